This design comes from an exercise in tuning for small area and a short achievable clock period on the open sky130 flow, not from production work. At most, simulation tests tie the RTL to the original design; equivalence was not proved. Order is by start time. A run may have started before the one above it ended, and the first run may already hold edits. Some runs may be left out. An edit can pass the tests and still lose a function that they never use. Function not checked in runs 5 to 14, 17 to 27 and 33 to 35: the RTL went through the layout flow alone. Power and IR drop assume default switching activity.

<file path="flow/run.sh">
#!/bin/bash
# synth_recipe.tcl (not shown) runs the flow's synth.tcl, then flattens the netlist and writes it again
# the make line also repeats each setting of config.mk as NAME=value (left out here)
make -C /OpenROAD-flow-scripts/flow DESIGN_CONFIG=/design/flow/config.mk WORK_HOME=/design/flow/orfs CLKGATE_MAP_FILE= SYNTH_SCRIPT=/design/flow/synth_recipe.tcl finish
</file>
<file path="flow/config.mk">
export PLATFORM = sky130hd
export DESIGN_NAME = bit_population_counter
export DESIGN_NICKNAME = bit_population_counter
export VERILOG_FILES = /design/flow/design.v
export SDC_FILE = /design/flow/constraint.sdc
export NUM_CORES = 4
export LEC_CHECK = 0
export CAP_MARGIN = 20
export CORE_MARGIN = 2
export CORE_UTILIZATION = 40
export SLEW_MARGIN = 20
</file>
<file path="flow/constraint.sdc">
create_clock -name core_clock -period 11.0 [get_ports {clk_i}]
set_input_delay 2.2000 -clock core_clock [delete_from_list [all_inputs] [get_ports {clk_i}]]
set_output_delay 2.2000 -clock core_clock [all_outputs]
set_load 0.01 [all_outputs]
</file>
<file path="flow/design.v">
module bit_population_counter #(
  parameter WIDTH                 = 256
) (
  input  logic                    clk_i,
  input  logic                    srst_i,
  input  logic [WIDTH-1:0]        data_i,
  input  logic                    data_val_i,
  output logic [$clog2(WIDTH):0]  data_o,
  output logic                    data_val_o
);
logic [$clog2(WIDTH):0] cnt;
always_ff @( posedge clk_i )
  begin
    if( srst_i )
      data_val_o <= 0;
    else
      data_val_o <= data_val_i;
  end
always_ff @( posedge clk_i )
  begin
    if( data_val_i === 1'b1 )
      data_o <= cnt;
  end
always_comb
  begin
    cnt = ($clog2(WIDTH)+1)'(0);   
    for( int i = 0; i < WIDTH; i++ )
      cnt = cnt + data_i[i];
  end
endmodule
</file>
==> results of run 1 <==
## state kept, by name (all words and copies together), names as in the netlist
register	cells
data_o	9
data_val_o	1
## cell usage after synthesis
library cell,n
o31a_1,1
o21ai_2,1
nor3_1,1
nor2b_1,2
o21ai_1,1
dfxtp_1,1
ha_1,38
a21oi_1,3
nor2b_4,1
nand2_1,1
a21boi_1,1
nand2b_1,1
o22ai_1,1
inv_1,422
fa_1,242
nand3b_1,1
o21a_1,2
a21oi_2,1
nor2_1,6
edfxtp_1,9
or3_1,1
a21boi_2,1
xnor2_1,4
## routing by layer
metal / track usage / up-vias / part of all wire
met5: 0 / - / 0
met3: 0.0253 / 4 / 0.060
met1: 0.214 / 2454 / 0.40
met4: 0.00684 / 0 / 0.0026
met2: 0.307 / 140 / 0.54
li1: - / 2414 / -
## worst max path at each step
stage / start / to / cells past startpoint
CTS: data_i[173] / data_o[8]$_DFFE_PP_ / 26
detailed placement: data_i[173] / data_o[6]$_DFFE_PP_ / 23
global route: data_i[173] / data_o[8]$_DFFE_PP_ / 26
finish: data_i[173] / data_o[8]$_DFFE_PP_ / 26
floorplan: data_i[149] / data_o[6]$_DFFE_PP_ / 24
global placement: data_i[173] / data_o[8]$_DFFE_PP_ / 26
## cells in the final DEF (no fill, tap or decap), drive strengths merged, types with 3 or more instances in the layout
| cell type | n |
|---|---|
| inv | 422 |
| clkdlybuf4s50 | 268 |
| fa | 242 |
| ha | 38 |
| edfxtp | 9 |
| nor2 | 6 |
| xnor2 | 4 |
| a21oi | 4 |
| clkbuf | 4 |
| nor2b | 3 |
## cells by family (layout without fill, tap and decap cells)
| group | Yosys count | after routing | share of synthesized area |
|---|---|---|---|
| AO/OA/AOI/OAI | 12 | 12 | 0.0117 |
| XOR/XNOR | 4 | 4 | 0.00474 |
| adder cells (fa/ha/maj) | 280 | 280 | 0.720 |
| buffers and inverters | 422 | 694 | 0.214 |
| flip-flops | 10 | 10 | 0.0393 |
| AND/OR/NAND/NOR | 14 | 14 | 0.0105 |
## metrics by stage
step                std cells  utilization  cell area (sq um)  hold WS [ns]  worst slack, ns
finish                   1243        0.580              10500          2.50             1.32
global route             1243        0.580              10500          2.51            0.985
CTS                      1243        0.580              10500          2.50             1.23
detailed placement       1239        0.575              10400          2.73            0.994
global placement         1239        0.575              10400          2.74             1.05
floorplan                 742            -               7390          2.27             1.75
## final cells by class
cell class	instances	share of cell area
multi-input cells	310	0.528
inverters	422	0.152
well taps	229	0.0274
repair buffers	268	0.257
clock buffers	4	0.00850
flip-flops and latches	10	0.0278
==> impl_metrics.tcl, run 1 <==
set metrics [dict create \
    cpMostUsedCell "fa_1" \
    yosysTopAreaCellShare 0.655 \
    ios 269 \
    synthTopCellsByArea "fa_1, inv_1, ha_1" \
    io_buffers 268 \
    whs_path_depth 2 \
    worstSetupPathType "in2reg" \
    path_buf_inv 9 \
    crit_arrival_ns 9.65 \
    die_y_um 140 \
    clk_path_buf_depth 2 \
    ys_seq_elements 10 \
    hold_viol_final 0 \
    path_clk_slew_ns 0.04 \
    wire_per_inst_um 12.2 \
    globalRouteOverflowTotal 0 \
    viasPerCell 4.03 \
    synth.avg_cell_area_sq_um 9.96 \
    fin_nets 1554 \
    grt_max_degree 11 \
    setup-tns-final_ns 0 \
    cts-root-buf "clkbuf_16" \
    synth_cells 742 \
    fillers 1633 \
    slew_headroom 0.698 \
    regArea_sq_um 290 \
    cp.required_ns 10.97 \
    cp-start-kind "input port" \
    htreeDepth 1 \
    drive_gt1_frac 0.00789 \
    hold_end "data_val_o$_SDFF_PP0_" \
    setup_violations 0 \
    die_area_sq_mm 0.0196 \
    drtAntennaViolNets 0 \
    diodes 0 \
    grt_pass1_vias 5771 \
    status "no timing/DRC/antenna violations" \
    cpMaxStageDelayCell "fa_1" \
    antenna_found_initial 0 \
    clock_sinks 10 \
    multi_input_area_sq_mm 0.00552 \
    core-area_sq_mm 0.0180 \
    max_freq_mhz 103 \
    end_kind "register" \
    postCtsResizedCells 0 \
    hold_class "in2reg" \
    ys_warn_count 1 \
    via_count 5012 \
    cp_max_fo 4 \
    area_growth_pct 41.4 \
    postCtsHoldBufs 0 \
    firstDrtPassIters 4 \
    ys_types 23 \
    cts_buffers 3 \
    first_iter_violations 63 \
    drt-total-wl_um 15100 \
    rows 49 \
    grt_use_total 0.164 \
    cp_top_family "adder cells" \
    rsz0062_at_grt "false" \
    slowest_delay_ns 0.56 \
    start_util 0.410 \
    post_cts_buffers 0 \
    max-cap-violations 0 \
    fin_crit_ns 9.68 \
    slew_violations 0 \
    drc_errors 0 \
    syn_area_sq_mm 0.00739 \
    hold_start "srst_i" \
    dp_hpwl_um 15400 \
    globalplace.congestion 0.779 \
    synth-seq-area-share 0.0393 \
    yosys.area.top_type "fa_1" \
    period_share 0.880 \
    cts_tree "yes" \
    die_w_um 140 \
    grt_pass1_wl_um 26000 \
    tightestPinTransition_ns 0.451 \
]
Power of run 1 is not shown: default switching activity piles up to over one toggle a cycle in this logic, so the estimate is an artifact.
==> run 2: changes to the inputs <==
==> flow/design.v (replaced) <==
module pc_fa (
  input  logic a,
  input  logic b,
  input  logic ci,
  output logic s,
  output logic co
);
  assign s  = a ^ b ^ ci;
  assign co = ( a & b ) | ( a & ci ) | ( b & ci );
endmodule
module pc_ha (
  input  logic a,
  input  logic b,
  output logic s,
  output logic co
);
  assign s  = a ^ b;
  assign co = a & b;
endmodule
module bit_population_counter #(
  parameter WIDTH                 = 256
) (
  input  logic                    clk_i,
  input  logic                    srst_i,
  input  logic [WIDTH-1:0]        data_i,
  input  logic                    data_val_i,
  output logic [$clog2(WIDTH):0]  data_o,
  output logic                    data_val_o
);
logic [18:0] cs_d, cs_q;
logic s1, c2, s3, c4, s5, c6, s7, c8, s9, c10, s11, c12, s13, c14, s15, c16;
logic s17, c18, s19, c20, s21, c22, s23, c24, s25, c26, s27, c28, s29, c30, s31, c32;
logic s33, c34, s35, c36, s37, c38, s39, c40, s41, c42, s43, c44, s45, c46, s47, c48;
logic s49, c50, s51, c52, s53, c54, s55, c56, s57, c58, s59, c60, s61, c62, s63, c64;
logic s65, c66, s67, c68, s69, c70, s71, c72, s73, c74, s75, c76, s77, c78, s79, c80;
logic s81, c82, s83, c84, s85, c86, s87, c88, s89, c90, s91, c92, s93, c94, s95, c96;
logic s97, c98, s99, c100, s101, c102, s103, c104, s105, c106, s107, c108, s109, c110, s111, c112;
logic s113, c114, s115, c116, s117, c118, s119, c120, s121, c122, s123, c124, s125, c126, s127, c128;
logic s129, c130, s131, c132, s133, c134, s135, c136, s137, c138, s139, c140, s141, c142, s143, c144;
logic s145, c146, s147, c148, s149, c150, s151, c152, s153, c154, s155, c156, s157, c158, s159, c160;
logic s161, c162, s163, c164, s165, c166, s167, c168, s169, c170, s171, c172, s173, c174, s175, c176;
logic s177, c178, s179, c180, s181, c182, s183, c184, s185, c186, s187, c188, s189, c190, s191, c192;
logic s193, c194, s195, c196, s197, c198, s199, c200, s201, c202, s203, c204, s205, c206, s207, c208;
logic s209, c210, s211, c212, s213, c214, s215, c216, s217, c218, s219, c220, s221, c222, s223, c224;
logic s225, c226, s227, c228, s229, c230, s231, c232, s233, c234, s235, c236, s237, c238, s239, c240;
logic s241, c242, s243, c244, s245, c246, s247, c248, s249, c250, s251, c252, s253, c254, s255, c256;
logic s257, c258, s259, c260, s261, c262, s263, c264, s265, c266, s267, c268, s269, c270, s271, c272;
logic s273, c274, s275, c276, s277, c278, s279, c280, s281, c282, s283, c284, s285, c286, s287, c288;
logic s289, c290, s291, c292, s293, c294, s295, c296, s297, c298, s299, c300, s301, c302, s303, c304;
logic s305, c306, s307, c308, s309, c310, s311, c312, s313, c314, s315, c316, s317, c318, s319, c320;
logic s321, c322, s323, c324, s325, c326, s327, c328, s329, c330, s331, c332, s333, c334, s335, c336;
logic s337, c338, s339, c340, s341, c342, s343, c344, s345, c346, s347, c348, s349, c350, s351, c352;
logic s353, c354, s355, c356, s357, c358, s359, c360, s361, c362, s363, c364, s365, c366, s367, c368;
logic s369, c370, s371, c372, s373, c374, s375, c376, s377, c378, s379, c380, s381, c382, s383, c384;
logic s385, c386, s387, c388, s389, c390, s391, c392, s393, c394, s395, c396, s397, c398, s399, c400;
logic s401, c402, s403, c404, s405, c406, s407, c408, s409, c410, s411, c412, s413, c414, s415, c416;
logic s417, c418, s419, c420, s421, c422, s423, c424, s425, c426, s427, c428, s429, c430, s431, c432;
logic s433, c434, s435, c436, s437, c438, s439, c440, s441, c442, s443, c444, s445, c446, s447, c448;
logic s449, c450, s451, c452, s453, c454, s455, c456, s457, c458, s459, c460, s461, c462, s463, c464;
logic s465, c466, s467, c468, s469, c470, s471, c472, s473, c474, s475, c476, s477, c478, s479, c480;
logic s481, c482, s483, c484, s485, c486, s487, c488, s489, c490, s491, c492, s493, c494, s495, c496;
logic s497, c498, s499, c500, s501, c502, s503, c504, s505, c506, s507, c508, s509, c510;
  pc_fa u_s1 (.a(data_i[0]), .b(data_i[1]), .ci(data_i[2]), .s(s1), .co(c2));
  pc_fa u_s3 (.a(data_i[3]), .b(data_i[4]), .ci(data_i[5]), .s(s3), .co(c4));
  pc_fa u_s5 (.a(data_i[6]), .b(data_i[7]), .ci(data_i[8]), .s(s5), .co(c6));
  pc_fa u_s7 (.a(data_i[9]), .b(data_i[10]), .ci(data_i[11]), .s(s7), .co(c8));
  pc_fa u_s9 (.a(data_i[12]), .b(data_i[13]), .ci(data_i[14]), .s(s9), .co(c10));
  pc_fa u_s11 (.a(data_i[15]), .b(data_i[16]), .ci(data_i[17]), .s(s11), .co(c12));
  pc_fa u_s13 (.a(data_i[18]), .b(data_i[19]), .ci(data_i[20]), .s(s13), .co(c14));
  pc_fa u_s15 (.a(data_i[21]), .b(data_i[22]), .ci(data_i[23]), .s(s15), .co(c16));
  pc_fa u_s17 (.a(data_i[24]), .b(data_i[25]), .ci(data_i[26]), .s(s17), .co(c18));
  pc_fa u_s19 (.a(data_i[27]), .b(data_i[28]), .ci(data_i[29]), .s(s19), .co(c20));
  pc_fa u_s21 (.a(data_i[30]), .b(data_i[31]), .ci(data_i[32]), .s(s21), .co(c22));
  pc_fa u_s23 (.a(data_i[33]), .b(data_i[34]), .ci(data_i[35]), .s(s23), .co(c24));
  pc_fa u_s25 (.a(data_i[36]), .b(data_i[37]), .ci(data_i[38]), .s(s25), .co(c26));
  pc_fa u_s27 (.a(data_i[39]), .b(data_i[40]), .ci(data_i[41]), .s(s27), .co(c28));
  pc_fa u_s29 (.a(data_i[42]), .b(data_i[43]), .ci(data_i[44]), .s(s29), .co(c30));
  pc_fa u_s31 (.a(data_i[45]), .b(data_i[46]), .ci(data_i[47]), .s(s31), .co(c32));
  pc_fa u_s33 (.a(data_i[48]), .b(data_i[49]), .ci(data_i[50]), .s(s33), .co(c34));
  pc_fa u_s35 (.a(data_i[51]), .b(data_i[52]), .ci(data_i[53]), .s(s35), .co(c36));
  pc_fa u_s37 (.a(data_i[54]), .b(data_i[55]), .ci(data_i[56]), .s(s37), .co(c38));
  pc_fa u_s39 (.a(data_i[57]), .b(data_i[58]), .ci(data_i[59]), .s(s39), .co(c40));
  pc_fa u_s41 (.a(data_i[60]), .b(data_i[61]), .ci(data_i[62]), .s(s41), .co(c42));
  pc_fa u_s43 (.a(data_i[63]), .b(data_i[64]), .ci(data_i[65]), .s(s43), .co(c44));
  pc_fa u_s45 (.a(data_i[66]), .b(data_i[67]), .ci(data_i[68]), .s(s45), .co(c46));
  pc_fa u_s47 (.a(data_i[69]), .b(data_i[70]), .ci(data_i[71]), .s(s47), .co(c48));
  pc_fa u_s49 (.a(data_i[72]), .b(data_i[73]), .ci(data_i[74]), .s(s49), .co(c50));
  pc_fa u_s51 (.a(data_i[75]), .b(data_i[76]), .ci(data_i[77]), .s(s51), .co(c52));
  pc_fa u_s53 (.a(data_i[78]), .b(data_i[79]), .ci(data_i[80]), .s(s53), .co(c54));
  pc_fa u_s55 (.a(data_i[81]), .b(data_i[82]), .ci(data_i[83]), .s(s55), .co(c56));
  pc_fa u_s57 (.a(data_i[84]), .b(data_i[85]), .ci(data_i[86]), .s(s57), .co(c58));
  pc_fa u_s59 (.a(data_i[87]), .b(data_i[88]), .ci(data_i[89]), .s(s59), .co(c60));
  pc_fa u_s61 (.a(data_i[90]), .b(data_i[91]), .ci(data_i[92]), .s(s61), .co(c62));
  pc_fa u_s63 (.a(data_i[93]), .b(data_i[94]), .ci(data_i[95]), .s(s63), .co(c64));
  pc_fa u_s65 (.a(data_i[96]), .b(data_i[97]), .ci(data_i[98]), .s(s65), .co(c66));
  pc_fa u_s67 (.a(data_i[99]), .b(data_i[100]), .ci(data_i[101]), .s(s67), .co(c68));
  pc_fa u_s69 (.a(data_i[102]), .b(data_i[103]), .ci(data_i[104]), .s(s69), .co(c70));
  pc_fa u_s71 (.a(data_i[105]), .b(data_i[106]), .ci(data_i[107]), .s(s71), .co(c72));
  pc_fa u_s73 (.a(data_i[108]), .b(data_i[109]), .ci(data_i[110]), .s(s73), .co(c74));
  pc_fa u_s75 (.a(data_i[111]), .b(data_i[112]), .ci(data_i[113]), .s(s75), .co(c76));
  pc_fa u_s77 (.a(data_i[114]), .b(data_i[115]), .ci(data_i[116]), .s(s77), .co(c78));
  pc_fa u_s79 (.a(data_i[117]), .b(data_i[118]), .ci(data_i[119]), .s(s79), .co(c80));
  pc_fa u_s81 (.a(data_i[120]), .b(data_i[121]), .ci(data_i[122]), .s(s81), .co(c82));
  pc_fa u_s83 (.a(data_i[123]), .b(data_i[124]), .ci(data_i[125]), .s(s83), .co(c84));
  pc_fa u_s85 (.a(data_i[126]), .b(data_i[127]), .ci(data_i[128]), .s(s85), .co(c86));
  pc_fa u_s87 (.a(data_i[129]), .b(data_i[130]), .ci(data_i[131]), .s(s87), .co(c88));
  pc_fa u_s89 (.a(data_i[132]), .b(data_i[133]), .ci(data_i[134]), .s(s89), .co(c90));
  pc_fa u_s91 (.a(data_i[135]), .b(data_i[136]), .ci(data_i[137]), .s(s91), .co(c92));
  pc_fa u_s93 (.a(data_i[138]), .b(data_i[139]), .ci(data_i[140]), .s(s93), .co(c94));
  pc_fa u_s95 (.a(data_i[141]), .b(data_i[142]), .ci(data_i[143]), .s(s95), .co(c96));
  pc_fa u_s97 (.a(data_i[144]), .b(data_i[145]), .ci(data_i[146]), .s(s97), .co(c98));
  pc_fa u_s99 (.a(data_i[147]), .b(data_i[148]), .ci(data_i[149]), .s(s99), .co(c100));
  pc_fa u_s101 (.a(data_i[150]), .b(data_i[151]), .ci(data_i[152]), .s(s101), .co(c102));
  pc_fa u_s103 (.a(data_i[153]), .b(data_i[154]), .ci(data_i[155]), .s(s103), .co(c104));
  pc_fa u_s105 (.a(data_i[156]), .b(data_i[157]), .ci(data_i[158]), .s(s105), .co(c106));
  pc_fa u_s107 (.a(data_i[159]), .b(data_i[160]), .ci(data_i[161]), .s(s107), .co(c108));
  pc_fa u_s109 (.a(data_i[162]), .b(data_i[163]), .ci(data_i[164]), .s(s109), .co(c110));
  pc_fa u_s111 (.a(data_i[165]), .b(data_i[166]), .ci(data_i[167]), .s(s111), .co(c112));
  pc_fa u_s113 (.a(data_i[168]), .b(data_i[169]), .ci(data_i[170]), .s(s113), .co(c114));
  pc_fa u_s115 (.a(data_i[171]), .b(data_i[172]), .ci(data_i[173]), .s(s115), .co(c116));
  pc_fa u_s117 (.a(data_i[174]), .b(data_i[175]), .ci(data_i[176]), .s(s117), .co(c118));
  pc_fa u_s119 (.a(data_i[177]), .b(data_i[178]), .ci(data_i[179]), .s(s119), .co(c120));
  pc_fa u_s121 (.a(data_i[180]), .b(data_i[181]), .ci(data_i[182]), .s(s121), .co(c122));
  pc_fa u_s123 (.a(data_i[183]), .b(data_i[184]), .ci(data_i[185]), .s(s123), .co(c124));
  pc_fa u_s125 (.a(data_i[186]), .b(data_i[187]), .ci(data_i[188]), .s(s125), .co(c126));
  pc_fa u_s127 (.a(data_i[189]), .b(data_i[190]), .ci(data_i[191]), .s(s127), .co(c128));
  pc_fa u_s129 (.a(data_i[192]), .b(data_i[193]), .ci(data_i[194]), .s(s129), .co(c130));
  pc_fa u_s131 (.a(data_i[195]), .b(data_i[196]), .ci(data_i[197]), .s(s131), .co(c132));
  pc_fa u_s133 (.a(data_i[198]), .b(data_i[199]), .ci(data_i[200]), .s(s133), .co(c134));
  pc_fa u_s135 (.a(data_i[201]), .b(data_i[202]), .ci(data_i[203]), .s(s135), .co(c136));
  pc_fa u_s137 (.a(data_i[204]), .b(data_i[205]), .ci(data_i[206]), .s(s137), .co(c138));
  pc_fa u_s139 (.a(data_i[207]), .b(data_i[208]), .ci(data_i[209]), .s(s139), .co(c140));
  pc_fa u_s141 (.a(data_i[210]), .b(data_i[211]), .ci(data_i[212]), .s(s141), .co(c142));
  pc_fa u_s143 (.a(data_i[213]), .b(data_i[214]), .ci(data_i[215]), .s(s143), .co(c144));
  pc_fa u_s145 (.a(data_i[216]), .b(data_i[217]), .ci(data_i[218]), .s(s145), .co(c146));
  pc_fa u_s147 (.a(data_i[219]), .b(data_i[220]), .ci(data_i[221]), .s(s147), .co(c148));
  pc_fa u_s149 (.a(data_i[222]), .b(data_i[223]), .ci(data_i[224]), .s(s149), .co(c150));
  pc_fa u_s151 (.a(data_i[225]), .b(data_i[226]), .ci(data_i[227]), .s(s151), .co(c152));
  pc_fa u_s153 (.a(data_i[228]), .b(data_i[229]), .ci(data_i[230]), .s(s153), .co(c154));
  pc_fa u_s155 (.a(data_i[231]), .b(data_i[232]), .ci(data_i[233]), .s(s155), .co(c156));
  pc_fa u_s157 (.a(data_i[234]), .b(data_i[235]), .ci(data_i[236]), .s(s157), .co(c158));
  pc_fa u_s159 (.a(data_i[237]), .b(data_i[238]), .ci(data_i[239]), .s(s159), .co(c160));
  pc_fa u_s161 (.a(data_i[240]), .b(data_i[241]), .ci(data_i[242]), .s(s161), .co(c162));
  pc_fa u_s163 (.a(data_i[243]), .b(data_i[244]), .ci(data_i[245]), .s(s163), .co(c164));
  pc_fa u_s165 (.a(data_i[246]), .b(data_i[247]), .ci(data_i[248]), .s(s165), .co(c166));
  pc_fa u_s167 (.a(data_i[249]), .b(data_i[250]), .ci(data_i[251]), .s(s167), .co(c168));
  pc_fa u_s169 (.a(data_i[252]), .b(data_i[253]), .ci(data_i[254]), .s(s169), .co(c170));
  pc_fa u_s171 (.a(data_i[255]), .b(s1), .ci(s3), .s(s171), .co(c172));
  pc_fa u_s173 (.a(s5), .b(s7), .ci(s9), .s(s173), .co(c174));
  pc_fa u_s175 (.a(s11), .b(s13), .ci(s15), .s(s175), .co(c176));
  pc_fa u_s177 (.a(s17), .b(s19), .ci(s21), .s(s177), .co(c178));
  pc_fa u_s179 (.a(s23), .b(s25), .ci(s27), .s(s179), .co(c180));
  pc_fa u_s181 (.a(s29), .b(s31), .ci(s33), .s(s181), .co(c182));
  pc_fa u_s183 (.a(s35), .b(s37), .ci(s39), .s(s183), .co(c184));
  pc_fa u_s185 (.a(s41), .b(s43), .ci(s45), .s(s185), .co(c186));
  pc_fa u_s187 (.a(s47), .b(s49), .ci(s51), .s(s187), .co(c188));
  pc_fa u_s189 (.a(s53), .b(s55), .ci(s57), .s(s189), .co(c190));
  pc_fa u_s191 (.a(s59), .b(s61), .ci(s63), .s(s191), .co(c192));
  pc_fa u_s193 (.a(s65), .b(s67), .ci(s69), .s(s193), .co(c194));
  pc_fa u_s195 (.a(s71), .b(s73), .ci(s75), .s(s195), .co(c196));
  pc_fa u_s197 (.a(s77), .b(s79), .ci(s81), .s(s197), .co(c198));
  pc_fa u_s199 (.a(s83), .b(s85), .ci(s87), .s(s199), .co(c200));
  pc_fa u_s201 (.a(s89), .b(s91), .ci(s93), .s(s201), .co(c202));
  pc_fa u_s203 (.a(s95), .b(s97), .ci(s99), .s(s203), .co(c204));
  pc_fa u_s205 (.a(s101), .b(s103), .ci(s105), .s(s205), .co(c206));
  pc_fa u_s207 (.a(s107), .b(s109), .ci(s111), .s(s207), .co(c208));
  pc_fa u_s209 (.a(s113), .b(s115), .ci(s117), .s(s209), .co(c210));
  pc_fa u_s211 (.a(s119), .b(s121), .ci(s123), .s(s211), .co(c212));
  pc_fa u_s213 (.a(s125), .b(s127), .ci(s129), .s(s213), .co(c214));
  pc_fa u_s215 (.a(s131), .b(s133), .ci(s135), .s(s215), .co(c216));
  pc_fa u_s217 (.a(s137), .b(s139), .ci(s141), .s(s217), .co(c218));
  pc_fa u_s219 (.a(s143), .b(s145), .ci(s147), .s(s219), .co(c220));
  pc_fa u_s221 (.a(s149), .b(s151), .ci(s153), .s(s221), .co(c222));
  pc_fa u_s223 (.a(s155), .b(s157), .ci(s159), .s(s223), .co(c224));
  pc_fa u_s225 (.a(s161), .b(s163), .ci(s165), .s(s225), .co(c226));
  pc_fa u_s227 (.a(s167), .b(s169), .ci(s171), .s(s227), .co(c228));
  pc_fa u_s229 (.a(s173), .b(s175), .ci(s177), .s(s229), .co(c230));
  pc_fa u_s231 (.a(s179), .b(s181), .ci(s183), .s(s231), .co(c232));
  pc_fa u_s233 (.a(s185), .b(s187), .ci(s189), .s(s233), .co(c234));
  pc_fa u_s235 (.a(s191), .b(s193), .ci(s195), .s(s235), .co(c236));
  pc_fa u_s237 (.a(s197), .b(s199), .ci(s201), .s(s237), .co(c238));
  pc_fa u_s239 (.a(s203), .b(s205), .ci(s207), .s(s239), .co(c240));
  pc_fa u_s241 (.a(s209), .b(s211), .ci(s213), .s(s241), .co(c242));
  pc_fa u_s243 (.a(s215), .b(s217), .ci(s219), .s(s243), .co(c244));
  pc_fa u_s245 (.a(s221), .b(s223), .ci(s225), .s(s245), .co(c246));
  pc_fa u_s247 (.a(s227), .b(s229), .ci(s231), .s(s247), .co(c248));
  pc_fa u_s249 (.a(s233), .b(s235), .ci(s237), .s(s249), .co(c250));
  pc_fa u_s251 (.a(s239), .b(s241), .ci(s243), .s(s251), .co(c252));
  pc_fa u_s253 (.a(s245), .b(s247), .ci(s249), .s(s253), .co(c254));
  pc_fa u_s255 (.a(c2), .b(c4), .ci(c6), .s(s255), .co(c256));
  pc_fa u_s257 (.a(c8), .b(c10), .ci(c12), .s(s257), .co(c258));
  pc_fa u_s259 (.a(c14), .b(c16), .ci(c18), .s(s259), .co(c260));
  pc_fa u_s261 (.a(c20), .b(c22), .ci(c24), .s(s261), .co(c262));
  pc_fa u_s263 (.a(c26), .b(c28), .ci(c30), .s(s263), .co(c264));
  pc_fa u_s265 (.a(c32), .b(c34), .ci(c36), .s(s265), .co(c266));
  pc_fa u_s267 (.a(c38), .b(c40), .ci(c42), .s(s267), .co(c268));
  pc_fa u_s269 (.a(c44), .b(c46), .ci(c48), .s(s269), .co(c270));
  pc_fa u_s271 (.a(c50), .b(c52), .ci(c54), .s(s271), .co(c272));
  pc_fa u_s273 (.a(c56), .b(c58), .ci(c60), .s(s273), .co(c274));
  pc_fa u_s275 (.a(c62), .b(c64), .ci(c66), .s(s275), .co(c276));
  pc_fa u_s277 (.a(c68), .b(c70), .ci(c72), .s(s277), .co(c278));
  pc_fa u_s279 (.a(c74), .b(c76), .ci(c78), .s(s279), .co(c280));
  pc_fa u_s281 (.a(c80), .b(c82), .ci(c84), .s(s281), .co(c282));
  pc_fa u_s283 (.a(c86), .b(c88), .ci(c90), .s(s283), .co(c284));
  pc_fa u_s285 (.a(c92), .b(c94), .ci(c96), .s(s285), .co(c286));
  pc_fa u_s287 (.a(c98), .b(c100), .ci(c102), .s(s287), .co(c288));
  pc_fa u_s289 (.a(c104), .b(c106), .ci(c108), .s(s289), .co(c290));
  pc_fa u_s291 (.a(c110), .b(c112), .ci(c114), .s(s291), .co(c292));
  pc_fa u_s293 (.a(c116), .b(c118), .ci(c120), .s(s293), .co(c294));
  pc_fa u_s295 (.a(c122), .b(c124), .ci(c126), .s(s295), .co(c296));
  pc_fa u_s297 (.a(c128), .b(c130), .ci(c132), .s(s297), .co(c298));
  pc_fa u_s299 (.a(c134), .b(c136), .ci(c138), .s(s299), .co(c300));
  pc_fa u_s301 (.a(c140), .b(c142), .ci(c144), .s(s301), .co(c302));
  pc_fa u_s303 (.a(c146), .b(c148), .ci(c150), .s(s303), .co(c304));
  pc_fa u_s305 (.a(c152), .b(c154), .ci(c156), .s(s305), .co(c306));
  pc_fa u_s307 (.a(c158), .b(c160), .ci(c162), .s(s307), .co(c308));
  pc_fa u_s309 (.a(c164), .b(c166), .ci(c168), .s(s309), .co(c310));
  pc_fa u_s311 (.a(c170), .b(c172), .ci(c174), .s(s311), .co(c312));
  pc_fa u_s313 (.a(c176), .b(c178), .ci(c180), .s(s313), .co(c314));
  pc_fa u_s315 (.a(c182), .b(c184), .ci(c186), .s(s315), .co(c316));
  pc_fa u_s317 (.a(c188), .b(c190), .ci(c192), .s(s317), .co(c318));
  pc_fa u_s319 (.a(c194), .b(c196), .ci(c198), .s(s319), .co(c320));
  pc_fa u_s321 (.a(c200), .b(c202), .ci(c204), .s(s321), .co(c322));
  pc_fa u_s323 (.a(c206), .b(c208), .ci(c210), .s(s323), .co(c324));
  pc_fa u_s325 (.a(c212), .b(c214), .ci(c216), .s(s325), .co(c326));
  pc_fa u_s327 (.a(c218), .b(c220), .ci(c222), .s(s327), .co(c328));
  pc_fa u_s329 (.a(c224), .b(c226), .ci(s255), .s(s329), .co(c330));
  pc_fa u_s331 (.a(s257), .b(s259), .ci(s261), .s(s331), .co(c332));
  pc_fa u_s333 (.a(s263), .b(s265), .ci(s267), .s(s333), .co(c334));
  pc_fa u_s335 (.a(s269), .b(s271), .ci(s273), .s(s335), .co(c336));
  pc_fa u_s337 (.a(s275), .b(s277), .ci(s279), .s(s337), .co(c338));
  pc_fa u_s339 (.a(s281), .b(s283), .ci(s285), .s(s339), .co(c340));
  pc_fa u_s341 (.a(s287), .b(s289), .ci(s291), .s(s341), .co(c342));
  pc_fa u_s343 (.a(s293), .b(s295), .ci(s297), .s(s343), .co(c344));
  pc_fa u_s345 (.a(s299), .b(s301), .ci(s303), .s(s345), .co(c346));
  pc_fa u_s347 (.a(s305), .b(s307), .ci(s309), .s(s347), .co(c348));
  pc_fa u_s349 (.a(c228), .b(s311), .ci(c230), .s(s349), .co(c350));
  pc_fa u_s351 (.a(c232), .b(c234), .ci(c236), .s(s351), .co(c352));
  pc_fa u_s353 (.a(c238), .b(c240), .ci(c242), .s(s353), .co(c354));
  pc_fa u_s355 (.a(c244), .b(c246), .ci(s313), .s(s355), .co(c356));
  pc_fa u_s357 (.a(s315), .b(s317), .ci(s319), .s(s357), .co(c358));
  pc_fa u_s359 (.a(s321), .b(s323), .ci(s325), .s(s359), .co(c360));
  pc_fa u_s361 (.a(s327), .b(s329), .ci(s331), .s(s361), .co(c362));
  pc_fa u_s363 (.a(s333), .b(s335), .ci(s337), .s(s363), .co(c364));
  pc_fa u_s365 (.a(s339), .b(s341), .ci(s343), .s(s365), .co(c366));
  pc_fa u_s367 (.a(s345), .b(s347), .ci(s349), .s(s367), .co(c368));
  pc_fa u_s369 (.a(c248), .b(s351), .ci(s353), .s(s369), .co(c370));
  pc_fa u_s371 (.a(s355), .b(s357), .ci(s359), .s(s371), .co(c372));
  pc_fa u_s373 (.a(s361), .b(s363), .ci(s365), .s(s373), .co(c374));
  pc_fa u_s375 (.a(c250), .b(c252), .ci(s367), .s(s375), .co(c376));
  pc_fa u_s377 (.a(c254), .b(s369), .ci(s371), .s(s377), .co(c378));
  pc_fa u_s379 (.a(s373), .b(s375), .ci(s377), .s(s379), .co(c380));
  pc_fa u_s381 (.a(c256), .b(c258), .ci(c260), .s(s381), .co(c382));
  pc_fa u_s383 (.a(c262), .b(c264), .ci(c266), .s(s383), .co(c384));
  pc_fa u_s385 (.a(c268), .b(c270), .ci(c272), .s(s385), .co(c386));
  pc_fa u_s387 (.a(c274), .b(c276), .ci(c278), .s(s387), .co(c388));
  pc_fa u_s389 (.a(c280), .b(c282), .ci(c284), .s(s389), .co(c390));
  pc_fa u_s391 (.a(c286), .b(c288), .ci(c290), .s(s391), .co(c392));
  pc_fa u_s393 (.a(c292), .b(c294), .ci(c296), .s(s393), .co(c394));
  pc_fa u_s395 (.a(c298), .b(c300), .ci(c302), .s(s395), .co(c396));
  pc_fa u_s397 (.a(c304), .b(c306), .ci(c308), .s(s397), .co(c398));
  pc_fa u_s399 (.a(c310), .b(c312), .ci(c314), .s(s399), .co(c400));
  pc_fa u_s401 (.a(c316), .b(c318), .ci(c320), .s(s401), .co(c402));
  pc_fa u_s403 (.a(c322), .b(c324), .ci(c326), .s(s403), .co(c404));
  pc_fa u_s405 (.a(c328), .b(c330), .ci(c332), .s(s405), .co(c406));
  pc_fa u_s407 (.a(c334), .b(c336), .ci(c338), .s(s407), .co(c408));
  pc_fa u_s409 (.a(c340), .b(c342), .ci(c344), .s(s409), .co(c410));
  pc_fa u_s411 (.a(c346), .b(c348), .ci(s381), .s(s411), .co(c412));
  pc_fa u_s413 (.a(s383), .b(s385), .ci(s387), .s(s413), .co(c414));
  pc_fa u_s415 (.a(s389), .b(s391), .ci(s393), .s(s415), .co(c416));
  pc_fa u_s417 (.a(s395), .b(s397), .ci(c350), .s(s417), .co(c418));
  pc_fa u_s419 (.a(s399), .b(c352), .ci(c354), .s(s419), .co(c420));
  pc_fa u_s421 (.a(c356), .b(c358), .ci(c360), .s(s421), .co(c422));
  pc_fa u_s423 (.a(c362), .b(c364), .ci(c366), .s(s423), .co(c424));
  pc_fa u_s425 (.a(s401), .b(s403), .ci(s405), .s(s425), .co(c426));
  pc_fa u_s427 (.a(s407), .b(s409), .ci(s411), .s(s427), .co(c428));
  pc_fa u_s429 (.a(s413), .b(s415), .ci(c368), .s(s429), .co(c430));
  pc_fa u_s431 (.a(s417), .b(c370), .ci(s419), .s(s431), .co(c432));
  pc_fa u_s433 (.a(c372), .b(c374), .ci(s421), .s(s433), .co(c434));
  pc_fa u_s435 (.a(s423), .b(s425), .ci(s427), .s(s435), .co(c436));
  pc_fa u_s437 (.a(c376), .b(s429), .ci(s431), .s(s437), .co(c438));
  pc_fa u_s439 (.a(c378), .b(s433), .ci(s435), .s(s439), .co(c440));
  pc_fa u_s441 (.a(c382), .b(c384), .ci(c386), .s(s441), .co(c442));
  pc_fa u_s443 (.a(c388), .b(c390), .ci(c392), .s(s443), .co(c444));
  pc_fa u_s445 (.a(c394), .b(c396), .ci(c398), .s(s445), .co(c446));
  pc_fa u_s447 (.a(c400), .b(c402), .ci(c404), .s(s447), .co(c448));
  pc_fa u_s449 (.a(c406), .b(c408), .ci(c410), .s(s449), .co(c450));
  pc_fa u_s451 (.a(c412), .b(c414), .ci(c416), .s(s451), .co(c452));
  pc_fa u_s453 (.a(s441), .b(s443), .ci(s445), .s(s453), .co(c454));
  pc_fa u_s455 (.a(c418), .b(c420), .ci(s447), .s(s455), .co(c456));
  pc_fa u_s457 (.a(s449), .b(s451), .ci(s453), .s(s457), .co(c458));
  pc_fa u_s459 (.a(c422), .b(c424), .ci(c426), .s(s459), .co(c460));
  pc_fa u_s461 (.a(c428), .b(c430), .ci(c432), .s(s461), .co(c462));
  pc_fa u_s463 (.a(s455), .b(s457), .ci(c434), .s(s463), .co(c464));
  pc_fa u_s465 (.a(c442), .b(c444), .ci(c446), .s(s465), .co(c466));
  pc_fa u_s467 (.a(c448), .b(c450), .ci(c452), .s(s467), .co(c468));
  pc_fa u_s469 (.a(c454), .b(s465), .ci(c456), .s(s469), .co(c470));
  pc_fa u_s471 (.a(s467), .b(c458), .ci(c460), .s(s471), .co(c472));
  pc_fa u_s473 (.a(c466), .b(c468), .ci(c470), .s(s473), .co(c474));
assign cs_d[0] = s251;  
assign cs_d[1] = s253;  
assign cs_d[2] = s379;  
assign cs_d[3] = s437;  
assign cs_d[4] = c380;  
assign cs_d[5] = s439;  
assign cs_d[6] = c436;  
assign cs_d[7] = s459;  
assign cs_d[8] = c438;  
assign cs_d[9] = s461;  
assign cs_d[10] = c440;  
assign cs_d[11] = s463;  
assign cs_d[12] = c462;  
assign cs_d[13] = s469;  
assign cs_d[14] = c464;  
assign cs_d[15] = s471;  
assign cs_d[16] = c472;  
assign cs_d[17] = s473;  
assign cs_d[18] = c474;  
always_ff @( posedge clk_i )
  cs_q <= cs_d;
always_ff @( posedge clk_i )
  begin
    if( srst_i )
      data_val_o <= 1'b0;
    else
      data_val_o <= data_val_i;
  end
  pc_ha u_s475 (.a(cs_q[0]), .b(cs_q[1]), .s(s475), .co(c476));
  pc_ha u_s477 (.a(cs_q[2]), .b(c476), .s(s477), .co(c478));
  pc_fa u_s479 (.a(cs_q[3]), .b(cs_q[4]), .ci(cs_q[5]), .s(s479), .co(c480));
  pc_ha u_s481 (.a(c478), .b(s479), .s(s481), .co(c482));
  pc_fa u_s483 (.a(cs_q[6]), .b(cs_q[7]), .ci(cs_q[8]), .s(s483), .co(c484));
  pc_fa u_s485 (.a(cs_q[9]), .b(cs_q[10]), .ci(cs_q[11]), .s(s485), .co(c486));
  pc_fa u_s487 (.a(c480), .b(s483), .ci(s485), .s(s487), .co(c488));
  pc_ha u_s489 (.a(c482), .b(s487), .s(s489), .co(c490));
  pc_fa u_s491 (.a(cs_q[12]), .b(cs_q[13]), .ci(cs_q[14]), .s(s491), .co(c492));
  pc_fa u_s493 (.a(cs_q[15]), .b(c484), .ci(c486), .s(s493), .co(c494));
  pc_fa u_s495 (.a(s491), .b(c488), .ci(s493), .s(s495), .co(c496));
  pc_ha u_s497 (.a(c490), .b(s495), .s(s497), .co(c498));
  pc_fa u_s499 (.a(cs_q[16]), .b(cs_q[17]), .ci(c492), .s(s499), .co(c500));
  pc_fa u_s501 (.a(c494), .b(s499), .ci(c496), .s(s501), .co(c502));
  pc_ha u_s503 (.a(c498), .b(s501), .s(s503), .co(c504));
  pc_fa u_s505 (.a(cs_q[18]), .b(c500), .ci(c502), .s(s505), .co(c506));
  pc_ha u_s507 (.a(c504), .b(s505), .s(s507), .co(c508));
  pc_ha u_s509 (.a(c506), .b(c508), .s(s509), .co(c510));
assign data_o = {c510, s509, s507, s503, s497, s489, s481, s477, s475};
endmodule
==> flow/flow/run.sh (new file) <==
#!/bin/bash
# The standard layout, with plain buf_1 cells as the port buffers.
set -euo pipefail
export BUFFER_PORTS_ARGS="-buffer_cell sky130_fd_sc_hd__buf_1"
bash standard.sh > standard.log 2>&1
==> flow/standard.sh (new file) <==
#!/bin/bash
# synth_recipe.tcl (not shown) runs the flow's synth.tcl, then flattens the netlist and writes it again
# the make line also repeats each setting of config.mk as NAME=value (left out here)
make -C /OpenROAD-flow-scripts/flow DESIGN_CONFIG=/design/flow/config.mk WORK_HOME=/design/flow/orfs CLKGATE_MAP_FILE= SYNTH_SCRIPT=/design/flow/synth_recipe.tcl "${@:-finish}"
--- a/flow/config.mk
+++ b/flow/config.mk
@@ -10,2 +10,3 @@
 export CORE_UTILIZATION = 40
 export SLEW_MARGIN = 20
+export SYNTH_HIERARCHICAL = 1
removed: flow/run.sh
==> impl_metrics.tcl, run 2 <==
set metrics [dict create \
    status "no timing/DRC/antenna violations" \
    via_count 3234 \
    globalRouteOverflowTotal 0 \
    synth_cells 285 \
    first_iter_violations 41 \
    cts_tree "yes" \
    area_growth_pct 22.9 \
    synth-seq-area-share 0.0724 \
    netlist_top_cells_count "fa_1, dfxtp_1, buf_4" \
    slew_headroom 0.885 \
    die_y_um 122 \
    yosysTopAreaCellShare 0.895 \
    setup_slack_ns 5.17 \
    die_w_um 122 \
    regMostFlops "cs_q" \
    postCtsResizedCells 0 \
    drc_errors 0 \
    drtAntennaViolNets 0 \
    clock_sinks 20 \
    diodes 0 \
    synth.avg_cell_area_sq_um 19.4 \
    io_buffers 268 \
    tightestPinTransition_ns 0.173 \
    largest_reg_flops 19 \
    globalplace.congestion 0.872 \
    antenna_found_initial 0 \
    cp.required_ns 11.13 \
    max-cap-violations 0 \
    hold_start "data_val_i" \
    setup-tns-final_ns 0 \
    ios 269 \
    yosys.area.top_type "fa_1" \
    drive_gt1_frac 0.00912 \
    rows 42 \
    end_kind "register" \
    reg_top3 "cs_q: 19 flops, data_val_o: 1 flops" \
    dp_slack_ns 4.86 \
    grt_use_total 0.182 \
    fin_nets 1063 \
    rsz0062_at_grt "false" \
    cp_max_fo 1 \
    synth_ff_type "dfxtp_1" \
    critPathLaunch "data_i[33]" \
    fin_crit_ns 5.83 \
    path_clk_slew_ns 0.06 \
    hold_class "in2reg" \
    wire_per_inst_um 17.3 \
    yosysMostFrequentCell "fa_1" \
    max_freq_mhz 172 \
    post_cts_buffers 0 \
    dp_hpwl_um 12900 \
    async_reset_ff_frac 0 \
    cts-root-buf "clkbuf_16" \
    grt_pass1_vias 4186 \
    grt_max_degree 13 \
    synthTopCellsByArea "fa_1, dfxtp_1, ha_1" \
    fillers 1153 \
    setup_violations 0 \
    ys_warn_count 7 \
    crit_arrival_ns 5.96 \
    placedCellCount 720 \
    finalNonFillerCells 724 \
    period_share 0.530 \
    whs_path_depth 2 \
    clk_path_buf_depth 2 \
    synth_edf_count 0 \
    syn_area_sq_mm 0.00553 \
    cts_buffers 3 \
    final_common_cell "buf_1" \
    worstSetupPathType "in2reg" \
    hold_viol_final 0 \
    drt-total-wl_um 12500 \
    grt_pass1_wl_um 20100 \
    hold_end "data_val_o$_SDFF_PP0_" \
    cp-start-kind "input port" \
    viasPerCell 4.47 \
    slew_violations 0 \
    die_area_sq_mm 0.0148 \
    ys_seq_elements 20 \
    postCtsHoldBufs 0 \
    htreeDepth 1 \
    firstDrtPassIters 4 \
    start_util 0.414 \
    core-area_sq_mm 0.0133 \
    layout_common_cells "buf_1, fa_1, dfxtp_1" \
    ys_types 5 \
]
-- run 2: cell type report --
type                       instances  area [sq um]  area share
multi-input combinational        256          5060       0.745
tap                              176           220      0.0324
clock buffer                       3          75.1      0.0111
timing repair buffer             268          1010       0.148
clock inverter                     1          30.0     0.00442
sequential                        20           400      0.0590
-- run 2: stage by stage --
step / utilization / hold slack (ns) / cell area, sq um
after floorplan: - / 2.26 / 5530
after global placement: 0.501 / 2.41 / 6690
after detailed placement: 0.501 / 2.42 / 6690
after CTS: 0.509 / 2.16 / 6790
after global routing: 0.509 / 2.16 / 6790
final: 0.509 / 2.16 / 6790
-- run 2: worst max path at each step --
| stage | endpoint | slack [ns] | cells past startpoint |
|---|---|---|---|
| floorplan | cs_q[17]$_DFF_P_ | 5.14 | 8 |
| global placement | cs_q[17]$_DFF_P_ | 4.92 | 9 |
| detailed placement | cs_q[17]$_DFF_P_ | 4.86 | 9 |
| CTS | cs_q[17]$_DFF_P_ | 5.14 | 9 |
| global route | cs_q[17]$_DFF_P_ | 5.05 | 9 |
| finish | cs_q[17]$_DFF_P_ | 5.17 | 9 |
-- run 2: modules after synthesis (local to each module, per instance) --
module                  cell area (sq um)  cells  flip-flops and latches  times used
pc_fa                                20.0      1                       0         247
bit_population_counter                482     30                      20           1
pc_ha                                12.5      1                       0           8
-- run 2: metal layers --
metal,GRT usage,up-vias,share of wire
met3,0.0187,2,0.058
li1,-,1379,-
met4,0.00862,0,0.00032
met5,0,-,0
met2,0.351,145,0.57
met1,0.233,1708,0.38
-- run 2: kinds of logic after synthesis --
logic type | share of synthesized area
adder cells (fa/ha/maj) | 0.913
buffers and inverters | 0.0122
flip-flops | 0.0724
AND/OR/NAND/NOR | 0.00249
-- run 2: critical path, stage by stage --
cell and delay, ns:
buf_1 0.10, fa_1 0.51, fa_1 0.53, fa_1 0.47
fa_1 0.47, fa_1 0.43, fa_1 0.41, fa_1 0.39
fa_1 0.45
Power of run 2 is not shown: the default activity estimate is doubtful for this run.
==> run 3: changes to the inputs <==
==> flow/run.sh (new file) <==
#!/bin/bash
# synth_recipe.tcl (not shown) runs the flow's synth.tcl, then flattens the netlist and writes it again
# the make line also repeats each setting of config.mk as NAME=value (left out here)
make -C /OpenROAD-flow-scripts/flow DESIGN_CONFIG=/design/flow/config.mk WORK_HOME=/design/flow/orfs CLKGATE_MAP_FILE= SYNTH_SCRIPT=/design/flow/synth_recipe.tcl finish
removed: flow/flow/run.sh
removed: flow/standard.sh
==> impl_metrics.tcl, run 3 <==
set metrics [dict create \
    netlist_top_cells_count "fa_1, dfxtp_1, buf_4" \
    area_growth_pct 52.7 \
    syn_area_sq_mm 0.00553 \
    worstSetupPathType "in2reg" \
    async_reset_ff_frac 0 \
    core-area_sq_mm 0.0133 \
    drc_errors 0 \
    rsz0062_at_grt "false" \
    comb_power_share 0.897 \
    reg_top3 "cs_q: 19 flops, data_val_o: 1 flops" \
    setup_violations 0 \
    peakVddDrop_uv 231 \
    post_cts_buffers 0 \
    p_switching_mw 1.20 \
    slowest_delay_ns 0.54 \
    cp-start-kind "input port" \
    synth_cells 285 \
    power.share.switching 0.455 \
    status "no timing/DRC/antenna violations" \
    whs_path_depth 2 \
    globalplace.congestion 0.800 \
    io_buffers 268 \
    pwr-share-clk 0.028 \
    postCtsResizedCells 0 \
    start_util 0.414 \
    die_area_sq_mm 0.0148 \
    grt_use_total 0.209 \
    setup-tns-final_ns 0 \
    postPlaceCellArea_sq_mm 0.00836 \
    hold_class "in2reg" \
    diodes 0 \
    hold_end "data_val_o$_SDFF_PP0_" \
    clock_sinks 20 \
    power.leakage_nw 3.13 \
    ios 269 \
    period_share 0.563 \
    cts_buffers 3 \
    max_freq_mhz 161 \
    grt_pass1_wl_um 22900 \
    grt_max_degree 11 \
    via_count 3256 \
    globalRouteOverflowTotal 0 \
    clk_path_buf_depth 2 \
    die_w_um 122 \
    viasPerCell 4.50 \
    rows 42 \
    power_density_mw_per_mm2 313 \
    yosysMostFrequentCell "fa_1" \
    firstDrtPassIters 4 \
    yosysTopAreaCellShare 0.895 \
    totalPowerFinal_mw 2.64 \
    final_common_cell "clkdlybuf4s50_1" \
    slew_headroom 0.883 \
    crit_arrival_ns 6.32 \
    regMostFlops "cs_q" \
    synth.avg_cell_area_sq_um 19.4 \
    hold_start "data_val_i" \
    cp.required_ns 11.13 \
    postCtsHoldBufs 0 \
    cts_tree "yes" \
    wire_per_inst_um 19.5 \
    critical_path.cell_chain "clkdlybuf4s50_1 > fa_1 > fa_1 > fa_1 > fa_1 > fa_1 > fa_1 > fa_1 > fa_1" \
    drt-total-wl_um 14100 \
    path_clk_slew_ns 0.05 \
    fin_nets 1063 \
    cts-root-buf "clkbuf_16" \
    end_kind "register" \
    grt_pass1_vias 4522 \
    tightestPinTransition_ns 0.175 \
    cp_max_fo 1 \
    layout_common_cells "clkdlybuf4s50_1, fa_1, dfxtp_1" \
    synth-seq-area-share 0.0724 \
    yosys.area.top_type "fa_1" \
    antenna_found_initial 0 \
    first_iter_violations 47 \
    ys_types 5 \
    ys_warn_count 7 \
    synthTopCellsByArea "fa_1, dfxtp_1, ha_1" \
    max-cap-violations 0 \
    drtAntennaViolNets 0 \
    htreeDepth 1 \
    cpMostUsedCell "fa_1" \
    largest_reg_flops 19 \
    dp_hpwl_um 14400 \
    die_y_um 122 \
    p_seq_frac 0.076 \
    final_area_sq_mm 0.00844 \
    drive_gt1_frac 0.00731 \
    synth_ff_type "dfxtp_1" \
    ys_seq_elements 20 \
    slew_violations 0 \
    cpMaxStageDelayCell "fa_1" \
    fin_crit_ns 6.19 \
    hold_viol_final 0 \
    internal-power_mw 1.44 \
    synth_edf_count 0 \
]
-- run 3: how the worst max path moves through the flow --
stage | startpoint | end | slack [ns] | depth (start not counted)
6_report | data_i[33] | cs_q[17]$_DFF_P_ | 4.81 | 9
5_1_grt | data_i[33] | cs_q[17]$_DFF_P_ | 4.65 | 9
4_1_cts | data_i[33] | cs_q[17]$_DFF_P_ | 4.77 | 9
3_5_place_dp | data_i[33] | cs_q[17]$_DFF_P_ | 4.49 | 9
3_3_place_gp | data_i[33] | cs_q[17]$_DFF_P_ | 4.55 | 9
2_1_floorplan | data_i[33] | cs_q[17]$_DFF_P_ | 5.14 | 8
-- run 3: critical path, delay by kind of cell --
family,cells,cell delay (ns)
adder cells (fa/ha/maj),8,3.69
buffers and inverters,1,0.43
-- run 3: metal layers --
metal / share of wire / track usage / wire (um) / vias to the layer above
li1: - / - / - / 1380
met1: 0.37 / 0.272 / 5260 / 1727
met2: 0.56 / 0.395 / 7930 / 143
met3: 0.060 / 0.0272 / 852 / 6
met4: 0.0051 / 0.0129 / 72 / 0
met5: 0 / 0 / 0 / -
-- run 3: modules after synthesis (local to each module, per instance) --
module | times used | flops+latches | cells | area (sq um)
pc_ha | 8 | 0 | 1 | 12.5
pc_fa | 247 | 0 | 1 | 20.0
bit_population_counter | 1 | 20 | 30 | 482
-- run 3: cell families (layout without fill, tap and decap cells) --
kind of cell | count (synthesis) | in the layout | synth area share
buffers and inverters | 9 | 271 | 0.0122
and+or+nand+nor | 1 | 1 | 0.00249
adders and majority gates | 255 | 255 | 0.913
DFF | 20 | 20 | 0.0724
-- run 3: through the flow --
| step | utilization | worst slack (ns) | hold slack, ns | cells |
|---|---|---|---|---|
| after floorplan | - | 5.14 | 2.26 | 285 |
| after global placement | 0.626 | 4.55 | 2.77 | 720 |
| after detailed placement | 0.626 | 4.49 | 2.78 | 720 |
| after CTS | 0.632 | 4.77 | 2.52 | 723 |
| after global routing | 0.632 | 4.65 | 2.52 | 723 |
| final | 0.632 | 4.81 | 2.52 | 723 |
-- run 3: area by class of cell --
class	count	area, sq um
multi-input combinational	256	5060
fill	1036	4910
timing repair buffer	268	2680
sequential	20	400
tap	176	220
clock buffer	3	75.1
-- run 3: power groups by stage --
stage	registers [mW]	logic [mW]	clock network [mW]
2_1_floorplan	0.198	1.61	0
3_3_place_gp	0.202	2.30	0
3_5_place_dp	0.203	2.40	0
4_1_cts	0.201	2.40	0.0742
5_1_grt	0.205	2.72	0.0772
6_report	0.200	2.37	0.0728
==> run 4: changes to the inputs <==
==> flow/flow/run.sh (new file) <==
#!/bin/bash
# The standard layout, with plain buf_1 cells as the port buffers and a small clock tree.
set -euo pipefail
export BUFFER_PORTS_ARGS="-buffer_cell sky130_fd_sc_hd__buf_1"
export CTS_ARGS="-sink_clustering_enable -repair_clock_nets -dont_use_dummy_load -buf_list sky130_fd_sc_hd__clkbuf_4"
bash standard.sh > standard.log 2>&1
==> flow/standard.sh (new file) <==
#!/bin/bash
# synth_recipe.tcl (not shown) runs the flow's synth.tcl, then flattens the netlist and writes it again
# the make line also repeats each setting of config.mk as NAME=value (left out here)
make -C /OpenROAD-flow-scripts/flow DESIGN_CONFIG=/design/flow/config.mk WORK_HOME=/design/flow/orfs CLKGATE_MAP_FILE= SYNTH_SCRIPT=/design/flow/synth_recipe.tcl "${@:-finish}"
--- a/flow/config.mk
+++ b/flow/config.mk
@@ -6,7 +6,9 @@
 export NUM_CORES = 4
 export LEC_CHECK = 0
+export ABC_AREA = 1
 export CAP_MARGIN = 20
 export CORE_MARGIN = 2
 export CORE_UTILIZATION = 40
+export CTS_BUF_LIST = sky130_fd_sc_hd__clkbuf_4
 export SLEW_MARGIN = 20
 export SYNTH_HIERARCHICAL = 1
removed: flow/run.sh
==> impl_metrics.tcl, run 4 <==
set metrics [dict create \
    status "no timing/DRC/antenna violations" \
    hold_class "in2reg" \
    yosysTopAreaCellShare 0.895 \
    finalNonFillerCells 724 \
    placedCellCount 721 \
    yosys.area.top_type "fa_1" \
    fin_nets 1064 \
    start_util 0.414 \
    hold_viol_final 0 \
    power.share.switching 0.494 \
    viasPerCell 4.46 \
    post_cts_buffers 0 \
    die_w_um 122 \
    grt_pass1_vias 4307 \
    period_share 0.524 \
    power.leakage_nw 2.38 \
    totalPowerFinal_mw 2.44 \
    use_met1 0.233 \
    area_growth_pct 21.4 \
    core-area_sq_mm 0.0133 \
    synth_edf_count 0 \
    cts_buffers 3 \
    synth_cells 286 \
    tightestPinTransition_ns 0.178 \
    final_common_cell "buf_1" \
    final_area_sq_mm 0.00670 \
    busiest_layer "met2" \
    ys_warn_count 7 \
    async_reset_ff_frac 0 \
    netlist_top_cells_count "fa_1, dfxtp_1, buf_4" \
    dp_hpwl_um 12900 \
    peakVddDrop_uv 277 \
    internal-power_mw 1.24 \
    ys_seq_elements 20 \
    globalRouteOverflowTotal 0 \
    globalplace.congestion 0.839 \
    rows 42 \
    drc_errors 0 \
    max_freq_mhz 174 \
    wire_per_inst_um 17.5 \
    drtAntennaViolNets 0 \
    fin_crit_ns 5.76 \
    clock_sinks 20 \
    synth_ff_type "dfxtp_1" \
    drive_gt1_frac 0.00730 \
    setup_violations 0 \
    ios 269 \
    met2_usage 0.369 \
    synth-seq-area-share 0.0725 \
    max-cap-violations 0 \
    htreeDepth 1 \
    power_density_mw_per_mm2 364 \
    via_count 3229 \
    synthTopCellsByArea "fa_1, dfxtp_1, ha_1" \
    grt_pass1_wl_um 20800 \
    reg_top3 "cs_q: 19 flops, data_val_o: 1 flops" \
    p_seq_frac 0.082 \
    cts-root-buf "clkbuf_4" \
    rsz0062_at_grt "false" \
    firstDrtPassIters 4 \
    cp_max_fo 1 \
    cp-start-kind "input port" \
    yosysMostFrequentCell "fa_1" \
    die_area_sq_mm 0.0148 \
    cp.required_ns 11.19 \
    postCtsHoldBufs 0 \
    io_buffers 268 \
    pwr-share-clk 0.014 \
    antenna_found_initial 0 \
    grtUsageMet3 0.0240 \
    slew_headroom 0.881 \
    largest_reg_flops 19 \
    syn_area_sq_mm 0.00552 \
    diodes 0 \
    die_y_um 122 \
    first_iter_violations 76 \
    slew_violations 0 \
    crit_arrival_ns 5.95 \
    comb_power_share 0.904 \
    path_clk_slew_ns 0.11 \
    worstSetupPathType "in2reg" \
    p_switching_mw 1.20 \
    drt-total-wl_um 12700 \
    layout_common_cells "buf_1, fa_1, dfxtp_1" \
    end_kind "register" \
    grt_max_degree 11 \
    ys_types 6 \
    clk_path_buf_depth 2 \
    cts_tree "yes" \
    synth.avg_cell_area_sq_um 19.3 \
    postPlaceCellArea_sq_mm 0.00668 \
    grt_use_total 0.188 \
    regMostFlops "cs_q" \
    setup-tns-final_ns 0 \
    fillers 1187 \
    postCtsResizedCells 0 \
]
run 4: through the flow:
step	util	setup WS (ns)	hold WS, ns
after floorplan	-	5.14	2.27
after global placement	0.501	4.93	2.38
after detailed placement	0.501	4.88	2.38
after CTS	0.502	5.22	2.06
after global routing	0.502	5.15	2.04
final	0.502	5.24	2.06
run 4: logic make-up (layout without fill, tap and decap cells):
group	after synthesis	after routing	synth area share
fa+ha+maj	255	255	0.913
buf+inv	10	272	0.0129
simple gates	1	1	0.00113
flops	20	20	0.0725
run 4: modules after synthesis, one instance, submodules excluded:
module	times used	flip-flops and latches	cells inside	area, sq um
pc_ha	8	0	1	12.5
bit_population_counter	1	20	31	478
pc_fa	247	0	1	20.0
run 4: path summary, 6_finish.rpt:
check	startpoint	endpoint	cells after the start
min	srst_i	data_val_o$_SDFF_PP0_	2
max	data_i[114]	cs_q[17]$_DFF_P_	9
run 4: power by group through the flow:
stage	Sequential [mW]	Combinational, mW	Clock (mW)
after detailed placement	0.204	2.28	0
after CTS	0.202	2.29	0.0358
final	0.200	2.21	0.0345
after global placement	0.202	2.19	0
after floorplan	0.198	1.61	0
after global routing	0.205	2.56	0.0396
run 4: critical path, cell delays in order:
cell and delay (ns):
buf_1 0.09, fa_1 0.50, fa_1 0.54, fa_1 0.47
fa_1 0.50, fa_1 0.41, fa_1 0.41, fa_1 0.39
fa_1 0.44
run 4: area by class of cell:
type / instances / area [sq um] / share of cell area
clock buffer: 3 / 22.5 / 0.00336
sequential: 20 / 400 / 0.0597
tap: 176 / 220 / 0.0328
inverter: 1 / 3.75 / 0.000560
timing repair buffer: 268 / 1010 / 0.150
multi-input combinational: 256 / 5050 / 0.753
run 4: per-layer routing:
layer	vias to the layer above	wire, um
li1	1382	-
met2	152	7250
met1	1691	4600
met3	4	803
met4	0	31
met5	-	0
==> run 5: changes to the inputs <==
--- a/flow/design.v
+++ b/flow/design.v
@@ -28,5 +28,5 @@
   output logic                    data_val_o
 );
-logic [18:0] cs_d, cs_q;
+logic [16:0] cs_d, cs_q;
 logic s1, c2, s3, c4, s5, c6, s7, c8, s9, c10, s11, c12, s13, c14, s15, c16;
 logic s17, c18, s19, c20, s21, c22, s23, c24, s25, c26, s27, c28, s29, c30, s31, c32;
@@ -59,6 +59,5 @@
 logic s449, c450, s451, c452, s453, c454, s455, c456, s457, c458, s459, c460, s461, c462, s463, c464;
 logic s465, c466, s467, c468, s469, c470, s471, c472, s473, c474, s475, c476, s477, c478, s479, c480;
-logic s481, c482, s483, c484, s485, c486, s487, c488, s489, c490, s491, c492, s493, c494, s495, c496;
-logic s497, c498, s499, c500, s501, c502, s503, c504, s505, c506, s507, c508, s509, c510;
+logic s481, c482, s483, c484, s485, c486, s487, c488, s489, c490, s491, c492, s493, c494;
   pc_fa u_s1 (.a(data_i[0]), .b(data_i[1]), .ci(data_i[2]), .s(s1), .co(c2));
   pc_fa u_s3 (.a(data_i[3]), .b(data_i[4]), .ci(data_i[5]), .s(s3), .co(c4));
@@ -293,9 +292,11 @@
   pc_fa u_s461 (.a(c428), .b(c430), .ci(c432), .s(s461), .co(c462));
   pc_fa u_s463 (.a(s455), .b(s457), .ci(c434), .s(s463), .co(c464));
-  pc_fa u_s465 (.a(c442), .b(c444), .ci(c446), .s(s465), .co(c466));
-  pc_fa u_s467 (.a(c448), .b(c450), .ci(c452), .s(s467), .co(c468));
-  pc_fa u_s469 (.a(c454), .b(s465), .ci(c456), .s(s469), .co(c470));
-  pc_fa u_s471 (.a(s467), .b(c458), .ci(c460), .s(s471), .co(c472));
-  pc_fa u_s473 (.a(c466), .b(c468), .ci(c470), .s(s473), .co(c474));
+  pc_fa u_s465 (.a(c436), .b(s459), .ci(c438), .s(s465), .co(c466));
+  pc_fa u_s467 (.a(c442), .b(c444), .ci(c446), .s(s467), .co(c468));
+  pc_fa u_s469 (.a(c448), .b(c450), .ci(c452), .s(s469), .co(c470));
+  pc_fa u_s471 (.a(c454), .b(s467), .ci(c456), .s(s471), .co(c472));
+  pc_fa u_s473 (.a(s469), .b(c458), .ci(c460), .s(s473), .co(c474));
+  pc_fa u_s475 (.a(c462), .b(s471), .ci(c464), .s(s475), .co(c476));
+  pc_fa u_s477 (.a(c468), .b(c470), .ci(c472), .s(s477), .co(c478));
 assign cs_d[0] = s251;  
 assign cs_d[1] = s253;  
@@ -304,17 +305,15 @@
 assign cs_d[4] = c380;  
 assign cs_d[5] = s439;  
-assign cs_d[6] = c436;  
-assign cs_d[7] = s459;  
-assign cs_d[8] = c438;  
-assign cs_d[9] = s461;  
-assign cs_d[10] = c440;  
-assign cs_d[11] = s463;  
-assign cs_d[12] = c462;  
-assign cs_d[13] = s469;  
-assign cs_d[14] = c464;  
-assign cs_d[15] = s471;  
-assign cs_d[16] = c472;  
-assign cs_d[17] = s473;  
-assign cs_d[18] = c474;  
+assign cs_d[6] = s461;  
+assign cs_d[7] = c440;  
+assign cs_d[8] = s463;  
+assign cs_d[9] = s465;  
+assign cs_d[10] = s473;  
+assign cs_d[11] = c466;  
+assign cs_d[12] = s475;  
+assign cs_d[13] = c474;  
+assign cs_d[14] = s477;  
+assign cs_d[15] = c476;  
+assign cs_d[16] = c478;  
 always_ff @( posedge clk_i )
   cs_q <= cs_d;
@@ -326,22 +325,12 @@
       data_val_o <= data_val_i;
   end
-  pc_ha u_s475 (.a(cs_q[0]), .b(cs_q[1]), .s(s475), .co(c476));
-  pc_ha u_s477 (.a(cs_q[2]), .b(c476), .s(s477), .co(c478));
   pc_fa u_s479 (.a(cs_q[3]), .b(cs_q[4]), .ci(cs_q[5]), .s(s479), .co(c480));
-  pc_ha u_s481 (.a(c478), .b(s479), .s(s481), .co(c482));
-  pc_fa u_s483 (.a(cs_q[6]), .b(cs_q[7]), .ci(cs_q[8]), .s(s483), .co(c484));
-  pc_fa u_s485 (.a(cs_q[9]), .b(cs_q[10]), .ci(cs_q[11]), .s(s485), .co(c486));
-  pc_fa u_s487 (.a(c480), .b(s483), .ci(s485), .s(s487), .co(c488));
-  pc_ha u_s489 (.a(c482), .b(s487), .s(s489), .co(c490));
-  pc_fa u_s491 (.a(cs_q[12]), .b(cs_q[13]), .ci(cs_q[14]), .s(s491), .co(c492));
-  pc_fa u_s493 (.a(cs_q[15]), .b(c484), .ci(c486), .s(s493), .co(c494));
-  pc_fa u_s495 (.a(s491), .b(c488), .ci(s493), .s(s495), .co(c496));
-  pc_ha u_s497 (.a(c490), .b(s495), .s(s497), .co(c498));
-  pc_fa u_s499 (.a(cs_q[16]), .b(cs_q[17]), .ci(c492), .s(s499), .co(c500));
-  pc_fa u_s501 (.a(c494), .b(s499), .ci(c496), .s(s501), .co(c502));
-  pc_ha u_s503 (.a(c498), .b(s501), .s(s503), .co(c504));
-  pc_fa u_s505 (.a(cs_q[18]), .b(c500), .ci(c502), .s(s505), .co(c506));
-  pc_ha u_s507 (.a(c504), .b(s505), .s(s507), .co(c508));
-  pc_ha u_s509 (.a(c506), .b(c508), .s(s509), .co(c510));
-assign data_o = {c510, s509, s507, s503, s497, s489, s481, s477, s475};
+  pc_fa u_s481 (.a(cs_q[6]), .b(cs_q[7]), .ci(cs_q[8]), .s(s481), .co(c482));
+  pc_fa u_s483 (.a(cs_q[9]), .b(c480), .ci(s481), .s(s483), .co(c484));
+  pc_fa u_s485 (.a(cs_q[10]), .b(cs_q[11]), .ci(cs_q[12]), .s(s485), .co(c486));
+  pc_fa u_s487 (.a(c482), .b(s485), .ci(c484), .s(s487), .co(c488));
+  pc_fa u_s489 (.a(cs_q[13]), .b(cs_q[14]), .ci(cs_q[15]), .s(s489), .co(c490));
+  pc_fa u_s491 (.a(c486), .b(s489), .ci(c488), .s(s491), .co(c492));
+  pc_fa u_s493 (.a(cs_q[16]), .b(c490), .ci(c492), .s(s493), .co(c494));
+assign data_o = {1'b0, c494, s493, s491, s487, s483, s479, cs_q[2], cs_q[0]} + {1'b0, 1'b0, 1'b0, 1'b0, 1'b0, 1'b0, 1'b0, 1'b0, cs_q[1]};
 endmodule
==> flow/flow/run.sh (replaced) <==
#!/bin/bash
# The standard layout, with plain buf_1 cells as the port buffers and a small clock tree.
set -euo pipefail
export BUFFER_PORTS_ARGS="-buffer_cell sky130_fd_sc_hd__buf_1"
bash standard.sh > standard.log 2>&1
--- a/flow/config.mk
+++ b/flow/config.mk
@@ -6,9 +6,7 @@
 export NUM_CORES = 4
 export LEC_CHECK = 0
-export ABC_AREA = 1
 export CAP_MARGIN = 20
 export CORE_MARGIN = 2
 export CORE_UTILIZATION = 40
-export CTS_BUF_LIST = sky130_fd_sc_hd__clkbuf_4
 export SLEW_MARGIN = 20
 export SYNTH_HIERARCHICAL = 1
==> impl_metrics.tcl, run 5 <==
set metrics [dict create \
    rsz0062_at_grt "false" \
    synth-seq-area-share 0.0663 \
    die_w_um 121 \
    fin_nets 1064 \
    ys_warn_count 7 \
    clk_path_buf_depth 2 \
    synth_ff_type "dfxtp_1" \
    postPlaceCellArea_sq_mm 0.00666 \
    htreeDepth 1 \
    ys_seq_elements 18 \
    regMostFlops "cs_q" \
    diodes 0 \
    viasPerCell 4.50 \
    cpMostUsedCell "fa_1" \
    drtAntennaViolNets 0 \
    yosysMostFrequentCell "fa_1" \
    grt_pass1_vias 4309 \
    postCtsHoldBufs 0 \
    end_kind "register" \
    path_clk_slew_ns 0.05 \
    cp_num_cells 9 \
    final_common_cell "buf_1" \
    synth_mux_area_frac 0 \
    cp_top_family "adder cells" \
    hold_viol_final 0 \
    io_buffers 268 \
    core-area_sq_mm 0.0132 \
    ys_types 12 \
    netlist_top_cells_count "fa_1, dfxtp_1, xnor2_1" \
    yosysTopAreaCellShare 0.910 \
    synth.avg_cell_area_sq_um 19.2 \
    drive_gt1_frac 0.00542 \
    start_util 0.411 \
    drc_errors 0 \
    synth-xor-area-share 0.00967 \
    rows 42 \
    firstDrtPassIters 2 \
    final_area_sq_mm 0.00674 \
    worstSetupPathType "in2reg" \
    synth_cells 283 \
    die_area_sq_mm 0.0145 \
    globalRouteOverflowTotal 0 \
    fin_crit_ns 6.02 \
    slowest_delay_ns 0.53 \
    globalplace.congestion 0.839 \
    layout_common_cells "buf_1, fa_1, dfxtp_1" \
    cts_buffers 3 \
    synth_edf_count 0 \
    setup-tns-final_ns 0 \
    largest_reg_flops 17 \
    max-cap-violations 0 \
    whs_path_depth 2 \
    ios 269 \
    postCtsResizedCells 0 \
    tightestPinTransition_ns 0.183 \
    setup_violations 0 \
    async_reset_ff_frac 0 \
    reg_top3 "cs_q: 17 flops, data_val_o: 1 flops" \
    placedCellCount 727 \
    path_buf_inv 1 \
    crit_arrival_ns 6.14 \
    post_cts_buffers 0 \
    yosys.area.top_type "fa_1" \
    dp_hpwl_um 12900 \
    area_growth_pct 23.9 \
    via_count 3287 \
    status "no timing/DRC/antenna violations" \
    cp_max_fo 1 \
    cp.required_ns 11.13 \
    first_iter_violations 64 \
    slew_violations 0 \
    die_y_um 121 \
    synth_adder_area_share 0.914 \
    cts-root-buf "clkbuf_16" \
    slew_headroom 0.878 \
    critical_path.cell_chain "buf_1 > fa_1 > fa_1 > fa_1 > fa_1 > fa_1 > fa_1 > fa_1 > fa_1" \
    grt_max_degree 10 \
    hold_class "in2reg" \
    cts_tree "yes" \
    cp-start-kind "input port" \
    synthSimpleGateAreaFrac 0.00990 \
    synthTopCellsByArea "fa_1, dfxtp_1, xnor2_1" \
    finalNonFillerCells 730 \
    drt-total-wl_um 12600 \
    period_share 0.547 \
    fillers 1200 \
    cpMaxStageDelayCell "fa_1" \
    syn_area_sq_mm 0.00544 \
    wire_per_inst_um 17.3 \
    max_freq_mhz 166 \
    clock_sinks 18 \
    grt_use_total 0.190 \
    grt_pass1_wl_um 20900 \
    synth_compound_area_frac 0 \
    antenna_found_initial 0 \
    hold-worst-slack_ns 2.11 \
    synth_top_family_by_area "adder cells" \
]
[run 5: changes by cell type in the layout (fill, tap and decap cells not counted), moves of 2 or more]
cell	delta
ha_1	-6
clkbuf_16	+3
dfxtp_1	-2
nand3_1	+3
xnor2_1	+5
nand2_1	+2
clkbuf_4	-3
[run 5: kinds of logic after synthesis]
logic type / Yosys count
flip-flops: 18
AND/OR/NAND/NOR: 10
adder cells (fa/ha/maj): 249
XOR/XNOR: 6
[run 5: per-module statistics from Yosys, one instance, submodules excluded]
module / copies in the design / area [sq um]
pc_fa: 247 / 20.0
bit_population_counter: 1 / 492
[run 5: final timing paths]
path | slack [ns] | startpoint | to
setup / recovery | 4.98 | data_i[204] | cs_q[12]$_DFF_P_
hold / removal | 2.11 | srst_i | data_val_o$_SDFF_PP0_
[run 5: final cells by class]
type                    count  area [sq um]  area share
repair buffers            268          1010       0.149
well taps                 176           220      0.0327
multi-input cells         265          5080       0.753
clock buffers               3          75.1      0.0111
flip-flops and latches     18           360      0.0535
[run 5: metal layers]
layer,vias to the layer above,global-route usage,share of wire
met1,1752,0.244,0.37
met4,0,0.0131,0.0027
met5,-,0,0
li1,1402,-,-
met3,6,0.0198,0.051
met2,127,0.363,0.58
[run 5: metrics by stage]
stage | utilization | setup slack [ns]
final | 0.509 | 4.98
after detailed placement | 0.503 | 4.69
after global placement | 0.503 | 4.74
after CTS | 0.509 | 4.96
after floorplan | - | 4.97
after global routing | 0.509 | 4.86
Power of run 5 is not shown: the default activity estimate is doubtful for this run.
==> run 6: changes to the inputs <==
--- a/flow/design.v
+++ b/flow/design.v
@@ -28,5 +28,5 @@
   output logic                    data_val_o
 );
-logic [16:0] cs_d, cs_q;
+logic [18:0] cs_d, cs_q;
 logic s1, c2, s3, c4, s5, c6, s7, c8, s9, c10, s11, c12, s13, c14, s15, c16;
 logic s17, c18, s19, c20, s21, c22, s23, c24, s25, c26, s27, c28, s29, c30, s31, c32;
@@ -58,6 +58,5 @@
 logic s433, c434, s435, c436, s437, c438, s439, c440, s441, c442, s443, c444, s445, c446, s447, c448;
 logic s449, c450, s451, c452, s453, c454, s455, c456, s457, c458, s459, c460, s461, c462, s463, c464;
-logic s465, c466, s467, c468, s469, c470, s471, c472, s473, c474, s475, c476, s477, c478, s479, c480;
-logic s481, c482, s483, c484, s485, c486, s487, c488, s489, c490, s491, c492, s493, c494;
+logic s465, c466, s467, c468, s469, c470, s471, c472, s473, c474;
   pc_fa u_s1 (.a(data_i[0]), .b(data_i[1]), .ci(data_i[2]), .s(s1), .co(c2));
   pc_fa u_s3 (.a(data_i[3]), .b(data_i[4]), .ci(data_i[5]), .s(s3), .co(c4));
@@ -292,11 +291,9 @@
   pc_fa u_s461 (.a(c428), .b(c430), .ci(c432), .s(s461), .co(c462));
   pc_fa u_s463 (.a(s455), .b(s457), .ci(c434), .s(s463), .co(c464));
-  pc_fa u_s465 (.a(c436), .b(s459), .ci(c438), .s(s465), .co(c466));
-  pc_fa u_s467 (.a(c442), .b(c444), .ci(c446), .s(s467), .co(c468));
-  pc_fa u_s469 (.a(c448), .b(c450), .ci(c452), .s(s469), .co(c470));
-  pc_fa u_s471 (.a(c454), .b(s467), .ci(c456), .s(s471), .co(c472));
-  pc_fa u_s473 (.a(s469), .b(c458), .ci(c460), .s(s473), .co(c474));
-  pc_fa u_s475 (.a(c462), .b(s471), .ci(c464), .s(s475), .co(c476));
-  pc_fa u_s477 (.a(c468), .b(c470), .ci(c472), .s(s477), .co(c478));
+  pc_fa u_s465 (.a(c442), .b(c444), .ci(c446), .s(s465), .co(c466));
+  pc_fa u_s467 (.a(c448), .b(c450), .ci(c452), .s(s467), .co(c468));
+  pc_fa u_s469 (.a(c454), .b(s465), .ci(c456), .s(s469), .co(c470));
+  pc_fa u_s471 (.a(s467), .b(c458), .ci(c460), .s(s471), .co(c472));
+  pc_fa u_s473 (.a(c466), .b(c468), .ci(c470), .s(s473), .co(c474));
 assign cs_d[0] = s251;  
 assign cs_d[1] = s253;  
@@ -305,15 +302,17 @@
 assign cs_d[4] = c380;  
 assign cs_d[5] = s439;  
-assign cs_d[6] = s461;  
-assign cs_d[7] = c440;  
-assign cs_d[8] = s463;  
-assign cs_d[9] = s465;  
-assign cs_d[10] = s473;  
-assign cs_d[11] = c466;  
-assign cs_d[12] = s475;  
-assign cs_d[13] = c474;  
-assign cs_d[14] = s477;  
-assign cs_d[15] = c476;  
-assign cs_d[16] = c478;  
+assign cs_d[6] = c436;  
+assign cs_d[7] = s459;  
+assign cs_d[8] = c438;  
+assign cs_d[9] = s461;  
+assign cs_d[10] = c440;  
+assign cs_d[11] = s463;  
+assign cs_d[12] = c462;  
+assign cs_d[13] = s469;  
+assign cs_d[14] = c464;  
+assign cs_d[15] = s471;  
+assign cs_d[16] = c472;  
+assign cs_d[17] = s473;  
+assign cs_d[18] = c474;  
 always_ff @( posedge clk_i )
   cs_q <= cs_d;
@@ -325,12 +324,9 @@
       data_val_o <= data_val_i;
   end
-  pc_fa u_s479 (.a(cs_q[3]), .b(cs_q[4]), .ci(cs_q[5]), .s(s479), .co(c480));
-  pc_fa u_s481 (.a(cs_q[6]), .b(cs_q[7]), .ci(cs_q[8]), .s(s481), .co(c482));
-  pc_fa u_s483 (.a(cs_q[9]), .b(c480), .ci(s481), .s(s483), .co(c484));
-  pc_fa u_s485 (.a(cs_q[10]), .b(cs_q[11]), .ci(cs_q[12]), .s(s485), .co(c486));
-  pc_fa u_s487 (.a(c482), .b(s485), .ci(c484), .s(s487), .co(c488));
-  pc_fa u_s489 (.a(cs_q[13]), .b(cs_q[14]), .ci(cs_q[15]), .s(s489), .co(c490));
-  pc_fa u_s491 (.a(c486), .b(s489), .ci(c488), .s(s491), .co(c492));
-  pc_fa u_s493 (.a(cs_q[16]), .b(c490), .ci(c492), .s(s493), .co(c494));
-assign data_o = {1'b0, c494, s493, s491, s487, s483, s479, cs_q[2], cs_q[0]} + {1'b0, 1'b0, 1'b0, 1'b0, 1'b0, 1'b0, 1'b0, 1'b0, cs_q[1]};
+assign data_o = 9'( {cs_q[18], cs_q[16], cs_q[12], cs_q[6], cs_q[3], cs_q[2], cs_q[0]} )
+              + 9'( {1'b0, cs_q[17], cs_q[13], cs_q[7], cs_q[4], 1'b0, cs_q[1]} )
+              + 9'( {1'b0, 1'b0, cs_q[14], cs_q[8], cs_q[5], 1'b0, 1'b0} )
+              + 9'( {1'b0, 1'b0, cs_q[15], cs_q[9], 1'b0, 1'b0, 1'b0} )
+              + 9'( {1'b0, 1'b0, 1'b0, cs_q[10], 1'b0, 1'b0, 1'b0} )
+              + 9'( {1'b0, 1'b0, 1'b0, cs_q[11], 1'b0, 1'b0, 1'b0} );
 endmodule
--- a/flow/flow/run.sh
+++ b/flow/flow/run.sh
@@ -3,3 +3,4 @@
 set -euo pipefail
 export BUFFER_PORTS_ARGS="-buffer_cell sky130_fd_sc_hd__buf_1"
+export CTS_ARGS="-sink_clustering_enable -repair_clock_nets -dont_use_dummy_load -buf_list sky130_fd_sc_hd__clkbuf_4"
 bash standard.sh > standard.log 2>&1
--- a/flow/config.mk
+++ b/flow/config.mk
@@ -9,4 +9,5 @@
 export CORE_MARGIN = 2
 export CORE_UTILIZATION = 40
+export CTS_BUF_LIST = sky130_fd_sc_hd__clkbuf_4
 export SLEW_MARGIN = 20
 export SYNTH_HIERARCHICAL = 1
==> impl_metrics.tcl, run 6 <==
set metrics [dict create \
    wire_per_inst_um 17.4 \
    async_reset_ff_frac 0 \
    largest_reg_flops 19 \
    syn_area_sq_mm 0.00560 \
    reg_top3 "cs_q: 19 flops, data_val_o: 1 flops" \
    start_util 0.407 \
    cp.required_ns 11.20 \
    dp_hpwl_um 13400 \
    synthTopCellsByArea "fa_1, dfxtp_1, ha_1" \
    yosys.area.top_type "fa_1" \
    via_count 3391 \
    setup-tns-final_ns 0 \
    setup_violations 0 \
    postCtsResizedCells 0 \
    synth_ff_type "dfxtp_1" \
    antenna_found_initial 0 \
    postPlaceCellArea_sq_mm 0.00683 \
    io_buffers 268 \
    rows 43 \
    netlist_top_cells_count "fa_1, dfxtp_1, inv_1" \
    fin_crit_ns 5.79 \
    die_area_sq_mm 0.0150 \
    diodes 0 \
    final_common_cell "buf_1" \
    finalNonFillerCells 755 \
    slew_headroom 0.886 \
    ys_warn_count 7 \
    yosysMostFrequentCell "fa_1" \
    firstDrtPassIters 4 \
    grt_use_total 0.186 \
    end_kind "register" \
    clk_path_buf_depth 2 \
    cts-root-buf "clkbuf_4" \
    status "no timing/DRC/antenna violations" \
    synth-seq-area-share 0.0715 \
    htreeDepth 1 \
    first_iter_violations 34 \
    grt_pass1_vias 4340 \
    regMostFlops "cs_q" \
    synth_edf_count 0 \
    slew_violations 0 \
    cp_max_fo 1 \
    fin_nets 1094 \
    drive_gt1_frac 0.00696 \
    cp-start-kind "input port" \
    cts_tree "yes" \
    crit_arrival_ns 6.00 \
    dp_slack_ns 4.84 \
    clock_sinks 20 \
    synth.avg_cell_area_sq_um 18.4 \
    drc_errors 0 \
    setup_slack_ns 5.21 \
    max_freq_mhz 173 \
    drtAntennaViolNets 0 \
    period_share 0.526 \
    final_area_sq_mm 0.00686 \
    worstSetupPathType "in2reg" \
    drt-total-wl_um 13100 \
    synth_cells 304 \
    grt_pass1_wl_um 20600 \
    ys_seq_elements 20 \
    placedCellCount 752 \
    max-cap-violations 0 \
    core-area_sq_mm 0.0138 \
    yosysTopAreaCellShare 0.876 \
    globalplace.congestion 0.908 \
    tightestPinTransition_ns 0.170 \
    hold_viol_final 0 \
    globalRouteOverflowTotal 0 \
    area_growth_pct 22.4 \
    path_clk_slew_ns 0.12 \
    rsz0062_at_grt "false" \
    post_cts_buffers 0 \
    ys_types 11 \
    postCtsHoldBufs 0 \
    viasPerCell 4.49 \
    die_w_um 122 \
    die_y_um 122 \
    cts_buffers 3 \
    grt_max_degree 13 \
    layout_common_cells "buf_1, fa_1, dfxtp_1" \
    ios 269 \
    hold_class "in2reg" \
]
[run 6: cell count changes after synthesis, sizes merged, moves of 3 or more]
cell,previous run,this run
inv,0,17
xnor2,5,0
nand3,3,0
ha,2,13
[run 6: area by class of cell]
class                      count  area [sq um]
clock buffer                   3          22.5
sequential                    20           400
fill                        1258          6920
inverter                      17          63.8
timing repair buffer         268          1010
tap                          180           225
multi-input combinational    267          5140
[run 6: logic make-up after synthesis]
group                      Yosys count  share of synthesized area
and+or+nand+nor                      1                    0.00112
buffers and inverters               17                     0.0114
AOI/OAI and AO/OA                    5                    0.00670
DFF                                 20                     0.0715
adders and majority gates          258                      0.905
xor gates and xnor gates             3                    0.00469
[run 6: per-stage QoR]
stage          hold WS [ns]  utilization
2_1_floorplan          2.27            -
3_3_place_gp           2.36        0.496
3_5_place_dp           2.36        0.496
4_1_cts                2.05        0.498
5_1_grt                2.06        0.498
6_report               2.06        0.498
[run 6: critical path, stage by stage]
cell	delay (ns)
buf_1	0.09
fa_1	0.50
fa_1	0.53
fa_1	0.48
fa_1	0.49
fa_1	0.43
fa_1	0.44
fa_1	0.39
fa_1	0.44
[run 6: worst paths after layout]
path / start / endpoint / depth (start not counted)
min: srst_i / data_val_o$_SDFF_PP0_ / 2
max: data_i[33] / cs_q[17]$_DFF_P_ / 9
[run 6: per-module statistics from Yosys, one instance, submodules excluded]
module | flip-flops and latches | cells inside | cell area [sq um]
pc_fa | 0 | 1 | 20.0
bit_population_counter | 20 | 67 | 857
[run 6: per-layer routing]
layer,share of wire,track usage
met4,0.015,0.0280
met3,0.053,0.0223
met1,0.36,0.227
met5,0,0
met2,0.57,0.359
Power of run 6 is not shown: the default activity estimate is doubtful for this run.
==> run 7: changes to the inputs <==
--- a/flow/design.v
+++ b/flow/design.v
@@ -18,4 +18,11 @@
   assign co = a & b;
 endmodule
+module pc_cpa (
+  input  logic [8:0] a,
+  input  logic [8:0] b,
+  output logic [8:0] s
+);
+  assign s = a + b;
+endmodule
 module bit_population_counter #(
   parameter WIDTH                 = 256
@@ -28,5 +35,5 @@
   output logic                    data_val_o
 );
-logic [18:0] cs_d, cs_q;
+logic [21:0] cs_d, cs_q;
 logic s1, c2, s3, c4, s5, c6, s7, c8, s9, c10, s11, c12, s13, c14, s15, c16;
 logic s17, c18, s19, c20, s21, c22, s23, c24, s25, c26, s27, c28, s29, c30, s31, c32;
@@ -58,5 +65,6 @@
 logic s433, c434, s435, c436, s437, c438, s439, c440, s441, c442, s443, c444, s445, c446, s447, c448;
 logic s449, c450, s451, c452, s453, c454, s455, c456, s457, c458, s459, c460, s461, c462, s463, c464;
-logic s465, c466, s467, c468, s469, c470, s471, c472, s473, c474;
+logic s465, c466, s467, c468, s469, c470, s471, c472, s473, c474, s475, c476, s477, c478, s479, c480;
+logic s481, c482, s483, c484, s485, c486, s487, c488, s489, c490, s491, c492, s493, c494;
   pc_fa u_s1 (.a(data_i[0]), .b(data_i[1]), .ci(data_i[2]), .s(s1), .co(c2));
   pc_fa u_s3 (.a(data_i[3]), .b(data_i[4]), .ci(data_i[5]), .s(s3), .co(c4));
@@ -248,71 +256,71 @@
   pc_fa u_s375 (.a(c250), .b(c252), .ci(s367), .s(s375), .co(c376));
   pc_fa u_s377 (.a(c254), .b(s369), .ci(s371), .s(s377), .co(c378));
-  pc_fa u_s379 (.a(s373), .b(s375), .ci(s377), .s(s379), .co(c380));
-  pc_fa u_s381 (.a(c256), .b(c258), .ci(c260), .s(s381), .co(c382));
-  pc_fa u_s383 (.a(c262), .b(c264), .ci(c266), .s(s383), .co(c384));
-  pc_fa u_s385 (.a(c268), .b(c270), .ci(c272), .s(s385), .co(c386));
-  pc_fa u_s387 (.a(c274), .b(c276), .ci(c278), .s(s387), .co(c388));
-  pc_fa u_s389 (.a(c280), .b(c282), .ci(c284), .s(s389), .co(c390));
-  pc_fa u_s391 (.a(c286), .b(c288), .ci(c290), .s(s391), .co(c392));
-  pc_fa u_s393 (.a(c292), .b(c294), .ci(c296), .s(s393), .co(c394));
-  pc_fa u_s395 (.a(c298), .b(c300), .ci(c302), .s(s395), .co(c396));
-  pc_fa u_s397 (.a(c304), .b(c306), .ci(c308), .s(s397), .co(c398));
-  pc_fa u_s399 (.a(c310), .b(c312), .ci(c314), .s(s399), .co(c400));
-  pc_fa u_s401 (.a(c316), .b(c318), .ci(c320), .s(s401), .co(c402));
-  pc_fa u_s403 (.a(c322), .b(c324), .ci(c326), .s(s403), .co(c404));
-  pc_fa u_s405 (.a(c328), .b(c330), .ci(c332), .s(s405), .co(c406));
-  pc_fa u_s407 (.a(c334), .b(c336), .ci(c338), .s(s407), .co(c408));
-  pc_fa u_s409 (.a(c340), .b(c342), .ci(c344), .s(s409), .co(c410));
-  pc_fa u_s411 (.a(c346), .b(c348), .ci(s381), .s(s411), .co(c412));
-  pc_fa u_s413 (.a(s383), .b(s385), .ci(s387), .s(s413), .co(c414));
-  pc_fa u_s415 (.a(s389), .b(s391), .ci(s393), .s(s415), .co(c416));
-  pc_fa u_s417 (.a(s395), .b(s397), .ci(c350), .s(s417), .co(c418));
-  pc_fa u_s419 (.a(s399), .b(c352), .ci(c354), .s(s419), .co(c420));
-  pc_fa u_s421 (.a(c356), .b(c358), .ci(c360), .s(s421), .co(c422));
-  pc_fa u_s423 (.a(c362), .b(c364), .ci(c366), .s(s423), .co(c424));
-  pc_fa u_s425 (.a(s401), .b(s403), .ci(s405), .s(s425), .co(c426));
-  pc_fa u_s427 (.a(s407), .b(s409), .ci(s411), .s(s427), .co(c428));
-  pc_fa u_s429 (.a(s413), .b(s415), .ci(c368), .s(s429), .co(c430));
-  pc_fa u_s431 (.a(s417), .b(c370), .ci(s419), .s(s431), .co(c432));
-  pc_fa u_s433 (.a(c372), .b(c374), .ci(s421), .s(s433), .co(c434));
-  pc_fa u_s435 (.a(s423), .b(s425), .ci(s427), .s(s435), .co(c436));
-  pc_fa u_s437 (.a(c376), .b(s429), .ci(s431), .s(s437), .co(c438));
-  pc_fa u_s439 (.a(c378), .b(s433), .ci(s435), .s(s439), .co(c440));
-  pc_fa u_s441 (.a(c382), .b(c384), .ci(c386), .s(s441), .co(c442));
-  pc_fa u_s443 (.a(c388), .b(c390), .ci(c392), .s(s443), .co(c444));
-  pc_fa u_s445 (.a(c394), .b(c396), .ci(c398), .s(s445), .co(c446));
-  pc_fa u_s447 (.a(c400), .b(c402), .ci(c404), .s(s447), .co(c448));
-  pc_fa u_s449 (.a(c406), .b(c408), .ci(c410), .s(s449), .co(c450));
-  pc_fa u_s451 (.a(c412), .b(c414), .ci(c416), .s(s451), .co(c452));
-  pc_fa u_s453 (.a(s441), .b(s443), .ci(s445), .s(s453), .co(c454));
-  pc_fa u_s455 (.a(c418), .b(c420), .ci(s447), .s(s455), .co(c456));
-  pc_fa u_s457 (.a(s449), .b(s451), .ci(s453), .s(s457), .co(c458));
-  pc_fa u_s459 (.a(c422), .b(c424), .ci(c426), .s(s459), .co(c460));
-  pc_fa u_s461 (.a(c428), .b(c430), .ci(c432), .s(s461), .co(c462));
-  pc_fa u_s463 (.a(s455), .b(s457), .ci(c434), .s(s463), .co(c464));
-  pc_fa u_s465 (.a(c442), .b(c444), .ci(c446), .s(s465), .co(c466));
-  pc_fa u_s467 (.a(c448), .b(c450), .ci(c452), .s(s467), .co(c468));
-  pc_fa u_s469 (.a(c454), .b(s465), .ci(c456), .s(s469), .co(c470));
-  pc_fa u_s471 (.a(s467), .b(c458), .ci(c460), .s(s471), .co(c472));
-  pc_fa u_s473 (.a(c466), .b(c468), .ci(c470), .s(s473), .co(c474));
+  pc_fa u_s379 (.a(c256), .b(c258), .ci(c260), .s(s379), .co(c380));
+  pc_fa u_s381 (.a(c262), .b(c264), .ci(c266), .s(s381), .co(c382));
+  pc_fa u_s383 (.a(c268), .b(c270), .ci(c272), .s(s383), .co(c384));
+  pc_fa u_s385 (.a(c274), .b(c276), .ci(c278), .s(s385), .co(c386));
+  pc_fa u_s387 (.a(c280), .b(c282), .ci(c284), .s(s387), .co(c388));
+  pc_fa u_s389 (.a(c286), .b(c288), .ci(c290), .s(s389), .co(c390));
+  pc_fa u_s391 (.a(c292), .b(c294), .ci(c296), .s(s391), .co(c392));
+  pc_fa u_s393 (.a(c298), .b(c300), .ci(c302), .s(s393), .co(c394));
+  pc_fa u_s395 (.a(c304), .b(c306), .ci(c308), .s(s395), .co(c396));
+  pc_fa u_s397 (.a(c310), .b(c312), .ci(c314), .s(s397), .co(c398));
+  pc_fa u_s399 (.a(c316), .b(c318), .ci(c320), .s(s399), .co(c400));
+  pc_fa u_s401 (.a(c322), .b(c324), .ci(c326), .s(s401), .co(c402));
+  pc_fa u_s403 (.a(c328), .b(c330), .ci(c332), .s(s403), .co(c404));
+  pc_fa u_s405 (.a(c334), .b(c336), .ci(c338), .s(s405), .co(c406));
+  pc_fa u_s407 (.a(c340), .b(c342), .ci(c344), .s(s407), .co(c408));
+  pc_fa u_s409 (.a(c346), .b(c348), .ci(s379), .s(s409), .co(c410));
+  pc_fa u_s411 (.a(s381), .b(s383), .ci(s385), .s(s411), .co(c412));
+  pc_fa u_s413 (.a(s387), .b(s389), .ci(s391), .s(s413), .co(c414));
+  pc_fa u_s415 (.a(s393), .b(s395), .ci(c350), .s(s415), .co(c416));
+  pc_fa u_s417 (.a(s397), .b(c352), .ci(c354), .s(s417), .co(c418));
+  pc_fa u_s419 (.a(c356), .b(c358), .ci(c360), .s(s419), .co(c420));
+  pc_fa u_s421 (.a(c362), .b(c364), .ci(c366), .s(s421), .co(c422));
+  pc_fa u_s423 (.a(s399), .b(s401), .ci(s403), .s(s423), .co(c424));
+  pc_fa u_s425 (.a(s405), .b(s407), .ci(s409), .s(s425), .co(c426));
+  pc_fa u_s427 (.a(s411), .b(s413), .ci(c368), .s(s427), .co(c428));
+  pc_fa u_s429 (.a(s415), .b(c370), .ci(s417), .s(s429), .co(c430));
+  pc_fa u_s431 (.a(c372), .b(c374), .ci(s419), .s(s431), .co(c432));
+  pc_fa u_s433 (.a(s421), .b(s423), .ci(s425), .s(s433), .co(c434));
+  pc_fa u_s435 (.a(c376), .b(s427), .ci(s429), .s(s435), .co(c436));
+  pc_fa u_s437 (.a(c380), .b(c382), .ci(c384), .s(s437), .co(c438));
+  pc_fa u_s439 (.a(c386), .b(c388), .ci(c390), .s(s439), .co(c440));
+  pc_fa u_s441 (.a(c392), .b(c394), .ci(c396), .s(s441), .co(c442));
+  pc_fa u_s443 (.a(c398), .b(c400), .ci(c402), .s(s443), .co(c444));
+  pc_fa u_s445 (.a(c404), .b(c406), .ci(c408), .s(s445), .co(c446));
+  pc_fa u_s447 (.a(c410), .b(c412), .ci(c414), .s(s447), .co(c448));
+  pc_fa u_s449 (.a(s437), .b(s439), .ci(s441), .s(s449), .co(c450));
+  pc_fa u_s451 (.a(c416), .b(c418), .ci(s443), .s(s451), .co(c452));
+  pc_fa u_s453 (.a(s445), .b(s447), .ci(s449), .s(s453), .co(c454));
+  pc_fa u_s455 (.a(c420), .b(c422), .ci(c424), .s(s455), .co(c456));
+  pc_fa u_s457 (.a(c426), .b(c428), .ci(c430), .s(s457), .co(c458));
+  pc_fa u_s459 (.a(s451), .b(s453), .ci(c432), .s(s459), .co(c460));
+  pc_fa u_s461 (.a(c438), .b(c440), .ci(c442), .s(s461), .co(c462));
+  pc_fa u_s463 (.a(c444), .b(c446), .ci(c448), .s(s463), .co(c464));
+  pc_fa u_s465 (.a(c450), .b(s461), .ci(c452), .s(s465), .co(c466));
+  pc_fa u_s467 (.a(s463), .b(c454), .ci(c456), .s(s467), .co(c468));
 assign cs_d[0] = s251;  
 assign cs_d[1] = s253;  
-assign cs_d[2] = s379;  
-assign cs_d[3] = s437;  
-assign cs_d[4] = c380;  
-assign cs_d[5] = s439;  
-assign cs_d[6] = c436;  
-assign cs_d[7] = s459;  
-assign cs_d[8] = c438;  
-assign cs_d[9] = s461;  
-assign cs_d[10] = c440;  
-assign cs_d[11] = s463;  
-assign cs_d[12] = c462;  
-assign cs_d[13] = s469;  
-assign cs_d[14] = c464;  
-assign cs_d[15] = s471;  
-assign cs_d[16] = c472;  
-assign cs_d[17] = s473;  
-assign cs_d[18] = c474;  
+assign cs_d[2] = s373;  
+assign cs_d[3] = s375;  
+assign cs_d[4] = s377;  
+assign cs_d[5] = c378;  
+assign cs_d[6] = s431;  
+assign cs_d[7] = s433;  
+assign cs_d[8] = s435;  
+assign cs_d[9] = c434;  
+assign cs_d[10] = s455;  
+assign cs_d[11] = c436;  
+assign cs_d[12] = s457;  
+assign cs_d[13] = s459;  
+assign cs_d[14] = c458;  
+assign cs_d[15] = s465;  
+assign cs_d[16] = c460;  
+assign cs_d[17] = s467;  
+assign cs_d[18] = c462;  
+assign cs_d[19] = c464;  
+assign cs_d[20] = c466;  
+assign cs_d[21] = c468;  
 always_ff @( posedge clk_i )
   cs_q <= cs_d;
@@ -324,9 +332,17 @@
       data_val_o <= data_val_i;
   end
-assign data_o = 9'( {cs_q[18], cs_q[16], cs_q[12], cs_q[6], cs_q[3], cs_q[2], cs_q[0]} )
-              + 9'( {1'b0, cs_q[17], cs_q[13], cs_q[7], cs_q[4], 1'b0, cs_q[1]} )
-              + 9'( {1'b0, 1'b0, cs_q[14], cs_q[8], cs_q[5], 1'b0, 1'b0} )
-              + 9'( {1'b0, 1'b0, cs_q[15], cs_q[9], 1'b0, 1'b0, 1'b0} )
-              + 9'( {1'b0, 1'b0, 1'b0, cs_q[10], 1'b0, 1'b0, 1'b0} )
-              + 9'( {1'b0, 1'b0, 1'b0, cs_q[11], 1'b0, 1'b0, 1'b0} );
+  pc_ha u_s469 (.a(cs_q[9]), .b(cs_q[10]), .s(s469), .co(c470));
+  pc_ha u_s471 (.a(cs_q[14]), .b(cs_q[15]), .s(s471), .co(c472));
+  pc_ha u_s473 (.a(cs_q[18]), .b(cs_q[19]), .s(s473), .co(c474));
+  pc_ha u_s475 (.a(cs_q[5]), .b(cs_q[6]), .s(s475), .co(c476));
+  pc_fa u_s477 (.a(cs_q[11]), .b(cs_q[12]), .ci(cs_q[13]), .s(s477), .co(c478));
+  pc_fa u_s479 (.a(cs_q[16]), .b(cs_q[17]), .ci(c470), .s(s479), .co(c480));
+  pc_fa u_s481 (.a(cs_q[20]), .b(cs_q[21]), .ci(c472), .s(s481), .co(c482));
+  pc_ha u_s483 (.a(cs_q[2]), .b(cs_q[3]), .s(s483), .co(c484));
+  pc_fa u_s485 (.a(cs_q[7]), .b(cs_q[8]), .ci(s475), .s(s485), .co(c486));
+  pc_fa u_s487 (.a(c476), .b(s469), .ci(s477), .s(s487), .co(c488));
+  pc_fa u_s489 (.a(s471), .b(c478), .ci(s479), .s(s489), .co(c490));
+  pc_fa u_s491 (.a(s473), .b(c480), .ci(s481), .s(s491), .co(c492));
+  pc_ha u_s493 (.a(c474), .b(c482), .s(s493), .co(c494));
+  pc_cpa u_cpa (.a({1'b0, c494, c492, c490, c488, c486, c484, s483, cs_q[0]}), .b({1'b0, 1'b0, s493, s491, s489, s487, s485, cs_q[4], cs_q[1]}), .s(data_o));
 endmodule
==> flow/flow/run.sh (replaced) <==
#!/bin/bash
# The standard layout, with plain buf_1 cells as the port buffers and a small clock tree.
set -euo pipefail
export BUFFER_PORTS_ARGS="-buffer_cell sky130_fd_sc_hd__buf_1"
export CTS_ARGS="-sink_clustering_enable -repair_clock_nets -dont_use_dummy_load -buf_list sky130_fd_sc_hd__clkbuf_8"
bash standard.sh > standard.log 2>&1
--- a/flow/config.mk
+++ b/flow/config.mk
@@ -9,5 +9,5 @@
 export CORE_MARGIN = 2
 export CORE_UTILIZATION = 40
-export CTS_BUF_LIST = sky130_fd_sc_hd__clkbuf_4
+export CTS_BUF_LIST = sky130_fd_sc_hd__clkbuf_8
 export SLEW_MARGIN = 20
 export SYNTH_HIERARCHICAL = 1
==> impl_metrics.tcl, run 7 <==
set metrics [dict create \
    status "no timing/DRC/antenna violations" \
    end_kind "register" \
    dp_hpwl_um 13800 \
    async_reset_ff_frac 0 \
    rsz0062_at_grt "false" \
    clk_path_buf_depth 2 \
    synth_cells 313 \
    synth.avg_cell_area_sq_um 18.3 \
    htreeDepth 1 \
    cpMostUsedCell "fa_1" \
    die_y_um 124 \
    worstSetupPathType "in2reg" \
    grt_pass1_wl_um 21500 \
    path_clk_slew_ns 0.08 \
    largest_reg_flops 22 \
    ios 269 \
    io_buffers 268 \
    cts-root-buf "clkbuf_8" \
    yosysMostFrequentCell "fa_1" \
    grt_max_degree 13 \
    firstDrtPassIters 4 \
    drc_errors 0 \
    grt_use_total 0.191 \
    ys_types 24 \
    cp.required_ns 11.15 \
    drtAntennaViolNets 0 \
    final_common_cell "buf_1" \
    cpMaxStageDelayCell "fa_1" \
    period_share 0.511 \
    whs_path_depth 2 \
    core-area_sq_mm 0.0139 \
    grt_pass1_vias 4545 \
    postCtsResizedCells 0 \
    slowest_delay_ns 0.57 \
    synth-seq-area-share 0.0805 \
    synthTopCellsByArea "fa_1, dfxtp_1, ha_1" \
    regMostFlops "cs_q" \
    netlist_top_cells_count "fa_1, dfxtp_1, ha_1" \
    cts_buffers 3 \
    start_util 0.411 \
    fin_crit_ns 5.62 \
    synth_ff_type "dfxtp_1" \
    synth_edf_count 0 \
    drive_gt1_frac 0.0137 \
    area_growth_pct 22.4 \
    via_count 3489 \
    ys_seq_elements 23 \
    path_buf_inv 1 \
    first_iter_violations 62 \
    die_w_um 124 \
    hold_viol_final 0 \
    post_cts_buffers 0 \
    yosysTopAreaCellShare 0.847 \
    globalRouteOverflowTotal 0 \
    cp_top_family "adder cells" \
    globalplace.congestion 0.889 \
    rows 43 \
    cp_max_fo 1 \
    diodes 0 \
    cp-start-kind "input port" \
    hold_class "in2reg" \
    crit_arrival_ns 5.77 \
    critical_path.cell_chain "buf_1 > fa_1 > fa_1 > fa_1 > fa_1 > fa_1 > fa_1 > fa_1" \
    ys_warn_count 7 \
    fin_nets 1103 \
    postCtsHoldBufs 0 \
    die_area_sq_mm 0.0153 \
    wire_per_inst_um 17.7 \
    slew_violations 0 \
    cp_num_cells 8 \
    setup-tns-final_ns 0 \
    drt-total-wl_um 13500 \
    max_freq_mhz 178 \
    setup_violations 0 \
    layout_common_cells "buf_1, fa_1, dfxtp_1" \
    clock_sinks 23 \
    syn_area_sq_mm 0.00572 \
    antenna_found_initial 0 \
    reg_top3 "cs_q: 22 flops, data_val_o: 1 flops" \
    yosys.area.top_type "fa_1" \
    viasPerCell 4.55 \
    max-cap-violations 0 \
    cts_tree "yes" \
]
## run 7: path summary, 6_finish.rpt
kind	endpoint	start	slack, ns
setup / recovery	cs_q[13]$_DFF_P_	data_i[204]	5.38
hold / removal	data_val_o$_SDFF_PP0_	srst_i	2.15
## run 7: metrics by stage
stage | instances | cell area, sq um | worst slack (ns) | hold slack (ns) | utilization
after floorplan | 315 | 5730 | 5.34 | 2.26 | -
after global placement | 763 | 6960 | 5.10 | 2.42 | 0.500
after detailed placement | 763 | 6960 | 5.05 | 2.43 | 0.500
after CTS | 766 | 7000 | 5.36 | 2.15 | 0.503
after global routing | 766 | 7000 | 5.27 | 2.14 | 0.503
final | 766 | 7000 | 5.38 | 2.15 | 0.503
## run 7: logic make-up after synthesis
logic type,synth area share
AOI/OAI and AO/OA,0.0181
xor gates and xnor gates,0.0107
adders and majority gates,0.877
buffers and inverters,0.000655
DFF,0.0805
muxes,0.00175
other,0.000655
and+or+nand+nor,0.0105
## run 7: cell type report
type	count	area [sq um]
sequential	23	460
fill	1204	6930
timing repair buffer	268	1010
inverter	1	3.75
multi-input combinational	291	5270
clock buffer	3	41.3
tap	180	225
## run 7: layer usage
layer	wire length, um	track usage	vias up
met5	0	0	-
met4	94	0.0199	0
met3	629	0.0238	10
met2	8080	0.376	123
met1	4740	0.230	1837
li1	-	-	1519
## run 7: modules after synthesis, one instance, submodules excluded
module | cells | times used
bit_population_counter | 25 | 1
pc_cpa | 41 | 1
pc_fa | 1 | 241
pc_ha | 1 | 6
Power of run 7 is not shown: the default activity estimate is doubtful for this run.
==> run 8: changes to the inputs <==
--- a/flow/design.v
+++ b/flow/design.v
@@ -35,5 +35,5 @@
   output logic                    data_val_o
 );
-logic [21:0] cs_d, cs_q;
+logic [24:0] cs_d, cs_q;
 logic s1, c2, s3, c4, s5, c6, s7, c8, s9, c10, s11, c12, s13, c14, s15, c16;
 logic s17, c18, s19, c20, s21, c22, s23, c24, s25, c26, s27, c28, s29, c30, s31, c32;
@@ -284,21 +284,18 @@
   pc_fa u_s431 (.a(c372), .b(c374), .ci(s419), .s(s431), .co(c432));
   pc_fa u_s433 (.a(s421), .b(s423), .ci(s425), .s(s433), .co(c434));
-  pc_fa u_s435 (.a(c376), .b(s427), .ci(s429), .s(s435), .co(c436));
-  pc_fa u_s437 (.a(c380), .b(c382), .ci(c384), .s(s437), .co(c438));
-  pc_fa u_s439 (.a(c386), .b(c388), .ci(c390), .s(s439), .co(c440));
-  pc_fa u_s441 (.a(c392), .b(c394), .ci(c396), .s(s441), .co(c442));
-  pc_fa u_s443 (.a(c398), .b(c400), .ci(c402), .s(s443), .co(c444));
-  pc_fa u_s445 (.a(c404), .b(c406), .ci(c408), .s(s445), .co(c446));
-  pc_fa u_s447 (.a(c410), .b(c412), .ci(c414), .s(s447), .co(c448));
-  pc_fa u_s449 (.a(s437), .b(s439), .ci(s441), .s(s449), .co(c450));
-  pc_fa u_s451 (.a(c416), .b(c418), .ci(s443), .s(s451), .co(c452));
-  pc_fa u_s453 (.a(s445), .b(s447), .ci(s449), .s(s453), .co(c454));
-  pc_fa u_s455 (.a(c420), .b(c422), .ci(c424), .s(s455), .co(c456));
-  pc_fa u_s457 (.a(c426), .b(c428), .ci(c430), .s(s457), .co(c458));
-  pc_fa u_s459 (.a(s451), .b(s453), .ci(c432), .s(s459), .co(c460));
-  pc_fa u_s461 (.a(c438), .b(c440), .ci(c442), .s(s461), .co(c462));
-  pc_fa u_s463 (.a(c444), .b(c446), .ci(c448), .s(s463), .co(c464));
-  pc_fa u_s465 (.a(c450), .b(s461), .ci(c452), .s(s465), .co(c466));
-  pc_fa u_s467 (.a(s463), .b(c454), .ci(c456), .s(s467), .co(c468));
+  pc_fa u_s435 (.a(c380), .b(c382), .ci(c384), .s(s435), .co(c436));
+  pc_fa u_s437 (.a(c386), .b(c388), .ci(c390), .s(s437), .co(c438));
+  pc_fa u_s439 (.a(c392), .b(c394), .ci(c396), .s(s439), .co(c440));
+  pc_fa u_s441 (.a(c398), .b(c400), .ci(c402), .s(s441), .co(c442));
+  pc_fa u_s443 (.a(c404), .b(c406), .ci(c408), .s(s443), .co(c444));
+  pc_fa u_s445 (.a(c410), .b(c412), .ci(c414), .s(s445), .co(c446));
+  pc_fa u_s447 (.a(s435), .b(s437), .ci(s439), .s(s447), .co(c448));
+  pc_fa u_s449 (.a(c416), .b(c418), .ci(s441), .s(s449), .co(c450));
+  pc_fa u_s451 (.a(s443), .b(s445), .ci(s447), .s(s451), .co(c452));
+  pc_fa u_s453 (.a(c420), .b(c422), .ci(c424), .s(s453), .co(c454));
+  pc_fa u_s455 (.a(c436), .b(c438), .ci(c440), .s(s455), .co(c456));
+  pc_fa u_s457 (.a(c442), .b(c444), .ci(c446), .s(s457), .co(c458));
+  pc_fa u_s459 (.a(c448), .b(s455), .ci(c450), .s(s459), .co(c460));
+  pc_fa u_s461 (.a(s457), .b(c452), .ci(c454), .s(s461), .co(c462));
 assign cs_d[0] = s251;  
 assign cs_d[1] = s253;  
@@ -306,21 +303,24 @@
 assign cs_d[3] = s375;  
 assign cs_d[4] = s377;  
-assign cs_d[5] = c378;  
-assign cs_d[6] = s431;  
-assign cs_d[7] = s433;  
-assign cs_d[8] = s435;  
-assign cs_d[9] = c434;  
-assign cs_d[10] = s455;  
-assign cs_d[11] = c436;  
-assign cs_d[12] = s457;  
-assign cs_d[13] = s459;  
-assign cs_d[14] = c458;  
-assign cs_d[15] = s465;  
-assign cs_d[16] = c460;  
-assign cs_d[17] = s467;  
-assign cs_d[18] = c462;  
-assign cs_d[19] = c464;  
-assign cs_d[20] = c466;  
-assign cs_d[21] = c468;  
+assign cs_d[5] = c376;  
+assign cs_d[6] = s427;  
+assign cs_d[7] = s429;  
+assign cs_d[8] = c378;  
+assign cs_d[9] = s431;  
+assign cs_d[10] = s433;  
+assign cs_d[11] = c426;  
+assign cs_d[12] = c428;  
+assign cs_d[13] = c430;  
+assign cs_d[14] = s449;  
+assign cs_d[15] = s451;  
+assign cs_d[16] = c432;  
+assign cs_d[17] = c434;  
+assign cs_d[18] = s453;  
+assign cs_d[19] = s459;  
+assign cs_d[20] = s461;  
+assign cs_d[21] = c456;  
+assign cs_d[22] = c458;  
+assign cs_d[23] = c460;  
+assign cs_d[24] = c462;  
 always_ff @( posedge clk_i )
   cs_q <= cs_d;
@@ -332,16 +332,19 @@
       data_val_o <= data_val_i;
   end
-  pc_ha u_s469 (.a(cs_q[9]), .b(cs_q[10]), .s(s469), .co(c470));
-  pc_ha u_s471 (.a(cs_q[14]), .b(cs_q[15]), .s(s471), .co(c472));
-  pc_ha u_s473 (.a(cs_q[18]), .b(cs_q[19]), .s(s473), .co(c474));
-  pc_ha u_s475 (.a(cs_q[5]), .b(cs_q[6]), .s(s475), .co(c476));
-  pc_fa u_s477 (.a(cs_q[11]), .b(cs_q[12]), .ci(cs_q[13]), .s(s477), .co(c478));
-  pc_fa u_s479 (.a(cs_q[16]), .b(cs_q[17]), .ci(c470), .s(s479), .co(c480));
-  pc_fa u_s481 (.a(cs_q[20]), .b(cs_q[21]), .ci(c472), .s(s481), .co(c482));
+  pc_fa u_s463 (.a(cs_q[11]), .b(cs_q[12]), .ci(cs_q[13]), .s(s463), .co(c464));
+  pc_fa u_s465 (.a(cs_q[5]), .b(cs_q[6]), .ci(cs_q[7]), .s(s465), .co(c466));
+  pc_fa u_s467 (.a(cs_q[14]), .b(cs_q[15]), .ci(cs_q[16]), .s(s467), .co(c468));
+  pc_ha u_s469 (.a(cs_q[17]), .b(cs_q[18]), .s(s469), .co(c470));
+  pc_ha u_s471 (.a(cs_q[19]), .b(cs_q[20]), .s(s471), .co(c472));
+  pc_ha u_s473 (.a(cs_q[21]), .b(cs_q[22]), .s(s473), .co(c474));
+  pc_ha u_s475 (.a(cs_q[8]), .b(cs_q[9]), .s(s475), .co(c476));
+  pc_fa u_s477 (.a(s469), .b(c466), .ci(s463), .s(s477), .co(c478));
+  pc_fa u_s479 (.a(c470), .b(s471), .ci(c464), .s(s479), .co(c480));
+  pc_fa u_s481 (.a(cs_q[23]), .b(cs_q[24]), .ci(c472), .s(s481), .co(c482));
   pc_ha u_s483 (.a(cs_q[2]), .b(cs_q[3]), .s(s483), .co(c484));
-  pc_fa u_s485 (.a(cs_q[7]), .b(cs_q[8]), .ci(s475), .s(s485), .co(c486));
-  pc_fa u_s487 (.a(c476), .b(s469), .ci(s477), .s(s487), .co(c488));
-  pc_fa u_s489 (.a(s471), .b(c478), .ci(s479), .s(s489), .co(c490));
-  pc_fa u_s491 (.a(s473), .b(c480), .ci(s481), .s(s491), .co(c492));
+  pc_fa u_s485 (.a(cs_q[10]), .b(s475), .ci(s465), .s(s485), .co(c486));
+  pc_fa u_s487 (.a(c476), .b(s467), .ci(s477), .s(s487), .co(c488));
+  pc_fa u_s489 (.a(c468), .b(c478), .ci(s479), .s(s489), .co(c490));
+  pc_fa u_s491 (.a(s473), .b(s481), .ci(c480), .s(s491), .co(c492));
   pc_ha u_s493 (.a(c474), .b(c482), .s(s493), .co(c494));
   pc_cpa u_cpa (.a({1'b0, c494, c492, c490, c488, c486, c484, s483, cs_q[0]}), .b({1'b0, 1'b0, s493, s491, s489, s487, s485, cs_q[4], cs_q[1]}), .s(data_o));
==> impl_metrics.tcl, run 8 <==
set metrics [dict create \
    synth-xor-area-share 0.0106 \
    io_buffers 268 \
    grt_pass1_wl_um 22700 \
    setup-tns-final_ns 0 \
    drc_errors 0 \
    largest_reg_flops 25 \
    ys_seq_elements 26 \
    die_area_sq_mm 0.0154 \
    cts_buffers 3 \
    period_share 0.504 \
    rsz0062_at_grt "false" \
    drtAntennaViolNets 0 \
    first_iter_violations 99 \
    regMostFlops "cs_q" \
    globalRouteOverflowTotal 0 \
    synthSimpleGateAreaFrac 0.0104 \
    crit_arrival_ns 5.70 \
    cp-start-kind "input port" \
    post_cts_buffers 0 \
    postCtsResizedCells 0 \
    fin_crit_ns 5.55 \
    async_reset_ff_frac 0 \
    grt_use_total 0.189 \
    grt_max_degree 16 \
    grt_pass1_vias 4784 \
    worstSetupPathType "in2reg" \
    rows 43 \
    hold_viol_final 0 \
    cp_max_fo 1 \
    final_common_cell "buf_1" \
    synthTopCellsByArea "fa_1, dfxtp_1, ha_1" \
    die_y_um 124 \
    fillers 1217 \
    cp.required_ns 11.15 \
    htreeDepth 1 \
    cts-root-buf "clkbuf_8" \
    dp_hpwl_um 13700 \
    max_freq_mhz 180 \
    synth_cells 316 \
    globalplace.congestion 0.855 \
    start_util 0.413 \
    core-area_sq_mm 0.0140 \
    yosys.area.top_type "fa_1" \
    synth_ff_type "dfxtp_1" \
    reg_top3 "cs_q: 25 flops, data_val_o: 1 flops" \
    setup_slack_ns 5.45 \
    slew_violations 0 \
    synth_compound_area_frac 0.0180 \
    synth_top_family_by_area "adder cells" \
    path_clk_slew_ns 0.09 \
    status "no timing/DRC/antenna violations" \
    clock_sinks 26 \
    synth-seq-area-share 0.0900 \
    hold_end "data_val_o$_SDFF_PP0_" \
    max-cap-violations 0 \
    placedCellCount 766 \
    synth.avg_cell_area_sq_um 18.3 \
    dp_slack_ns 5.10 \
    fin_nets 1106 \
    diodes 0 \
    finalNonFillerCells 769 \
    wire_per_inst_um 17.8 \
    viasPerCell 4.57 \
    ys_types 24 \
    area_growth_pct 22.1 \
    drt-total-wl_um 13700 \
    yosysTopAreaCellShare 0.838 \
    synth_adder_area_share 0.868 \
    netlist_top_cells_count "fa_1, dfxtp_1, ha_1" \
    hold_class "in2reg" \
    whs_path_depth 2 \
    setup_violations 0 \
    die_w_um 124 \
    synth_mux_area_frac 0.00173 \
    drive_gt1_frac 0.0136 \
    clk_path_buf_depth 2 \
    postCtsHoldBufs 0 \
    hold_start "srst_i" \
    end_kind "register" \
    syn_area_sq_mm 0.00578 \
    yosysMostFrequentCell "fa_1" \
    firstDrtPassIters 4 \
    via_count 3516 \
    cts_tree "yes" \
    ys_warn_count 7 \
    antenna_found_initial 0 \
    ios 269 \
    layout_common_cells "buf_1, fa_1, dfxtp_1" \
    synth_edf_count 0 \
]
-- run 8: cell types whose count changed in the layout (fill, tap and decap cells not counted), sizes merged --
cell   change
dfxtp      +3
-- run 8: worst max path at each step --
| stage | start | to | depth (start not counted) |
|---|---|---|---|
| 3_5_place_dp | data_i[204] | cs_q[20]$_DFF_P_ | 8 |
| 2_1_floorplan | data_i[204] | cs_q[20]$_DFF_P_ | 7 |
| 4_1_cts | data_i[204] | cs_q[20]$_DFF_P_ | 8 |
| 6_report | data_i[204] | cs_q[20]$_DFF_P_ | 8 |
| 5_1_grt | data_i[204] | cs_q[20]$_DFF_P_ | 8 |
| 3_3_place_gp | data_i[195] | cs_q[20]$_DFF_P_ | 8 |
-- run 8: kinds of logic after synthesis --
| family | Yosys count |
|---|---|
| AOI/OAI and AO/OA | 14 |
| xor gates and xnor gates | 7 |
| adders and majority gates | 256 |
| buffers and inverters | 1 |
| DFF | 26 |
| muxes | 1 |
| other | 1 |
| and+or+nand+nor | 10 |
-- run 8: per-layer routing --
layer,wire length (um),track usage,up-vias
met1,4880,0.220,1858
met2,8150,0.384,123
met3,568,0.0189,8
li1,-,-,1527
met5,0,0,-
met4,86,0.0172,0
-- run 8: worst max-delay path, stage by stage --
cell and delay (ns):
buf_1 0.10, fa_1 0.51, fa_1 0.48, fa_1 0.48, fa_1 0.49, fa_1 0.46
fa_1 0.50, fa_1 0.48
-- run 8: through the flow --
stage	cell area, sq um	hold WS, ns	util
finish	7060	2.15	0.505
global route	7060	2.14	0.505
detailed placement	7020	2.41	0.502
CTS	7060	2.14	0.505
floorplan	5790	2.26	-
global placement	7020	2.42	0.502
-- run 8: layout make-up --
| type | instances | area (sq um) | share of cell area |
|---|---|---|---|
| repair buffers | 268 | 1010 | 0.142 |
| well taps | 180 | 225 | 0.0319 |
| clock buffers | 3 | 41.3 | 0.00585 |
| flip-flops and latches | 26 | 520 | 0.0737 |
| multi-input cells | 291 | 5270 | 0.746 |
| inverters | 1 | 3.75 | 0.000531 |
-- run 8: per-module statistics from Yosys, one instance, submodules excluded --
module	times used	flops+latches
pc_fa	241	0
pc_cpa	1	0
bit_population_counter	1	26
pc_ha	6	0
Power of run 8 is not shown: the default activity estimate is doubtful for this run.
==> run 9: changes to the inputs <==
--- a/flow/design.v
+++ b/flow/design.v
@@ -18,11 +18,4 @@
   assign co = a & b;
 endmodule
-module pc_cpa (
-  input  logic [8:0] a,
-  input  logic [8:0] b,
-  output logic [8:0] s
-);
-  assign s = a + b;
-endmodule
 module bit_population_counter #(
   parameter WIDTH                 = 256
@@ -35,5 +28,5 @@
   output logic                    data_val_o
 );
-logic [24:0] cs_d, cs_q;
+logic [26:0] cs_d, cs_q;
 logic s1, c2, s3, c4, s5, c6, s7, c8, s9, c10, s11, c12, s13, c14, s15, c16;
 logic s17, c18, s19, c20, s21, c22, s23, c24, s25, c26, s27, c28, s29, c30, s31, c32;
@@ -296,6 +289,4 @@
   pc_fa u_s455 (.a(c436), .b(c438), .ci(c440), .s(s455), .co(c456));
   pc_fa u_s457 (.a(c442), .b(c444), .ci(c446), .s(s457), .co(c458));
-  pc_fa u_s459 (.a(c448), .b(s455), .ci(c450), .s(s459), .co(c460));
-  pc_fa u_s461 (.a(s457), .b(c452), .ci(c454), .s(s461), .co(c462));
 assign cs_d[0] = s251;  
 assign cs_d[1] = s253;  
@@ -317,10 +308,12 @@
 assign cs_d[17] = c434;  
 assign cs_d[18] = s453;  
-assign cs_d[19] = s459;  
-assign cs_d[20] = s461;  
-assign cs_d[21] = c456;  
-assign cs_d[22] = c458;  
-assign cs_d[23] = c460;  
-assign cs_d[24] = c462;  
+assign cs_d[19] = c448;  
+assign cs_d[20] = s455;  
+assign cs_d[21] = c450;  
+assign cs_d[22] = s457;  
+assign cs_d[23] = c452;  
+assign cs_d[24] = c454;  
+assign cs_d[25] = c456;  
+assign cs_d[26] = c458;  
 always_ff @( posedge clk_i )
   cs_q <= cs_d;
@@ -332,20 +325,23 @@
       data_val_o <= data_val_i;
   end
-  pc_fa u_s463 (.a(cs_q[11]), .b(cs_q[12]), .ci(cs_q[13]), .s(s463), .co(c464));
-  pc_fa u_s465 (.a(cs_q[5]), .b(cs_q[6]), .ci(cs_q[7]), .s(s465), .co(c466));
-  pc_fa u_s467 (.a(cs_q[14]), .b(cs_q[15]), .ci(cs_q[16]), .s(s467), .co(c468));
-  pc_ha u_s469 (.a(cs_q[17]), .b(cs_q[18]), .s(s469), .co(c470));
-  pc_ha u_s471 (.a(cs_q[19]), .b(cs_q[20]), .s(s471), .co(c472));
-  pc_ha u_s473 (.a(cs_q[21]), .b(cs_q[22]), .s(s473), .co(c474));
+  pc_fa u_s459 (.a(cs_q[11]), .b(cs_q[12]), .ci(cs_q[13]), .s(s459), .co(c460));
+  pc_ha u_s461 (.a(cs_q[19]), .b(cs_q[20]), .s(s461), .co(c462));
+  pc_fa u_s463 (.a(cs_q[5]), .b(cs_q[6]), .ci(cs_q[7]), .s(s463), .co(c464));
+  pc_fa u_s465 (.a(cs_q[14]), .b(cs_q[15]), .ci(cs_q[16]), .s(s465), .co(c466));
+  pc_ha u_s467 (.a(cs_q[17]), .b(cs_q[18]), .s(s467), .co(c468));
+  pc_fa u_s469 (.a(cs_q[21]), .b(cs_q[22]), .ci(cs_q[23]), .s(s469), .co(c470));
+  pc_fa u_s471 (.a(cs_q[24]), .b(s461), .ci(c460), .s(s471), .co(c472));
+  pc_ha u_s473 (.a(cs_q[25]), .b(cs_q[26]), .s(s473), .co(c474));
   pc_ha u_s475 (.a(cs_q[8]), .b(cs_q[9]), .s(s475), .co(c476));
-  pc_fa u_s477 (.a(s469), .b(c466), .ci(s463), .s(s477), .co(c478));
-  pc_fa u_s479 (.a(c470), .b(s471), .ci(c464), .s(s479), .co(c480));
-  pc_fa u_s481 (.a(cs_q[23]), .b(cs_q[24]), .ci(c472), .s(s481), .co(c482));
+  pc_fa u_s477 (.a(s467), .b(c464), .ci(s459), .s(s477), .co(c478));
+  pc_fa u_s479 (.a(c468), .b(c466), .ci(s469), .s(s479), .co(c480));
+  pc_fa u_s481 (.a(c462), .b(s473), .ci(c470), .s(s481), .co(c482));
   pc_ha u_s483 (.a(cs_q[2]), .b(cs_q[3]), .s(s483), .co(c484));
-  pc_fa u_s485 (.a(cs_q[10]), .b(s475), .ci(s465), .s(s485), .co(c486));
-  pc_fa u_s487 (.a(c476), .b(s467), .ci(s477), .s(s487), .co(c488));
-  pc_fa u_s489 (.a(c468), .b(c478), .ci(s479), .s(s489), .co(c490));
-  pc_fa u_s491 (.a(s473), .b(s481), .ci(c480), .s(s491), .co(c492));
+  pc_fa u_s485 (.a(cs_q[10]), .b(s475), .ci(s463), .s(s485), .co(c486));
+  pc_fa u_s487 (.a(c476), .b(s465), .ci(s477), .s(s487), .co(c488));
+  pc_fa u_s489 (.a(s471), .b(c478), .ci(s479), .s(s489), .co(c490));
+  pc_fa u_s491 (.a(c472), .b(c480), .ci(s481), .s(s491), .co(c492));
   pc_ha u_s493 (.a(c474), .b(c482), .s(s493), .co(c494));
-  pc_cpa u_cpa (.a({1'b0, c494, c492, c490, c488, c486, c484, s483, cs_q[0]}), .b({1'b0, 1'b0, s493, s491, s489, s487, s485, cs_q[4], cs_q[1]}), .s(data_o));
+assign data_o = {1'b0, c494, c492, c490, c488, c486, c484, s483, cs_q[0]}
+              + {1'b0, 1'b0, s493, s491, s489, s487, s485, cs_q[4], cs_q[1]};
 endmodule
==> impl_metrics.tcl, run 9 <==
set metrics [dict create \
    ys_warn_count 7 \
    area_growth_pct 22.0 \
    synth_ff_type "dfxtp_1" \
    clk_path_buf_depth 2 \
    postCtsResizedCells 0 \
    cp.required_ns 8.80 \
    drive_gt1_frac 0.0102 \
    crit_arrival_ns 3.42 \
    slew_violations 0 \
    first_iter_violations 74 \
    hold_viol_final 0 \
    setup_violations 0 \
    globalplace.congestion 0.823 \
    diodes 0 \
    hold_start "srst_i" \
    grt_max_degree 16 \
    post_cts_buffers 0 \
    layout_common_cells "buf_1, fa_1, dfxtp_1" \
    cts-root-buf "clkbuf_8" \
    fin_nets 1105 \
    cp-start-kind "register" \
    via_count 3552 \
    syn_area_sq_mm 0.00578 \
    firstDrtPassIters 4 \
    worstSetupPathType "reg2out" \
    setup-tns-final_ns 0 \
    max_freq_mhz 178 \
    cp_max_fo 6 \
    yosysTopAreaCellShare 0.838 \
    rows 43 \
    async_reset_ff_frac 0 \
    synth_edf_count 0 \
    final_common_cell "buf_1" \
    ios 269 \
    regMostFlops "cs_q" \
    grt_use_total 0.189 \
    rsz0062_at_grt "false" \
    grt_pass1_vias 4665 \
    tightestPinTransition_ns 0.302 \
    drc_errors 0 \
    grt_pass1_wl_um 22600 \
    dp_hpwl_um 13500 \
    fin_crit_ns 5.62 \
    synth.avg_cell_area_sq_um 18.2 \
    drtAntennaViolNets 0 \
    die_area_sq_mm 0.0154 \
    core-area_sq_mm 0.0140 \
    cts_buffers 3 \
    die_w_um 124 \
    hold_end "data_val_o$_SDFF_PP0_" \
    globalRouteOverflowTotal 0 \
    reg_top3 "cs_q: 27 flops, data_val_o: 1 flops" \
    path_clk_slew_ns 0.09 \
    htreeDepth 1 \
    viasPerCell 4.62 \
    yosys.area.top_type "fa_1" \
    hold_class "in2reg" \
    netlist_top_cells_count "fa_1, dfxtp_1, ha_1" \
    whs_path_depth 2 \
    synthTopCellsByArea "fa_1, dfxtp_1, ha_1" \
    largest_reg_flops 27 \
    synth_cells 318 \
    start_util 0.413 \
    wire_per_inst_um 17.5 \
    slew_headroom 0.797 \
    end_kind "output port" \
    antenna_found_initial 0 \
    yosysMostFrequentCell "fa_1" \
    status "no timing/DRC/antenna violations" \
    postCtsHoldBufs 0 \
    die_y_um 124 \
    max-cap-violations 0 \
    period_share 0.511 \
    ys_types 22 \
    cts_tree "yes" \
    ys_seq_elements 28 \
    drt-total-wl_um 13500 \
    clock_sinks 28 \
    io_buffers 268 \
    synth-seq-area-share 0.0970 \
]
run 9: cell count changes after synthesis, moves of 2 or more:
| cell | before | now |
|---|---|---|
| dfxtp_1 | 26 | 28 |
| nor2_1 | 0 | 2 |
| inv_1 | 1 | 5 |
| nand2_1 | 4 | 2 |
| xnor2_1 | 5 | 2 |
| nand3_1 | 1 | 3 |
run 9: worst max path at each step:
stage	slack, ns	start	end
3_3_place_gp	5.51	data_i[195]	cs_q[4]$_DFF_P_
5_1_grt	5.23	cs_q[21]$_DFF_P_	data_o[7]
3_5_place_dp	5.48	data_i[195]	cs_q[4]$_DFF_P_
4_1_cts	5.37	cs_q[21]$_DFF_P_	data_o[7]
2_1_floorplan	5.75	data_i[195]	cs_q[4]$_DFF_P_
6_report	5.38	cs_q[21]$_DFF_P_	data_o[7]
run 9: kinds of logic after synthesis:
family,Yosys count,synth area share
compound gates,13,0.0154
xor+xnor,4,0.00606
fa+ha+maj,255,0.866
buf+inv,5,0.00325
flops,28,0.0970
simple gates,13,0.0119
run 9: area by class of cell:
type | count | area (sq um)
flip-flops and latches | 28 | 561
well taps | 180 | 225
fillers | 1263 | 6940
repair buffers | 268 | 1010
clock buffers | 3 | 41.3
inverters | 5 | 18.8
multi-input cells | 285 | 5200
run 9: critical path, stage by stage, from the launching register on:
cell and delay, ns:
dfxtp_1 0.33, fa_1 0.58, fa_1 0.43, fa_1 0.44
ha_1 0.38, a21oi_2 0.18, o21bai_2 0.09, or4_1 0.47
nand3_1 0.08, buf_1 0.16
run 9: Yosys stat by module (local to each module, per instance):
module | cells | copies in the design | flip-flops and latches
bit_population_counter | 71 | 1 | 28
pc_fa | 1 | 241 | 0
pc_ha | 1 | 6 | 0
run 9: stage by stage:
stage	util	std cells	worst slack, ns	hold WS (ns)	cell area (sq um)
global route	0.504	769	5.23	2.07	7050
floorplan	-	318	5.75	2.27	5780
finish	0.504	769	5.38	2.08	7050
CTS	0.504	769	5.37	2.07	7050
global placement	0.501	766	5.51	2.36	7010
detailed placement	0.501	766	5.48	2.37	7010
run 9: layer usage:
layer	up-vias	wire, um	track usage
met5	-	0	0
met4	0	138	0.0278
met3	13	581	0.0176
met2	127	7760	0.369
met1	1880	5010	0.229
li1	1532	-	-
Power of run 9 is not shown: the default activity estimate is doubtful for this run.
==> run 10: changes to the inputs <==
--- a/flow/design.v
+++ b/flow/design.v
@@ -28,5 +28,5 @@
   output logic                    data_val_o
 );
-logic [26:0] cs_d, cs_q;
+logic [25:0] cs_d, cs_q;
 logic s1, c2, s3, c4, s5, c6, s7, c8, s9, c10, s11, c12, s13, c14, s15, c16;
 logic s17, c18, s19, c20, s21, c22, s23, c24, s25, c26, s27, c28, s29, c30, s31, c32;
@@ -289,4 +289,5 @@
   pc_fa u_s455 (.a(c436), .b(c438), .ci(c440), .s(s455), .co(c456));
   pc_fa u_s457 (.a(c442), .b(c444), .ci(c446), .s(s457), .co(c458));
+  pc_fa u_s459 (.a(c448), .b(s455), .ci(c450), .s(s459), .co(c460));
 assign cs_d[0] = s251;  
 assign cs_d[1] = s253;  
@@ -308,12 +309,11 @@
 assign cs_d[17] = c434;  
 assign cs_d[18] = s453;  
-assign cs_d[19] = c448;  
-assign cs_d[20] = s455;  
-assign cs_d[21] = c450;  
-assign cs_d[22] = s457;  
-assign cs_d[23] = c452;  
-assign cs_d[24] = c454;  
-assign cs_d[25] = c456;  
-assign cs_d[26] = c458;  
+assign cs_d[19] = s457;  
+assign cs_d[20] = c452;  
+assign cs_d[21] = c454;  
+assign cs_d[22] = s459;  
+assign cs_d[23] = c456;  
+assign cs_d[24] = c458;  
+assign cs_d[25] = c460;  
 always_ff @( posedge clk_i )
   cs_q <= cs_d;
@@ -325,16 +325,15 @@
       data_val_o <= data_val_i;
   end
-  pc_fa u_s459 (.a(cs_q[11]), .b(cs_q[12]), .ci(cs_q[13]), .s(s459), .co(c460));
-  pc_ha u_s461 (.a(cs_q[19]), .b(cs_q[20]), .s(s461), .co(c462));
+  pc_fa u_s461 (.a(cs_q[11]), .b(cs_q[12]), .ci(cs_q[13]), .s(s461), .co(c462));
   pc_fa u_s463 (.a(cs_q[5]), .b(cs_q[6]), .ci(cs_q[7]), .s(s463), .co(c464));
   pc_fa u_s465 (.a(cs_q[14]), .b(cs_q[15]), .ci(cs_q[16]), .s(s465), .co(c466));
   pc_ha u_s467 (.a(cs_q[17]), .b(cs_q[18]), .s(s467), .co(c468));
-  pc_fa u_s469 (.a(cs_q[21]), .b(cs_q[22]), .ci(cs_q[23]), .s(s469), .co(c470));
-  pc_fa u_s471 (.a(cs_q[24]), .b(s461), .ci(c460), .s(s471), .co(c472));
-  pc_ha u_s473 (.a(cs_q[25]), .b(cs_q[26]), .s(s473), .co(c474));
+  pc_fa u_s469 (.a(cs_q[19]), .b(cs_q[20]), .ci(cs_q[21]), .s(s469), .co(c470));
+  pc_ha u_s471 (.a(cs_q[22]), .b(c462), .s(s471), .co(c472));
+  pc_ha u_s473 (.a(cs_q[23]), .b(cs_q[24]), .s(s473), .co(c474));
   pc_ha u_s475 (.a(cs_q[8]), .b(cs_q[9]), .s(s475), .co(c476));
-  pc_fa u_s477 (.a(s467), .b(c464), .ci(s459), .s(s477), .co(c478));
+  pc_fa u_s477 (.a(s467), .b(c464), .ci(s461), .s(s477), .co(c478));
   pc_fa u_s479 (.a(c468), .b(c466), .ci(s469), .s(s479), .co(c480));
-  pc_fa u_s481 (.a(c462), .b(s473), .ci(c470), .s(s481), .co(c482));
+  pc_fa u_s481 (.a(cs_q[25]), .b(s473), .ci(c470), .s(s481), .co(c482));
   pc_ha u_s483 (.a(cs_q[2]), .b(cs_q[3]), .s(s483), .co(c484));
   pc_fa u_s485 (.a(cs_q[10]), .b(s475), .ci(s463), .s(s485), .co(c486));
==> impl_metrics.tcl, run 10 <==
set metrics [dict create \
    cts_buffers 3 \
    synth.avg_cell_area_sq_um 18.2 \
    globalplace.congestion 0.857 \
    grt_pass1_vias 4556 \
    drtAntennaViolNets 0 \
    largest_reg_flops 26 \
    htreeDepth 1 \
    drive_gt1_frac 0.0102 \
    drc_errors 0 \
    cp-start-kind "register" \
    netlist_top_cells_count "fa_1, dfxtp_1, ha_1" \
    rsz0062_at_grt "false" \
    fin_nets 1104 \
    wire_per_inst_um 17.7 \
    setup_slack_ns 5.34 \
    fillers 1255 \
    area_growth_pct 22.1 \
    dp_slack_ns 5.26 \
    start_util 0.412 \
    setup-tns-final_ns 0 \
    diodes 0 \
    ios 269 \
    synth_ff_type "dfxtp_1" \
    cts_tree "yes" \
    cp_max_fo 6 \
    worstSetupPathType "reg2out" \
    die_area_sq_mm 0.0154 \
    status "no timing/DRC/antenna violations" \
    hold-worst-slack_ns 2.09 \
    period_share 0.515 \
    hold_viol_final 0 \
    slew_violations 0 \
    ys_warn_count 7 \
    die_w_um 124 \
    grt_use_total 0.195 \
    clk_path_buf_depth 2 \
    yosysMostFrequentCell "fa_1" \
    drt-total-wl_um 13600 \
    rows 43 \
    setup_violations 0 \
    first_iter_violations 109 \
    layout_common_cells "buf_1, fa_1, dfxtp_1" \
    postCtsHoldBufs 0 \
    yosysTopAreaCellShare 0.841 \
    reg_top3 "cs_q: 26 flops, data_val_o: 1 flops" \
    max-cap-violations 0 \
    async_reset_ff_frac 0 \
    syn_area_sq_mm 0.00576 \
    synth_cells 317 \
    hold_class "in2reg" \
    tightestPinTransition_ns 0.263 \
    antenna_found_initial 0 \
    synth_edf_count 0 \
    core-area_sq_mm 0.0140 \
    cts-root-buf "clkbuf_8" \
    postCtsResizedCells 0 \
    slew_headroom 0.823 \
    grt_pass1_wl_um 22100 \
    path_clk_slew_ns 0.10 \
    cp.required_ns 8.80 \
    post_cts_buffers 0 \
    clock_sinks 27 \
    firstDrtPassIters 4 \
    final_common_cell "buf_1" \
    crit_arrival_ns 3.46 \
    synthTopCellsByArea "fa_1, dfxtp_1, ha_1" \
    die_y_um 124 \
    ys_types 22 \
    viasPerCell 4.55 \
    multi_input_area_sq_mm 0.00520 \
    max_freq_mhz 177 \
    ys_seq_elements 27 \
    dp_hpwl_um 13700 \
    end_kind "output port" \
    via_count 3498 \
    globalRouteOverflowTotal 0 \
    grt_max_degree 18 \
    yosys.area.top_type "fa_1" \
    io_buffers 268 \
    synth-seq-area-share 0.0939 \
    regMostFlops "cs_q" \
    fin_crit_ns 5.66 \
    regArea_sq_um 541 \
]
-- run 10: changes by cell type after synthesis --
cell and change:
dfxtp_1 -1
-- run 10: logic make-up after synthesis --
logic type | share of synthesized area
AO/OA/AOI/OAI | 0.0154
adder cells (fa/ha/maj) | 0.869
AND/OR/NAND/NOR | 0.0119
buffers and inverters | 0.00326
XOR/XNOR | 0.00608
flip-flops | 0.0939
-- run 10: area by class of cell --
type                       count  share of cell area
clock buffer                   3             0.00587
inverter                       5             0.00267
sequential                    27              0.0769
tap                          180              0.0320
multi-input combinational    285               0.740
timing repair buffer         268               0.143
-- run 10: modules after synthesis (local to each module, per instance) --
module	flip-flops and latches	copies in the design	cell area (sq um)
bit_population_counter	27	1	860
pc_fa	0	241	20.0
pc_ha	0	6	12.5
-- run 10: routing by layer --
metal	vias up	global-route usage	wire length [um]
li1	1529	-	-
met1	1835	0.242	4940
met2	124	0.378	7880
met3	10	0.0238	701
met4	0	0.0197	75
met5	-	0	0
-- run 10: path summary, 6_finish.rpt --
| check | endpoint | from | depth (start not counted) | slack [ns] |
|---|---|---|---|---|
| setup / recovery | data_o[7] | cs_q[19]$_DFF_P_ | 9 | 5.34 |
| hold / removal | data_val_o$_SDFF_PP0_ | srst_i | 2 | 2.09 |
-- run 10: worst max-delay path: stages, from the launching register on --
cell and delay (ns):
dfxtp_1 0.33, fa_1 0.58, fa_1 0.44, fa_1 0.45
ha_1 0.38, a21oi_2 0.18, o21bai_2 0.09, or4_1 0.49
nand3_1 0.09, buf_1 0.16
-- run 10: through the flow --
stage,cell area (sq um),cells,utilization
after floorplan,5760,317,-
after global placement,6990,765,0.500
after detailed placement,6990,765,0.500
after CTS,7030,768,0.503
after global routing,7030,768,0.503
final,7030,768,0.503
Power of run 10 is not shown: the default activity estimate is doubtful for this run.
==> run 11: changes to the inputs <==
--- a/flow/design.v
+++ b/flow/design.v
@@ -28,5 +28,5 @@
   output logic                    data_val_o
 );
-logic [25:0] cs_d, cs_q;
+logic [24:0] cs_d, cs_q;
 logic s1, c2, s3, c4, s5, c6, s7, c8, s9, c10, s11, c12, s13, c14, s15, c16;
 logic s17, c18, s19, c20, s21, c22, s23, c24, s25, c26, s27, c28, s29, c30, s31, c32;
@@ -290,4 +290,5 @@
   pc_fa u_s457 (.a(c442), .b(c444), .ci(c446), .s(s457), .co(c458));
   pc_fa u_s459 (.a(c448), .b(s455), .ci(c450), .s(s459), .co(c460));
+  pc_fa u_s461 (.a(s457), .b(c452), .ci(c454), .s(s461), .co(c462));
 assign cs_d[0] = s251;  
 assign cs_d[1] = s253;  
@@ -309,11 +310,10 @@
 assign cs_d[17] = c434;  
 assign cs_d[18] = s453;  
-assign cs_d[19] = s457;  
-assign cs_d[20] = c452;  
-assign cs_d[21] = c454;  
-assign cs_d[22] = s459;  
-assign cs_d[23] = c456;  
-assign cs_d[24] = c458;  
-assign cs_d[25] = c460;  
+assign cs_d[19] = s459;  
+assign cs_d[20] = s461;  
+assign cs_d[21] = c456;  
+assign cs_d[22] = c458;  
+assign cs_d[23] = c460;  
+assign cs_d[24] = c462;  
 always_ff @( posedge clk_i )
   cs_q <= cs_d;
@@ -325,20 +325,19 @@
       data_val_o <= data_val_i;
   end
-  pc_fa u_s461 (.a(cs_q[11]), .b(cs_q[12]), .ci(cs_q[13]), .s(s461), .co(c462));
-  pc_fa u_s463 (.a(cs_q[5]), .b(cs_q[6]), .ci(cs_q[7]), .s(s463), .co(c464));
-  pc_fa u_s465 (.a(cs_q[14]), .b(cs_q[15]), .ci(cs_q[16]), .s(s465), .co(c466));
-  pc_ha u_s467 (.a(cs_q[17]), .b(cs_q[18]), .s(s467), .co(c468));
-  pc_fa u_s469 (.a(cs_q[19]), .b(cs_q[20]), .ci(cs_q[21]), .s(s469), .co(c470));
-  pc_ha u_s471 (.a(cs_q[22]), .b(c462), .s(s471), .co(c472));
-  pc_ha u_s473 (.a(cs_q[23]), .b(cs_q[24]), .s(s473), .co(c474));
+  pc_fa u_s463 (.a(cs_q[11]), .b(cs_q[12]), .ci(cs_q[13]), .s(s463), .co(c464));
+  pc_fa u_s465 (.a(cs_q[5]), .b(cs_q[6]), .ci(cs_q[7]), .s(s465), .co(c466));
+  pc_fa u_s467 (.a(cs_q[14]), .b(cs_q[15]), .ci(cs_q[16]), .s(s467), .co(c468));
+  pc_ha u_s469 (.a(cs_q[17]), .b(cs_q[18]), .s(s469), .co(c470));
+  pc_ha u_s471 (.a(cs_q[19]), .b(cs_q[20]), .s(s471), .co(c472));
+  pc_ha u_s473 (.a(cs_q[21]), .b(cs_q[22]), .s(s473), .co(c474));
   pc_ha u_s475 (.a(cs_q[8]), .b(cs_q[9]), .s(s475), .co(c476));
-  pc_fa u_s477 (.a(s467), .b(c464), .ci(s461), .s(s477), .co(c478));
-  pc_fa u_s479 (.a(c468), .b(c466), .ci(s469), .s(s479), .co(c480));
-  pc_fa u_s481 (.a(cs_q[25]), .b(s473), .ci(c470), .s(s481), .co(c482));
+  pc_fa u_s477 (.a(s469), .b(c466), .ci(s463), .s(s477), .co(c478));
+  pc_fa u_s479 (.a(c470), .b(s471), .ci(c464), .s(s479), .co(c480));
+  pc_fa u_s481 (.a(cs_q[23]), .b(cs_q[24]), .ci(c472), .s(s481), .co(c482));
   pc_ha u_s483 (.a(cs_q[2]), .b(cs_q[3]), .s(s483), .co(c484));
-  pc_fa u_s485 (.a(cs_q[10]), .b(s475), .ci(s463), .s(s485), .co(c486));
-  pc_fa u_s487 (.a(c476), .b(s465), .ci(s477), .s(s487), .co(c488));
-  pc_fa u_s489 (.a(s471), .b(c478), .ci(s479), .s(s489), .co(c490));
-  pc_fa u_s491 (.a(c472), .b(c480), .ci(s481), .s(s491), .co(c492));
+  pc_fa u_s485 (.a(cs_q[10]), .b(s475), .ci(s465), .s(s485), .co(c486));
+  pc_fa u_s487 (.a(c476), .b(s467), .ci(s477), .s(s487), .co(c488));
+  pc_fa u_s489 (.a(c468), .b(c478), .ci(s479), .s(s489), .co(c490));
+  pc_fa u_s491 (.a(s473), .b(s481), .ci(c480), .s(s491), .co(c492));
   pc_ha u_s493 (.a(c474), .b(c482), .s(s493), .co(c494));
 assign data_o = {1'b0, c494, c492, c490, c488, c486, c484, s483, cs_q[0]}
==> impl_metrics.tcl, run 11 <==
set metrics [dict create \
    status "no timing/DRC/antenna violations" \
    fin_nets 1103 \
    syn_area_sq_mm 0.00574 \
    yosysTopAreaCellShare 0.844 \
    dp_hpwl_um 13600 \
    first_iter_violations 80 \
    synth.avg_cell_area_sq_um 18.2 \
    fillers 1223 \
    grt_use_total 0.189 \
    synth_cells 316 \
    critical_path.cell_chain "fa_1 > fa_1 > fa_1 > ha_1 > a21oi_2 > o21bai_2 > or4_1 > nand3_1 > buf_1" \
    cp-start-kind "register" \
    slew_violations 0 \
    clk_path_buf_depth 2 \
    ys_warn_count 7 \
    post_cts_buffers 0 \
    clock_sinks 26 \
    synth-seq-area-share 0.0907 \
    drive_gt1_frac 0.0102 \
    die_y_um 124 \
    cpMaxStageDelayCell "fa_1" \
    yosys.area.top_type "fa_1" \
    cpMostUsedCell "fa_1" \
    hold_viol_final 0 \
    cp.required_ns 8.80 \
    ios 269 \
    wire_per_inst_um 17.5 \
    netlist_top_cells_count "fa_1, dfxtp_1, ha_1" \
    placedCellCount 764 \
    period_share 0.509 \
    end_kind "output port" \
    path_clk_slew_ns 0.09 \
    viasPerCell 4.56 \
    crit_arrival_ns 3.40 \
    synthTopCellsByArea "fa_1, dfxtp_1, ha_1" \
    die_area_sq_mm 0.0153 \
    start_util 0.412 \
    cts-root-buf "clkbuf_8" \
    ys_seq_elements 26 \
    globalRouteOverflowTotal 0 \
    grt_pass1_vias 4506 \
    postCtsHoldBufs 0 \
    multi_input_area_sq_mm 0.00520 \
    drtAntennaViolNets 0 \
    max_freq_mhz 179 \
    diodes 0 \
    hold_class "in2reg" \
    cts_tree "yes" \
    reg_top3 "cs_q: 25 flops, data_val_o: 1 flops" \
    worstSetupPathType "reg2out" \
    synth_ff_type "dfxtp_1" \
    max-cap-violations 0 \
    grt_max_degree 16 \
    rows 43 \
    via_count 3501 \
    regMostFlops "cs_q" \
    die_w_um 124 \
    antenna_found_initial 0 \
    setup_violations 0 \
    synth_edf_count 0 \
    slowest_delay_ns 0.54 \
    yosysMostFrequentCell "fa_1" \
    setup-tns-final_ns 0 \
    cts_buffers 3 \
    regArea_sq_um 520 \
    core-area_sq_mm 0.0139 \
    tightestPinTransition_ns 0.252 \
    layout_common_cells "buf_1, fa_1, dfxtp_1" \
    hold-worst-slack_ns 2.08 \
    cp_top_family "adder cells" \
    drt-total-wl_um 13400 \
    area_growth_pct 22.2 \
    htreeDepth 1 \
    io_buffers 268 \
    cp_max_fo 6 \
    rsz0062_at_grt "false" \
    slew_headroom 0.831 \
    finalNonFillerCells 767 \
    largest_reg_flops 25 \
    postCtsResizedCells 0 \
    ys_types 22 \
    drc_errors 0 \
    final_common_cell "buf_1" \
    firstDrtPassIters 4 \
    grt_pass1_wl_um 21100 \
    path_buf_inv 1 \
    fin_crit_ns 5.60 \
    globalplace.congestion 0.844 \
    async_reset_ff_frac 0 \
]
-- run 11: metal layers --
layer,GRT usage,vias up,routed length [um]
met5,0,-,0
met4,0.0362,0,176
met3,0.0243,16,665
met2,0.375,129,7870
met1,0.217,1831,4720
li1,-,1525,-
-- run 11: kinds of logic (layout without fill, tap and decap cells) --
family / Yosys count / count (layout) / share of synthesized area
compound gates: 13 / 13 / 0.0155
xor+xnor: 4 / 4 / 0.00611
fa+ha+maj: 255 / 255 / 0.872
buf+inv: 5 / 276 / 0.00327
flops: 26 / 26 / 0.0907
simple gates: 13 / 13 / 0.0120
-- run 11: per-module statistics from Yosys (local to each module, per instance) --
module	cells	area, sq um	copies in the design	flops+latches
bit_population_counter	69	840	1	26
pc_ha	1	12.5	6	0
pc_fa	1	20.0	241	0
-- run 11: stage by stage --
step	utilization	setup slack, ns	instance area, sq um
floorplan	-	5.42	5740
global placement	0.500	5.15	6970
detailed placement	0.500	5.14	6970
CTS	0.503	5.38	7010
global route	0.503	5.27	7010
finish	0.503	5.40	7010
-- run 11: final cells by class --
type / instances / area share
Inverter: 5 / 0.00268
Multi-Input combinational cell: 285 / 0.742
Timing Repair Buffer: 268 / 0.143
Tap cell: 180 / 0.0321
Clock buffer: 3 / 0.00589
Sequential cell: 26 / 0.0742
-- run 11: path summary, 6_finish.rpt --
kind | start | end | slack [ns] | cells past startpoint
worst min-delay path | srst_i | data_val_o$_SDFF_PP0_ | 2.08 | 2
worst max-delay path | cs_q[11]$_DFF_P_ | data_o[7] | 5.40 | 9
Power of run 11 is not shown: the default activity estimate is doubtful for this run.
==> run 12: changes to the inputs <==
--- a/flow/design.v
+++ b/flow/design.v
@@ -28,5 +28,5 @@
   output logic                    data_val_o
 );
-logic [24:0] cs_d, cs_q;
+logic [22:0] cs_d, cs_q;
 logic s1, c2, s3, c4, s5, c6, s7, c8, s9, c10, s11, c12, s13, c14, s15, c16;
 logic s17, c18, s19, c20, s21, c22, s23, c24, s25, c26, s27, c28, s29, c30, s31, c32;
@@ -287,8 +287,10 @@
   pc_fa u_s451 (.a(s443), .b(s445), .ci(s447), .s(s451), .co(c452));
   pc_fa u_s453 (.a(c420), .b(c422), .ci(c424), .s(s453), .co(c454));
-  pc_fa u_s455 (.a(c436), .b(c438), .ci(c440), .s(s455), .co(c456));
-  pc_fa u_s457 (.a(c442), .b(c444), .ci(c446), .s(s457), .co(c458));
-  pc_fa u_s459 (.a(c448), .b(s455), .ci(c450), .s(s459), .co(c460));
-  pc_fa u_s461 (.a(s457), .b(c452), .ci(c454), .s(s461), .co(c462));
+  pc_fa u_s455 (.a(c426), .b(c428), .ci(c430), .s(s455), .co(c456));
+  pc_fa u_s457 (.a(s449), .b(s451), .ci(c432), .s(s457), .co(c458));
+  pc_fa u_s459 (.a(c436), .b(c438), .ci(c440), .s(s459), .co(c460));
+  pc_fa u_s461 (.a(c442), .b(c444), .ci(c446), .s(s461), .co(c462));
+  pc_fa u_s463 (.a(c448), .b(s459), .ci(c450), .s(s463), .co(c464));
+  pc_fa u_s465 (.a(s461), .b(c452), .ci(c454), .s(s465), .co(c466));
 assign cs_d[0] = s251;  
 assign cs_d[1] = s253;  
@@ -302,18 +304,16 @@
 assign cs_d[9] = s431;  
 assign cs_d[10] = s433;  
-assign cs_d[11] = c426;  
-assign cs_d[12] = c428;  
-assign cs_d[13] = c430;  
-assign cs_d[14] = s449;  
-assign cs_d[15] = s451;  
-assign cs_d[16] = c432;  
-assign cs_d[17] = c434;  
-assign cs_d[18] = s453;  
-assign cs_d[19] = s459;  
-assign cs_d[20] = s461;  
-assign cs_d[21] = c456;  
-assign cs_d[22] = c458;  
-assign cs_d[23] = c460;  
-assign cs_d[24] = c462;  
+assign cs_d[11] = c434;  
+assign cs_d[12] = s453;  
+assign cs_d[13] = s455;  
+assign cs_d[14] = s457;  
+assign cs_d[15] = c456;  
+assign cs_d[16] = s463;  
+assign cs_d[17] = c458;  
+assign cs_d[18] = s465;  
+assign cs_d[19] = c460;  
+assign cs_d[20] = c462;  
+assign cs_d[21] = c464;  
+assign cs_d[22] = c466;  
 always_ff @( posedge clk_i )
   cs_q <= cs_d;
@@ -325,19 +325,17 @@
       data_val_o <= data_val_i;
   end
-  pc_fa u_s463 (.a(cs_q[11]), .b(cs_q[12]), .ci(cs_q[13]), .s(s463), .co(c464));
-  pc_fa u_s465 (.a(cs_q[5]), .b(cs_q[6]), .ci(cs_q[7]), .s(s465), .co(c466));
-  pc_fa u_s467 (.a(cs_q[14]), .b(cs_q[15]), .ci(cs_q[16]), .s(s467), .co(c468));
-  pc_ha u_s469 (.a(cs_q[17]), .b(cs_q[18]), .s(s469), .co(c470));
-  pc_ha u_s471 (.a(cs_q[19]), .b(cs_q[20]), .s(s471), .co(c472));
-  pc_ha u_s473 (.a(cs_q[21]), .b(cs_q[22]), .s(s473), .co(c474));
+  pc_fa u_s467 (.a(cs_q[5]), .b(cs_q[6]), .ci(cs_q[7]), .s(s467), .co(c468));
+  pc_ha u_s469 (.a(cs_q[11]), .b(cs_q[12]), .s(s469), .co(c470));
+  pc_ha u_s471 (.a(cs_q[15]), .b(cs_q[16]), .s(s471), .co(c472));
+  pc_ha u_s473 (.a(cs_q[19]), .b(cs_q[20]), .s(s473), .co(c474));
   pc_ha u_s475 (.a(cs_q[8]), .b(cs_q[9]), .s(s475), .co(c476));
-  pc_fa u_s477 (.a(s469), .b(c466), .ci(s463), .s(s477), .co(c478));
-  pc_fa u_s479 (.a(c470), .b(s471), .ci(c464), .s(s479), .co(c480));
-  pc_fa u_s481 (.a(cs_q[23]), .b(cs_q[24]), .ci(c472), .s(s481), .co(c482));
+  pc_fa u_s477 (.a(cs_q[13]), .b(cs_q[14]), .ci(s469), .s(s477), .co(c478));
+  pc_fa u_s479 (.a(cs_q[17]), .b(cs_q[18]), .ci(c470), .s(s479), .co(c480));
+  pc_fa u_s481 (.a(cs_q[21]), .b(cs_q[22]), .ci(c472), .s(s481), .co(c482));
   pc_ha u_s483 (.a(cs_q[2]), .b(cs_q[3]), .s(s483), .co(c484));
-  pc_fa u_s485 (.a(cs_q[10]), .b(s475), .ci(s465), .s(s485), .co(c486));
-  pc_fa u_s487 (.a(c476), .b(s467), .ci(s477), .s(s487), .co(c488));
-  pc_fa u_s489 (.a(c468), .b(c478), .ci(s479), .s(s489), .co(c490));
-  pc_fa u_s491 (.a(s473), .b(s481), .ci(c480), .s(s491), .co(c492));
+  pc_fa u_s485 (.a(cs_q[10]), .b(s475), .ci(s467), .s(s485), .co(c486));
+  pc_fa u_s487 (.a(c476), .b(c468), .ci(s477), .s(s487), .co(c488));
+  pc_fa u_s489 (.a(s471), .b(c478), .ci(s479), .s(s489), .co(c490));
+  pc_fa u_s491 (.a(s473), .b(c480), .ci(s481), .s(s491), .co(c492));
   pc_ha u_s493 (.a(c474), .b(c482), .s(s493), .co(c494));
 assign data_o = {1'b0, c494, c492, c490, c488, c486, c484, s483, cs_q[0]}
==> impl_metrics.tcl, run 12 <==
set metrics [dict create \
    status "no timing/DRC/antenna violations" \
    cts_tree "yes" \
    drc_errors 0 \
    finalNonFillerCells 765 \
    yosys.area.top_type "fa_1" \
    start_util 0.411 \
    dp_hpwl_um 13500 \
    die_area_sq_mm 0.0152 \
    postCtsHoldBufs 0 \
    rsz0062_at_grt "false" \
    cts-root-buf "clkbuf_8" \
    core-area_sq_mm 0.0139 \
    htreeDepth 1 \
    tightestPinTransition_ns 0.279 \
    die_w_um 123 \
    multi_input_area_sq_mm 0.00520 \
    grt_max_degree 15 \
    rows 43 \
    firstDrtPassIters 4 \
    postCtsResizedCells 0 \
    die_y_um 123 \
    slowest_delay_ns 0.58 \
    reg_top3 "cs_q: 23 flops, data_val_o: 1 flops" \
    postPlaceCellArea_sq_mm 0.00693 \
    post_cts_buffers 0 \
    synth-seq-area-share 0.0843 \
    area_growth_pct 22.3 \
    regArea_sq_um 480 \
    whs_path_depth 2 \
    slew_violations 0 \
    cp.required_ns 11.15 \
    clk_path_buf_depth 2 \
    synth.avg_cell_area_sq_um 18.2 \
    io_buffers 268 \
    cp-start-kind "input port" \
    globalplace.congestion 0.829 \
    via_count 3486 \
    slew_headroom 0.813 \
    max-cap-violations 0 \
    wire_per_inst_um 17.5 \
    placedCellCount 762 \
    critical_path.cell_chain "buf_1 > fa_1 > fa_1 > fa_1 > fa_1 > fa_1 > fa_1 > fa_1" \
    drtAntennaViolNets 0 \
    ys_types 22 \
    hold_end "data_val_o$_SDFF_PP0_" \
    cpMostUsedCell "fa_1" \
    ios 269 \
    diodes 0 \
    grt_pass1_wl_um 21500 \
    globalRouteOverflowTotal 0 \
    final_area_sq_mm 0.00697 \
    setup_violations 0 \
    fillers 1230 \
    hold_viol_final 0 \
    synth_ff_type "dfxtp_1" \
    fin_crit_ns 5.64 \
    ys_warn_count 7 \
    final_common_cell "buf_1" \
    drt-total-wl_um 13400 \
    viasPerCell 4.56 \
    period_share 0.513 \
    cp_max_fo 1 \
    yosysMostFrequentCell "fa_1" \
    crit_arrival_ns 5.79 \
    ys_seq_elements 24 \
    cts_buffers 3 \
    async_reset_ff_frac 0 \
    setup-tns-final_ns 0 \
    cpMaxStageDelayCell "fa_1" \
    antenna_found_initial 0 \
    hold_class "in2reg" \
    grt_use_total 0.190 \
    first_iter_violations 65 \
    fin_nets 1101 \
    grt_pass1_vias 4535 \
    synth_cells 314 \
    clock_sinks 24 \
    synthTopCellsByArea "fa_1, dfxtp_1, ha_1" \
    final_core_util 0.502 \
    path_clk_slew_ns 0.09 \
    synth_edf_count 0 \
    largest_reg_flops 23 \
    yosysTopAreaCellShare 0.850 \
    regMostFlops "cs_q" \
    layout_common_cells "buf_1, fa_1, dfxtp_1" \
    worstSetupPathType "in2reg" \
    syn_area_sq_mm 0.00570 \
    hold_start "srst_i" \
    netlist_top_cells_count "fa_1, dfxtp_1, ha_1" \
    max_freq_mhz 177 \
    drive_gt1_frac 0.0103 \
    end_kind "register" \
]
[run 12: changes by cell type after synthesis, sizes merged]
| cell | previous run | this run |
|---|---|---|
| dfxtp | 26 | 24 |
[run 12: modules after synthesis, one instance, submodules excluded]
module	area, sq um	flops+latches	cells inside	times used
bit_population_counter	800	24	67	1
pc_fa	20.0	0	1	241
pc_ha	12.5	0	1	6
[run 12: kinds of logic after synthesis]
kind of cell | count (synthesis) | share of synthesized area
adders and majority gates | 255 | 0.879
and+or+nand+nor | 13 | 0.0121
xor gates and xnor gates | 4 | 0.00615
DFF | 24 | 0.0843
buffers and inverters | 5 | 0.00329
AOI/OAI and AO/OA | 13 | 0.0156
[run 12: metrics by stage]
step | setup slack, ns | hold WS [ns]
global placement | 5.09 | 2.35
global route | 5.26 | 2.11
floorplan | 5.34 | 2.27
detailed placement | 5.03 | 2.36
CTS | 5.34 | 2.10
finish | 5.36 | 2.10
[run 12: final cells by class]
type                            instances  area share
Multi-Input combinational cell        285       0.746
Timing Repair Buffer                  268       0.144
Sequential cell                        24      0.0689
Tap cell                              180      0.0323
Clock buffer                            3     0.00592
Inverter                                5     0.00269
[run 12: worst max-delay path by stage]
stage / startpoint / endpoint / cells after the start
global placement: data_i[204] / cs_q[14]$_DFF_P_ / 8
global route: data_i[204] / cs_q[14]$_DFF_P_ / 8
CTS: data_i[204] / cs_q[14]$_DFF_P_ / 8
detailed placement: data_i[204] / cs_q[14]$_DFF_P_ / 8
finish: data_i[204] / cs_q[14]$_DFF_P_ / 8
floorplan: data_i[204] / cs_q[14]$_DFF_P_ / 7
[run 12: worst max-delay path: cells and delay by family]
family     cells  cell delay [ns]
buf+inv        1             0.09
fa+ha+maj      7             3.49
[run 12: routing by layer]
| metal | vias to the layer above | routed length, um | GRT usage |
|---|---|---|---|
| met5 | - | 0 | 0 |
| met4 | 0 | 96 | 0.0178 |
| met3 | 8 | 507 | 0.0166 |
| met2 | 110 | 8020 | 0.382 |
| met1 | 1848 | 4790 | 0.228 |
| li1 | 1520 | - | - |
Power of run 12 is not shown: the default activity estimate is doubtful for this run.
==> run 13: changes to the inputs <==
--- a/flow/design.v
+++ b/flow/design.v
@@ -28,5 +28,5 @@
   output logic                    data_val_o
 );
-logic [22:0] cs_d, cs_q;
+logic [21:0] cs_d, cs_q;
 logic s1, c2, s3, c4, s5, c6, s7, c8, s9, c10, s11, c12, s13, c14, s15, c16;
 logic s17, c18, s19, c20, s21, c22, s23, c24, s25, c26, s27, c28, s29, c30, s31, c32;
@@ -277,20 +277,21 @@
   pc_fa u_s431 (.a(c372), .b(c374), .ci(s419), .s(s431), .co(c432));
   pc_fa u_s433 (.a(s421), .b(s423), .ci(s425), .s(s433), .co(c434));
-  pc_fa u_s435 (.a(c380), .b(c382), .ci(c384), .s(s435), .co(c436));
-  pc_fa u_s437 (.a(c386), .b(c388), .ci(c390), .s(s437), .co(c438));
-  pc_fa u_s439 (.a(c392), .b(c394), .ci(c396), .s(s439), .co(c440));
-  pc_fa u_s441 (.a(c398), .b(c400), .ci(c402), .s(s441), .co(c442));
-  pc_fa u_s443 (.a(c404), .b(c406), .ci(c408), .s(s443), .co(c444));
-  pc_fa u_s445 (.a(c410), .b(c412), .ci(c414), .s(s445), .co(c446));
-  pc_fa u_s447 (.a(s435), .b(s437), .ci(s439), .s(s447), .co(c448));
-  pc_fa u_s449 (.a(c416), .b(c418), .ci(s441), .s(s449), .co(c450));
-  pc_fa u_s451 (.a(s443), .b(s445), .ci(s447), .s(s451), .co(c452));
-  pc_fa u_s453 (.a(c420), .b(c422), .ci(c424), .s(s453), .co(c454));
-  pc_fa u_s455 (.a(c426), .b(c428), .ci(c430), .s(s455), .co(c456));
-  pc_fa u_s457 (.a(s449), .b(s451), .ci(c432), .s(s457), .co(c458));
-  pc_fa u_s459 (.a(c436), .b(c438), .ci(c440), .s(s459), .co(c460));
-  pc_fa u_s461 (.a(c442), .b(c444), .ci(c446), .s(s461), .co(c462));
-  pc_fa u_s463 (.a(c448), .b(s459), .ci(c450), .s(s463), .co(c464));
-  pc_fa u_s465 (.a(s461), .b(c452), .ci(c454), .s(s465), .co(c466));
+  pc_fa u_s435 (.a(c376), .b(s427), .ci(s429), .s(s435), .co(c436));
+  pc_fa u_s437 (.a(c380), .b(c382), .ci(c384), .s(s437), .co(c438));
+  pc_fa u_s439 (.a(c386), .b(c388), .ci(c390), .s(s439), .co(c440));
+  pc_fa u_s441 (.a(c392), .b(c394), .ci(c396), .s(s441), .co(c442));
+  pc_fa u_s443 (.a(c398), .b(c400), .ci(c402), .s(s443), .co(c444));
+  pc_fa u_s445 (.a(c404), .b(c406), .ci(c408), .s(s445), .co(c446));
+  pc_fa u_s447 (.a(c410), .b(c412), .ci(c414), .s(s447), .co(c448));
+  pc_fa u_s449 (.a(s437), .b(s439), .ci(s441), .s(s449), .co(c450));
+  pc_fa u_s451 (.a(c416), .b(c418), .ci(s443), .s(s451), .co(c452));
+  pc_fa u_s453 (.a(s445), .b(s447), .ci(s449), .s(s453), .co(c454));
+  pc_fa u_s455 (.a(c420), .b(c422), .ci(c424), .s(s455), .co(c456));
+  pc_fa u_s457 (.a(c426), .b(c428), .ci(c430), .s(s457), .co(c458));
+  pc_fa u_s459 (.a(s451), .b(s453), .ci(c432), .s(s459), .co(c460));
+  pc_fa u_s461 (.a(c438), .b(c440), .ci(c442), .s(s461), .co(c462));
+  pc_fa u_s463 (.a(c444), .b(c446), .ci(c448), .s(s463), .co(c464));
+  pc_fa u_s465 (.a(c450), .b(s461), .ci(c452), .s(s465), .co(c466));
+  pc_fa u_s467 (.a(s463), .b(c454), .ci(c456), .s(s467), .co(c468));
 assign cs_d[0] = s251;  
 assign cs_d[1] = s253;  
@@ -298,22 +299,21 @@
 assign cs_d[3] = s375;  
 assign cs_d[4] = s377;  
-assign cs_d[5] = c376;  
-assign cs_d[6] = s427;  
-assign cs_d[7] = s429;  
-assign cs_d[8] = c378;  
-assign cs_d[9] = s431;  
-assign cs_d[10] = s433;  
-assign cs_d[11] = c434;  
-assign cs_d[12] = s453;  
-assign cs_d[13] = s455;  
-assign cs_d[14] = s457;  
-assign cs_d[15] = c456;  
-assign cs_d[16] = s463;  
-assign cs_d[17] = c458;  
-assign cs_d[18] = s465;  
-assign cs_d[19] = c460;  
-assign cs_d[20] = c462;  
-assign cs_d[21] = c464;  
-assign cs_d[22] = c466;  
+assign cs_d[5] = c378;  
+assign cs_d[6] = s431;  
+assign cs_d[7] = s433;  
+assign cs_d[8] = s435;  
+assign cs_d[9] = c434;  
+assign cs_d[10] = s455;  
+assign cs_d[11] = c436;  
+assign cs_d[12] = s457;  
+assign cs_d[13] = s459;  
+assign cs_d[14] = c458;  
+assign cs_d[15] = s465;  
+assign cs_d[16] = c460;  
+assign cs_d[17] = s467;  
+assign cs_d[18] = c462;  
+assign cs_d[19] = c464;  
+assign cs_d[20] = c466;  
+assign cs_d[21] = c468;  
 always_ff @( posedge clk_i )
   cs_q <= cs_d;
@@ -325,15 +325,14 @@
       data_val_o <= data_val_i;
   end
-  pc_fa u_s467 (.a(cs_q[5]), .b(cs_q[6]), .ci(cs_q[7]), .s(s467), .co(c468));
-  pc_ha u_s469 (.a(cs_q[11]), .b(cs_q[12]), .s(s469), .co(c470));
-  pc_ha u_s471 (.a(cs_q[15]), .b(cs_q[16]), .s(s471), .co(c472));
-  pc_ha u_s473 (.a(cs_q[19]), .b(cs_q[20]), .s(s473), .co(c474));
-  pc_ha u_s475 (.a(cs_q[8]), .b(cs_q[9]), .s(s475), .co(c476));
-  pc_fa u_s477 (.a(cs_q[13]), .b(cs_q[14]), .ci(s469), .s(s477), .co(c478));
-  pc_fa u_s479 (.a(cs_q[17]), .b(cs_q[18]), .ci(c470), .s(s479), .co(c480));
-  pc_fa u_s481 (.a(cs_q[21]), .b(cs_q[22]), .ci(c472), .s(s481), .co(c482));
+  pc_ha u_s469 (.a(cs_q[9]), .b(cs_q[10]), .s(s469), .co(c470));
+  pc_ha u_s471 (.a(cs_q[14]), .b(cs_q[15]), .s(s471), .co(c472));
+  pc_ha u_s473 (.a(cs_q[18]), .b(cs_q[19]), .s(s473), .co(c474));
+  pc_ha u_s475 (.a(cs_q[5]), .b(cs_q[6]), .s(s475), .co(c476));
+  pc_fa u_s477 (.a(cs_q[11]), .b(cs_q[12]), .ci(cs_q[13]), .s(s477), .co(c478));
+  pc_fa u_s479 (.a(cs_q[16]), .b(cs_q[17]), .ci(c470), .s(s479), .co(c480));
+  pc_fa u_s481 (.a(cs_q[20]), .b(cs_q[21]), .ci(c472), .s(s481), .co(c482));
   pc_ha u_s483 (.a(cs_q[2]), .b(cs_q[3]), .s(s483), .co(c484));
-  pc_fa u_s485 (.a(cs_q[10]), .b(s475), .ci(s467), .s(s485), .co(c486));
-  pc_fa u_s487 (.a(c476), .b(c468), .ci(s477), .s(s487), .co(c488));
+  pc_fa u_s485 (.a(cs_q[7]), .b(cs_q[8]), .ci(s475), .s(s485), .co(c486));
+  pc_fa u_s487 (.a(c476), .b(s469), .ci(s477), .s(s487), .co(c488));
   pc_fa u_s489 (.a(s471), .b(c478), .ci(s479), .s(s489), .co(c490));
   pc_fa u_s491 (.a(s473), .b(c480), .ci(s481), .s(s491), .co(c492));
==> impl_metrics.tcl, run 13 <==
set metrics [dict create \
    critical_path.cell_chain "buf_1 > fa_1 > fa_1 > fa_1 > fa_1 > fa_1 > fa_1 > fa_1" \
    cpMostUsedCell "fa_1" \
    hold_class "in2reg" \
    grt_pass1_vias 4467 \
    yosys.area.top_type "fa_1" \
    die_y_um 123 \
    area_growth_pct 22.4 \
    max-cap-violations 0 \
    cts_tree "yes" \
    drtAntennaViolNets 0 \
    slowest_delay_ns 0.57 \
    reg_top3 "cs_q: 22 flops, data_val_o: 1 flops" \
    clock_sinks 23 \
    synth_cells 313 \
    drc_errors 0 \
    rows 43 \
    cp_top_family "adder cells" \
    ys_seq_elements 23 \
    worstSetupPathType "in2reg" \
    cts_buffers 3 \
    final_common_cell "buf_1" \
    rsz0062_at_grt "false" \
    htreeDepth 1 \
    drt-total-wl_um 13400 \
    cp_max_fo 1 \
    syn_area_sq_mm 0.00568 \
    synth_adder_area_share 0.882 \
    finalNonFillerCells 764 \
    core-area_sq_mm 0.0139 \
    postCtsResizedCells 0 \
    cpMaxStageDelayCell "fa_1" \
    layout_common_cells "buf_1, fa_1, dfxtp_1" \
    post_cts_buffers 0 \
    hold_end "data_val_o$_SDFF_PP0_" \
    synth_edf_count 0 \
    path_clk_slew_ns 0.09 \
    clk_path_buf_depth 2 \
    whs_path_depth 2 \
    drive_gt1_frac 0.0103 \
    fin_crit_ns 5.65 \
    regMostFlops "cs_q" \
    largest_reg_flops 22 \
    grt_pass1_wl_um 21300 \
    status "no timing/DRC/antenna violations" \
    die_area_sq_mm 0.0152 \
    max_freq_mhz 177 \
    wire_per_inst_um 17.5 \
    fin_nets 1100 \
    synth-seq-area-share 0.0811 \
    netlist_top_cells_count "fa_1, dfxtp_1, ha_1" \
    viasPerCell 4.54 \
    slew_violations 0 \
    via_count 3471 \
    start_util 0.409 \
    yosysTopAreaCellShare 0.853 \
    ios 269 \
    synthTopCellsByArea "fa_1, dfxtp_1, ha_1" \
    antenna_found_initial 0 \
    grt_max_degree 15 \
    die_w_um 123 \
    cp.required_ns 11.15 \
    synth_ff_type "dfxtp_1" \
    io_buffers 268 \
    globalplace.congestion 0.856 \
    synth_mux_area_frac 0 \
    fillers 1247 \
    final_core_util 0.501 \
    firstDrtPassIters 4 \
    slew_headroom 0.834 \
    ys_types 22 \
    async_reset_ff_frac 0 \
    period_share 0.514 \
    globalRouteOverflowTotal 0 \
    dp_hpwl_um 13600 \
    path_buf_inv 1 \
    synthSimpleGateAreaFrac 0.0121 \
    setup_violations 0 \
    end_kind "register" \
    ys_warn_count 7 \
    first_iter_violations 66 \
    synth-xor-area-share 0.00617 \
    placedCellCount 761 \
    diodes 0 \
    hold_viol_final 0 \
    tightestPinTransition_ns 0.246 \
    grt_use_total 0.188 \
    cp-start-kind "input port" \
    cts-root-buf "clkbuf_8" \
    synth_top_family_by_area "adder cells" \
    postCtsHoldBufs 0 \
    crit_arrival_ns 5.80 \
    synth_compound_area_frac 0.0156 \
    synth.avg_cell_area_sq_um 18.1 \
    yosysMostFrequentCell "fa_1" \
    hold_start "srst_i" \
    setup-tns-final_ns 0 \
]
==> run 13: cell count changes after synthesis, sizes merged <==
| cell | delta |
|---|---|
| dfxtp | -1 |
==> run 13: cell type report <==
cell class / instances / area, sq um / share of cell area
clock buffer: 3 / 41.3 / 0.00594
timing repair buffer: 268 / 1010 / 0.145
inverter: 5 / 18.8 / 0.00270
multi-input combinational: 285 / 5200 / 0.748
sequential: 23 / 460 / 0.0662
tap: 180 / 225 / 0.0324
==> run 13: layer usage <==
metal | GRT usage | vias to the layer above | wire [um]
li1 | - | 1518 | -
met1 | 0.228 | 1835 | 4750
met2 | 0.373 | 112 | 7960
met3 | 0.0185 | 6 | 624
met4 | 0.0135 | 0 | 73
met5 | 0 | - | 0
==> run 13: logic make-up after synthesis <==
| group | after synthesis |
|---|---|
| simple gates | 13 |
| compound gates | 13 |
| flops | 23 |
| buf+inv | 5 |
| fa+ha+maj | 255 |
| xor+xnor | 4 |
==> run 13: per-stage QoR <==
step	worst slack (ns)	hold slack, ns	instance area [sq um]
final	5.35	2.11	6950
after global routing	5.24	2.12	6950
after CTS	5.34	2.11	6950
after detailed placement	5.04	2.37	6910
after global placement	5.10	2.36	6910
after floorplan	5.34	2.27	5680
==> run 13: per-module statistics from Yosys, one instance, submodules excluded <==
module	area (sq um)	flip-flops and latches	cells inside	times used
pc_ha	12.5	0	1	6
pc_fa	20.0	0	1	241
bit_population_counter	779	23	66	1
==> run 13: worst max path at each step <==
stage	start	endpoint	slack [ns]	cells past startpoint
CTS	data_i[204]	cs_q[13]$_DFF_P_	5.34	8
finish	data_i[204]	cs_q[13]$_DFF_P_	5.35	8
global route	data_i[204]	cs_q[13]$_DFF_P_	5.24	8
detailed placement	data_i[204]	cs_q[13]$_DFF_P_	5.04	8
floorplan	data_i[204]	cs_q[13]$_DFF_P_	5.34	7
global placement	data_i[204]	cs_q[13]$_DFF_P_	5.10	8
Power of run 13 is not shown: the default activity estimate is doubtful for this run.
==> run 14: changes to the inputs <==
--- a/flow/design.v
+++ b/flow/design.v
@@ -28,5 +28,5 @@
   output logic                    data_val_o
 );
-logic [21:0] cs_d, cs_q;
+logic [18:0] cs_d, cs_q;
 logic s1, c2, s3, c4, s5, c6, s7, c8, s9, c10, s11, c12, s13, c14, s15, c16;
 logic s17, c18, s19, c20, s21, c22, s23, c24, s25, c26, s27, c28, s29, c30, s31, c32;
@@ -249,71 +249,71 @@
   pc_fa u_s375 (.a(c250), .b(c252), .ci(s367), .s(s375), .co(c376));
   pc_fa u_s377 (.a(c254), .b(s369), .ci(s371), .s(s377), .co(c378));
-  pc_fa u_s379 (.a(c256), .b(c258), .ci(c260), .s(s379), .co(c380));
-  pc_fa u_s381 (.a(c262), .b(c264), .ci(c266), .s(s381), .co(c382));
-  pc_fa u_s383 (.a(c268), .b(c270), .ci(c272), .s(s383), .co(c384));
-  pc_fa u_s385 (.a(c274), .b(c276), .ci(c278), .s(s385), .co(c386));
-  pc_fa u_s387 (.a(c280), .b(c282), .ci(c284), .s(s387), .co(c388));
-  pc_fa u_s389 (.a(c286), .b(c288), .ci(c290), .s(s389), .co(c390));
-  pc_fa u_s391 (.a(c292), .b(c294), .ci(c296), .s(s391), .co(c392));
-  pc_fa u_s393 (.a(c298), .b(c300), .ci(c302), .s(s393), .co(c394));
-  pc_fa u_s395 (.a(c304), .b(c306), .ci(c308), .s(s395), .co(c396));
-  pc_fa u_s397 (.a(c310), .b(c312), .ci(c314), .s(s397), .co(c398));
-  pc_fa u_s399 (.a(c316), .b(c318), .ci(c320), .s(s399), .co(c400));
-  pc_fa u_s401 (.a(c322), .b(c324), .ci(c326), .s(s401), .co(c402));
-  pc_fa u_s403 (.a(c328), .b(c330), .ci(c332), .s(s403), .co(c404));
-  pc_fa u_s405 (.a(c334), .b(c336), .ci(c338), .s(s405), .co(c406));
-  pc_fa u_s407 (.a(c340), .b(c342), .ci(c344), .s(s407), .co(c408));
-  pc_fa u_s409 (.a(c346), .b(c348), .ci(s379), .s(s409), .co(c410));
-  pc_fa u_s411 (.a(s381), .b(s383), .ci(s385), .s(s411), .co(c412));
-  pc_fa u_s413 (.a(s387), .b(s389), .ci(s391), .s(s413), .co(c414));
-  pc_fa u_s415 (.a(s393), .b(s395), .ci(c350), .s(s415), .co(c416));
-  pc_fa u_s417 (.a(s397), .b(c352), .ci(c354), .s(s417), .co(c418));
-  pc_fa u_s419 (.a(c356), .b(c358), .ci(c360), .s(s419), .co(c420));
-  pc_fa u_s421 (.a(c362), .b(c364), .ci(c366), .s(s421), .co(c422));
-  pc_fa u_s423 (.a(s399), .b(s401), .ci(s403), .s(s423), .co(c424));
-  pc_fa u_s425 (.a(s405), .b(s407), .ci(s409), .s(s425), .co(c426));
-  pc_fa u_s427 (.a(s411), .b(s413), .ci(c368), .s(s427), .co(c428));
-  pc_fa u_s429 (.a(s415), .b(c370), .ci(s417), .s(s429), .co(c430));
-  pc_fa u_s431 (.a(c372), .b(c374), .ci(s419), .s(s431), .co(c432));
-  pc_fa u_s433 (.a(s421), .b(s423), .ci(s425), .s(s433), .co(c434));
-  pc_fa u_s435 (.a(c376), .b(s427), .ci(s429), .s(s435), .co(c436));
-  pc_fa u_s437 (.a(c380), .b(c382), .ci(c384), .s(s437), .co(c438));
-  pc_fa u_s439 (.a(c386), .b(c388), .ci(c390), .s(s439), .co(c440));
-  pc_fa u_s441 (.a(c392), .b(c394), .ci(c396), .s(s441), .co(c442));
-  pc_fa u_s443 (.a(c398), .b(c400), .ci(c402), .s(s443), .co(c444));
-  pc_fa u_s445 (.a(c404), .b(c406), .ci(c408), .s(s445), .co(c446));
-  pc_fa u_s447 (.a(c410), .b(c412), .ci(c414), .s(s447), .co(c448));
-  pc_fa u_s449 (.a(s437), .b(s439), .ci(s441), .s(s449), .co(c450));
-  pc_fa u_s451 (.a(c416), .b(c418), .ci(s443), .s(s451), .co(c452));
-  pc_fa u_s453 (.a(s445), .b(s447), .ci(s449), .s(s453), .co(c454));
-  pc_fa u_s455 (.a(c420), .b(c422), .ci(c424), .s(s455), .co(c456));
-  pc_fa u_s457 (.a(c426), .b(c428), .ci(c430), .s(s457), .co(c458));
-  pc_fa u_s459 (.a(s451), .b(s453), .ci(c432), .s(s459), .co(c460));
-  pc_fa u_s461 (.a(c438), .b(c440), .ci(c442), .s(s461), .co(c462));
-  pc_fa u_s463 (.a(c444), .b(c446), .ci(c448), .s(s463), .co(c464));
-  pc_fa u_s465 (.a(c450), .b(s461), .ci(c452), .s(s465), .co(c466));
-  pc_fa u_s467 (.a(s463), .b(c454), .ci(c456), .s(s467), .co(c468));
+  pc_fa u_s379 (.a(s373), .b(s375), .ci(s377), .s(s379), .co(c380));
+  pc_fa u_s381 (.a(c256), .b(c258), .ci(c260), .s(s381), .co(c382));
+  pc_fa u_s383 (.a(c262), .b(c264), .ci(c266), .s(s383), .co(c384));
+  pc_fa u_s385 (.a(c268), .b(c270), .ci(c272), .s(s385), .co(c386));
+  pc_fa u_s387 (.a(c274), .b(c276), .ci(c278), .s(s387), .co(c388));
+  pc_fa u_s389 (.a(c280), .b(c282), .ci(c284), .s(s389), .co(c390));
+  pc_fa u_s391 (.a(c286), .b(c288), .ci(c290), .s(s391), .co(c392));
+  pc_fa u_s393 (.a(c292), .b(c294), .ci(c296), .s(s393), .co(c394));
+  pc_fa u_s395 (.a(c298), .b(c300), .ci(c302), .s(s395), .co(c396));
+  pc_fa u_s397 (.a(c304), .b(c306), .ci(c308), .s(s397), .co(c398));
+  pc_fa u_s399 (.a(c310), .b(c312), .ci(c314), .s(s399), .co(c400));
+  pc_fa u_s401 (.a(c316), .b(c318), .ci(c320), .s(s401), .co(c402));
+  pc_fa u_s403 (.a(c322), .b(c324), .ci(c326), .s(s403), .co(c404));
+  pc_fa u_s405 (.a(c328), .b(c330), .ci(c332), .s(s405), .co(c406));
+  pc_fa u_s407 (.a(c334), .b(c336), .ci(c338), .s(s407), .co(c408));
+  pc_fa u_s409 (.a(c340), .b(c342), .ci(c344), .s(s409), .co(c410));
+  pc_fa u_s411 (.a(c346), .b(c348), .ci(s381), .s(s411), .co(c412));
+  pc_fa u_s413 (.a(s383), .b(s385), .ci(s387), .s(s413), .co(c414));
+  pc_fa u_s415 (.a(s389), .b(s391), .ci(s393), .s(s415), .co(c416));
+  pc_fa u_s417 (.a(s395), .b(s397), .ci(c350), .s(s417), .co(c418));
+  pc_fa u_s419 (.a(s399), .b(c352), .ci(c354), .s(s419), .co(c420));
+  pc_fa u_s421 (.a(c356), .b(c358), .ci(c360), .s(s421), .co(c422));
+  pc_fa u_s423 (.a(c362), .b(c364), .ci(c366), .s(s423), .co(c424));
+  pc_fa u_s425 (.a(s401), .b(s403), .ci(s405), .s(s425), .co(c426));
+  pc_fa u_s427 (.a(s407), .b(s409), .ci(s411), .s(s427), .co(c428));
+  pc_fa u_s429 (.a(s413), .b(s415), .ci(c368), .s(s429), .co(c430));
+  pc_fa u_s431 (.a(s417), .b(c370), .ci(s419), .s(s431), .co(c432));
+  pc_fa u_s433 (.a(c372), .b(c374), .ci(s421), .s(s433), .co(c434));
+  pc_fa u_s435 (.a(s423), .b(s425), .ci(s427), .s(s435), .co(c436));
+  pc_fa u_s437 (.a(c376), .b(s429), .ci(s431), .s(s437), .co(c438));
+  pc_fa u_s439 (.a(c378), .b(s433), .ci(s435), .s(s439), .co(c440));
+  pc_fa u_s441 (.a(c382), .b(c384), .ci(c386), .s(s441), .co(c442));
+  pc_fa u_s443 (.a(c388), .b(c390), .ci(c392), .s(s443), .co(c444));
+  pc_fa u_s445 (.a(c394), .b(c396), .ci(c398), .s(s445), .co(c446));
+  pc_fa u_s447 (.a(c400), .b(c402), .ci(c404), .s(s447), .co(c448));
+  pc_fa u_s449 (.a(c406), .b(c408), .ci(c410), .s(s449), .co(c450));
+  pc_fa u_s451 (.a(c412), .b(c414), .ci(c416), .s(s451), .co(c452));
+  pc_fa u_s453 (.a(s441), .b(s443), .ci(s445), .s(s453), .co(c454));
+  pc_fa u_s455 (.a(c418), .b(c420), .ci(s447), .s(s455), .co(c456));
+  pc_fa u_s457 (.a(s449), .b(s451), .ci(s453), .s(s457), .co(c458));
+  pc_fa u_s459 (.a(c422), .b(c424), .ci(c426), .s(s459), .co(c460));
+  pc_fa u_s461 (.a(c428), .b(c430), .ci(c432), .s(s461), .co(c462));
+  pc_fa u_s463 (.a(s455), .b(s457), .ci(c434), .s(s463), .co(c464));
+  pc_fa u_s465 (.a(c442), .b(c444), .ci(c446), .s(s465), .co(c466));
+  pc_fa u_s467 (.a(c448), .b(c450), .ci(c452), .s(s467), .co(c468));
+  pc_fa u_s469 (.a(c454), .b(s465), .ci(c456), .s(s469), .co(c470));
+  pc_fa u_s471 (.a(s467), .b(c458), .ci(c460), .s(s471), .co(c472));
+  pc_fa u_s473 (.a(c466), .b(c468), .ci(c470), .s(s473), .co(c474));
 assign cs_d[0] = s251;  
 assign cs_d[1] = s253;  
-assign cs_d[2] = s373;  
-assign cs_d[3] = s375;  
-assign cs_d[4] = s377;  
-assign cs_d[5] = c378;  
-assign cs_d[6] = s431;  
-assign cs_d[7] = s433;  
-assign cs_d[8] = s435;  
-assign cs_d[9] = c434;  
-assign cs_d[10] = s455;  
-assign cs_d[11] = c436;  
-assign cs_d[12] = s457;  
-assign cs_d[13] = s459;  
-assign cs_d[14] = c458;  
-assign cs_d[15] = s465;  
-assign cs_d[16] = c460;  
-assign cs_d[17] = s467;  
-assign cs_d[18] = c462;  
-assign cs_d[19] = c464;  
-assign cs_d[20] = c466;  
-assign cs_d[21] = c468;  
+assign cs_d[2] = s379;  
+assign cs_d[3] = s437;  
+assign cs_d[4] = c380;  
+assign cs_d[5] = s439;  
+assign cs_d[6] = c436;  
+assign cs_d[7] = s459;  
+assign cs_d[8] = c438;  
+assign cs_d[9] = s461;  
+assign cs_d[10] = c440;  
+assign cs_d[11] = s463;  
+assign cs_d[12] = c462;  
+assign cs_d[13] = s469;  
+assign cs_d[14] = c464;  
+assign cs_d[15] = s471;  
+assign cs_d[16] = c472;  
+assign cs_d[17] = s473;  
+assign cs_d[18] = c474;  
 always_ff @( posedge clk_i )
   cs_q <= cs_d;
@@ -325,18 +325,15 @@
       data_val_o <= data_val_i;
   end
-  pc_ha u_s469 (.a(cs_q[9]), .b(cs_q[10]), .s(s469), .co(c470));
-  pc_ha u_s471 (.a(cs_q[14]), .b(cs_q[15]), .s(s471), .co(c472));
-  pc_ha u_s473 (.a(cs_q[18]), .b(cs_q[19]), .s(s473), .co(c474));
-  pc_ha u_s475 (.a(cs_q[5]), .b(cs_q[6]), .s(s475), .co(c476));
-  pc_fa u_s477 (.a(cs_q[11]), .b(cs_q[12]), .ci(cs_q[13]), .s(s477), .co(c478));
-  pc_fa u_s479 (.a(cs_q[16]), .b(cs_q[17]), .ci(c470), .s(s479), .co(c480));
-  pc_fa u_s481 (.a(cs_q[20]), .b(cs_q[21]), .ci(c472), .s(s481), .co(c482));
-  pc_ha u_s483 (.a(cs_q[2]), .b(cs_q[3]), .s(s483), .co(c484));
-  pc_fa u_s485 (.a(cs_q[7]), .b(cs_q[8]), .ci(s475), .s(s485), .co(c486));
-  pc_fa u_s487 (.a(c476), .b(s469), .ci(s477), .s(s487), .co(c488));
-  pc_fa u_s489 (.a(s471), .b(c478), .ci(s479), .s(s489), .co(c490));
-  pc_fa u_s491 (.a(s473), .b(c480), .ci(s481), .s(s491), .co(c492));
-  pc_ha u_s493 (.a(c474), .b(c482), .s(s493), .co(c494));
-assign data_o = {1'b0, c494, c492, c490, c488, c486, c484, s483, cs_q[0]}
-              + {1'b0, 1'b0, s493, s491, s489, s487, s485, cs_q[4], cs_q[1]};
+  pc_fa u_s475 (.a(cs_q[6]), .b(cs_q[7]), .ci(cs_q[8]), .s(s475), .co(c476));
+  pc_ha u_s477 (.a(cs_q[12]), .b(cs_q[13]), .s(s477), .co(c478));
+  pc_ha u_s479 (.a(cs_q[9]), .b(cs_q[10]), .s(s479), .co(c480));
+  pc_fa u_s481 (.a(cs_q[14]), .b(cs_q[15]), .ci(s477), .s(s481), .co(c482));
+  pc_ha u_s483 (.a(cs_q[16]), .b(cs_q[17]), .s(s483), .co(c484));
+  pc_ha u_s485 (.a(cs_q[3]), .b(cs_q[4]), .s(s485), .co(c486));
+  pc_fa u_s487 (.a(cs_q[11]), .b(s479), .ci(s475), .s(s487), .co(c488));
+  pc_fa u_s489 (.a(c480), .b(c476), .ci(s481), .s(s489), .co(c490));
+  pc_fa u_s491 (.a(c478), .b(s483), .ci(c482), .s(s491), .co(c492));
+  pc_ha u_s493 (.a(cs_q[18]), .b(c484), .s(s493), .co(c494));
+assign data_o = {1'b0, c494, c492, c490, c488, c486, s485, cs_q[2], cs_q[0]}
+              + {1'b0, 1'b0, s493, s491, s489, s487, cs_q[5], 1'b0, cs_q[1]};
 endmodule
==> impl_metrics.tcl, run 14 <==
set metrics [dict create \
    status "no timing/DRC/antenna violations" \
    path_clk_slew_ns 0.08 \
    dp_hpwl_um 13500 \
    cpMostUsedCell "fa_1" \
    ios 269 \
    placedCellCount 746 \
    die_area_sq_mm 0.0148 \
    cts_buffers 3 \
    core-area_sq_mm 0.0137 \
    cts_tree "yes" \
    firstDrtPassIters 4 \
    first_iter_violations 95 \
    regArea_sq_um 400 \
    yosysTopAreaCellShare 0.873 \
    period_share 0.528 \
    synth-seq-area-share 0.0722 \
    globalRouteOverflowTotal 0 \
    ys_seq_elements 20 \
    postPlaceCellArea_sq_mm 0.00678 \
    regMostFlops "cs_q" \
    cpMaxStageDelayCell "fa_1" \
    setup_violations 0 \
    final_area_sq_mm 0.00682 \
    drc_errors 0 \
    synth_cells 298 \
    slew_headroom 0.841 \
    use_met1 0.241 \
    slew_violations 0 \
    clk_path_buf_depth 2 \
    grtUsageMet3 0.0215 \
    yosys.area.top_type "fa_1" \
    setup-tns-final_ns 0 \
    whs_path_depth 2 \
    rsz0062_at_grt "false" \
    largest_reg_flops 19 \
    ys_warn_count 7 \
    hold_class "in2reg" \
    postCtsHoldBufs 0 \
    cts-root-buf "clkbuf_8" \
    postCtsResizedCells 0 \
    area_growth_pct 22.9 \
    synthTopCellsByArea "fa_1, dfxtp_1, ha_1" \
    tightestPinTransition_ns 0.236 \
    grt_pass1_wl_um 20900 \
    critical_path.cell_chain "buf_1 > fa_1 > fa_1 > fa_1 > fa_1 > fa_1 > fa_1 > fa_1 > fa_1" \
    crit_arrival_ns 5.96 \
    max_freq_mhz 172 \
    drtAntennaViolNets 0 \
    hold_viol_final 0 \
    start_util 0.404 \
    syn_area_sq_mm 0.00555 \
    clock_sinks 20 \
    post_cts_buffers 0 \
    layout_common_cells "buf_1, fa_1, dfxtp_1" \
    synth.avg_cell_area_sq_um 18.6 \
    fin_nets 1084 \
    final_core_util 0.497 \
    busiest_layer "met2" \
    fin_crit_ns 5.81 \
    rows 43 \
    drive_gt1_frac 0.00879 \
    multi_input_area_sq_mm 0.00514 \
    wire_per_inst_um 17.7 \
    slowest_delay_ns 0.51 \
    final_common_cell "buf_1" \
    max-cap-violations 0 \
    grt_pass1_vias 4386 \
    viasPerCell 4.55 \
    globalplace.congestion 0.830 \
    synth_edf_count 0 \
    end_kind "register" \
    diodes 0 \
    worstSetupPathType "in2reg" \
    reg_top3 "cs_q: 19 flops, data_val_o: 1 flops" \
    cp-start-kind "input port" \
    die_w_um 122 \
    async_reset_ff_frac 0 \
    ys_types 18 \
    via_count 3405 \
    die_y_um 122 \
    cp_max_fo 1 \
    htreeDepth 1 \
    yosysMostFrequentCell "fa_1" \
    finalNonFillerCells 749 \
    fillers 1203 \
    synth_ff_type "dfxtp_1" \
    drt-total-wl_um 13300 \
    io_buffers 268 \
    cp.required_ns 11.14 \
    antenna_found_initial 0 \
    met2_usage 0.362 \
    netlist_top_cells_count "fa_1, dfxtp_1, ha_1" \
    grt_use_total 0.191 \
    grt_max_degree 12 \
]
run 14: per-stage QoR:
stage	hold WS, ns	worst slack, ns
floorplan	2.27	5.14
global placement	2.36	4.95
detailed placement	2.37	4.87
CTS	2.10	5.16
global route	2.12	5.08
finish	2.10	5.19
run 14: cell type report:
cell class	count	area share
Clock buffer	3	0.00605
Inverter	3	0.00165
Multi-Input combinational cell	275	0.753
Sequential cell	20	0.0587
Tap cell	180	0.0330
Timing Repair Buffer	268	0.147
run 14: worst paths after layout:
kind                       start                    end  slack (ns)
worst max-delay path  data_i[46]       cs_q[17]$_DFF_P_        5.19
worst min-delay path      srst_i  data_val_o$_SDFF_PP0_        2.10
run 14: worst max-delay path, delay by kind of cell:
family                     cells  cell delay (ns)
adders and majority gates      8             3.62
buffers and inverters          1             0.15
run 14: logic make-up after synthesis:
logic type,Yosys count,synth area share
adders and majority gates,254,0.900
AOI/OAI and AO/OA,9,0.0119
buffers and inverters,3,0.00203
DFF,20,0.0722
and+or+nand+nor,7,0.00586
xor gates and xnor gates,5,0.00789
run 14: metal layers:
layer / part of all wire / vias to the layer above
li1: - / 1465
met1: 0.36 / 1816
met3: 0.043 / 10
met2: 0.58 / 114
met4: 0.016 / 0
met5: 0 / -
run 14: per-module statistics from Yosys, one instance, submodules excluded:
module | cells inside | times used | cell area (sq um)
bit_population_counter | 51 | 1 | 642
pc_fa | 1 | 242 | 20.0
pc_ha | 1 | 5 | 12.5
Power of run 14 is not shown: the default activity estimate is doubtful for this run.
==> run 15: changes to the inputs <==
==> flow/design.v: back to that of run 2 <==
--- a/flow/config.mk
+++ b/flow/config.mk
@@ -6,4 +6,5 @@
 export NUM_CORES = 4
 export LEC_CHECK = 0
+export ABC_AREA = 1
 export CAP_MARGIN = 20
 export CORE_MARGIN = 2
==> impl_metrics.tcl, run 15 <==
set metrics [dict create \
    die_y_um 122 \
    fin_nets 1064 \
    diodes 0 \
    htreeDepth 1 \
    status "no timing/DRC/antenna violations" \
    max-cap-violations 0 \
    p_seq_frac 0.082 \
    ys_warn_count 7 \
    slowest_delay_ns 0.54 \
    cts_tree "yes" \
    yosys.area.top_type "fa_1" \
    netlist_top_cells_count "fa_1, dfxtp_1, buf_4" \
    synth_cells 286 \
    cp_top_family "adder cells" \
    rows 42 \
    cp_max_fo 1 \
    firstDrtPassIters 4 \
    postCtsResizedCells 0 \
    grt_max_degree 11 \
    first_iter_violations 83 \
    largest_reg_flops 19 \
    antenna_found_initial 0 \
    path_buf_inv 1 \
    tightestPinTransition_ns 0.179 \
    hold_class "in2reg" \
    grt_pass1_wl_um 20800 \
    dp_hpwl_um 12900 \
    postCtsHoldBufs 0 \
    regMostFlops "cs_q" \
    drtAntennaViolNets 0 \
    pwr-share-clk 0.019 \
    die_w_um 122 \
    max_freq_mhz 172 \
    totalPowerFinal_mw 2.46 \
    worstSetupPathType "in2reg" \
    power_density_mw_per_mm2 365 \
    clock_sinks 20 \
    ios 269 \
    post_cts_buffers 0 \
    cts_buffers 3 \
    drive_gt1_frac 0.00730 \
    synth.avg_cell_area_sq_um 19.3 \
    p_switching_mw 1.21 \
    fillers 1185 \
    cp.required_ns 11.13 \
    cp-start-kind "input port" \
    power.leakage_nw 2.39 \
    period_share 0.529 \
    comb_power_share 0.899 \
    internal-power_mw 1.25 \
    clk_path_buf_depth 2 \
    end_kind "register" \
    globalplace.congestion 0.839 \
    ys_seq_elements 20 \
    synthTopCellsByArea "fa_1, dfxtp_1, ha_1" \
    slew_violations 0 \
    setup-tns-final_ns 0 \
    path_clk_slew_ns 0.07 \
    viasPerCell 4.45 \
    power.share.switching 0.492 \
    reg_top3 "cs_q: 19 flops, data_val_o: 1 flops" \
    cpMaxStageDelayCell "fa_1" \
    drc_errors 0 \
    area_growth_pct 21.7 \
    die_area_sq_mm 0.0148 \
    syn_area_sq_mm 0.00552 \
    synth-seq-area-share 0.0725 \
    crit_arrival_ns 5.95 \
    cpMostUsedCell "fa_1" \
    io_buffers 268 \
    cts-root-buf "clkbuf_8" \
    grt_use_total 0.188 \
    hold_viol_final 0 \
    wire_per_inst_um 17.5 \
    layout_common_cells "buf_1, fa_1, dfxtp_1" \
    slew_headroom 0.880 \
    peakVddDrop_uv 275 \
    fin_crit_ns 5.82 \
    rsz0062_at_grt "false" \
    via_count 3219 \
    synth_ff_type "dfxtp_1" \
    final_common_cell "buf_1" \
    grt_pass1_vias 4306 \
    yosysMostFrequentCell "fa_1" \
    start_util 0.414 \
    synth_edf_count 0 \
    critical_path.cell_chain "buf_1 > fa_1 > fa_1 > fa_1 > fa_1 > fa_1 > fa_1 > fa_1 > fa_1" \
    drt-total-wl_um 12700 \
    globalRouteOverflowTotal 0 \
    ys_types 6 \
    async_reset_ff_frac 0 \
    core-area_sq_mm 0.0133 \
    setup_violations 0 \
    yosysTopAreaCellShare 0.895 \
]
[run 15: layout make-up]
type / instances / area [sq um] / area share
Sequential cell: 20 / 400 / 0.0596
Tap cell: 176 / 220 / 0.0328
Clock buffer: 3 / 41.3 / 0.00614
Inverter: 1 / 3.75 / 0.000558
Timing Repair Buffer: 268 / 1010 / 0.150
Multi-Input combinational cell: 256 / 5050 / 0.751
[run 15: kinds of logic after synthesis]
| logic type | share of synthesized area |
|---|---|
| simple gates | 0.00113 |
| flops | 0.0725 |
| buf+inv | 0.0129 |
| fa+ha+maj | 0.913 |
[run 15: path summary, 6_finish.rpt]
path                        start                    end  slack (ns)  cells after the start
worst max-delay path  data_i[114]       cs_q[17]$_DFF_P_        5.18                      9
worst min-delay path       srst_i  data_val_o$_SDFF_PP0_        2.11                      2
[run 15: power by group through the flow]
stage	Combinational, mW	Clock (mW)	Sequential, mW
4_1_cts	2.29	0.0482	0.202
6_report	2.21	0.0473	0.201
5_1_grt	2.56	0.0514	0.206
2_1_floorplan	1.61	0	0.198
3_3_place_gp	2.19	0	0.202
3_5_place_dp	2.28	0	0.204
[run 15: through the flow]
| stage | cells | setup WS (ns) | utilization | cell area, sq um | hold WS, ns |
|---|---|---|---|---|---|
| 2_1_floorplan | 286 | 5.14 | - | 5520 | 2.27 |
| 3_3_place_gp | 721 | 4.93 | 0.501 | 6680 | 2.38 |
| 3_5_place_dp | 721 | 4.88 | 0.501 | 6680 | 2.38 |
| 4_1_cts | 724 | 5.16 | 0.504 | 6720 | 2.11 |
| 6_report | 724 | 5.18 | 0.504 | 6720 | 2.11 |
| 5_1_grt | 724 | 5.08 | 0.504 | 6720 | 2.11 |
[run 15: modules after synthesis (local to each module, per instance)]
module                  times used  flops+latches  cells inside  cell area [sq um]
bit_population_counter           1             20            31                478
pc_fa                          247              0             1               20.0
pc_ha                            8              0             1               12.5
[run 15: metal layers]
| metal | track usage | up-vias | wire length [um] |
|---|---|---|---|
| met5 | 0 | - | 0 |
| met1 | 0.233 | 1688 | 4620 |
| met3 | 0.0240 | 4 | 785 |
| li1 | - | 1381 | - |
| met2 | 0.369 | 146 | 7260 |
| met4 | 0.00862 | 0 | 31 |
==> run 16: changes to the inputs <==
--- a/flow/design.v
+++ b/flow/design.v
@@ -18,4 +18,11 @@
   assign co = a & b;
 endmodule
+module pc_cpa (
+  input  logic [8:0] x,
+  output logic [8:0] s
+);
+  assign s = {1'b0, x[7], x[6], x[5], x[4], x[3], x[2], x[1], x[0]}
+           + {1'b0, 1'b0, 1'b0, 1'b0, 1'b0, 1'b0, 1'b0, 1'b0, x[8]};
+endmodule
 module bit_population_counter #(
   parameter WIDTH                 = 256
@@ -28,5 +35,5 @@
   output logic                    data_val_o
 );
-logic [18:0] cs_d, cs_q;
+logic [19:0] cs_d, cs_q;
 logic s1, c2, s3, c4, s5, c6, s7, c8, s9, c10, s11, c12, s13, c14, s15, c16;
 logic s17, c18, s19, c20, s21, c22, s23, c24, s25, c26, s27, c28, s29, c30, s31, c32;
@@ -59,6 +66,5 @@
 logic s449, c450, s451, c452, s453, c454, s455, c456, s457, c458, s459, c460, s461, c462, s463, c464;
 logic s465, c466, s467, c468, s469, c470, s471, c472, s473, c474, s475, c476, s477, c478, s479, c480;
-logic s481, c482, s483, c484, s485, c486, s487, c488, s489, c490, s491, c492, s493, c494, s495, c496;
-logic s497, c498, s499, c500, s501, c502, s503, c504, s505, c506, s507, c508, s509, c510;
+logic s481, c482, s483, c484, s485, c486, s487, c488, s489, c490, s491, c492, s493, c494;
   pc_fa u_s1 (.a(data_i[0]), .b(data_i[1]), .ci(data_i[2]), .s(s1), .co(c2));
   pc_fa u_s3 (.a(data_i[3]), .b(data_i[4]), .ci(data_i[5]), .s(s3), .co(c4));
@@ -297,5 +303,4 @@
   pc_fa u_s469 (.a(c454), .b(s465), .ci(c456), .s(s469), .co(c470));
   pc_fa u_s471 (.a(s467), .b(c458), .ci(c460), .s(s471), .co(c472));
-  pc_fa u_s473 (.a(c466), .b(c468), .ci(c470), .s(s473), .co(c474));
 assign cs_d[0] = s251;  
 assign cs_d[1] = s253;  
@@ -314,7 +319,8 @@
 assign cs_d[14] = c464;  
 assign cs_d[15] = s471;  
-assign cs_d[16] = c472;  
-assign cs_d[17] = s473;  
-assign cs_d[18] = c474;  
+assign cs_d[16] = c466;  
+assign cs_d[17] = c468;  
+assign cs_d[18] = c470;  
+assign cs_d[19] = c472;  
 always_ff @( posedge clk_i )
   cs_q <= cs_d;
@@ -326,22 +332,15 @@
       data_val_o <= data_val_i;
   end
-  pc_ha u_s475 (.a(cs_q[0]), .b(cs_q[1]), .s(s475), .co(c476));
-  pc_ha u_s477 (.a(cs_q[2]), .b(c476), .s(s477), .co(c478));
-  pc_fa u_s479 (.a(cs_q[3]), .b(cs_q[4]), .ci(cs_q[5]), .s(s479), .co(c480));
-  pc_ha u_s481 (.a(c478), .b(s479), .s(s481), .co(c482));
-  pc_fa u_s483 (.a(cs_q[6]), .b(cs_q[7]), .ci(cs_q[8]), .s(s483), .co(c484));
-  pc_fa u_s485 (.a(cs_q[9]), .b(cs_q[10]), .ci(cs_q[11]), .s(s485), .co(c486));
-  pc_fa u_s487 (.a(c480), .b(s483), .ci(s485), .s(s487), .co(c488));
-  pc_ha u_s489 (.a(c482), .b(s487), .s(s489), .co(c490));
-  pc_fa u_s491 (.a(cs_q[12]), .b(cs_q[13]), .ci(cs_q[14]), .s(s491), .co(c492));
-  pc_fa u_s493 (.a(cs_q[15]), .b(c484), .ci(c486), .s(s493), .co(c494));
-  pc_fa u_s495 (.a(s491), .b(c488), .ci(s493), .s(s495), .co(c496));
-  pc_ha u_s497 (.a(c490), .b(s495), .s(s497), .co(c498));
-  pc_fa u_s499 (.a(cs_q[16]), .b(cs_q[17]), .ci(c492), .s(s499), .co(c500));
-  pc_fa u_s501 (.a(c494), .b(s499), .ci(c496), .s(s501), .co(c502));
-  pc_ha u_s503 (.a(c498), .b(s501), .s(s503), .co(c504));
-  pc_fa u_s505 (.a(cs_q[18]), .b(c500), .ci(c502), .s(s505), .co(c506));
-  pc_ha u_s507 (.a(c504), .b(s505), .s(s507), .co(c508));
-  pc_ha u_s509 (.a(c506), .b(c508), .s(s509), .co(c510));
-assign data_o = {c510, s509, s507, s503, s497, s489, s481, s477, s475};
+  pc_fa u_s473 (.a(cs_q[3]), .b(cs_q[4]), .ci(cs_q[5]), .s(s473), .co(c474));
+  pc_fa u_s475 (.a(cs_q[6]), .b(cs_q[7]), .ci(cs_q[8]), .s(s475), .co(c476));
+  pc_fa u_s477 (.a(cs_q[9]), .b(cs_q[10]), .ci(cs_q[11]), .s(s477), .co(c478));
+  pc_fa u_s479 (.a(c474), .b(s475), .ci(s477), .s(s479), .co(c480));
+  pc_fa u_s481 (.a(cs_q[12]), .b(cs_q[13]), .ci(cs_q[14]), .s(s481), .co(c482));
+  pc_fa u_s483 (.a(cs_q[15]), .b(c476), .ci(c478), .s(s483), .co(c484));
+  pc_fa u_s485 (.a(s481), .b(c480), .ci(s483), .s(s485), .co(c486));
+  pc_fa u_s487 (.a(cs_q[16]), .b(cs_q[17]), .ci(cs_q[18]), .s(s487), .co(c488));
+  pc_fa u_s489 (.a(cs_q[19]), .b(c482), .ci(s487), .s(s489), .co(c490));
+  pc_fa u_s491 (.a(c484), .b(s489), .ci(c486), .s(s491), .co(c492));
+  pc_fa u_s493 (.a(c488), .b(c490), .ci(c492), .s(s493), .co(c494));
+  pc_cpa u_cpa (.x({cs_q[1], c494, s493, s491, s485, s479, s473, cs_q[2], cs_q[0]}), .s(data_o));
 endmodule
==> flow/flow/run.sh (replaced) <==
#!/bin/bash
# The standard layout (standard.sh), with plain buf_1 cells as the port buffers and a
# small clock tree. The make output goes to standard.log; each ORFS step logs to orfs/logs/.
set -euo pipefail
export BUFFER_PORTS_ARGS="-buffer_cell sky130_fd_sc_hd__buf_1"
export CTS_ARGS="-sink_clustering_enable -repair_clock_nets -dont_use_dummy_load -buf_list sky130_fd_sc_hd__clkbuf_8"
bash standard.sh > standard.log 2>&1
--- a/flow/config.mk
+++ b/flow/config.mk
@@ -6,5 +6,4 @@
 export NUM_CORES = 4
 export LEC_CHECK = 0
-export ABC_AREA = 1
 export CAP_MARGIN = 20
 export CORE_MARGIN = 2
==> impl_metrics.tcl, run 16 <==
set metrics [dict create \
    setup-tns-final_ns 0 \
    final_common_cell "buf_1" \
    hold_viol_final 0 \
    synthTopCellsByArea "fa_1, dfxtp_1, xnor2_1" \
    synth_cells 286 \
    globalplace.congestion 0.844 \
    cp_max_fo 1 \
    rsz0062_at_grt "false" \
    synth_ff_type "dfxtp_1" \
    yosysTopAreaCellShare 0.898 \
    hold-worst-slack_ns 2.15 \
    io_buffers 268 \
    cp_num_cells 8 \
    whs_path_depth 2 \
    netlist_top_cells_count "fa_1, dfxtp_1, xnor2_1" \
    synth-seq-area-share 0.0764 \
    hold_start "srst_i" \
    regMostFlops "cs_q" \
    ios 269 \
    cts-root-buf "clkbuf_8" \
    synth.avg_cell_area_sq_um 19.2 \
    post_cts_buffers 0 \
    tightestPinTransition_ns 0.184 \
    grt_max_degree 12 \
    cpMaxStageDelayCell "fa_1" \
    end_kind "register" \
    layout_common_cells "buf_1, fa_1, dfxtp_1" \
    critical_path.cell_chain "buf_1 > fa_1 > fa_1 > fa_1 > fa_1 > fa_1 > fa_1 > fa_1" \
    drc_errors 0 \
    ys_types 12 \
    period_share 0.520 \
    postCtsResizedCells 0 \
    cts_buffers 3 \
    viasPerCell 4.53 \
    async_reset_ff_frac 0 \
    ys_seq_elements 21 \
    grt_pass1_wl_um 20700 \
    first_iter_violations 62 \
    clk_path_buf_depth 2 \
    setup_violations 0 \
    area_growth_pct 23.0 \
    cp-start-kind "input port" \
    ys_warn_count 7 \
    status "no timing/DRC/antenna violations" \
    hold_class "in2reg" \
    largest_reg_flops 20 \
    drt-total-wl_um 13000 \
    reg_top3 "cs_q: 20 flops, data_val_o: 1 flops" \
    antenna_found_initial 0 \
    crit_arrival_ns 5.85 \
    clock_sinks 21 \
    slowest_delay_ns 0.58 \
    yosysMostFrequentCell "fa_1" \
    drive_gt1_frac 0.00898 \
    globalRouteOverflowTotal 0 \
    path_clk_slew_ns 0.07 \
    via_count 3319 \
    die_y_um 121 \
    cp.required_ns 11.14 \
    setup_slack_ns 5.28 \
    die_area_sq_mm 0.0147 \
    yosys.area.top_type "fa_1" \
    slew_headroom 0.877 \
    wire_per_inst_um 17.7 \
    htreeDepth 1 \
    firstDrtPassIters 4 \
    start_util 0.412 \
    path_buf_inv 1 \
    grt_use_total 0.190 \
    dp_slack_ns 4.99 \
    synth_edf_count 0 \
    die_w_um 121 \
    rows 42 \
    fin_crit_ns 5.72 \
    max_freq_mhz 175 \
    cpMostUsedCell "fa_1" \
    fin_nets 1067 \
    diodes 0 \
    hold_end "data_val_o$_SDFF_PP0_" \
    max-cap-violations 0 \
    worstSetupPathType "in2reg" \
    cts_tree "yes" \
    core-area_sq_mm 0.0133 \
    syn_area_sq_mm 0.00551 \
    cp_top_family "adder cells" \
    drtAntennaViolNets 0 \
    dp_hpwl_um 13200 \
    postCtsHoldBufs 0 \
    slew_violations 0 \
    grt_pass1_vias 4291 \
]
## run 16: worst max-delay path by stage
stage | startpoint | end
2_1_floorplan | data_i[195] | cs_q[5]$_DFF_P_
3_3_place_gp | data_i[195] | cs_q[5]$_DFF_P_
3_5_place_dp | data_i[195] | cs_q[5]$_DFF_P_
4_1_cts | data_i[195] | cs_q[5]$_DFF_P_
5_1_grt | data_i[204] | cs_q[5]$_DFF_P_
6_report | data_i[60] | cs_q[2]$_DFF_P_
## run 16: cell families after synthesis
kind of cell               Yosys count  synth area share
and+or+nand+nor                     10            0.0114
xor gates and xnor gates             6           0.00955
adders and majority gates          249             0.903
DFF                                 21            0.0764
## run 16: metal layers
metal	GRT usage	vias to the layer above	share of wire
met1	0.230	1754	0.36
met5	0	-	0
li1	-	1411	-
met3	0.0188	11	0.057
met2	0.371	143	0.57
met4	0.0280	0	0.010
## run 16: metrics by stage
stage,cell area [sq um],utilization,instances
5_1_grt,6770,0.507,733
6_report,6770,0.507,733
4_1_cts,6770,0.507,733
2_1_floorplan,5510,-,286
3_5_place_dp,6730,0.504,730
3_3_place_gp,6730,0.504,730
## run 16: cell type report
class                   instances  area, sq um
clock buffers                   3         41.3
repair buffers                268         1010
fillers                      1174         6580
well taps                     176          220
multi-input cells             265         5080
flip-flops and latches         21          420
## run 16: Yosys stat by module, one instance, submodules excluded
module,times used,cell area (sq um)
bit_population_counter,1,434
pc_cpa,1,126
pc_fa,247,20.0
Power of run 16 is not shown: the default activity estimate is doubtful for this run.
==> run 17: changes to the inputs <==
--- a/flow/design.v
+++ b/flow/design.v
@@ -18,11 +18,4 @@
   assign co = a & b;
 endmodule
-module pc_cpa (
-  input  logic [8:0] x,
-  output logic [8:0] s
-);
-  assign s = {1'b0, x[7], x[6], x[5], x[4], x[3], x[2], x[1], x[0]}
-           + {1'b0, 1'b0, 1'b0, 1'b0, 1'b0, 1'b0, 1'b0, 1'b0, x[8]};
-endmodule
 module bit_population_counter #(
   parameter WIDTH                 = 256
@@ -35,5 +28,5 @@
   output logic                    data_val_o
 );
-logic [19:0] cs_d, cs_q;
+logic [23:0] cs_d, cs_q;
 logic s1, c2, s3, c4, s5, c6, s7, c8, s9, c10, s11, c12, s13, c14, s15, c16;
 logic s17, c18, s19, c20, s21, c22, s23, c24, s25, c26, s27, c28, s29, c30, s31, c32;
@@ -256,71 +249,71 @@
   pc_fa u_s375 (.a(c250), .b(c252), .ci(s367), .s(s375), .co(c376));
   pc_fa u_s377 (.a(c254), .b(s369), .ci(s371), .s(s377), .co(c378));
-  pc_fa u_s379 (.a(s373), .b(s375), .ci(s377), .s(s379), .co(c380));
-  pc_fa u_s381 (.a(c256), .b(c258), .ci(c260), .s(s381), .co(c382));
-  pc_fa u_s383 (.a(c262), .b(c264), .ci(c266), .s(s383), .co(c384));
-  pc_fa u_s385 (.a(c268), .b(c270), .ci(c272), .s(s385), .co(c386));
-  pc_fa u_s387 (.a(c274), .b(c276), .ci(c278), .s(s387), .co(c388));
-  pc_fa u_s389 (.a(c280), .b(c282), .ci(c284), .s(s389), .co(c390));
-  pc_fa u_s391 (.a(c286), .b(c288), .ci(c290), .s(s391), .co(c392));
-  pc_fa u_s393 (.a(c292), .b(c294), .ci(c296), .s(s393), .co(c394));
-  pc_fa u_s395 (.a(c298), .b(c300), .ci(c302), .s(s395), .co(c396));
-  pc_fa u_s397 (.a(c304), .b(c306), .ci(c308), .s(s397), .co(c398));
-  pc_fa u_s399 (.a(c310), .b(c312), .ci(c314), .s(s399), .co(c400));
-  pc_fa u_s401 (.a(c316), .b(c318), .ci(c320), .s(s401), .co(c402));
-  pc_fa u_s403 (.a(c322), .b(c324), .ci(c326), .s(s403), .co(c404));
-  pc_fa u_s405 (.a(c328), .b(c330), .ci(c332), .s(s405), .co(c406));
-  pc_fa u_s407 (.a(c334), .b(c336), .ci(c338), .s(s407), .co(c408));
-  pc_fa u_s409 (.a(c340), .b(c342), .ci(c344), .s(s409), .co(c410));
-  pc_fa u_s411 (.a(c346), .b(c348), .ci(s381), .s(s411), .co(c412));
-  pc_fa u_s413 (.a(s383), .b(s385), .ci(s387), .s(s413), .co(c414));
-  pc_fa u_s415 (.a(s389), .b(s391), .ci(s393), .s(s415), .co(c416));
-  pc_fa u_s417 (.a(s395), .b(s397), .ci(c350), .s(s417), .co(c418));
-  pc_fa u_s419 (.a(s399), .b(c352), .ci(c354), .s(s419), .co(c420));
-  pc_fa u_s421 (.a(c356), .b(c358), .ci(c360), .s(s421), .co(c422));
-  pc_fa u_s423 (.a(c362), .b(c364), .ci(c366), .s(s423), .co(c424));
-  pc_fa u_s425 (.a(s401), .b(s403), .ci(s405), .s(s425), .co(c426));
-  pc_fa u_s427 (.a(s407), .b(s409), .ci(s411), .s(s427), .co(c428));
-  pc_fa u_s429 (.a(s413), .b(s415), .ci(c368), .s(s429), .co(c430));
-  pc_fa u_s431 (.a(s417), .b(c370), .ci(s419), .s(s431), .co(c432));
-  pc_fa u_s433 (.a(c372), .b(c374), .ci(s421), .s(s433), .co(c434));
-  pc_fa u_s435 (.a(s423), .b(s425), .ci(s427), .s(s435), .co(c436));
-  pc_fa u_s437 (.a(c376), .b(s429), .ci(s431), .s(s437), .co(c438));
-  pc_fa u_s439 (.a(c378), .b(s433), .ci(s435), .s(s439), .co(c440));
-  pc_fa u_s441 (.a(c382), .b(c384), .ci(c386), .s(s441), .co(c442));
-  pc_fa u_s443 (.a(c388), .b(c390), .ci(c392), .s(s443), .co(c444));
-  pc_fa u_s445 (.a(c394), .b(c396), .ci(c398), .s(s445), .co(c446));
-  pc_fa u_s447 (.a(c400), .b(c402), .ci(c404), .s(s447), .co(c448));
-  pc_fa u_s449 (.a(c406), .b(c408), .ci(c410), .s(s449), .co(c450));
-  pc_fa u_s451 (.a(c412), .b(c414), .ci(c416), .s(s451), .co(c452));
-  pc_fa u_s453 (.a(s441), .b(s443), .ci(s445), .s(s453), .co(c454));
-  pc_fa u_s455 (.a(c418), .b(c420), .ci(s447), .s(s455), .co(c456));
-  pc_fa u_s457 (.a(s449), .b(s451), .ci(s453), .s(s457), .co(c458));
-  pc_fa u_s459 (.a(c422), .b(c424), .ci(c426), .s(s459), .co(c460));
-  pc_fa u_s461 (.a(c428), .b(c430), .ci(c432), .s(s461), .co(c462));
-  pc_fa u_s463 (.a(s455), .b(s457), .ci(c434), .s(s463), .co(c464));
-  pc_fa u_s465 (.a(c442), .b(c444), .ci(c446), .s(s465), .co(c466));
-  pc_fa u_s467 (.a(c448), .b(c450), .ci(c452), .s(s467), .co(c468));
-  pc_fa u_s469 (.a(c454), .b(s465), .ci(c456), .s(s469), .co(c470));
-  pc_fa u_s471 (.a(s467), .b(c458), .ci(c460), .s(s471), .co(c472));
+  pc_fa u_s379 (.a(c256), .b(c258), .ci(c260), .s(s379), .co(c380));
+  pc_fa u_s381 (.a(c262), .b(c264), .ci(c266), .s(s381), .co(c382));
+  pc_fa u_s383 (.a(c268), .b(c270), .ci(c272), .s(s383), .co(c384));
+  pc_fa u_s385 (.a(c274), .b(c276), .ci(c278), .s(s385), .co(c386));
+  pc_fa u_s387 (.a(c280), .b(c282), .ci(c284), .s(s387), .co(c388));
+  pc_fa u_s389 (.a(c286), .b(c288), .ci(c290), .s(s389), .co(c390));
+  pc_fa u_s391 (.a(c292), .b(c294), .ci(c296), .s(s391), .co(c392));
+  pc_fa u_s393 (.a(c298), .b(c300), .ci(c302), .s(s393), .co(c394));
+  pc_fa u_s395 (.a(c304), .b(c306), .ci(c308), .s(s395), .co(c396));
+  pc_fa u_s397 (.a(c310), .b(c312), .ci(c314), .s(s397), .co(c398));
+  pc_fa u_s399 (.a(c316), .b(c318), .ci(c320), .s(s399), .co(c400));
+  pc_fa u_s401 (.a(c322), .b(c324), .ci(c326), .s(s401), .co(c402));
+  pc_fa u_s403 (.a(c328), .b(c330), .ci(c332), .s(s403), .co(c404));
+  pc_fa u_s405 (.a(c334), .b(c336), .ci(c338), .s(s405), .co(c406));
+  pc_fa u_s407 (.a(c340), .b(c342), .ci(c344), .s(s407), .co(c408));
+  pc_fa u_s409 (.a(c346), .b(c348), .ci(s379), .s(s409), .co(c410));
+  pc_fa u_s411 (.a(s381), .b(s383), .ci(s385), .s(s411), .co(c412));
+  pc_fa u_s413 (.a(s387), .b(s389), .ci(s391), .s(s413), .co(c414));
+  pc_fa u_s415 (.a(s393), .b(s395), .ci(c350), .s(s415), .co(c416));
+  pc_fa u_s417 (.a(s397), .b(c352), .ci(c354), .s(s417), .co(c418));
+  pc_fa u_s419 (.a(c356), .b(c358), .ci(c360), .s(s419), .co(c420));
+  pc_fa u_s421 (.a(c362), .b(c364), .ci(c366), .s(s421), .co(c422));
+  pc_fa u_s423 (.a(s399), .b(s401), .ci(s403), .s(s423), .co(c424));
+  pc_fa u_s425 (.a(s405), .b(s407), .ci(s409), .s(s425), .co(c426));
+  pc_fa u_s427 (.a(s411), .b(s413), .ci(c368), .s(s427), .co(c428));
+  pc_fa u_s429 (.a(s415), .b(c370), .ci(s417), .s(s429), .co(c430));
+  pc_fa u_s431 (.a(c372), .b(c374), .ci(s419), .s(s431), .co(c432));
+  pc_fa u_s433 (.a(s421), .b(s423), .ci(s425), .s(s433), .co(c434));
+  pc_fa u_s435 (.a(c380), .b(c382), .ci(c384), .s(s435), .co(c436));
+  pc_fa u_s437 (.a(c386), .b(c388), .ci(c390), .s(s437), .co(c438));
+  pc_fa u_s439 (.a(c392), .b(c394), .ci(c396), .s(s439), .co(c440));
+  pc_fa u_s441 (.a(c398), .b(c400), .ci(c402), .s(s441), .co(c442));
+  pc_fa u_s443 (.a(c404), .b(c406), .ci(c408), .s(s443), .co(c444));
+  pc_fa u_s445 (.a(c410), .b(c412), .ci(c414), .s(s445), .co(c446));
+  pc_fa u_s447 (.a(s435), .b(s437), .ci(s439), .s(s447), .co(c448));
+  pc_fa u_s449 (.a(c416), .b(c418), .ci(s441), .s(s449), .co(c450));
+  pc_fa u_s451 (.a(s443), .b(s445), .ci(s447), .s(s451), .co(c452));
+  pc_fa u_s453 (.a(c420), .b(c422), .ci(c424), .s(s453), .co(c454));
+  pc_fa u_s455 (.a(c426), .b(c428), .ci(c430), .s(s455), .co(c456));
+  pc_fa u_s457 (.a(c436), .b(c438), .ci(c440), .s(s457), .co(c458));
+  pc_fa u_s459 (.a(c442), .b(c444), .ci(c446), .s(s459), .co(c460));
+  pc_fa u_s461 (.a(c448), .b(s457), .ci(c450), .s(s461), .co(c462));
+  pc_fa u_s463 (.a(s459), .b(c452), .ci(c454), .s(s463), .co(c464));
 assign cs_d[0] = s251;  
 assign cs_d[1] = s253;  
-assign cs_d[2] = s379;  
-assign cs_d[3] = s437;  
-assign cs_d[4] = c380;  
-assign cs_d[5] = s439;  
-assign cs_d[6] = c436;  
-assign cs_d[7] = s459;  
-assign cs_d[8] = c438;  
-assign cs_d[9] = s461;  
-assign cs_d[10] = c440;  
-assign cs_d[11] = s463;  
-assign cs_d[12] = c462;  
-assign cs_d[13] = s469;  
-assign cs_d[14] = c464;  
-assign cs_d[15] = s471;  
-assign cs_d[16] = c466;  
-assign cs_d[17] = c468;  
-assign cs_d[18] = c470;  
-assign cs_d[19] = c472;  
+assign cs_d[2] = s373;  
+assign cs_d[3] = s375;  
+assign cs_d[4] = s377;  
+assign cs_d[5] = c376;  
+assign cs_d[6] = s427;  
+assign cs_d[7] = s429;  
+assign cs_d[8] = c378;  
+assign cs_d[9] = s431;  
+assign cs_d[10] = s433;  
+assign cs_d[11] = s449;  
+assign cs_d[12] = s451;  
+assign cs_d[13] = c432;  
+assign cs_d[14] = c434;  
+assign cs_d[15] = s453;  
+assign cs_d[16] = s455;  
+assign cs_d[17] = c456;  
+assign cs_d[18] = s461;  
+assign cs_d[19] = s463;  
+assign cs_d[20] = c458;  
+assign cs_d[21] = c460;  
+assign cs_d[22] = c462;  
+assign cs_d[23] = c464;  
 always_ff @( posedge clk_i )
   cs_q <= cs_d;
@@ -332,15 +325,20 @@
       data_val_o <= data_val_i;
   end
-  pc_fa u_s473 (.a(cs_q[3]), .b(cs_q[4]), .ci(cs_q[5]), .s(s473), .co(c474));
-  pc_fa u_s475 (.a(cs_q[6]), .b(cs_q[7]), .ci(cs_q[8]), .s(s475), .co(c476));
-  pc_fa u_s477 (.a(cs_q[9]), .b(cs_q[10]), .ci(cs_q[11]), .s(s477), .co(c478));
-  pc_fa u_s479 (.a(c474), .b(s475), .ci(s477), .s(s479), .co(c480));
-  pc_fa u_s481 (.a(cs_q[12]), .b(cs_q[13]), .ci(cs_q[14]), .s(s481), .co(c482));
-  pc_fa u_s483 (.a(cs_q[15]), .b(c476), .ci(c478), .s(s483), .co(c484));
-  pc_fa u_s485 (.a(s481), .b(c480), .ci(s483), .s(s485), .co(c486));
-  pc_fa u_s487 (.a(cs_q[16]), .b(cs_q[17]), .ci(cs_q[18]), .s(s487), .co(c488));
-  pc_fa u_s489 (.a(cs_q[19]), .b(c482), .ci(s487), .s(s489), .co(c490));
-  pc_fa u_s491 (.a(c484), .b(s489), .ci(c486), .s(s491), .co(c492));
-  pc_fa u_s493 (.a(c488), .b(c490), .ci(c492), .s(s493), .co(c494));
-  pc_cpa u_cpa (.x({cs_q[1], c494, s493, s491, s485, s479, s473, cs_q[2], cs_q[0]}), .s(data_o));
+  pc_fa u_s465 (.a(cs_q[5]), .b(cs_q[6]), .ci(cs_q[7]), .s(s465), .co(c466));
+  pc_fa u_s467 (.a(cs_q[11]), .b(cs_q[12]), .ci(cs_q[13]), .s(s467), .co(c468));
+  pc_ha u_s469 (.a(cs_q[14]), .b(cs_q[15]), .s(s469), .co(c470));
+  pc_ha u_s471 (.a(cs_q[17]), .b(cs_q[18]), .s(s471), .co(c472));
+  pc_ha u_s473 (.a(cs_q[20]), .b(cs_q[21]), .s(s473), .co(c474));
+  pc_ha u_s475 (.a(cs_q[8]), .b(cs_q[9]), .s(s475), .co(c476));
+  pc_fa u_s477 (.a(cs_q[16]), .b(s469), .ci(c466), .s(s477), .co(c478));
+  pc_fa u_s479 (.a(cs_q[19]), .b(c470), .ci(s471), .s(s479), .co(c480));
+  pc_fa u_s481 (.a(cs_q[22]), .b(cs_q[23]), .ci(c472), .s(s481), .co(c482));
+  pc_ha u_s483 (.a(cs_q[2]), .b(cs_q[3]), .s(s483), .co(c484));
+  pc_fa u_s485 (.a(cs_q[10]), .b(s475), .ci(s465), .s(s485), .co(c486));
+  pc_fa u_s487 (.a(c476), .b(s467), .ci(s477), .s(s487), .co(c488));
+  pc_fa u_s489 (.a(c468), .b(c478), .ci(s479), .s(s489), .co(c490));
+  pc_fa u_s491 (.a(s473), .b(c480), .ci(s481), .s(s491), .co(c492));
+  pc_ha u_s493 (.a(c474), .b(c482), .s(s493), .co(c494));
+assign data_o = {1'b0, c494, c492, c490, c488, c486, c484, s483, cs_q[0]}
+              + {1'b0, 1'b0, s493, s491, s489, s487, s485, cs_q[4], cs_q[1]};
 endmodule
==> impl_metrics.tcl, run 17 <==
set metrics [dict create \
    dp_slack_ns 5.10 \
    drt-total-wl_um 13400 \
    grt_max_degree 14 \
    clk_path_buf_depth 2 \
    fin_crit_ns 5.57 \
    hold_end "data_val_o$_SDFF_PP0_" \
    clock_sinks 25 \
    worstSetupPathType "in2reg" \
    synth.avg_cell_area_sq_um 18.2 \
    drtAntennaViolNets 0 \
    rows 43 \
    grt_pass1_vias 4515 \
    hold_class "in2reg" \
    tightestPinTransition_ns 0.257 \
    htreeDepth 1 \
    setup_violations 0 \
    regMostFlops "cs_q" \
    cp-start-kind "input port" \
    cp.required_ns 11.15 \
    ios 269 \
    slew_headroom 0.827 \
    yosysMostFrequentCell "fa_1" \
    globalplace.congestion 0.875 \
    max_freq_mhz 180 \
    syn_area_sq_mm 0.00572 \
    hold_viol_final 0 \
    drive_gt1_frac 0.0102 \
    globalRouteOverflowTotal 0 \
    dp_hpwl_um 13600 \
    synth_ff_type "dfxtp_1" \
    core-area_sq_mm 0.0139 \
    first_iter_violations 77 \
    fin_nets 1102 \
    grt_use_total 0.190 \
    largest_reg_flops 24 \
    final_area_sq_mm 0.00699 \
    die_w_um 124 \
    firstDrtPassIters 4 \
    setup-tns-final_ns 0 \
    die_area_sq_mm 0.0153 \
    cp_max_fo 1 \
    cts_buffers 3 \
    via_count 3500 \
    antenna_found_initial 0 \
    max-cap-violations 0 \
    synth_cells 315 \
    async_reset_ff_frac 0 \
    hold_start "srst_i" \
    placedCellCount 763 \
    status "no timing/DRC/antenna violations" \
    diodes 0 \
    whs_path_depth 2 \
    cts_tree "yes" \
    period_share 0.506 \
    synth-seq-area-share 0.0875 \
    final_common_cell "buf_1" \
    wire_per_inst_um 17.5 \
    ys_types 22 \
    setup_slack_ns 5.43 \
    postCtsResizedCells 0 \
    viasPerCell 4.57 \
    ys_warn_count 7 \
    path_clk_slew_ns 0.08 \
    yosysTopAreaCellShare 0.847 \
    start_util 0.410 \
    slew_violations 0 \
    cts-root-buf "clkbuf_8" \
    postPlaceCellArea_sq_mm 0.00695 \
    rsz0062_at_grt "false" \
    layout_common_cells "buf_1, fa_1, dfxtp_1" \
    reg_top3 "cs_q: 24 flops, data_val_o: 1 flops" \
    grt_pass1_wl_um 21300 \
    postCtsHoldBufs 0 \
    post_cts_buffers 0 \
    drc_errors 0 \
    netlist_top_cells_count "fa_1, dfxtp_1, ha_1" \
    synthTopCellsByArea "fa_1, dfxtp_1, ha_1" \
    io_buffers 268 \
    finalNonFillerCells 766 \
    crit_arrival_ns 5.71 \
    ys_seq_elements 25 \
    die_y_um 124 \
    synth_edf_count 0 \
    end_kind "register" \
    area_growth_pct 22.2 \
    yosys.area.top_type "fa_1" \
]
run 17: kinds of logic (layout without fill, tap and decap cells):
group / Yosys count / count (layout) / share of synthesized area
buf+inv: 5 / 276 / 0.00328
flops: 25 / 25 / 0.0875
simple gates: 13 / 13 / 0.0120
compound gates: 13 / 13 / 0.0155
xor+xnor: 4 / 4 / 0.00613
fa+ha+maj: 255 / 255 / 0.876
run 17: cell type report:
class,instances,area [sq um]
well taps,180,225
repair buffers,268,1010
fillers,1233,6940
flip-flops and latches,25,500
clock buffers,3,41.3
inverters,5,18.8
multi-input cells,285,5200
run 17: layer usage:
layer,track usage,wire length [um],up-vias
met4,0.0241,106,0
met2,0.377,8020,113
met1,0.230,4750,1856
met3,0.0147,546,9
met5,0,0,-
li1,-,-,1522
run 17: stage by stage:
step,utilization,hold slack (ns)
3_3_place_gp,0.499,2.36
3_5_place_dp,0.499,2.36
6_report,0.502,2.08
4_1_cts,0.502,2.08
2_1_floorplan,-,2.27
5_1_grt,0.502,2.10
run 17: Yosys stat by module, one instance, submodules excluded:
module / flops+latches / cells inside / copies in the design
pc_ha: 0 / 1 / 6
pc_fa: 0 / 1 / 241
bit_population_counter: 25 / 68 / 1
run 17: how the worst max path moves through the flow:
stage	startpoint	to	slack, ns
2_1_floorplan	data_i[204]	cs_q[19]$_DFF_P_	5.42
3_5_place_dp	data_i[195]	cs_q[19]$_DFF_P_	5.10
6_report	data_i[195]	cs_q[19]$_DFF_P_	5.43
5_1_grt	data_i[204]	cs_q[19]$_DFF_P_	5.33
4_1_cts	data_i[195]	cs_q[19]$_DFF_P_	5.40
3_3_place_gp	data_i[195]	cs_q[19]$_DFF_P_	5.16
run 17: worst max-delay path: stages:
cell and delay [ns]:
buf_1 0.10, fa_1 0.56, fa_1 0.53, fa_1 0.48
fa_1 0.48, fa_1 0.46, fa_1 0.45, fa_1 0.45
Power of run 17 is not shown: the default activity estimate is doubtful for this run.
==> run 18: changes to the inputs <==
--- a/flow/design.v
+++ b/flow/design.v
@@ -18,4 +18,11 @@
   assign co = a & b;
 endmodule
+module pc_cpa (
+  input  logic [14:0] x,
+  output logic [8:0] s
+);
+  assign s = {1'b0, x[7], x[6], x[5], x[4], x[3], x[2], x[1], x[0]}
+           + {1'b0, 1'b0, x[14], x[13], x[12], x[11], x[10], x[9], x[8]};
+endmodule
 module bit_population_counter #(
   parameter WIDTH                 = 256
@@ -340,5 +347,4 @@
   pc_fa u_s491 (.a(s473), .b(c480), .ci(s481), .s(s491), .co(c492));
   pc_ha u_s493 (.a(c474), .b(c482), .s(s493), .co(c494));
-assign data_o = {1'b0, c494, c492, c490, c488, c486, c484, s483, cs_q[0]}
-              + {1'b0, 1'b0, s493, s491, s489, s487, s485, cs_q[4], cs_q[1]};
+  pc_cpa u_cpa (.x({s493, s491, s489, s487, s485, cs_q[4], cs_q[1], c494, c492, c490, c488, c486, c484, s483, cs_q[0]}), .s(data_o));
 endmodule
==> impl_metrics.tcl, run 18 <==
set metrics [dict create \
    status "no timing/DRC/antenna violations" \
    die_area_sq_mm 0.0153 \
    synth.avg_cell_area_sq_um 18.2 \
    cp.required_ns 11.16 \
    slew_violations 0 \
    drtAntennaViolNets 0 \
    synth_cells 315 \
    use_met1 0.227 \
    cts-root-buf "clkbuf_8" \
    drive_gt1_frac 0.0119 \
    synth_ff_type "dfxtp_1" \
    hold_class "in2reg" \
    cp_max_fo 1 \
    rows 43 \
    wire_per_inst_um 17.8 \
    htreeDepth 1 \
    reg_top3 "cs_q: 24 flops, data_val_o: 1 flops" \
    viasPerCell 4.60 \
    grt_pass1_vias 4458 \
    cts_tree "yes" \
    fin_crit_ns 5.54 \
    regArea_sq_um 500 \
    yosysMostFrequentCell "fa_1" \
    yosysTopAreaCellShare 0.846 \
    ios 269 \
    start_util 0.411 \
    via_count 3527 \
    syn_area_sq_mm 0.00573 \
    area_growth_pct 22.2 \
    max-cap-violations 0 \
    max_freq_mhz 181 \
    core-area_sq_mm 0.0139 \
    drt-total-wl_um 13600 \
    antenna_found_initial 0 \
    grt_pass1_wl_um 21300 \
    synth_edf_count 0 \
    busiest_layer "met2" \
    regMostFlops "cs_q" \
    hold_viol_final 0 \
    yosys.area.top_type "fa_1" \
    io_buffers 268 \
    async_reset_ff_frac 0 \
    postCtsHoldBufs 0 \
    post_cts_buffers 0 \
    path_clk_slew_ns 0.10 \
    hold_start "srst_i" \
    final_common_cell "buf_1" \
    period_share 0.503 \
    multi_input_area_sq_mm 0.00521 \
    firstDrtPassIters 4 \
    crit_arrival_ns 5.70 \
    grt_max_degree 17 \
    grtUsageMet3 0.0174 \
    cp-start-kind "input port" \
    synth-seq-area-share 0.0874 \
    met2_usage 0.371 \
    setup-tns-final_ns 0 \
    die_w_um 124 \
    end_kind "register" \
    ys_seq_elements 25 \
    fin_nets 1102 \
    layout_common_cells "buf_1, fa_1, dfxtp_1" \
    ys_warn_count 7 \
    largest_reg_flops 24 \
    setup_violations 0 \
    rsz0062_at_grt "false" \
    diodes 0 \
    tightestPinTransition_ns 0.246 \
    clk_path_buf_depth 2 \
    ys_types 23 \
    cts_buffers 3 \
    drc_errors 0 \
    postCtsResizedCells 0 \
    die_y_um 124 \
    synthTopCellsByArea "fa_1, dfxtp_1, ha_1" \
    worstSetupPathType "in2reg" \
    globalplace.congestion 0.863 \
    grt_use_total 0.188 \
    fillers 1209 \
    hold-worst-slack_ns 2.16 \
    first_iter_violations 69 \
    dp_hpwl_um 13700 \
    slew_headroom 0.834 \
    globalRouteOverflowTotal 0 \
    critPathLaunch "data_i[42]" \
    clock_sinks 25 \
    netlist_top_cells_count "fa_1, dfxtp_1, ha_1" \
]
[run 18: logic make-up (layout without fill, tap and decap cells)]
kind of cell | Yosys count | after routing | share of synthesized area
AOI/OAI and AO/OA | 13 | 13 | 0.0155
DFF | 25 | 25 | 0.0874
buffers and inverters | 5 | 276 | 0.00328
adders and majority gates | 255 | 255 | 0.874
and+or+nand+nor | 13 | 13 | 0.0133
xor gates and xnor gates | 4 | 4 | 0.00612
[run 18: cell type report]
class	count	share of cell area
clock buffers	3	0.00590
flip-flops and latches	25	0.0715
inverters	5	0.00268
multi-input cells	285	0.744
well taps	180	0.0322
repair buffers	268	0.144
[run 18: path summary, 6_finish.rpt]
check / cells after the start / slack (ns) / endpoint
hold / removal: 2 / 2.16 / data_val_o$_SDFF_PP0_
setup / recovery: 8 / 5.46 / cs_q[19]$_DFF_P_
[run 18: stage by stage]
step                      instances  cell area (sq um)  setup slack (ns)   util
after global routing            766               7000              5.37  0.502
after CTS                       766               7000              5.45  0.502
final                           766               7000              5.46  0.502
after detailed placement        763               6960              5.14  0.499
after global placement          763               6960              5.17  0.499
after floorplan                 315               5730              5.42      -
[run 18: Yosys stat by module (local to each module, per instance)]
| module | cells inside | area (sq um) |
|---|---|---|
| pc_cpa | 42 | 313 |
| pc_ha | 1 | 12.5 |
| bit_population_counter | 26 | 514 |
| pc_fa | 1 | 20.0 |
[run 18: critical path, stage by stage]
cell	delay [ns]
buf_1	0.11
fa_1	0.52
fa_1	0.47
fa_1	0.48
fa_1	0.47
fa_1	0.45
fa_1	0.52
fa_1	0.48
[run 18: routing by layer]
layer / vias up / routed length [um]
li1: 1524 / -
met1: 1875 / 4890
met2: 118 / 8000
met3: 10 / 603
met4: 0 / 133
met5: - / 0
Power of run 18 is not shown: the default activity estimate is doubtful for this run.
==> run 19: changes to the inputs <==
--- a/flow/design.v
+++ b/flow/design.v
@@ -18,11 +18,4 @@
   assign co = a & b;
 endmodule
-module pc_cpa (
-  input  logic [14:0] x,
-  output logic [8:0] s
-);
-  assign s = {1'b0, x[7], x[6], x[5], x[4], x[3], x[2], x[1], x[0]}
-           + {1'b0, 1'b0, x[14], x[13], x[12], x[11], x[10], x[9], x[8]};
-endmodule
 module bit_population_counter #(
   parameter WIDTH                 = 256
@@ -35,5 +28,5 @@
   output logic                    data_val_o
 );
-logic [23:0] cs_d, cs_q;
+logic [19:0] cs_d, cs_q;
 logic s1, c2, s3, c4, s5, c6, s7, c8, s9, c10, s11, c12, s13, c14, s15, c16;
 logic s17, c18, s19, c20, s21, c22, s23, c24, s25, c26, s27, c28, s29, c30, s31, c32;
@@ -256,71 +249,71 @@
   pc_fa u_s375 (.a(c250), .b(c252), .ci(s367), .s(s375), .co(c376));
   pc_fa u_s377 (.a(c254), .b(s369), .ci(s371), .s(s377), .co(c378));
-  pc_fa u_s379 (.a(c256), .b(c258), .ci(c260), .s(s379), .co(c380));
-  pc_fa u_s381 (.a(c262), .b(c264), .ci(c266), .s(s381), .co(c382));
-  pc_fa u_s383 (.a(c268), .b(c270), .ci(c272), .s(s383), .co(c384));
-  pc_fa u_s385 (.a(c274), .b(c276), .ci(c278), .s(s385), .co(c386));
-  pc_fa u_s387 (.a(c280), .b(c282), .ci(c284), .s(s387), .co(c388));
-  pc_fa u_s389 (.a(c286), .b(c288), .ci(c290), .s(s389), .co(c390));
-  pc_fa u_s391 (.a(c292), .b(c294), .ci(c296), .s(s391), .co(c392));
-  pc_fa u_s393 (.a(c298), .b(c300), .ci(c302), .s(s393), .co(c394));
-  pc_fa u_s395 (.a(c304), .b(c306), .ci(c308), .s(s395), .co(c396));
-  pc_fa u_s397 (.a(c310), .b(c312), .ci(c314), .s(s397), .co(c398));
-  pc_fa u_s399 (.a(c316), .b(c318), .ci(c320), .s(s399), .co(c400));
-  pc_fa u_s401 (.a(c322), .b(c324), .ci(c326), .s(s401), .co(c402));
-  pc_fa u_s403 (.a(c328), .b(c330), .ci(c332), .s(s403), .co(c404));
-  pc_fa u_s405 (.a(c334), .b(c336), .ci(c338), .s(s405), .co(c406));
-  pc_fa u_s407 (.a(c340), .b(c342), .ci(c344), .s(s407), .co(c408));
-  pc_fa u_s409 (.a(c346), .b(c348), .ci(s379), .s(s409), .co(c410));
-  pc_fa u_s411 (.a(s381), .b(s383), .ci(s385), .s(s411), .co(c412));
-  pc_fa u_s413 (.a(s387), .b(s389), .ci(s391), .s(s413), .co(c414));
-  pc_fa u_s415 (.a(s393), .b(s395), .ci(c350), .s(s415), .co(c416));
-  pc_fa u_s417 (.a(s397), .b(c352), .ci(c354), .s(s417), .co(c418));
-  pc_fa u_s419 (.a(c356), .b(c358), .ci(c360), .s(s419), .co(c420));
-  pc_fa u_s421 (.a(c362), .b(c364), .ci(c366), .s(s421), .co(c422));
-  pc_fa u_s423 (.a(s399), .b(s401), .ci(s403), .s(s423), .co(c424));
-  pc_fa u_s425 (.a(s405), .b(s407), .ci(s409), .s(s425), .co(c426));
-  pc_fa u_s427 (.a(s411), .b(s413), .ci(c368), .s(s427), .co(c428));
-  pc_fa u_s429 (.a(s415), .b(c370), .ci(s417), .s(s429), .co(c430));
-  pc_fa u_s431 (.a(c372), .b(c374), .ci(s419), .s(s431), .co(c432));
-  pc_fa u_s433 (.a(s421), .b(s423), .ci(s425), .s(s433), .co(c434));
-  pc_fa u_s435 (.a(c380), .b(c382), .ci(c384), .s(s435), .co(c436));
-  pc_fa u_s437 (.a(c386), .b(c388), .ci(c390), .s(s437), .co(c438));
-  pc_fa u_s439 (.a(c392), .b(c394), .ci(c396), .s(s439), .co(c440));
-  pc_fa u_s441 (.a(c398), .b(c400), .ci(c402), .s(s441), .co(c442));
-  pc_fa u_s443 (.a(c404), .b(c406), .ci(c408), .s(s443), .co(c444));
-  pc_fa u_s445 (.a(c410), .b(c412), .ci(c414), .s(s445), .co(c446));
-  pc_fa u_s447 (.a(s435), .b(s437), .ci(s439), .s(s447), .co(c448));
-  pc_fa u_s449 (.a(c416), .b(c418), .ci(s441), .s(s449), .co(c450));
-  pc_fa u_s451 (.a(s443), .b(s445), .ci(s447), .s(s451), .co(c452));
-  pc_fa u_s453 (.a(c420), .b(c422), .ci(c424), .s(s453), .co(c454));
-  pc_fa u_s455 (.a(c426), .b(c428), .ci(c430), .s(s455), .co(c456));
-  pc_fa u_s457 (.a(c436), .b(c438), .ci(c440), .s(s457), .co(c458));
-  pc_fa u_s459 (.a(c442), .b(c444), .ci(c446), .s(s459), .co(c460));
-  pc_fa u_s461 (.a(c448), .b(s457), .ci(c450), .s(s461), .co(c462));
-  pc_fa u_s463 (.a(s459), .b(c452), .ci(c454), .s(s463), .co(c464));
+  pc_fa u_s379 (.a(s373), .b(s375), .ci(s377), .s(s379), .co(c380));
+  pc_fa u_s381 (.a(c256), .b(c258), .ci(c260), .s(s381), .co(c382));
+  pc_fa u_s383 (.a(c262), .b(c264), .ci(c266), .s(s383), .co(c384));
+  pc_fa u_s385 (.a(c268), .b(c270), .ci(c272), .s(s385), .co(c386));
+  pc_fa u_s387 (.a(c274), .b(c276), .ci(c278), .s(s387), .co(c388));
+  pc_fa u_s389 (.a(c280), .b(c282), .ci(c284), .s(s389), .co(c390));
+  pc_fa u_s391 (.a(c286), .b(c288), .ci(c290), .s(s391), .co(c392));
+  pc_fa u_s393 (.a(c292), .b(c294), .ci(c296), .s(s393), .co(c394));
+  pc_fa u_s395 (.a(c298), .b(c300), .ci(c302), .s(s395), .co(c396));
+  pc_fa u_s397 (.a(c304), .b(c306), .ci(c308), .s(s397), .co(c398));
+  pc_fa u_s399 (.a(c310), .b(c312), .ci(c314), .s(s399), .co(c400));
+  pc_fa u_s401 (.a(c316), .b(c318), .ci(c320), .s(s401), .co(c402));
+  pc_fa u_s403 (.a(c322), .b(c324), .ci(c326), .s(s403), .co(c404));
+  pc_fa u_s405 (.a(c328), .b(c330), .ci(c332), .s(s405), .co(c406));
+  pc_fa u_s407 (.a(c334), .b(c336), .ci(c338), .s(s407), .co(c408));
+  pc_fa u_s409 (.a(c340), .b(c342), .ci(c344), .s(s409), .co(c410));
+  pc_fa u_s411 (.a(c346), .b(c348), .ci(s381), .s(s411), .co(c412));
+  pc_fa u_s413 (.a(s383), .b(s385), .ci(s387), .s(s413), .co(c414));
+  pc_fa u_s415 (.a(s389), .b(s391), .ci(s393), .s(s415), .co(c416));
+  pc_fa u_s417 (.a(s395), .b(s397), .ci(c350), .s(s417), .co(c418));
+  pc_fa u_s419 (.a(s399), .b(c352), .ci(c354), .s(s419), .co(c420));
+  pc_fa u_s421 (.a(c356), .b(c358), .ci(c360), .s(s421), .co(c422));
+  pc_fa u_s423 (.a(c362), .b(c364), .ci(c366), .s(s423), .co(c424));
+  pc_fa u_s425 (.a(s401), .b(s403), .ci(s405), .s(s425), .co(c426));
+  pc_fa u_s427 (.a(s407), .b(s409), .ci(s411), .s(s427), .co(c428));
+  pc_fa u_s429 (.a(s413), .b(s415), .ci(c368), .s(s429), .co(c430));
+  pc_fa u_s431 (.a(s417), .b(c370), .ci(s419), .s(s431), .co(c432));
+  pc_fa u_s433 (.a(c372), .b(c374), .ci(s421), .s(s433), .co(c434));
+  pc_fa u_s435 (.a(s423), .b(s425), .ci(s427), .s(s435), .co(c436));
+  pc_fa u_s437 (.a(c376), .b(s429), .ci(s431), .s(s437), .co(c438));
+  pc_fa u_s439 (.a(c378), .b(s433), .ci(s435), .s(s439), .co(c440));
+  pc_fa u_s441 (.a(c382), .b(c384), .ci(c386), .s(s441), .co(c442));
+  pc_fa u_s443 (.a(c388), .b(c390), .ci(c392), .s(s443), .co(c444));
+  pc_fa u_s445 (.a(c394), .b(c396), .ci(c398), .s(s445), .co(c446));
+  pc_fa u_s447 (.a(c400), .b(c402), .ci(c404), .s(s447), .co(c448));
+  pc_fa u_s449 (.a(c406), .b(c408), .ci(c410), .s(s449), .co(c450));
+  pc_fa u_s451 (.a(c412), .b(c414), .ci(c416), .s(s451), .co(c452));
+  pc_fa u_s453 (.a(s441), .b(s443), .ci(s445), .s(s453), .co(c454));
+  pc_fa u_s455 (.a(c418), .b(c420), .ci(s447), .s(s455), .co(c456));
+  pc_fa u_s457 (.a(s449), .b(s451), .ci(s453), .s(s457), .co(c458));
+  pc_fa u_s459 (.a(c422), .b(c424), .ci(c426), .s(s459), .co(c460));
+  pc_fa u_s461 (.a(c428), .b(c430), .ci(c432), .s(s461), .co(c462));
+  pc_fa u_s463 (.a(s455), .b(s457), .ci(c434), .s(s463), .co(c464));
+  pc_fa u_s465 (.a(c442), .b(c444), .ci(c446), .s(s465), .co(c466));
+  pc_fa u_s467 (.a(c448), .b(c450), .ci(c452), .s(s467), .co(c468));
+  pc_fa u_s469 (.a(c454), .b(s465), .ci(c456), .s(s469), .co(c470));
+  pc_fa u_s471 (.a(s467), .b(c458), .ci(c460), .s(s471), .co(c472));
 assign cs_d[0] = s251;  
 assign cs_d[1] = s253;  
-assign cs_d[2] = s373;  
-assign cs_d[3] = s375;  
-assign cs_d[4] = s377;  
-assign cs_d[5] = c376;  
-assign cs_d[6] = s427;  
-assign cs_d[7] = s429;  
-assign cs_d[8] = c378;  
-assign cs_d[9] = s431;  
-assign cs_d[10] = s433;  
-assign cs_d[11] = s449;  
-assign cs_d[12] = s451;  
-assign cs_d[13] = c432;  
-assign cs_d[14] = c434;  
-assign cs_d[15] = s453;  
-assign cs_d[16] = s455;  
-assign cs_d[17] = c456;  
-assign cs_d[18] = s461;  
-assign cs_d[19] = s463;  
-assign cs_d[20] = c458;  
-assign cs_d[21] = c460;  
-assign cs_d[22] = c462;  
-assign cs_d[23] = c464;  
+assign cs_d[2] = s379;  
+assign cs_d[3] = s437;  
+assign cs_d[4] = c380;  
+assign cs_d[5] = s439;  
+assign cs_d[6] = c436;  
+assign cs_d[7] = s459;  
+assign cs_d[8] = c438;  
+assign cs_d[9] = s461;  
+assign cs_d[10] = c440;  
+assign cs_d[11] = s463;  
+assign cs_d[12] = c462;  
+assign cs_d[13] = s469;  
+assign cs_d[14] = c464;  
+assign cs_d[15] = s471;  
+assign cs_d[16] = c466;  
+assign cs_d[17] = c468;  
+assign cs_d[18] = c470;  
+assign cs_d[19] = c472;  
 always_ff @( posedge clk_i )
   cs_q <= cs_d;
@@ -332,19 +325,16 @@
       data_val_o <= data_val_i;
   end
-  pc_fa u_s465 (.a(cs_q[5]), .b(cs_q[6]), .ci(cs_q[7]), .s(s465), .co(c466));
-  pc_fa u_s467 (.a(cs_q[11]), .b(cs_q[12]), .ci(cs_q[13]), .s(s467), .co(c468));
-  pc_ha u_s469 (.a(cs_q[14]), .b(cs_q[15]), .s(s469), .co(c470));
-  pc_ha u_s471 (.a(cs_q[17]), .b(cs_q[18]), .s(s471), .co(c472));
-  pc_ha u_s473 (.a(cs_q[20]), .b(cs_q[21]), .s(s473), .co(c474));
-  pc_ha u_s475 (.a(cs_q[8]), .b(cs_q[9]), .s(s475), .co(c476));
-  pc_fa u_s477 (.a(cs_q[16]), .b(s469), .ci(c466), .s(s477), .co(c478));
-  pc_fa u_s479 (.a(cs_q[19]), .b(c470), .ci(s471), .s(s479), .co(c480));
-  pc_fa u_s481 (.a(cs_q[22]), .b(cs_q[23]), .ci(c472), .s(s481), .co(c482));
-  pc_ha u_s483 (.a(cs_q[2]), .b(cs_q[3]), .s(s483), .co(c484));
-  pc_fa u_s485 (.a(cs_q[10]), .b(s475), .ci(s465), .s(s485), .co(c486));
-  pc_fa u_s487 (.a(c476), .b(s467), .ci(s477), .s(s487), .co(c488));
-  pc_fa u_s489 (.a(c468), .b(c478), .ci(s479), .s(s489), .co(c490));
-  pc_fa u_s491 (.a(s473), .b(c480), .ci(s481), .s(s491), .co(c492));
-  pc_ha u_s493 (.a(c474), .b(c482), .s(s493), .co(c494));
-  pc_cpa u_cpa (.x({s493, s491, s489, s487, s485, cs_q[4], cs_q[1], c494, c492, c490, c488, c486, c484, s483, cs_q[0]}), .s(data_o));
+  pc_fa u_s473 (.a(cs_q[6]), .b(cs_q[7]), .ci(cs_q[8]), .s(s473), .co(c474));
+  pc_ha u_s475 (.a(cs_q[12]), .b(cs_q[13]), .s(s475), .co(c476));
+  pc_ha u_s477 (.a(cs_q[16]), .b(cs_q[17]), .s(s477), .co(c478));
+  pc_ha u_s479 (.a(cs_q[9]), .b(cs_q[10]), .s(s479), .co(c480));
+  pc_fa u_s481 (.a(cs_q[14]), .b(cs_q[15]), .ci(s475), .s(s481), .co(c482));
+  pc_fa u_s483 (.a(cs_q[18]), .b(cs_q[19]), .ci(c476), .s(s483), .co(c484));
+  pc_ha u_s485 (.a(cs_q[3]), .b(cs_q[4]), .s(s485), .co(c486));
+  pc_fa u_s487 (.a(cs_q[11]), .b(s479), .ci(s473), .s(s487), .co(c488));
+  pc_fa u_s489 (.a(c480), .b(c474), .ci(s481), .s(s489), .co(c490));
+  pc_fa u_s491 (.a(s477), .b(c482), .ci(s483), .s(s491), .co(c492));
+  pc_ha u_s493 (.a(c478), .b(c484), .s(s493), .co(c494));
+assign data_o = {1'b0, c494, c492, c490, c488, c486, s485, cs_q[2], cs_q[0]}
+              + {1'b0, 1'b0, s493, s491, s489, s487, cs_q[5], 1'b0, cs_q[1]};
 endmodule
==> impl_metrics.tcl, run 19 <==
set metrics [dict create \
    status "no timing/DRC/antenna violations" \
    post_cts_buffers 0 \
    end_kind "register" \
    area_growth_pct 22.8 \
    cp_max_fo 1 \
    rows 43 \
    via_count 3367 \
    viasPerCell 4.49 \
    cts_tree "yes" \
    cp.required_ns 11.13 \
    drtAntennaViolNets 0 \
    hold_end "data_val_o$_SDFF_PP0_" \
    grt_pass1_vias 4255 \
    met2_usage 0.354 \
    grtUsageMet3 0.0136 \
    ys_warn_count 7 \
    hold_start "srst_i" \
    largest_reg_flops 20 \
    grt_max_degree 12 \
    crit_arrival_ns 5.85 \
    io_buffers 268 \
    htreeDepth 1 \
    diodes 0 \
    worstSetupPathType "in2reg" \
    firstDrtPassIters 4 \
    busiest_layer "met2" \
    rsz0062_at_grt "false" \
    grt_pass1_wl_um 20300 \
    cts_buffers 3 \
    fillers 1243 \
    synth_edf_count 0 \
    syn_area_sq_mm 0.00557 \
    antenna_found_initial 0 \
    max_freq_mhz 175 \
    async_reset_ff_frac 0 \
    clock_sinks 21 \
    start_util 0.406 \
    drive_gt1_frac 0.00877 \
    cp-start-kind "input port" \
    grt_use_total 0.183 \
    period_share 0.519 \
    hold_viol_final 0 \
    setup-tns-final_ns 0 \
    path_clk_slew_ns 0.06 \
    regMostFlops "cs_q" \
    drt-total-wl_um 12900 \
    first_iter_violations 73 \
    synthTopCellsByArea "fa_1, dfxtp_1, ha_1" \
    yosysTopAreaCellShare 0.870 \
    hold_class "in2reg" \
    tightestPinTransition_ns 0.230 \
    ios 269 \
    die_area_sq_mm 0.0149 \
    fin_nets 1085 \
    globalRouteOverflowTotal 0 \
    clk_path_buf_depth 2 \
    use_met1 0.232 \
    yosys.area.top_type "fa_1" \
    whs_path_depth 2 \
    multi_input_area_sq_mm 0.00514 \
    reg_top3 "cs_q: 20 flops, data_val_o: 1 flops" \
    fin_crit_ns 5.71 \
    yosysMostFrequentCell "fa_1" \
    globalplace.congestion 0.880 \
    die_y_um 122 \
    synth_cells 299 \
    layout_common_cells "buf_1, fa_1, dfxtp_1" \
    wire_per_inst_um 17.1 \
    final_common_cell "buf_1" \
    slew_headroom 0.845 \
    dp_hpwl_um 13200 \
    regArea_sq_um 420 \
    synth.avg_cell_area_sq_um 18.6 \
    cts-root-buf "clkbuf_8" \
    hold-worst-slack_ns 2.09 \
    slew_violations 0 \
    postCtsHoldBufs 0 \
    core-area_sq_mm 0.0137 \
    synth-seq-area-share 0.0755 \
    synth_ff_type "dfxtp_1" \
    postCtsResizedCells 0 \
    drc_errors 0 \
    die_w_um 122 \
    ys_seq_elements 21 \
    netlist_top_cells_count "fa_1, dfxtp_1, ha_1" \
    setup_violations 0 \
    max-cap-violations 0 \
    ys_types 18 \
]
run 19: cell count changes after synthesis, sizes merged, moves of 2 or more:
cell,before,now
a21oi,6,4
inv,5,3
xnor2,2,4
nand3,3,1
dfxtp,25,21
run 19: stage by stage:
step / setup slack (ns) / util / instance area (sq um) / std cells
after floorplan: 5.28 / - / 5570 / 299
after global placement: 5.02 / 0.496 / 6800 / 747
after detailed placement: 4.99 / 0.496 / 6800 / 747
after CTS: 5.27 / 0.499 / 6840 / 750
after global routing: 5.17 / 0.499 / 6840 / 750
final: 5.29 / 0.499 / 6840 / 750
run 19: logic make-up (layout without fill, tap and decap cells):
group,Yosys count,count (layout),share of synthesized area
xor gates and xnor gates,5,5,0.00786
AOI/OAI and AO/OA,9,9,0.0119
buffers and inverters,3,274,0.00202
and+or+nand+nor,7,7,0.00584
DFF,21,21,0.0755
adders and majority gates,254,254,0.897
run 19: Yosys stat by module (local to each module, per instance):
| module | flip-flops and latches | cells |
|---|---|---|
| pc_fa | 0 | 1 |
| pc_ha | 0 | 1 |
| bit_population_counter | 21 | 52 |
run 19: how the worst max path moves through the flow:
stage | endpoint | from | slack [ns] | cells past startpoint
floorplan | cs_q[5]$_DFF_P_ | data_i[195] | 5.28 | 7
global placement | cs_q[2]$_DFF_P_ | data_i[60] | 5.02 | 8
detailed placement | cs_q[2]$_DFF_P_ | data_i[60] | 4.99 | 8
CTS | cs_q[5]$_DFF_P_ | data_i[195] | 5.27 | 8
global route | cs_q[5]$_DFF_P_ | data_i[195] | 5.17 | 8
finish | cs_q[5]$_DFF_P_ | data_i[195] | 5.29 | 8
run 19: cell type report:
cell class                 instances  share of cell area
clock buffer                       3             0.00604
inverter                           3             0.00165
multi-input combinational        275               0.751
sequential                        21              0.0614
tap                              180              0.0329
timing repair buffer             268               0.147
run 19: worst max-delay path, cell delays in order:
cell	delay, ns
buf_1	0.09
fa_1	0.52
fa_1	0.54
fa_1	0.50
fa_1	0.53
fa_1	0.46
fa_1	0.57
fa_1	0.43
run 19: metal layers:
| metal | up-vias | share of wire |
|---|---|---|
| met5 | - | 0 |
| met4 | 0 | 0.0071 |
| met3 | 9 | 0.055 |
| met2 | 137 | 0.57 |
| met1 | 1757 | 0.37 |
| li1 | 1464 | - |
Power of run 19 is not shown: the default activity estimate is doubtful for this run.
==> run 20: changes to the inputs <==
--- a/flow/design.v
+++ b/flow/design.v
@@ -18,4 +18,11 @@
   assign co = a & b;
 endmodule
+module pc_cpa (
+  input  logic [14:0] x,
+  output logic [8:0] s
+);
+  assign s = {1'b0, x[7], x[6], x[5], x[4], x[3], x[2], x[1], x[0]}
+           + {1'b0, 1'b0, x[14], x[13], x[12], x[11], x[10], x[9], x[8]};
+endmodule
 module bit_population_counter #(
   parameter WIDTH                 = 256
@@ -28,5 +35,5 @@
   output logic                    data_val_o
 );
-logic [19:0] cs_d, cs_q;
+logic [24:0] cs_d, cs_q;
 logic s1, c2, s3, c4, s5, c6, s7, c8, s9, c10, s11, c12, s13, c14, s15, c16;
 logic s17, c18, s19, c20, s21, c22, s23, c24, s25, c26, s27, c28, s29, c30, s31, c32;
@@ -249,71 +256,71 @@
   pc_fa u_s375 (.a(c250), .b(c252), .ci(s367), .s(s375), .co(c376));
   pc_fa u_s377 (.a(c254), .b(s369), .ci(s371), .s(s377), .co(c378));
-  pc_fa u_s379 (.a(s373), .b(s375), .ci(s377), .s(s379), .co(c380));
-  pc_fa u_s381 (.a(c256), .b(c258), .ci(c260), .s(s381), .co(c382));
-  pc_fa u_s383 (.a(c262), .b(c264), .ci(c266), .s(s383), .co(c384));
-  pc_fa u_s385 (.a(c268), .b(c270), .ci(c272), .s(s385), .co(c386));
-  pc_fa u_s387 (.a(c274), .b(c276), .ci(c278), .s(s387), .co(c388));
-  pc_fa u_s389 (.a(c280), .b(c282), .ci(c284), .s(s389), .co(c390));
-  pc_fa u_s391 (.a(c286), .b(c288), .ci(c290), .s(s391), .co(c392));
-  pc_fa u_s393 (.a(c292), .b(c294), .ci(c296), .s(s393), .co(c394));
-  pc_fa u_s395 (.a(c298), .b(c300), .ci(c302), .s(s395), .co(c396));
-  pc_fa u_s397 (.a(c304), .b(c306), .ci(c308), .s(s397), .co(c398));
-  pc_fa u_s399 (.a(c310), .b(c312), .ci(c314), .s(s399), .co(c400));
-  pc_fa u_s401 (.a(c316), .b(c318), .ci(c320), .s(s401), .co(c402));
-  pc_fa u_s403 (.a(c322), .b(c324), .ci(c326), .s(s403), .co(c404));
-  pc_fa u_s405 (.a(c328), .b(c330), .ci(c332), .s(s405), .co(c406));
-  pc_fa u_s407 (.a(c334), .b(c336), .ci(c338), .s(s407), .co(c408));
-  pc_fa u_s409 (.a(c340), .b(c342), .ci(c344), .s(s409), .co(c410));
-  pc_fa u_s411 (.a(c346), .b(c348), .ci(s381), .s(s411), .co(c412));
-  pc_fa u_s413 (.a(s383), .b(s385), .ci(s387), .s(s413), .co(c414));
-  pc_fa u_s415 (.a(s389), .b(s391), .ci(s393), .s(s415), .co(c416));
-  pc_fa u_s417 (.a(s395), .b(s397), .ci(c350), .s(s417), .co(c418));
-  pc_fa u_s419 (.a(s399), .b(c352), .ci(c354), .s(s419), .co(c420));
-  pc_fa u_s421 (.a(c356), .b(c358), .ci(c360), .s(s421), .co(c422));
-  pc_fa u_s423 (.a(c362), .b(c364), .ci(c366), .s(s423), .co(c424));
-  pc_fa u_s425 (.a(s401), .b(s403), .ci(s405), .s(s425), .co(c426));
-  pc_fa u_s427 (.a(s407), .b(s409), .ci(s411), .s(s427), .co(c428));
-  pc_fa u_s429 (.a(s413), .b(s415), .ci(c368), .s(s429), .co(c430));
-  pc_fa u_s431 (.a(s417), .b(c370), .ci(s419), .s(s431), .co(c432));
-  pc_fa u_s433 (.a(c372), .b(c374), .ci(s421), .s(s433), .co(c434));
-  pc_fa u_s435 (.a(s423), .b(s425), .ci(s427), .s(s435), .co(c436));
-  pc_fa u_s437 (.a(c376), .b(s429), .ci(s431), .s(s437), .co(c438));
-  pc_fa u_s439 (.a(c378), .b(s433), .ci(s435), .s(s439), .co(c440));
-  pc_fa u_s441 (.a(c382), .b(c384), .ci(c386), .s(s441), .co(c442));
-  pc_fa u_s443 (.a(c388), .b(c390), .ci(c392), .s(s443), .co(c444));
-  pc_fa u_s445 (.a(c394), .b(c396), .ci(c398), .s(s445), .co(c446));
-  pc_fa u_s447 (.a(c400), .b(c402), .ci(c404), .s(s447), .co(c448));
-  pc_fa u_s449 (.a(c406), .b(c408), .ci(c410), .s(s449), .co(c450));
-  pc_fa u_s451 (.a(c412), .b(c414), .ci(c416), .s(s451), .co(c452));
-  pc_fa u_s453 (.a(s441), .b(s443), .ci(s445), .s(s453), .co(c454));
-  pc_fa u_s455 (.a(c418), .b(c420), .ci(s447), .s(s455), .co(c456));
-  pc_fa u_s457 (.a(s449), .b(s451), .ci(s453), .s(s457), .co(c458));
-  pc_fa u_s459 (.a(c422), .b(c424), .ci(c426), .s(s459), .co(c460));
-  pc_fa u_s461 (.a(c428), .b(c430), .ci(c432), .s(s461), .co(c462));
-  pc_fa u_s463 (.a(s455), .b(s457), .ci(c434), .s(s463), .co(c464));
-  pc_fa u_s465 (.a(c442), .b(c444), .ci(c446), .s(s465), .co(c466));
-  pc_fa u_s467 (.a(c448), .b(c450), .ci(c452), .s(s467), .co(c468));
-  pc_fa u_s469 (.a(c454), .b(s465), .ci(c456), .s(s469), .co(c470));
-  pc_fa u_s471 (.a(s467), .b(c458), .ci(c460), .s(s471), .co(c472));
+  pc_fa u_s379 (.a(c256), .b(c258), .ci(c260), .s(s379), .co(c380));
+  pc_fa u_s381 (.a(c262), .b(c264), .ci(c266), .s(s381), .co(c382));
+  pc_fa u_s383 (.a(c268), .b(c270), .ci(c272), .s(s383), .co(c384));
+  pc_fa u_s385 (.a(c274), .b(c276), .ci(c278), .s(s385), .co(c386));
+  pc_fa u_s387 (.a(c280), .b(c282), .ci(c284), .s(s387), .co(c388));
+  pc_fa u_s389 (.a(c286), .b(c288), .ci(c290), .s(s389), .co(c390));
+  pc_fa u_s391 (.a(c292), .b(c294), .ci(c296), .s(s391), .co(c392));
+  pc_fa u_s393 (.a(c298), .b(c300), .ci(c302), .s(s393), .co(c394));
+  pc_fa u_s395 (.a(c304), .b(c306), .ci(c308), .s(s395), .co(c396));
+  pc_fa u_s397 (.a(c310), .b(c312), .ci(c314), .s(s397), .co(c398));
+  pc_fa u_s399 (.a(c316), .b(c318), .ci(c320), .s(s399), .co(c400));
+  pc_fa u_s401 (.a(c322), .b(c324), .ci(c326), .s(s401), .co(c402));
+  pc_fa u_s403 (.a(c328), .b(c330), .ci(c332), .s(s403), .co(c404));
+  pc_fa u_s405 (.a(c334), .b(c336), .ci(c338), .s(s405), .co(c406));
+  pc_fa u_s407 (.a(c340), .b(c342), .ci(c344), .s(s407), .co(c408));
+  pc_fa u_s409 (.a(c346), .b(c348), .ci(s379), .s(s409), .co(c410));
+  pc_fa u_s411 (.a(s381), .b(s383), .ci(s385), .s(s411), .co(c412));
+  pc_fa u_s413 (.a(s387), .b(s389), .ci(s391), .s(s413), .co(c414));
+  pc_fa u_s415 (.a(s393), .b(s395), .ci(c350), .s(s415), .co(c416));
+  pc_fa u_s417 (.a(s397), .b(c352), .ci(c354), .s(s417), .co(c418));
+  pc_fa u_s419 (.a(c356), .b(c358), .ci(c360), .s(s419), .co(c420));
+  pc_fa u_s421 (.a(c362), .b(c364), .ci(c366), .s(s421), .co(c422));
+  pc_fa u_s423 (.a(s399), .b(s401), .ci(s403), .s(s423), .co(c424));
+  pc_fa u_s425 (.a(s405), .b(s407), .ci(s409), .s(s425), .co(c426));
+  pc_fa u_s427 (.a(s411), .b(s413), .ci(c368), .s(s427), .co(c428));
+  pc_fa u_s429 (.a(s415), .b(c370), .ci(s417), .s(s429), .co(c430));
+  pc_fa u_s431 (.a(c372), .b(c374), .ci(s419), .s(s431), .co(c432));
+  pc_fa u_s433 (.a(s421), .b(s423), .ci(s425), .s(s433), .co(c434));
+  pc_fa u_s435 (.a(c380), .b(c382), .ci(c384), .s(s435), .co(c436));
+  pc_fa u_s437 (.a(c386), .b(c388), .ci(c390), .s(s437), .co(c438));
+  pc_fa u_s439 (.a(c392), .b(c394), .ci(c396), .s(s439), .co(c440));
+  pc_fa u_s441 (.a(c398), .b(c400), .ci(c402), .s(s441), .co(c442));
+  pc_fa u_s443 (.a(c404), .b(c406), .ci(c408), .s(s443), .co(c444));
+  pc_fa u_s445 (.a(c410), .b(c412), .ci(c414), .s(s445), .co(c446));
+  pc_fa u_s447 (.a(s435), .b(s437), .ci(s439), .s(s447), .co(c448));
+  pc_fa u_s449 (.a(c416), .b(c418), .ci(s441), .s(s449), .co(c450));
+  pc_fa u_s451 (.a(s443), .b(s445), .ci(s447), .s(s451), .co(c452));
+  pc_fa u_s453 (.a(c420), .b(c422), .ci(c424), .s(s453), .co(c454));
+  pc_fa u_s455 (.a(c426), .b(c428), .ci(c430), .s(s455), .co(c456));
+  pc_fa u_s457 (.a(c436), .b(c438), .ci(c440), .s(s457), .co(c458));
+  pc_fa u_s459 (.a(c442), .b(c444), .ci(c446), .s(s459), .co(c460));
+  pc_fa u_s461 (.a(c448), .b(s457), .ci(c450), .s(s461), .co(c462));
 assign cs_d[0] = s251;  
 assign cs_d[1] = s253;  
-assign cs_d[2] = s379;  
-assign cs_d[3] = s437;  
-assign cs_d[4] = c380;  
-assign cs_d[5] = s439;  
-assign cs_d[6] = c436;  
-assign cs_d[7] = s459;  
-assign cs_d[8] = c438;  
-assign cs_d[9] = s461;  
-assign cs_d[10] = c440;  
-assign cs_d[11] = s463;  
-assign cs_d[12] = c462;  
-assign cs_d[13] = s469;  
-assign cs_d[14] = c464;  
-assign cs_d[15] = s471;  
-assign cs_d[16] = c466;  
-assign cs_d[17] = c468;  
-assign cs_d[18] = c470;  
-assign cs_d[19] = c472;  
+assign cs_d[2] = s373;  
+assign cs_d[3] = s375;  
+assign cs_d[4] = s377;  
+assign cs_d[5] = c376;  
+assign cs_d[6] = s427;  
+assign cs_d[7] = s429;  
+assign cs_d[8] = c378;  
+assign cs_d[9] = s431;  
+assign cs_d[10] = s433;  
+assign cs_d[11] = s449;  
+assign cs_d[12] = s451;  
+assign cs_d[13] = c432;  
+assign cs_d[14] = c434;  
+assign cs_d[15] = s453;  
+assign cs_d[16] = s455;  
+assign cs_d[17] = s459;  
+assign cs_d[18] = c452;  
+assign cs_d[19] = c454;  
+assign cs_d[20] = c456;  
+assign cs_d[21] = s461;  
+assign cs_d[22] = c458;  
+assign cs_d[23] = c460;  
+assign cs_d[24] = c462;  
 always_ff @( posedge clk_i )
   cs_q <= cs_d;
@@ -325,16 +332,20 @@
       data_val_o <= data_val_i;
   end
-  pc_fa u_s473 (.a(cs_q[6]), .b(cs_q[7]), .ci(cs_q[8]), .s(s473), .co(c474));
-  pc_ha u_s475 (.a(cs_q[12]), .b(cs_q[13]), .s(s475), .co(c476));
-  pc_ha u_s477 (.a(cs_q[16]), .b(cs_q[17]), .s(s477), .co(c478));
-  pc_ha u_s479 (.a(cs_q[9]), .b(cs_q[10]), .s(s479), .co(c480));
-  pc_fa u_s481 (.a(cs_q[14]), .b(cs_q[15]), .ci(s475), .s(s481), .co(c482));
-  pc_fa u_s483 (.a(cs_q[18]), .b(cs_q[19]), .ci(c476), .s(s483), .co(c484));
-  pc_ha u_s485 (.a(cs_q[3]), .b(cs_q[4]), .s(s485), .co(c486));
-  pc_fa u_s487 (.a(cs_q[11]), .b(s479), .ci(s473), .s(s487), .co(c488));
-  pc_fa u_s489 (.a(c480), .b(c474), .ci(s481), .s(s489), .co(c490));
-  pc_fa u_s491 (.a(s477), .b(c482), .ci(s483), .s(s491), .co(c492));
-  pc_ha u_s493 (.a(c478), .b(c484), .s(s493), .co(c494));
-assign data_o = {1'b0, c494, c492, c490, c488, c486, s485, cs_q[2], cs_q[0]}
-              + {1'b0, 1'b0, s493, s491, s489, s487, cs_q[5], 1'b0, cs_q[1]};
+  pc_fa u_s463 (.a(cs_q[5]), .b(cs_q[6]), .ci(cs_q[7]), .s(s463), .co(c464));
+  pc_fa u_s465 (.a(cs_q[11]), .b(cs_q[12]), .ci(cs_q[13]), .s(s465), .co(c466));
+  pc_ha u_s467 (.a(cs_q[14]), .b(cs_q[15]), .s(s467), .co(c468));
+  pc_fa u_s469 (.a(cs_q[17]), .b(cs_q[18]), .ci(cs_q[19]), .s(s469), .co(c470));
+  pc_ha u_s471 (.a(cs_q[20]), .b(cs_q[21]), .s(s471), .co(c472));
+  pc_ha u_s473 (.a(cs_q[22]), .b(cs_q[23]), .s(s473), .co(c474));
+  pc_ha u_s475 (.a(cs_q[8]), .b(cs_q[9]), .s(s475), .co(c476));
+  pc_fa u_s477 (.a(cs_q[16]), .b(s467), .ci(c464), .s(s477), .co(c478));
+  pc_fa u_s479 (.a(c468), .b(s471), .ci(c466), .s(s479), .co(c480));
+  pc_fa u_s481 (.a(cs_q[24]), .b(c472), .ci(s473), .s(s481), .co(c482));
+  pc_ha u_s483 (.a(cs_q[2]), .b(cs_q[3]), .s(s483), .co(c484));
+  pc_fa u_s485 (.a(cs_q[10]), .b(s475), .ci(s463), .s(s485), .co(c486));
+  pc_fa u_s487 (.a(c476), .b(s465), .ci(s477), .s(s487), .co(c488));
+  pc_fa u_s489 (.a(s469), .b(c478), .ci(s479), .s(s489), .co(c490));
+  pc_fa u_s491 (.a(c470), .b(c480), .ci(s481), .s(s491), .co(c492));
+  pc_ha u_s493 (.a(c474), .b(c482), .s(s493), .co(c494));
+  pc_cpa u_cpa (.x({s493, s491, s489, s487, s485, cs_q[4], cs_q[1], c494, c492, c490, c488, c486, c484, s483, cs_q[0]}), .s(data_o));
 endmodule
==> impl_metrics.tcl, run 20 <==
set metrics [dict create \
    hold-worst-slack_ns 2.13 \
    postCtsHoldBufs 0 \
    cts_tree "yes" \
    die_y_um 124 \
    slew_headroom 0.827 \
    cts-root-buf "clkbuf_8" \
    io_buffers 268 \
    hold_end "data_val_o$_SDFF_PP0_" \
    netlist_top_cells_count "fa_1, dfxtp_1, ha_1" \
    final_common_cell "buf_1" \
    die_w_um 124 \
    regMostFlops "cs_q" \
    synth_compound_area_frac 0.0155 \
    ios 269 \
    grt_pass1_vias 4612 \
    synth-seq-area-share 0.0906 \
    synth_top_family_by_area "adder cells" \
    slew_violations 0 \
    period_share 0.507 \
    antenna_found_initial 0 \
    fillers 1236 \
    fin_crit_ns 5.58 \
    end_kind "output port" \
    postCtsResizedCells 0 \
    globalRouteOverflowTotal 0 \
    synth_ff_type "dfxtp_1" \
    critPathLaunch "cs_q[11]$_DFF_P_" \
    synth_cells 316 \
    fin_nets 1103 \
    synth_edf_count 0 \
    ys_seq_elements 26 \
    area_growth_pct 22.1 \
    synth.avg_cell_area_sq_um 18.2 \
    setup-tns-final_ns 0 \
    synthSimpleGateAreaFrac 0.0133 \
    largest_reg_flops 25 \
    drive_gt1_frac 0.0119 \
    dp_hpwl_um 13900 \
    worstSetupPathType "reg2out" \
    rows 43 \
    clock_sinks 26 \
    drt-total-wl_um 13900 \
    setup_violations 0 \
    status "no timing/DRC/antenna violations" \
    syn_area_sq_mm 0.00575 \
    start_util 0.412 \
    hold_class "in2reg" \
    synthTopCellsByArea "fa_1, dfxtp_1, ha_1" \
    final_core_util 0.504 \
    cts_buffers 3 \
    async_reset_ff_frac 0 \
    drtAntennaViolNets 0 \
    crit_arrival_ns 3.38 \
    grt_use_total 0.198 \
    max-cap-violations 0 \
    synth-xor-area-share 0.00610 \
    yosysTopAreaCellShare 0.843 \
    htreeDepth 1 \
    yosysMostFrequentCell "fa_1" \
    ys_warn_count 7 \
    reg_top3 "cs_q: 25 flops, data_val_o: 1 flops" \
    clk_path_buf_depth 2 \
    globalplace.congestion 0.845 \
    core-area_sq_mm 0.0139 \
    yosys.area.top_type "fa_1" \
    viasPerCell 4.54 \
    cp.required_ns 8.80 \
    grt_pass1_wl_um 22400 \
    synth_adder_area_share 0.871 \
    path_clk_slew_ns 0.10 \
    max_freq_mhz 179 \
    cp_max_fo 6 \
    hold_start "srst_i" \
    post_cts_buffers 0 \
    layout_common_cells "buf_1, fa_1, dfxtp_1" \
    rsz0062_at_grt "false" \
    wire_per_inst_um 18.1 \
    drc_errors 0 \
    firstDrtPassIters 4 \
    via_count 3484 \
    cp-start-kind "register" \
    whs_path_depth 2 \
    tightestPinTransition_ns 0.257 \
    die_area_sq_mm 0.0153 \
    diodes 0 \
    first_iter_violations 91 \
    synth_mux_area_frac 0 \
    grt_max_degree 16 \
    ys_types 23 \
    hold_viol_final 0 \
]
==> run 20: changes by cell type after synthesis, sizes merged, moves of 2 or more <==
cell	before	now
dfxtp	21	26
xnor2	4	2
inv	3	5
nand3	1	3
a21oi	4	6
==> run 20: area by class of cell <==
type                    instances  area (sq um)  area share
clock buffers                   3          41.3     0.00588
inverters                       5          18.8     0.00267
well taps                     180           225      0.0321
flip-flops and latches         26           520      0.0742
repair buffers                268          1010       0.143
multi-input cells             285          5210       0.742
==> run 20: worst max-delay path by stage <==
| stage | endpoint |
|---|---|
| floorplan | cs_q[16]$_DFF_P_ |
| global placement | cs_q[16]$_DFF_P_ |
| detailed placement | cs_q[16]$_DFF_P_ |
| global route | data_o[7] |
| finish | data_o[7] |
| CTS | data_o[7] |
==> run 20: kinds of logic (layout without fill, tap and decap cells) <==
logic type,count (synthesis),count (layout)
adders and majority gates,255,255
DFF,26,26
AOI/OAI and AO/OA,13,13
and+or+nand+nor,13,13
buffers and inverters,5,276
xor gates and xnor gates,4,4
==> run 20: Yosys stat by module, one instance, submodules excluded <==
module / flip-flops and latches / area (sq um)
bit_population_counter: 26 / 534
pc_fa: 0 / 20.0
pc_ha: 0 / 12.5
pc_cpa: 0 / 313
==> run 20: metrics by stage <==
| step | instance area (sq um) | instances | worst slack (ns) |
|---|---|---|---|
| 3_3_place_gp | 6980 | 764 | 5.26 |
| 5_1_grt | 7020 | 767 | 5.30 |
| 2_1_floorplan | 5750 | 316 | 5.46 |
| 3_5_place_dp | 6980 | 764 | 5.20 |
| 6_report | 7020 | 767 | 5.42 |
| 4_1_cts | 7020 | 767 | 5.40 |
==> run 20: worst max-delay path, stage by stage (launching register included) <==
cell and delay [ns]:
dfxtp_1 0.34, fa_1 0.45, fa_1 0.51, fa_1 0.43, ha_1 0.39, a21oi_2 0.18
o21bai_2 0.09, or4_1 0.47, nand3_1 0.07, buf_1 0.17
==> run 20: layer usage <==
| layer | part of all wire | GRT usage | vias to the layer above | wire length (um) |
|---|---|---|---|---|
| met3 | 0.048 | 0.0307 | 13 | 664 |
| met4 | 0.0090 | 0.0234 | 0 | 125 |
| met1 | 0.35 | 0.236 | 1827 | 4880 |
| li1 | - | - | 1525 | - |
| met2 | 0.59 | 0.386 | 119 | 8180 |
| met5 | 0 | 0 | - | 0 |
Power of run 20 is not shown: the default activity estimate is doubtful for this run.
==> run 21: changes to the inputs <==
==> flow/design.v: back to that of run 18 <==
--- a/flow/flow/run.sh
+++ b/flow/flow/run.sh
@@ -4,4 +4,4 @@
 set -euo pipefail
 export BUFFER_PORTS_ARGS="-buffer_cell sky130_fd_sc_hd__buf_1"
-export CTS_ARGS="-sink_clustering_enable -repair_clock_nets -dont_use_dummy_load -buf_list sky130_fd_sc_hd__clkbuf_8"
+export CTS_ARGS="-sink_clustering_enable -sink_clustering_size 50 -sink_clustering_max_diameter 400 -repair_clock_nets -dont_use_dummy_load -buf_list sky130_fd_sc_hd__clkbuf_8"
 bash standard.sh > standard.log 2>&1
==> impl_metrics.tcl, run 21 <==
set metrics [dict create \
    status "no timing/DRC/antenna violations" \
    hold_viol_final 0 \
    ios 269 \
    synth.avg_cell_area_sq_um 18.2 \
    crit_arrival_ns 5.70 \
    grt_max_degree 17 \
    first_iter_violations 69 \
    ys_types 23 \
    viasPerCell 4.60 \
    synth_cells 315 \
    cp-start-kind "input port" \
    netlist_top_cells_count "fa_1, dfxtp_1, ha_1" \
    setup-tns-final_ns 0 \
    max_freq_mhz 181 \
    start_util 0.411 \
    grt_pass1_vias 4458 \
    hold_class "in2reg" \
    ys_warn_count 7 \
    dp_hpwl_um 13700 \
    fin_nets 1102 \
    path_clk_slew_ns 0.10 \
    cts_tree "yes" \
    regArea_sq_um 500 \
    globalRouteOverflowTotal 0 \
    cp_max_fo 1 \
    syn_area_sq_mm 0.00573 \
    synthTopCellsByArea "fa_1, dfxtp_1, ha_1" \
    reg_top3 "cs_q: 24 flops, data_val_o: 1 flops" \
    die_w_um 124 \
    globalplace.congestion 0.863 \
    clock_sinks 25 \
    htreeDepth 1 \
    synth_edf_count 0 \
    rows 43 \
    hold-worst-slack_ns 2.16 \
    postCtsResizedCells 0 \
    cts-root-buf "clkbuf_8" \
    dp_slack_ns 5.14 \
    final_common_cell "buf_1" \
    drc_errors 0 \
    fillers 1209 \
    largest_reg_flops 24 \
    slew_headroom 0.834 \
    tightestPinTransition_ns 0.246 \
    grt_use_total 0.188 \
    synth_ff_type "dfxtp_1" \
    firstDrtPassIters 4 \
    die_area_sq_mm 0.0153 \
    async_reset_ff_frac 0 \
    postCtsHoldBufs 0 \
    drive_gt1_frac 0.0119 \
    io_buffers 268 \
    clk_path_buf_depth 2 \
    yosys.area.top_type "fa_1" \
    antenna_found_initial 0 \
    cp.required_ns 11.16 \
    yosysTopAreaCellShare 0.846 \
    setup_slack_ns 5.46 \
    hold_end "data_val_o$_SDFF_PP0_" \
    diodes 0 \
    hold_start "srst_i" \
    slew_violations 0 \
    worstSetupPathType "in2reg" \
    layout_common_cells "buf_1, fa_1, dfxtp_1" \
    post_cts_buffers 0 \
    core-area_sq_mm 0.0139 \
    grt_pass1_wl_um 21300 \
    via_count 3527 \
    fin_crit_ns 5.54 \
    max-cap-violations 0 \
    drt-total-wl_um 13600 \
    end_kind "register" \
    yosysMostFrequentCell "fa_1" \
    period_share 0.503 \
    wire_per_inst_um 17.8 \
    die_y_um 124 \
    rsz0062_at_grt "false" \
    multi_input_area_sq_mm 0.00521 \
    whs_path_depth 2 \
    critPathLaunch "data_i[42]" \
    cts_buffers 3 \
    drtAntennaViolNets 0 \
    synth-seq-area-share 0.0874 \
    regMostFlops "cs_q" \
    ys_seq_elements 25 \
    setup_violations 0 \
    area_growth_pct 22.2 \
]
==> run 21: cell count changes after synthesis, sizes merged <==
cell and delta:
dfxtp -1
==> run 21: cells by family after synthesis <==
kind of cell / after synthesis / share of synthesized area
AO/OA/AOI/OAI: 13 / 0.0155
XOR/XNOR: 4 / 0.00612
adder cells (fa/ha/maj): 255 / 0.874
buffers and inverters: 5 / 0.00328
flip-flops: 25 / 0.0874
AND/OR/NAND/NOR: 13 / 0.0133
==> run 21: worst max path at each step <==
stage	endpoint	slack (ns)	cells after the start
floorplan	cs_q[19]$_DFF_P_	5.42	7
global placement	cs_q[19]$_DFF_P_	5.17	8
detailed placement	cs_q[19]$_DFF_P_	5.14	8
CTS	cs_q[19]$_DFF_P_	5.45	8
global route	cs_q[19]$_DFF_P_	5.37	8
finish	cs_q[19]$_DFF_P_	5.46	8
==> run 21: cell type report <==
type                    instances  share of cell area
clock buffers                   3             0.00590
inverters                       5             0.00268
multi-input cells             285               0.744
flip-flops and latches         25              0.0715
well taps                     180              0.0322
repair buffers                268               0.144
==> run 21: through the flow <==
| step | util | instances | instance area, sq um |
|---|---|---|---|
| final | 0.502 | 766 | 7000 |
| after global routing | 0.502 | 766 | 7000 |
| after CTS | 0.502 | 766 | 7000 |
| after detailed placement | 0.499 | 763 | 6960 |
| after global placement | 0.499 | 763 | 6960 |
| after floorplan | - | 315 | 5730 |
==> run 21: per-module statistics from Yosys, one instance, submodules excluded <==
module,area (sq um),times used,flip-flops and latches
bit_population_counter,514,1,25
pc_cpa,313,1,0
pc_fa,20.0,241,0
pc_ha,12.5,6,0
==> run 21: per-layer routing <==
layer	part of all wire	wire length, um	track usage
met3	0.044	603	0.0174
met5	0	0	0
met4	0.0098	133	0.0270
met1	0.36	4890	0.227
met2	0.59	8000	0.371
==> run 21: critical path, stage by stage <==
cell   delay [ns]
buf_1        0.11
fa_1         0.52
fa_1         0.47
fa_1         0.48
fa_1         0.47
fa_1         0.45
fa_1         0.52
fa_1         0.48
Power of run 21 is not shown: the default activity estimate is doubtful for this run.
==> run 22: changes to the inputs <==
==> flow/flow/run.sh (replaced) <==
#!/bin/bash
# The standard layout (standard.sh), with plain buf_1 cells as the port buffers and a
# small clock tree. The make output goes to standard.log; each ORFS step logs to orfs/logs/.
set -euo pipefail
export BUFFER_PORTS_ARGS="-buffer_cell sky130_fd_sc_hd__buf_1"
export CTS_ARGS="-sink_clustering_enable -sink_clustering_size 50 -sink_clustering_max_diameter 400 -repair_clock_nets -dont_use_dummy_load -buf_list sky130_fd_sc_hd__clkbuf_16 -root_buf sky130_fd_sc_hd__clkbuf_16"
bash standard.sh > standard.log 2>&1
==> impl_metrics.tcl, run 22 <==
set metrics [dict create \
    grt_max_degree 17 \
    diodes 0 \
    via_count 3516 \
    ys_seq_elements 25 \
    cts_buffers 3 \
    post_cts_buffers 0 \
    largest_reg_flops 24 \
    yosysMostFrequentCell "fa_1" \
    fin_nets 1102 \
    cp_top_family "adder cells" \
    max_freq_mhz 180 \
    synth-seq-area-share 0.0874 \
    cts-root-buf "clkbuf_16" \
    grt_pass1_vias 4459 \
    cp_num_cells 8 \
    cts_tree "yes" \
    area_growth_pct 22.8 \
    postCtsResizedCells 0 \
    crit_arrival_ns 5.70 \
    first_iter_violations 74 \
    setup_violations 0 \
    grt_pass1_wl_um 21300 \
    ys_types 23 \
    cp_max_fo 1 \
    cpMostUsedCell "fa_1" \
    path_clk_slew_ns 0.07 \
    die_y_um 124 \
    grt_use_total 0.188 \
    slew_violations 0 \
    yosysTopAreaCellShare 0.846 \
    drt-total-wl_um 13600 \
    regArea_sq_um 500 \
    tightestPinTransition_ns 0.247 \
    hold_viol_final 0 \
    drc_errors 0 \
    antenna_found_initial 0 \
    globalRouteOverflowTotal 0 \
    slowest_delay_ns 0.52 \
    cpMaxStageDelayCell "fa_1" \
    period_share 0.505 \
    rows 43 \
    clock_sinks 25 \
    critical_path.cell_chain "buf_1 > fa_1 > fa_1 > fa_1 > fa_1 > fa_1 > fa_1 > fa_1" \
    setup-tns-final_ns 0 \
    synth_edf_count 0 \
    async_reset_ff_frac 0 \
    regMostFlops "cs_q" \
    reg_top3 "cs_q: 24 flops, data_val_o: 1 flops" \
    synth_ff_type "dfxtp_1" \
    htreeDepth 1 \
    globalplace.congestion 0.863 \
    fin_crit_ns 5.56 \
    drive_gt1_frac 0.0119 \
    slew_headroom 0.834 \
    cp.required_ns 11.14 \
    drtAntennaViolNets 0 \
    clk_path_buf_depth 2 \
    die_w_um 124 \
    yosys.area.top_type "fa_1" \
    die_area_sq_mm 0.0153 \
    max-cap-violations 0 \
    layout_common_cells "buf_1, fa_1, dfxtp_1" \
    status "no timing/DRC/antenna violations" \
    final_common_cell "buf_1" \
    dp_hpwl_um 13700 \
    postCtsHoldBufs 0 \
    end_kind "register" \
    wire_per_inst_um 17.8 \
    final_core_util 0.505 \
    start_util 0.411 \
    rsz0062_at_grt "false" \
    multi_input_area_sq_mm 0.00521 \
    path_buf_inv 1 \
    firstDrtPassIters 3 \
    ys_warn_count 7 \
    ios 269 \
    worstSetupPathType "in2reg" \
    synth_cells 315 \
    hold_class "in2reg" \
    fillers 1207 \
    netlist_top_cells_count "fa_1, dfxtp_1, ha_1" \
    cp-start-kind "input port" \
    synthTopCellsByArea "fa_1, dfxtp_1, ha_1" \
    whs_path_depth 2 \
    io_buffers 268 \
    core-area_sq_mm 0.0139 \
    syn_area_sq_mm 0.00573 \
    viasPerCell 4.59 \
    synth.avg_cell_area_sq_um 18.2 \
]
==> run 22: cell counts after synthesis <==
Identical to the previous run, type by type.
==> run 22: path summary, 6_finish.rpt <==
check                   from               endpoint  slack [ns]
setup / recovery  data_i[42]       cs_q[19]$_DFF_P_        5.44
hold / removal    data_val_i  data_val_o$_SDFF_PP0_        2.16
==> run 22: modules after synthesis, one instance, submodules excluded <==
module / flip-flops and latches / copies in the design / cells
bit_population_counter: 25 / 1 / 26
pc_cpa: 0 / 1 / 42
pc_fa: 0 / 241 / 1
pc_ha: 0 / 6 / 1
==> run 22: layout make-up <==
| type | instances | share of cell area |
|---|---|---|
| inverter | 5 | 0.00267 |
| clock buffer | 3 | 0.0107 |
| sequential | 25 | 0.0712 |
| tap | 180 | 0.0320 |
| timing repair buffer | 268 | 0.143 |
| multi-input combinational | 285 | 0.740 |
==> run 22: logic make-up after synthesis <==
family,Yosys count,share of synthesized area
buf+inv,5,0.00328
compound gates,13,0.0155
xor+xnor,4,0.00612
flops,25,0.0874
simple gates,13,0.0133
fa+ha+maj,255,0.874
==> run 22: routing by layer <==
layer	track usage	part of all wire	up-vias
met3	0.0174	0.042	10
met1	0.227	0.36	1866
met4	0.0270	0.010	0
li1	-	-	1524
met5	0	0	-
met2	0.371	0.59	116
==> run 22: metrics by stage <==
stage          hold slack, ns  instances  instance area (sq um)  setup WS, ns
2_1_floorplan            2.26        315                   5730          5.42
3_3_place_gp             2.42        763                   6960          5.17
3_5_place_dp             2.42        763                   6960          5.14
4_1_cts                  2.16        766                   7030          5.42
5_1_grt                  2.16        766                   7030          5.35
6_report                 2.16        766                   7030          5.44
Power of run 22 is not shown: the default activity estimate is doubtful for this run.
==> run 23: changes to the inputs <==
--- a/flow/design.v
+++ b/flow/design.v
@@ -18,11 +18,4 @@
   assign co = a & b;
 endmodule
-module pc_cpa (
-  input  logic [14:0] x,
-  output logic [8:0] s
-);
-  assign s = {1'b0, x[7], x[6], x[5], x[4], x[3], x[2], x[1], x[0]}
-           + {1'b0, 1'b0, x[14], x[13], x[12], x[11], x[10], x[9], x[8]};
-endmodule
 module bit_population_counter #(
   parameter WIDTH                 = 256
@@ -35,5 +28,5 @@
   output logic                    data_val_o
 );
-logic [23:0] cs_d, cs_q;
+logic [19:0] cs_d, cs_q;
 logic s1, c2, s3, c4, s5, c6, s7, c8, s9, c10, s11, c12, s13, c14, s15, c16;
 logic s17, c18, s19, c20, s21, c22, s23, c24, s25, c26, s27, c28, s29, c30, s31, c32;
@@ -256,71 +249,71 @@
   pc_fa u_s375 (.a(c250), .b(c252), .ci(s367), .s(s375), .co(c376));
   pc_fa u_s377 (.a(c254), .b(s369), .ci(s371), .s(s377), .co(c378));
-  pc_fa u_s379 (.a(c256), .b(c258), .ci(c260), .s(s379), .co(c380));
-  pc_fa u_s381 (.a(c262), .b(c264), .ci(c266), .s(s381), .co(c382));
-  pc_fa u_s383 (.a(c268), .b(c270), .ci(c272), .s(s383), .co(c384));
-  pc_fa u_s385 (.a(c274), .b(c276), .ci(c278), .s(s385), .co(c386));
-  pc_fa u_s387 (.a(c280), .b(c282), .ci(c284), .s(s387), .co(c388));
-  pc_fa u_s389 (.a(c286), .b(c288), .ci(c290), .s(s389), .co(c390));
-  pc_fa u_s391 (.a(c292), .b(c294), .ci(c296), .s(s391), .co(c392));
-  pc_fa u_s393 (.a(c298), .b(c300), .ci(c302), .s(s393), .co(c394));
-  pc_fa u_s395 (.a(c304), .b(c306), .ci(c308), .s(s395), .co(c396));
-  pc_fa u_s397 (.a(c310), .b(c312), .ci(c314), .s(s397), .co(c398));
-  pc_fa u_s399 (.a(c316), .b(c318), .ci(c320), .s(s399), .co(c400));
-  pc_fa u_s401 (.a(c322), .b(c324), .ci(c326), .s(s401), .co(c402));
-  pc_fa u_s403 (.a(c328), .b(c330), .ci(c332), .s(s403), .co(c404));
-  pc_fa u_s405 (.a(c334), .b(c336), .ci(c338), .s(s405), .co(c406));
-  pc_fa u_s407 (.a(c340), .b(c342), .ci(c344), .s(s407), .co(c408));
-  pc_fa u_s409 (.a(c346), .b(c348), .ci(s379), .s(s409), .co(c410));
-  pc_fa u_s411 (.a(s381), .b(s383), .ci(s385), .s(s411), .co(c412));
-  pc_fa u_s413 (.a(s387), .b(s389), .ci(s391), .s(s413), .co(c414));
-  pc_fa u_s415 (.a(s393), .b(s395), .ci(c350), .s(s415), .co(c416));
-  pc_fa u_s417 (.a(s397), .b(c352), .ci(c354), .s(s417), .co(c418));
-  pc_fa u_s419 (.a(c356), .b(c358), .ci(c360), .s(s419), .co(c420));
-  pc_fa u_s421 (.a(c362), .b(c364), .ci(c366), .s(s421), .co(c422));
-  pc_fa u_s423 (.a(s399), .b(s401), .ci(s403), .s(s423), .co(c424));
-  pc_fa u_s425 (.a(s405), .b(s407), .ci(s409), .s(s425), .co(c426));
-  pc_fa u_s427 (.a(s411), .b(s413), .ci(c368), .s(s427), .co(c428));
-  pc_fa u_s429 (.a(s415), .b(c370), .ci(s417), .s(s429), .co(c430));
-  pc_fa u_s431 (.a(c372), .b(c374), .ci(s419), .s(s431), .co(c432));
-  pc_fa u_s433 (.a(s421), .b(s423), .ci(s425), .s(s433), .co(c434));
-  pc_fa u_s435 (.a(c380), .b(c382), .ci(c384), .s(s435), .co(c436));
-  pc_fa u_s437 (.a(c386), .b(c388), .ci(c390), .s(s437), .co(c438));
-  pc_fa u_s439 (.a(c392), .b(c394), .ci(c396), .s(s439), .co(c440));
-  pc_fa u_s441 (.a(c398), .b(c400), .ci(c402), .s(s441), .co(c442));
-  pc_fa u_s443 (.a(c404), .b(c406), .ci(c408), .s(s443), .co(c444));
-  pc_fa u_s445 (.a(c410), .b(c412), .ci(c414), .s(s445), .co(c446));
-  pc_fa u_s447 (.a(s435), .b(s437), .ci(s439), .s(s447), .co(c448));
-  pc_fa u_s449 (.a(c416), .b(c418), .ci(s441), .s(s449), .co(c450));
-  pc_fa u_s451 (.a(s443), .b(s445), .ci(s447), .s(s451), .co(c452));
-  pc_fa u_s453 (.a(c420), .b(c422), .ci(c424), .s(s453), .co(c454));
-  pc_fa u_s455 (.a(c426), .b(c428), .ci(c430), .s(s455), .co(c456));
-  pc_fa u_s457 (.a(c436), .b(c438), .ci(c440), .s(s457), .co(c458));
-  pc_fa u_s459 (.a(c442), .b(c444), .ci(c446), .s(s459), .co(c460));
-  pc_fa u_s461 (.a(c448), .b(s457), .ci(c450), .s(s461), .co(c462));
-  pc_fa u_s463 (.a(s459), .b(c452), .ci(c454), .s(s463), .co(c464));
+  pc_fa u_s379 (.a(s373), .b(s375), .ci(s377), .s(s379), .co(c380));
+  pc_fa u_s381 (.a(c256), .b(c258), .ci(c260), .s(s381), .co(c382));
+  pc_fa u_s383 (.a(c262), .b(c264), .ci(c266), .s(s383), .co(c384));
+  pc_fa u_s385 (.a(c268), .b(c270), .ci(c272), .s(s385), .co(c386));
+  pc_fa u_s387 (.a(c274), .b(c276), .ci(c278), .s(s387), .co(c388));
+  pc_fa u_s389 (.a(c280), .b(c282), .ci(c284), .s(s389), .co(c390));
+  pc_fa u_s391 (.a(c286), .b(c288), .ci(c290), .s(s391), .co(c392));
+  pc_fa u_s393 (.a(c292), .b(c294), .ci(c296), .s(s393), .co(c394));
+  pc_fa u_s395 (.a(c298), .b(c300), .ci(c302), .s(s395), .co(c396));
+  pc_fa u_s397 (.a(c304), .b(c306), .ci(c308), .s(s397), .co(c398));
+  pc_fa u_s399 (.a(c310), .b(c312), .ci(c314), .s(s399), .co(c400));
+  pc_fa u_s401 (.a(c316), .b(c318), .ci(c320), .s(s401), .co(c402));
+  pc_fa u_s403 (.a(c322), .b(c324), .ci(c326), .s(s403), .co(c404));
+  pc_fa u_s405 (.a(c328), .b(c330), .ci(c332), .s(s405), .co(c406));
+  pc_fa u_s407 (.a(c334), .b(c336), .ci(c338), .s(s407), .co(c408));
+  pc_fa u_s409 (.a(c340), .b(c342), .ci(c344), .s(s409), .co(c410));
+  pc_fa u_s411 (.a(c346), .b(c348), .ci(s381), .s(s411), .co(c412));
+  pc_fa u_s413 (.a(s383), .b(s385), .ci(s387), .s(s413), .co(c414));
+  pc_fa u_s415 (.a(s389), .b(s391), .ci(s393), .s(s415), .co(c416));
+  pc_fa u_s417 (.a(s395), .b(s397), .ci(c350), .s(s417), .co(c418));
+  pc_fa u_s419 (.a(s399), .b(c352), .ci(c354), .s(s419), .co(c420));
+  pc_fa u_s421 (.a(c356), .b(c358), .ci(c360), .s(s421), .co(c422));
+  pc_fa u_s423 (.a(c362), .b(c364), .ci(c366), .s(s423), .co(c424));
+  pc_fa u_s425 (.a(s401), .b(s403), .ci(s405), .s(s425), .co(c426));
+  pc_fa u_s427 (.a(s407), .b(s409), .ci(s411), .s(s427), .co(c428));
+  pc_fa u_s429 (.a(s413), .b(s415), .ci(c368), .s(s429), .co(c430));
+  pc_fa u_s431 (.a(s417), .b(c370), .ci(s419), .s(s431), .co(c432));
+  pc_fa u_s433 (.a(c372), .b(c374), .ci(s421), .s(s433), .co(c434));
+  pc_fa u_s435 (.a(s423), .b(s425), .ci(s427), .s(s435), .co(c436));
+  pc_fa u_s437 (.a(c376), .b(s429), .ci(s431), .s(s437), .co(c438));
+  pc_fa u_s439 (.a(c378), .b(s433), .ci(s435), .s(s439), .co(c440));
+  pc_fa u_s441 (.a(c382), .b(c384), .ci(c386), .s(s441), .co(c442));
+  pc_fa u_s443 (.a(c388), .b(c390), .ci(c392), .s(s443), .co(c444));
+  pc_fa u_s445 (.a(c394), .b(c396), .ci(c398), .s(s445), .co(c446));
+  pc_fa u_s447 (.a(c400), .b(c402), .ci(c404), .s(s447), .co(c448));
+  pc_fa u_s449 (.a(c406), .b(c408), .ci(c410), .s(s449), .co(c450));
+  pc_fa u_s451 (.a(c412), .b(c414), .ci(c416), .s(s451), .co(c452));
+  pc_fa u_s453 (.a(s441), .b(s443), .ci(s445), .s(s453), .co(c454));
+  pc_fa u_s455 (.a(c418), .b(c420), .ci(s447), .s(s455), .co(c456));
+  pc_fa u_s457 (.a(s449), .b(s451), .ci(s453), .s(s457), .co(c458));
+  pc_fa u_s459 (.a(c422), .b(c424), .ci(c426), .s(s459), .co(c460));
+  pc_fa u_s461 (.a(c428), .b(c430), .ci(c432), .s(s461), .co(c462));
+  pc_fa u_s463 (.a(s455), .b(s457), .ci(c434), .s(s463), .co(c464));
+  pc_fa u_s465 (.a(c442), .b(c444), .ci(c446), .s(s465), .co(c466));
+  pc_fa u_s467 (.a(c448), .b(c450), .ci(c452), .s(s467), .co(c468));
+  pc_fa u_s469 (.a(c454), .b(s465), .ci(c456), .s(s469), .co(c470));
+  pc_fa u_s471 (.a(s467), .b(c458), .ci(c460), .s(s471), .co(c472));
 assign cs_d[0] = s251;  
 assign cs_d[1] = s253;  
-assign cs_d[2] = s373;  
-assign cs_d[3] = s375;  
-assign cs_d[4] = s377;  
-assign cs_d[5] = c376;  
-assign cs_d[6] = s427;  
-assign cs_d[7] = s429;  
-assign cs_d[8] = c378;  
-assign cs_d[9] = s431;  
-assign cs_d[10] = s433;  
-assign cs_d[11] = s449;  
-assign cs_d[12] = s451;  
-assign cs_d[13] = c432;  
-assign cs_d[14] = c434;  
-assign cs_d[15] = s453;  
-assign cs_d[16] = s455;  
-assign cs_d[17] = c456;  
-assign cs_d[18] = s461;  
-assign cs_d[19] = s463;  
-assign cs_d[20] = c458;  
-assign cs_d[21] = c460;  
-assign cs_d[22] = c462;  
-assign cs_d[23] = c464;  
+assign cs_d[2] = s379;  
+assign cs_d[3] = s437;  
+assign cs_d[4] = c380;  
+assign cs_d[5] = s439;  
+assign cs_d[6] = c436;  
+assign cs_d[7] = s459;  
+assign cs_d[8] = c438;  
+assign cs_d[9] = s461;  
+assign cs_d[10] = c440;  
+assign cs_d[11] = s463;  
+assign cs_d[12] = c462;  
+assign cs_d[13] = s469;  
+assign cs_d[14] = c464;  
+assign cs_d[15] = s471;  
+assign cs_d[16] = c466;  
+assign cs_d[17] = c468;  
+assign cs_d[18] = c470;  
+assign cs_d[19] = c472;  
 always_ff @( posedge clk_i )
   cs_q <= cs_d;
@@ -332,19 +325,16 @@
       data_val_o <= data_val_i;
   end
-  pc_fa u_s465 (.a(cs_q[5]), .b(cs_q[6]), .ci(cs_q[7]), .s(s465), .co(c466));
-  pc_fa u_s467 (.a(cs_q[11]), .b(cs_q[12]), .ci(cs_q[13]), .s(s467), .co(c468));
-  pc_ha u_s469 (.a(cs_q[14]), .b(cs_q[15]), .s(s469), .co(c470));
-  pc_ha u_s471 (.a(cs_q[17]), .b(cs_q[18]), .s(s471), .co(c472));
-  pc_ha u_s473 (.a(cs_q[20]), .b(cs_q[21]), .s(s473), .co(c474));
-  pc_ha u_s475 (.a(cs_q[8]), .b(cs_q[9]), .s(s475), .co(c476));
-  pc_fa u_s477 (.a(cs_q[16]), .b(s469), .ci(c466), .s(s477), .co(c478));
-  pc_fa u_s479 (.a(cs_q[19]), .b(c470), .ci(s471), .s(s479), .co(c480));
-  pc_fa u_s481 (.a(cs_q[22]), .b(cs_q[23]), .ci(c472), .s(s481), .co(c482));
-  pc_ha u_s483 (.a(cs_q[2]), .b(cs_q[3]), .s(s483), .co(c484));
-  pc_fa u_s485 (.a(cs_q[10]), .b(s475), .ci(s465), .s(s485), .co(c486));
-  pc_fa u_s487 (.a(c476), .b(s467), .ci(s477), .s(s487), .co(c488));
-  pc_fa u_s489 (.a(c468), .b(c478), .ci(s479), .s(s489), .co(c490));
-  pc_fa u_s491 (.a(s473), .b(c480), .ci(s481), .s(s491), .co(c492));
-  pc_ha u_s493 (.a(c474), .b(c482), .s(s493), .co(c494));
-  pc_cpa u_cpa (.x({s493, s491, s489, s487, s485, cs_q[4], cs_q[1], c494, c492, c490, c488, c486, c484, s483, cs_q[0]}), .s(data_o));
+  pc_fa u_s473 (.a(cs_q[3]), .b(cs_q[4]), .ci(cs_q[5]), .s(s473), .co(c474));
+  pc_fa u_s475 (.a(cs_q[6]), .b(cs_q[7]), .ci(cs_q[8]), .s(s475), .co(c476));
+  pc_fa u_s477 (.a(cs_q[9]), .b(cs_q[10]), .ci(cs_q[11]), .s(s477), .co(c478));
+  pc_fa u_s479 (.a(c474), .b(s475), .ci(s477), .s(s479), .co(c480));
+  pc_fa u_s481 (.a(cs_q[12]), .b(cs_q[13]), .ci(cs_q[14]), .s(s481), .co(c482));
+  pc_fa u_s483 (.a(cs_q[15]), .b(c476), .ci(c478), .s(s483), .co(c484));
+  pc_fa u_s485 (.a(s481), .b(c480), .ci(s483), .s(s485), .co(c486));
+  pc_fa u_s487 (.a(cs_q[16]), .b(cs_q[17]), .ci(cs_q[18]), .s(s487), .co(c488));
+  pc_fa u_s489 (.a(cs_q[19]), .b(c482), .ci(s487), .s(s489), .co(c490));
+  pc_fa u_s491 (.a(c484), .b(s489), .ci(c486), .s(s491), .co(c492));
+  pc_fa u_s493 (.a(c488), .b(c490), .ci(c492), .s(s493), .co(c494));
+assign data_o = {1'b0, c494, s493, s491, s485, s479, s473, cs_q[2], cs_q[0]}
+              + {1'b0, 1'b0, 1'b0, 1'b0, 1'b0, 1'b0, 1'b0, 1'b0, cs_q[1]};
 endmodule
==> flow/flow/run.sh (replaced) <==
#!/bin/bash
# The standard layout (standard.sh), with plain buf_1 cells as the port buffers and a
# small clock tree. The make output goes to standard.log; each ORFS step logs to orfs/logs/.
set -euo pipefail
export BUFFER_PORTS_ARGS="-buffer_cell sky130_fd_sc_hd__buf_1"
export CTS_ARGS="-sink_clustering_enable -repair_clock_nets -dont_use_dummy_load -buf_list sky130_fd_sc_hd__clkbuf_8"
bash standard.sh > standard.log 2>&1
==> impl_metrics.tcl, run 23 <==
set metrics [dict create \
    status "no timing/DRC/antenna violations" \
    grt_use_total 0.186 \
    clk_path_buf_depth 2 \
    ys_warn_count 7 \
    fin_crit_ns 5.75 \
    rows 42 \
    ios 269 \
    path_clk_slew_ns 0.08 \
    synthTopCellsByArea "fa_1, dfxtp_1, xnor2_1" \
    busiest_layer "met2" \
    postCtsHoldBufs 0 \
    start_util 0.412 \
    wire_per_inst_um 17.3 \
    area_growth_pct 23.1 \
    synth_ff_type "dfxtp_1" \
    period_share 0.523 \
    slew_violations 0 \
    syn_area_sq_mm 0.00550 \
    synth_adder_area_share 0.904 \
    grtUsageMet3 0.0179 \
    synth_compound_area_frac 0 \
    setup_violations 0 \
    yosysMostFrequentCell "fa_1" \
    max-cap-violations 0 \
    end_kind "register" \
    whs_path_depth 2 \
    postCtsResizedCells 0 \
    met2_usage 0.356 \
    regMostFlops "cs_q" \
    hold_viol_final 0 \
    first_iter_violations 43 \
    diodes 0 \
    setup-tns-final_ns 0 \
    async_reset_ff_frac 0 \
    clock_sinks 21 \
    cts-root-buf "clkbuf_8" \
    antenna_found_initial 0 \
    ys_seq_elements 21 \
    die_area_sq_mm 0.0147 \
    synth_edf_count 0 \
    viasPerCell 4.50 \
    hold_class "in2reg" \
    via_count 3297 \
    grt_pass1_wl_um 20300 \
    yosys.area.top_type "fa_1" \
    cp-start-kind "input port" \
    final_common_cell "buf_1" \
    critPathLaunch "data_i[60]" \
    synth-xor-area-share 0.00956 \
    fillers 1186 \
    reg_top3 "cs_q: 20 flops, data_val_o: 1 flops" \
    io_buffers 268 \
    largest_reg_flops 20 \
    cp.required_ns 11.14 \
    crit_arrival_ns 5.90 \
    synthSimpleGateAreaFrac 0.00979 \
    synth.avg_cell_area_sq_um 19.2 \
    cts_buffers 3 \
    cts_tree "yes" \
    htreeDepth 1 \
    use_met1 0.235 \
    netlist_top_cells_count "fa_1, dfxtp_1, xnor2_1" \
    post_cts_buffers 0 \
    max_freq_mhz 174 \
    postPlaceCellArea_sq_mm 0.00672 \
    die_w_um 121 \
    dp_hpwl_um 13000 \
    worstSetupPathType "in2reg" \
    layout_common_cells "buf_1, fa_1, dfxtp_1" \
    drc_errors 0 \
    firstDrtPassIters 4 \
    synth-seq-area-share 0.0765 \
    drive_gt1_frac 0.00539 \
    cp_max_fo 1 \
    final_area_sq_mm 0.00676 \
    grt_max_degree 12 \
    drt-total-wl_um 12700 \
    synth_cells 286 \
    slew_headroom 0.866 \
    rsz0062_at_grt "false" \
    core-area_sq_mm 0.0133 \
    yosysTopAreaCellShare 0.900 \
    tightestPinTransition_ns 0.200 \
    globalplace.congestion 0.822 \
    synth_top_family_by_area "adder cells" \
    globalRouteOverflowTotal 0 \
    synth_mux_area_frac 0 \
    drtAntennaViolNets 0 \
    fin_nets 1067 \
    grt_pass1_vias 4244 \
    ys_types 12 \
    die_y_um 121 \
    hold_start "srst_i" \
]
-- run 23: cell count changes after synthesis, moves of 2 or more --
cell     before  now
ha_1         13    2
a21oi_1       5    0
fa_1        242  247
inv_1         5    0
dfxtp_1      25   21
xnor2_1       2    5
o21ai_0       2    0
-- run 23: final timing paths --
path and to:
max cs_q[2]$_DFF_P_, min data_val_o$_SDFF_PP0_
-- run 23: through the flow --
step	setup WS, ns	instances	utilization	hold slack [ns]
2_1_floorplan	5.28	286	-	2.27
3_3_place_gp	4.99	730	0.504	2.37
3_5_place_dp	4.96	730	0.504	2.37
4_1_cts	5.25	733	0.507	2.09
5_1_grt	5.14	733	0.507	2.10
6_report	5.25	733	0.507	2.09
-- run 23: per-layer routing --
metal	vias up	share of wire
met5	-	0
met4	0	0.011
met3	10	0.057
met2	151	0.56
met1	1726	0.37
li1	1410	-
-- run 23: kinds of logic after synthesis --
group / after synthesis
xor+xnor: 6
fa+ha+maj: 249
flops: 21
simple gates: 10
-- run 23: area by class of cell --
cell class / count / area (sq um) / share of cell area
timing repair buffer: 268 / 1010 / 0.149
clock buffer: 3 / 41.3 / 0.00610
multi-input combinational: 265 / 5080 / 0.750
sequential: 21 / 420 / 0.0622
tap: 176 / 220 / 0.0326
-- run 23: worst max-delay path, cell delays in order --
cell and delay [ns]:
buf_1 0.09, fa_1 0.53, fa_1 0.52, fa_1 0.58, fa_1 0.57, fa_1 0.42
fa_1 0.58, fa_1 0.40
-- run 23: modules after synthesis (local to each module, per instance) --
module,flops+latches,area (sq um),cells inside
bit_population_counter,21,552,39
pc_fa,0,20.0,1
Power of run 23 is not shown: the default activity estimate is doubtful for this run.
==> run 24: changes to the inputs <==
--- a/flow/design.v
+++ b/flow/design.v
@@ -18,4 +18,20 @@
   assign co = a & b;
 endmodule
+module pc_x3 (
+  input  logic a,
+  input  logic b,
+  input  logic c,
+  output logic y
+);
+  assign y = a ^ b ^ c;
+endmodule
+module pc_mj (
+  input  logic a,
+  input  logic b,
+  input  logic c,
+  output logic y
+);
+  assign y = ( a & b ) | ( a & c ) | ( b & c );
+endmodule
 module bit_population_counter #(
   parameter WIDTH                 = 256
@@ -28,5 +44,5 @@
   output logic                    data_val_o
 );
-logic [19:0] cs_d, cs_q;
+logic [26:0] cs_d, cs_q;
 logic s1, c2, s3, c4, s5, c6, s7, c8, s9, c10, s11, c12, s13, c14, s15, c16;
 logic s17, c18, s19, c20, s21, c22, s23, c24, s25, c26, s27, c28, s29, c30, s31, c32;
@@ -249,71 +265,71 @@
   pc_fa u_s375 (.a(c250), .b(c252), .ci(s367), .s(s375), .co(c376));
   pc_fa u_s377 (.a(c254), .b(s369), .ci(s371), .s(s377), .co(c378));
-  pc_fa u_s379 (.a(s373), .b(s375), .ci(s377), .s(s379), .co(c380));
-  pc_fa u_s381 (.a(c256), .b(c258), .ci(c260), .s(s381), .co(c382));
-  pc_fa u_s383 (.a(c262), .b(c264), .ci(c266), .s(s383), .co(c384));
-  pc_fa u_s385 (.a(c268), .b(c270), .ci(c272), .s(s385), .co(c386));
-  pc_fa u_s387 (.a(c274), .b(c276), .ci(c278), .s(s387), .co(c388));
-  pc_fa u_s389 (.a(c280), .b(c282), .ci(c284), .s(s389), .co(c390));
-  pc_fa u_s391 (.a(c286), .b(c288), .ci(c290), .s(s391), .co(c392));
-  pc_fa u_s393 (.a(c292), .b(c294), .ci(c296), .s(s393), .co(c394));
-  pc_fa u_s395 (.a(c298), .b(c300), .ci(c302), .s(s395), .co(c396));
-  pc_fa u_s397 (.a(c304), .b(c306), .ci(c308), .s(s397), .co(c398));
-  pc_fa u_s399 (.a(c310), .b(c312), .ci(c314), .s(s399), .co(c400));
-  pc_fa u_s401 (.a(c316), .b(c318), .ci(c320), .s(s401), .co(c402));
-  pc_fa u_s403 (.a(c322), .b(c324), .ci(c326), .s(s403), .co(c404));
-  pc_fa u_s405 (.a(c328), .b(c330), .ci(c332), .s(s405), .co(c406));
-  pc_fa u_s407 (.a(c334), .b(c336), .ci(c338), .s(s407), .co(c408));
-  pc_fa u_s409 (.a(c340), .b(c342), .ci(c344), .s(s409), .co(c410));
-  pc_fa u_s411 (.a(c346), .b(c348), .ci(s381), .s(s411), .co(c412));
-  pc_fa u_s413 (.a(s383), .b(s385), .ci(s387), .s(s413), .co(c414));
-  pc_fa u_s415 (.a(s389), .b(s391), .ci(s393), .s(s415), .co(c416));
-  pc_fa u_s417 (.a(s395), .b(s397), .ci(c350), .s(s417), .co(c418));
-  pc_fa u_s419 (.a(s399), .b(c352), .ci(c354), .s(s419), .co(c420));
-  pc_fa u_s421 (.a(c356), .b(c358), .ci(c360), .s(s421), .co(c422));
-  pc_fa u_s423 (.a(c362), .b(c364), .ci(c366), .s(s423), .co(c424));
-  pc_fa u_s425 (.a(s401), .b(s403), .ci(s405), .s(s425), .co(c426));
-  pc_fa u_s427 (.a(s407), .b(s409), .ci(s411), .s(s427), .co(c428));
-  pc_fa u_s429 (.a(s413), .b(s415), .ci(c368), .s(s429), .co(c430));
-  pc_fa u_s431 (.a(s417), .b(c370), .ci(s419), .s(s431), .co(c432));
-  pc_fa u_s433 (.a(c372), .b(c374), .ci(s421), .s(s433), .co(c434));
-  pc_fa u_s435 (.a(s423), .b(s425), .ci(s427), .s(s435), .co(c436));
-  pc_fa u_s437 (.a(c376), .b(s429), .ci(s431), .s(s437), .co(c438));
-  pc_fa u_s439 (.a(c378), .b(s433), .ci(s435), .s(s439), .co(c440));
-  pc_fa u_s441 (.a(c382), .b(c384), .ci(c386), .s(s441), .co(c442));
-  pc_fa u_s443 (.a(c388), .b(c390), .ci(c392), .s(s443), .co(c444));
-  pc_fa u_s445 (.a(c394), .b(c396), .ci(c398), .s(s445), .co(c446));
-  pc_fa u_s447 (.a(c400), .b(c402), .ci(c404), .s(s447), .co(c448));
-  pc_fa u_s449 (.a(c406), .b(c408), .ci(c410), .s(s449), .co(c450));
-  pc_fa u_s451 (.a(c412), .b(c414), .ci(c416), .s(s451), .co(c452));
-  pc_fa u_s453 (.a(s441), .b(s443), .ci(s445), .s(s453), .co(c454));
-  pc_fa u_s455 (.a(c418), .b(c420), .ci(s447), .s(s455), .co(c456));
-  pc_fa u_s457 (.a(s449), .b(s451), .ci(s453), .s(s457), .co(c458));
-  pc_fa u_s459 (.a(c422), .b(c424), .ci(c426), .s(s459), .co(c460));
-  pc_fa u_s461 (.a(c428), .b(c430), .ci(c432), .s(s461), .co(c462));
-  pc_fa u_s463 (.a(s455), .b(s457), .ci(c434), .s(s463), .co(c464));
-  pc_fa u_s465 (.a(c442), .b(c444), .ci(c446), .s(s465), .co(c466));
-  pc_fa u_s467 (.a(c448), .b(c450), .ci(c452), .s(s467), .co(c468));
-  pc_fa u_s469 (.a(c454), .b(s465), .ci(c456), .s(s469), .co(c470));
-  pc_fa u_s471 (.a(s467), .b(c458), .ci(c460), .s(s471), .co(c472));
+  pc_fa u_s379 (.a(c256), .b(c258), .ci(c260), .s(s379), .co(c380));
+  pc_fa u_s381 (.a(c262), .b(c264), .ci(c266), .s(s381), .co(c382));
+  pc_fa u_s383 (.a(c268), .b(c270), .ci(c272), .s(s383), .co(c384));
+  pc_fa u_s385 (.a(c274), .b(c276), .ci(c278), .s(s385), .co(c386));
+  pc_fa u_s387 (.a(c280), .b(c282), .ci(c284), .s(s387), .co(c388));
+  pc_fa u_s389 (.a(c286), .b(c288), .ci(c290), .s(s389), .co(c390));
+  pc_fa u_s391 (.a(c292), .b(c294), .ci(c296), .s(s391), .co(c392));
+  pc_fa u_s393 (.a(c298), .b(c300), .ci(c302), .s(s393), .co(c394));
+  pc_fa u_s395 (.a(c304), .b(c306), .ci(c308), .s(s395), .co(c396));
+  pc_fa u_s397 (.a(c310), .b(c312), .ci(c314), .s(s397), .co(c398));
+  pc_fa u_s399 (.a(c316), .b(c318), .ci(c320), .s(s399), .co(c400));
+  pc_fa u_s401 (.a(c322), .b(c324), .ci(c326), .s(s401), .co(c402));
+  pc_fa u_s403 (.a(c328), .b(c330), .ci(c332), .s(s403), .co(c404));
+  pc_fa u_s405 (.a(c334), .b(c336), .ci(c338), .s(s405), .co(c406));
+  pc_fa u_s407 (.a(c340), .b(c342), .ci(c344), .s(s407), .co(c408));
+  pc_fa u_s409 (.a(c346), .b(c348), .ci(s379), .s(s409), .co(c410));
+  pc_fa u_s411 (.a(s381), .b(s383), .ci(s385), .s(s411), .co(c412));
+  pc_fa u_s413 (.a(s387), .b(s389), .ci(s391), .s(s413), .co(c414));
+  pc_fa u_s415 (.a(s393), .b(s395), .ci(c350), .s(s415), .co(c416));
+  pc_fa u_s417 (.a(s397), .b(c352), .ci(c354), .s(s417), .co(c418));
+  pc_fa u_s419 (.a(c356), .b(c358), .ci(c360), .s(s419), .co(c420));
+  pc_fa u_s421 (.a(c362), .b(c364), .ci(c366), .s(s421), .co(c422));
+  pc_fa u_s423 (.a(s399), .b(s401), .ci(s403), .s(s423), .co(c424));
+  pc_fa u_s425 (.a(s405), .b(s407), .ci(s409), .s(s425), .co(c426));
+  pc_fa u_s427 (.a(s411), .b(s413), .ci(c368), .s(s427), .co(c428));
+  pc_fa u_s429 (.a(s415), .b(c370), .ci(s417), .s(s429), .co(c430));
+  pc_fa u_s431 (.a(c372), .b(c374), .ci(s419), .s(s431), .co(c432));
+  pc_fa u_s433 (.a(s421), .b(s423), .ci(s425), .s(s433), .co(c434));
+  pc_fa u_s435 (.a(c380), .b(c382), .ci(c384), .s(s435), .co(c436));
+  pc_fa u_s437 (.a(c386), .b(c388), .ci(c390), .s(s437), .co(c438));
+  pc_fa u_s439 (.a(c392), .b(c394), .ci(c396), .s(s439), .co(c440));
+  pc_fa u_s441 (.a(c398), .b(c400), .ci(c402), .s(s441), .co(c442));
+  pc_fa u_s443 (.a(c404), .b(c406), .ci(c408), .s(s443), .co(c444));
+  pc_fa u_s445 (.a(c410), .b(c412), .ci(c414), .s(s445), .co(c446));
+  pc_fa u_s447 (.a(s435), .b(s437), .ci(s439), .s(s447), .co(c448));
+  pc_fa u_s449 (.a(c416), .b(c418), .ci(s441), .s(s449), .co(c450));
+  pc_fa u_s451 (.a(s443), .b(s445), .ci(s447), .s(s451), .co(c452));
+  pc_fa u_s453 (.a(c420), .b(c422), .ci(c424), .s(s453), .co(c454));
+  pc_fa u_s455 (.a(c436), .b(c438), .ci(c440), .s(s455), .co(c456));
+  pc_fa u_s457 (.a(c442), .b(c444), .ci(c446), .s(s457), .co(c458));
 assign cs_d[0] = s251;  
 assign cs_d[1] = s253;  
-assign cs_d[2] = s379;  
-assign cs_d[3] = s437;  
-assign cs_d[4] = c380;  
-assign cs_d[5] = s439;  
-assign cs_d[6] = c436;  
-assign cs_d[7] = s459;  
-assign cs_d[8] = c438;  
-assign cs_d[9] = s461;  
-assign cs_d[10] = c440;  
-assign cs_d[11] = s463;  
-assign cs_d[12] = c462;  
-assign cs_d[13] = s469;  
-assign cs_d[14] = c464;  
-assign cs_d[15] = s471;  
-assign cs_d[16] = c466;  
-assign cs_d[17] = c468;  
-assign cs_d[18] = c470;  
-assign cs_d[19] = c472;  
+assign cs_d[2] = s373;  
+assign cs_d[3] = s375;  
+assign cs_d[4] = s377;  
+assign cs_d[5] = c376;  
+assign cs_d[6] = s427;  
+assign cs_d[7] = s429;  
+assign cs_d[8] = c378;  
+assign cs_d[9] = s431;  
+assign cs_d[10] = s433;  
+assign cs_d[11] = c426;  
+assign cs_d[12] = c428;  
+assign cs_d[13] = c430;  
+assign cs_d[14] = s449;  
+assign cs_d[15] = s451;  
+assign cs_d[16] = c432;  
+assign cs_d[17] = c434;  
+assign cs_d[18] = s453;  
+assign cs_d[19] = c448;  
+assign cs_d[20] = s455;  
+assign cs_d[21] = c450;  
+assign cs_d[22] = s457;  
+assign cs_d[23] = c452;  
+assign cs_d[24] = c454;  
+assign cs_d[25] = c456;  
+assign cs_d[26] = c458;  
 always_ff @( posedge clk_i )
   cs_q <= cs_d;
@@ -325,16 +341,35 @@
       data_val_o <= data_val_i;
   end
-  pc_fa u_s473 (.a(cs_q[3]), .b(cs_q[4]), .ci(cs_q[5]), .s(s473), .co(c474));
-  pc_fa u_s475 (.a(cs_q[6]), .b(cs_q[7]), .ci(cs_q[8]), .s(s475), .co(c476));
-  pc_fa u_s477 (.a(cs_q[9]), .b(cs_q[10]), .ci(cs_q[11]), .s(s477), .co(c478));
-  pc_fa u_s479 (.a(c474), .b(s475), .ci(s477), .s(s479), .co(c480));
-  pc_fa u_s481 (.a(cs_q[12]), .b(cs_q[13]), .ci(cs_q[14]), .s(s481), .co(c482));
-  pc_fa u_s483 (.a(cs_q[15]), .b(c476), .ci(c478), .s(s483), .co(c484));
-  pc_fa u_s485 (.a(s481), .b(c480), .ci(s483), .s(s485), .co(c486));
-  pc_fa u_s487 (.a(cs_q[16]), .b(cs_q[17]), .ci(cs_q[18]), .s(s487), .co(c488));
-  pc_fa u_s489 (.a(cs_q[19]), .b(c482), .ci(s487), .s(s489), .co(c490));
-  pc_fa u_s491 (.a(c484), .b(s489), .ci(c486), .s(s491), .co(c492));
-  pc_fa u_s493 (.a(c488), .b(c490), .ci(c492), .s(s493), .co(c494));
-assign data_o = {1'b0, c494, s493, s491, s485, s479, s473, cs_q[2], cs_q[0]}
-              + {1'b0, 1'b0, 1'b0, 1'b0, 1'b0, 1'b0, 1'b0, 1'b0, cs_q[1]};
+  pc_x3 u_s459 (.a(cs_q[11]), .b(cs_q[12]), .c(cs_q[13]), .y(s459));
+  pc_mj u_c460 (.a(cs_q[11]), .b(cs_q[12]), .c(cs_q[13]), .y(c460));
+  pc_ha u_s461 (.a(cs_q[19]), .b(cs_q[20]), .s(s461), .co(c462));
+  pc_x3 u_s463 (.a(cs_q[5]), .b(cs_q[6]), .c(cs_q[7]), .y(s463));
+  pc_mj u_c464 (.a(cs_q[5]), .b(cs_q[6]), .c(cs_q[7]), .y(c464));
+  pc_x3 u_s465 (.a(cs_q[14]), .b(cs_q[15]), .c(cs_q[16]), .y(s465));
+  pc_mj u_c466 (.a(cs_q[14]), .b(cs_q[15]), .c(cs_q[16]), .y(c466));
+  pc_ha u_s467 (.a(cs_q[17]), .b(cs_q[18]), .s(s467), .co(c468));
+  pc_x3 u_s469 (.a(cs_q[21]), .b(cs_q[22]), .c(cs_q[23]), .y(s469));
+  pc_mj u_c470 (.a(cs_q[21]), .b(cs_q[22]), .c(cs_q[23]), .y(c470));
+  pc_x3 u_s471 (.a(cs_q[24]), .b(s461), .c(c460), .y(s471));
+  pc_mj u_c472 (.a(cs_q[24]), .b(s461), .c(c460), .y(c472));
+  pc_ha u_s473 (.a(cs_q[25]), .b(cs_q[26]), .s(s473), .co(c474));
+  pc_ha u_s475 (.a(cs_q[8]), .b(cs_q[9]), .s(s475), .co(c476));
+  pc_x3 u_s477 (.a(s467), .b(c464), .c(s459), .y(s477));
+  pc_mj u_c478 (.a(s467), .b(c464), .c(s459), .y(c478));
+  pc_x3 u_s479 (.a(c468), .b(c466), .c(s469), .y(s479));
+  pc_mj u_c480 (.a(c468), .b(c466), .c(s469), .y(c480));
+  pc_x3 u_s481 (.a(c462), .b(s473), .c(c470), .y(s481));
+  pc_mj u_c482 (.a(c462), .b(s473), .c(c470), .y(c482));
+  pc_ha u_s483 (.a(cs_q[2]), .b(cs_q[3]), .s(s483), .co(c484));
+  pc_x3 u_s485 (.a(cs_q[10]), .b(s475), .c(s463), .y(s485));
+  pc_mj u_c486 (.a(cs_q[10]), .b(s475), .c(s463), .y(c486));
+  pc_x3 u_s487 (.a(c476), .b(s465), .c(s477), .y(s487));
+  pc_mj u_c488 (.a(c476), .b(s465), .c(s477), .y(c488));
+  pc_x3 u_s489 (.a(s471), .b(s479), .c(c478), .y(s489));
+  pc_mj u_c490 (.a(s471), .b(s479), .c(c478), .y(c490));
+  pc_x3 u_s491 (.a(s481), .b(c472), .c(c480), .y(s491));
+  pc_mj u_c492 (.a(s481), .b(c472), .c(c480), .y(c492));
+  pc_ha u_s493 (.a(c474), .b(c482), .s(s493), .co(c494));
+assign data_o = {1'b0, c494, c492, c490, c488, c486, c484, s483, cs_q[0]}
+              + {1'b0, 1'b0, s493, s491, s489, s487, s485, cs_q[4], cs_q[1]};
 endmodule
==> impl_metrics.tcl, run 24 <==
set metrics [dict create \
    drive_gt1_frac 0.0300 \
    cts_buffers 3 \
    grt_pass1_wl_um 23000 \
    cp.required_ns 8.80 \
    ys_warn_count 7 \
    multi_input_area_sq_mm 0.00538 \
    yosysMostFrequentCell "fa_1" \
    rows 44 \
    synth-xor-area-share 0.0537 \
    wire_per_inst_um 17.8 \
    synth_mux_area_frac 0 \
    htreeDepth 1 \
    rsz0062_at_grt "false" \
    syn_area_sq_mm 0.00596 \
    end_kind "output port" \
    regMostFlops "cs_q" \
    synth_adder_area_share 0.823 \
    ys_types 24 \
    globalplace.congestion 0.912 \
    netlist_top_cells_count "fa_1, dfxtp_1, ha_1" \
    wl_met1_um 5230 \
    regArea_sq_um 561 \
    layout_common_cells "buf_1, fa_1, dfxtp_1" \
    yosysTopAreaCellShare 0.773 \
    area_growth_pct 21.4 \
    dp_hpwl_um 14000 \
    synth_compound_area_frac 0.0149 \
    clock_sinks 28 \
    tightestPinTransition_ns 0.301 \
    max-cap-violations 0 \
    synth_ff_type "dfxtp_1" \
    core-area_sq_mm 0.0145 \
    status "no timing/DRC/antenna violations" \
    setup_slack_ns 5.63 \
    first_iter_violations 75 \
    io_buffers 268 \
    finalNonFillerCells 785 \
    grt_max_degree 16 \
    start_util 0.410 \
    synth.avg_cell_area_sq_um 18.1 \
    synthSimpleGateAreaFrac 0.0115 \
    die_y_um 126 \
    cts-root-buf "clkbuf_8" \
    largest_reg_flops 27 \
    slew_violations 0 \
    fin_nets 1105 \
    fin_crit_ns 5.37 \
    hold-worst-slack_ns 2.07 \
    dr_wl_met2_um 8120 \
    hold_class "in2reg" \
    synth_edf_count 0 \
    grt_use_total 0.189 \
    drc_errors 0 \
    diodes 0 \
    via_count 3652 \
    firstDrtPassIters 4 \
    drtAntennaViolNets 0 \
    slew_headroom 0.797 \
    final_common_cell "buf_1" \
    synth-seq-area-share 0.0941 \
    postCtsResizedCells 0 \
    setup-tns-final_ns 0 \
    globalRouteOverflowTotal 0 \
    viasPerCell 4.65 \
    grt_pass1_vias 4770 \
    synthTopCellsByArea "fa_1, dfxtp_1, xor3_1" \
    routed.top_layer "met4" \
    cp-start-kind "register" \
    clk_path_buf_depth 2 \
    route.met3.wl_um 555 \
    crit_arrival_ns 3.17 \
    placedCellCount 782 \
    synth_cells 330 \
    ios 269 \
    max_freq_mhz 186 \
    cts_tree "yes" \
    ys_seq_elements 28 \
    die_w_um 126 \
    postCtsHoldBufs 0 \
    drt-total-wl_um 14000 \
    synth_top_family_by_area "adder cells" \
    period_share 0.488 \
    die_area_sq_mm 0.0159 \
    path_clk_slew_ns 0.09 \
    yosys.area.top_type "fa_1" \
    async_reset_ff_frac 0 \
    hold_viol_final 0 \
    dp_slack_ns 5.48 \
    fillers 1299 \
    setup_violations 0 \
    antenna_found_initial 0 \
    post_cts_buffers 0 \
    worstSetupPathType "reg2out" \
    cp_max_fo 6 \
    reg_top3 "cs_q: 27 flops, data_val_o: 1 flops" \
]
## run 24: cell types whose count changed after synthesis, moves of 2 or more
cell	before	now
maj3_2	0	12
ha_1	2	13
dfxtp_1	21	28
fa_1	247	230
xor3_1	0	12
o21ai_0	0	2
a21oi_1	0	5
inv_1	0	5
xnor2_1	5	2
## run 24: worst paths after layout
kind / slack, ns / to / depth (start not counted) / start
max: 5.63 / data_o[7] / 9 / cs_q[15]$_DFF_P_
min: 2.07 / data_val_o$_SDFF_PP0_ / 2 / srst_i
## run 24: per-layer routing
metal,vias up,track usage
met3,8,0.0132
met1,1917,0.230
met4,0,0.0187
met2,135,0.377
li1,1592,-
met5,-,0
## run 24: metrics by stage
| stage | util | cell area [sq um] |
|---|---|---|
| finish | 0.498 | 7240 |
| global route | 0.498 | 7240 |
| CTS | 0.498 | 7240 |
| detailed placement | 0.495 | 7200 |
| global placement | 0.495 | 7200 |
| floorplan | - | 5960 |
## run 24: layout make-up
class | instances | area share
Clock buffer | 3 | 0.00571
Inverter | 5 | 0.00259
Multi-Input combinational cell | 297 | 0.743
Sequential cell | 28 | 0.0775
Tap cell | 184 | 0.0318
Timing Repair Buffer | 268 | 0.139
## run 24: Yosys stat by module (local to each module, per instance)
| module | flops+latches | cell area (sq um) | times used | cells |
|---|---|---|---|---|
| pc_fa | 0 | 20.0 | 229 | 1 |
| pc_mj | 0 | 11.3 | 12 | 1 |
| pc_ha | 0 | 12.5 | 6 | 1 |
| pc_x3 | 0 | 23.8 | 12 | 1 |
| bit_population_counter | 28 | 880 | 1 | 71 |
## run 24: kinds of logic after synthesis
| logic type | Yosys count |
|---|---|
| AND/OR/NAND/NOR | 13 |
| XOR/XNOR | 16 |
| flip-flops | 28 |
| adder cells (fa/ha/maj) | 255 |
| buffers and inverters | 5 |
| AO/OA/AOI/OAI | 13 |
## run 24: critical path: stages (launching register included)
cell,delay [ns]
dfxtp_1,0.34
maj3_2,0.34
xor3_1,0.43
xor3_1,0.43
ha_1,0.38
a21oi_2,0.18
o21bai_2,0.09
or4_1,0.47
nand3_1,0.08
buf_1,0.15
Power of run 24 is not shown: the default activity estimate is doubtful for this run.
==> run 25: changes to the inputs <==
--- a/flow/design.v
+++ b/flow/design.v
@@ -44,5 +44,5 @@
   output logic                    data_val_o
 );
-logic [26:0] cs_d, cs_q;
+logic [25:0] cs_d, cs_q;
 logic s1, c2, s3, c4, s5, c6, s7, c8, s9, c10, s11, c12, s13, c14, s15, c16;
 logic s17, c18, s19, c20, s21, c22, s23, c24, s25, c26, s27, c28, s29, c30, s31, c32;
@@ -305,4 +305,5 @@
   pc_fa u_s455 (.a(c436), .b(c438), .ci(c440), .s(s455), .co(c456));
   pc_fa u_s457 (.a(c442), .b(c444), .ci(c446), .s(s457), .co(c458));
+  pc_fa u_s459 (.a(c448), .b(s455), .ci(c450), .s(s459), .co(c460));
 assign cs_d[0] = s251;  
 assign cs_d[1] = s253;  
@@ -324,12 +325,11 @@
 assign cs_d[17] = c434;  
 assign cs_d[18] = s453;  
-assign cs_d[19] = c448;  
-assign cs_d[20] = s455;  
-assign cs_d[21] = c450;  
-assign cs_d[22] = s457;  
-assign cs_d[23] = c452;  
-assign cs_d[24] = c454;  
-assign cs_d[25] = c456;  
-assign cs_d[26] = c458;  
+assign cs_d[19] = s457;  
+assign cs_d[20] = c452;  
+assign cs_d[21] = c454;  
+assign cs_d[22] = s459;  
+assign cs_d[23] = c456;  
+assign cs_d[24] = c458;  
+assign cs_d[25] = c460;  
 always_ff @( posedge clk_i )
   cs_q <= cs_d;
@@ -341,35 +341,39 @@
       data_val_o <= data_val_i;
   end
-  pc_x3 u_s459 (.a(cs_q[11]), .b(cs_q[12]), .c(cs_q[13]), .y(s459));
-  pc_mj u_c460 (.a(cs_q[11]), .b(cs_q[12]), .c(cs_q[13]), .y(c460));
-  pc_ha u_s461 (.a(cs_q[19]), .b(cs_q[20]), .s(s461), .co(c462));
+  pc_x3 u_s461 (.a(cs_q[2]), .b(cs_q[3]), .c(cs_q[4]), .y(s461));
+  pc_mj u_c462 (.a(cs_q[2]), .b(cs_q[3]), .c(cs_q[4]), .y(c462));
   pc_x3 u_s463 (.a(cs_q[5]), .b(cs_q[6]), .c(cs_q[7]), .y(s463));
   pc_mj u_c464 (.a(cs_q[5]), .b(cs_q[6]), .c(cs_q[7]), .y(c464));
-  pc_x3 u_s465 (.a(cs_q[14]), .b(cs_q[15]), .c(cs_q[16]), .y(s465));
-  pc_mj u_c466 (.a(cs_q[14]), .b(cs_q[15]), .c(cs_q[16]), .y(c466));
-  pc_ha u_s467 (.a(cs_q[17]), .b(cs_q[18]), .s(s467), .co(c468));
-  pc_x3 u_s469 (.a(cs_q[21]), .b(cs_q[22]), .c(cs_q[23]), .y(s469));
-  pc_mj u_c470 (.a(cs_q[21]), .b(cs_q[22]), .c(cs_q[23]), .y(c470));
-  pc_x3 u_s471 (.a(cs_q[24]), .b(s461), .c(c460), .y(s471));
-  pc_mj u_c472 (.a(cs_q[24]), .b(s461), .c(c460), .y(c472));
-  pc_ha u_s473 (.a(cs_q[25]), .b(cs_q[26]), .s(s473), .co(c474));
-  pc_ha u_s475 (.a(cs_q[8]), .b(cs_q[9]), .s(s475), .co(c476));
-  pc_x3 u_s477 (.a(s467), .b(c464), .c(s459), .y(s477));
-  pc_mj u_c478 (.a(s467), .b(c464), .c(s459), .y(c478));
-  pc_x3 u_s479 (.a(c468), .b(c466), .c(s469), .y(s479));
-  pc_mj u_c480 (.a(c468), .b(c466), .c(s469), .y(c480));
-  pc_x3 u_s481 (.a(c462), .b(s473), .c(c470), .y(s481));
-  pc_mj u_c482 (.a(c462), .b(s473), .c(c470), .y(c482));
-  pc_ha u_s483 (.a(cs_q[2]), .b(cs_q[3]), .s(s483), .co(c484));
-  pc_x3 u_s485 (.a(cs_q[10]), .b(s475), .c(s463), .y(s485));
-  pc_mj u_c486 (.a(cs_q[10]), .b(s475), .c(s463), .y(c486));
-  pc_x3 u_s487 (.a(c476), .b(s465), .c(s477), .y(s487));
-  pc_mj u_c488 (.a(c476), .b(s465), .c(s477), .y(c488));
-  pc_x3 u_s489 (.a(s471), .b(s479), .c(c478), .y(s489));
-  pc_mj u_c490 (.a(s471), .b(s479), .c(c478), .y(c490));
-  pc_x3 u_s491 (.a(s481), .b(c472), .c(c480), .y(s491));
-  pc_mj u_c492 (.a(s481), .b(c472), .c(c480), .y(c492));
-  pc_ha u_s493 (.a(c474), .b(c482), .s(s493), .co(c494));
-assign data_o = {1'b0, c494, c492, c490, c488, c486, c484, s483, cs_q[0]}
-              + {1'b0, 1'b0, s493, s491, s489, s487, s485, cs_q[4], cs_q[1]};
+  pc_x3 u_s465 (.a(cs_q[8]), .b(cs_q[9]), .c(cs_q[10]), .y(s465));
+  pc_mj u_c466 (.a(cs_q[8]), .b(cs_q[9]), .c(cs_q[10]), .y(c466));
+  pc_x3 u_s467 (.a(c462), .b(s463), .c(s465), .y(s467));
+  pc_mj u_c468 (.a(c462), .b(s463), .c(s465), .y(c468));
+  pc_x3 u_s469 (.a(cs_q[11]), .b(cs_q[12]), .c(cs_q[13]), .y(s469));
+  pc_mj u_c470 (.a(cs_q[11]), .b(cs_q[12]), .c(cs_q[13]), .y(c470));
+  pc_x3 u_s471 (.a(cs_q[14]), .b(cs_q[15]), .c(cs_q[16]), .y(s471));
+  pc_mj u_c472 (.a(cs_q[14]), .b(cs_q[15]), .c(cs_q[16]), .y(c472));
+  pc_x3 u_s473 (.a(cs_q[17]), .b(cs_q[18]), .c(c464), .y(s473));
+  pc_mj u_c474 (.a(cs_q[17]), .b(cs_q[18]), .c(c464), .y(c474));
+  pc_x3 u_s475 (.a(c466), .b(s469), .c(s471), .y(s475));
+  pc_mj u_c476 (.a(c466), .b(s469), .c(s471), .y(c476));
+  pc_x3 u_s477 (.a(s473), .b(c468), .c(s475), .y(s477));
+  pc_mj u_c478 (.a(s473), .b(c468), .c(s475), .y(c478));
+  pc_x3 u_s479 (.a(cs_q[19]), .b(cs_q[20]), .c(cs_q[21]), .y(s479));
+  pc_mj u_c480 (.a(cs_q[19]), .b(cs_q[20]), .c(cs_q[21]), .y(c480));
+  pc_x3 u_s481 (.a(cs_q[22]), .b(c470), .c(c472), .y(s481));
+  pc_mj u_c482 (.a(cs_q[22]), .b(c470), .c(c472), .y(c482));
+  pc_x3 u_s483 (.a(s479), .b(c474), .c(s481), .y(s483));
+  pc_mj u_c484 (.a(s479), .b(c474), .c(s481), .y(c484));
+  pc_x3 u_s485 (.a(c476), .b(s483), .c(c478), .y(s485));
+  pc_mj u_c486 (.a(c476), .b(s483), .c(c478), .y(c486));
+  pc_x3 u_s487 (.a(cs_q[23]), .b(cs_q[24]), .c(cs_q[25]), .y(s487));
+  pc_mj u_c488 (.a(cs_q[23]), .b(cs_q[24]), .c(cs_q[25]), .y(c488));
+  pc_x3 u_s489 (.a(c480), .b(s487), .c(c482), .y(s489));
+  pc_mj u_c490 (.a(c480), .b(s487), .c(c482), .y(c490));
+  pc_x3 u_s491 (.a(s489), .b(c484), .c(c486), .y(s491));
+  pc_mj u_c492 (.a(s489), .b(c484), .c(c486), .y(c492));
+  pc_x3 u_s493 (.a(c488), .b(c490), .c(c492), .y(s493));
+  pc_mj u_c494 (.a(c488), .b(c490), .c(c492), .y(c494));
+assign data_o = {1'b0, c494, s493, s491, s485, s477, s467, s461, cs_q[0]}
+              + {1'b0, 1'b0, 1'b0, 1'b0, 1'b0, 1'b0, 1'b0, 1'b0, cs_q[1]};
 endmodule
==> impl_metrics.tcl, run 25 <==
set metrics [dict create \
    via_count 3555 \
    netlist_top_cells_count "fa_1, dfxtp_1, maj3_2, xor3_1, xnor2_1" \
    crit_arrival_ns 3.26 \
    status "no timing/DRC/antenna violations" \
    grt_max_degree 17 \
    synthTopCellsByArea "fa_1, dfxtp_1, xor3_1" \
    dp_slack_ns 5.24 \
    globalplace.congestion 0.906 \
    async_reset_ff_frac 0 \
    max_freq_mhz 183 \
    rsz0062_at_grt "false" \
    fin_nets 1073 \
    setup_violations 0 \
    rows 44 \
    die_area_sq_mm 0.0157 \
    io_buffers 268 \
    ys_warn_count 7 \
    die_y_um 125 \
    cts_buffers 3 \
    regMostFlops "cs_q" \
    slowest_delay_ns 0.48 \
    htreeDepth 1 \
    postCtsResizedCells 0 \
    wire_per_inst_um 17.8 \
    cts_tree "yes" \
    cts-root-buf "clkbuf_8" \
    slew_violations 0 \
    worstSetupPathType "reg2out" \
    period_share 0.496 \
    cp.required_ns 8.80 \
    cp-start-kind "register" \
    setup-tns-final_ns 0 \
    synth.avg_cell_area_sq_um 19.0 \
    yosysMostFrequentCell "fa_1" \
    drc_errors 0 \
    synth_cells 309 \
    postCtsHoldBufs 0 \
    first_iter_violations 66 \
    reg_top3 "cs_q: 26 flops, data_val_o: 1 flops" \
    fin_crit_ns 5.46 \
    synth-seq-area-share 0.0921 \
    drt-total-wl_um 13600 \
    largest_reg_flops 26 \
    ys_types 14 \
    hold_viol_final 0 \
    cpMaxStageDelayCell "xor3_1" \
    cp_max_fo 3 \
    grt_use_total 0.186 \
    ys_seq_elements 27 \
    ios 269 \
    grt_pass1_vias 4528 \
    drtAntennaViolNets 0 \
    yosys.area.top_type "fa_1" \
    core-area_sq_mm 0.0144 \
    end_kind "output port" \
    die_w_um 125 \
    tightestPinTransition_ns 0.206 \
    clk_path_buf_depth 2 \
    critical_path.cell_chain "xor3_1 > xor3_1 > maj3_2 > maj3_2 > maj3_2 > xor3_1 > nand4_1 > xnor2_1 > buf_1" \
    globalRouteOverflowTotal 0 \
    syn_area_sq_mm 0.00587 \
    final_common_cell "buf_1" \
    clock_sinks 27 \
    antenna_found_initial 0 \
    fillers 1309 \
    diodes 0 \
    start_util 0.407 \
    post_cts_buffers 0 \
    slew_headroom 0.862 \
    synth_ff_type "dfxtp_1" \
    setup_slack_ns 5.54 \
    dp_hpwl_um 13500 \
    layout_common_cells "buf_1, fa_1, dfxtp_1" \
    synth_edf_count 0 \
    viasPerCell 4.65 \
    max-cap-violations 0 \
    area_growth_pct 21.8 \
    whs_path_depth 2 \
    yosysTopAreaCellShare 0.784 \
    drive_gt1_frac 0.0345 \
    hold_class "in2reg" \
    grt_pass1_wl_um 22400 \
    firstDrtPassIters 4 \
    path_clk_slew_ns 0.10 \
]
run 25: cell type report:
type                       instances  area (sq um)  area share
clock buffer                       3          41.3     0.00578
sequential                        27           541      0.0756
tap                              184           230      0.0322
multi-input combinational        282          5330       0.746
timing repair buffer             268          1010       0.141
run 25: logic make-up (layout without fill, tap and decap cells):
| kind of cell | after synthesis | in the layout | synth area share |
|---|---|---|---|
| xor+xnor | 23 | 23 | 0.0778 |
| flops | 27 | 27 | 0.0921 |
| buf+inv | 0 | 271 | 0 |
| fa+ha+maj | 249 | 249 | 0.821 |
| simple gates | 10 | 10 | 0.00916 |
run 25: per-layer routing:
metal	share of wire	track usage	up-vias
met2	0.58	0.366	118
met4	0.0056	0.0157	0
met5	0	0	-
met1	0.37	0.230	1912
li1	-	-	1517
met3	0.038	0.0197	8
run 25: worst paths after layout:
check,startpoint,slack [ns],end
worst max-delay path,cs_q[12]$_DFF_P_,5.54,data_o[7]
worst min-delay path,srst_i,2.08,data_val_o$_SDFF_PP0_
run 25: worst max-delay path: cells and delay by family, from the launching register on:
| kind | cells | cell delay, ns |
|---|---|---|
| xor+xnor | 4 | 1.36 |
| fa+ha+maj | 3 | 1.00 |
| flops | 1 | 0.33 |
| buf+inv | 1 | 0.16 |
| simple gates | 1 | 0.13 |
run 25: stage by stage:
stage	hold WS, ns	utilization	instances	cell area, sq um
detailed placement	2.36	0.493	761	7110
global route	2.09	0.496	764	7150
CTS	2.08	0.496	764	7150
floorplan	2.27	-	309	5870
finish	2.08	0.496	764	7150
global placement	2.36	0.493	761	7110
run 25: per-module statistics from Yosys, one instance, submodules excluded:
module / cell area, sq um / flip-flops and latches / copies in the design
bit_population_counter: 672 / 27 / 1
pc_mj: 11.3 / 0 / 17
pc_x3: 23.8 / 0 / 17
pc_fa: 20.0 / 0 / 230
Power of run 25 is not shown: the default activity estimate is doubtful for this run.
==> run 26: too many edits to list; what changed since run 25 <==
flow/design.v: 379 -> 355 lines; modules unchanged: 2
  pc_cpa: new, 7 lines
  bit_population_counter: edited, 344 -> 329 lines, shown in part
  removed: pc_x3, pc_mj
==> module pc_cpa as of run 26 <==
module pc_cpa (
  input  logic [13:0] x,
  output logic [8:0] s
);
  assign s = {1'b0, x[7], x[6], x[5], x[4], x[3], x[2], x[1], x[0]}
           + {1'b0, 1'b0, x[13], x[12], x[11], x[10], x[9], x[8], 1'b0};
endmodule
==> module bit_population_counter as of run 26, first 26 of 329 lines <==
module bit_population_counter #(
  parameter WIDTH                 = 256
) (
  input  logic                    clk_i,
  input  logic                    srst_i,
  input  logic [WIDTH-1:0]        data_i,
  input  logic                    data_val_i,
  output logic [$clog2(WIDTH):0]  data_o,
  output logic                    data_val_o
);
logic [25:0] cs_d, cs_q;
logic s1, c2, s3, c4, s5, c6, s7, c8, s9, c10, s11, c12, s13, c14, s15, c16;
logic s17, c18, s19, c20, s21, c22, s23, c24, s25, c26, s27, c28, s29, c30, s31, c32;
logic s33, c34, s35, c36, s37, c38, s39, c40, s41, c42, s43, c44, s45, c46, s47, c48;
logic s49, c50, s51, c52, s53, c54, s55, c56, s57, c58, s59, c60, s61, c62, s63, c64;
logic s65, c66, s67, c68, s69, c70, s71, c72, s73, c74, s75, c76, s77, c78, s79, c80;
logic s81, c82, s83, c84, s85, c86, s87, c88, s89, c90, s91, c92, s93, c94, s95, c96;
logic s97, c98, s99, c100, s101, c102, s103, c104, s105, c106, s107, c108, s109, c110, s111, c112;
logic s113, c114, s115, c116, s117, c118, s119, c120, s121, c122, s123, c124, s125, c126, s127, c128;
logic s129, c130, s131, c132, s133, c134, s135, c136, s137, c138, s139, c140, s141, c142, s143, c144;
logic s145, c146, s147, c148, s149, c150, s151, c152, s153, c154, s155, c156, s157, c158, s159, c160;
logic s161, c162, s163, c164, s165, c166, s167, c168, s169, c170, s171, c172, s173, c174, s175, c176;
logic s177, c178, s179, c180, s181, c182, s183, c184, s185, c186, s187, c188, s189, c190, s191, c192;
logic s193, c194, s195, c196, s197, c198, s199, c200, s201, c202, s203, c204, s205, c206, s207, c208;
logic s209, c210, s211, c212, s213, c214, s215, c216, s217, c218, s219, c220, s221, c222, s223, c224;
logic s225, c226, s227, c228, s229, c230, s231, c232, s233, c234, s235, c236, s237, c238, s239, c240;
==> impl_metrics.tcl, run 26 <==
set metrics [dict create \
    status "no timing/DRC/antenna violations" \
    grtUsageMet3 0.0207 \
    start_util 0.413 \
    path_clk_slew_ns 0.11 \
    htreeDepth 1 \
    clk_path_buf_depth 2 \
    core-area_sq_mm 0.0140 \
    viasPerCell 4.52 \
    synth_edf_count 0 \
    io_buffers 268 \
    yosysTopAreaCellShare 0.842 \
    grt_use_total 0.184 \
    largest_reg_flops 26 \
    wire_per_inst_um 17.5 \
    max_freq_mhz 180 \
    met2_usage 0.365 \
    slew_violations 0 \
    synthTopCellsByArea "fa_1, dfxtp_1, ha_1" \
    drive_gt1_frac 0.0120 \
    die_area_sq_mm 0.0154 \
    drt-total-wl_um 13400 \
    ys_types 21 \
    clock_sinks 27 \
    drc_errors 0 \
    hold_class "in2reg" \
    regMostFlops "cs_q" \
    cts_buffers 3 \
    grt_pass1_vias 4620 \
    ys_warn_count 7 \
    grt_max_degree 18 \
    max-cap-violations 0 \
    dp_hpwl_um 13600 \
    synth_adder_area_share 0.870 \
    use_met1 0.224 \
    via_count 3453 \
    crit_arrival_ns 3.36 \
    synth_ff_type "dfxtp_1" \
    finalNonFillerCells 764 \
    synthSimpleGateAreaFrac 0.0136 \
    fin_crit_ns 5.56 \
    reg_top3 "cs_q: 26 flops, data_val_o: 1 flops" \
    synth-xor-area-share 0.00455 \
    netlist_top_cells_count "fa_1, dfxtp_1, ha_1" \
    area_growth_pct 21.9 \
    layout_common_cells "buf_1, fa_1, dfxtp_1" \
    yosysMostFrequentCell "fa_1" \
    fin_nets 1101 \
    grt_pass1_wl_um 22200 \
    syn_area_sq_mm 0.00578 \
    period_share 0.505 \
    postCtsHoldBufs 0 \
    synth_cells 314 \
    worstSetupPathType "reg2out" \
    synth.avg_cell_area_sq_um 18.4 \
    yosys.area.top_type "fa_1" \
    cp.required_ns 8.80 \
    cp-start-kind "register" \
    cts-root-buf "clkbuf_8" \
    async_reset_ff_frac 0 \
    antenna_found_initial 0 \
    die_w_um 124 \
    ios 269 \
    globalRouteOverflowTotal 0 \
    firstDrtPassIters 4 \
    synth_top_family_by_area "adder cells" \
    hold_viol_final 0 \
    cp_max_fo 4 \
    synth-seq-area-share 0.0935 \
    setup-tns-final_ns 0 \
    placedCellCount 761 \
    slew_headroom 0.866 \
    tightestPinTransition_ns 0.201 \
    end_kind "output port" \
    synth_mux_area_frac 0 \
    busiest_layer "met2" \
    die_y_um 124 \
    setup_violations 0 \
    first_iter_violations 80 \
    globalplace.congestion 0.817 \
    post_cts_buffers 0 \
    synth_compound_area_frac 0.0141 \
    diodes 0 \
    rsz0062_at_grt "false" \
    drtAntennaViolNets 0 \
    final_common_cell "buf_1" \
    rows 43 \
    ys_seq_elements 27 \
    cts_tree "yes" \
    postCtsResizedCells 0 \
]
## run 26: cell count changes after synthesis, sizes merged, moves of 3 or more
cell	delta
nand3	-3
xnor2	-3
fa	+13
a21oi	+3
nor2b	+3
maj3	-17
xor3	-17
inv	+5
ha	+11
## run 26: cells by family (layout without fill, tap and decap cells)
kind of cell               count (synthesis)  count (layout)
adders and majority gates                256             256
DFF                                       27              27
AOI/OAI and AO/OA                         12              12
and+or+nand+nor                           10              10
buffers and inverters                      6             276
xor gates and xnor gates                   3               3
## run 26: stage by stage
stage	instance area (sq um)	util	hold WS (ns)	setup WS, ns
3_5_place_dp	7000	0.501	2.41	5.28
2_1_floorplan	5780	-	2.26	5.52
4_1_cts	7050	0.504	2.15	5.42
6_report	7050	0.504	2.15	5.44
3_3_place_gp	7000	0.501	2.42	5.31
5_1_grt	7050	0.504	2.15	5.32
## run 26: layout make-up
class | count | area (sq um)
clock buffer | 3 | 41.3
fill | 1265 | 6940
inverter | 5 | 18.8
multi-input combinational | 281 | 5210
sequential | 27 | 541
tap | 180 | 225
timing repair buffer | 268 | 1010
## run 26: worst paths after layout
| check | startpoint | to | slack (ns) | cells after the start |
|---|---|---|---|---|
| min | srst_i | data_val_o$_SDFF_PP0_ | 2.15 | 2 |
| max | cs_q[11]$_DFF_P_ | data_o[7] | 5.44 | 9 |
## run 26: worst max-delay path, cell delays in order, from the launching register on
cell and delay [ns]:
dfxtp_1 0.34, fa_1 0.56, fa_1 0.43, fa_1 0.44, ha_1 0.34, nor2b_4 0.15, o31a_1 0.28, nor4b_2 0.23
a211o_2 0.13, buf_1 0.18
## run 26: per-module statistics from Yosys (local to each module, per instance)
module,cells,copies in the design
bit_population_counter,28,1
pc_cpa,37,1
pc_fa,1,242
pc_ha,1,7
## run 26: metal layers
layer	part of all wire	vias to the layer above
met3	0.043	2
li1	-	1510
met1	0.37	1823
met2	0.59	118
met4	0.0014	0
met5	0	-
Power of run 26 is not shown: the default activity estimate is doubtful for this run.
## Run 27: large edit since run 26, in outline
flow/design.v: 355 -> 362 lines; modules unchanged: 2
  pc_x3: new, 8 lines
  pc_mj: new, 8 lines
  bit_population_counter: edited, 329 -> 327 lines, shown in part
  removed: pc_cpa
==> module pc_x3 as of run 27 <==
module pc_x3 (
  input  logic a,
  input  logic b,
  input  logic c,
  output logic y
);
  assign y = a ^ b ^ c;
endmodule
==> module pc_mj as of run 27 <==
module pc_mj (
  input  logic a,
  input  logic b,
  input  logic c,
  output logic y
);
  assign y = ( a & b ) | ( a & c ) | ( b & c );
endmodule
==> module bit_population_counter as of run 27, first 26 of 327 lines <==
module bit_population_counter #(
  parameter WIDTH                 = 256
) (
  input  logic                    clk_i,
  input  logic                    srst_i,
  input  logic [WIDTH-1:0]        data_i,
  input  logic                    data_val_i,
  output logic [$clog2(WIDTH):0]  data_o,
  output logic                    data_val_o
);
logic [19:0] cs_d, cs_q;
logic s1, c2, s3, c4, s5, c6, s7, c8, s9, c10, s11, c12, s13, c14, s15, c16;
logic s17, c18, s19, c20, s21, c22, s23, c24, s25, c26, s27, c28, s29, c30, s31, c32;
logic s33, c34, s35, c36, s37, c38, s39, c40, s41, c42, s43, c44, s45, c46, s47, c48;
logic s49, c50, s51, c52, s53, c54, s55, c56, s57, c58, s59, c60, s61, c62, s63, c64;
logic s65, c66, s67, c68, s69, c70, s71, c72, s73, c74, s75, c76, s77, c78, s79, c80;
logic s81, c82, s83, c84, s85, c86, s87, c88, s89, c90, s91, c92, s93, c94, s95, c96;
logic s97, c98, s99, c100, s101, c102, s103, c104, s105, c106, s107, c108, s109, c110, s111, c112;
logic s113, c114, s115, c116, s117, c118, s119, c120, s121, c122, s123, c124, s125, c126, s127, c128;
logic s129, c130, s131, c132, s133, c134, s135, c136, s137, c138, s139, c140, s141, c142, s143, c144;
logic s145, c146, s147, c148, s149, c150, s151, c152, s153, c154, s155, c156, s157, c158, s159, c160;
logic s161, c162, s163, c164, s165, c166, s167, c168, s169, c170, s171, c172, s173, c174, s175, c176;
logic s177, c178, s179, c180, s181, c182, s183, c184, s185, c186, s187, c188, s189, c190, s191, c192;
logic s193, c194, s195, c196, s197, c198, s199, c200, s201, c202, s203, c204, s205, c206, s207, c208;
logic s209, c210, s211, c212, s213, c214, s215, c216, s217, c218, s219, c220, s221, c222, s223, c224;
logic s225, c226, s227, c228, s229, c230, s231, c232, s233, c234, s235, c236, s237, c238, s239, c240;
==> impl_metrics.tcl, run 27 <==
set metrics [dict create \
    first_iter_violations 56 \
    fin_nets 1085 \
    synth_top_family_by_area "adder cells" \
    post_cts_buffers 0 \
    htreeDepth 1 \
    die_y_um 123 \
    firstDrtPassIters 4 \
    synth_ff_type "dfxtp_1" \
    postPlaceCellArea_sq_mm 0.00689 \
    start_util 0.409 \
    hold_viol_final 0 \
    syn_area_sq_mm 0.00566 \
    synth-xor-area-share 0.0329 \
    grt_max_degree 14 \
    die_w_um 123 \
    period_share 0.520 \
    wire_per_inst_um 17.9 \
    critical_path.cell_chain "buf_1 > fa_1 > fa_1 > fa_1 > fa_1 > fa_1 > fa_1 > fa_1" \
    cpMostUsedCell "fa_1" \
    globalplace.congestion 0.922 \
    synthTopCellsByArea "fa_1, dfxtp_1, ha_1" \
    synth_compound_area_frac 0.0117 \
    ys_types 20 \
    cts_buffers 3 \
    grt_pass1_vias 4349 \
    crit_arrival_ns 5.84 \
    path_clk_slew_ns 0.06 \
    fillers 1194 \
    grt_use_total 0.189 \
    synth_cells 305 \
    slew_violations 0 \
    dp_slack_ns 4.99 \
    slew_headroom 0.836 \
    setup-tns-final_ns 0 \
    ios 269 \
    reg_top3 "cs_q: 20 flops, data_val_o: 1 flops" \
    drive_gt1_frac 0.0191 \
    cts_tree "yes" \
    status "no timing/DRC/antenna violations" \
    cp.required_ns 11.12 \
    grt_pass1_wl_um 20900 \
    clk_path_buf_depth 2 \
    cts-root-buf "clkbuf_8" \
    clock_sinks 21 \
    cp_top_family "adder cells" \
    fin_crit_ns 5.72 \
    synth-seq-area-share 0.0743 \
    synth_edf_count 0 \
    die_area_sq_mm 0.0151 \
    synth.avg_cell_area_sq_um 18.6 \
    postCtsHoldBufs 0 \
    cp-start-kind "input port" \
    postCtsResizedCells 0 \
    final_area_sq_mm 0.00693 \
    drc_errors 0 \
    worstSetupPathType "in2reg" \
    setup_violations 0 \
    yosys.area.top_type "fa_1" \
    core-area_sq_mm 0.0138 \
    synth_adder_area_share 0.873 \
    antenna_found_initial 0 \
    synth_mux_area_frac 0 \
    setup_slack_ns 5.28 \
    globalRouteOverflowTotal 0 \
    yosysTopAreaCellShare 0.835 \
    ys_seq_elements 21 \
    viasPerCell 4.56 \
    async_reset_ff_frac 0 \
    final_common_cell "buf_1" \
    path_buf_inv 1 \
    layout_common_cells "buf_1, fa_1, dfxtp_1" \
    area_growth_pct 22.5 \
    netlist_top_cells_count "fa_1, dfxtp_1, ha_1" \
    rsz0062_at_grt "false" \
    end_kind "register" \
    ys_warn_count 7 \
    slowest_delay_ns 0.57 \
    hold-worst-slack_ns 2.10 \
    io_buffers 268 \
    cp_max_fo 1 \
    via_count 3450 \
    yosysMostFrequentCell "fa_1" \
    drt-total-wl_um 13500 \
    max-cap-violations 0 \
    largest_reg_flops 20 \
    tightestPinTransition_ns 0.244 \
    max_freq_mhz 175 \
    rows 43 \
    drtAntennaViolNets 0 \
    cpMaxStageDelayCell "fa_1" \
    regMostFlops "cs_q" \
    dp_hpwl_um 13700 \
    synthSimpleGateAreaFrac 0.00575 \
    diodes 0 \
    hold_class "in2reg" \
]
==> run 27: cell families after synthesis <==
logic type | after synthesis
AOI/OAI and AO/OA | 9
xor gates and xnor gates | 11
buffers and inverters | 3
adders and majority gates | 254
DFF | 21
and+or+nand+nor | 7
==> run 27: stage by stage <==
| stage | std cells | utilization |
|---|---|---|
| 6_report | 756 | 0.501 |
| 5_1_grt | 756 | 0.501 |
| 4_1_cts | 756 | 0.501 |
| 3_5_place_dp | 753 | 0.498 |
| 3_3_place_gp | 753 | 0.498 |
| 2_1_floorplan | 305 | - |
==> run 27: routing by layer <==
layer  part of all wire  global-route usage  up-vias  routed length [um]
li1                   -                   -     1495                   -
met4             0.0079              0.0223        0                 106
met5                  0                   0        -                   0
met2               0.58               0.363      126                7800
met1               0.37               0.240     1816                5040
met3              0.041              0.0125       13                 558
==> run 27: final timing paths <==
| path | start | to | depth (start not counted) |
|---|---|---|---|
| hold / removal | srst_i | data_val_o$_SDFF_PP0_ | 2 |
| setup / recovery | data_i[195] | cs_q[5]$_DFF_P_ | 8 |
==> run 27: cell type report <==
class	instances	area [sq um]	share of cell area
inverter	3	11.3	0.00162
timing repair buffer	268	1010	0.145
clock buffer	3	41.3	0.00596
multi-input combinational	281	5230	0.754
tap	180	225	0.0325
sequential	21	420	0.0606
==> run 27: per-module statistics from Yosys (local to each module, per instance) <==
module | flip-flops and latches | cell area (sq um)
pc_mj | 0 | 11.3
bit_population_counter | 21 | 662
pc_fa | 0 | 20.0
pc_x3 | 0 | 23.8
pc_ha | 0 | 12.5
Power of run 27 is not shown: the default activity estimate is doubtful for this run.
==> run 28: changes to the inputs <==
==> flow/design.v: back to that of run 16 <==
--- a/flow/config.mk
+++ b/flow/config.mk
@@ -8,5 +8,5 @@
 export CAP_MARGIN = 20
 export CORE_MARGIN = 2
-export CORE_UTILIZATION = 40
+export CORE_UTILIZATION = 65
 export CTS_BUF_LIST = sky130_fd_sc_hd__clkbuf_8
 export SLEW_MARGIN = 20
==> impl_metrics.tcl, run 28 <==
set metrics [dict create \
    rows 33 \
    drtAntennaViolNets 0 \
    hold_start "srst_i" \
    layout_common_cells "buf_1, fa_1, dfxtp_1" \
    regMostFlops "cs_q" \
    final_common_cell "buf_1" \
    slew_violations 0 \
    yosys.area.top_type "fa_1" \
    core-area_sq_mm 0.00822 \
    ios 269 \
    die_area_sq_mm 0.00922 \
    grt_pass1_wl_um 20100 \
    hold_end "data_val_o$_SDFF_PP0_" \
    critical_path.cell_chain "buf_1 > fa_1 > fa_1 > fa_1 > fa_1 > fa_1 > fa_1 > fa_1" \
    firstDrtPassIters 4 \
    cpMaxStageDelayCell "fa_1" \
    status "no timing/DRC/antenna violations" \
    grt_max_degree 12 \
    synth_cells 286 \
    globalplace.congestion 0.912 \
    final_area_sq_mm 0.00668 \
    post_cts_buffers 0 \
    final_core_util 0.813 \
    fillers 478 \
    fin_nets 1067 \
    ys_types 12 \
    globalRouteOverflowTotal 0 \
    slew_headroom 0.873 \
    ys_seq_elements 21 \
    end_kind "register" \
    max-cap-violations 0 \
    yosysTopAreaCellShare 0.898 \
    viasPerCell 5.10 \
    rsz0062_at_grt "false" \
    cp-start-kind "input port" \
    largest_reg_flops 20 \
    cp.required_ns 11.14 \
    area_growth_pct 21.4 \
    drc_errors 0 \
    async_reset_ff_frac 0 \
    cts_tree "yes" \
    via_count 3379 \
    antenna_found_initial 0 \
    netlist_top_cells_count "fa_1, dfxtp_1, xnor2_1" \
    hold_class "in2reg" \
    crit_arrival_ns 5.83 \
    grt_use_total 0.308 \
    diodes 0 \
    setup-tns-final_ns 0 \
    ys_warn_count 7 \
    synth.avg_cell_area_sq_um 19.2 \
    wire_per_inst_um 18.9 \
    clock_sinks 21 \
    syn_area_sq_mm 0.00551 \
    hold_viol_final 0 \
    cpMostUsedCell "fa_1" \
    placedCellCount 659 \
    postCtsResizedCells 0 \
    setup_violations 0 \
    io_buffers 268 \
    die_w_um 96.0 \
    postCtsHoldBufs 0 \
    die_y_um 96.0 \
    dp_hpwl_um 12600 \
    cts_buffers 3 \
    fin_crit_ns 5.70 \
    start_util 0.670 \
    reg_top3 "cs_q: 20 flops, data_val_o: 1 flops" \
    cts-root-buf "clkbuf_8" \
    drive_gt1_frac 0.00898 \
    clk_path_buf_depth 2 \
    max_freq_mhz 176 \
    cp_max_fo 1 \
    yosysMostFrequentCell "fa_1" \
    slowest_delay_ns 0.57 \
    drt-total-wl_um 12500 \
    whs_path_depth 2 \
    grt_pass1_vias 4293 \
    tightestPinTransition_ns 0.190 \
    synthTopCellsByArea "fa_1, dfxtp_1, xnor2_1" \
    finalNonFillerCells 662 \
    postPlaceCellArea_sq_mm 0.00664 \
    path_clk_slew_ns 0.07 \
    first_iter_violations 51 \
    synth_edf_count 0 \
    worstSetupPathType "in2reg" \
    htreeDepth 1 \
    period_share 0.518 \
    synth_ff_type "dfxtp_1" \
    synth-seq-area-share 0.0764 \
]
run 28: cell count changes after synthesis, moves of 2 or more:
cell | before | now
maj3_2 | 6 | 0
ha_1 | 12 | 2
nor2_1 | 3 | 1
fa_1 | 236 | 247
a21oi_1 | 3 | 0
xor3_1 | 6 | 0
nand3_1 | 1 | 3
inv_1 | 3 | 0
run 28: layer usage:
metal,global-route usage,up-vias,share of wire
met5,0,-,0
met4,0.0619,0,0.018
met3,0.0493,22,0.072
met2,0.575,173,0.58
met1,0.381,1771,0.33
li1,-,1413,-
run 28: how the worst max path moves through the flow:
stage | start | to | cells past startpoint
floorplan | data_i[195] | cs_q[5]$_DFF_P_ | 7
global placement | data_i[33] | cs_q[2]$_DFF_P_ | 8
detailed placement | data_i[63] | cs_q[2]$_DFF_P_ | 8
CTS | data_i[63] | cs_q[2]$_DFF_P_ | 8
global route | data_i[195] | cs_q[5]$_DFF_P_ | 8
finish | data_i[63] | cs_q[2]$_DFF_P_ | 8
run 28: critical path, delay by kind of cell:
| family | cells | cell delay (ns) |
|---|---|---|
| adders and majority gates | 7 | 3.55 |
| buffers and inverters | 1 | 0.10 |
run 28: layout make-up:
class / count / area [sq um] / share of cell area
clock buffer: 3 / 41.3 / 0.00618
sequential: 21 / 420 / 0.0629
timing repair buffer: 268 / 1010 / 0.151
tap: 105 / 131 / 0.0197
multi-input combinational: 265 / 5080 / 0.761
run 28: kinds of logic (layout without fill, tap and decap cells):
| kind of cell | Yosys count | after routing | share of synthesized area |
|---|---|---|---|
| fa+ha+maj | 249 | 249 | 0.903 |
| simple gates | 10 | 10 | 0.0114 |
| buf+inv | 0 | 271 | 0 |
| flops | 21 | 21 | 0.0764 |
| xor+xnor | 6 | 6 | 0.00955 |
run 28: modules after synthesis (local to each module, per instance):
| module | area, sq um | flops+latches | copies in the design | cells inside |
|---|---|---|---|---|
| bit_population_counter | 434 | 21 | 1 | 22 |
| pc_cpa | 126 | 0 | 1 | 17 |
| pc_fa | 20.0 | 0 | 247 | 1 |
run 28: per-stage QoR:
stage / setup slack (ns) / hold WS, ns
6_report: 5.30 / 2.15
3_3_place_gp: 5.06 / 2.42
5_1_grt: 5.20 / 2.15
2_1_floorplan: 5.28 / 2.26
3_5_place_dp: 5.02 / 2.42
4_1_cts: 5.30 / 2.15
Power of run 28 is not shown: the default activity estimate is doubtful for this run.
==> run 29: changes to the inputs <==
--- a/flow/config.mk
+++ b/flow/config.mk
@@ -8,5 +8,5 @@
 export CAP_MARGIN = 20
 export CORE_MARGIN = 2
-export CORE_UTILIZATION = 65
+export CORE_UTILIZATION = 75
 export CTS_BUF_LIST = sky130_fd_sc_hd__clkbuf_8
 export SLEW_MARGIN = 20
==> impl_metrics.tcl, run 29 <==
set metrics [dict create \
    clk_path_buf_depth 2 \
    postCtsHoldBufs 0 \
    placedCellCount 653 \
    ys_types 12 \
    post_cts_buffers 0 \
    ys_warn_count 7 \
    synth.avg_cell_area_sq_um 19.2 \
    cts-root-buf "clkbuf_8" \
    io_buffers 268 \
    ys_seq_elements 21 \
    error_line "[ERROR DPL-0033] detailed placement checks failed during check placement." \
    yosys.area.top_type "fa_1" \
    stop_stage "clock tree synthesis" \
    status "did not finish" \
    netlist_top_cells_count "fa_1, dfxtp_1, xnor2_1" \
    postCtsResizedCells 0 \
    ios 269 \
    synth_cells 286 \
    cts_buffers 3 \
    dp_slack_ns 4.91 \
    globalplace.congestion 0.880 \
    synth_ff_type "dfxtp_1" \
    die_y_um 89.7 \
    start_util 0.767 \
    clock_sinks 21 \
    synthTopCellsByArea "fa_1, dfxtp_1, xnor2_1" \
    htreeDepth 1 \
    die_w_um 89.7 \
    async_reset_ff_frac 0 \
    synth-seq-area-share 0.0764 \
    yosysMostFrequentCell "fa_1" \
    synth_edf_count 0 \
    syn_area_sq_mm 0.00551 \
    rows 31 \
    dp_hpwl_um 17700 \
    yosysTopAreaCellShare 0.898 \
]
[run 29: modules after synthesis (local to each module, per instance)]
module / copies in the design / area [sq um]
pc_cpa: 1 / 126
pc_fa: 247 / 20.0
bit_population_counter: 1 / 434
[run 29: how the worst max path moves through the flow]
stage / start / end / depth (start not counted)
detailed placement: data_i[63] / cs_q[2]$_DFF_P_ / 8
global placement: data_i[195] / cs_q[5]$_DFF_P_ / 8
floorplan: data_i[195] / cs_q[5]$_DFF_P_ / 7
[run 29: cell families after synthesis]
logic type               share of synthesized area
flip-flops                                  0.0764
AND/OR/NAND/NOR                             0.0114
XOR/XNOR                                   0.00955
adder cells (fa/ha/maj)                      0.903
[run 29: through the flow]
| step | cell area (sq um) | utilization |
|---|---|---|
| 2_1_floorplan | 5510 | - |
| 3_3_place_gp | 6640 | 0.925 |
| 3_5_place_dp | 6640 | 0.925 |
==> run 30: changes to the inputs <==
--- a/flow/config.mk
+++ b/flow/config.mk
@@ -8,6 +8,7 @@
 export CAP_MARGIN = 20
 export CORE_MARGIN = 2
-export CORE_UTILIZATION = 75
+export CORE_UTILIZATION = 65
 export CTS_BUF_LIST = sky130_fd_sc_hd__clkbuf_8
+export PLACE_DENSITY = 0.85
 export SLEW_MARGIN = 20
 export SYNTH_HIERARCHICAL = 1
==> impl_metrics.tcl, run 30 <==
set metrics [dict create \
    via_count 3438 \
    final_common_cell "buf_1" \
    tightestPinTransition_ns 0.176 \
    synthTopCellsByArea "fa_1, dfxtp_1, xnor2_1" \
    setup-tns-final_ns 0 \
    antenna_found_initial 0 \
    cpMostUsedCell "fa_1" \
    yosysTopAreaCellShare 0.898 \
    grt_pass1_vias 4415 \
    cts-root-buf "clkbuf_8" \
    multi_input_area_sq_mm 0.00508 \
    cp.required_ns 11.15 \
    synth_cells 286 \
    yosysMostFrequentCell "fa_1" \
    cts_buffers 3 \
    critPathLaunch "data_i[114]" \
    status "no timing/DRC/antenna violations" \
    fin_crit_ns 5.70 \
    netlist_top_cells_count "fa_1, dfxtp_1, xnor2_1" \
    max-cap-violations 0 \
    async_reset_ff_frac 0 \
    max_freq_mhz 175 \
    largest_reg_flops 20 \
    synth.avg_cell_area_sq_um 19.2 \
    dp_hpwl_um 12800 \
    drtAntennaViolNets 0 \
    fillers 488 \
    layout_common_cells "buf_1, fa_1, dfxtp_1" \
    whs_path_depth 2 \
    hold_class "in2reg" \
    hold_start "srst_i" \
    ys_types 12 \
    hold_viol_final 0 \
    end_kind "register" \
    period_share 0.518 \
    ios 269 \
    syn_area_sq_mm 0.00551 \
    slowest_delay_ns 0.61 \
    cp-start-kind "input port" \
    start_util 0.670 \
    regMostFlops "cs_q" \
    cp_top_family "adder cells" \
    synth_ff_type "dfxtp_1" \
    drc_errors 0 \
    synth_edf_count 0 \
    synth-seq-area-share 0.0764 \
    path_clk_slew_ns 0.08 \
    rows 33 \
    crit_arrival_ns 5.85 \
    setup_violations 0 \
    regArea_sq_um 420 \
    ys_warn_count 7 \
    core-area_sq_mm 0.00822 \
    clk_path_buf_depth 2 \
    postCtsHoldBufs 0 \
    fin_nets 1067 \
    drt-total-wl_um 12800 \
    cts_tree "yes" \
    die_y_um 96.0 \
    first_iter_violations 59 \
    postCtsResizedCells 0 \
    die_area_sq_mm 0.00922 \
    drive_gt1_frac 0.00898 \
    cp_num_cells 8 \
    area_growth_pct 21.4 \
    post_cts_buffers 0 \
    path_buf_inv 1 \
    slew_headroom 0.883 \
    ys_seq_elements 21 \
    io_buffers 268 \
    wire_per_inst_um 19.3 \
    critical_path.cell_chain "buf_1 > fa_1 > fa_1 > fa_1 > fa_1 > fa_1 > fa_1 > fa_1" \
    globalplace.congestion 0.914 \
    cp_max_fo 1 \
    viasPerCell 5.19 \
    grt_max_degree 13 \
    yosys.area.top_type "fa_1" \
    cpMaxStageDelayCell "fa_1" \
    worstSetupPathType "in2reg" \
    die_w_um 96.0 \
    clock_sinks 21 \
    slew_violations 0 \
    reg_top3 "cs_q: 20 flops, data_val_o: 1 flops" \
    rsz0062_at_grt "false" \
    firstDrtPassIters 4 \
    grt_use_total 0.307 \
    htreeDepth 1 \
    grt_pass1_wl_um 20000 \
    diodes 0 \
    globalRouteOverflowTotal 0 \
]
[run 30: cell counts after synthesis]
Identical to the previous run, type by type.
[run 30: modules after synthesis, one instance, submodules excluded]
module,cells inside,flip-flops and latches,cell area [sq um]
pc_cpa,17,0,126
bit_population_counter,22,21,434
pc_fa,1,0,20.0
[run 30: layout make-up]
cell class | count | area share
well taps | 105 | 0.0197
repair buffers | 268 | 0.151
flip-flops and latches | 21 | 0.0629
multi-input cells | 265 | 0.761
clock buffers | 3 | 0.00618
[run 30: through the flow]
stage	hold WS (ns)	cell area, sq um	util	worst slack, ns	std cells
global route	2.14	6680	0.813	5.22	662
detailed placement	2.42	6640	0.808	5.03	659
finish	2.14	6680	0.813	5.30	662
CTS	2.14	6680	0.813	5.32	662
global placement	2.41	6640	0.808	5.08	659
floorplan	2.26	5510	-	5.28	286
[run 30: path summary, 6_finish.rpt]
path / endpoint / slack, ns
setup / recovery: cs_q[2]$_DFF_P_ / 5.30
hold / removal: data_val_o$_SDFF_PP0_ / 2.14
[run 30: metal layers]
layer	track usage	wire length, um	up-vias
li1	-	-	1414
met1	0.388	4300	1826
met2	0.575	7560	172
met3	0.0392	703	26
met4	0.0631	233	0
met5	0	0	-
[run 30: kinds of logic (layout without fill, tap and decap cells)]
group / after synthesis / after routing / share of synthesized area
adder cells (fa/ha/maj): 249 / 249 / 0.903
flip-flops: 21 / 21 / 0.0764
AND/OR/NAND/NOR: 10 / 10 / 0.0114
XOR/XNOR: 6 / 6 / 0.00955
buffers and inverters: 0 / 271 / 0
Power of run 30 is not shown: the default activity estimate is doubtful for this run.
==> run 31: changes to the inputs <==
--- a/flow/flow/run.sh
+++ b/flow/flow/run.sh
@@ -5,3 +5,5 @@
 export BUFFER_PORTS_ARGS="-buffer_cell sky130_fd_sc_hd__buf_1"
 export CTS_ARGS="-sink_clustering_enable -repair_clock_nets -dont_use_dummy_load -buf_list sky130_fd_sc_hd__clkbuf_8"
+export SETUP_SLACK_MARGIN=5.6
+export SETUP_MOVE_SEQUENCE=swap
 bash standard.sh > standard.log 2>&1
--- a/flow/config.mk
+++ b/flow/config.mk
@@ -10,5 +10,4 @@
 export CORE_UTILIZATION = 65
 export CTS_BUF_LIST = sky130_fd_sc_hd__clkbuf_8
-export PLACE_DENSITY = 0.85
 export SLEW_MARGIN = 20
 export SYNTH_HIERARCHICAL = 1
==> impl_metrics.tcl, run 31 <==
set metrics [dict create \
    cp-start-kind "input port" \
    yosys.area.top_type "fa_1" \
    die_area_sq_mm 0.00922 \
    setup-tns-final_ns 0 \
    yosysTopAreaCellShare 0.898 \
    drive_gt1_frac 0.0503 \
    cp_max_fo 1 \
    postCtsResizedCells 0 \
    die_w_um 96.0 \
    netlist_top_cells_count "fa_1, dfxtp_1, xnor2_1" \
    max-cap-violations 0 \
    ios 269 \
    crit_arrival_ns 5.78 \
    fin_nets 1067 \
    ys_seq_elements 21 \
    reg_top3 "cs_q: 20 flops, data_val_o: 1 flops" \
    wire_per_inst_um 19.9 \
    io_buffers 268 \
    via_count 3458 \
    tightestPinTransition_ns 0.192 \
    grt_pass1_vias 4510 \
    first_iter_violations 88 \
    antenna_found_initial 0 \
    ys_warn_count 7 \
    grt_max_degree 14 \
    cts-root-buf "clkbuf_8" \
    core-area_sq_mm 0.00822 \
    diodes 0 \
    area_growth_pct 22.5 \
    layout_common_cells "buf_1, fa_1, fa_2" \
    synth_ff_type "dfxtp_1" \
    regMostFlops "cs_q" \
    grt_use_total 0.320 \
    cp.required_ns 11.13 \
    status "no timing/DRC/antenna violations" \
    cts_buffers 3 \
    grt_pass1_wl_um 20900 \
    synth-seq-area-share 0.0764 \
    synth_edf_count 0 \
    max_freq_mhz 177 \
    drc_errors 0 \
    yosysMostFrequentCell "fa_1" \
    final_common_cell "buf_1" \
    viasPerCell 5.22 \
    cts_tree "yes" \
    drt-total-wl_um 13200 \
    globalplace.congestion 0.839 \
    hold_class "in2reg" \
    ys_types 12 \
    slew_violations 0 \
    drtAntennaViolNets 0 \
    end_kind "register" \
    syn_area_sq_mm 0.00551 \
    rsz0062_at_grt "true" \
    synth.avg_cell_area_sq_um 19.2 \
    globalRouteOverflowTotal 0 \
    largest_reg_flops 20 \
    start_util 0.670 \
    synth_cells 286 \
    setup_violations 0 \
    postCtsHoldBufs 0 \
    synthTopCellsByArea "fa_1, dfxtp_1, xnor2_1" \
    dp_hpwl_um 13200 \
    period_share 0.514 \
    hold_start "srst_i" \
    slew_headroom 0.872 \
    critPathLaunch "data_i[60]" \
    fin_crit_ns 5.65 \
    firstDrtPassIters 4 \
    async_reset_ff_frac 0 \
    die_y_um 96.0 \
    hold_viol_final 0 \
    worstSetupPathType "in2reg" \
    rows 33 \
    fillers 460 \
    clk_path_buf_depth 2 \
    htreeDepth 1 \
    path_clk_slew_ns 0.06 \
    clock_sinks 21 \
]
## run 31: kinds of logic (layout without fill, tap and decap cells)
family | after synthesis | after routing | share of synthesized area
xor+xnor | 6 | 6 | 0.00955
fa+ha+maj | 249 | 249 | 0.903
buf+inv | 0 | 271 | 0
flops | 21 | 21 | 0.0764
simple gates | 10 | 10 | 0.0114
## run 31: final cells by class
class                           count  area (sq um)  area share
Tap cell                          105           131      0.0195
Timing Repair Buffer              268          1010       0.149
Clock buffer                        3          41.3     0.00612
Multi-Input combinational cell    265          5140       0.763
Sequential cell                    21           420      0.0624
## run 31: layer usage
metal	vias up	share of wire	track usage
li1	1412	-	-
met1	1801	0.31	0.373
met2	205	0.59	0.616
met3	40	0.070	0.0470
met4	0	0.029	0.0833
met5	-	0	0
## run 31: through the flow
stage / cells / instance area [sq um] / util / hold WS [ns] / setup WS, ns
after floorplan: 286 / 5560 / - / 2.26 / 5.32
after global placement: 659 / 6700 / 0.815 / 2.42 / 5.06
after detailed placement: 659 / 6700 / 0.815 / 2.42 / 5.01
after CTS: 662 / 6740 / 0.820 / 2.17 / 5.33
after global routing: 662 / 6740 / 0.820 / 2.16 / 5.27
final: 662 / 6740 / 0.820 / 2.17 / 5.35
## run 31: path summary, 6_finish.rpt
kind	to	slack, ns	cells past startpoint
setup / recovery	cs_q[2]$_DFF_P_	5.35	8
hold / removal	data_val_o$_SDFF_PP0_	2.17	2
## run 31: repair_timing
action                                 CTS  global route
pin swaps                               42            29
setup buffers                            0             0
setup endpoints to repair               17            17
endpoints found under the hold margin    0             0
## run 31: per-module statistics from Yosys, one instance, submodules excluded
module | cells | times used | flip-flops and latches
bit_population_counter | 22 | 1 | 21
pc_cpa | 17 | 1 | 0
pc_fa | 1 | 247 | 0
## run 31: critical path, stage by stage
cell	delay, ns
buf_1	0.09
fa_1	0.50
fa_1	0.55
fa_1	0.48
fa_1	0.57
fa_1	0.45
fa_1	0.54
fa_1	0.40
Power of run 31 is not shown: the default activity estimate is doubtful for this run.
==> run 32: changes to the inputs <==
--- a/flow/flow/run.sh
+++ b/flow/flow/run.sh
@@ -6,4 +6,3 @@
 export CTS_ARGS="-sink_clustering_enable -repair_clock_nets -dont_use_dummy_load -buf_list sky130_fd_sc_hd__clkbuf_8"
 export SETUP_SLACK_MARGIN=5.6
-export SETUP_MOVE_SEQUENCE=swap
 bash standard.sh > standard.log 2>&1
==> impl_metrics.tcl, run 32 <==
set metrics [dict create \
    yosysMostFrequentCell "fa_1" \
    fin_crit_ns 5.70 \
    crit_arrival_ns 5.83 \
    cp.required_ns 11.13 \
    clock_sinks 21 \
    clk_path_buf_depth 2 \
    antenna_found_initial 0 \
    regMostFlops "cs_q" \
    synth_cells 286 \
    max_freq_mhz 175 \
    grt_pass1_wl_um 22000 \
    end_kind "register" \
    wire_per_inst_um 22.5 \
    dp_hpwl_um 13200 \
    cp-start-kind "input port" \
    start_util 0.670 \
    slew_headroom 0.861 \
    final_common_cell "buf_1" \
    io_buffers 268 \
    setup_violations 0 \
    hold_start "srst_i" \
    hold_class "in2reg" \
    diodes 0 \
    htreeDepth 1 \
    die_w_um 96.0 \
    synth-seq-area-share 0.0764 \
    ys_types 12 \
    netlist_top_cells_count "fa_1, dfxtp_1, xnor2_1" \
    synthSimpleGateAreaFrac 0.0114 \
    drt-total-wl_um 14900 \
    rows 33 \
    synth-xor-area-share 0.00955 \
    yosysTopAreaCellShare 0.898 \
    ios 269 \
    syn_area_sq_mm 0.00551 \
    reg_top3 "cs_q: 20 flops, data_val_o: 1 flops" \
    whs_path_depth 2 \
    drive_gt1_frac 0.349 \
    first_iter_violations 87 \
    yosys.area.top_type "fa_1" \
    synth_edf_count 0 \
    async_reset_ff_frac 0 \
    ys_warn_count 7 \
    hold_end "data_val_o$_SDFF_PP0_" \
    cts-root-buf "clkbuf_8" \
    synth_top_family_by_area "adder cells" \
    grt_max_degree 14 \
    core-area_sq_mm 0.00822 \
    die_y_um 96.0 \
    setup-tns-final_ns 0 \
    synth_ff_type "dfxtp_1" \
    ys_seq_elements 21 \
    hold_viol_final 0 \
    viasPerCell 5.37 \
    cts_buffers 3 \
    grt_use_total 0.341 \
    synth_mux_area_frac 0 \
    via_count 3562 \
    slew_violations 0 \
    grt_pass1_vias 4683 \
    drtAntennaViolNets 0 \
    globalRouteOverflowTotal 0 \
    synth_compound_area_frac 0 \
    synth_adder_area_share 0.903 \
    die_area_sq_mm 0.00922 \
    layout_common_cells "buf_1, fa_2, fa_1" \
    firstDrtPassIters 4 \
    drc_errors 0 \
    max-cap-violations 0 \
    postCtsHoldBufs 0 \
    rsz0062_at_grt "true" \
    cp_max_fo 1 \
    path_clk_slew_ns 0.07 \
    fin_nets 1068 \
    globalplace.congestion 0.839 \
    synthTopCellsByArea "fa_1, dfxtp_1, xnor2_1" \
    tightestPinTransition_ns 0.208 \
    cts_tree "yes" \
    synth.avg_cell_area_sq_um 19.2 \
    worstSetupPathType "in2reg" \
    largest_reg_flops 20 \
    period_share 0.518 \
    area_growth_pct 30.6 \
    status "no timing/DRC/antenna violations" \
]
run 32: cell types whose count changed in the layout (fill, tap and decap cells not counted), sizes merged:
cell and delta:
clkbuf +7, buf -6
run 32: final cells by class:
| class | count | area (sq um) |
|---|---|---|
| Clock buffer | 3 | 41.3 |
| Multi-Input combinational cell | 265 | 5520 |
| Timing Repair Buffer | 269 | 1080 |
| Tap cell | 105 | 131 |
| Fill cell | 360 | 1030 |
| Sequential cell | 21 | 422 |
run 32: worst max-delay path, stage by stage:
cell   delay [ns]
buf_6        0.10
fa_1         0.62
fa_2         0.51
fa_2         0.44
fa_2         0.58
fa_2         0.45
fa_1         0.54
fa_1         0.40
run 32: worst max path at each step:
stage                            to  cells past startpoint  slack, ns   startpoint
finish              cs_q[2]$_DFF_P_                      8       5.30  data_i[123]
global route        cs_q[2]$_DFF_P_                      8       5.29  data_i[123]
CTS                 cs_q[2]$_DFF_P_                      8       5.36  data_i[131]
detailed placement  cs_q[2]$_DFF_P_                      8       5.01  data_i[123]
global placement    cs_q[5]$_DFF_P_                      8       5.06  data_i[126]
floorplan           cs_q[2]$_DFF_P_                      7       5.32   data_i[60]
run 32: per-module statistics from Yosys (local to each module, per instance):
| module | cells inside | area (sq um) | flip-flops and latches |
|---|---|---|---|
| bit_population_counter | 22 | 434 | 21 |
| pc_cpa | 17 | 126 | 0 |
| pc_fa | 1 | 20.0 | 0 |
run 32: logic make-up (layout without fill, tap and decap cells):
kind of cell	Yosys count	after routing
flip-flops	21	21
XOR/XNOR	6	6
buffers and inverters	0	272
adder cells (fa/ha/maj)	249	249
AND/OR/NAND/NOR	10	10
run 32: repair_timing:
action	4_1_cts	5_1_grt
resized for setup	109	66
setup buffers	1	0
pin swaps	54	61
endpoints found under the setup margin	17	14
run 32: stage by stage:
stage          instance area (sq um)  hold WS, ns  setup WS (ns)   util  instances
2_1_floorplan                   5560         2.26           5.32      -        286
3_3_place_gp                    6700         2.42           5.06  0.815        659
3_5_place_dp                    6700         2.42           5.01  0.815        659
4_1_cts                         7020         2.17           5.36  0.854        663
5_1_grt                         7190         2.16           5.29  0.875        663
6_report                        7190         2.17           5.30  0.875        663
run 32: layer usage:
layer  vias up  GRT usage  part of all wire  wire, um
met5         -          0                 0         0
met2       235      0.643              0.58      8680
li1       1412          -                 -         -
met4         0      0.136             0.051       758
met3        62     0.0579             0.070      1040
met1      1853      0.383              0.30      4420
Power of run 32 is not shown: the default activity estimate is doubtful for this run.
==> run 33: changes to the inputs <==
==> flow/design.v: back to that of run 18 <==
--- a/flow/flow/run.sh
+++ b/flow/flow/run.sh
@@ -5,4 +5,3 @@
 export BUFFER_PORTS_ARGS="-buffer_cell sky130_fd_sc_hd__buf_1"
 export CTS_ARGS="-sink_clustering_enable -repair_clock_nets -dont_use_dummy_load -buf_list sky130_fd_sc_hd__clkbuf_8"
-export SETUP_SLACK_MARGIN=5.6
 bash standard.sh > standard.log 2>&1
==> impl_metrics.tcl, run 33 <==
set metrics [dict create \
    status "no timing/DRC/antenna violations" \
    firstDrtPassIters 4 \
    antenna_found_initial 0 \
    core-area_sq_mm 0.00864 \
    busiest_layer "met2" \
    grt_pass1_wl_um 22300 \
    ys_types 23 \
    die_w_um 97.9 \
    max_freq_mhz 179 \
    die_y_um 97.9 \
    viasPerCell 5.26 \
    yosys.area.top_type "fa_1" \
    met2_usage 0.564 \
    io_buffers 268 \
    reg_top3 "cs_q: 24 flops, data_val_o: 1 flops" \
    largest_reg_flops 24 \
    dp_slack_ns 5.08 \
    postCtsHoldBufs 0 \
    setup-tns-final_ns 0 \
    cp.required_ns 11.15 \
    cp-start-kind "input port" \
    grt_max_degree 14 \
    grtUsageMet3 0.0508 \
    postCtsResizedCells 0 \
    cts_tree "yes" \
    ys_seq_elements 25 \
    synth-seq-area-share 0.0874 \
    ios 269 \
    synth_edf_count 0 \
    syn_area_sq_mm 0.00573 \
    synthTopCellsByArea "fa_1, dfxtp_1, ha_1" \
    period_share 0.508 \
    htreeDepth 1 \
    wire_per_inst_um 18.8 \
    netlist_top_cells_count "fa_1, dfxtp_1, ha_1" \
    synth_ff_type "dfxtp_1" \
    dp_hpwl_um 13100 \
    regArea_sq_um 500 \
    first_iter_violations 106 \
    rows 34 \
    hold_viol_final 0 \
    fin_crit_ns 5.59 \
    slew_violations 0 \
    clk_path_buf_depth 2 \
    path_clk_slew_ns 0.08 \
    cts_buffers 3 \
    fin_nets 1102 \
    setup_slack_ns 5.41 \
    multi_input_area_sq_mm 0.00521 \
    diodes 0 \
    globalRouteOverflowTotal 0 \
    hold-worst-slack_ns 2.14 \
    drc_errors 0 \
    slew_headroom 0.827 \
    end_kind "register" \
    cp_max_fo 1 \
    grt_use_total 0.309 \
    clock_sinks 25 \
    setup_violations 0 \
    globalplace.congestion 0.879 \
    drt-total-wl_um 13100 \
    yosysTopAreaCellShare 0.846 \
    area_growth_pct 20.6 \
    drtAntennaViolNets 0 \
    layout_common_cells "buf_1, fa_1, dfxtp_1" \
    fillers 512 \
    rsz0062_at_grt "false" \
    worstSetupPathType "in2reg" \
    via_count 3650 \
    yosysMostFrequentCell "fa_1" \
    final_common_cell "buf_1" \
    drive_gt1_frac 0.0119 \
    async_reset_ff_frac 0 \
    start_util 0.663 \
    regMostFlops "cs_q" \
    synth.avg_cell_area_sq_um 18.2 \
    cts-root-buf "clkbuf_8" \
    tightestPinTransition_ns 0.258 \
    hold_class "in2reg" \
    max-cap-violations 0 \
    crit_arrival_ns 5.74 \
    grt_pass1_vias 4737 \
    post_cts_buffers 0 \
    ys_warn_count 7 \
    die_area_sq_mm 0.00958 \
    use_met1 0.392 \
    synth_cells 315 \
]
## run 33: worst max-delay path, cell delays in order
cell,delay (ns)
buf_1,0.11
fa_1,0.53
fa_1,0.48
fa_1,0.46
fa_1,0.49
fa_1,0.54
fa_1,0.47
fa_1,0.46
## run 33: layout make-up
cell class	instances	share of cell area
Clock buffer	3	0.00598
Inverter	5	0.00272
Timing Repair Buffer	268	0.146
Sequential cell	25	0.0724
Tap cell	108	0.0196
Multi-Input combinational cell	285	0.754
## run 33: worst paths after layout
check	from	endpoint	slack (ns)	cells past startpoint
worst min-delay path	srst_i	data_val_o$_SDFF_PP0_	2.14	2
worst max-delay path	data_i[204]	cs_q[19]$_DFF_P_	5.41	8
## run 33: cell families (layout without fill, tap and decap cells)
group | Yosys count | count (layout) | share of synthesized area
DFF | 25 | 25 | 0.0874
xor gates and xnor gates | 4 | 4 | 0.00612
AOI/OAI and AO/OA | 13 | 13 | 0.0155
buffers and inverters | 5 | 276 | 0.00328
and+or+nand+nor | 13 | 13 | 0.0133
adders and majority gates | 255 | 255 | 0.874
## run 33: metal layers
| layer | wire, um | part of all wire |
|---|---|---|
| met5 | 0 | 0 |
| met4 | 256 | 0.020 |
| met3 | 910 | 0.070 |
| met2 | 7480 | 0.57 |
| met1 | 4430 | 0.34 |
## run 33: per-stage QoR
stage	instance area (sq um)	instances	utilization
floorplan	5730	315	-
global placement	6870	691	0.795
detailed placement	6870	691	0.795
CTS	6910	694	0.800
global route	6910	694	0.800
finish	6910	694	0.800
## run 33: modules after synthesis (local to each module, per instance)
module                  times used  area (sq um)  cells inside
bit_population_counter           1           514            26
pc_cpa                           1           313            42
pc_fa                          241          20.0             1
pc_ha                            6          12.5             1
Power of run 33 is not shown: the default activity estimate is doubtful for this run.
==> run 34: changes to the inputs <==
==> flow/design.v: back to that of run 24 <==
==> impl_metrics.tcl, run 34 <==
set metrics [dict create \
    cts-root-buf "clkbuf_8" \
    multi_input_area_sq_mm 0.00538 \
    wire_per_inst_um 25.1 \
    largest_reg_flops 27 \
    drt-total-wl_um 17900 \
    period_share 0.496 \
    via_count 4027 \
    syn_area_sq_mm 0.00596 \
    setup-tns-final_ns 0 \
    synth.avg_cell_area_sq_um 18.1 \
    hold_class "in2reg" \
    max-cap-violations 0 \
    use_met1 0.417 \
    first_iter_violations 150 \
    firstDrtPassIters 7 \
    path_buf_inv 1 \
    fin_crit_ns 5.46 \
    globalplace.congestion 0.962 \
    slew_headroom 0.808 \
    start_util 0.677 \
    crit_arrival_ns 3.26 \
    cp_top_family "XOR/XNOR gates" \
    synth_cells 330 \
    antenna_found_initial 3 \
    status "no timing/DRC/antenna violations" \
    cts_buffers 3 \
    max_freq_mhz 183 \
    end_kind "output port" \
    final_common_cell "buf_1" \
    synth_edf_count 0 \
    slew_violations 0 \
    fillers 479 \
    drtAntennaViolNets 0 \
    worstSetupPathType "reg2out" \
    path_clk_slew_ns 0.10 \
    grt_pass1_vias 5294 \
    die_area_sq_mm 0.00995 \
    hold_viol_final 0 \
    post_cts_buffers 0 \
    postCtsResizedCells 0 \
    ys_warn_count 7 \
    io_buffers 268 \
    setup_violations 0 \
    drc_errors 0 \
    die_w_um 99.8 \
    fin_nets 1105 \
    ios 269 \
    busiest_layer "met2" \
    ys_seq_elements 28 \
    layout_common_cells "buf_1, fa_1, dfxtp_1" \
    grt_pass1_wl_um 27100 \
    globalRouteOverflowTotal 0 \
    async_reset_ff_frac 0 \
    postCtsHoldBufs 0 \
    cpMaxStageDelayCell "xor3_1" \
    area_growth_pct 20.0 \
    cpMostUsedCell "xor3_1" \
    grt_max_degree 17 \
    viasPerCell 5.66 \
    die_y_um 99.8 \
    slowest_delay_ns 0.49 \
    yosys.area.top_type "fa_1" \
    regArea_sq_um 561 \
    grtUsageMet3 0.0991 \
    grt_use_total 0.393 \
    regMostFlops "cs_q" \
    netlist_top_cells_count "fa_1, dfxtp_1, ha_1" \
    critical_path.cell_chain "xor3_1 > xor3_1 > xor3_1 > ha_1 > a21oi_2 > o21bai_2 > or4_1 > nand3_1 > buf_1" \
    cp.required_ns 8.80 \
    yosysTopAreaCellShare 0.773 \
    cp_max_fo 6 \
    clk_path_buf_depth 2 \
    dp_hpwl_um 16900 \
    tightestPinTransition_ns 0.286 \
    synth_ff_type "dfxtp_1" \
    met2_usage 0.713 \
    synth-seq-area-share 0.0941 \
    clock_sinks 28 \
    core-area_sq_mm 0.00881 \
    cp-start-kind "register" \
    yosysMostFrequentCell "fa_1" \
    ys_types 24 \
    drive_gt1_frac 0.0300 \
    cts_tree "yes" \
    rows 34 \
    reg_top3 "cs_q: 27 flops, data_val_o: 1 flops" \
    htreeDepth 1 \
    rsz0062_at_grt "false" \
    synthTopCellsByArea "fa_1, dfxtp_1, xor3_1" \
]
[run 34: Yosys stat by module, one instance, submodules excluded]
module,flip-flops and latches,area [sq um],cells
pc_x3,0,23.8,1
pc_fa,0,20.0,1
bit_population_counter,28,880,71
pc_mj,0,11.3,1
pc_ha,0,12.5,1
[run 34: cell families after synthesis]
kind of cell             synth area share
XOR/XNOR                           0.0537
flip-flops                         0.0941
buffers and inverters             0.00315
AND/OR/NAND/NOR                    0.0115
AO/OA/AOI/OAI                      0.0149
adder cells (fa/ha/maj)             0.823
[run 34: worst paths after layout]
path | slack, ns | end | from | cells after the start
setup / recovery | 5.54 | data_o[7] | cs_q[22]$_DFF_P_ | 9
hold / removal | 2.09 | data_val_o$_SDFF_PP0_ | srst_i | 2
[run 34: area by class of cell]
cell class	instances	area share
well taps	108	0.0189
inverters	5	0.00263
clock buffers	3	0.00578
diodes	3	0.00105
repair buffers	268	0.141
flip-flops and latches	28	0.0784
multi-input cells	297	0.753
[run 34: stage by stage]
stage          cell area (sq um)  hold slack, ns  worst slack, ns  std cells  utilization
3_5_place_dp                7100            2.38             5.43        706        0.806
6_report                    7150            2.09             5.54        712        0.812
3_3_place_gp                7100            2.36             5.47        706        0.806
4_1_cts                     7140            2.10             5.57        709        0.811
2_1_floorplan               5960            2.27             5.75        330            -
5_1_grt                     7150            2.11             5.41        712        0.812
[run 34: layer usage]
metal,part of all wire,up-vias
met5,0,-
met4,0.062,0
met3,0.078,72
met2,0.55,277
met1,0.31,2080
li1,-,1598
Power of run 34 is not shown: the default activity estimate is doubtful for this run.
==> run 35: changes to the inputs <==
==> flow/design.v: back to that of run 23 <==
==> impl_metrics.tcl, run 35 <==
set metrics [dict create \
    tightestPinTransition_ns 0.178 \
    max_freq_mhz 175 \
    crit_arrival_ns 5.85 \
    synth.avg_cell_area_sq_um 19.2 \
    period_share 0.519 \
    layout_common_cells "buf_1, fa_1, dfxtp_1" \
    ys_warn_count 7 \
    slew_headroom 0.881 \
    synth-seq-area-share 0.0765 \
    netlist_top_cells_count "fa_1, dfxtp_1, xnor2_1" \
    clk_path_buf_depth 2 \
    io_buffers 268 \
    start_util 0.669 \
    via_count 3400 \
    core-area_sq_mm 0.00822 \
    cp-start-kind "input port" \
    status "no timing/DRC/antenna violations" \
    drtAntennaViolNets 0 \
    syn_area_sq_mm 0.00550 \
    clock_sinks 21 \
    fillers 456 \
    ys_types 12 \
    diodes 0 \
    wire_per_inst_um 19.1 \
    yosysMostFrequentCell "fa_1" \
    ys_seq_elements 21 \
    hold_viol_final 0 \
    first_iter_violations 71 \
    synth-xor-area-share 0.00956 \
    drc_errors 0 \
    synth_compound_area_frac 0 \
    dp_hpwl_um 12700 \
    viasPerCell 5.14 \
    yosysTopAreaCellShare 0.900 \
    die_y_um 96.0 \
    synth_top_family_by_area "adder cells" \
    rows 33 \
    slowest_delay_ns 0.60 \
    grt_max_degree 12 \
    async_reset_ff_frac 0 \
    max-cap-violations 0 \
    ios 269 \
    synth_mux_area_frac 0 \
    synthTopCellsByArea "fa_1, dfxtp_1, xnor2_1" \
    synth_cells 286 \
    setup_violations 0 \
    regMostFlops "cs_q" \
    cts-root-buf "clkbuf_8" \
    die_w_um 96.0 \
    grt_pass1_vias 4396 \
    postCtsHoldBufs 0 \
    hold_class "in2reg" \
    rsz0062_at_grt "false" \
    post_cts_buffers 0 \
    drt-total-wl_um 12700 \
    path_buf_inv 1 \
    final_common_cell "buf_1" \
    cpMaxStageDelayCell "fa_1" \
    synthSimpleGateAreaFrac 0.00979 \
    cp.required_ns 11.14 \
    postCtsResizedCells 0 \
    cp_top_family "adder cells" \
    die_area_sq_mm 0.00921 \
    slew_violations 0 \
    synth_edf_count 0 \
    path_clk_slew_ns 0.07 \
    cts_tree "yes" \
    globalRouteOverflowTotal 0 \
    area_growth_pct 21.4 \
    setup-tns-final_ns 0 \
    end_kind "register" \
    cts_buffers 3 \
    worstSetupPathType "in2reg" \
    reg_top3 "cs_q: 20 flops, data_val_o: 1 flops" \
    firstDrtPassIters 4 \
    critical_path.cell_chain "buf_1 > fa_1 > fa_1 > fa_1 > fa_1 > fa_1 > fa_1 > fa_1" \
    largest_reg_flops 20 \
    cp_max_fo 1 \
    drive_gt1_frac 0.00539 \
    htreeDepth 1 \
    synth_adder_area_share 0.904 \
    yosys.area.top_type "fa_1" \
    fin_nets 1067 \
    grt_use_total 0.310 \
    synth_ff_type "dfxtp_1" \
    cpMostUsedCell "fa_1" \
    fin_crit_ns 5.71 \
    antenna_found_initial 0 \
    grt_pass1_wl_um 20300 \
    globalplace.congestion 0.902 \
]
-- run 35: cell types whose count changed after synthesis, moves of 2 or more --
cell / previous run / this run
a21oi_1: 5 / 0
dfxtp_1: 28 / 21
fa_1: 230 / 247
ha_1: 13 / 2
inv_1: 5 / 0
maj3_2: 12 / 0
o21ai_0: 2 / 0
xnor2_1: 2 / 5
xor3_1: 12 / 0
-- run 35: final timing paths --
check	from	cells after the start	endpoint	slack (ns)
setup / recovery	data_i[33]	8	cs_q[2]$_DFF_P_	5.29
hold / removal	srst_i	2	data_val_o$_SDFF_PP0_	2.08
-- run 35: routing by layer --
metal	up-vias	routed length (um)	track usage
met5	-	0	0
met4	0	325	0.0774
met3	27	824	0.0384
met2	185	7280	0.579
met1	1777	4240	0.387
li1	1411	-	-
-- run 35: cells by family (layout without fill, tap and decap cells) --
logic type	count (synthesis)	in the layout
XOR/XNOR	6	6
AND/OR/NAND/NOR	10	10
adder cells (fa/ha/maj)	249	249
flip-flops	21	21
buffers and inverters	0	271
-- run 35: modules after synthesis (local to each module, per instance) --
module | area [sq um] | flip-flops and latches | cells
bit_population_counter | 552 | 21 | 39
pc_fa | 20.0 | 0 | 1
-- run 35: metrics by stage --
stage	cell area, sq um	hold WS (ns)	std cells	setup slack [ns]	util
5_1_grt	6680	2.09	662	5.15	0.812
6_report	6680	2.08	662	5.29	0.812
2_1_floorplan	5500	2.27	286	5.28	-
3_3_place_gp	6630	2.36	659	5.07	0.807
3_5_place_dp	6630	2.36	659	5.01	0.807
4_1_cts	6680	2.08	662	5.28	0.812
-- run 35: area by class of cell --
type / count / area, sq um / share of cell area
Clock buffer: 3 / 41.3 / 0.00619
Multi-Input combinational cell: 265 / 5080 / 0.760
Sequential cell: 21 / 420 / 0.0630
Tap cell: 105 / 131 / 0.0197
Timing Repair Buffer: 268 / 1010 / 0.151
Power of run 35 is not shown: the default activity estimate is doubtful for this run.

-- what the ideal ports hide --
In the flow no input, the clock included, has a driving cell. The finished layouts below were timed again as built, in two steps. Step 1 assumes that a clkbuf_16 drives the clock port and a buf_2 every other input. Step 2 also shifts input and output timing later by t, the mid clock arrival at the registers, as if the neighbouring blocks saw the same clock. Three values: ideal, step 1, step 2; two values: the first two.
run	t (ns)	setup WS [ns]	worst hold slack (ns)	worst setup path after step 2	latest minus earliest clock arrival (ns)
run 1	0.259	1.324 / 1.311 / 1.053	2.503 / 2.505 / 2.764	input to register	0.001 / 0.001
run 2	0.281	5.174 / 5.179 / 4.898	2.165 / 2.160 / 2.441	input to register	0.005 / 0.004
run 3	0.278	4.807 / 4.811 / 4.534	2.522 / 2.516 / 2.794	input to register	0.003 / 0.003
run 4	0.322	5.239 / 5.246 / 4.924	2.064 / 2.065 / 2.386	input to register	0.007 / 0.007
run 5	0.275	4.985 / 4.993 / 4.719	2.106 / 2.100 / 2.374	input to register	0.003 / 0.003
run 6	0.320	5.209 / 5.211 / 4.891	2.058 / 2.058 / 2.378	input to register	0.028 / 0.028
run 7	0.288	5.376 / 5.377 / 5.089	2.149 / 2.146 / 2.434	input to register	0.006 / 0.006
run 8	0.288	5.452 / 5.457 / 5.169	2.147 / 2.147 / 2.436	input to register	0.015 / 0.015
run 9	0.297	5.378 / 5.351 / 5.497	2.077 / 2.072 / 2.369	input to register	0.008 / 0.007
run 10	0.298	5.340 / 5.310 / 5.330	2.089 / 2.083 / 2.382	input to register	0.027 / 0.027
run 11	0.296	5.404 / 5.373 / 5.154	2.080 / 2.074 / 2.370	input to register	0.014 / 0.014
run 12	0.280	5.357 / 5.364 / 5.084	2.101 / 2.100 / 2.380	input to register	0.015 / 0.016
run 13	0.279	5.349 / 5.355 / 5.076	2.109 / 2.107 / 2.386	input to register	0.021 / 0.020
run 14	0.283	5.187 / 5.191 / 4.907	2.100 / 2.098 / 2.381	input to register	0.011 / 0.011
run 15	0.279	5.184 / 5.191 / 4.913	2.111 / 2.111 / 2.390	input to register	0.002 / 0.001
run 16	0.285	5.283 / 5.288 / 5.003	2.148 / 2.148 / 2.433	input to register	0.004 / 0.004
run 17	0.292	5.431 / 5.439 / 5.147	2.083 / 2.076 / 2.368	input to register	0.005 / 0.006
run 18	0.292	5.463 / 5.472 / 5.179	2.156 / 2.149 / 2.442	input to register	0.026 / 0.027
run 19	0.282	5.287 / 5.287 / 5.005	2.093 / 2.091 / 2.373	input to register	0.006 / 0.006
run 20	0.300	5.421 / 5.394 / 5.255	2.135 / 2.130 / 2.430	input to register	0.013 / 0.012
run 21	0.292	5.463 / 5.472 / 5.179	2.156 / 2.149 / 2.442	input to register	0.026 / 0.027
run 22	0.288	5.442 / 5.455 / 5.167	2.163 / 2.151 / 2.440	input to register	0.017 / 0.017
run 23	0.282	5.247 / 5.255 / 4.973	2.094 / 2.092 / 2.374	input to register	0.007 / 0.008
run 24	0.293	5.633 / 5.606 / 5.481	2.075 / 2.073 / 2.367	input to register	0.004 / 0.005
run 25	0.298	5.540 / 5.509 / 5.283	2.083 / 2.080 / 2.378	input to register	0.017 / 0.017
run 26	0.295	5.444 / 5.416 / 5.331	2.155 / 2.152 / 2.447	input to register	0.035 / 0.034
run 27	0.278	5.276 / 5.273 / 4.995	2.100 / 2.101 / 2.379	input to register	0.017 / 0.016
run 28	0.283	5.303 / 5.297 / 5.013	2.152 / 2.145 / 2.429	input to register	0.001 / 0.001
run 30	0.281	5.301 / 5.303 / 5.022	2.142 / 2.142 / 2.424	input to register	0.008 / 0.007
run 31	0.274	5.347 / 5.343 / 5.069	2.169 / 2.169 / 2.444	input to register	0.015 / 0.015
run 32	0.276	5.298 / 5.287 / 5.011	2.166 / 2.175 / 2.452	input to register	0.011 / 0.011
run 33	0.292	5.408 / 5.412 / 5.120	2.135 / 2.131 / 2.423	input to register	0.004 / 0.004
run 34	0.296	5.540 / 5.511 / 5.329	2.095 / 2.101 / 2.398	input to register	0.016 / 0.015
run 35	0.282	5.288 / 5.293 / 5.011	2.085 / 2.083 / 2.365	input to register	0.003 / 0.002
After both steps setup and hold are still met in every run listed. For run 6, which loses most, drivers alone change the setup slack by +0.002 ns; drivers and shift together by -0.318 ns.
